This design comes from an exercise in tuning for small area and a short achievable clock period on the open sky130 flow, not from production work. RTL that was checked went through simulation tests only; none was proved equivalent to the original. Runs are listed by start time; runs that overlapped did not see each other's results, and the first one shown may already differ from the original design. Some runs may be left out. An edit can pass the tests and still lose a function that they never use. The RTL of run 5 was laid out without a check of its function. Power is estimated from default activity; no workload was simulated.

--- flow/run.sh ---
#!/bin/bash
# synth_recipe.tcl (not shown) runs the flow's synth.tcl, then flattens the netlist and writes it again
# the make line also repeats each setting of config.mk as NAME=value (left out here)
make -C /OpenROAD-flow-scripts/flow DESIGN_CONFIG=/design/flow/config.mk WORK_HOME=/design/flow/orfs CLKGATE_MAP_FILE= SYNTH_SCRIPT=/design/flow/synth_recipe.tcl finish
--- flow/config.mk ---
export PLATFORM = sky130hd
export DESIGN_NAME = rv32i_cpu
export DESIGN_NICKNAME = rv32i_cpu
export VERILOG_FILES = /design/flow/design.v
export SDC_FILE = /design/flow/constraint.sdc
export NUM_CORES = 8
export LEC_CHECK = 0
export CAP_MARGIN = 20
export CORE_MARGIN = 2
export CORE_UTILIZATION = 40
export PLACE_DENSITY = 0.6
export SLEW_MARGIN = 20
--- flow/constraint.sdc ---
create_clock -name core_clock -period 19.5 [get_ports {clk}]
set_input_delay 3.9000 -clock core_clock [delete_from_list [all_inputs] [get_ports {clk}]]
set_output_delay 3.9000 -clock core_clock [all_outputs]
set_load 0.01 [all_outputs]
--- flow/design.v ---
module FullAdder (
    input a, 
    input b, 
    input cin,
    output sum, 
    output cout 
);
  assign sum = a ^ b ^ cin;
  assign cout = ((a ^ b) & cin) | (a & b);
endmodule
module RippleAdder (
    input[31:0] a, 
    input[31:0] b,
    input ci,
    output[31:0] s,
    output co,
    output last_ci
);
    wire [32:0] c;
    assign c[0] = ci;
    assign co = c[32];
    assign last_ci = c[31];
  FullAdder fa0(a[0], b[0], c[0], s[0], c[1]);
  FullAdder fa1(a[1], b[1], c[1], s[1], c[2]);
  FullAdder fa2(a[2], b[2], c[2], s[2], c[3]);
  FullAdder fa3(a[3], b[3], c[3], s[3], c[4]);
  FullAdder fa4(a[4], b[4], c[4], s[4], c[5]);
  FullAdder fa5(a[5], b[5], c[5], s[5], c[6]);
  FullAdder fa6(a[6], b[6], c[6], s[6], c[7]);
  FullAdder fa7(a[7], b[7], c[7], s[7], c[8]);
  FullAdder fa8(a[8], b[8], c[8], s[8], c[9]);
  FullAdder fa9(a[9], b[9], c[9], s[9], c[10]);
  FullAdder fa10(a[10], b[10], c[10], s[10], c[11]);
  FullAdder fa11(a[11], b[11], c[11], s[11], c[12]);
  FullAdder fa12(a[12], b[12], c[12], s[12], c[13]);
  FullAdder fa13(a[13], b[13], c[13], s[13], c[14]);
  FullAdder fa14(a[14], b[14], c[14], s[14], c[15]);
  FullAdder fa15(a[15], b[15], c[15], s[15], c[16]);
  FullAdder fa16(a[16], b[16], c[16], s[16], c[17]);
  FullAdder fa17(a[17], b[17], c[17], s[17], c[18]);
  FullAdder fa18(a[18], b[18], c[18], s[18], c[19]);
  FullAdder fa19(a[19], b[19], c[19], s[19], c[20]);
  FullAdder fa20(a[20], b[20], c[20], s[20], c[21]);
  FullAdder fa21(a[21], b[21], c[21], s[21], c[22]);
  FullAdder fa22(a[22], b[22], c[22], s[22], c[23]);
  FullAdder fa23(a[23], b[23], c[23], s[23], c[24]);
  FullAdder fa24(a[24], b[24], c[24], s[24], c[25]);
  FullAdder fa25(a[25], b[25], c[25], s[25], c[26]);
  FullAdder fa26(a[26], b[26], c[26], s[26], c[27]);
  FullAdder fa27(a[27], b[27], c[27], s[27], c[28]);
  FullAdder fa28(a[28], b[28], c[28], s[28], c[29]);
  FullAdder fa29(a[29], b[29], c[29], s[29], c[30]);
  FullAdder fa30(a[30], b[30], c[30], s[30], c[31]);
  FullAdder fa31(a[31], b[31], c[31], s[31], c[32]);
endmodule
module alu(
input [31:0] a, b,
input [4:0] control,
output reg [31:0] result,
output N,
output Z,
output C,
output V
);
    wire [31:0] sum, bxor;
    wire [32:0] c;
    wire sign;
    always @ (*) begin
        case (control)
            5'b0_0000: begin
                result = a + b; 
            end
            5'b1_0000: begin
                result = a - b;
            end
            5'b0_0010:  result = a | b;
            5'b0_0001: result = a & b;
            5'b0_0011: result = a ^ b;
            5'b0_0101: result = a >> b[4:0];
            5'b0_0110: result = $signed(a) >>> b[4:0];
            5'b0_0100: result = a << b[4:0];
            5'b1_0111: result = ($signed(a) < $signed(b)) ? 1 : 0;
            5'b1_1000: result = ( a < b ) ? 1 : 0;
            default: result = 0;
        endcase
    end
    assign sign = control[4];
    assign bxor = (sign)? ~b : b;
    RippleAdder rca (
        .a(a), 
        .b(bxor),
        .ci(sign),
        .s(sum),
        .co(c[32]),
        .last_ci(c[31])        
    );
    assign N = sum[31];
    assign Z = (sum == 32'b0);
    assign C = c[32];    
    assign V = c[31] ^ c[32];
endmodule
module regfile( 
  input		clk, 
  input		we, 
  input   	[4:0]    	rs1, rs2, rd, 
  input    	[31:0]   	rd_data, 
  output reg [31:0]  	rs1_data, rs2_data);
	reg [31:0] x1;
	reg [31:0] x2;
	reg [31:0] x3;
	reg [31:0] x4;
	reg [31:0] x5;
	reg [31:0] x6;
	reg [31:0] x7;
	reg [31:0] x8;
	reg [31:0] x9;
	reg [31:0] x10;
	reg [31:0] x11;
	reg [31:0] x12;
	reg [31:0] x13;
	reg [31:0] x14;
	reg [31:0] x15;
	reg [31:0] x16;
	reg [31:0] x17;
	reg [31:0] x18;
	reg [31:0] x19;
	reg [31:0] x20;
	reg [31:0] x21;
	reg [31:0] x22;
	reg [31:0] x23;
	reg [31:0] x24;
	reg [31:0] x25;
	reg [31:0] x26;
	reg [31:0] x27;
	reg [31:0] x28;
	reg [31:0] x29;
	reg [31:0] x30;
	reg [31:0] x31;
always @(*)	begin
           case (rs1[4:0])
	5'd0:   rs1_data = 32'b0;
	5'd1:   rs1_data = x1;
	5'd2:   rs1_data = x2;
	5'd3:   rs1_data = x3;
	5'd4:   rs1_data = x4;
	5'd5:   rs1_data = x5;
	5'd6:   rs1_data = x6;
	5'd7:   rs1_data = x7;
	5'd8:   rs1_data = x8;
	5'd9:   rs1_data = x9;
	5'd10:  rs1_data = x10;
	5'd11:  rs1_data = x11;
	5'd12:  rs1_data = x12;
	5'd13:  rs1_data = x13;
	5'd14:  rs1_data = x14;
	5'd15:  rs1_data = x15;
	5'd16:  rs1_data = x16;
	5'd17:  rs1_data = x17;
	5'd18:  rs1_data = x18;
	5'd19:  rs1_data = x19;
	5'd20:  rs1_data = x20;
	5'd21:  rs1_data = x21;
	5'd22:  rs1_data = x22;
	5'd23:  rs1_data = x23;
	5'd24:  rs1_data = x24;
	5'd25:  rs1_data = x25;
	5'd26:  rs1_data = x26;
	5'd27:  rs1_data = x27;
	5'd28:  rs1_data = x28;
	5'd29:  rs1_data = x29;
	5'd30:  rs1_data = x30;
	5'd31:  rs1_data = x31;
          endcase
end
always @(*) begin
         case (rs2[4:0])
	5'd0:   rs2_data = 32'b0;
	5'd1:   rs2_data = x1;
	5'd2:   rs2_data = x2;
	5'd3:   rs2_data = x3;
	5'd4:   rs2_data = x4;
	5'd5:   rs2_data = x5;
	5'd6:   rs2_data = x6;
	5'd7:   rs2_data = x7;
	5'd8:   rs2_data = x8;
	5'd9:   rs2_data = x9;
	5'd10:  rs2_data = x10;
	5'd11:  rs2_data = x11;
	5'd12:  rs2_data = x12;
	5'd13:  rs2_data = x13;
	5'd14:  rs2_data = x14;
	5'd15:  rs2_data = x15;
	5'd16:  rs2_data = x16;
	5'd17:  rs2_data = x17;
	5'd18:  rs2_data = x18;
	5'd19:  rs2_data = x19;
	5'd20:  rs2_data = x20;
	5'd21:  rs2_data = x21;
	5'd22:  rs2_data = x22;
	5'd23:  rs2_data = x23;
	5'd24:  rs2_data = x24;
	5'd25:  rs2_data = x25;
	5'd26:  rs2_data = x26;
	5'd27:  rs2_data = x27;
	5'd28:  rs2_data = x28;
	5'd29:  rs2_data = x29;
	5'd30:  rs2_data = x30;
	5'd31:  rs2_data = x31;
          endcase
end
always @(posedge clk) begin
    if (we) begin
        case (rd[4:0])
	5'd0:   ;
	5'd1:   x1  <= rd_data;
	5'd2:   x2  <= rd_data;
	5'd3:   x3  <= rd_data;
	5'd4:   x4  <= rd_data;
	5'd5:   x5  <= rd_data;
	5'd6:   x6  <= rd_data;
	5'd7:   x7  <= rd_data;
	5'd8:   x8  <= rd_data;
	5'd9:   x9  <= rd_data;
	5'd10:  x10 <= rd_data;
	5'd11:  x11 <= rd_data;
	5'd12:  x12 <= rd_data;
	5'd13:  x13 <= rd_data;
	5'd14:  x14 <= rd_data;
	5'd15:  x15 <= rd_data;
	5'd16:  x16 <= rd_data;
	5'd17:  x17 <= rd_data;
	5'd18:  x18 <= rd_data;
	5'd19:  x19 <= rd_data;
	5'd20:  x20 <= rd_data;
	5'd21:  x21 <= rd_data;
	5'd22:  x22 <= rd_data;
	5'd23:  x23 <= rd_data;
	5'd24:  x24 <= rd_data;
	5'd25:  x25 <= rd_data;
	5'd26:  x26 <= rd_data;
	5'd27:  x27 <= rd_data;
	5'd28:  x28 <= rd_data;
	5'd29:  x29 <= rd_data;
	5'd30:  x30 <= rd_data;
	5'd31:  x31 <= rd_data;
	endcase
        end
end
endmodule
module rv32i_cpu(
        input   clk, 
        input   rst,
        output reg [31:0]  pc,  
        input   [31:0]  inst,  
        output  MemWen, 	
        output  [31:0]  MemAddr, 
        output  [31:0]  MemWdata, 
        input   [31:0]  MemRdata 
    );
    wire [6:0] opcode; 
    wire [4:0] rs1, rs2, rd;
    wire [31:0] rs1_data, rs2_data; 
    reg [31:0] rd_data;
    wire [6:0] funct7; 
    wire [2:0] funct3;
    reg [31:0] alusrc1, alusrc2;    
    wire [31:0] aluout; 
    reg [4:0] alucontrol;   
    reg alusrc, regwrite, lui, auipc, memwrite, branch, jal, jalr, mem2reg;
    wire fjbeq, fjbne, fjblt, fjbge, fjbltu, fjbgeu;
    wire Nflag, Zflag, Cflag, Vflag;
    wire beq_true, bne_true, blt_true, bge_true, bltu_true, bgeu_true;
    wire branch_true;
assign fjbeq = {funct3 == 3'b000};
assign fjbne = {funct3 == 3'b001};
assign fjblt = {funct3 == 3'b100};
assign fjbge = {funct3 == 3'b101};
assign fjbltu = {funct3 == 3'b110};
assign fjbgeu = {funct3 == 3'b111};
assign beq_true = branch & fjbeq & Zflag;
assign bne_true = branch & fjbne & ~Zflag;
assign blt_true = branch & fjblt & (Nflag ^ Vflag);
assign bge_true = branch & fjbge & ~(Nflag ^ Vflag);
assign bltu_true = branch & fjbltu & ~Cflag;
assign bgeu_true = branch & fjbgeu & Cflag;
assign branch_true = beq_true | bne_true | blt_true | bge_true | bltu_true | bgeu_true;
    always @ (posedge clk, posedge rst)
    begin
        if (rst)
            pc <= 0;
        else if(jalr)
            pc <= {aluout[31:1], 1'b0};
        else if(jal)
            pc <= pc + {{11{inst[31]}}, {inst[31], inst[19:12], inst[20], inst[30:21], 1'b0} };
        else if(branch_true)
            pc <=pc + {{19{inst[31]}}, {inst[31], inst[7], inst[30:25], inst[11:8], 1'b0} };
        else
            pc <= pc+4; 
    end
    regfile regfile_inst( 
        .clk(clk), 
        .we(regwrite),
        .rs1(rs1),
        .rs2(rs2),
        .rd(rd),
        .rd_data(rd_data),
        .rs1_data(rs1_data),
        .rs2_data(rs2_data)
    );  
    assign rs1 = inst[19:15]; 
    assign rs2 = inst[24:20];
    assign rd = inst[11:7];
    assign opcode = inst[6:0];
    assign funct7 = inst[31:25];
    assign funct3 = inst[14:12];
    always @* begin 
        case (opcode)
            7'b0110011:  
                case ({funct7,funct3}) 
                    10'b0000000_000: alucontrol = 5'b0_0000;
                    10'b0100000_000: alucontrol = 5'b1_0000;
                    10'b0000000_001: alucontrol = 5'b0_0100;
                    10'b0000000_010: alucontrol = 5'b1_0111;
                    10'b0000000_011: alucontrol = 5'b1_1000;
                    10'b0000000_100: alucontrol = 5'b0_0011;
                    10'b0000000_101: alucontrol = 5'b0_0101;
                    10'b0100000_101: alucontrol = 5'b0_0110;
                    10'b0000000_110: alucontrol = 5'b0_0010;
                    10'b0000000_111: alucontrol = 5'b0_0001;
                    default: alucontrol = 5'b0_0000;
                endcase
            7'b0010011:  
                case (funct3)
                    3'b000 : alucontrol = 5'b0_0000;  
                    3'b001 : alucontrol = 5'b0_0100;  
                    3'b010 : alucontrol = 5'b1_0111;  
                    3'b011 : alucontrol = 5'b1_1000;  
                    3'b100 : alucontrol = 5'b0_0011;  
                    3'b101 : alucontrol = funct7[5] ? 5'b0_0110 : 5'b0_0101;  
                    3'b110 : alucontrol = 5'b0_0010;  
                    3'b111 : alucontrol = 5'b0_0001;  
                    default: alucontrol = 5'b0_0000; 
                endcase
            7'b0110111 : alucontrol = 5'b0_0000;
            7'b1101111 : alucontrol = 5'b0_0000;
            7'b1100111 : alucontrol = 5'b0_0000;
            7'b0000011 : alucontrol = 5'b0_0000;
            7'b0010111 : alucontrol = 5'b0_0000;
            7'b0100011: alucontrol = 5'b0_0000;
            7'b1100011: alucontrol = 5'b1_0000;
            default: 
                alucontrol = 5'b0;
        endcase
    end
    always @* begin
        alusrc = 1'b0; 
        regwrite = 1'b0;
        lui = 1'b0; 
        auipc = 1'b0;
        memwrite = 1'b0;
        jal = 1'b0;
        jalr = 1'b0;
        mem2reg = 1'b0;
        branch = 1'b0; 
        case (opcode)
            7'b0110011: begin  
                regwrite = 1'b1;
            end 
            7'b0010011: begin  
                alusrc = 1'b1; 
                regwrite = 1'b1;
            end
            7'b0110111: begin
                regwrite = 1'b1;
                lui = 1'b1; 
             end
            7'b0010111: begin
                regwrite = 1'b1;
                auipc = 1'b1; 
             end
             7'b0100011: begin
                 memwrite = 1'b1;
              end
              7'b1101111: begin
                regwrite = 1'b1;
                jal = 1'b1;
              end 
              7'b1100111: begin
                alusrc = 1'b1; 
                regwrite = 1'b1;
                jalr = 1'b1;
             end
             7'b1100011: begin
                branch = 1'b1;
             end
             7'b0000011: begin
                alusrc = 1'b1; 
                regwrite = 1'b1;
                mem2reg = 1'b1;
             end  
             default: begin
            end
         endcase
    end 
    always @* begin
        if (lui) alusrc1 = 0; 
        else if (jal | auipc) alusrc1 = pc;
        else alusrc1 = rs1_data; 
    end
    always @* begin
        if (alusrc) alusrc2 = {{20{inst[31]}}, inst[31:20]};
        else if (lui | auipc) alusrc2 = {inst[31:12], 12'b0};
        else if (memwrite) alusrc2 = {{20{inst[31]}}, inst[31:25], inst[11:7]};
        else if (jal) alusrc2 = 4;  
        else alusrc2 = rs2_data;
    end
    alu alu_inst(
          .a(alusrc1), 
          .b(alusrc2),
          .control(alucontrol),
          .result(aluout),
          .N(Nflag),
          .Z(Zflag),
          .C(Cflag),
          .V(Vflag)
    );   
    always@* begin
        if(mem2reg) rd_data = MemRdata;
        else if(jalr) rd_data = pc+4;
        else rd_data = aluout;
    end
    assign MemAddr = aluout;  
    assign MemWdata = rs2_data; 
    assign MemWen = memwrite; 
endmodule
==> impl_metrics.tcl, run 1 <==
set metrics [dict create \
    synth_area_leaders "edfxtp_1 (50%), a22oi_1 (8.5%), and3_1 (3.5%), ha_1 (3.0%), nand2_1 (2.4%)" \
    rsz0062_at_grt "no" \
    synth_edf_count 992 \
    cp_slowest_cell "or4_1" \
    syn_inst 5429 \
    leakage_nw 26.4 \
    sw_frac_of_total 0.378 \
    numCtsBuffers 107 \
    ys_seq_area_frac 0.512 \
    grt_max_degree 60 \
    fin_util 0.480 \
    io_buffers 161 \
    track_usage 0.442 \
    cts_hold_buf 0 \
    coreArea_um2 148000 \
    crit_path_start_kind "input pin" \
    h-tree-depth 3 \
    grtUsageMet1 0.546 \
    synth_ff_type "edfxtp_1" \
    slew_headroom 0.0752 \
    avgSynthCellArea_um2 11.0 \
    worst_hold_path.num_cells 3 \
    seq_power_share 0.368 \
    initial_core_util 0.403 \
    layout_common_cells "edfxtp_1 (992), a22oi_1 (673), buf_4 (517)" \
    final_layout_size_suffix_gt1_frac 0.175 \
    worst_ep_required_time_ps 20110 \
    grt_antenna_before_repair 43 \
    holdPathEnd "pc[23]$_DFF_PP0_" \
    area_growth_pct 19.1 \
    vias_per_cell 7.64 \
    crit_path_frequent_cell "fa_2" \
    nNetsFinal 6071 \
    power_density_nw_per_um2 112 \
    p_clk_frac 0.277 \
    min_period_over_period 0.977 \
    grt_pass1_vias 54600 \
    num_rows 141 \
    place_congestion 1.03 \
    grt-ovfl-total 0 \
    clkTransAtPathRegs_ps 60 \
    firstDrtPassIters 12 \
    die-area_um2 152000 \
    vias 60200 \
    grt_busiest_layer "met2" \
    pin_count 163 \
    period_minus_slack_ps 19050 \
    end_kind "flop" \
    fin_cells 7880 \
    min_from "pc[23]$_DFF_PP0_" \
    cts_buffer_depth 3 \
    synthDistinctLibCells 120 \
    placed_area_um2 67100 \
    finalSetupViolations 0 \
    wire_per_inst_um 44.5 \
    final_antenna_net_count 0 \
    die-width_um 390 \
    maxCapViolCount 0 \
    r2r_start "regfile_inst.x18[0]$_DFFE_PP_" \
    status "timing/DRC/antenna clean" \
    crit_path_max_incr_delay_ps 570 \
    hold_viol 0 \
    reg2reg_to "pc[23]$_DFF_PP0_" \
    layout_commonest_cell "edfxtp_1" \
    crit_fanout 15 \
    drt-initial-drc-count 14800 \
    placed_cells 7641 \
    max_freq_ghz 0.0525 \
    dp_hpwl_mm 229 \
    insertion_delay_ps 780 \
    skew_ps 69.1 \
    path_class "input pin to flop" \
    worst-slew-pin-transition_ps 1380 \
    routed_wirelength_mm 351 \
    drv_slew 0 \
    irDropWorstVdd_mv 0.0712 \
    synth_top_area_frac 0.499 \
    worst_hold_path_type "flop to flop" \
    ys_warn_count 3 \
    r2r_slack_ps 3680 \
    cts_tree "built" \
    async_flop_share 0.0303 \
    ctsRootBufferMaster "clkbuf_16" \
    final_area_um2 71100 \
    p_switching_mw 3.00 \
    worst-r2r-cell-count 55 \
    cp.arrival_ps 19660 \
    use_met2 0.611 \
    n_fill_cell 13400 \
    intPower_mw 4.94 \
    combinationalPowerShare 0.355 \
    clkSinkCount 1023 \
    synth_seq_cells 1023 \
    grt_pass1_wl_mm 464 \
    netlist_area_um2 59700 \
    fp.dieH_um 390 \
    yosysTopAreaCell "edfxtp_1" \
    drc 0 \
    gr-usage-met3 0.190 \
]
worst max-delay path: cells and delay by family:
| family | cells | cell delay (ps) |
|---|---|---|
| XOR/XNOR | 1 | 80 |
| AND/OR/NAND/NOR | 10 | 2660 |
| adder cells (fa/ha/maj) | 31 | 11040 |
| buffers and inverters | 6 | 680 |
| AO/OA/AOI/OAI | 7 | 1240 |
how the worst max path moves through the flow:
stage / end / startpoint / cells past startpoint
after floorplan: pc[10]$_DFF_PP0_ / inst[3] / 58
after global placement: pc[23]$_DFF_PP0_ / inst[21] / 58
after detailed placement: pc[23]$_DFF_PP0_ / inst[21] / 58
after CTS: pc[23]$_DFF_PP0_ / inst[21] / 58
after global routing: pc[23]$_DFF_PP0_ / inst[3] / 58
final: pc[23]$_DFF_PP0_ / inst[18] / 55
power by group through the flow:
stage,registers (mW),logic [mW],clock network (mW)
2_1_floorplan,2.92,1.42,0
3_3_place_gp,2.96,2.65,0
3_5_place_dp,2.96,2.66,0
4_1_cts,2.91,2.67,2.19
5_1_grt,2.92,2.89,2.27
6_report,2.92,2.82,2.20
synthesized netlist by cell type, types with 115 or more instances:
library cell  count
and3_1          333
nand4_1         115
a22oi_1         673
nand3_1         161
o21ai_0         119
edfxtp_1        992
nand2_1         379
mux2i_1         133
a21oi_1         173
ha_1            141
clkbuf_1        257
nor2_1          341
cells by family (layout without fill, tap and decap cells):
| family | Yosys count | in the layout | share of synthesized area |
|---|---|---|---|
| AOI/OAI and AO/OA | 1683 | 1683 | 0.209 |
| DFF | 1023 | 1023 | 0.512 |
| and+or+nand+nor | 1701 | 1701 | 0.149 |
| other | 1 | 32 | 0.0000628 |
| xor gates and xnor gates | 127 | 127 | 0.0186 |
| adders and majority gates | 177 | 177 | 0.0416 |
| buffers and inverters | 546 | 1036 | 0.0390 |
| muxes | 171 | 171 | 0.0300 |
layer usage:
layer  share of wire  wire length, µm  vias to the layer above
met3            0.17            59600                     1962
met2            0.39           137000                     6748
met1            0.34           119000                    29000
met4           0.097            34200                       50
met5          0.0016              563                        -
li1                -                -                    22500
layout make-up:
class	instances	area (µm²)	area share
diodes	31	77.6	0.00109
repair buffers	707	6000	0.0844
flip-flops and latches	1023	30600	0.430
well taps	1930	2410	0.0340
inverters	129	493	0.00693
multi-input cells	3860	27900	0.392
clock buffers	128	2760	0.0388
clock inverters	72	941	0.0132
stage by stage:
stage	hold WS (ps)	power, mW	setup TNS, ps	setup WS [ps]
after floorplan	771	4.33	0	22.1
after global placement	942	5.61	-17420	-689
after detailed placement	949	5.62	-21650	-850
after CTS	964	7.77	0	8.71
after global routing	1030	8.07	0	20.9
final	994	7.94	0	446
timing repair:
item	4_1_cts	5_1_grt
pin swaps	1	14
setup endpoints to repair	16	31
resized for setup	1	50
cloned	0	2
hold endpoints to repair	0	0
setup buffers	1	5
==> inputs of run 2 (changes only) <==
==> flow/design.v (replaced) <==
module add_bk #(parameter N = 32, parameter L = 5) (
  input  [N-1:0] a, b,
  input          cin,
  output [N-1:0] s,
  output         cout,
  output [N-1:0] p, g
);
  assign p = a ^ b;
  assign g = a & b;
  wire [N-1:0] G [0:2*L-1];
  wire [N-1:0] P [0:2*L-1];
  assign G[0] = {g[N-1:1], g[0] | (p[0] & cin)};
  assign P[0] = p;
  genvar st, i;
  generate
    for (st = 1; st < 2*L; st = st + 1) begin : g_st
      for (i = 0; i < N; i = i + 1) begin : g_i
        localparam integer l  = (st <= L) ? st - 1 : 2*L - 1 - st;
        localparam integer d  = 1 << l;
        localparam integer ok = (st <= L) ? (((i + 1) % (2*d)) == 0)
                                          : ((i >= 3*d - 1) && (((i + 1 - d) % (2*d)) == 0));
        if (ok && i - d >= 0) begin : g_c
          assign G[st][i] = G[st-1][i] | (P[st-1][i] & G[st-1][i-d]);
          assign P[st][i] = P[st-1][i] & P[st-1][i-d];
        end else begin : g_p
          assign G[st][i] = G[st-1][i];
          assign P[st][i] = P[st-1][i];
        end
      end
    end
  endgenerate
  assign s    = p ^ {G[2*L-1][N-2:0], cin};
  assign cout = G[2*L-1][N-1];
endmodule
module agu (
  input  [31:0] r,
  input  [11:0] m,
  output [31:0] y
);
  wire [11:0] lo;
  wire        c12;
  wire [11:0] pl, gl;
  add_bk #(12, 4) lo_add (.a(r[11:0]), .b(m), .cin(1'b0), .s(lo), .cout(c12), .p(pl), .g(gl));
  wire sg = m[11];
  genvar i;
  generate
    for (i = 12; i < 32; i = i + 1) begin : g_hi
      wire all1 = (i == 12) ? 1'b1 : &r[(i > 12 ? i - 1 : 12):12];
      wire all0 = (i == 12) ? 1'b1 : ~|r[(i > 12 ? i - 1 : 12):12];
      assign y[i] = r[i] ^ (c12 ? (~sg & all1) : (sg & all0));
    end
  endgenerate
  assign y[11:0] = lo;
endmodule
module mx2n (input a, input b, input s, input sn, output y);
  assign y = ~((a | s) & (b | sn));
endmodule
module shr32 (
  input  [31:0] a,
  input  [4:0]  sh,
  input         left,
  input         fill,
  output [31:0] y
);
  wire [31:0] x [0:5];
  wire [4:0] shn = ~sh;
  wire leftn = ~left;
  wire filln = ~fill;
  genvar i, k;
  generate
    for (i = 0; i < 32; i = i + 1) begin : g_rev
      mx2n m (.a(a[i]), .b(a[31-i]), .s(left), .sn(leftn), .y(x[0][i]));
    end
    for (k = 0; k < 5; k = k + 1) begin : g_st
      for (i = 0; i < 32; i = i + 1) begin : g_i
        if (i + (1 << k) < 32) begin : g_m
          mx2n m (.a(x[k][i]), .b(x[k][i + (1 << k)]), .s(sh[k]), .sn(shn[k]), .y(x[k+1][i]));
        end else begin : g_f
          mx2n m (.a(x[k][i]), .b((k % 2 == 0) ? filln : fill), .s(sh[k]), .sn(shn[k]), .y(x[k+1][i]));
        end
      end
    end
  endgenerate
  assign y = x[5];
endmodule
module rf_hold (input q, input d, input w, input wn, output y);
  assign y = (q & wn) | (d & w);
endmodule
module rf_aoi3 (input a, input sa, input b, input sb, input c, input sc, output y);
  assign y = ~((a & sa) | (b & sb) | (c & sc));
endmodule
module regfile (
  input             clk,
  input             we,
  input      [4:0]  rs1, rs2, rd,
  input      [31:0] rd_data,
  output     [31:0] rs1_data, rs2_data
);
  wire [31:0] q [0:31];
  wire [31:0] s1, s2;
  assign q[0] = 32'b0;
  genvar r, k, j;
  generate
    for (r = 0; r < 32; r = r + 1) begin : g_dec
      assign s1[r] = (rs1 == r);
      assign s2[r] = (rs2 == r);
    end
    for (r = 1; r < 32; r = r + 1) begin : g_r
      reg  [31:0] x;
      wire [31:0] d;
      wire        w  = we & (rd == r);
      wire        wn = ~w;
      for (k = 0; k < 32; k = k + 1) begin : g_b
        rf_hold h (.q(x[k]), .d(rd_data[k]), .w(w), .wn(wn), .y(d[k]));
      end
      always @(posedge clk) x <= d;
      assign q[r] = x;
    end
    for (k = 0; k < 32; k = k + 1) begin : g_col
      wire [10:0] a1, a2;
      for (j = 0; j < 10; j = j + 1) begin : g_t
        rf_aoi3 t1 (.a(q[3*j+1][k]), .sa(s1[3*j+1]), .b(q[3*j+2][k]), .sb(s1[3*j+2]),
                    .c(q[3*j+3][k]), .sc(s1[3*j+3]), .y(a1[j]));
        rf_aoi3 t2 (.a(q[3*j+1][k]), .sa(s2[3*j+1]), .b(q[3*j+2][k]), .sb(s2[3*j+2]),
                    .c(q[3*j+3][k]), .sc(s2[3*j+3]), .y(a2[j]));
      end
      assign a1[10] = ~(q[31][k] & s1[31]);
      assign a2[10] = ~(q[31][k] & s2[31]);
      assign rs1_data[k] = ~&a1;
      assign rs2_data[k] = ~&a2;
    end
  endgenerate
endmodule
module rv32i_cpu (
  input             clk,
  input             rst,
  output     [31:0] pc,
  input      [31:0] inst,
  output            MemWen,
  output     [31:0] MemAddr,
  output     [31:0] MemWdata,
  input      [31:0] MemRdata
);
  wire b6 = inst[6], b5 = inst[5], b4 = inst[4], b3 = inst[3], b2 = inst[2];
  wire [2:0] f3 = inst[14:12];
  wire is_store  = ~b6 &  b5 & ~b4;
  wire is_load   = ~b6 & ~b5 & ~b4;
  wire is_branch =  b6 & ~b2;
  wire is_jalr   =  b6 & ~b3 & b2;
  wire is_jal    =  b6 &  b3;
  wire is_lui    = ~b6 &  b5 & b4 &  b2;
  wire is_auipc  = ~b6 & ~b5 & b4 &  b2;
  wire is_alu    = ~b6 & b4 & ~b2;           
  wire regwrite  = ~(is_store | is_branch);
  wire [31:0] immI = {{20{inst[31]}}, inst[31:20]};
  wire [31:0] immB = {{20{inst[31]}}, inst[7], inst[30:25], inst[11:8], 1'b0};
  wire [31:0] immJ = {{12{inst[31]}}, inst[19:12], inst[20], inst[30:21], 1'b0};
  wire [31:0] immU = {inst[31:12], 12'b0};
  wire [31:0] rs1v, rs2v;
  reg  [31:0] rd_data;
  regfile rf (
    .clk(clk), .we(regwrite), .rs1(inst[19:15]), .rs2(inst[24:20]), .rd(inst[11:7]),
    .rd_data(rd_data), .rs1_data(rs1v), .rs2_data(rs2v)
  );
  wire [31:0] agu_y;
  agu agu_i (.r(rs1v), .m({inst[31:25], is_store ? inst[11:7] : inst[24:20]}), .y(agu_y));
  assign MemAddr  = agu_y;
  assign MemWdata = rs2v;
  assign MemWen   = is_store;
  wire [31:0] op2 = b5 ? rs2v : immI;
  wire sub = is_branch | (f3[2:1] == 2'b01) | (b5 & inst[30] & (f3 == 3'b000));
  wire [31:0] sum, p, g;
  wire cout;
  add_bk #(32, 5) alu_add (.a(rs1v), .b(op2 ^ {32{sub}}), .cin(sub), .s(sum), .cout(cout), .p(p), .g(g));
  wire ltu = ~cout;
  wire lt  = (rs1v[31] ^ op2[31]) ? rs1v[31] : ltu;
  wire eq  = &p;
  wire cond = f3[2] ? (f3[1] ? ltu : lt) : eq;
  wire taken = cond ^ f3[0];
  wire [31:0] shr;
  shr32 sh_i (.a(rs1v), .sh(op2[4:0]), .left(~f3[2]), .fill(inst[30] & rs1v[31]), .y(shr));
  wire [31:0] shl;
  genvar gi;
  generate for (gi = 0; gi < 32; gi = gi + 1) begin : g_shl
    assign shl[gi] = shr[31-gi];
  end endgenerate
  wire [31:0] logic_r = (p & {32{~(f3[1] & f3[0])}}) | (g & {32{f3[1]}});
  wire [31:0] tgt, tp, tg;
  wire tc;
  add_bk #(32, 5) pc_add (.a(pc), .b(b6 ? (b3 ? immJ : immB) : immU), .cin(1'b0), .s(tgt), .cout(tc), .p(tp), .g(tg));
  wire [31:0] pc4 = {pc[31:2] + 30'd1, pc[1:0]};
  wire s_sum   = is_alu & (f3 == 3'b000);
  wire s_sll   = is_alu & (f3 == 3'b001);
  wire s_slt   = is_alu & (f3 == 3'b010);
  wire s_sltu  = is_alu & (f3 == 3'b011);
  wire s_logic = is_alu & f3[2] & (f3[1] | ~f3[0]);
  wire s_shr   = is_alu & (f3 == 3'b101);
  always @* begin
    rd_data = ({32{s_sum}}    & sum)
            | ({32{s_sll}}    & shl)
            | ({32{s_slt}}    & {31'b0, lt})
            | ({32{s_sltu}}   & {31'b0, ltu})
            | ({32{s_logic}}  & logic_r)
            | ({32{s_shr}}    & shr)
            | ({32{is_load}}  & MemRdata)
            | ({32{b6}}       & pc4)
            | ({32{is_lui}}   & immU)
            | ({32{is_auipc}} & tgt);
  end
  reg [31:1] pcr;
  assign pc = {pcr, 1'b0};
  always @(posedge clk or posedge rst) begin
    if (rst)                               pcr <= 31'b0;
    else if (is_jalr)                      pcr <= agu_y[31:1];
    else if (is_jal | (is_branch & taken)) pcr <= tgt[31:1];
    else                                   pcr <= pc4[31:1];
  end
endmodule
--- a/flow/config.mk
+++ b/flow/config.mk
@@ -10,3 +10,4 @@
 export CORE_UTILIZATION = 40
 export PLACE_DENSITY = 0.6
 export SLEW_MARGIN = 20
+export SYNTH_HIERARCHICAL = 1
==> impl_metrics.tcl, run 2 <==
set metrics [dict create \
    status "timing/DRC/antenna clean" \
    crit_path_start_kind "input pin" \
    regMostFlops "rf.g_r.x" \
    n_fill_cell 10900 \
    dp_hpwl_mm 150 \
    ys_warn_count 11 \
    syn_inst 4428 \
    final_area_um2 56400 \
    irDropWorstVdd_mv 0.0880 \
    coreArea_um2 118000 \
    grt_pass1_vias 46300 \
    crit_fanout 32 \
    post_cts_buffers 0 \
    grt_antenna_before_repair 9 \
    routed_wirelength_mm 244 \
    grt_max_degree 47 \
    netlist_area_um2 47500 \
    placed_area_um2 52600 \
    largest_reg_flops 992 \
    min_period_over_period 0.797 \
    maxCapViolCount 0 \
    period_minus_slack_ps 15540 \
    numCtsBuffers 106 \
    final_layout_size_suffix_gt1_frac 0.108 \
    place_congestion 1.05 \
    power_density_nw_per_um2 153 \
    place_ws_ps 4240 \
    vias_per_cell 7.76 \
    drt-initial-drc-count 11500 \
    reg_top3 "rf.g_r.x: 992 flops, pcr: 31 flops" \
    cts_hold_buf 0 \
    h-tree-depth 3 \
    seqCellArea_um2 20600 \
    worst-slew-pin-transition_ps 1290 \
    drv_slew 0 \
    grt-ovfl-total 0 \
    max_freq_ghz 0.0643 \
    fp.dieH_um 349 \
    worst_hold_path_type "flop to flop" \
    ctsRootBufferMaster "clkbuf_16" \
    die-area_um2 122000 \
    num_rows 126 \
    layout_common_cells "a22o_1 (993), dfxtp_1 (992), a222oi_1 (677)" \
    vias 49700 \
    nNetsFinal 4960 \
    finalSetupViolations 0 \
    skew_ps 46.9 \
    io_buffers 159 \
    initial_core_util 0.403 \
    drc 0 \
    clkTransAtPathRegs_ps 60 \
    wire_per_inst_um 38.1 \
    die-width_um 349 \
    rsz0062_at_grt "no" \
    grt_pass1_wl_mm 339 \
    leakage_nw 21.4 \
    area_growth_pct 18.8 \
    multi_input_area_um2 26800 \
    fin_util 0.479 \
    clkSinkCount 1023 \
    layout_commonest_cell "a22o_1" \
    avgSynthCellArea_um2 10.7 \
    path_class "input pin to output port" \
    end_kind "output port" \
    track_usage 0.380 \
    pin_count 163 \
    firstDrtPassIters 13 \
    setup_slack_ps 3960 \
    fin_tns_setup_ps 0 \
    insertion_delay_ps 740 \
    cp.arrival_ps 11640 \
    slew_headroom 0.140 \
    cts_tree "built" \
    hold_viol 0 \
    worst_ep_required_time_ps 15600 \
    final_antenna_net_count 0 \
    cts_buffer_depth 3 \
    postCtsResizedCells 0 \
]
[run 2: critical path, cell delays in order]
cell             delay (ps)
clkdlybuf4s50_1         890
nand2b_1                790
nor2_4                   10
buf_4                   330
a222oi_1                450
nand4_1                 350
a2111o_1                670
inv_1                   160
fa_1                    180
inv_1                    50
fa_1                    410
a211oi_2                270
nor3_2                   90
o211ai_2                180
a311oi_2                240
or4b_1                  780
nor4_4                  580
a32oi_1                 240
xnor2_1                 380
clkdlybuf4s50_1         620
[run 2: final timing paths]
kind / from / end / slack [ps] / depth (start not counted)
setup / recovery: inst[16] / MemAddr[31] / 3960 / 20
hold / removal: rf.g_r[14].x[10]$_DFF_P_ / rf.g_r[14].x[10]$_DFF_P_ / 510 / 1
setup reg to reg: rf.g_r[1].x[0]$_DFF_P_ / pcr[20]$_DFF_PP0_ / 12860 / 22
hold reg to reg: rf.g_r[14].x[10]$_DFF_P_ / rf.g_r[14].x[10]$_DFF_P_ / 510 / 1
max in group asynchronous: rst / pcr[24]$_DFF_PP0_ / 15540 / 3
min in group asynchronous: rst / pcr[1]$_DFFE_PP0P_ / 3580 / 3
[run 2: per-stage QoR]
stage,hold WS (ps),instances,total power [mW]
4_1_cts,511,6405,8.45
2_1_floorplan,477,4431,5.09
6_report,513,6409,8.61
5_1_grt,523,6407,8.88
3_5_place_dp,492,6207,6.28
3_3_place_gp,487,6203,6.22
[run 2: power breakdown]
part	internal (mW)	leakage, nW	switching, mW	total, mW
sequential	2.83	8.58	0.628	3.45
combinational	1.25	11.0	1.70	2.96
clock	1.26	1.84	0.929	2.19
total	5.34	21.4	3.26	8.61
[run 2: layer usage]
metal / track usage / wire length [µm] / share of wire / vias up
li1: - / - / - / 20300
met1: 0.468 / 87700 / 0.36 / 24200
met2: 0.554 / 102000 / 0.42 / 4307
met3: 0.124 / 34600 / 0.14 / 914
met4: 0.276 / 20000 / 0.082 / 12
met5: 0 / 75 / 0.00031 / -
[run 2: area by class of cell]
cell class / count / share of cell area
multi-input combinational: 3229 / 0.475
sequential: 1023 / 0.366
clock buffer: 151 / 0.0559
timing repair buffer: 328 / 0.0526
tap: 1536 / 0.0341
clock inverter: 47 / 0.0109
inverter: 93 / 0.00619
antenna: 2 / 0.0000887
==> inputs of run 3 (changes only) <==
==> flow/flow/run.sh (new file) <==
#!/bin/bash
# Own layout flow: the standard flow (standard.sh), with
#  - the standard synthesis run on its own first, unchanged;
#  - port buffers of a normal buffer cell instead of the default delay cell;
#  - clock tree synthesis without dummy loads;
#  - a larger setup margin for the timing repair steps.
# Each step's full output goes to a log file in this folder; ORFS's own logs are under orfs/logs.
set -euo pipefail
cd "$(dirname "$0")/.."
bash standard.sh synth > flow_synth.log 2>&1
bash standard.sh \
  "BUFFER_PORTS_ARGS=-buffer_cell sky130_fd_sc_hd__buf_2" \
  "CTS_ARGS=-sink_clustering_enable -repair_clock_nets -dont_use_dummy_load" \
  finish > flow_finish.log 2>&1
==> flow/standard.sh (new file) <==
#!/bin/bash
# synth_recipe.tcl (not shown) runs the flow's synth.tcl, then flattens the netlist and writes it again
# the make line also repeats each setting of config.mk as NAME=value (left out here)
make -C /OpenROAD-flow-scripts/flow DESIGN_CONFIG=/design/flow/config.mk WORK_HOME=/design/flow/orfs CLKGATE_MAP_FILE= SYNTH_SCRIPT=/design/flow/synth_recipe.tcl "${@:-finish}"
removed: flow/run.sh
==> impl_metrics.tcl, run 3 <==
set metrics [dict create \
    netlist_area_um2 47500 \
    pin_count 163 \
    post_cts_buffers 0 \
    place_congestion 1.02 \
    path_class "input pin to output port" \
    worst-r2r-cell-count 22 \
    placed_cells 6204 \
    fin_tns_setup_ps 0 \
    reg_top3 "rf.g_r.x: 992 flops, pcr: 31 flops" \
    grt-ovfl-total 0 \
    fp.dieH_um 349 \
    drt-initial-drc-count 11500 \
    drv_slew 0 \
    worst-slew-pin-transition_ps 1250 \
    avgSynthCellArea_um2 10.7 \
    num_rows 126 \
    slew_headroom 0.162 \
    worst_hold_path.num_cells 1 \
    fin_cells 6313 \
    crit_path_start_kind "input pin" \
    worst_hold_path_type "flop to flop" \
    track_usage 0.381 \
    grt_antenna_before_repair 13 \
    clkSinkCount 1023 \
    coreArea_um2 118000 \
    max_freq_ghz 0.0689 \
    nNetsFinal 4956 \
    regMostFlops "rf.g_r.x" \
    initial_core_util 0.403 \
    fin_util 0.462 \
    irDropWorstVdd_mv 0.0886 \
    hold_viol 0 \
    postCtsResizedCells 0 \
    routed_wirelength_mm 243 \
    finalSetupViolations 0 \
    grt_pass1_vias 46200 \
    min_period_over_period 0.744 \
    worst_ep_required_time_ps 15600 \
    crit_fanout 32 \
    area_growth_pct 14.6 \
    power_density_nw_per_um2 149 \
    maxCapViolCount 0 \
    numCtsBuffers 106 \
    skew_ps 101 \
    cts_tree "built" \
    layout_commonest_cell "a22o_1" \
    die-area_um2 122000 \
    clkTransAtPathRegs_ps 60 \
    insertion_delay_ps 740 \
    ys_warn_count 11 \
    end_kind "output port" \
    ctsRootBufferMaster "clkbuf_16" \
    die-width_um 349 \
    largest_reg_flops 992 \
    dp_hpwl_mm 151 \
    final_layout_size_suffix_gt1_frac 0.125 \
    grt_pass1_wl_mm 340 \
    leakage_nw 20.9 \
    cts_buffer_depth 3 \
    syn_inst 4428 \
    cp.arrival_ps 10620 \
    grt_max_degree 43 \
    drc 0 \
    period_minus_slack_ps 14520 \
    io_buffers 159 \
    firstDrtPassIters 14 \
    status "timing/DRC/antenna clean" \
    vias_per_cell 7.82 \
    n_fill_cell 11100 \
    total_power_mw 8.10 \
    rsz0062_at_grt "no" \
    vias 49400 \
    h-tree-depth 3 \
    wire_per_inst_um 38.5 \
    layout_common_cells "a22o_1 (993), dfxtp_1 (992), a222oi_1 (677)" \
    final_antenna_net_count 0 \
    cts_hold_buf 0 \
]
==> run 3: cell types whose count changed in the layout (fill, tap and decap cells not counted), moves of 3 or more <==
cell and change:
bufinv_16 -10, nor2_2 -4, clkinv_4 -3, nor2_4 +4
clkbuf_8 -31, clkdlybuf4s50_1 -158, buf_2 +158, buf_16 -4
clkinv_2 -18, clkinvlp_4 -8, clkbuf_1 -13
==> run 3: final cells by class <==
cell class / instances / area, µm² / share of cell area
multi-input combinational: 3229 / 26800 / 0.492
sequential: 1023 / 20600 / 0.379
clock buffer: 106 / 2650 / 0.0487
timing repair buffer: 324 / 2090 / 0.0384
tap: 1536 / 1920 / 0.0353
inverter: 93 / 349 / 0.00641
antenna: 2 / 5.00 / 0.0000919
==> run 3: where the power goes <==
group,internal [mW],switching (mW),total [mW]
clock network,0.945,0.814,1.76
registers,2.83,0.630,3.46
logic,1.16,1.73,2.88
==> run 3: per-layer routing <==
metal	wire, µm	track usage	up-vias
li1	-	-	20200
met1	89900	0.477	24200
met2	100000	0.553	4125
met3	34900	0.134	791
met4	18300	0.249	18
met5	126	0	-
==> run 3: worst max-delay path: stages <==
cell	delay, ps
buf_2	300
nand2b_1	780
nor2_4	0
buf_4	320
a222oi_1	460
nand4_1	380
a2111o_1	660
inv_1	160
fa_1	180
inv_1	50
fa_1	420
a211oi_2	300
nor3_2	100
o211ai_2	180
a311oi_2	240
or4b_1	790
nor4_4	560
a32oi_1	160
xnor2_1	400
buf_2	220
==> run 3: path summary, 6_finish.rpt <==
check,from,to,slack (ps)
min,rf.g_r[2].x[21]$_DFF_P_,rf.g_r[2].x[21]$_DFF_P_,510
max reg2reg,rf.g_r[28].x[0]$_DFF_P_,pcr[20]$_DFF_PP0_,12600
max,inst[16],MemAddr[31],4980
min reg2reg,rf.g_r[2].x[21]$_DFF_P_,rf.g_r[2].x[21]$_DFF_P_,510
min in group asynchronous,rst,pcr[1]$_DFFE_PP0P_,3270
max in group asynchronous,rst,pcr[12]$_DFF_PP0_,15800
==> run 3: per-stage QoR <==
step,worst slack (ps),area (µm²),hold slack (ps)
4_1_cts,5220,54400,510
3_5_place_dp,5230,51800,493
5_1_grt,4950,54400,520
2_1_floorplan,7010,47500,477
3_3_place_gp,5210,51700,487
6_report,4980,54500,511
==> inputs of run 4 (changes only) <==
--- a/flow/design.v
+++ b/flow/design.v
@@ -1,3 +1,281 @@
+module c_inv   (input a, output y);                   assign y = ~a;                    endmodule
+module c_nand2 (input a, input b, output y);          assign y = ~(a & b);              endmodule
+module c_nand3 (input a, input b, input c, output y); assign y = ~(a & b & c);          endmodule
+module c_nand4 (input a, input b, input c, input d, output y); assign y = ~(a & b & c & d); endmodule
+module c_nor2  (input a, input b, output y);          assign y = ~(a | b);              endmodule
+module c_nor3  (input a, input b, input c, output y); assign y = ~(a | b | c);          endmodule
+module c_xor2  (input a, input b, output y);          assign y = a ^ b;                 endmodule
+module c_xnor2 (input a, input b, output y);          assign y = ~(a ^ b);              endmodule
+module c_a21oi (input a, input b, input c, output y); assign y = ~((a & b) | c);        endmodule
+module c_o21ai (input a, input b, input c, output y); assign y = ~((a | b) & c);        endmodule
+module c_mux2i (input a, input b, input s, output y); assign y = ~(s ? b : a);          endmodule
+module c_mxi   (input a, input b, input s, input sn, output y); assign y = ~((a | s) & (b | sn)); endmodule
+module agu (
+  input  [31:0] rn,
+  input  [11:0] m,
+  output [31:0] y
+);
+  wire a_n1, a_n2, a_n3, a_n4, a_n5, a_n6, a_n7, a_n8, a_n9, a_n10, a_n11, a_n12, a_n13, a_n14, a_n15, a_n16, a_n17, a_n18, a_n19, a_n20, a_n21, a_n22, a_n23, a_n24, a_n25, a_n26, a_n27, a_n28, a_n29, a_n30, a_n31, a_n32, a_n33, a_n34, a_n35, a_n36, a_n37, a_n38, a_n39, a_n40, a_n41, a_n42, a_n43, a_n44, a_n45, a_n46, a_n47, a_n48, a_n49, a_n50, a_n51, a_n52, a_n53, a_n54, a_n55, a_n56, a_n57, a_n58, a_n59, a_n60, a_n61, a_n62, a_n63, a_n64, a_n65, a_n66, a_n67, a_n68, a_n69, a_n70, a_n71, a_n72, a_n73, a_n74, a_n75, a_n76, a_n77, a_n78, a_n79, a_n80, a_n81, a_n82, a_n83, a_n84, a_n85, a_n86, a_n87, a_n88, a_n89, a_n90, a_n91, a_n92, a_n93, a_n94, a_n95, a_n96, a_n97, a_n98, a_n99, a_n100, a_n101, a_n102, a_n103, a_n104, a_n105, a_n106, a_n107, a_n108, a_n109, a_n110, a_n111, a_n112, a_n113, a_n114, a_n115, a_n116, a_n117, a_n118, a_n119, a_n120, a_n121, a_n122, a_n123, a_n124, a_n125, a_n126, a_n127, a_n128, a_n129, a_n130, a_n131, a_n132, a_n133, a_n134, a_n135, a_n136, a_n137, a_n138, a_n139, a_n140, a_n141, a_n142, a_n143, a_n144, a_n145, a_n146, a_n147, a_n148, a_n149, a_n150, a_n151, a_n152, a_n153, a_n154, a_n155, a_n156, a_n157, a_n158, a_n159, a_n160, a_n161, a_n162, a_n163, a_n164, a_n165, a_n166, a_n167, a_n168, a_n169, a_n170, a_n171, a_n172, a_n173, a_n174, a_n175, a_n176, a_n177, a_n178, a_n179, a_n180, a_n181, a_n182, a_n183, a_n184, a_n185, a_n186, a_n187, a_n188, a_n189, a_n190, a_n191, a_n192, a_n193, a_n194, a_n195, a_n196, a_n197, a_n198, a_n199, a_n200, a_n201, a_n202, a_n203, a_n204, a_n205, a_n206, a_n207, a_n208, a_n209, a_n210, a_n211, a_n212, a_n213, a_n214, a_n215, a_n216, a_n217, a_n218, a_n219, a_n220, a_n221, a_n222, a_n223, a_n224, a_n225, a_n226, a_n227;
+  c_inv u_a_n1 (m[0], a_n1);
+  c_inv u_a_n2 (m[1], a_n2);
+  c_inv u_a_n3 (m[2], a_n3);
+  c_inv u_a_n4 (m[3], a_n4);
+  c_inv u_a_n5 (m[4], a_n5);
+  c_inv u_a_n6 (m[5], a_n6);
+  c_inv u_a_n7 (m[6], a_n7);
+  c_inv u_a_n8 (m[7], a_n8);
+  c_inv u_a_n9 (m[8], a_n9);
+  c_inv u_a_n10 (m[9], a_n10);
+  c_inv u_a_n11 (m[10], a_n11);
+  c_inv u_a_n12 (m[11], a_n12);
+  c_nor2 u_a_n13 (rn[0], a_n1, a_n13);
+  c_nand2 u_a_n14 (rn[0], a_n1, a_n14);
+  c_nor2 u_a_n15 (rn[1], a_n2, a_n15);
+  c_nand2 u_a_n16 (rn[1], a_n2, a_n16);
+  c_nor2 u_a_n17 (rn[2], a_n3, a_n17);
+  c_nand2 u_a_n18 (rn[2], a_n3, a_n18);
+  c_nor2 u_a_n19 (rn[3], a_n4, a_n19);
+  c_nand2 u_a_n20 (rn[3], a_n4, a_n20);
+  c_nor2 u_a_n21 (rn[4], a_n5, a_n21);
+  c_nand2 u_a_n22 (rn[4], a_n5, a_n22);
+  c_nor2 u_a_n23 (rn[5], a_n6, a_n23);
+  c_nand2 u_a_n24 (rn[5], a_n6, a_n24);
+  c_nor2 u_a_n25 (rn[6], a_n7, a_n25);
+  c_nand2 u_a_n26 (rn[6], a_n7, a_n26);
+  c_nor2 u_a_n27 (rn[7], a_n8, a_n27);
+  c_nand2 u_a_n28 (rn[7], a_n8, a_n28);
+  c_nor2 u_a_n29 (rn[8], a_n9, a_n29);
+  c_nand2 u_a_n30 (rn[8], a_n9, a_n30);
+  c_nor2 u_a_n31 (rn[9], a_n10, a_n31);
+  c_nand2 u_a_n32 (rn[9], a_n10, a_n32);
+  c_nor2 u_a_n33 (rn[10], a_n11, a_n33);
+  c_nand2 u_a_n34 (rn[10], a_n11, a_n34);
+  c_nor2 u_a_n35 (rn[11], a_n12, a_n35);
+  c_nand2 u_a_n36 (rn[11], a_n12, a_n36);
+  c_a21oi u_a_n37 (a_n16, a_n13, a_n15, a_n37);
+  c_a21oi u_a_n38 (a_n20, a_n17, a_n19, a_n38);
+  c_nand2 u_a_n39 (a_n20, a_n18, a_n39);
+  c_a21oi u_a_n40 (a_n24, a_n21, a_n23, a_n40);
+  c_nand2 u_a_n41 (a_n24, a_n22, a_n41);
+  c_a21oi u_a_n42 (a_n28, a_n25, a_n27, a_n42);
+  c_nand2 u_a_n43 (a_n28, a_n26, a_n43);
+  c_a21oi u_a_n44 (a_n32, a_n29, a_n31, a_n44);
+  c_nand2 u_a_n45 (a_n32, a_n30, a_n45);
+  c_a21oi u_a_n46 (a_n36, a_n33, a_n35, a_n46);
+  c_nand2 u_a_n47 (a_n36, a_n34, a_n47);
+  c_inv u_a_n48 (a_n37, a_n48);
+  c_a21oi u_a_n49 (a_n18, a_n48, a_n17, a_n49);
+  c_o21ai u_a_n50 (a_n39, a_n37, a_n38, a_n50);
+  c_inv u_a_n51 (a_n40, a_n51);
+  c_a21oi u_a_n52 (a_n26, a_n51, a_n25, a_n52);
+  c_inv u_a_n53 (a_n41, a_n53);
+  c_nand2 u_a_n54 (a_n26, a_n53, a_n54);
+  c_o21ai u_a_n55 (a_n43, a_n40, a_n42, a_n55);
+  c_nor2 u_a_n56 (a_n43, a_n41, a_n56);
+  c_inv u_a_n57 (a_n44, a_n57);
+  c_a21oi u_a_n58 (a_n34, a_n57, a_n33, a_n58);
+  c_inv u_a_n59 (a_n45, a_n59);
+  c_nand2 u_a_n60 (a_n34, a_n59, a_n60);
+  c_o21ai u_a_n61 (a_n47, a_n44, a_n46, a_n61);
+  c_nor2 u_a_n62 (a_n47, a_n45, a_n62);
+  c_a21oi u_a_n63 (a_n22, a_n50, a_n21, a_n63);
+  c_inv u_a_n64 (a_n50, a_n64);
+  c_o21ai u_a_n65 (a_n41, a_n64, a_n40, a_n65);
+  c_o21ai u_a_n66 (a_n54, a_n64, a_n52, a_n66);
+  c_a21oi u_a_n67 (a_n56, a_n50, a_n55, a_n67);
+  c_inv u_a_n68 (a_n67, a_n68);
+  c_a21oi u_a_n69 (a_n30, a_n68, a_n29, a_n69);
+  c_o21ai u_a_n70 (a_n45, a_n67, a_n44, a_n70);
+  c_o21ai u_a_n71 (a_n60, a_n67, a_n58, a_n71);
+  c_a21oi u_a_n72 (a_n62, a_n68, a_n61, a_n72);
+  c_a21oi u_a_n73 (a_n62, a_n68, a_n61, a_n73);
+  c_a21oi u_a_n74 (a_n62, a_n68, a_n61, a_n74);
+  c_a21oi u_a_n75 (a_n62, a_n68, a_n61, a_n75);
+  c_xnor2 u_a_n76 (rn[0], m[0], a_n76);
+  c_xnor2 u_a_n77 (rn[1], m[1], a_n77);
+  c_xnor2 u_a_n78 (rn[2], m[2], a_n78);
+  c_xnor2 u_a_n79 (rn[3], m[3], a_n79);
+  c_xnor2 u_a_n80 (rn[4], m[4], a_n80);
+  c_xnor2 u_a_n81 (rn[5], m[5], a_n81);
+  c_xnor2 u_a_n82 (rn[6], m[6], a_n82);
+  c_xnor2 u_a_n83 (rn[7], m[7], a_n83);
+  c_xnor2 u_a_n84 (rn[8], m[8], a_n84);
+  c_xnor2 u_a_n85 (rn[9], m[9], a_n85);
+  c_xnor2 u_a_n86 (rn[10], m[10], a_n86);
+  c_xnor2 u_a_n87 (rn[11], m[11], a_n87);
+  c_xnor2 u_y_0 (rn[0], m[0], y[0]);
+  c_xor2 u_y_1 (a_n77, a_n13, y[1]);
+  c_xnor2 u_y_2 (a_n78, a_n37, y[2]);
+  c_xnor2 u_y_3 (a_n79, a_n49, y[3]);
+  c_xor2 u_y_4 (a_n80, a_n50, y[4]);
+  c_xnor2 u_y_5 (a_n81, a_n63, y[5]);
+  c_xor2 u_y_6 (a_n82, a_n65, y[6]);
+  c_xor2 u_y_7 (a_n83, a_n66, y[7]);
+  c_xnor2 u_y_8 (a_n84, a_n67, y[8]);
+  c_xnor2 u_y_9 (a_n85, a_n69, y[9]);
+  c_xor2 u_y_10 (a_n86, a_n70, y[10]);
+  c_xor2 u_y_11 (a_n87, a_n71, y[11]);
+  c_nor2 u_a_n88 (rn[12], m[11], a_n88);
+  c_nor2 u_a_n89 (rn[14], rn[13], a_n89);
+  c_nor2 u_a_n90 (rn[16], rn[15], a_n90);
+  c_nor2 u_a_n91 (rn[18], rn[17], a_n91);
+  c_nor2 u_a_n92 (rn[20], rn[19], a_n92);
+  c_nor2 u_a_n93 (rn[22], rn[21], a_n93);
+  c_nor2 u_a_n94 (rn[24], rn[23], a_n94);
+  c_nor2 u_a_n95 (rn[26], rn[25], a_n95);
+  c_nor2 u_a_n96 (rn[28], rn[27], a_n96);
+  c_nor2 u_a_n97 (rn[30], rn[29], a_n97);
+  c_inv u_a_n98 (rn[13], a_n98);
+  c_nand2 u_a_n99 (a_n98, a_n88, a_n99);
+  c_nand2 u_a_n100 (a_n89, a_n88, a_n100);
+  c_inv u_a_n101 (rn[17], a_n101);
+  c_nand2 u_a_n102 (a_n101, a_n90, a_n102);
+  c_nand2 u_a_n103 (a_n91, a_n90, a_n103);
+  c_inv u_a_n104 (rn[21], a_n104);
+  c_nand2 u_a_n105 (a_n104, a_n92, a_n105);
+  c_nand2 u_a_n106 (a_n93, a_n92, a_n106);
+  c_inv u_a_n107 (rn[25], a_n107);
+  c_nand2 u_a_n108 (a_n107, a_n94, a_n108);
+  c_nand2 u_a_n109 (a_n95, a_n94, a_n109);
+  c_inv u_a_n110 (rn[29], a_n110);
+  c_nand2 u_a_n111 (a_n110, a_n96, a_n111);
+  c_nand2 u_a_n112 (a_n97, a_n96, a_n112);
+  c_nor2 u_a_n113 (rn[15], a_n100, a_n113);
+  c_inv u_a_n114 (a_n100, a_n114);
+  c_nand2 u_a_n115 (a_n90, a_n114, a_n115);
+  c_nor2 u_a_n116 (a_n102, a_n100, a_n116);
+  c_nor2 u_a_n117 (a_n103, a_n100, a_n117);
+  c_nor2 u_a_n118 (rn[23], a_n106, a_n118);
+  c_inv u_a_n119 (a_n106, a_n119);
+  c_nand2 u_a_n120 (a_n94, a_n119, a_n120);
+  c_nor2 u_a_n121 (a_n108, a_n106, a_n121);
+  c_nor2 u_a_n122 (a_n109, a_n106, a_n122);
+  c_inv u_a_n123 (rn[19], a_n123);
+  c_nand2 u_a_n124 (a_n123, a_n117, a_n124);
+  c_nand2 u_a_n125 (a_n92, a_n117, a_n125);
+  c_inv u_a_n126 (a_n105, a_n126);
+  c_nand2 u_a_n127 (a_n126, a_n117, a_n127);
+  c_nand2 u_a_n128 (a_n119, a_n117, a_n128);
+  c_nand2 u_a_n129 (a_n118, a_n117, a_n129);
+  c_inv u_a_n130 (a_n120, a_n130);
+  c_nand2 u_a_n131 (a_n130, a_n117, a_n131);
+  c_nand2 u_a_n132 (a_n121, a_n117, a_n132);
+  c_nand2 u_a_n133 (a_n122, a_n117, a_n133);
+  c_nor2 u_a_n134 (rn[27], a_n133, a_n134);
+  c_inv u_a_n135 (a_n133, a_n135);
+  c_nand2 u_a_n136 (a_n96, a_n135, a_n136);
+  c_nor2 u_a_n137 (a_n111, a_n133, a_n137);
+  c_nor2 u_a_n138 (a_n112, a_n133, a_n138);
+  c_nand2 u_a_n139 (rn[12], m[11], a_n139);
+  c_nand2 u_a_n140 (rn[14], rn[13], a_n140);
+  c_nand2 u_a_n141 (rn[16], rn[15], a_n141);
+  c_nand2 u_a_n142 (rn[18], rn[17], a_n142);
+  c_nand2 u_a_n143 (rn[20], rn[19], a_n143);
+  c_nand2 u_a_n144 (rn[22], rn[21], a_n144);
+  c_nand2 u_a_n145 (rn[24], rn[23], a_n145);
+  c_nand2 u_a_n146 (rn[26], rn[25], a_n146);
+  c_nand2 u_a_n147 (rn[28], rn[27], a_n147);
+  c_nand2 u_a_n148 (rn[30], rn[29], a_n148);
+  c_inv u_a_n149 (a_n139, a_n149);
+  c_nand2 u_a_n150 (rn[13], a_n149, a_n150);
+  c_nor2 u_a_n151 (a_n140, a_n139, a_n151);
+  c_inv u_a_n152 (a_n141, a_n152);
+  c_nand2 u_a_n153 (rn[17], a_n152, a_n153);
+  c_nor2 u_a_n154 (a_n142, a_n141, a_n154);
+  c_inv u_a_n155 (a_n143, a_n155);
+  c_nand2 u_a_n156 (rn[21], a_n155, a_n156);
+  c_nor2 u_a_n157 (a_n144, a_n143, a_n157);
+  c_inv u_a_n158 (a_n145, a_n158);
+  c_nand2 u_a_n159 (rn[25], a_n158, a_n159);
+  c_nor2 u_a_n160 (a_n146, a_n145, a_n160);
+  c_inv u_a_n161 (a_n147, a_n161);
+  c_nand2 u_a_n162 (rn[29], a_n161, a_n162);
+  c_nor2 u_a_n163 (a_n148, a_n147, a_n163);
+  c_nand2 u_a_n164 (rn[15], a_n151, a_n164);
+  c_nand2 u_a_n165 (a_n152, a_n151, a_n165);
+  c_inv u_a_n166 (a_n153, a_n166);
+  c_nand2 u_a_n167 (a_n166, a_n151, a_n167);
+  c_nand2 u_a_n168 (a_n154, a_n151, a_n168);
+  c_nand2 u_a_n169 (rn[23], a_n157, a_n169);
+  c_nand2 u_a_n170 (a_n158, a_n157, a_n170);
+  c_inv u_a_n171 (a_n159, a_n171);
+  c_nand2 u_a_n172 (a_n171, a_n157, a_n172);
+  c_nand2 u_a_n173 (a_n160, a_n157, a_n173);
+  c_inv u_a_n174 (a_n168, a_n174);
+  c_nand2 u_a_n175 (rn[19], a_n174, a_n175);
+  c_nor2 u_a_n176 (a_n143, a_n168, a_n176);
+  c_nor2 u_a_n177 (a_n156, a_n168, a_n177);
+  c_nand2 u_a_n178 (a_n157, a_n174, a_n178);
+  c_nor2 u_a_n179 (a_n169, a_n168, a_n179);
+  c_nor2 u_a_n180 (a_n170, a_n168, a_n180);
+  c_nor2 u_a_n181 (a_n172, a_n168, a_n181);
+  c_nor2 u_a_n182 (a_n173, a_n168, a_n182);
+  c_nand2 u_a_n183 (rn[27], a_n182, a_n183);
+  c_nand2 u_a_n184 (a_n161, a_n182, a_n184);
+  c_inv u_a_n185 (a_n162, a_n185);
+  c_nand2 u_a_n186 (a_n185, a_n182, a_n186);
+  c_nand2 u_a_n187 (a_n163, a_n182, a_n187);
+  c_xnor2 u_a_n188 (rn[12], m[11], a_n188);
+  c_xor2 u_a_n189 (rn[12], m[11], a_n189);
+  c_mux2i u_y_12 (a_n188, a_n189, a_n72, y[12]);
+  c_xor2 u_a_n190 (rn[13], a_n88, a_n190);
+  c_xnor2 u_a_n191 (rn[13], a_n139, a_n191);
+  c_mux2i u_y_13 (a_n190, a_n191, a_n73, y[13]);
+  c_xnor2 u_a_n192 (rn[14], a_n99, a_n192);
+  c_xnor2 u_a_n193 (rn[14], a_n150, a_n193);
+  c_mux2i u_y_14 (a_n192, a_n193, a_n74, y[14]);
+  c_xnor2 u_a_n194 (rn[15], a_n100, a_n194);
+  c_xor2 u_a_n195 (rn[15], a_n151, a_n195);
+  c_mux2i u_y_15 (a_n194, a_n195, a_n75, y[15]);
+  c_xor2 u_a_n196 (rn[16], a_n113, a_n196);
+  c_xnor2 u_a_n197 (rn[16], a_n164, a_n197);
+  c_mux2i u_y_16 (a_n196, a_n197, a_n72, y[16]);
+  c_xnor2 u_a_n198 (rn[17], a_n115, a_n198);
+  c_xnor2 u_a_n199 (rn[17], a_n165, a_n199);
+  c_mux2i u_y_17 (a_n198, a_n199, a_n73, y[17]);
+  c_xor2 u_a_n200 (rn[18], a_n116, a_n200);
+  c_xnor2 u_a_n201 (rn[18], a_n167, a_n201);
+  c_mux2i u_y_18 (a_n200, a_n201, a_n74, y[18]);
+  c_xor2 u_a_n202 (rn[19], a_n117, a_n202);
+  c_xnor2 u_a_n203 (rn[19], a_n168, a_n203);
+  c_mux2i u_y_19 (a_n202, a_n203, a_n75, y[19]);
+  c_xnor2 u_a_n204 (rn[20], a_n124, a_n204);
+  c_xnor2 u_a_n205 (rn[20], a_n175, a_n205);
+  c_mux2i u_y_20 (a_n204, a_n205, a_n72, y[20]);
+  c_xnor2 u_a_n206 (rn[21], a_n125, a_n206);
+  c_xor2 u_a_n207 (rn[21], a_n176, a_n207);
+  c_mux2i u_y_21 (a_n206, a_n207, a_n73, y[21]);
+  c_xnor2 u_a_n208 (rn[22], a_n127, a_n208);
+  c_xor2 u_a_n209 (rn[22], a_n177, a_n209);
+  c_mux2i u_y_22 (a_n208, a_n209, a_n74, y[22]);
+  c_xnor2 u_a_n210 (rn[23], a_n128, a_n210);
+  c_xnor2 u_a_n211 (rn[23], a_n178, a_n211);
+  c_mux2i u_y_23 (a_n210, a_n211, a_n75, y[23]);
+  c_xnor2 u_a_n212 (rn[24], a_n129, a_n212);
+  c_xor2 u_a_n213 (rn[24], a_n179, a_n213);
+  c_mux2i u_y_24 (a_n212, a_n213, a_n72, y[24]);
+  c_xnor2 u_a_n214 (rn[25], a_n131, a_n214);
+  c_xor2 u_a_n215 (rn[25], a_n180, a_n215);
+  c_mux2i u_y_25 (a_n214, a_n215, a_n73, y[25]);
+  c_xnor2 u_a_n216 (rn[26], a_n132, a_n216);
+  c_xor2 u_a_n217 (rn[26], a_n181, a_n217);
+  c_mux2i u_y_26 (a_n216, a_n217, a_n74, y[26]);
+  c_xnor2 u_a_n218 (rn[27], a_n133, a_n218);
+  c_xor2 u_a_n219 (rn[27], a_n182, a_n219);
+  c_mux2i u_y_27 (a_n218, a_n219, a_n75, y[27]);
+  c_xor2 u_a_n220 (rn[28], a_n134, a_n220);
+  c_xnor2 u_a_n221 (rn[28], a_n183, a_n221);
+  c_mux2i u_y_28 (a_n220, a_n221, a_n72, y[28]);
+  c_xnor2 u_a_n222 (rn[29], a_n136, a_n222);
+  c_xnor2 u_a_n223 (rn[29], a_n184, a_n223);
+  c_mux2i u_y_29 (a_n222, a_n223, a_n73, y[29]);
+  c_xor2 u_a_n224 (rn[30], a_n137, a_n224);
+  c_xnor2 u_a_n225 (rn[30], a_n186, a_n225);
+  c_mux2i u_y_30 (a_n224, a_n225, a_n74, y[30]);
+  c_xor2 u_a_n226 (rn[31], a_n138, a_n226);
+  c_xnor2 u_a_n227 (rn[31], a_n187, a_n227);
+  c_mux2i u_y_31 (a_n226, a_n227, a_n75, y[31]);
+endmodule
 module add_bk #(parameter N = 32, parameter L = 5) (
   input  [N-1:0] a, b,
   input          cin,
@@ -32,29 +310,6 @@
   assign s    = p ^ {G[2*L-1][N-2:0], cin};
   assign cout = G[2*L-1][N-1];
 endmodule
-module agu (
-  input  [31:0] r,
-  input  [11:0] m,
-  output [31:0] y
-);
-  wire [11:0] lo;
-  wire        c12;
-  wire [11:0] pl, gl;
-  add_bk #(12, 4) lo_add (.a(r[11:0]), .b(m), .cin(1'b0), .s(lo), .cout(c12), .p(pl), .g(gl));
-  wire sg = m[11];
-  genvar i;
-  generate
-    for (i = 12; i < 32; i = i + 1) begin : g_hi
-      wire all1 = (i == 12) ? 1'b1 : &r[(i > 12 ? i - 1 : 12):12];
-      wire all0 = (i == 12) ? 1'b1 : ~|r[(i > 12 ? i - 1 : 12):12];
-      assign y[i] = r[i] ^ (c12 ? (~sg & all1) : (sg & all0));
-    end
-  endgenerate
-  assign y[11:0] = lo;
-endmodule
-module mx2n (input a, input b, input s, input sn, output y);
-  assign y = ~((a | s) & (b | sn));
-endmodule
 module shr32 (
   input  [31:0] a,
   input  [4:0]  sh,
@@ -62,26 +317,41 @@
   input         fill,
   output [31:0] y
 );
-  wire [31:0] x [0:5];
+  wire [31:0] x0, x1, x2, x3, x4;
   wire [4:0] shn = ~sh;
   wire leftn = ~left;
   wire filln = ~fill;
-  genvar i, k;
+  genvar i;
   generate
-    for (i = 0; i < 32; i = i + 1) begin : g_rev
-      mx2n m (.a(a[i]), .b(a[31-i]), .s(left), .sn(leftn), .y(x[0][i]));
-    end
-    for (k = 0; k < 5; k = k + 1) begin : g_st
-      for (i = 0; i < 32; i = i + 1) begin : g_i
-        if (i + (1 << k) < 32) begin : g_m
-          mx2n m (.a(x[k][i]), .b(x[k][i + (1 << k)]), .s(sh[k]), .sn(shn[k]), .y(x[k+1][i]));
-        end else begin : g_f
-          mx2n m (.a(x[k][i]), .b((k % 2 == 0) ? filln : fill), .s(sh[k]), .sn(shn[k]), .y(x[k+1][i]));
-        end
+    for (i = 0; i < 32; i = i + 1) begin : g_i
+      c_mxi m0 (.a(a[i]), .b(a[31-i]), .s(left), .sn(leftn), .y(x0[i]));
+      if (i + 1 < 32) begin : s0
+        c_mxi m (.a(x0[i]), .b(x0[i+1]), .s(sh[0]), .sn(shn[0]), .y(x1[i]));
+      end else begin : f0
+        c_mxi m (.a(x0[i]), .b(filln), .s(sh[0]), .sn(shn[0]), .y(x1[i]));
+      end
+      if (i + 2 < 32) begin : s1
+        c_mxi m (.a(x1[i]), .b(x1[i+2]), .s(sh[1]), .sn(shn[1]), .y(x2[i]));
+      end else begin : f1
+        c_mxi m (.a(x1[i]), .b(fill), .s(sh[1]), .sn(shn[1]), .y(x2[i]));
+      end
+      if (i + 4 < 32) begin : s2
+        c_mxi m (.a(x2[i]), .b(x2[i+4]), .s(sh[2]), .sn(shn[2]), .y(x3[i]));
+      end else begin : f2
+        c_mxi m (.a(x2[i]), .b(filln), .s(sh[2]), .sn(shn[2]), .y(x3[i]));
+      end
+      if (i + 8 < 32) begin : s3
+        c_mxi m (.a(x3[i]), .b(x3[i+8]), .s(sh[3]), .sn(shn[3]), .y(x4[i]));
+      end else begin : f3
+        c_mxi m (.a(x3[i]), .b(fill), .s(sh[3]), .sn(shn[3]), .y(x4[i]));
+      end
+      if (i + 16 < 32) begin : s4
+        c_mxi m (.a(x4[i]), .b(x4[i+16]), .s(sh[4]), .sn(shn[4]), .y(y[i]));
+      end else begin : f4
+        c_mxi m (.a(x4[i]), .b(filln), .s(sh[4]), .sn(shn[4]), .y(y[i]));
       end
     end
   endgenerate
-  assign y = x[5];
 endmodule
 module rf_hold (input q, input d, input w, input wn, output y);
   assign y = (q & wn) | (d & w);
@@ -94,7 +364,7 @@
   input             we,
   input      [4:0]  rs1, rs2, rd,
   input      [31:0] rd_data,
-  output     [31:0] rs1_data, rs2_data
+  output     [31:0] rs1n, rs1n_agu, rs2n
 );
   wire [31:0] q [0:31];
   wire [31:0] s1, s2;
@@ -118,16 +388,24 @@
     end
     for (k = 0; k < 32; k = k + 1) begin : g_col
       wire [10:0] a1, a2;
+      wire [2:0]  o1, o2;
       for (j = 0; j < 10; j = j + 1) begin : g_t
         rf_aoi3 t1 (.a(q[3*j+1][k]), .sa(s1[3*j+1]), .b(q[3*j+2][k]), .sb(s1[3*j+2]),
                     .c(q[3*j+3][k]), .sc(s1[3*j+3]), .y(a1[j]));
         rf_aoi3 t2 (.a(q[3*j+1][k]), .sa(s2[3*j+1]), .b(q[3*j+2][k]), .sb(s2[3*j+2]),
                     .c(q[3*j+3][k]), .sc(s2[3*j+3]), .y(a2[j]));
       end
-      assign a1[10] = ~(q[31][k] & s1[31]);
-      assign a2[10] = ~(q[31][k] & s2[31]);
-      assign rs1_data[k] = ~&a1;
-      assign rs2_data[k] = ~&a2;
+      c_nand2 n1 (.a(q[31][k]), .b(s1[31]), .y(a1[10]));
+      c_nand2 n2 (.a(q[31][k]), .b(s2[31]), .y(a2[10]));
+      c_nand4 p10 (.a(a1[0]), .b(a1[1]), .c(a1[2]), .d(a1[3]), .y(o1[0]));
+      c_nand4 p11 (.a(a1[4]), .b(a1[5]), .c(a1[6]), .d(a1[7]), .y(o1[1]));
+      c_nand3 p12 (.a(a1[8]), .b(a1[9]), .c(a1[10]), .y(o1[2]));
+      c_nand4 p20 (.a(a2[0]), .b(a2[1]), .c(a2[2]), .d(a2[3]), .y(o2[0]));
+      c_nand4 p21 (.a(a2[4]), .b(a2[5]), .c(a2[6]), .d(a2[7]), .y(o2[1]));
+      c_nand3 p22 (.a(a2[8]), .b(a2[9]), .c(a2[10]), .y(o2[2]));
+      c_nor3 f1a (.a(o1[0]), .b(o1[1]), .c(o1[2]), .y(rs1n_agu[k]));
+      c_nor3 f1b (.a(o1[0]), .b(o1[1]), .c(o1[2]), .y(rs1n[k]));
+      c_nor3 f2  (.a(o2[0]), .b(o2[1]), .c(o2[2]), .y(rs2n[k]));
     end
   endgenerate
 endmodule
@@ -156,14 +434,16 @@
   wire [31:0] immB = {{20{inst[31]}}, inst[7], inst[30:25], inst[11:8], 1'b0};
   wire [31:0] immJ = {{12{inst[31]}}, inst[19:12], inst[20], inst[30:21], 1'b0};
   wire [31:0] immU = {inst[31:12], 12'b0};
-  wire [31:0] rs1v, rs2v;
+  wire [31:0] rs1n, rs1n_agu, rs2n;
   reg  [31:0] rd_data;
   regfile rf (
     .clk(clk), .we(regwrite), .rs1(inst[19:15]), .rs2(inst[24:20]), .rd(inst[11:7]),
-    .rd_data(rd_data), .rs1_data(rs1v), .rs2_data(rs2v)
+    .rd_data(rd_data), .rs1n(rs1n), .rs1n_agu(rs1n_agu), .rs2n(rs2n)
   );
+  wire [31:0] rs1v = ~rs1n;
+  wire [31:0] rs2v = ~rs2n;
   wire [31:0] agu_y;
-  agu agu_i (.r(rs1v), .m({inst[31:25], is_store ? inst[11:7] : inst[24:20]}), .y(agu_y));
+  agu agu_i (.rn(rs1n_agu), .m({inst[31:25], is_store ? inst[11:7] : inst[24:20]}), .y(agu_y));
   assign MemAddr  = agu_y;
   assign MemWdata = rs2v;
   assign MemWen   = is_store;
==> flow/flow/run.sh (replaced) <==
#!/bin/bash
# Own layout flow: the standard flow (standard.sh) with these changes:
#  - the standard synthesis runs first, on its own and unchanged;
#  - ports are buffered with buf_2 instead of the default delay cell;
#  - clock tree synthesis uses clkbuf_4/clkbuf_8 and inserts no dummy loads;
#  - the timing repair steps aim for a setup slack margin, which sizes up the critical path.
# Each step's full output goes to its own log file in this folder; ORFS's logs are under orfs/logs.
set -euo pipefail
cd "$(dirname "$0")/.."
MARGIN=${MARGIN:-9}
bash standard.sh synth > flow_synth.log 2>&1
bash standard.sh \
  "BUFFER_PORTS_ARGS=-buffer_cell sky130_fd_sc_hd__buf_2" \
  "CTS_ARGS=-sink_clustering_enable -repair_clock_nets -dont_use_dummy_load -buf_list {sky130_fd_sc_hd__clkbuf_4 sky130_fd_sc_hd__clkbuf_8}" \
  "SETUP_SLACK_MARGIN=$MARGIN" \
  "TNS_END_PERCENT=5" \
  finish > flow_finish.log 2>&1
==> impl_metrics.tcl, run 4 <==
set metrics [dict create \
    seq_power_share 0.419 \
    sw_frac_of_total 0.399 \
    grt_max_degree 57 \
    placed_area_um2 53200 \
    worst-r2r-cell-count 22 \
    clkSinkCount 1023 \
    slew_headroom 0.141 \
    coreArea_um2 120000 \
    track_usage 0.388 \
    min_period_over_period 0.583 \
    holdPathEnd "rf.g_r[21].x[27]$_DFF_P_" \
    combinationalPowerShare 0.384 \
    maxCapViolCount 0 \
    min_from "rf.g_r[21].x[27]$_DFF_P_" \
    leakage_nw 22.8 \
    num_rows 127 \
    drc 0 \
    intPower_mw 4.91 \
    dp_hpwl_mm 152 \
    finalSetupViolations 0 \
    fp.dieH_um 352 \
    total_power_mw 8.18 \
    cts_hold_buf 0 \
    ctsRootBufferMaster "clkbuf_8" \
    rsz0062_at_grt "yes" \
    layout_common_cells "a22o_1 (994), dfxtp_1 (992), a222oi_1 (674)" \
    final_antenna_net_count 0 \
    insertion_delay_ps 940 \
    grt-ovfl-total 0 \
    skew_ps 145 \
    vias_per_cell 7.55 \
    ys_warn_count 9 \
    drv_slew 0 \
    n_fill_cell 11200 \
    status "timing/DRC/antenna clean" \
    worst_ep_required_time_ps 15600 \
    irDropWorstVdd_mv 0.0773 \
    final_area_um2 58600 \
    drt-initial-drc-count 12600 \
    largest_reg_flops 992 \
    regMostFlops "rf.g_r.x" \
    r2r_start "rf.g_r[16].x[0]$_DFF_P_" \
    setup_slack_ps 8120 \
    fin_cells 6885 \
    vias 52000 \
    reg_top3 "rf.g_r.x: 992 flops, pcr: 31 flops" \
    hold_viol 0 \
    period_minus_slack_ps 11380 \
    initial_core_util 0.404 \
    die-area_um2 124000 \
    cts_tree "built" \
    p_switching_mw 3.27 \
    die-width_um 352 \
    worst-slew-pin-transition_ps 1290 \
    worst_hold_path.num_cells 1 \
    p_clk_frac 0.197 \
    placed_cells 6517 \
    cts_buffer_depth 3 \
    max_freq_ghz 0.0879 \
    crit_path_frequent_cell "buf_2" \
    nNetsFinal 5431 \
    numCtsBuffers 172 \
    pin_count 163 \
    grt_antenna_before_repair 3 \
    area_growth_pct 20.7 \
    h-tree-depth 4 \
    syn_inst 4659 \
    final_layout_size_suffix_gt1_frac 0.189 \
    avgSynthCellArea_um2 10.4 \
    wire_per_inst_um 37.2 \
    end_kind "output port" \
    power_density_nw_per_um2 140 \
    fin_tns_setup_ps 0 \
    cp_slowest_cell "a222oi_1" \
    grt_pass1_vias 48200 \
    clkTransAtPathRegs_ps 50 \
    layout_commonest_cell "a22o_1" \
    cp.arrival_ps 7480 \
    r2r_slack_ps 13020 \
    io_buffers 159 \
    crit_path_max_incr_delay_ps 680 \
    place_ws_ps 6500 \
    crit_fanout 32 \
    place_congestion 1.03 \
    path_class "input pin to output port" \
    routed_wirelength_mm 256 \
    reg2reg_to "rf.g_r[21].x[31]$_DFF_P_" \
    worst_hold_path_type "flop to flop" \
    firstDrtPassIters 14 \
    grt_pass1_wl_mm 353 \
    crit_path_start_kind "input pin" \
    crit_chain "buf_2 -> nand2b_2 -> nor2_4 -> buf_4 -> a222oi_1 -> nand4_1 -> nor3_2 -> inv_1 -> buf_2" \
    netlist_area_um2 48600 \
]
[run 4: repair_timing]
action,in CTS,in global routing
cloned,11,4
hold endpoints to repair,0,0
buffers inserted,140,28
endpoints found under the setup margin,64,298
gates resized for setup,185,56
pin swaps,105,43
[run 4: worst max path at each step]
stage          startpoint      endpoint  slack (ps)
4_1_cts          inst[17]   MemAddr[17]        8340
5_1_grt          inst[17]   MemAddr[18]        8220
6_report         inst[24]  MemWdata[17]        8120
3_5_place_dp     inst[19]   MemAddr[28]        6500
3_3_place_gp     inst[19]   MemAddr[28]        6490
2_1_floorplan    inst[15]   MemAddr[29]        9010
[run 4: final cells by class]
type / instances / area, µm² / area share
multi-input combinational: 3385 / 28300 / 0.483
sequential: 1023 / 20600 / 0.352
clock buffer: 172 / 2370 / 0.0404
tap: 1612 / 2020 / 0.0344
antenna: 6 / 15.0 / 0.000256
timing repair buffer: 506 / 4550 / 0.0776
inverter: 181 / 687 / 0.0117
[run 4: power by group through the flow]
stage / sequential (mW) / clock, mW / combinational (mW)
after global routing: 3.50 / 1.70 / 3.27
final: 3.43 / 1.61 / 3.14
after global placement: 3.39 / 0 / 2.74
after CTS: 3.39 / 1.61 / 2.93
after detailed placement: 3.42 / 0 / 2.76
after floorplan: 3.29 / 0 / 1.81
[run 4: layer usage]
layer | global-route usage | wire length (µm)
met3 | 0.144 | 38000
met5 | 0.00923 | 167
met4 | 0.270 | 19800
met2 | 0.538 | 103000
met1 | 0.493 | 95000
[run 4: worst max-delay path, delay by kind of cell]
| kind | cells | cell delay, ps |
|---|---|---|
| and+or+nand+nor | 4 | 1900 |
| buffers and inverters | 4 | 960 |
| AOI/OAI and AO/OA | 1 | 680 |
[run 4: metrics by stage]
step                      utilization  hold WS [ps]
after floorplan                     -           477
after global placement          0.441           487
after detailed placement        0.443           494
after CTS                       0.481           509
after global routing            0.488           517
final                           0.488           510
==> inputs of run 5 (changes only) <==
--- a/flow/design.v
+++ b/flow/design.v
@@ -2,7 +2,9 @@
 module c_nand2 (input a, input b, output y);          assign y = ~(a & b);              endmodule
 module c_nand3 (input a, input b, input c, output y); assign y = ~(a & b & c);          endmodule
 module c_nand4 (input a, input b, input c, input d, output y); assign y = ~(a & b & c & d); endmodule
+module c_and2  (input a, input b, output y);          assign y = a & b;                 endmodule
 module c_nor2  (input a, input b, output y);          assign y = ~(a | b);              endmodule
+module c_or3   (input a, input b, input c, output y); assign y = a | b | c;            endmodule
 module c_nor3  (input a, input b, input c, output y); assign y = ~(a | b | c);          endmodule
 module c_xor2  (input a, input b, output y);          assign y = a ^ b;                 endmodule
 module c_xnor2 (input a, input b, output y);          assign y = ~(a ^ b);              endmodule
@@ -276,6 +278,133 @@
   c_xnor2 u_a_n227 (rn[31], a_n187, a_n227);
   c_mux2i u_y_31 (a_n226, a_n227, a_n75, y[31]);
 endmodule
+module pc_add (
+  input  [30:0] a, b,
+  output [30:0] s
+);
+  wire r_n1, r_n2, r_n3, r_n4, r_n5, r_n6, r_n7, r_n8, r_n9, r_n10, r_n11, r_n12, r_n13, r_n14, r_n15, r_n16, r_n17, r_n18, r_n19, r_n20, r_n21, r_n22, r_n23, r_n24, r_n25, r_n26, r_n27, r_n28, r_n29, r_n30, r_n31, r_n32, r_n33, r_n34, r_n35, r_n36, r_n37, r_n38, r_n39, r_n40, r_n41, r_n42, r_n43, r_n44, r_n45, r_n46, r_n47, r_n48, r_n49, r_n50, r_n51, r_n52, r_n53, r_n54, r_n55, r_n56, r_n57, r_n58, r_n59, r_n60, r_n61, r_n62, r_n63, r_n64, r_n65, r_n66, r_n67, r_n68, r_n69, r_n70, r_n71, r_n72, r_n73, r_n74, r_n75, r_n76, r_n77, r_n78, r_n79, r_n80, r_n81, r_n82, r_n83, r_n84, r_n85, r_n86, r_n87, r_n88, r_n89, r_n90;
+  c_xor2 u_s_0 (a[0], b[0], s[0]);
+  c_nand2 u_r_n1 (a[0], b[0], r_n1);
+  c_xnor2 u_r_n2 (a[1], b[1], r_n2);
+  c_nand2 u_r_n3 (a[1], b[1], r_n3);
+  c_xor2 u_s_1 (r_n2, r_n1, s[1]);
+  c_o21ai u_r_n4 (r_n2, r_n1, r_n3, r_n4);
+  c_xor2 u_r_n5 (a[2], b[2], r_n5);
+  c_and2 u_r_n6 (a[2], b[2], r_n6);
+  c_xor2 u_s_2 (r_n5, r_n4, s[2]);
+  c_a21oi u_r_n7 (r_n5, r_n4, r_n6, r_n7);
+  c_xnor2 u_r_n8 (a[3], b[3], r_n8);
+  c_nand2 u_r_n9 (a[3], b[3], r_n9);
+  c_xor2 u_s_3 (r_n8, r_n7, s[3]);
+  c_o21ai u_r_n10 (r_n8, r_n7, r_n9, r_n10);
+  c_xor2 u_r_n11 (a[4], b[4], r_n11);
+  c_and2 u_r_n12 (a[4], b[4], r_n12);
+  c_xor2 u_s_4 (r_n11, r_n10, s[4]);
+  c_a21oi u_r_n13 (r_n11, r_n10, r_n12, r_n13);
+  c_xnor2 u_r_n14 (a[5], b[5], r_n14);
+  c_nand2 u_r_n15 (a[5], b[5], r_n15);
+  c_xor2 u_s_5 (r_n14, r_n13, s[5]);
+  c_o21ai u_r_n16 (r_n14, r_n13, r_n15, r_n16);
+  c_xor2 u_r_n17 (a[6], b[6], r_n17);
+  c_and2 u_r_n18 (a[6], b[6], r_n18);
+  c_xor2 u_s_6 (r_n17, r_n16, s[6]);
+  c_a21oi u_r_n19 (r_n17, r_n16, r_n18, r_n19);
+  c_xnor2 u_r_n20 (a[7], b[7], r_n20);
+  c_nand2 u_r_n21 (a[7], b[7], r_n21);
+  c_xor2 u_s_7 (r_n20, r_n19, s[7]);
+  c_o21ai u_r_n22 (r_n20, r_n19, r_n21, r_n22);
+  c_xor2 u_r_n23 (a[8], b[8], r_n23);
+  c_and2 u_r_n24 (a[8], b[8], r_n24);
+  c_xor2 u_s_8 (r_n23, r_n22, s[8]);
+  c_a21oi u_r_n25 (r_n23, r_n22, r_n24, r_n25);
+  c_xnor2 u_r_n26 (a[9], b[9], r_n26);
+  c_nand2 u_r_n27 (a[9], b[9], r_n27);
+  c_xor2 u_s_9 (r_n26, r_n25, s[9]);
+  c_o21ai u_r_n28 (r_n26, r_n25, r_n27, r_n28);
+  c_xor2 u_r_n29 (a[10], b[10], r_n29);
+  c_and2 u_r_n30 (a[10], b[10], r_n30);
+  c_xor2 u_s_10 (r_n29, r_n28, s[10]);
+  c_a21oi u_r_n31 (r_n29, r_n28, r_n30, r_n31);
+  c_xnor2 u_r_n32 (a[11], b[11], r_n32);
+  c_nand2 u_r_n33 (a[11], b[11], r_n33);
+  c_xor2 u_s_11 (r_n32, r_n31, s[11]);
+  c_o21ai u_r_n34 (r_n32, r_n31, r_n33, r_n34);
+  c_xor2 u_r_n35 (a[12], b[12], r_n35);
+  c_and2 u_r_n36 (a[12], b[12], r_n36);
+  c_xor2 u_s_12 (r_n35, r_n34, s[12]);
+  c_a21oi u_r_n37 (r_n35, r_n34, r_n36, r_n37);
+  c_xnor2 u_r_n38 (a[13], b[13], r_n38);
+  c_nand2 u_r_n39 (a[13], b[13], r_n39);
+  c_xor2 u_s_13 (r_n38, r_n37, s[13]);
+  c_o21ai u_r_n40 (r_n38, r_n37, r_n39, r_n40);
+  c_xor2 u_r_n41 (a[14], b[14], r_n41);
+  c_and2 u_r_n42 (a[14], b[14], r_n42);
+  c_xor2 u_s_14 (r_n41, r_n40, s[14]);
+  c_a21oi u_r_n43 (r_n41, r_n40, r_n42, r_n43);
+  c_xnor2 u_r_n44 (a[15], b[15], r_n44);
+  c_nand2 u_r_n45 (a[15], b[15], r_n45);
+  c_xor2 u_s_15 (r_n44, r_n43, s[15]);
+  c_o21ai u_r_n46 (r_n44, r_n43, r_n45, r_n46);
+  c_xor2 u_r_n47 (a[16], b[16], r_n47);
+  c_and2 u_r_n48 (a[16], b[16], r_n48);
+  c_xor2 u_s_16 (r_n47, r_n46, s[16]);
+  c_a21oi u_r_n49 (r_n47, r_n46, r_n48, r_n49);
+  c_xnor2 u_r_n50 (a[17], b[17], r_n50);
+  c_nand2 u_r_n51 (a[17], b[17], r_n51);
+  c_xor2 u_s_17 (r_n50, r_n49, s[17]);
+  c_o21ai u_r_n52 (r_n50, r_n49, r_n51, r_n52);
+  c_xor2 u_r_n53 (a[18], b[18], r_n53);
+  c_and2 u_r_n54 (a[18], b[18], r_n54);
+  c_xor2 u_s_18 (r_n53, r_n52, s[18]);
+  c_a21oi u_r_n55 (r_n53, r_n52, r_n54, r_n55);
+  c_xnor2 u_r_n56 (a[19], b[19], r_n56);
+  c_nand2 u_r_n57 (a[19], b[19], r_n57);
+  c_xor2 u_s_19 (r_n56, r_n55, s[19]);
+  c_o21ai u_r_n58 (r_n56, r_n55, r_n57, r_n58);
+  c_xor2 u_r_n59 (a[20], b[20], r_n59);
+  c_and2 u_r_n60 (a[20], b[20], r_n60);
+  c_xor2 u_s_20 (r_n59, r_n58, s[20]);
+  c_a21oi u_r_n61 (r_n59, r_n58, r_n60, r_n61);
+  c_xnor2 u_r_n62 (a[21], b[21], r_n62);
+  c_nand2 u_r_n63 (a[21], b[21], r_n63);
+  c_xor2 u_s_21 (r_n62, r_n61, s[21]);
+  c_o21ai u_r_n64 (r_n62, r_n61, r_n63, r_n64);
+  c_xor2 u_r_n65 (a[22], b[22], r_n65);
+  c_and2 u_r_n66 (a[22], b[22], r_n66);
+  c_xor2 u_s_22 (r_n65, r_n64, s[22]);
+  c_a21oi u_r_n67 (r_n65, r_n64, r_n66, r_n67);
+  c_xnor2 u_r_n68 (a[23], b[23], r_n68);
+  c_nand2 u_r_n69 (a[23], b[23], r_n69);
+  c_xor2 u_s_23 (r_n68, r_n67, s[23]);
+  c_o21ai u_r_n70 (r_n68, r_n67, r_n69, r_n70);
+  c_xor2 u_r_n71 (a[24], b[24], r_n71);
+  c_and2 u_r_n72 (a[24], b[24], r_n72);
+  c_xor2 u_s_24 (r_n71, r_n70, s[24]);
+  c_a21oi u_r_n73 (r_n71, r_n70, r_n72, r_n73);
+  c_xnor2 u_r_n74 (a[25], b[25], r_n74);
+  c_nand2 u_r_n75 (a[25], b[25], r_n75);
+  c_xor2 u_s_25 (r_n74, r_n73, s[25]);
+  c_o21ai u_r_n76 (r_n74, r_n73, r_n75, r_n76);
+  c_xor2 u_r_n77 (a[26], b[26], r_n77);
+  c_and2 u_r_n78 (a[26], b[26], r_n78);
+  c_xor2 u_s_26 (r_n77, r_n76, s[26]);
+  c_a21oi u_r_n79 (r_n77, r_n76, r_n78, r_n79);
+  c_xnor2 u_r_n80 (a[27], b[27], r_n80);
+  c_nand2 u_r_n81 (a[27], b[27], r_n81);
+  c_xor2 u_s_27 (r_n80, r_n79, s[27]);
+  c_o21ai u_r_n82 (r_n80, r_n79, r_n81, r_n82);
+  c_xor2 u_r_n83 (a[28], b[28], r_n83);
+  c_and2 u_r_n84 (a[28], b[28], r_n84);
+  c_xor2 u_s_28 (r_n83, r_n82, s[28]);
+  c_a21oi u_r_n85 (r_n83, r_n82, r_n84, r_n85);
+  c_xnor2 u_r_n86 (a[29], b[29], r_n86);
+  c_nand2 u_r_n87 (a[29], b[29], r_n87);
+  c_xor2 u_s_29 (r_n86, r_n85, s[29]);
+  c_o21ai u_r_n88 (r_n86, r_n85, r_n87, r_n88);
+  c_xor2 u_r_n89 (a[30], b[30], r_n89);
+  c_and2 u_r_n90 (a[30], b[30], r_n90);
+  c_xor2 u_s_30 (r_n89, r_n88, s[30]);
+endmodule
 module add_bk #(parameter N = 32, parameter L = 5) (
   input  [N-1:0] a, b,
   input          cin,
@@ -364,7 +493,9 @@
   input             we,
   input      [4:0]  rs1, rs2, rd,
   input      [31:0] rd_data,
-  output     [31:0] rs1n, rs1n_agu, rs2n
+  input             use_imm,
+  input      [31:0] imm,
+  output     [31:0] rs1v, rs1n_agu, rs2v
 );
   wire [31:0] q [0:31];
   wire [31:0] s1, s2;
@@ -373,7 +504,7 @@
   generate
     for (r = 0; r < 32; r = r + 1) begin : g_dec
       assign s1[r] = (rs1 == r);
-      assign s2[r] = (rs2 == r);
+      assign s2[r] = (rs2 == r) & ~use_imm;
     end
     for (r = 1; r < 32; r = r + 1) begin : g_r
       reg  [31:0] x;
@@ -396,7 +527,7 @@
                     .c(q[3*j+3][k]), .sc(s2[3*j+3]), .y(a2[j]));
       end
       c_nand2 n1 (.a(q[31][k]), .b(s1[31]), .y(a1[10]));
-      c_nand2 n2 (.a(q[31][k]), .b(s2[31]), .y(a2[10]));
+      rf_aoi3 n2 (.a(q[31][k]), .sa(s2[31]), .b(imm[k]), .sb(use_imm), .c(1'b0), .sc(1'b0), .y(a2[10]));
       c_nand4 p10 (.a(a1[0]), .b(a1[1]), .c(a1[2]), .d(a1[3]), .y(o1[0]));
       c_nand4 p11 (.a(a1[4]), .b(a1[5]), .c(a1[6]), .d(a1[7]), .y(o1[1]));
       c_nand3 p12 (.a(a1[8]), .b(a1[9]), .c(a1[10]), .y(o1[2]));
@@ -404,8 +535,8 @@
       c_nand4 p21 (.a(a2[4]), .b(a2[5]), .c(a2[6]), .d(a2[7]), .y(o2[1]));
       c_nand3 p22 (.a(a2[8]), .b(a2[9]), .c(a2[10]), .y(o2[2]));
       c_nor3 f1a (.a(o1[0]), .b(o1[1]), .c(o1[2]), .y(rs1n_agu[k]));
-      c_nor3 f1b (.a(o1[0]), .b(o1[1]), .c(o1[2]), .y(rs1n[k]));
-      c_nor3 f2  (.a(o2[0]), .b(o2[1]), .c(o2[2]), .y(rs2n[k]));
+      c_or3  f1b (.a(o1[0]), .b(o1[1]), .c(o1[2]), .y(rs1v[k]));
+      c_or3  f2  (.a(o2[0]), .b(o2[1]), .c(o2[2]), .y(rs2v[k]));
     end
   endgenerate
 endmodule
@@ -434,20 +565,18 @@
   wire [31:0] immB = {{20{inst[31]}}, inst[7], inst[30:25], inst[11:8], 1'b0};
   wire [31:0] immJ = {{12{inst[31]}}, inst[19:12], inst[20], inst[30:21], 1'b0};
   wire [31:0] immU = {inst[31:12], 12'b0};
-  wire [31:0] rs1n, rs1n_agu, rs2n;
+  wire [31:0] rs1v, rs1n_agu, op2;
   reg  [31:0] rd_data;
   regfile rf (
     .clk(clk), .we(regwrite), .rs1(inst[19:15]), .rs2(inst[24:20]), .rd(inst[11:7]),
-    .rd_data(rd_data), .rs1n(rs1n), .rs1n_agu(rs1n_agu), .rs2n(rs2n)
+    .rd_data(rd_data), .use_imm(~b5), .imm(immI),
+    .rs1v(rs1v), .rs1n_agu(rs1n_agu), .rs2v(op2)
   );
-  wire [31:0] rs1v = ~rs1n;
-  wire [31:0] rs2v = ~rs2n;
   wire [31:0] agu_y;
   agu agu_i (.rn(rs1n_agu), .m({inst[31:25], is_store ? inst[11:7] : inst[24:20]}), .y(agu_y));
   assign MemAddr  = agu_y;
-  assign MemWdata = rs2v;
+  assign MemWdata = op2;       
   assign MemWen   = is_store;
-  wire [31:0] op2 = b5 ? rs2v : immI;
   wire sub = is_branch | (f3[2:1] == 2'b01) | (b5 & inst[30] & (f3 == 3'b000));
   wire [31:0] sum, p, g;
   wire cout;
@@ -465,10 +594,19 @@
     assign shl[gi] = shr[31-gi];
   end endgenerate
   wire [31:0] logic_r = (p & {32{~(f3[1] & f3[0])}}) | (g & {32{f3[1]}});
-  wire [31:0] tgt, tp, tg;
-  wire tc;
-  add_bk #(32, 5) pc_add (.a(pc), .b(b6 ? (b3 ? immJ : immB) : immU), .cin(1'b0), .s(tgt), .cout(tc), .p(tp), .g(tg));
-  wire [31:0] pc4 = {pc[31:2] + 30'd1, pc[1:0]};
+  wire [31:0] pimm = b6 ? (b3 ? immJ : immB) : immU;
+  wire [31:0] tgt;
+  pc_add pc_add_i (.a(pc[31:1]), .b(pimm[31:1]), .s(tgt[31:1]));
+  assign tgt[0] = 1'b0;
+  wire [31:0] pc4;
+  wire [30:0] ic;
+  assign ic[0] = 1'b1;
+  genvar ii;
+  generate for (ii = 2; ii < 32; ii = ii + 1) begin : g_inc
+    assign pc4[ii]  = pc[ii] ^ ic[ii-2];
+    assign ic[ii-1] = pc[ii] & ic[ii-2];
+  end endgenerate
+  assign pc4[1:0] = pc[1:0];
   wire s_sum   = is_alu & (f3 == 3'b000);
   wire s_sll   = is_alu & (f3 == 3'b001);
   wire s_slt   = is_alu & (f3 == 3'b010);
--- a/flow/flow/run.sh
+++ b/flow/flow/run.sh
@@ -7,7 +7,7 @@
 # Each step's full output goes to its own log file in this folder; ORFS's logs are under orfs/logs.
 set -euo pipefail
 cd "$(dirname "$0")/.."
-MARGIN=${MARGIN:-9}
+MARGIN=${MARGIN:-0}
 bash standard.sh synth > flow_synth.log 2>&1
 bash standard.sh \
   "BUFFER_PORTS_ARGS=-buffer_cell sky130_fd_sc_hd__buf_2" \
==> impl_metrics.tcl, run 5 <==
set metrics [dict create \
    grt-ovfl-total 0 \
    cp_slowest_cell "nand2b_1" \
    leakage_nw 20.9 \
    fin_tns_setup_ps 0 \
    ys_warn_count 9 \
    power_density_nw_per_um2 137 \
    firstDrtPassIters 13 \
    crit_chain "buf_2 -> nand2b_1 -> nor2_4 -> buf_4 -> a222oi_1 -> nand4_1 -> nor3_2 -> nor2_1 -> a21oi_2 -> o21ai_1 -> a21oi_2 -> inv_1 -> a21oi_2 -> mux2i_1 -> buf_2" \
    track_usage 0.383 \
    largest_reg_flops 992 \
    crit_buf_inv 4 \
    drv_slew 0 \
    yosysMostFrequentCell "a22o_1" \
    crit_fanout 32 \
    h-tree-depth 4 \
    insertion_delay_ps 950 \
    min_period_over_period 0.682 \
    end_kind "output port" \
    crit_path_max_incr_delay_ps 750 \
    clkTransAtPathRegs_ps 60 \
    die-area_um2 122000 \
    final_antenna_net_count 0 \
    cts_hold_buf 0 \
    clkSinkCount 1023 \
    numCtsBuffers 168 \
    cp.arrival_ps 9400 \
    synth_edf_count 0 \
    cts_buffer_depth 3 \
    total_power_mw 7.52 \
    grt_antenna_before_repair 18 \
    avgSynthCellArea_um2 10.6 \
    routed_wirelength_mm 247 \
    reg_top3 "rf.g_r.x: 992 flops, pcr: 31 flops" \
    seq_power_share 0.448 \
    post_cts_buffers 0 \
    irDropWorstVdd_mv 0.0733 \
    status "timing/DRC/antenna clean" \
    period_minus_slack_ps 13300 \
    io_buffers 159 \
    worst_ep_required_time_ps 15600 \
    grt_max_degree 65 \
    synth_top_area_frac 0.416 \
    async_flop_share 0.0303 \
    skew_ps 145 \
    layout_common_cells "a22o_1 (993), dfxtp_1 (992), a222oi_1 (703)" \
    crit_path_frequent_cell "a21oi_2" \
    vias 50700 \
    layout_commonest_cell "a22o_1" \
    die-width_um 350 \
    final_layout_size_suffix_gt1_frac 0.140 \
    cp_top_family "simple AND/OR/NAND/NOR gates" \
    crit_path_start_kind "input pin" \
    rsz0062_at_grt "no" \
    drc 0 \
    combinationalPowerShare 0.343 \
    cts_tree "built" \
    p_switching_mw 2.90 \
    r2r_slack_ps 11630 \
    drt-initial-drc-count 11800 \
    num_rows 126 \
    ys_seq_area_frac 0.432 \
    fp.dieH_um 350 \
    setup_slack_ps 6200 \
    ctsRootBufferMaster "clkbuf_8" \
    sw_frac_of_total 0.386 \
    initial_core_util 0.404 \
    postCtsResizedCells 0 \
    finalSetupViolations 0 \
    maxCapViolCount 0 \
    wire_per_inst_um 37.7 \
    area_growth_pct 15.2 \
    nNetsFinal 5149 \
    place_congestion 1.02 \
    slew_headroom 0.140 \
    vias_per_cell 7.74 \
    ys_top_cells_by_count "a22o_1 (993), dfxtp_1 (992), a222oi_1 (703)" \
    synth_seq_cells 1023 \
    path_class "input pin to output port" \
    grt_pass1_wl_mm 341 \
    pin_count 163 \
    place_ws_ps 6460 \
    p_clk_frac 0.209 \
    regMostFlops "rf.g_r.x" \
    dp_hpwl_mm 149 \
    grt_pass1_vias 46600 \
    worst-slew-pin-transition_ps 1290 \
    holdWs_ps 512 \
    synth_area_leaders "dfxtp_1 (42%), a22o_1 (18%), a222oi_1 (15%), o22ai_1 (2.5%), nand2_1 (2.1%)" \
    worst_hold_path_type "flop to flop" \
    fin_util 0.465 \
    syn_inst 4515 \
    intPower_mw 4.62 \
    max_freq_ghz 0.0752 \
    synth_ff_type "dfxtp_1" \
    coreArea_um2 118000 \
    netlist_area_um2 47800 \
    synthDistinctLibCells 83 \
    hold_viol 0 \
    yosysTopAreaCell "dfxtp_1" \
]
[run 5: path summary, 6_finish.rpt]
kind	startpoint	to	depth (start not counted)
worst max-delay path	inst[19]	MemAddr[29]	15
worst min-delay path	rf.g_r[7].x[31]$_DFF_P_	rf.g_r[7].x[31]$_DFF_P_	1
worst max register to register	pcr[2]$_DFF_PP0_	rf.g_r[18].x[31]$_DFF_P_	33
worst min register to register	rf.g_r[7].x[31]$_DFF_P_	rf.g_r[7].x[31]$_DFF_P_	1
max in group asynchronous	rst	pcr[14]$_DFF_PP0_	3
min in group asynchronous	rst	pcr[1]$_DFFE_PP0P_	3
[run 5: cells by family (layout without fill, tap and decap cells)]
group	after synthesis	count (layout)	share of synthesized area
AOI/OAI and AO/OA	2204	2204	0.401
xor gates and xnor gates	172	172	0.0315
DFF	1023	1023	0.432
muxes	25	25	0.00524
other	2	75	0.000157
adders and majority gates	77	77	0.0228
and+or+nand+nor	843	843	0.0927
buffers and inverters	169	595	0.0140
[run 5: area by class of cell]
type                       instances  area [µm²]
timing repair buffer             339        2380
inverter                          88         330
multi-input combinational       3386       27400
sequential                      1023       20600
clock buffer                     168        2310
antenna                           10        25.0
tap                             1536        1920
fill                           11000       63200
[run 5: routing by layer]
layer	global-route usage	up-vias	wire length (µm)
met5	0.0102	-	160
met3	0.155	874	37300
li1	-	20700	-
met2	0.535	4395	99200
met4	0.265	10	18600
met1	0.479	24700	91600
[run 5: Yosys stat by module, one instance, submodules excluded, a selection]
| module | cells | cell area [µm²] | flip-flops and latches |
|---|---|---|---|
| c_a21oi | 1 | 8.76 | 0 |
| c_inv | 1 | 3.75 | 0 |
| c_mxi | 1 | 6.26 | 0 |
| c_nand2 | 1 | 3.75 | 0 |
| c_nand3 | 1 | 5.00 | 0 |
| c_nor3 | 1 | 10.0 | 0 |
| c_o21ai | 1 | 5.00 | 0 |
| c_xnor2 | 1 | 8.76 | 0 |
| c_xor2 | 1 | 8.76 | 0 |
| regfile | 1181 | 20800 | 992 |
| rf_aoi3 | 1 | 10.0 | 0 |
| rv32i_cpu | 608 | 4500 | 31 |
[run 5: through the flow]
stage | instance area [µm²] | cells
4_1_cts | 54800 | 6529
5_1_grt | 55000 | 6547
3_3_place_gp | 52300 | 6357
6_report | 55000 | 6550
2_1_floorplan | 48000 | 4578
3_5_place_dp | 52500 | 6361
[run 5: power groups by stage]
stage / logic, mW / registers [mW] / clock network [mW]
after CTS: 2.47 / 3.33 / 1.58
after global routing: 2.69 / 3.44 / 1.66
after global placement: 2.44 / 3.34 / 0
after detailed placement: 2.46 / 3.37 / 0
after floorplan: 1.65 / 3.25 / 0
final: 2.58 / 3.37 / 1.57
==> inputs of run 6 (changes only) <==
--- a/flow/design.v
+++ b/flow/design.v
@@ -495,7 +495,7 @@
   input      [31:0] rd_data,
   input             use_imm,
   input      [31:0] imm,
-  output     [31:0] rs1v, rs1n_agu, rs2v
+  output     [31:0] rs1v, rs1n_agu, rs2v, rs2v_mem
 );
   wire [31:0] q [0:31];
   wire [31:0] s1, s2;
@@ -536,7 +536,8 @@
       c_nand3 p22 (.a(a2[8]), .b(a2[9]), .c(a2[10]), .y(o2[2]));
       c_nor3 f1a (.a(o1[0]), .b(o1[1]), .c(o1[2]), .y(rs1n_agu[k]));
       c_or3  f1b (.a(o1[0]), .b(o1[1]), .c(o1[2]), .y(rs1v[k]));
-      c_or3  f2  (.a(o2[0]), .b(o2[1]), .c(o2[2]), .y(rs2v[k]));
+      c_or3  f2a (.a(o2[0]), .b(o2[1]), .c(o2[2]), .y(rs2v[k]));
+      c_or3  f2b (.a(o2[0]), .b(o2[1]), .c(o2[2]), .y(rs2v_mem[k]));
     end
   endgenerate
 endmodule
@@ -565,17 +566,17 @@
   wire [31:0] immB = {{20{inst[31]}}, inst[7], inst[30:25], inst[11:8], 1'b0};
   wire [31:0] immJ = {{12{inst[31]}}, inst[19:12], inst[20], inst[30:21], 1'b0};
   wire [31:0] immU = {inst[31:12], 12'b0};
-  wire [31:0] rs1v, rs1n_agu, op2;
+  wire [31:0] rs1v, rs1n_agu, op2, rs2_mem;
   reg  [31:0] rd_data;
   regfile rf (
     .clk(clk), .we(regwrite), .rs1(inst[19:15]), .rs2(inst[24:20]), .rd(inst[11:7]),
     .rd_data(rd_data), .use_imm(~b5), .imm(immI),
-    .rs1v(rs1v), .rs1n_agu(rs1n_agu), .rs2v(op2)
+    .rs1v(rs1v), .rs1n_agu(rs1n_agu), .rs2v(op2), .rs2v_mem(rs2_mem)
   );
   wire [31:0] agu_y;
   agu agu_i (.rn(rs1n_agu), .m({inst[31:25], is_store ? inst[11:7] : inst[24:20]}), .y(agu_y));
   assign MemAddr  = agu_y;
-  assign MemWdata = op2;       
+  assign MemWdata = rs2_mem;   
   assign MemWen   = is_store;
   wire sub = is_branch | (f3[2:1] == 2'b01) | (b5 & inst[30] & (f3 == 3'b000));
   wire [31:0] sum, p, g;
==> flow/flow/run.sh (replaced) <==
#!/bin/bash
# Own layout flow: the standard flow (standard.sh) with these changes:
#  - the standard synthesis runs first, on its own and unchanged;
#  - ports are buffered with buf_2 instead of the default delay cell;
#  - clock tree synthesis uses clusters of up to 14 sinks and 60 um, clkbuf_4/8, no dummy loads;
#  - the timing repair steps aim for a setup slack margin, which sizes up the critical path.
# Each step's full output goes to its own log file in this folder; ORFS's logs are under orfs/logs.
set -euo pipefail
cd "$(dirname "$0")/.."
MARGIN=${MARGIN:-9}
bash standard.sh synth > flow_synth.log 2>&1
bash standard.sh \
  "BUFFER_PORTS_ARGS=-buffer_cell sky130_fd_sc_hd__buf_2" \
  "CTS_ARGS=-sink_clustering_enable -repair_clock_nets -dont_use_dummy_load -sink_clustering_size 14 -sink_clustering_max_diameter 60 -buf_list {sky130_fd_sc_hd__clkbuf_4 sky130_fd_sc_hd__clkbuf_8}" \
  "SETUP_SLACK_MARGIN=$MARGIN" \
  "TNS_END_PERCENT=5" \
  finish > flow_finish.log 2>&1
==> impl_metrics.tcl, run 6 <==
set metrics [dict create \
    synth_top_area_frac 0.414 \
    regMostFlops "rf.g_r.x" \
    synth_area_leaders "dfxtp_1 (41%), a22o_1 (18%), a222oi_1 (15%), o22ai_1 (2.5%), nand2_1 (2.1%)" \
    numCtsBuffers 93 \
    netlist_area_um2 48000 \
    cts_buffer_depth 3 \
    grt_max_degree 65 \
    coreArea_um2 119000 \
    ys_warn_count 9 \
    end_kind "output port" \
    num_rows 127 \
    final_area_um2 56400 \
    period_minus_slack_ps 11430 \
    layout_commonest_cell "a22o_1" \
    cts_tree "built" \
    hold_viol 0 \
    power_density_nw_per_um2 130 \
    startpoint "inst[17]" \
    grt_pass1_vias 46800 \
    pin_count 163 \
    async_flop_share 0.0303 \
    grt_busiest_layer "met2" \
    clkTransAtPathRegs_ps 40 \
    min_from "rf.g_r[28].x[18]$_DFF_P_" \
    vias_per_cell 7.68 \
    yosysMostFrequentCell "a22o_1" \
    clkSinkCount 1023 \
    largest_reg_flops 992 \
    synth_compound_area_frac 0.400 \
    grt-ovfl-total 0 \
    ctsRootBufferMaster "clkbuf_8" \
    drc 0 \
    layout_common_cells "a22o_1 (993), dfxtp_1 (992), a222oi_1 (703)" \
    gr-usage-met3 0.149 \
    leakage_nw 21.4 \
    muxShareOfSynthArea 0.00522 \
    fin_tns_setup_ps 0 \
    ys_top_cells_by_count "a22o_1 (993), dfxtp_1 (992), a222oi_1 (703)" \
    drv_slew 0 \
    placed_area_um2 52800 \
    setup_slack_ps 8070 \
    yosysTopAreaCell "dfxtp_1" \
    use_met2 0.546 \
    fin_cells 6697 \
    crit_fanout 8 \
    reg_top3 "rf.g_r.x: 992 flops, pcr: 31 flops" \
    firstDrtPassIters 15 \
    status "timing/DRC/antenna clean" \
    worst_hold_path_type "flop to flop" \
    die-width_um 350 \
    nNetsFinal 5217 \
    synth_top_family_by_area "compound AO/OA/AOI/OAI gates" \
    placed_cells 6465 \
    synth_ff_type "dfxtp_1" \
    ys_seq_area_frac 0.430 \
    vias 51400 \
    fp.dieH_um 350 \
    skew_ps 122 \
    maxCapViolCount 0 \
    final_layout_size_suffix_gt1_frac 0.156 \
    insertion_delay_ps 860 \
    rsz0062_at_grt "yes" \
    avgSynthCellArea_um2 10.5 \
    path_class "input pin to output port" \
    finalSetupViolations 0 \
    place_congestion 1.04 \
    syn_inst 4547 \
    r2r_start "pcr[2]$_DFF_PP0_" \
    h-tree-depth 3 \
    synth_seq_cells 1023 \
    routed_wirelength_mm 252 \
    place_ws_ps 6330 \
    synthXorXnorAreaFrac 0.0314 \
    io_buffers 159 \
    grtUsageMet1 0.478 \
    irDropWorstVdd_mv 0.0604 \
    initial_core_util 0.401 \
    crit_path_start_kind "input pin" \
    worst_ep_required_time_ps 15600 \
    synthDistinctLibCells 83 \
    drt-initial-drc-count 12900 \
    final_antenna_net_count 0 \
    grt_antenna_before_repair 18 \
    cp.arrival_ps 7530 \
    synth_edf_count 0 \
    max_freq_ghz 0.0875 \
    total_power_mw 7.32 \
    min_period_over_period 0.586 \
    dp_hpwl_mm 149 \
    worst-slew-pin-transition_ps 1290 \
    synthAdderAreaFrac 0.0227 \
    wire_per_inst_um 37.7 \
    grt_pass1_wl_mm 344 \
    area_growth_pct 17.6 \
    synthSimpleGateAreaFrac 0.0965 \
    die-area_um2 123000 \
    slew_headroom 0.135 \
    track_usage 0.386 \
]
[run 6: cell count changes after synthesis]
cell / previous run / this run
or3_1: 68 / 100
[run 6: final timing paths]
| path | depth (start not counted) | slack (ps) | end |
|---|---|---|---|
| worst max-delay path | 16 | 8070 | MemAddr[21] |
| worst min-delay path | 1 | 510 | rf.g_r[28].x[18]$_DFF_P_ |
| worst max register to register | 33 | 11790 | rf.g_r[6].x[30]$_DFF_P_ |
| worst min register to register | 1 | 510 | rf.g_r[28].x[18]$_DFF_P_ |
| max in group asynchronous | 3 | 15910 | pcr[9]$_DFF_PP0_ |
| min in group asynchronous | 3 | 3170 | pcr[25]$_DFF_PP0_ |
[run 6: per-layer routing]
layer	vias up	share of wire
met2	4436	0.40
met3	952	0.15
met5	-	0.00040
met4	16	0.080
met1	25100	0.36
li1	21000	-
[run 6: kinds of logic after synthesis]
group                      count (synthesis)
AOI/OAI and AO/OA                       2204
other                                      2
adders and majority gates                 77
xor gates and xnor gates                 172
buffers and inverters                    169
DFF                                     1023
muxes                                     25
and+or+nand+nor                          875
[run 6: per-module statistics from Yosys (local to each module, per instance), a selection]
module	cell area, µm²	flip-flops and latches	cells	times used
rf_aoi3	10.0	0	1	672
c_nor2	3.75	0	1	44
c_o21ai	5.00	0	1	22
regfile	20800	992	1181	1
c_nand2	3.75	0	1	116
c_nand3	5.00	0	1	64
shr32	26.3	0	7	1
[run 6: critical path, cell delays in order]
cell      delay (ps)
buf_16           130
or3b_4           270
buf_12           110
nor2_4            60
buf_12           170
buf_8            160
a222oi_1         420
nand4_1          490
nor3_2           400
nand2_1          130
a21oi_2          220
o21ai_2          180
a21oi_4          180
buf_12           160
mux2i_4          330
buf_2            190
[run 6: timing repair]
item | 4_1_cts | 5_1_grt
setup endpoints to repair | 291 | 419
hold buffers | 0 | 0
gates cloned | 3 | 3
resized for setup | 165 | 48
pin swaps | 89 | 35
setup buffers | 100 | 8
[run 6: power breakdown]
part | internal (mW) | switching (mW) | total, mW
clock network | 0.423 | 0.735 | 1.16
registers | 2.79 | 0.576 | 3.37
logic | 1.19 | 1.61 | 2.80
total | 4.40 | 2.92 | 7.32
[run 6: metrics by stage]
stage           util  hold WS (ps)
2_1_floorplan      -           477
3_3_place_gp   0.441           487
3_5_place_dp   0.442           493
4_1_cts        0.467           511
5_1_grt        0.472           528
6_report       0.472           511
[run 6: layout make-up]
type,count,area [µm²]
fill,11200,63100
clock buffer,93,1280
multi-input combinational,3420,28300
inverter,88,335
antenna,13,32.5
tap,1612,2020
timing repair buffer,448,3840
sequential,1023,20600
==> inputs of run 7 (changes only) <==
--- a/flow/design.v
+++ b/flow/design.v
@@ -502,9 +502,28 @@
   assign q[0] = 32'b0;
   genvar r, k, j;
   generate
-    for (r = 0; r < 32; r = r + 1) begin : g_dec
-      assign s1[r] = (rs1 == r);
-      assign s2[r] = (rs2 == r) & ~use_imm;
+    wire [4:0] rs1n, rs2n;
+    wire [3:0] lo1n, lo2n;
+    wire [7:0] hi1n, hi2n;
+    wire       use_imm_n;
+    c_inv ui (.a(use_imm), .y(use_imm_n));
+    for (j = 0; j < 5; j = j + 1) begin : g_inv
+      c_inv i1 (.a(rs1[j]), .y(rs1n[j]));
+      c_inv i2 (.a(rs2[j]), .y(rs2n[j]));
+    end
+    for (j = 0; j < 4; j = j + 1) begin : g_lo
+      c_nand2 l1 (.a(j[0] ? rs1[0] : rs1n[0]), .b(j[1] ? rs1[1] : rs1n[1]), .y(lo1n[j]));
+      c_nand3 l2 (.a(j[0] ? rs2[0] : rs2n[0]), .b(j[1] ? rs2[1] : rs2n[1]), .c(use_imm_n), .y(lo2n[j]));
+    end
+    for (j = 0; j < 8; j = j + 1) begin : g_hi
+      c_nand3 h1 (.a(j[0] ? rs1[2] : rs1n[2]), .b(j[1] ? rs1[3] : rs1n[3]), .c(j[2] ? rs1[4] : rs1n[4]), .y(hi1n[j]));
+      c_nand3 h2 (.a(j[0] ? rs2[2] : rs2n[2]), .b(j[1] ? rs2[3] : rs2n[3]), .c(j[2] ? rs2[4] : rs2n[4]), .y(hi2n[j]));
+    end
+    assign s1[0] = 1'b0;
+    assign s2[0] = 1'b0;
+    for (r = 1; r < 32; r = r + 1) begin : g_dec
+      c_nor2 d1 (.a(hi1n[r/4]), .b(lo1n[r%4]), .y(s1[r]));
+      c_nor2 d2 (.a(hi2n[r/4]), .b(lo2n[r%4]), .y(s2[r]));
     end
     for (r = 1; r < 32; r = r + 1) begin : g_r
       reg  [31:0] x;
@@ -520,6 +539,7 @@
     for (k = 0; k < 32; k = k + 1) begin : g_col
       wire [10:0] a1, a2;
       wire [2:0]  o1, o2;
+      wire        a2i;
       for (j = 0; j < 10; j = j + 1) begin : g_t
         rf_aoi3 t1 (.a(q[3*j+1][k]), .sa(s1[3*j+1]), .b(q[3*j+2][k]), .sb(s1[3*j+2]),
                     .c(q[3*j+3][k]), .sc(s1[3*j+3]), .y(a1[j]));
@@ -527,13 +547,14 @@
                     .c(q[3*j+3][k]), .sc(s2[3*j+3]), .y(a2[j]));
       end
       c_nand2 n1 (.a(q[31][k]), .b(s1[31]), .y(a1[10]));
-      rf_aoi3 n2 (.a(q[31][k]), .sa(s2[31]), .b(imm[k]), .sb(use_imm), .c(1'b0), .sc(1'b0), .y(a2[10]));
+      c_nand2 n2 (.a(q[31][k]), .b(s2[31]), .y(a2[10]));
+      c_nand2 n3 (.a(imm[k]), .b(use_imm), .y(a2i));
       c_nand4 p10 (.a(a1[0]), .b(a1[1]), .c(a1[2]), .d(a1[3]), .y(o1[0]));
       c_nand4 p11 (.a(a1[4]), .b(a1[5]), .c(a1[6]), .d(a1[7]), .y(o1[1]));
       c_nand3 p12 (.a(a1[8]), .b(a1[9]), .c(a1[10]), .y(o1[2]));
       c_nand4 p20 (.a(a2[0]), .b(a2[1]), .c(a2[2]), .d(a2[3]), .y(o2[0]));
       c_nand4 p21 (.a(a2[4]), .b(a2[5]), .c(a2[6]), .d(a2[7]), .y(o2[1]));
-      c_nand3 p22 (.a(a2[8]), .b(a2[9]), .c(a2[10]), .y(o2[2]));
+      c_nand4 p22 (.a(a2[8]), .b(a2[9]), .c(a2[10]), .d(a2i), .y(o2[2]));
       c_nor3 f1a (.a(o1[0]), .b(o1[1]), .c(o1[2]), .y(rs1n_agu[k]));
       c_or3  f1b (.a(o1[0]), .b(o1[1]), .c(o1[2]), .y(rs1v[k]));
       c_or3  f2a (.a(o2[0]), .b(o2[1]), .c(o2[2]), .y(rs2v[k]));
--- a/flow/config.mk
+++ b/flow/config.mk
@@ -7,7 +7,7 @@
 export LEC_CHECK = 0
 export CAP_MARGIN = 20
 export CORE_MARGIN = 2
-export CORE_UTILIZATION = 40
-export PLACE_DENSITY = 0.6
+export CORE_UTILIZATION = 50
+export PLACE_DENSITY = 0.65
 export SLEW_MARGIN = 20
 export SYNTH_HIERARCHICAL = 1
==> impl_metrics.tcl, run 7 <==
set metrics [dict create \
    crit_path_frequent_cell "nand2_1" \
    grt_max_degree 65 \
    clkSinkCount 1023 \
    synth_area_leaders "dfxtp_1 (41%), a22o_1 (18%), a222oi_1 (14%), o22ai_1 (2.5%), nand2_1 (2.5%)" \
    cts_buffer_depth 3 \
    wire_per_inst_um 39.4 \
    placed_cells 6096 \
    fin_tns_setup_ps 0 \
    skew_ps 97.7 \
    holdWs_ps 513 \
    yosysMostFrequentCell "a22o_1" \
    drt-initial-drc-count 13900 \
    combinationalPowerShare 0.389 \
    die-area_um2 98300 \
    sw_frac_of_total 0.403 \
    insertion_delay_ps 820 \
    critPathCapture "MemAddr[31]" \
    grt_pass1_wl_mm 342 \
    grt_busiest_layer "met2" \
    reg_top3 "rf.g_r.x: 992 flops, pcr: 31 flops" \
    status "timing/DRC/antenna clean" \
    nNetsFinal 5235 \
    maxCapViolCount 0 \
    finalSetupViolations 0 \
    seq_power_share 0.454 \
    cp_top_family "simple AND/OR/NAND/NOR gates" \
    crit_chain "buf_12 -> clkinvlp_4 -> buf_6 -> nand3_4 -> nor2_4 -> buf_4 -> bufbuf_16 -> a222oi_1 -> nand4_1 -> nor3_4 -> nand2_1 -> nor2_1 -> nand2_1 -> xnor2_1 -> mux2i_2 -> buf_2" \
    dp_hpwl_mm 148 \
    cp.arrival_ps 7750 \
    io_buffers 159 \
    reg2reg_to "rf.g_r[4].x[30]$_DFF_P_" \
    leakage_nw 21.5 \
    vias_per_cell 8.12 \
    crit_path_start_kind "input pin" \
    final_layout_size_suffix_gt1_frac 0.167 \
    worst_ep_required_time_ps 15600 \
    r2r_start "pcr[2]$_DFF_PP0_" \
    worst_hold_path_type "flop to flop" \
    async_flop_share 0.0303 \
    synth_edf_count 0 \
    ctsRootBufferMaster "clkbuf_8" \
    critical_path_cell_count 16 \
    p_clk_frac 0.157 \
    fp.dieH_um 314 \
    largest_reg_flops 992 \
    drv_slew 0 \
    power_density_nw_per_um2 132 \
    synth_top_area_frac 0.415 \
    layout_commonest_cell "a22o_1" \
    place_congestion 1.04 \
    die-width_um 314 \
    vias 51800 \
    layout_common_cells "a22o_1 (993), dfxtp_1 (992), a222oi_1 (671)" \
    h-tree-depth 3 \
    irDropWorstVdd_mv 0.0590 \
    max_freq_ghz 0.0859 \
    worst-slew-pin-transition_ps 1340 \
    startpoint "inst[19]" \
    cts_tree "built" \
    yosysTopAreaCell "dfxtp_1" \
    worst-r2r-cell-count 33 \
    grt_pass1_vias 46200 \
    pin_count 163 \
    min_period_over_period 0.597 \
    crit_buf_inv 6 \
    avgSynthCellArea_um2 10.4 \
    period_minus_slack_ps 11650 \
    num_rows 113 \
    crit_fanout 16 \
    initial_core_util 0.504 \
    coreArea_um2 95000 \
    grt_antenna_before_repair 15 \
    use_met2 0.664 \
    syn_inst 4587 \
    numCtsBuffers 92 \
    ys_seq_area_frac 0.431 \
    intPower_mw 4.42 \
    final_antenna_net_count 0 \
    grt-ovfl-total 0 \
    p_switching_mw 2.98 \
    drc 0 \
    gr-usage-met3 0.215 \
    cp_slowest_cell "nand4_1" \
    ys_top_cells_by_count "a22o_1 (993), dfxtp_1 (992), a222oi_1 (671)" \
    ys_warn_count 9 \
    hold_viol 0 \
    crit_path_max_incr_delay_ps 800 \
    worst_hold_path.num_cells 1 \
    synth_ff_type "dfxtp_1" \
    clkTransAtPathRegs_ps 60 \
    path_class "input pin to output port" \
    firstDrtPassIters 14 \
    track_usage 0.477 \
    area_growth_pct 17.1 \
    slew_headroom 0.103 \
    fin_cells 6370 \
    end_kind "output port" \
    cts_hold_buf 0 \
    synthDistinctLibCells 78 \
    routed_wirelength_mm 251 \
    rsz0062_at_grt "yes" \
    grtUsageMet1 0.583 \
    regMostFlops "rf.g_r.x" \
    synth_seq_cells 1023 \
    r2r_slack_ps 12130 \
    netlist_area_um2 47900 \
]
==> run 7: routing by layer <==
layer  vias to the layer above  part of all wire
met1                     25000              0.35
met4                        10             0.090
met2                      4676              0.39
li1                      21000                 -
met3                       996              0.17
met5                         -           0.00095
==> run 7: cell families (layout without fill, tap and decap cells) <==
logic type	after synthesis	after routing	synth area share
xor+xnor	172	172	0.0314
other cells	1	16	0.0000783
buf+inv	174	673	0.0144
simple gates	943	947	0.102
flops	1023	1023	0.431
mux	25	25	0.00522
fa+ha+maj	77	77	0.0228
compound gates	2172	2172	0.394
==> run 7: modules after synthesis, one instance, submodules excluded, excerpt <==
module	times used	flops+latches
regfile	1	992
rv32i_cpu	1	31
rf_aoi3	640	0
c_xnor2	57	0
c_a21oi	30	0
c_nand4	160	0
c_nand3	52	0
c_o21ai	22	0
c_inv	50	0
==> run 7: power groups by stage <==
stage	registers [mW]	logic, mW	clock network (mW)
floorplan	3.25	1.68	0
global placement	3.33	2.50	0
detailed placement	3.36	2.53	0
CTS	3.32	2.67	1.14
global route	3.43	2.98	1.22
finish	3.36	2.88	1.16
==> run 7: repair_timing <==
action / in CTS / in global routing
gates resized for setup: 175 / 90
endpoints found under the setup margin: 313 / 711
gates cloned: 7 / 5
buffers inserted: 92 / 57
pin swaps: 99 / 74
==> run 7: how the worst min path moves through the flow <==
stage                                    end                startpoint
finish              rf.g_r[31].x[15]$_DFF_P_  rf.g_r[31].x[15]$_DFF_P_
global route        rf.g_r[14].x[25]$_DFF_P_  rf.g_r[14].x[25]$_DFF_P_
CTS                 rf.g_r[31].x[14]$_DFF_P_  rf.g_r[31].x[14]$_DFF_P_
detailed placement   rf.g_r[22].x[4]$_DFF_P_   rf.g_r[22].x[4]$_DFF_P_
global placement      rf.g_r[7].x[7]$_DFF_P_    rf.g_r[7].x[7]$_DFF_P_
floorplan            rf.g_r[10].x[0]$_DFF_P_   rf.g_r[10].x[0]$_DFF_P_
==> run 7: final cells by class <==
cell class | instances | area [µm²]
Sequential cell | 1023 | 20600
Timing Repair Buffer | 482 | 4130
Antenna cell | 15 | 37.5
Clock buffer | 92 | 1270
Multi-Input combinational cell | 3394 | 28100
Inverter | 99 | 394
Tap cell | 1265 | 1580
Fill cell | 8092 | 38900
==> run 7: stage by stage <==
step | total power [mW] | cell area, µm² | setup slack (ps) | utilization
2_1_floorplan | 4.93 | 47900 | 8590 | -
4_1_cts | 7.13 | 55000 | 8050 | 0.579
3_5_place_dp | 5.90 | 51900 | 6610 | 0.546
3_3_place_gp | 5.84 | 51800 | 6620 | 0.546
6_report | 7.40 | 56100 | 7850 | 0.590
5_1_grt | 7.63 | 56100 | 7860 | 0.590
==> run 7: worst register-to-register path, delay by kind of cell, from the launching register on <==
kind / cells / cell delay [ps]
adder cells (fa/ha/maj): 28 / 5440
flip-flops: 1 / 480
buffers and inverters: 1 / 280
AO/OA/AOI/OAI: 4 / 1090
==> inputs of run 8 (changes only) <==
--- a/flow/design.v
+++ b/flow/design.v
@@ -3,11 +3,17 @@
 module c_nand3 (input a, input b, input c, output y); assign y = ~(a & b & c);          endmodule
 module c_nand4 (input a, input b, input c, input d, output y); assign y = ~(a & b & c & d); endmodule
 module c_and2  (input a, input b, output y);          assign y = a & b;                 endmodule
+module c_and3  (input a, input b, input c, output y); assign y = a & b & c;            endmodule
+module c_and4  (input a, input b, input c, input d, output y); assign y = a & b & c & d;  endmodule
+module c_or2   (input a, input b, output y);          assign y = a | b;                 endmodule
+module c_or4   (input a, input b, input c, input d, output y); assign y = a | b | c | d;  endmodule
 module c_nor2  (input a, input b, output y);          assign y = ~(a | b);              endmodule
 module c_or3   (input a, input b, input c, output y); assign y = a | b | c;            endmodule
 module c_nor3  (input a, input b, input c, output y); assign y = ~(a | b | c);          endmodule
 module c_xor2  (input a, input b, output y);          assign y = a ^ b;                 endmodule
 module c_xnor2 (input a, input b, output y);          assign y = ~(a ^ b);              endmodule
+module c_nor4  (input a, input b, input c, input d, output y); assign y = ~(a | b | c | d); endmodule
+module c_a221oi (input a1, input a2, input b1, input b2, input c, output y); assign y = ~((a1 & a2) | (b1 & b2) | c); endmodule
 module c_a21oi (input a, input b, input c, output y); assign y = ~((a & b) | c);        endmodule
 module c_o21ai (input a, input b, input c, output y); assign y = ~((a | b) & c);        endmodule
 module c_mux2i (input a, input b, input s, output y); assign y = ~(s ? b : a);          endmodule
@@ -17,7 +23,7 @@
   input  [11:0] m,
   output [31:0] y
 );
-  wire a_n1, a_n2, a_n3, a_n4, a_n5, a_n6, a_n7, a_n8, a_n9, a_n10, a_n11, a_n12, a_n13, a_n14, a_n15, a_n16, a_n17, a_n18, a_n19, a_n20, a_n21, a_n22, a_n23, a_n24, a_n25, a_n26, a_n27, a_n28, a_n29, a_n30, a_n31, a_n32, a_n33, a_n34, a_n35, a_n36, a_n37, a_n38, a_n39, a_n40, a_n41, a_n42, a_n43, a_n44, a_n45, a_n46, a_n47, a_n48, a_n49, a_n50, a_n51, a_n52, a_n53, a_n54, a_n55, a_n56, a_n57, a_n58, a_n59, a_n60, a_n61, a_n62, a_n63, a_n64, a_n65, a_n66, a_n67, a_n68, a_n69, a_n70, a_n71, a_n72, a_n73, a_n74, a_n75, a_n76, a_n77, a_n78, a_n79, a_n80, a_n81, a_n82, a_n83, a_n84, a_n85, a_n86, a_n87, a_n88, a_n89, a_n90, a_n91, a_n92, a_n93, a_n94, a_n95, a_n96, a_n97, a_n98, a_n99, a_n100, a_n101, a_n102, a_n103, a_n104, a_n105, a_n106, a_n107, a_n108, a_n109, a_n110, a_n111, a_n112, a_n113, a_n114, a_n115, a_n116, a_n117, a_n118, a_n119, a_n120, a_n121, a_n122, a_n123, a_n124, a_n125, a_n126, a_n127, a_n128, a_n129, a_n130, a_n131, a_n132, a_n133, a_n134, a_n135, a_n136, a_n137, a_n138, a_n139, a_n140, a_n141, a_n142, a_n143, a_n144, a_n145, a_n146, a_n147, a_n148, a_n149, a_n150, a_n151, a_n152, a_n153, a_n154, a_n155, a_n156, a_n157, a_n158, a_n159, a_n160, a_n161, a_n162, a_n163, a_n164, a_n165, a_n166, a_n167, a_n168, a_n169, a_n170, a_n171, a_n172, a_n173, a_n174, a_n175, a_n176, a_n177, a_n178, a_n179, a_n180, a_n181, a_n182, a_n183, a_n184, a_n185, a_n186, a_n187, a_n188, a_n189, a_n190, a_n191, a_n192, a_n193, a_n194, a_n195, a_n196, a_n197, a_n198, a_n199, a_n200, a_n201, a_n202, a_n203, a_n204, a_n205, a_n206, a_n207, a_n208, a_n209, a_n210, a_n211, a_n212, a_n213, a_n214, a_n215, a_n216, a_n217, a_n218, a_n219, a_n220, a_n221, a_n222, a_n223, a_n224, a_n225, a_n226, a_n227;
+  wire a_n1, a_n2, a_n3, a_n4, a_n5, a_n6, a_n7, a_n8, a_n9, a_n10, a_n11, a_n12, a_n13, a_n14, a_n15, a_n16, a_n17, a_n18, a_n19, a_n20, a_n21, a_n22, a_n23, a_n24, a_n25, a_n26, a_n27, a_n28, a_n29, a_n30, a_n31, a_n32, a_n33, a_n34, a_n35, a_n36, a_n37, a_n38, a_n39, a_n40, a_n41, a_n42, a_n43, a_n44, a_n45, a_n46, a_n47, a_n48, a_n49, a_n50, a_n51, a_n52, a_n53, a_n54, a_n55, a_n56, a_n57, a_n58, a_n59, a_n60, a_n61, a_n62, a_n63, a_n64, a_n65, a_n66, a_n67, a_n68, a_n69, a_n70, a_n71, a_n72, a_n73, a_n74, a_n75, a_n76, a_n77, a_n78, a_n79, a_n80, a_n81, a_n82, a_n83, a_n84, a_n85, a_n86, a_n87, a_n88, a_n89, a_n90, a_n91, a_n92, a_n93, a_n94, a_n95, a_n96, a_n97, a_n98, a_n99, a_n100, a_n101, a_n102, a_n103, a_n104, a_n105, a_n106, a_n107, a_n108, a_n109, a_n110, a_n111, a_n112, a_n113, a_n114, a_n115, a_n116, a_n117, a_n118, a_n119, a_n120, a_n121, a_n122, a_n123, a_n124, a_n125, a_n126, a_n127, a_n128, a_n129, a_n130, a_n131, a_n132, a_n133, a_n134, a_n135, a_n136, a_n137, a_n138, a_n139, a_n140, a_n141, a_n142, a_n143, a_n144, a_n145, a_n146, a_n147, a_n148, a_n149, a_n150, a_n151, a_n152, a_n153, a_n154, a_n155, a_n156, a_n157, a_n158, a_n159, a_n160, a_n161, a_n162, a_n163, a_n164, a_n165, a_n166, a_n167, a_n168, a_n169, a_n170, a_n171, a_n172, a_n173, a_n174, a_n175, a_n176, a_n177, a_n178, a_n179, a_n180, a_n181, a_n182, a_n183, a_n184, a_n185, a_n186, a_n187, a_n188, a_n189, a_n190, a_n191, a_n192, a_n193, a_n194, a_n195, a_n196, a_n197, a_n198, a_n199, a_n200, a_n201, a_n202, a_n203, a_n204, a_n205, a_n206, a_n207, a_n208, a_n209, a_n210, a_n211, a_n212, a_n213, a_n214, a_n215, a_n216, a_n217, a_n218, a_n219, a_n220, a_n221, a_n222;
   c_inv u_a_n1 (m[0], a_n1);
   c_inv u_a_n2 (m[1], a_n2);
   c_inv u_a_n3 (m[2], a_n3);
@@ -31,252 +37,247 @@
   c_inv u_a_n11 (m[10], a_n11);
   c_inv u_a_n12 (m[11], a_n12);
   c_nor2 u_a_n13 (rn[0], a_n1, a_n13);
-  c_nand2 u_a_n14 (rn[0], a_n1, a_n14);
-  c_nor2 u_a_n15 (rn[1], a_n2, a_n15);
-  c_nand2 u_a_n16 (rn[1], a_n2, a_n16);
-  c_nor2 u_a_n17 (rn[2], a_n3, a_n17);
-  c_nand2 u_a_n18 (rn[2], a_n3, a_n18);
-  c_nor2 u_a_n19 (rn[3], a_n4, a_n19);
-  c_nand2 u_a_n20 (rn[3], a_n4, a_n20);
-  c_nor2 u_a_n21 (rn[4], a_n5, a_n21);
-  c_nand2 u_a_n22 (rn[4], a_n5, a_n22);
-  c_nor2 u_a_n23 (rn[5], a_n6, a_n23);
-  c_nand2 u_a_n24 (rn[5], a_n6, a_n24);
-  c_nor2 u_a_n25 (rn[6], a_n7, a_n25);
-  c_nand2 u_a_n26 (rn[6], a_n7, a_n26);
-  c_nor2 u_a_n27 (rn[7], a_n8, a_n27);
-  c_nand2 u_a_n28 (rn[7], a_n8, a_n28);
-  c_nor2 u_a_n29 (rn[8], a_n9, a_n29);
-  c_nand2 u_a_n30 (rn[8], a_n9, a_n30);
-  c_nor2 u_a_n31 (rn[9], a_n10, a_n31);
-  c_nand2 u_a_n32 (rn[9], a_n10, a_n32);
-  c_nor2 u_a_n33 (rn[10], a_n11, a_n33);
-  c_nand2 u_a_n34 (rn[10], a_n11, a_n34);
-  c_nor2 u_a_n35 (rn[11], a_n12, a_n35);
+  c_nor2 u_a_n14 (rn[1], a_n2, a_n14);
+  c_nor2 u_a_n15 (rn[2], a_n3, a_n15);
+  c_nor2 u_a_n16 (rn[3], a_n4, a_n16);
+  c_nor2 u_a_n17 (rn[4], a_n5, a_n17);
+  c_nor2 u_a_n18 (rn[5], a_n6, a_n18);
+  c_nor2 u_a_n19 (rn[6], a_n7, a_n19);
+  c_nor2 u_a_n20 (rn[7], a_n8, a_n20);
+  c_nor2 u_a_n21 (rn[8], a_n9, a_n21);
+  c_nor2 u_a_n22 (rn[9], a_n10, a_n22);
+  c_nor2 u_a_n23 (rn[10], a_n11, a_n23);
+  c_nor2 u_a_n24 (rn[11], a_n12, a_n24);
+  c_nand2 u_a_n25 (rn[0], a_n1, a_n25);
+  c_nand2 u_a_n26 (rn[1], a_n2, a_n26);
+  c_nand2 u_a_n27 (rn[2], a_n3, a_n27);
+  c_nand2 u_a_n28 (rn[3], a_n4, a_n28);
+  c_nand2 u_a_n29 (rn[4], a_n5, a_n29);
+  c_nand2 u_a_n30 (rn[5], a_n6, a_n30);
+  c_nand2 u_a_n31 (rn[6], a_n7, a_n31);
+  c_nand2 u_a_n32 (rn[7], a_n8, a_n32);
+  c_nand2 u_a_n33 (rn[8], a_n9, a_n33);
+  c_nand2 u_a_n34 (rn[9], a_n10, a_n34);
+  c_nand2 u_a_n35 (rn[10], a_n11, a_n35);
   c_nand2 u_a_n36 (rn[11], a_n12, a_n36);
-  c_a21oi u_a_n37 (a_n16, a_n13, a_n15, a_n37);
-  c_a21oi u_a_n38 (a_n20, a_n17, a_n19, a_n38);
-  c_nand2 u_a_n39 (a_n20, a_n18, a_n39);
-  c_a21oi u_a_n40 (a_n24, a_n21, a_n23, a_n40);
-  c_nand2 u_a_n41 (a_n24, a_n22, a_n41);
-  c_a21oi u_a_n42 (a_n28, a_n25, a_n27, a_n42);
-  c_nand2 u_a_n43 (a_n28, a_n26, a_n43);
-  c_a21oi u_a_n44 (a_n32, a_n29, a_n31, a_n44);
-  c_nand2 u_a_n45 (a_n32, a_n30, a_n45);
-  c_a21oi u_a_n46 (a_n36, a_n33, a_n35, a_n46);
-  c_nand2 u_a_n47 (a_n36, a_n34, a_n47);
-  c_inv u_a_n48 (a_n37, a_n48);
-  c_a21oi u_a_n49 (a_n18, a_n48, a_n17, a_n49);
-  c_o21ai u_a_n50 (a_n39, a_n37, a_n38, a_n50);
-  c_inv u_a_n51 (a_n40, a_n51);
-  c_a21oi u_a_n52 (a_n26, a_n51, a_n25, a_n52);
-  c_inv u_a_n53 (a_n41, a_n53);
-  c_nand2 u_a_n54 (a_n26, a_n53, a_n54);
-  c_o21ai u_a_n55 (a_n43, a_n40, a_n42, a_n55);
-  c_nor2 u_a_n56 (a_n43, a_n41, a_n56);
-  c_inv u_a_n57 (a_n44, a_n57);
-  c_a21oi u_a_n58 (a_n34, a_n57, a_n33, a_n58);
-  c_inv u_a_n59 (a_n45, a_n59);
-  c_nand2 u_a_n60 (a_n34, a_n59, a_n60);
-  c_o21ai u_a_n61 (a_n47, a_n44, a_n46, a_n61);
-  c_nor2 u_a_n62 (a_n47, a_n45, a_n62);
-  c_a21oi u_a_n63 (a_n22, a_n50, a_n21, a_n63);
-  c_inv u_a_n64 (a_n50, a_n64);
-  c_o21ai u_a_n65 (a_n41, a_n64, a_n40, a_n65);
-  c_o21ai u_a_n66 (a_n54, a_n64, a_n52, a_n66);
-  c_a21oi u_a_n67 (a_n56, a_n50, a_n55, a_n67);
-  c_inv u_a_n68 (a_n67, a_n68);
-  c_a21oi u_a_n69 (a_n30, a_n68, a_n29, a_n69);
-  c_o21ai u_a_n70 (a_n45, a_n67, a_n44, a_n70);
-  c_o21ai u_a_n71 (a_n60, a_n67, a_n58, a_n71);
-  c_a21oi u_a_n72 (a_n62, a_n68, a_n61, a_n72);
-  c_a21oi u_a_n73 (a_n62, a_n68, a_n61, a_n73);
-  c_a21oi u_a_n74 (a_n62, a_n68, a_n61, a_n74);
-  c_a21oi u_a_n75 (a_n62, a_n68, a_n61, a_n75);
-  c_xnor2 u_a_n76 (rn[0], m[0], a_n76);
-  c_xnor2 u_a_n77 (rn[1], m[1], a_n77);
-  c_xnor2 u_a_n78 (rn[2], m[2], a_n78);
-  c_xnor2 u_a_n79 (rn[3], m[3], a_n79);
-  c_xnor2 u_a_n80 (rn[4], m[4], a_n80);
-  c_xnor2 u_a_n81 (rn[5], m[5], a_n81);
-  c_xnor2 u_a_n82 (rn[6], m[6], a_n82);
-  c_xnor2 u_a_n83 (rn[7], m[7], a_n83);
-  c_xnor2 u_a_n84 (rn[8], m[8], a_n84);
-  c_xnor2 u_a_n85 (rn[9], m[9], a_n85);
-  c_xnor2 u_a_n86 (rn[10], m[10], a_n86);
-  c_xnor2 u_a_n87 (rn[11], m[11], a_n87);
+  c_a21oi u_a_n37 (a_n26, a_n13, a_n14, a_n37);
+  c_nand2 u_a_n38 (a_n26, a_n25, a_n38);
+  c_a21oi u_a_n39 (a_n28, a_n15, a_n16, a_n39);
+  c_nand2 u_a_n40 (a_n28, a_n27, a_n40);
+  c_a21oi u_a_n41 (a_n30, a_n17, a_n18, a_n41);
+  c_nand2 u_a_n42 (a_n30, a_n29, a_n42);
+  c_a21oi u_a_n43 (a_n32, a_n19, a_n20, a_n43);
+  c_nand2 u_a_n44 (a_n32, a_n31, a_n44);
+  c_a21oi u_a_n45 (a_n34, a_n21, a_n22, a_n45);
+  c_nand2 u_a_n46 (a_n34, a_n33, a_n46);
+  c_a21oi u_a_n47 (a_n36, a_n23, a_n24, a_n47);
+  c_nand2 u_a_n48 (a_n36, a_n35, a_n48);
+  c_o21ai u_a_n49 (a_n40, a_n37, a_n39, a_n49);
+  c_nor2 u_a_n50 (a_n40, a_n38, a_n50);
+  c_o21ai u_a_n51 (a_n44, a_n41, a_n43, a_n51);
+  c_nor2 u_a_n52 (a_n44, a_n42, a_n52);
+  c_o21ai u_a_n53 (a_n48, a_n45, a_n47, a_n53);
+  c_nor2 u_a_n54 (a_n48, a_n46, a_n54);
+  c_nor4 u_a_n55 (a_n48, a_n46, a_n44, a_n42, a_n55);
+  c_a221oi u_a_n56 (a_n54, a_n51, a_n55, a_n49, a_n53, a_n56);
+  c_a221oi u_a_n57 (a_n54, a_n51, a_n55, a_n49, a_n53, a_n57);
+  c_a221oi u_a_n58 (a_n54, a_n51, a_n55, a_n49, a_n53, a_n58);
+  c_a221oi u_a_n59 (a_n54, a_n51, a_n55, a_n49, a_n53, a_n59);
+  c_inv u_a_n60 (a_n37, a_n60);
+  c_a21oi u_a_n61 (a_n27, a_n60, a_n15, a_n61);
+  c_a21oi u_a_n62 (a_n29, a_n49, a_n17, a_n62);
+  c_inv u_a_n63 (a_n49, a_n63);
+  c_o21ai u_a_n64 (a_n42, a_n63, a_n41, a_n64);
+  c_a21oi u_a_n65 (a_n31, a_n64, a_n19, a_n65);
+  c_a21oi u_a_n66 (a_n52, a_n49, a_n51, a_n66);
+  c_inv u_a_n67 (a_n66, a_n67);
+  c_a21oi u_a_n68 (a_n33, a_n67, a_n21, a_n68);
+  c_o21ai u_a_n69 (a_n46, a_n66, a_n45, a_n69);
+  c_a21oi u_a_n70 (a_n35, a_n69, a_n23, a_n70);
+  c_xnor2 u_a_n71 (rn[0], m[0], a_n71);
+  c_xnor2 u_a_n72 (rn[1], m[1], a_n72);
+  c_xnor2 u_a_n73 (rn[2], m[2], a_n73);
+  c_xnor2 u_a_n74 (rn[3], m[3], a_n74);
+  c_xnor2 u_a_n75 (rn[4], m[4], a_n75);
+  c_xnor2 u_a_n76 (rn[5], m[5], a_n76);
+  c_xnor2 u_a_n77 (rn[6], m[6], a_n77);
+  c_xnor2 u_a_n78 (rn[7], m[7], a_n78);
+  c_xnor2 u_a_n79 (rn[8], m[8], a_n79);
+  c_xnor2 u_a_n80 (rn[9], m[9], a_n80);
+  c_xnor2 u_a_n81 (rn[10], m[10], a_n81);
+  c_xnor2 u_a_n82 (rn[11], m[11], a_n82);
   c_xnor2 u_y_0 (rn[0], m[0], y[0]);
-  c_xor2 u_y_1 (a_n77, a_n13, y[1]);
-  c_xnor2 u_y_2 (a_n78, a_n37, y[2]);
-  c_xnor2 u_y_3 (a_n79, a_n49, y[3]);
-  c_xor2 u_y_4 (a_n80, a_n50, y[4]);
-  c_xnor2 u_y_5 (a_n81, a_n63, y[5]);
-  c_xor2 u_y_6 (a_n82, a_n65, y[6]);
-  c_xor2 u_y_7 (a_n83, a_n66, y[7]);
-  c_xnor2 u_y_8 (a_n84, a_n67, y[8]);
-  c_xnor2 u_y_9 (a_n85, a_n69, y[9]);
-  c_xor2 u_y_10 (a_n86, a_n70, y[10]);
-  c_xor2 u_y_11 (a_n87, a_n71, y[11]);
-  c_nor2 u_a_n88 (rn[12], m[11], a_n88);
-  c_nor2 u_a_n89 (rn[14], rn[13], a_n89);
-  c_nor2 u_a_n90 (rn[16], rn[15], a_n90);
-  c_nor2 u_a_n91 (rn[18], rn[17], a_n91);
-  c_nor2 u_a_n92 (rn[20], rn[19], a_n92);
-  c_nor2 u_a_n93 (rn[22], rn[21], a_n93);
-  c_nor2 u_a_n94 (rn[24], rn[23], a_n94);
-  c_nor2 u_a_n95 (rn[26], rn[25], a_n95);
-  c_nor2 u_a_n96 (rn[28], rn[27], a_n96);
-  c_nor2 u_a_n97 (rn[30], rn[29], a_n97);
-  c_inv u_a_n98 (rn[13], a_n98);
-  c_nand2 u_a_n99 (a_n98, a_n88, a_n99);
-  c_nand2 u_a_n100 (a_n89, a_n88, a_n100);
-  c_inv u_a_n101 (rn[17], a_n101);
-  c_nand2 u_a_n102 (a_n101, a_n90, a_n102);
-  c_nand2 u_a_n103 (a_n91, a_n90, a_n103);
-  c_inv u_a_n104 (rn[21], a_n104);
-  c_nand2 u_a_n105 (a_n104, a_n92, a_n105);
-  c_nand2 u_a_n106 (a_n93, a_n92, a_n106);
-  c_inv u_a_n107 (rn[25], a_n107);
-  c_nand2 u_a_n108 (a_n107, a_n94, a_n108);
-  c_nand2 u_a_n109 (a_n95, a_n94, a_n109);
-  c_inv u_a_n110 (rn[29], a_n110);
-  c_nand2 u_a_n111 (a_n110, a_n96, a_n111);
-  c_nand2 u_a_n112 (a_n97, a_n96, a_n112);
-  c_nor2 u_a_n113 (rn[15], a_n100, a_n113);
-  c_inv u_a_n114 (a_n100, a_n114);
-  c_nand2 u_a_n115 (a_n90, a_n114, a_n115);
-  c_nor2 u_a_n116 (a_n102, a_n100, a_n116);
-  c_nor2 u_a_n117 (a_n103, a_n100, a_n117);
-  c_nor2 u_a_n118 (rn[23], a_n106, a_n118);
-  c_inv u_a_n119 (a_n106, a_n119);
-  c_nand2 u_a_n120 (a_n94, a_n119, a_n120);
-  c_nor2 u_a_n121 (a_n108, a_n106, a_n121);
-  c_nor2 u_a_n122 (a_n109, a_n106, a_n122);
-  c_inv u_a_n123 (rn[19], a_n123);
-  c_nand2 u_a_n124 (a_n123, a_n117, a_n124);
-  c_nand2 u_a_n125 (a_n92, a_n117, a_n125);
-  c_inv u_a_n126 (a_n105, a_n126);
-  c_nand2 u_a_n127 (a_n126, a_n117, a_n127);
-  c_nand2 u_a_n128 (a_n119, a_n117, a_n128);
-  c_nand2 u_a_n129 (a_n118, a_n117, a_n129);
-  c_inv u_a_n130 (a_n120, a_n130);
-  c_nand2 u_a_n131 (a_n130, a_n117, a_n131);
-  c_nand2 u_a_n132 (a_n121, a_n117, a_n132);
-  c_nand2 u_a_n133 (a_n122, a_n117, a_n133);
-  c_nor2 u_a_n134 (rn[27], a_n133, a_n134);
-  c_inv u_a_n135 (a_n133, a_n135);
-  c_nand2 u_a_n136 (a_n96, a_n135, a_n136);
-  c_nor2 u_a_n137 (a_n111, a_n133, a_n137);
-  c_nor2 u_a_n138 (a_n112, a_n133, a_n138);
-  c_nand2 u_a_n139 (rn[12], m[11], a_n139);
-  c_nand2 u_a_n140 (rn[14], rn[13], a_n140);
-  c_nand2 u_a_n141 (rn[16], rn[15], a_n141);
-  c_nand2 u_a_n142 (rn[18], rn[17], a_n142);
-  c_nand2 u_a_n143 (rn[20], rn[19], a_n143);
-  c_nand2 u_a_n144 (rn[22], rn[21], a_n144);
-  c_nand2 u_a_n145 (rn[24], rn[23], a_n145);
-  c_nand2 u_a_n146 (rn[26], rn[25], a_n146);
-  c_nand2 u_a_n147 (rn[28], rn[27], a_n147);
-  c_nand2 u_a_n148 (rn[30], rn[29], a_n148);
-  c_inv u_a_n149 (a_n139, a_n149);
-  c_nand2 u_a_n150 (rn[13], a_n149, a_n150);
-  c_nor2 u_a_n151 (a_n140, a_n139, a_n151);
-  c_inv u_a_n152 (a_n141, a_n152);
-  c_nand2 u_a_n153 (rn[17], a_n152, a_n153);
-  c_nor2 u_a_n154 (a_n142, a_n141, a_n154);
-  c_inv u_a_n155 (a_n143, a_n155);
-  c_nand2 u_a_n156 (rn[21], a_n155, a_n156);
-  c_nor2 u_a_n157 (a_n144, a_n143, a_n157);
-  c_inv u_a_n158 (a_n145, a_n158);
-  c_nand2 u_a_n159 (rn[25], a_n158, a_n159);
-  c_nor2 u_a_n160 (a_n146, a_n145, a_n160);
-  c_inv u_a_n161 (a_n147, a_n161);
-  c_nand2 u_a_n162 (rn[29], a_n161, a_n162);
-  c_nor2 u_a_n163 (a_n148, a_n147, a_n163);
-  c_nand2 u_a_n164 (rn[15], a_n151, a_n164);
-  c_nand2 u_a_n165 (a_n152, a_n151, a_n165);
-  c_inv u_a_n166 (a_n153, a_n166);
-  c_nand2 u_a_n167 (a_n166, a_n151, a_n167);
-  c_nand2 u_a_n168 (a_n154, a_n151, a_n168);
-  c_nand2 u_a_n169 (rn[23], a_n157, a_n169);
-  c_nand2 u_a_n170 (a_n158, a_n157, a_n170);
-  c_inv u_a_n171 (a_n159, a_n171);
-  c_nand2 u_a_n172 (a_n171, a_n157, a_n172);
-  c_nand2 u_a_n173 (a_n160, a_n157, a_n173);
-  c_inv u_a_n174 (a_n168, a_n174);
-  c_nand2 u_a_n175 (rn[19], a_n174, a_n175);
-  c_nor2 u_a_n176 (a_n143, a_n168, a_n176);
-  c_nor2 u_a_n177 (a_n156, a_n168, a_n177);
-  c_nand2 u_a_n178 (a_n157, a_n174, a_n178);
-  c_nor2 u_a_n179 (a_n169, a_n168, a_n179);
-  c_nor2 u_a_n180 (a_n170, a_n168, a_n180);
-  c_nor2 u_a_n181 (a_n172, a_n168, a_n181);
-  c_nor2 u_a_n182 (a_n173, a_n168, a_n182);
-  c_nand2 u_a_n183 (rn[27], a_n182, a_n183);
-  c_nand2 u_a_n184 (a_n161, a_n182, a_n184);
-  c_inv u_a_n185 (a_n162, a_n185);
-  c_nand2 u_a_n186 (a_n185, a_n182, a_n186);
-  c_nand2 u_a_n187 (a_n163, a_n182, a_n187);
-  c_xnor2 u_a_n188 (rn[12], m[11], a_n188);
-  c_xor2 u_a_n189 (rn[12], m[11], a_n189);
-  c_mux2i u_y_12 (a_n188, a_n189, a_n72, y[12]);
-  c_xor2 u_a_n190 (rn[13], a_n88, a_n190);
-  c_xnor2 u_a_n191 (rn[13], a_n139, a_n191);
-  c_mux2i u_y_13 (a_n190, a_n191, a_n73, y[13]);
-  c_xnor2 u_a_n192 (rn[14], a_n99, a_n192);
-  c_xnor2 u_a_n193 (rn[14], a_n150, a_n193);
-  c_mux2i u_y_14 (a_n192, a_n193, a_n74, y[14]);
-  c_xnor2 u_a_n194 (rn[15], a_n100, a_n194);
-  c_xor2 u_a_n195 (rn[15], a_n151, a_n195);
-  c_mux2i u_y_15 (a_n194, a_n195, a_n75, y[15]);
-  c_xor2 u_a_n196 (rn[16], a_n113, a_n196);
-  c_xnor2 u_a_n197 (rn[16], a_n164, a_n197);
-  c_mux2i u_y_16 (a_n196, a_n197, a_n72, y[16]);
-  c_xnor2 u_a_n198 (rn[17], a_n115, a_n198);
-  c_xnor2 u_a_n199 (rn[17], a_n165, a_n199);
-  c_mux2i u_y_17 (a_n198, a_n199, a_n73, y[17]);
-  c_xor2 u_a_n200 (rn[18], a_n116, a_n200);
-  c_xnor2 u_a_n201 (rn[18], a_n167, a_n201);
-  c_mux2i u_y_18 (a_n200, a_n201, a_n74, y[18]);
-  c_xor2 u_a_n202 (rn[19], a_n117, a_n202);
-  c_xnor2 u_a_n203 (rn[19], a_n168, a_n203);
-  c_mux2i u_y_19 (a_n202, a_n203, a_n75, y[19]);
-  c_xnor2 u_a_n204 (rn[20], a_n124, a_n204);
-  c_xnor2 u_a_n205 (rn[20], a_n175, a_n205);
-  c_mux2i u_y_20 (a_n204, a_n205, a_n72, y[20]);
-  c_xnor2 u_a_n206 (rn[21], a_n125, a_n206);
-  c_xor2 u_a_n207 (rn[21], a_n176, a_n207);
-  c_mux2i u_y_21 (a_n206, a_n207, a_n73, y[21]);
-  c_xnor2 u_a_n208 (rn[22], a_n127, a_n208);
-  c_xor2 u_a_n209 (rn[22], a_n177, a_n209);
-  c_mux2i u_y_22 (a_n208, a_n209, a_n74, y[22]);
-  c_xnor2 u_a_n210 (rn[23], a_n128, a_n210);
-  c_xnor2 u_a_n211 (rn[23], a_n178, a_n211);
-  c_mux2i u_y_23 (a_n210, a_n211, a_n75, y[23]);
-  c_xnor2 u_a_n212 (rn[24], a_n129, a_n212);
-  c_xor2 u_a_n213 (rn[24], a_n179, a_n213);
-  c_mux2i u_y_24 (a_n212, a_n213, a_n72, y[24]);
-  c_xnor2 u_a_n214 (rn[25], a_n131, a_n214);
-  c_xor2 u_a_n215 (rn[25], a_n180, a_n215);
-  c_mux2i u_y_25 (a_n214, a_n215, a_n73, y[25]);
-  c_xnor2 u_a_n216 (rn[26], a_n132, a_n216);
-  c_xor2 u_a_n217 (rn[26], a_n181, a_n217);
-  c_mux2i u_y_26 (a_n216, a_n217, a_n74, y[26]);
-  c_xnor2 u_a_n218 (rn[27], a_n133, a_n218);
-  c_xor2 u_a_n219 (rn[27], a_n182, a_n219);
-  c_mux2i u_y_27 (a_n218, a_n219, a_n75, y[27]);
-  c_xor2 u_a_n220 (rn[28], a_n134, a_n220);
-  c_xnor2 u_a_n221 (rn[28], a_n183, a_n221);
-  c_mux2i u_y_28 (a_n220, a_n221, a_n72, y[28]);
-  c_xnor2 u_a_n222 (rn[29], a_n136, a_n222);
-  c_xnor2 u_a_n223 (rn[29], a_n184, a_n223);
-  c_mux2i u_y_29 (a_n222, a_n223, a_n73, y[29]);
-  c_xor2 u_a_n224 (rn[30], a_n137, a_n224);
-  c_xnor2 u_a_n225 (rn[30], a_n186, a_n225);
-  c_mux2i u_y_30 (a_n224, a_n225, a_n74, y[30]);
-  c_xor2 u_a_n226 (rn[31], a_n138, a_n226);
-  c_xnor2 u_a_n227 (rn[31], a_n187, a_n227);
-  c_mux2i u_y_31 (a_n226, a_n227, a_n75, y[31]);
+  c_xor2 u_y_1 (a_n72, a_n13, y[1]);
+  c_xnor2 u_y_2 (a_n73, a_n37, y[2]);
+  c_xnor2 u_y_3 (a_n74, a_n61, y[3]);
+  c_xor2 u_y_4 (a_n75, a_n49, y[4]);
+  c_xnor2 u_y_5 (a_n76, a_n62, y[5]);
+  c_xor2 u_y_6 (a_n77, a_n64, y[6]);
+  c_xnor2 u_y_7 (a_n78, a_n65, y[7]);
+  c_xnor2 u_y_8 (a_n79, a_n66, y[8]);
+  c_xnor2 u_y_9 (a_n80, a_n68, y[9]);
+  c_xor2 u_y_10 (a_n81, a_n69, y[10]);
+  c_xnor2 u_y_11 (a_n82, a_n70, y[11]);
+  c_nor2 u_a_n83 (rn[12], m[11], a_n83);
+  c_nor2 u_a_n84 (rn[14], rn[13], a_n84);
+  c_nor2 u_a_n85 (rn[16], rn[15], a_n85);
+  c_nor2 u_a_n86 (rn[18], rn[17], a_n86);
+  c_nor2 u_a_n87 (rn[20], rn[19], a_n87);
+  c_nor2 u_a_n88 (rn[22], rn[21], a_n88);
+  c_nor2 u_a_n89 (rn[24], rn[23], a_n89);
+  c_nor2 u_a_n90 (rn[26], rn[25], a_n90);
+  c_nor2 u_a_n91 (rn[28], rn[27], a_n91);
+  c_nor2 u_a_n92 (rn[30], rn[29], a_n92);
+  c_inv u_a_n93 (rn[13], a_n93);
+  c_nand2 u_a_n94 (a_n93, a_n83, a_n94);
+  c_nand2 u_a_n95 (a_n84, a_n83, a_n95);
+  c_inv u_a_n96 (rn[17], a_n96);
+  c_nand2 u_a_n97 (a_n96, a_n85, a_n97);
+  c_nand2 u_a_n98 (a_n86, a_n85, a_n98);
+  c_inv u_a_n99 (rn[21], a_n99);
+  c_nand2 u_a_n100 (a_n99, a_n87, a_n100);
+  c_nand2 u_a_n101 (a_n88, a_n87, a_n101);
+  c_inv u_a_n102 (rn[25], a_n102);
+  c_nand2 u_a_n103 (a_n102, a_n89, a_n103);
+  c_nand2 u_a_n104 (a_n90, a_n89, a_n104);
+  c_inv u_a_n105 (rn[29], a_n105);
+  c_nand2 u_a_n106 (a_n105, a_n91, a_n106);
+  c_nand2 u_a_n107 (a_n92, a_n91, a_n107);
+  c_nor2 u_a_n108 (rn[15], a_n95, a_n108);
+  c_inv u_a_n109 (a_n95, a_n109);
+  c_nand2 u_a_n110 (a_n85, a_n109, a_n110);
+  c_nor2 u_a_n111 (a_n97, a_n95, a_n111);
+  c_nor2 u_a_n112 (a_n98, a_n95, a_n112);
+  c_nor2 u_a_n113 (rn[23], a_n101, a_n113);
+  c_inv u_a_n114 (a_n101, a_n114);
+  c_nand2 u_a_n115 (a_n89, a_n114, a_n115);
+  c_nor2 u_a_n116 (a_n103, a_n101, a_n116);
+  c_nor2 u_a_n117 (a_n104, a_n101, a_n117);
+  c_inv u_a_n118 (rn[19], a_n118);
+  c_nand2 u_a_n119 (a_n118, a_n112, a_n119);
+  c_nand2 u_a_n120 (a_n87, a_n112, a_n120);
+  c_inv u_a_n121 (a_n100, a_n121);
+  c_nand2 u_a_n122 (a_n121, a_n112, a_n122);
+  c_nand2 u_a_n123 (a_n114, a_n112, a_n123);
+  c_nand2 u_a_n124 (a_n113, a_n112, a_n124);
+  c_inv u_a_n125 (a_n115, a_n125);
+  c_nand2 u_a_n126 (a_n125, a_n112, a_n126);
+  c_nand2 u_a_n127 (a_n116, a_n112, a_n127);
+  c_nand2 u_a_n128 (a_n117, a_n112, a_n128);
+  c_nor2 u_a_n129 (rn[27], a_n128, a_n129);
+  c_inv u_a_n130 (a_n128, a_n130);
+  c_nand2 u_a_n131 (a_n91, a_n130, a_n131);
+  c_nor2 u_a_n132 (a_n106, a_n128, a_n132);
+  c_nor2 u_a_n133 (a_n107, a_n128, a_n133);
+  c_nand2 u_a_n134 (rn[12], m[11], a_n134);
+  c_nand2 u_a_n135 (rn[14], rn[13], a_n135);
+  c_nand2 u_a_n136 (rn[16], rn[15], a_n136);
+  c_nand2 u_a_n137 (rn[18], rn[17], a_n137);
+  c_nand2 u_a_n138 (rn[20], rn[19], a_n138);
+  c_nand2 u_a_n139 (rn[22], rn[21], a_n139);
+  c_nand2 u_a_n140 (rn[24], rn[23], a_n140);
+  c_nand2 u_a_n141 (rn[26], rn[25], a_n141);
+  c_nand2 u_a_n142 (rn[28], rn[27], a_n142);
+  c_nand2 u_a_n143 (rn[30], rn[29], a_n143);
+  c_inv u_a_n144 (a_n134, a_n144);
+  c_nand2 u_a_n145 (rn[13], a_n144, a_n145);
+  c_nor2 u_a_n146 (a_n135, a_n134, a_n146);
+  c_inv u_a_n147 (a_n136, a_n147);
+  c_nand2 u_a_n148 (rn[17], a_n147, a_n148);
+  c_nor2 u_a_n149 (a_n137, a_n136, a_n149);
+  c_inv u_a_n150 (a_n138, a_n150);
+  c_nand2 u_a_n151 (rn[21], a_n150, a_n151);
+  c_nor2 u_a_n152 (a_n139, a_n138, a_n152);
+  c_inv u_a_n153 (a_n140, a_n153);
+  c_nand2 u_a_n154 (rn[25], a_n153, a_n154);
+  c_nor2 u_a_n155 (a_n141, a_n140, a_n155);
+  c_inv u_a_n156 (a_n142, a_n156);
+  c_nand2 u_a_n157 (rn[29], a_n156, a_n157);
+  c_nor2 u_a_n158 (a_n143, a_n142, a_n158);
+  c_nand2 u_a_n159 (rn[15], a_n146, a_n159);
+  c_nand2 u_a_n160 (a_n147, a_n146, a_n160);
+  c_inv u_a_n161 (a_n148, a_n161);
+  c_nand2 u_a_n162 (a_n161, a_n146, a_n162);
+  c_nand2 u_a_n163 (a_n149, a_n146, a_n163);
+  c_nand2 u_a_n164 (rn[23], a_n152, a_n164);
+  c_nand2 u_a_n165 (a_n153, a_n152, a_n165);
+  c_inv u_a_n166 (a_n154, a_n166);
+  c_nand2 u_a_n167 (a_n166, a_n152, a_n167);
+  c_nand2 u_a_n168 (a_n155, a_n152, a_n168);
+  c_inv u_a_n169 (a_n163, a_n169);
+  c_nand2 u_a_n170 (rn[19], a_n169, a_n170);
+  c_nor2 u_a_n171 (a_n138, a_n163, a_n171);
+  c_nor2 u_a_n172 (a_n151, a_n163, a_n172);
+  c_nand2 u_a_n173 (a_n152, a_n169, a_n173);
+  c_nor2 u_a_n174 (a_n164, a_n163, a_n174);
+  c_nor2 u_a_n175 (a_n165, a_n163, a_n175);
+  c_nor2 u_a_n176 (a_n167, a_n163, a_n176);
+  c_nor2 u_a_n177 (a_n168, a_n163, a_n177);
+  c_nand2 u_a_n178 (rn[27], a_n177, a_n178);
+  c_nand2 u_a_n179 (a_n156, a_n177, a_n179);
+  c_inv u_a_n180 (a_n157, a_n180);
+  c_nand2 u_a_n181 (a_n180, a_n177, a_n181);
+  c_nand2 u_a_n182 (a_n158, a_n177, a_n182);
+  c_xnor2 u_a_n183 (rn[12], m[11], a_n183);
+  c_xor2 u_a_n184 (rn[12], m[11], a_n184);
+  c_mux2i u_y_12 (a_n183, a_n184, a_n56, y[12]);
+  c_xor2 u_a_n185 (rn[13], a_n83, a_n185);
+  c_xnor2 u_a_n186 (rn[13], a_n134, a_n186);
+  c_mux2i u_y_13 (a_n185, a_n186, a_n57, y[13]);
+  c_xnor2 u_a_n187 (rn[14], a_n94, a_n187);
+  c_xnor2 u_a_n188 (rn[14], a_n145, a_n188);
+  c_mux2i u_y_14 (a_n187, a_n188, a_n58, y[14]);
+  c_xnor2 u_a_n189 (rn[15], a_n95, a_n189);
+  c_xor2 u_a_n190 (rn[15], a_n146, a_n190);
+  c_mux2i u_y_15 (a_n189, a_n190, a_n59, y[15]);
+  c_xor2 u_a_n191 (rn[16], a_n108, a_n191);
+  c_xnor2 u_a_n192 (rn[16], a_n159, a_n192);
+  c_mux2i u_y_16 (a_n191, a_n192, a_n56, y[16]);
+  c_xnor2 u_a_n193 (rn[17], a_n110, a_n193);
+  c_xnor2 u_a_n194 (rn[17], a_n160, a_n194);
+  c_mux2i u_y_17 (a_n193, a_n194, a_n57, y[17]);
+  c_xor2 u_a_n195 (rn[18], a_n111, a_n195);
+  c_xnor2 u_a_n196 (rn[18], a_n162, a_n196);
+  c_mux2i u_y_18 (a_n195, a_n196, a_n58, y[18]);
+  c_xor2 u_a_n197 (rn[19], a_n112, a_n197);
+  c_xnor2 u_a_n198 (rn[19], a_n163, a_n198);
+  c_mux2i u_y_19 (a_n197, a_n198, a_n59, y[19]);
+  c_xnor2 u_a_n199 (rn[20], a_n119, a_n199);
+  c_xnor2 u_a_n200 (rn[20], a_n170, a_n200);
+  c_mux2i u_y_20 (a_n199, a_n200, a_n56, y[20]);
+  c_xnor2 u_a_n201 (rn[21], a_n120, a_n201);
+  c_xor2 u_a_n202 (rn[21], a_n171, a_n202);
+  c_mux2i u_y_21 (a_n201, a_n202, a_n57, y[21]);
+  c_xnor2 u_a_n203 (rn[22], a_n122, a_n203);
+  c_xor2 u_a_n204 (rn[22], a_n172, a_n204);
+  c_mux2i u_y_22 (a_n203, a_n204, a_n58, y[22]);
+  c_xnor2 u_a_n205 (rn[23], a_n123, a_n205);
+  c_xnor2 u_a_n206 (rn[23], a_n173, a_n206);
+  c_mux2i u_y_23 (a_n205, a_n206, a_n59, y[23]);
+  c_xnor2 u_a_n207 (rn[24], a_n124, a_n207);
+  c_xor2 u_a_n208 (rn[24], a_n174, a_n208);
+  c_mux2i u_y_24 (a_n207, a_n208, a_n56, y[24]);
+  c_xnor2 u_a_n209 (rn[25], a_n126, a_n209);
+  c_xor2 u_a_n210 (rn[25], a_n175, a_n210);
+  c_mux2i u_y_25 (a_n209, a_n210, a_n57, y[25]);
+  c_xnor2 u_a_n211 (rn[26], a_n127, a_n211);
+  c_xor2 u_a_n212 (rn[26], a_n176, a_n212);
+  c_mux2i u_y_26 (a_n211, a_n212, a_n58, y[26]);
+  c_xnor2 u_a_n213 (rn[27], a_n128, a_n213);
+  c_xor2 u_a_n214 (rn[27], a_n177, a_n214);
+  c_mux2i u_y_27 (a_n213, a_n214, a_n59, y[27]);
+  c_xor2 u_a_n215 (rn[28], a_n129, a_n215);
+  c_xnor2 u_a_n216 (rn[28], a_n178, a_n216);
+  c_mux2i u_y_28 (a_n215, a_n216, a_n56, y[28]);
+  c_xnor2 u_a_n217 (rn[29], a_n131, a_n217);
+  c_xnor2 u_a_n218 (rn[29], a_n179, a_n218);
+  c_mux2i u_y_29 (a_n217, a_n218, a_n57, y[29]);
+  c_xor2 u_a_n219 (rn[30], a_n132, a_n219);
+  c_xnor2 u_a_n220 (rn[30], a_n181, a_n220);
+  c_mux2i u_y_30 (a_n219, a_n220, a_n58, y[30]);
+  c_xor2 u_a_n221 (rn[31], a_n133, a_n221);
+  c_xnor2 u_a_n222 (rn[31], a_n182, a_n222);
+  c_mux2i u_y_31 (a_n221, a_n222, a_n59, y[31]);
 endmodule
 module pc_add (
   input  [30:0] a, b,
==> impl_metrics.tcl, run 8 <==
set metrics [dict create \
    hold_viol 0 \
    fin_tns_setup_ps 0 \
    firstDrtPassIters 15 \
    place_congestion 1.02 \
    path_class "input pin to output port" \
    track_usage 0.486 \
    min_period_over_period 0.588 \
    crit_chain "buf_2 -> inv_1 -> buf_4 -> inv_1 -> nand3_2 -> nor2_4 -> buf_4 -> a222oi_1 -> nand4_1 -> or3_1 -> buf_2" \
    synth_top_area_frac 0.414 \
    final_antenna_net_count 0 \
    grt-ovfl-total 0 \
    h-tree-depth 3 \
    period_minus_slack_ps 11470 \
    netlist_area_um2 47900 \
    irDropWorstVdd_mv 0.0674 \
    grt_max_degree 65 \
    num_rows 113 \
    coreArea_um2 95000 \
    largest_reg_flops 992 \
    n_fill_cell 8202 \
    initial_core_util 0.504 \
    synth_area_leaders "dfxtp_1 (41%), a22o_1 (18%), a222oi_1 (14%), o22ai_1 (2.5%), nand2_1 (2.5%)" \
    regMostFlops "rf.g_r.x" \
    insertion_delay_ps 850 \
    placed_cells 6086 \
    nNetsFinal 5255 \
    end_kind "output port" \
    leakage_nw 21.7 \
    wire_per_inst_um 40.0 \
    area_growth_pct 17.7 \
    worst-slew-pin-transition_ps 1320 \
    crit_path_start_kind "input pin" \
    ctsRootBufferMaster "clkbuf_8" \
    crit_fanout 34 \
    ys_top_cells_by_count "a22o_1 (993), dfxtp_1 (992), a222oi_1 (671)" \
    grt_pass1_vias 47300 \
    clkSinkCount 1023 \
    maxCapViolCount 0 \
    clkTransAtPathRegs_ps 70 \
    slew_headroom 0.115 \
    seqCellArea_um2 20600 \
    drv_slew 0 \
    syn_inst 4580 \
    cts_hold_buf 0 \
    fin_cells 6382 \
    power_density_nw_per_um2 133 \
    cp.arrival_ps 7570 \
    dp_hpwl_mm 150 \
    skew_ps 154 \
    drc 0 \
    numCtsBuffers 97 \
    ys_seq_area_frac 0.431 \
    vias 52300 \
    multi_input_area_um2 28100 \
    fin_util 0.594 \
    ys_warn_count 9 \
    avgSynthCellArea_um2 10.5 \
    cp_slowest_cell "or3_1" \
    grt_pass1_wl_mm 348 \
    final_layout_size_suffix_gt1_frac 0.175 \
    die-width_um 314 \
    yosysTopAreaCell "dfxtp_1" \
    io_buffers 159 \
    grt_antenna_before_repair 15 \
    vias_per_cell 8.20 \
    reg_top3 "rf.g_r.x: 992 flops, pcr: 31 flops" \
    finalSetupViolations 0 \
    layout_common_cells "a22o_1 (993), dfxtp_1 (992), a222oi_1 (671)" \
    drt-initial-drc-count 13700 \
    crit_path_max_incr_delay_ps 610 \
    yosysMostFrequentCell "a22o_1" \
    synth_seq_cells 1023 \
    die-area_um2 98300 \
    rsz0062_at_grt "yes" \
    pin_count 163 \
    routed_wirelength_mm 256 \
    async_flop_share 0.0303 \
    fp.dieH_um 314 \
    synthDistinctLibCells 79 \
    worst_ep_required_time_ps 15600 \
    cts_buffer_depth 3 \
    layout_commonest_cell "a22o_1" \
    synth_edf_count 0 \
    max_freq_ghz 0.0872 \
    r2r_slack_ps 11910 \
    worst_hold_path_type "flop to flop" \
    holdWs_ps 513 \
    cts_tree "built" \
    synth_ff_type "dfxtp_1" \
    status "timing/DRC/antenna clean" \
]
run 8: cell types whose count changed after synthesis, sizes merged:
cell | before | now
nor4 | 6 | 7
inv | 99 | 95
xor2 | 78 | 76
o21ai | 80 | 78
a221oi | 21 | 25
a21oi | 73 | 69
nand2 | 323 | 321
xnor2 | 94 | 96
run 8: metrics by stage:
step                      worst slack (ps)  instance area, µm²  power (mW)
final                                 8030               56400        7.51
after global routing                  7960               56400        7.73
after CTS                             8290               55700        7.24
after detailed placement              6580               51900        5.91
after global placement                6590               51800        5.86
after floorplan                       8460               47900        4.94
run 8: timing repair:
action | 4_1_cts | 5_1_grt
pin swaps | 124 | 66
buffers inserted | 140 | 38
setup endpoints to repair | 479 | 710
gates resized for setup | 221 | 69
cloned | 8 | 4
run 8: logic make-up after synthesis:
logic type	synth area share
adder cells (fa/ha/maj)	0.0228
XOR/XNOR	0.0314
AO/OA/AOI/OAI	0.394
multiplexers	0.00522
flip-flops	0.431
other	0.0000783
buffers and inverters	0.0141
AND/OR/NAND/NOR	0.102
run 8: routing by layer:
layer | share of wire | vias up | global-route usage
li1 | - | 21100 | -
met1 | 0.34 | 25200 | 0.587
met2 | 0.40 | 4970 | 0.687
met3 | 0.16 | 1056 | 0.200
met4 | 0.096 | 6 | 0.366
met5 | 0.00015 | - | 0
run 8: per-module statistics from Yosys, one instance, submodules excluded, excerpt:
module   cell area [µm²]  flip-flops and latches  cells
c_nand2             3.75                       0      1
c_mxi               6.26                       0      1
c_xor2              8.76                       0      1
c_nand4             6.26                       0      1
c_xnor2             8.76                       0      1
c_mux2i             10.0                       0      1
rf_hold             8.76                       0      1
c_nor2              3.75                       0      1
run 8: final timing paths:
kind,depth (start not counted),from,endpoint
max,11,inst[5],MemWdata[4]
max in group asynchronous,3,rst,pcr[4]$_DFF_PP0_
max reg2reg,33,pcr[2]$_DFF_PP0_,rf.g_r[15].x[30]$_DFF_P_
min in group asynchronous,3,rst,pcr[24]$_DFF_PP0_
min,1,rf.g_r[31].x[4]$_DFF_P_,rf.g_r[31].x[4]$_DFF_P_
min reg2reg,1,rf.g_r[31].x[4]$_DFF_P_,rf.g_r[31].x[4]$_DFF_P_
run 8: worst max-delay path: cells and delay by family:
kind / cells / cell delay, ps
compound gates: 1 / 590
buf+inv: 6 / 1460
simple gates: 4 / 1550
run 8: power breakdown:
group	total (mW)	internal [mW]	leakage (nW)	switching (mW)
combinational	2.97	1.24	12.4	1.73
clock	1.18	0.440	0.697	0.739
sequential	3.36	2.79	8.58	0.571
total	7.51	4.47	21.7	3.03
run 8: cell type report:
type                    instances  share of cell area
multi-input cells            3387               0.499
flip-flops and latches       1023               0.366
well taps                    1265              0.0281
diodes                          7            0.000311
inverters                      95             0.00652
repair buffers                508              0.0767
clock buffers                  97              0.0237
==> inputs of run 9 (changes only) <==
==> flow/design.v: back to that of run 6 <==
--- a/flow/flow/run.sh
+++ b/flow/flow/run.sh
@@ -13,5 +13,5 @@
   "BUFFER_PORTS_ARGS=-buffer_cell sky130_fd_sc_hd__buf_2" \
   "CTS_ARGS=-sink_clustering_enable -repair_clock_nets -dont_use_dummy_load -sink_clustering_size 14 -sink_clustering_max_diameter 60 -buf_list {sky130_fd_sc_hd__clkbuf_4 sky130_fd_sc_hd__clkbuf_8}" \
   "SETUP_SLACK_MARGIN=$MARGIN" \
-  "TNS_END_PERCENT=5" \
+  "TNS_END_PERCENT=25" \
   finish > flow_finish.log 2>&1
--- a/flow/config.mk
+++ b/flow/config.mk
@@ -7,7 +7,7 @@
 export LEC_CHECK = 0
 export CAP_MARGIN = 20
 export CORE_MARGIN = 2
-export CORE_UTILIZATION = 50
-export PLACE_DENSITY = 0.65
+export CORE_UTILIZATION = 40
+export PLACE_DENSITY = 0.6
 export SLEW_MARGIN = 20
 export SYNTH_HIERARCHICAL = 1
==> impl_metrics.tcl, run 9 <==
set metrics [dict create \
    fin_tns_setup_ps 0 \
    cp.arrival_ps 7460 \
    area_growth_pct 19.9 \
    layout_commonest_cell "a22o_1" \
    final_layout_size_suffix_gt1_frac 0.172 \
    grt_pass1_wl_mm 346 \
    placed_area_um2 52800 \
    firstDrtPassIters 13 \
    synth_top_family_by_area "compound AO/OA/AOI/OAI gates" \
    synthAdderAreaFrac 0.0227 \
    vias_per_cell 7.63 \
    layout_common_cells "a22o_1 (993), dfxtp_1 (992), a222oi_1 (703)" \
    ys_seq_area_frac 0.430 \
    clkTransAtPathRegs_ps 40 \
    end_kind "output port" \
    reg_top3 "rf.g_r.x: 992 flops, pcr: 31 flops" \
    insertion_delay_ps 840 \
    fp.dieH_um 350 \
    grt_max_degree 65 \
    maxCapViolCount 0 \
    avgSynthCellArea_um2 10.5 \
    yosysMostFrequentCell "a22o_1" \
    holdWs_ps 512 \
    grt_antenna_before_repair 14 \
    min_period_over_period 0.583 \
    max_freq_ghz 0.0880 \
    die-area_um2 123000 \
    finalSetupViolations 0 \
    yosysTopAreaCell "dfxtp_1" \
    h-tree-depth 3 \
    syn_inst 4547 \
    grt_pass1_vias 47100 \
    synth_seq_cells 1023 \
    placed_cells 6460 \
    synth_compound_area_frac 0.400 \
    place_ws_ps 6290 \
    synth_top_area_frac 0.414 \
    hold_viol 0 \
    final_antenna_net_count 0 \
    nNetsFinal 5289 \
    routed_wirelength_mm 253 \
    numCtsBuffers 94 \
    io_buffers 159 \
    power_density_nw_per_um2 129 \
    track_usage 0.386 \
    vias 51600 \
    cts_buffer_depth 3 \
    synthXorXnorAreaFrac 0.0314 \
    ys_warn_count 9 \
    dp_hpwl_mm 150 \
    path_class "input pin to output port" \
    final_area_um2 57500 \
    crit_fanout 32 \
    fin_util 0.481 \
    synth_edf_count 0 \
    slew_headroom 0.127 \
    netlist_area_um2 48000 \
    n_fill_cell 11100 \
    wire_per_inst_um 37.4 \
    num_rows 127 \
    muxShareOfSynthArea 0.00522 \
    synth_area_leaders "dfxtp_1 (41%), a22o_1 (18%), a222oi_1 (15%), o22ai_1 (2.5%), nand2_1 (2.1%)" \
    skew_ps 126 \
    coreArea_um2 119000 \
    grt-ovfl-total 0 \
    rsz0062_at_grt "yes" \
    drt-initial-drc-count 12800 \
    regMostFlops "rf.g_r.x" \
    synth_ff_type "dfxtp_1" \
    clkSinkCount 1023 \
    period_minus_slack_ps 11360 \
    worst-slew-pin-transition_ps 1310 \
    total_power_mw 7.43 \
    setup_slack_ps 8140 \
    fin_cells 6764 \
    pin_count 163 \
    ctsRootBufferMaster "clkbuf_8" \
    worst_ep_required_time_ps 15600 \
    worst_hold_path_type "flop to flop" \
    crit_path_start_kind "input pin" \
    drc 0 \
    synthSimpleGateAreaFrac 0.0965 \
    irDropWorstVdd_mv 0.0640 \
    largest_reg_flops 992 \
    status "timing/DRC/antenna clean" \
    synthDistinctLibCells 83 \
    cts_tree "built" \
    initial_core_util 0.401 \
    place_congestion 1.06 \
    die-width_um 350 \
    ys_top_cells_by_count "a22o_1 (993), dfxtp_1 (992), a222oi_1 (703)" \
    leakage_nw 21.9 \
    drv_slew 0 \
    async_flop_share 0.0303 \
]
[run 9: cell types whose count changed after synthesis, sizes merged, moves of 4 or more]
cell,change
nand3,+5
nor2,+6
clkbuf,+7
a221oi,-4
a21oi,+4
inv,-7
nand2,-57
nand4,-32
nor3,-7
a222oi,+32
[run 9: worst max-delay path, stage by stage]
cell and delay [ps]:
buf_16 150, nand2b_4 210, buf_12 130, buf_12 100
nor2_4 30, buf_6 220, a222oi_1 290, nand4_1 650
nor3_4 710, nand2_1 140, inv_1 100, nand2_1 50
inv_1 70, nand2_1 80, xnor2_2 160, mux2i_4 230
buf_2 180
[run 9: report_power, final]
group	total (mW)	internal (mW)	switching [mW]	leakage, nW
Combinational	2.89	1.25	1.64	12.6
Sequential	3.37	2.79	0.577	8.58
Clock	1.17	0.428	0.745	0.676
Total	7.43	4.47	2.96	21.9
[run 9: layer usage]
metal,up-vias,wire [µm],global-route usage
li1,21100,-,-
met1,25200,93000,0.491
met2,4458,102000,0.537
met3,821,38900,0.137
met4,6,19800,0.274
met5,-,39,0.00314
[run 9: layout make-up]
class | instances | area, µm² | area share
tap | 1612 | 2020 | 0.0351
antenna | 8 | 20.0 | 0.000348
multi-input combinational | 3420 | 28500 | 0.495
clock buffer | 94 | 1290 | 0.0225
inverter | 88 | 335 | 0.00583
sequential | 1023 | 20600 | 0.359
timing repair buffer | 519 | 4730 | 0.0823
[run 9: kinds of logic (layout without fill, tap and decap cells)]
group,count (synthesis),after routing
buffers and inverters,169,701
XOR/XNOR,172,172
AO/OA/AOI/OAI,2204,2206
AND/OR/NAND/NOR,875,875
other,2,73
adder cells (fa/ha/maj),77,77
flip-flops,1023,1023
multiplexers,25,25
[run 9: timing repair]
item / in CTS / in global routing
cloned: 8 / 10
pin swaps: 99 / 62
resized for setup: 194 / 79
setup buffers: 132 / 43
endpoints found under the setup margin: 161 / 338
endpoints found under the hold margin: 0 / 0
hold buffers: 0 / 0
[run 9: worst paths after layout]
kind                                           from                       end  slack, ps  depth (start not counted)
min in group asynchronous                       rst         pcr[24]$_DFF_PP0_       3200                          3
min                        rf.g_r[31].x[18]$_DFF_P_  rf.g_r[31].x[18]$_DFF_P_        510                          1
min reg2reg                rf.g_r[31].x[18]$_DFF_P_  rf.g_r[31].x[18]$_DFF_P_        510                          1
max                                        inst[19]               MemAddr[30]       8140                         17
max reg2reg                        pcr[2]$_DFF_PP0_  rf.g_r[22].x[30]$_DFF_P_      11650                         33
max in group asynchronous                       rst         pcr[25]$_DFF_PP0_      15910                          3
[run 9: modules after synthesis, one instance, submodules excluded, a selection]
module | cell area [µm²] | copies in the design
c_and2 | 6.26 | 14
c_inv | 3.75 | 39
c_mux2i | 10.0 | 20
c_mxi | 6.26 | 192
c_nand4 | 6.26 | 128
c_nor3 | 10.0 | 32
c_o21ai | 5.00 | 22
c_or3 | 6.26 | 96
c_xor2 | 8.76 | 67
regfile | 20800 | 1
rf_aoi3 | 10.0 | 672
rf_hold | 8.76 | 992
rv32i_cpu | 4500 | 1
shr32 | 26.3 | 1
==> inputs of run 10 (changes only) <==
==> flow/design.v (replaced) <==
module c_inv   (input a, output y);                   assign y = ~a;                    endmodule
module c_nand2 (input a, input b, output y);          assign y = ~(a & b);              endmodule
module c_nand3 (input a, input b, input c, output y); assign y = ~(a & b & c);          endmodule
module c_nand4 (input a, input b, input c, input d, output y); assign y = ~(a & b & c & d); endmodule
module c_and2  (input a, input b, output y);          assign y = a & b;                 endmodule
module c_and3  (input a, input b, input c, output y); assign y = a & b & c;            endmodule
module c_and4  (input a, input b, input c, input d, output y); assign y = a & b & c & d;  endmodule
module c_or2   (input a, input b, output y);          assign y = a | b;                 endmodule
module c_or4   (input a, input b, input c, input d, output y); assign y = a | b | c | d;  endmodule
module c_nor2  (input a, input b, output y);          assign y = ~(a | b);              endmodule
module c_or3   (input a, input b, input c, output y); assign y = a | b | c;            endmodule
module c_nor3  (input a, input b, input c, output y); assign y = ~(a | b | c);          endmodule
module c_xor2  (input a, input b, output y);          assign y = a ^ b;                 endmodule
module c_xnor2 (input a, input b, output y);          assign y = ~(a ^ b);              endmodule
module c_nor4  (input a, input b, input c, input d, output y); assign y = ~(a | b | c | d); endmodule
module c_a221oi (input a1, input a2, input b1, input b2, input c, output y); assign y = ~((a1 & a2) | (b1 & b2) | c); endmodule
module c_a21oi (input a, input b, input c, output y); assign y = ~((a & b) | c);        endmodule
module c_o21ai (input a, input b, input c, output y); assign y = ~((a | b) & c);        endmodule
module c_mux2i (input a, input b, input s, output y); assign y = ~(s ? b : a);          endmodule
module c_mxi   (input a, input b, input s, input sn, output y); assign y = ~((a | s) & (b | sn)); endmodule
module agu (
  input  [31:0] rn,
  input  [11:0] m,
  output [31:0] y
);
  wire a_n1, a_n2, a_n3, a_n4, a_n5, a_n6, a_n7, a_n8, a_n9, a_n10, a_n11, a_n12, a_n13, a_n14, a_n15, a_n16, a_n17, a_n18, a_n19, a_n20, a_n21, a_n22, a_n23, a_n24, a_n25, a_n26, a_n27, a_n28, a_n29, a_n30, a_n31, a_n32, a_n33, a_n34, a_n35, a_n36, a_n37, a_n38, a_n39, a_n40, a_n41, a_n42, a_n43, a_n44, a_n45, a_n46, a_n47, a_n48, a_n49, a_n50, a_n51, a_n52, a_n53, a_n54, a_n55, a_n56, a_n57, a_n58, a_n59, a_n60, a_n61, a_n62, a_n63, a_n64, a_n65, a_n66, a_n67, a_n68, a_n69, a_n70, a_n71, a_n72, a_n73, a_n74, a_n75, a_n76, a_n77, a_n78, a_n79, a_n80, a_n81, a_n82, a_n83, a_n84, a_n85, a_n86, a_n87, a_n88, a_n89, a_n90, a_n91, a_n92, a_n93, a_n94, a_n95, a_n96, a_n97, a_n98, a_n99, a_n100, a_n101, a_n102, a_n103, a_n104, a_n105, a_n106, a_n107, a_n108, a_n109, a_n110, a_n111, a_n112, a_n113, a_n114, a_n115, a_n116, a_n117, a_n118, a_n119, a_n120, a_n121, a_n122, a_n123, a_n124, a_n125, a_n126, a_n127, a_n128, a_n129, a_n130, a_n131, a_n132, a_n133, a_n134, a_n135, a_n136, a_n137, a_n138, a_n139, a_n140, a_n141, a_n142, a_n143, a_n144, a_n145, a_n146, a_n147, a_n148, a_n149, a_n150, a_n151, a_n152, a_n153, a_n154, a_n155, a_n156, a_n157, a_n158, a_n159, a_n160, a_n161, a_n162, a_n163, a_n164, a_n165, a_n166, a_n167, a_n168, a_n169, a_n170, a_n171, a_n172, a_n173, a_n174, a_n175, a_n176, a_n177, a_n178, a_n179, a_n180, a_n181, a_n182, a_n183, a_n184, a_n185, a_n186, a_n187, a_n188, a_n189, a_n190, a_n191, a_n192, a_n193, a_n194, a_n195, a_n196, a_n197, a_n198, a_n199, a_n200, a_n201, a_n202, a_n203, a_n204, a_n205, a_n206, a_n207, a_n208, a_n209, a_n210, a_n211, a_n212, a_n213, a_n214, a_n215, a_n216, a_n217, a_n218, a_n219, a_n220, a_n221, a_n222;
  c_inv u_a_n1 (m[0], a_n1);
  c_inv u_a_n2 (m[1], a_n2);
  c_inv u_a_n3 (m[2], a_n3);
  c_inv u_a_n4 (m[3], a_n4);
  c_inv u_a_n5 (m[4], a_n5);
  c_inv u_a_n6 (m[5], a_n6);
  c_inv u_a_n7 (m[6], a_n7);
  c_inv u_a_n8 (m[7], a_n8);
  c_inv u_a_n9 (m[8], a_n9);
  c_inv u_a_n10 (m[9], a_n10);
  c_inv u_a_n11 (m[10], a_n11);
  c_inv u_a_n12 (m[11], a_n12);
  c_nor2 u_a_n13 (rn[0], a_n1, a_n13);
  c_nor2 u_a_n14 (rn[1], a_n2, a_n14);
  c_nor2 u_a_n15 (rn[2], a_n3, a_n15);
  c_nor2 u_a_n16 (rn[3], a_n4, a_n16);
  c_nor2 u_a_n17 (rn[4], a_n5, a_n17);
  c_nor2 u_a_n18 (rn[5], a_n6, a_n18);
  c_nor2 u_a_n19 (rn[6], a_n7, a_n19);
  c_nor2 u_a_n20 (rn[7], a_n8, a_n20);
  c_nor2 u_a_n21 (rn[8], a_n9, a_n21);
  c_nor2 u_a_n22 (rn[9], a_n10, a_n22);
  c_nor2 u_a_n23 (rn[10], a_n11, a_n23);
  c_nor2 u_a_n24 (rn[11], a_n12, a_n24);
  c_nand2 u_a_n25 (rn[0], a_n1, a_n25);
  c_nand2 u_a_n26 (rn[1], a_n2, a_n26);
  c_nand2 u_a_n27 (rn[2], a_n3, a_n27);
  c_nand2 u_a_n28 (rn[3], a_n4, a_n28);
  c_nand2 u_a_n29 (rn[4], a_n5, a_n29);
  c_nand2 u_a_n30 (rn[5], a_n6, a_n30);
  c_nand2 u_a_n31 (rn[6], a_n7, a_n31);
  c_nand2 u_a_n32 (rn[7], a_n8, a_n32);
  c_nand2 u_a_n33 (rn[8], a_n9, a_n33);
  c_nand2 u_a_n34 (rn[9], a_n10, a_n34);
  c_nand2 u_a_n35 (rn[10], a_n11, a_n35);
  c_nand2 u_a_n36 (rn[11], a_n12, a_n36);
  c_a21oi u_a_n37 (a_n26, a_n13, a_n14, a_n37);
  c_nand2 u_a_n38 (a_n26, a_n25, a_n38);
  c_a21oi u_a_n39 (a_n28, a_n15, a_n16, a_n39);
  c_nand2 u_a_n40 (a_n28, a_n27, a_n40);
  c_a21oi u_a_n41 (a_n30, a_n17, a_n18, a_n41);
  c_nand2 u_a_n42 (a_n30, a_n29, a_n42);
  c_a21oi u_a_n43 (a_n32, a_n19, a_n20, a_n43);
  c_nand2 u_a_n44 (a_n32, a_n31, a_n44);
  c_a21oi u_a_n45 (a_n34, a_n21, a_n22, a_n45);
  c_nand2 u_a_n46 (a_n34, a_n33, a_n46);
  c_a21oi u_a_n47 (a_n36, a_n23, a_n24, a_n47);
  c_nand2 u_a_n48 (a_n36, a_n35, a_n48);
  c_o21ai u_a_n49 (a_n40, a_n37, a_n39, a_n49);
  c_nor2 u_a_n50 (a_n40, a_n38, a_n50);
  c_o21ai u_a_n51 (a_n44, a_n41, a_n43, a_n51);
  c_nor2 u_a_n52 (a_n44, a_n42, a_n52);
  c_o21ai u_a_n53 (a_n48, a_n45, a_n47, a_n53);
  c_nor2 u_a_n54 (a_n48, a_n46, a_n54);
  c_nor4 u_a_n55 (a_n48, a_n46, a_n44, a_n42, a_n55);
  c_a221oi u_a_n56 (a_n54, a_n51, a_n55, a_n49, a_n53, a_n56);
  c_a221oi u_a_n57 (a_n54, a_n51, a_n55, a_n49, a_n53, a_n57);
  c_a221oi u_a_n58 (a_n54, a_n51, a_n55, a_n49, a_n53, a_n58);
  c_a221oi u_a_n59 (a_n54, a_n51, a_n55, a_n49, a_n53, a_n59);
  c_inv u_a_n60 (a_n37, a_n60);
  c_a21oi u_a_n61 (a_n27, a_n60, a_n15, a_n61);
  c_a21oi u_a_n62 (a_n29, a_n49, a_n17, a_n62);
  c_inv u_a_n63 (a_n49, a_n63);
  c_o21ai u_a_n64 (a_n42, a_n63, a_n41, a_n64);
  c_a21oi u_a_n65 (a_n31, a_n64, a_n19, a_n65);
  c_a21oi u_a_n66 (a_n52, a_n49, a_n51, a_n66);
  c_inv u_a_n67 (a_n66, a_n67);
  c_a21oi u_a_n68 (a_n33, a_n67, a_n21, a_n68);
  c_o21ai u_a_n69 (a_n46, a_n66, a_n45, a_n69);
  c_a21oi u_a_n70 (a_n35, a_n69, a_n23, a_n70);
  c_xnor2 u_a_n71 (rn[0], m[0], a_n71);
  c_xnor2 u_a_n72 (rn[1], m[1], a_n72);
  c_xnor2 u_a_n73 (rn[2], m[2], a_n73);
  c_xnor2 u_a_n74 (rn[3], m[3], a_n74);
  c_xnor2 u_a_n75 (rn[4], m[4], a_n75);
  c_xnor2 u_a_n76 (rn[5], m[5], a_n76);
  c_xnor2 u_a_n77 (rn[6], m[6], a_n77);
  c_xnor2 u_a_n78 (rn[7], m[7], a_n78);
  c_xnor2 u_a_n79 (rn[8], m[8], a_n79);
  c_xnor2 u_a_n80 (rn[9], m[9], a_n80);
  c_xnor2 u_a_n81 (rn[10], m[10], a_n81);
  c_xnor2 u_a_n82 (rn[11], m[11], a_n82);
  c_xnor2 u_y_0 (rn[0], m[0], y[0]);
  c_xor2 u_y_1 (a_n72, a_n13, y[1]);
  c_xnor2 u_y_2 (a_n73, a_n37, y[2]);
  c_xnor2 u_y_3 (a_n74, a_n61, y[3]);
  c_xor2 u_y_4 (a_n75, a_n49, y[4]);
  c_xnor2 u_y_5 (a_n76, a_n62, y[5]);
  c_xor2 u_y_6 (a_n77, a_n64, y[6]);
  c_xnor2 u_y_7 (a_n78, a_n65, y[7]);
  c_xnor2 u_y_8 (a_n79, a_n66, y[8]);
  c_xnor2 u_y_9 (a_n80, a_n68, y[9]);
  c_xor2 u_y_10 (a_n81, a_n69, y[10]);
  c_xnor2 u_y_11 (a_n82, a_n70, y[11]);
  c_nor2 u_a_n83 (rn[12], m[11], a_n83);
  c_nor2 u_a_n84 (rn[14], rn[13], a_n84);
  c_nor2 u_a_n85 (rn[16], rn[15], a_n85);
  c_nor2 u_a_n86 (rn[18], rn[17], a_n86);
  c_nor2 u_a_n87 (rn[20], rn[19], a_n87);
  c_nor2 u_a_n88 (rn[22], rn[21], a_n88);
  c_nor2 u_a_n89 (rn[24], rn[23], a_n89);
  c_nor2 u_a_n90 (rn[26], rn[25], a_n90);
  c_nor2 u_a_n91 (rn[28], rn[27], a_n91);
  c_nor2 u_a_n92 (rn[30], rn[29], a_n92);
  c_inv u_a_n93 (rn[13], a_n93);
  c_nand2 u_a_n94 (a_n93, a_n83, a_n94);
  c_nand2 u_a_n95 (a_n84, a_n83, a_n95);
  c_inv u_a_n96 (rn[17], a_n96);
  c_nand2 u_a_n97 (a_n96, a_n85, a_n97);
  c_nand2 u_a_n98 (a_n86, a_n85, a_n98);
  c_inv u_a_n99 (rn[21], a_n99);
  c_nand2 u_a_n100 (a_n99, a_n87, a_n100);
  c_nand2 u_a_n101 (a_n88, a_n87, a_n101);
  c_inv u_a_n102 (rn[25], a_n102);
  c_nand2 u_a_n103 (a_n102, a_n89, a_n103);
  c_nand2 u_a_n104 (a_n90, a_n89, a_n104);
  c_inv u_a_n105 (rn[29], a_n105);
  c_nand2 u_a_n106 (a_n105, a_n91, a_n106);
  c_nand2 u_a_n107 (a_n92, a_n91, a_n107);
  c_nor2 u_a_n108 (rn[15], a_n95, a_n108);
  c_inv u_a_n109 (a_n95, a_n109);
  c_nand2 u_a_n110 (a_n85, a_n109, a_n110);
  c_nor2 u_a_n111 (a_n97, a_n95, a_n111);
  c_nor2 u_a_n112 (a_n98, a_n95, a_n112);
  c_nor2 u_a_n113 (rn[23], a_n101, a_n113);
  c_inv u_a_n114 (a_n101, a_n114);
  c_nand2 u_a_n115 (a_n89, a_n114, a_n115);
  c_nor2 u_a_n116 (a_n103, a_n101, a_n116);
  c_nor2 u_a_n117 (a_n104, a_n101, a_n117);
  c_inv u_a_n118 (rn[19], a_n118);
  c_nand2 u_a_n119 (a_n118, a_n112, a_n119);
  c_nand2 u_a_n120 (a_n87, a_n112, a_n120);
  c_inv u_a_n121 (a_n100, a_n121);
  c_nand2 u_a_n122 (a_n121, a_n112, a_n122);
  c_nand2 u_a_n123 (a_n114, a_n112, a_n123);
  c_nand2 u_a_n124 (a_n113, a_n112, a_n124);
  c_inv u_a_n125 (a_n115, a_n125);
  c_nand2 u_a_n126 (a_n125, a_n112, a_n126);
  c_nand2 u_a_n127 (a_n116, a_n112, a_n127);
  c_nand2 u_a_n128 (a_n117, a_n112, a_n128);
  c_nor2 u_a_n129 (rn[27], a_n128, a_n129);
  c_inv u_a_n130 (a_n128, a_n130);
  c_nand2 u_a_n131 (a_n91, a_n130, a_n131);
  c_nor2 u_a_n132 (a_n106, a_n128, a_n132);
  c_nor2 u_a_n133 (a_n107, a_n128, a_n133);
  c_nand2 u_a_n134 (rn[12], m[11], a_n134);
  c_nand2 u_a_n135 (rn[14], rn[13], a_n135);
  c_nand2 u_a_n136 (rn[16], rn[15], a_n136);
  c_nand2 u_a_n137 (rn[18], rn[17], a_n137);
  c_nand2 u_a_n138 (rn[20], rn[19], a_n138);
  c_nand2 u_a_n139 (rn[22], rn[21], a_n139);
  c_nand2 u_a_n140 (rn[24], rn[23], a_n140);
  c_nand2 u_a_n141 (rn[26], rn[25], a_n141);
  c_nand2 u_a_n142 (rn[28], rn[27], a_n142);
  c_nand2 u_a_n143 (rn[30], rn[29], a_n143);
  c_inv u_a_n144 (a_n134, a_n144);
  c_nand2 u_a_n145 (rn[13], a_n144, a_n145);
  c_nor2 u_a_n146 (a_n135, a_n134, a_n146);
  c_inv u_a_n147 (a_n136, a_n147);
  c_nand2 u_a_n148 (rn[17], a_n147, a_n148);
  c_nor2 u_a_n149 (a_n137, a_n136, a_n149);
  c_inv u_a_n150 (a_n138, a_n150);
  c_nand2 u_a_n151 (rn[21], a_n150, a_n151);
  c_nor2 u_a_n152 (a_n139, a_n138, a_n152);
  c_inv u_a_n153 (a_n140, a_n153);
  c_nand2 u_a_n154 (rn[25], a_n153, a_n154);
  c_nor2 u_a_n155 (a_n141, a_n140, a_n155);
  c_inv u_a_n156 (a_n142, a_n156);
  c_nand2 u_a_n157 (rn[29], a_n156, a_n157);
  c_nor2 u_a_n158 (a_n143, a_n142, a_n158);
  c_nand2 u_a_n159 (rn[15], a_n146, a_n159);
  c_nand2 u_a_n160 (a_n147, a_n146, a_n160);
  c_inv u_a_n161 (a_n148, a_n161);
  c_nand2 u_a_n162 (a_n161, a_n146, a_n162);
  c_nand2 u_a_n163 (a_n149, a_n146, a_n163);
  c_nand2 u_a_n164 (rn[23], a_n152, a_n164);
  c_nand2 u_a_n165 (a_n153, a_n152, a_n165);
  c_inv u_a_n166 (a_n154, a_n166);
  c_nand2 u_a_n167 (a_n166, a_n152, a_n167);
  c_nand2 u_a_n168 (a_n155, a_n152, a_n168);
  c_inv u_a_n169 (a_n163, a_n169);
  c_nand2 u_a_n170 (rn[19], a_n169, a_n170);
  c_nor2 u_a_n171 (a_n138, a_n163, a_n171);
  c_nor2 u_a_n172 (a_n151, a_n163, a_n172);
  c_nand2 u_a_n173 (a_n152, a_n169, a_n173);
  c_nor2 u_a_n174 (a_n164, a_n163, a_n174);
  c_nor2 u_a_n175 (a_n165, a_n163, a_n175);
  c_nor2 u_a_n176 (a_n167, a_n163, a_n176);
  c_nor2 u_a_n177 (a_n168, a_n163, a_n177);
  c_nand2 u_a_n178 (rn[27], a_n177, a_n178);
  c_nand2 u_a_n179 (a_n156, a_n177, a_n179);
  c_inv u_a_n180 (a_n157, a_n180);
  c_nand2 u_a_n181 (a_n180, a_n177, a_n181);
  c_nand2 u_a_n182 (a_n158, a_n177, a_n182);
  c_xnor2 u_a_n183 (rn[12], m[11], a_n183);
  c_xor2 u_a_n184 (rn[12], m[11], a_n184);
  c_mux2i u_y_12 (a_n183, a_n184, a_n56, y[12]);
  c_xor2 u_a_n185 (rn[13], a_n83, a_n185);
  c_xnor2 u_a_n186 (rn[13], a_n134, a_n186);
  c_mux2i u_y_13 (a_n185, a_n186, a_n57, y[13]);
  c_xnor2 u_a_n187 (rn[14], a_n94, a_n187);
  c_xnor2 u_a_n188 (rn[14], a_n145, a_n188);
  c_mux2i u_y_14 (a_n187, a_n188, a_n58, y[14]);
  c_xnor2 u_a_n189 (rn[15], a_n95, a_n189);
  c_xor2 u_a_n190 (rn[15], a_n146, a_n190);
  c_mux2i u_y_15 (a_n189, a_n190, a_n59, y[15]);
  c_xor2 u_a_n191 (rn[16], a_n108, a_n191);
  c_xnor2 u_a_n192 (rn[16], a_n159, a_n192);
  c_mux2i u_y_16 (a_n191, a_n192, a_n56, y[16]);
  c_xnor2 u_a_n193 (rn[17], a_n110, a_n193);
  c_xnor2 u_a_n194 (rn[17], a_n160, a_n194);
  c_mux2i u_y_17 (a_n193, a_n194, a_n57, y[17]);
  c_xor2 u_a_n195 (rn[18], a_n111, a_n195);
  c_xnor2 u_a_n196 (rn[18], a_n162, a_n196);
  c_mux2i u_y_18 (a_n195, a_n196, a_n58, y[18]);
  c_xor2 u_a_n197 (rn[19], a_n112, a_n197);
  c_xnor2 u_a_n198 (rn[19], a_n163, a_n198);
  c_mux2i u_y_19 (a_n197, a_n198, a_n59, y[19]);
  c_xnor2 u_a_n199 (rn[20], a_n119, a_n199);
  c_xnor2 u_a_n200 (rn[20], a_n170, a_n200);
  c_mux2i u_y_20 (a_n199, a_n200, a_n56, y[20]);
  c_xnor2 u_a_n201 (rn[21], a_n120, a_n201);
  c_xor2 u_a_n202 (rn[21], a_n171, a_n202);
  c_mux2i u_y_21 (a_n201, a_n202, a_n57, y[21]);
  c_xnor2 u_a_n203 (rn[22], a_n122, a_n203);
  c_xor2 u_a_n204 (rn[22], a_n172, a_n204);
  c_mux2i u_y_22 (a_n203, a_n204, a_n58, y[22]);
  c_xnor2 u_a_n205 (rn[23], a_n123, a_n205);
  c_xnor2 u_a_n206 (rn[23], a_n173, a_n206);
  c_mux2i u_y_23 (a_n205, a_n206, a_n59, y[23]);
  c_xnor2 u_a_n207 (rn[24], a_n124, a_n207);
  c_xor2 u_a_n208 (rn[24], a_n174, a_n208);
  c_mux2i u_y_24 (a_n207, a_n208, a_n56, y[24]);
  c_xnor2 u_a_n209 (rn[25], a_n126, a_n209);
  c_xor2 u_a_n210 (rn[25], a_n175, a_n210);
  c_mux2i u_y_25 (a_n209, a_n210, a_n57, y[25]);
  c_xnor2 u_a_n211 (rn[26], a_n127, a_n211);
  c_xor2 u_a_n212 (rn[26], a_n176, a_n212);
  c_mux2i u_y_26 (a_n211, a_n212, a_n58, y[26]);
  c_xnor2 u_a_n213 (rn[27], a_n128, a_n213);
  c_xor2 u_a_n214 (rn[27], a_n177, a_n214);
  c_mux2i u_y_27 (a_n213, a_n214, a_n59, y[27]);
  c_xor2 u_a_n215 (rn[28], a_n129, a_n215);
  c_xnor2 u_a_n216 (rn[28], a_n178, a_n216);
  c_mux2i u_y_28 (a_n215, a_n216, a_n56, y[28]);
  c_xnor2 u_a_n217 (rn[29], a_n131, a_n217);
  c_xnor2 u_a_n218 (rn[29], a_n179, a_n218);
  c_mux2i u_y_29 (a_n217, a_n218, a_n57, y[29]);
  c_xor2 u_a_n219 (rn[30], a_n132, a_n219);
  c_xnor2 u_a_n220 (rn[30], a_n181, a_n220);
  c_mux2i u_y_30 (a_n219, a_n220, a_n58, y[30]);
  c_xor2 u_a_n221 (rn[31], a_n133, a_n221);
  c_xnor2 u_a_n222 (rn[31], a_n182, a_n222);
  c_mux2i u_y_31 (a_n221, a_n222, a_n59, y[31]);
endmodule
module pc_add (
  input  [30:0] a, b,
  output [30:0] s
);
  wire r_n1, r_n2, r_n3, r_n4, r_n5, r_n6, r_n7, r_n8, r_n9, r_n10, r_n11, r_n12, r_n13, r_n14, r_n15, r_n16, r_n17, r_n18, r_n19, r_n20, r_n21, r_n22, r_n23, r_n24, r_n25, r_n26, r_n27, r_n28, r_n29, r_n30, r_n31, r_n32, r_n33, r_n34, r_n35, r_n36, r_n37, r_n38, r_n39, r_n40, r_n41, r_n42, r_n43, r_n44, r_n45, r_n46, r_n47, r_n48, r_n49, r_n50, r_n51, r_n52, r_n53, r_n54, r_n55, r_n56, r_n57, r_n58, r_n59, r_n60, r_n61, r_n62, r_n63, r_n64, r_n65, r_n66, r_n67, r_n68, r_n69, r_n70, r_n71, r_n72, r_n73, r_n74, r_n75, r_n76, r_n77, r_n78, r_n79, r_n80, r_n81, r_n82, r_n83, r_n84, r_n85, r_n86, r_n87, r_n88, r_n89, r_n90;
  c_xor2 u_s_0 (a[0], b[0], s[0]);
  c_nand2 u_r_n1 (a[0], b[0], r_n1);
  c_xnor2 u_r_n2 (a[1], b[1], r_n2);
  c_nand2 u_r_n3 (a[1], b[1], r_n3);
  c_xor2 u_s_1 (r_n2, r_n1, s[1]);
  c_o21ai u_r_n4 (r_n2, r_n1, r_n3, r_n4);
  c_xor2 u_r_n5 (a[2], b[2], r_n5);
  c_and2 u_r_n6 (a[2], b[2], r_n6);
  c_xor2 u_s_2 (r_n5, r_n4, s[2]);
  c_a21oi u_r_n7 (r_n5, r_n4, r_n6, r_n7);
  c_xnor2 u_r_n8 (a[3], b[3], r_n8);
  c_nand2 u_r_n9 (a[3], b[3], r_n9);
  c_xor2 u_s_3 (r_n8, r_n7, s[3]);
  c_o21ai u_r_n10 (r_n8, r_n7, r_n9, r_n10);
  c_xor2 u_r_n11 (a[4], b[4], r_n11);
  c_and2 u_r_n12 (a[4], b[4], r_n12);
  c_xor2 u_s_4 (r_n11, r_n10, s[4]);
  c_a21oi u_r_n13 (r_n11, r_n10, r_n12, r_n13);
  c_xnor2 u_r_n14 (a[5], b[5], r_n14);
  c_nand2 u_r_n15 (a[5], b[5], r_n15);
  c_xor2 u_s_5 (r_n14, r_n13, s[5]);
  c_o21ai u_r_n16 (r_n14, r_n13, r_n15, r_n16);
  c_xor2 u_r_n17 (a[6], b[6], r_n17);
  c_and2 u_r_n18 (a[6], b[6], r_n18);
  c_xor2 u_s_6 (r_n17, r_n16, s[6]);
  c_a21oi u_r_n19 (r_n17, r_n16, r_n18, r_n19);
  c_xnor2 u_r_n20 (a[7], b[7], r_n20);
  c_nand2 u_r_n21 (a[7], b[7], r_n21);
  c_xor2 u_s_7 (r_n20, r_n19, s[7]);
  c_o21ai u_r_n22 (r_n20, r_n19, r_n21, r_n22);
  c_xor2 u_r_n23 (a[8], b[8], r_n23);
  c_and2 u_r_n24 (a[8], b[8], r_n24);
  c_xor2 u_s_8 (r_n23, r_n22, s[8]);
  c_a21oi u_r_n25 (r_n23, r_n22, r_n24, r_n25);
  c_xnor2 u_r_n26 (a[9], b[9], r_n26);
  c_nand2 u_r_n27 (a[9], b[9], r_n27);
  c_xor2 u_s_9 (r_n26, r_n25, s[9]);
  c_o21ai u_r_n28 (r_n26, r_n25, r_n27, r_n28);
  c_xor2 u_r_n29 (a[10], b[10], r_n29);
  c_and2 u_r_n30 (a[10], b[10], r_n30);
  c_xor2 u_s_10 (r_n29, r_n28, s[10]);
  c_a21oi u_r_n31 (r_n29, r_n28, r_n30, r_n31);
  c_xnor2 u_r_n32 (a[11], b[11], r_n32);
  c_nand2 u_r_n33 (a[11], b[11], r_n33);
  c_xor2 u_s_11 (r_n32, r_n31, s[11]);
  c_o21ai u_r_n34 (r_n32, r_n31, r_n33, r_n34);
  c_xor2 u_r_n35 (a[12], b[12], r_n35);
  c_and2 u_r_n36 (a[12], b[12], r_n36);
  c_xor2 u_s_12 (r_n35, r_n34, s[12]);
  c_a21oi u_r_n37 (r_n35, r_n34, r_n36, r_n37);
  c_xnor2 u_r_n38 (a[13], b[13], r_n38);
  c_nand2 u_r_n39 (a[13], b[13], r_n39);
  c_xor2 u_s_13 (r_n38, r_n37, s[13]);
  c_o21ai u_r_n40 (r_n38, r_n37, r_n39, r_n40);
  c_xor2 u_r_n41 (a[14], b[14], r_n41);
  c_and2 u_r_n42 (a[14], b[14], r_n42);
  c_xor2 u_s_14 (r_n41, r_n40, s[14]);
  c_a21oi u_r_n43 (r_n41, r_n40, r_n42, r_n43);
  c_xnor2 u_r_n44 (a[15], b[15], r_n44);
  c_nand2 u_r_n45 (a[15], b[15], r_n45);
  c_xor2 u_s_15 (r_n44, r_n43, s[15]);
  c_o21ai u_r_n46 (r_n44, r_n43, r_n45, r_n46);
  c_xor2 u_r_n47 (a[16], b[16], r_n47);
  c_and2 u_r_n48 (a[16], b[16], r_n48);
  c_xor2 u_s_16 (r_n47, r_n46, s[16]);
  c_a21oi u_r_n49 (r_n47, r_n46, r_n48, r_n49);
  c_xnor2 u_r_n50 (a[17], b[17], r_n50);
  c_nand2 u_r_n51 (a[17], b[17], r_n51);
  c_xor2 u_s_17 (r_n50, r_n49, s[17]);
  c_o21ai u_r_n52 (r_n50, r_n49, r_n51, r_n52);
  c_xor2 u_r_n53 (a[18], b[18], r_n53);
  c_and2 u_r_n54 (a[18], b[18], r_n54);
  c_xor2 u_s_18 (r_n53, r_n52, s[18]);
  c_a21oi u_r_n55 (r_n53, r_n52, r_n54, r_n55);
  c_xnor2 u_r_n56 (a[19], b[19], r_n56);
  c_nand2 u_r_n57 (a[19], b[19], r_n57);
  c_xor2 u_s_19 (r_n56, r_n55, s[19]);
  c_o21ai u_r_n58 (r_n56, r_n55, r_n57, r_n58);
  c_xor2 u_r_n59 (a[20], b[20], r_n59);
  c_and2 u_r_n60 (a[20], b[20], r_n60);
  c_xor2 u_s_20 (r_n59, r_n58, s[20]);
  c_a21oi u_r_n61 (r_n59, r_n58, r_n60, r_n61);
  c_xnor2 u_r_n62 (a[21], b[21], r_n62);
  c_nand2 u_r_n63 (a[21], b[21], r_n63);
  c_xor2 u_s_21 (r_n62, r_n61, s[21]);
  c_o21ai u_r_n64 (r_n62, r_n61, r_n63, r_n64);
  c_xor2 u_r_n65 (a[22], b[22], r_n65);
  c_and2 u_r_n66 (a[22], b[22], r_n66);
  c_xor2 u_s_22 (r_n65, r_n64, s[22]);
  c_a21oi u_r_n67 (r_n65, r_n64, r_n66, r_n67);
  c_xnor2 u_r_n68 (a[23], b[23], r_n68);
  c_nand2 u_r_n69 (a[23], b[23], r_n69);
  c_xor2 u_s_23 (r_n68, r_n67, s[23]);
  c_o21ai u_r_n70 (r_n68, r_n67, r_n69, r_n70);
  c_xor2 u_r_n71 (a[24], b[24], r_n71);
  c_and2 u_r_n72 (a[24], b[24], r_n72);
  c_xor2 u_s_24 (r_n71, r_n70, s[24]);
  c_a21oi u_r_n73 (r_n71, r_n70, r_n72, r_n73);
  c_xnor2 u_r_n74 (a[25], b[25], r_n74);
  c_nand2 u_r_n75 (a[25], b[25], r_n75);
  c_xor2 u_s_25 (r_n74, r_n73, s[25]);
  c_o21ai u_r_n76 (r_n74, r_n73, r_n75, r_n76);
  c_xor2 u_r_n77 (a[26], b[26], r_n77);
  c_and2 u_r_n78 (a[26], b[26], r_n78);
  c_xor2 u_s_26 (r_n77, r_n76, s[26]);
  c_a21oi u_r_n79 (r_n77, r_n76, r_n78, r_n79);
  c_xnor2 u_r_n80 (a[27], b[27], r_n80);
  c_nand2 u_r_n81 (a[27], b[27], r_n81);
  c_xor2 u_s_27 (r_n80, r_n79, s[27]);
  c_o21ai u_r_n82 (r_n80, r_n79, r_n81, r_n82);
  c_xor2 u_r_n83 (a[28], b[28], r_n83);
  c_and2 u_r_n84 (a[28], b[28], r_n84);
  c_xor2 u_s_28 (r_n83, r_n82, s[28]);
  c_a21oi u_r_n85 (r_n83, r_n82, r_n84, r_n85);
  c_xnor2 u_r_n86 (a[29], b[29], r_n86);
  c_nand2 u_r_n87 (a[29], b[29], r_n87);
  c_xor2 u_s_29 (r_n86, r_n85, s[29]);
  c_o21ai u_r_n88 (r_n86, r_n85, r_n87, r_n88);
  c_xor2 u_r_n89 (a[30], b[30], r_n89);
  c_and2 u_r_n90 (a[30], b[30], r_n90);
  c_xor2 u_s_30 (r_n89, r_n88, s[30]);
endmodule
module add_bk #(parameter N = 32, parameter L = 5) (
  input  [N-1:0] a, b,
  input          cin,
  output [N-1:0] s,
  output         cout,
  output [N-1:0] p, g
);
  assign p = a ^ b;
  assign g = a & b;
  wire [N-1:0] G [0:2*L-1];
  wire [N-1:0] P [0:2*L-1];
  assign G[0] = {g[N-1:1], g[0] | (p[0] & cin)};
  assign P[0] = p;
  genvar st, i;
  generate
    for (st = 1; st < 2*L; st = st + 1) begin : g_st
      for (i = 0; i < N; i = i + 1) begin : g_i
        localparam integer l  = (st <= L) ? st - 1 : 2*L - 1 - st;
        localparam integer d  = 1 << l;
        localparam integer ok = (st <= L) ? (((i + 1) % (2*d)) == 0)
                                          : ((i >= 3*d - 1) && (((i + 1 - d) % (2*d)) == 0));
        if (ok && i - d >= 0) begin : g_c
          assign G[st][i] = G[st-1][i] | (P[st-1][i] & G[st-1][i-d]);
          assign P[st][i] = P[st-1][i] & P[st-1][i-d];
        end else begin : g_p
          assign G[st][i] = G[st-1][i];
          assign P[st][i] = P[st-1][i];
        end
      end
    end
  endgenerate
  assign s    = p ^ {G[2*L-1][N-2:0], cin};
  assign cout = G[2*L-1][N-1];
endmodule
module shr32 (
  input  [31:0] a,
  input  [4:0]  sh,
  input         left,
  input         fill,
  output [31:0] y
);
  wire [31:0] x0, x1, x2, x3, x4;
  wire [4:0] shn = ~sh;
  wire leftn = ~left;
  wire filln = ~fill;
  genvar i;
  generate
    for (i = 0; i < 32; i = i + 1) begin : g_i
      c_mxi m0 (.a(a[i]), .b(a[31-i]), .s(left), .sn(leftn), .y(x0[i]));
      if (i + 1 < 32) begin : s0
        c_mxi m (.a(x0[i]), .b(x0[i+1]), .s(sh[0]), .sn(shn[0]), .y(x1[i]));
      end else begin : f0
        c_mxi m (.a(x0[i]), .b(filln), .s(sh[0]), .sn(shn[0]), .y(x1[i]));
      end
      if (i + 2 < 32) begin : s1
        c_mxi m (.a(x1[i]), .b(x1[i+2]), .s(sh[1]), .sn(shn[1]), .y(x2[i]));
      end else begin : f1
        c_mxi m (.a(x1[i]), .b(fill), .s(sh[1]), .sn(shn[1]), .y(x2[i]));
      end
      if (i + 4 < 32) begin : s2
        c_mxi m (.a(x2[i]), .b(x2[i+4]), .s(sh[2]), .sn(shn[2]), .y(x3[i]));
      end else begin : f2
        c_mxi m (.a(x2[i]), .b(filln), .s(sh[2]), .sn(shn[2]), .y(x3[i]));
      end
      if (i + 8 < 32) begin : s3
        c_mxi m (.a(x3[i]), .b(x3[i+8]), .s(sh[3]), .sn(shn[3]), .y(x4[i]));
      end else begin : f3
        c_mxi m (.a(x3[i]), .b(fill), .s(sh[3]), .sn(shn[3]), .y(x4[i]));
      end
      if (i + 16 < 32) begin : s4
        c_mxi m (.a(x4[i]), .b(x4[i+16]), .s(sh[4]), .sn(shn[4]), .y(y[i]));
      end else begin : f4
        c_mxi m (.a(x4[i]), .b(filln), .s(sh[4]), .sn(shn[4]), .y(y[i]));
      end
    end
  endgenerate
endmodule
module rf_hold (input q, input d, input w, input wn, output y);
  assign y = (q & wn) | (d & w);
endmodule
module rf_aoi3 (input a, input sa, input b, input sb, input c, input sc, output y);
  assign y = ~((a & sa) | (b & sb) | (c & sc));
endmodule
module regfile (
  input             clk,
  input             we,
  input      [4:0]  rs1, rs2, rd,
  input      [31:0] rd_data,
  input             use_imm,
  input      [31:0] imm,
  output     [31:0] rs1v, rs1n_agu, rs2v, rs2v_mem
);
  wire [31:0] q [0:31];
  wire [127:0] s1f, s2f, wf, wnf;
  assign q[0] = 32'b0;
  genvar r, k, j;
  generate
    wire [4:0] rs1n, rs2n;
    wire [3:0] lo1n, lo2n;
    wire [7:0] hi1n, hi2n;
    wire       use_imm_n;
    c_inv ui (.a(use_imm), .y(use_imm_n));
    for (j = 0; j < 5; j = j + 1) begin : g_inv
      c_inv i1 (.a(rs1[j]), .y(rs1n[j]));
      c_inv i2 (.a(rs2[j]), .y(rs2n[j]));
    end
    for (j = 0; j < 4; j = j + 1) begin : g_lo
      c_nand2 l1 (.a(j[0] ? rs1[0] : rs1n[0]), .b(j[1] ? rs1[1] : rs1n[1]), .y(lo1n[j]));
      c_nand3 l2 (.a(j[0] ? rs2[0] : rs2n[0]), .b(j[1] ? rs2[1] : rs2n[1]), .c(use_imm_n), .y(lo2n[j]));
    end
    for (j = 0; j < 8; j = j + 1) begin : g_hi
      c_nand3 h1 (.a(j[0] ? rs1[2] : rs1n[2]), .b(j[1] ? rs1[3] : rs1n[3]), .c(j[2] ? rs1[4] : rs1n[4]), .y(hi1n[j]));
      c_nand3 h2 (.a(j[0] ? rs2[2] : rs2n[2]), .b(j[1] ? rs2[3] : rs2n[3]), .c(j[2] ? rs2[4] : rs2n[4]), .y(hi2n[j]));
    end
    wire [4:0] rdn;
    wire [3:0] low_n;
    wire [7:0] hiw_n;
    for (j = 0; j < 5; j = j + 1) begin : g_invw
      c_inv iw (.a(rd[j]), .y(rdn[j]));
    end
    for (j = 0; j < 4; j = j + 1) begin : g_low
      c_nand3 lw (.a(j[0] ? rd[0] : rdn[0]), .b(j[1] ? rd[1] : rdn[1]), .c(we), .y(low_n[j]));
    end
    for (j = 0; j < 8; j = j + 1) begin : g_hiw
      c_nand3 hw (.a(j[0] ? rd[2] : rdn[2]), .b(j[1] ? rd[3] : rdn[3]), .c(j[2] ? rd[4] : rdn[4]), .y(hiw_n[j]));
    end
    for (r = 1; r < 32; r = r + 1) begin : g_dec
      for (j = 0; j < 4; j = j + 1) begin : g_grp
        c_nor2 d1 (.a(hi1n[r/4]), .b(lo1n[r%4]), .y(s1f[32*j+r]));
        c_nor2 d2 (.a(hi2n[r/4]), .b(lo2n[r%4]), .y(s2f[32*j+r]));
        c_nor2 dw (.a(hiw_n[r/4]), .b(low_n[r%4]), .y(wf[32*j+r]));
        c_inv  dn (.a(wf[32*j+r]), .y(wnf[32*j+r]));
      end
    end
    for (r = 1; r < 32; r = r + 1) begin : g_r
      reg  [31:0] x;
      wire [31:0] d;
      for (k = 0; k < 32; k = k + 1) begin : g_b
        rf_hold h (.q(x[k]), .d(rd_data[k]), .w(wf[32*(k/8)+r]), .wn(wnf[32*(k/8)+r]), .y(d[k]));
      end
      always @(posedge clk) x <= d;
      assign q[r] = x;
    end
    for (k = 0; k < 32; k = k + 1) begin : g_col
      wire [10:0] a1, a2;
      wire [2:0]  o1, o2;
      wire        a2i;
      for (j = 0; j < 10; j = j + 1) begin : g_t
        rf_aoi3 t1 (.a(q[3*j+1][k]), .sa(s1f[32*(k/8)+3*j+1]), .b(q[3*j+2][k]), .sb(s1f[32*(k/8)+3*j+2]),
                    .c(q[3*j+3][k]), .sc(s1f[32*(k/8)+3*j+3]), .y(a1[j]));
        rf_aoi3 t2 (.a(q[3*j+1][k]), .sa(s2f[32*(k/8)+3*j+1]), .b(q[3*j+2][k]), .sb(s2f[32*(k/8)+3*j+2]),
                    .c(q[3*j+3][k]), .sc(s2f[32*(k/8)+3*j+3]), .y(a2[j]));
      end
      c_nand2 n1 (.a(q[31][k]), .b(s1f[32*(k/8)+31]), .y(a1[10]));
      c_nand2 n2 (.a(q[31][k]), .b(s2f[32*(k/8)+31]), .y(a2[10]));
      c_nand2 n3 (.a(imm[k]), .b(use_imm), .y(a2i));
      c_nand4 p10 (.a(a1[0]), .b(a1[1]), .c(a1[2]), .d(a1[3]), .y(o1[0]));
      c_nand4 p11 (.a(a1[4]), .b(a1[5]), .c(a1[6]), .d(a1[7]), .y(o1[1]));
      c_nand3 p12 (.a(a1[8]), .b(a1[9]), .c(a1[10]), .y(o1[2]));
      c_nand4 p20 (.a(a2[0]), .b(a2[1]), .c(a2[2]), .d(a2[3]), .y(o2[0]));
      c_nand4 p21 (.a(a2[4]), .b(a2[5]), .c(a2[6]), .d(a2[7]), .y(o2[1]));
      c_nand4 p22 (.a(a2[8]), .b(a2[9]), .c(a2[10]), .d(a2i), .y(o2[2]));
      c_nor3 f1a (.a(o1[0]), .b(o1[1]), .c(o1[2]), .y(rs1n_agu[k]));
      c_or3  f1b (.a(o1[0]), .b(o1[1]), .c(o1[2]), .y(rs1v[k]));
      c_or3  f2a (.a(o2[0]), .b(o2[1]), .c(o2[2]), .y(rs2v[k]));
      c_or3  f2b (.a(o2[0]), .b(o2[1]), .c(o2[2]), .y(rs2v_mem[k]));
    end
  endgenerate
endmodule
module rv32i_cpu (
  input             clk,
  input             rst,
  output     [31:0] pc,
  input      [31:0] inst,
  output            MemWen,
  output     [31:0] MemAddr,
  output     [31:0] MemWdata,
  input      [31:0] MemRdata
);
  wire b6 = inst[6], b5 = inst[5], b4 = inst[4], b3 = inst[3], b2 = inst[2];
  wire [2:0] f3 = inst[14:12];
  wire is_store  = ~b6 &  b5 & ~b4;
  wire is_load   = ~b6 & ~b5 & ~b4;
  wire is_branch =  b6 & ~b2;
  wire is_jalr   =  b6 & ~b3 & b2;
  wire is_jal    =  b6 &  b3;
  wire is_lui    = ~b6 &  b5 & b4 &  b2;
  wire is_auipc  = ~b6 & ~b5 & b4 &  b2;
  wire is_alu    = ~b6 & b4 & ~b2;           
  wire regwrite  = ~(is_store | is_branch);
  wire [31:0] immI = {{20{inst[31]}}, inst[31:20]};
  wire [31:0] immB = {{20{inst[31]}}, inst[7], inst[30:25], inst[11:8], 1'b0};
  wire [31:0] immJ = {{12{inst[31]}}, inst[19:12], inst[20], inst[30:21], 1'b0};
  wire [31:0] immU = {inst[31:12], 12'b0};
  wire [31:0] rs1v, rs1n_agu, op2, rs2_mem;
  reg  [31:0] rd_data;
  regfile rf (
    .clk(clk), .we(regwrite), .rs1(inst[19:15]), .rs2(inst[24:20]), .rd(inst[11:7]),
    .rd_data(rd_data), .use_imm(~b5), .imm(immI),
    .rs1v(rs1v), .rs1n_agu(rs1n_agu), .rs2v(op2), .rs2v_mem(rs2_mem)
  );
  wire [31:0] agu_y;
  agu agu_i (.rn(rs1n_agu), .m({inst[31:25], is_store ? inst[11:7] : inst[24:20]}), .y(agu_y));
  assign MemAddr  = agu_y;
  assign MemWdata = rs2_mem;   
  assign MemWen   = is_store;
  wire sub = is_branch | (f3[2:1] == 2'b01) | (b5 & inst[30] & (f3 == 3'b000));
  wire [31:0] sum, p, g;
  wire cout;
  add_bk #(32, 5) alu_add (.a(rs1v), .b(op2 ^ {32{sub}}), .cin(sub), .s(sum), .cout(cout), .p(p), .g(g));
  wire ltu = ~cout;
  wire lt  = (rs1v[31] ^ op2[31]) ? rs1v[31] : ltu;
  wire eq  = &p;
  wire cond = f3[2] ? (f3[1] ? ltu : lt) : eq;
  wire taken = cond ^ f3[0];
  wire [31:0] shr;
  shr32 sh_i (.a(rs1v), .sh(op2[4:0]), .left(~f3[2]), .fill(inst[30] & rs1v[31]), .y(shr));
  wire [31:0] shl;
  genvar gi;
  generate for (gi = 0; gi < 32; gi = gi + 1) begin : g_shl
    assign shl[gi] = shr[31-gi];
  end endgenerate
  wire [31:0] logic_r = (p & {32{~(f3[1] & f3[0])}}) | (g & {32{f3[1]}});
  wire [31:0] pimm = b6 ? (b3 ? immJ : immB) : immU;
  wire [31:0] tgt;
  pc_add pc_add_i (.a(pc[31:1]), .b(pimm[31:1]), .s(tgt[31:1]));
  assign tgt[0] = 1'b0;
  wire [31:0] pc4;
  wire [30:0] ic;
  assign ic[0] = 1'b1;
  genvar ii;
  generate for (ii = 2; ii < 32; ii = ii + 1) begin : g_inc
    assign pc4[ii]  = pc[ii] ^ ic[ii-2];
    assign ic[ii-1] = pc[ii] & ic[ii-2];
  end endgenerate
  assign pc4[1:0] = pc[1:0];
  wire s_sum   = is_alu & (f3 == 3'b000);
  wire s_sll   = is_alu & (f3 == 3'b001);
  wire s_slt   = is_alu & (f3 == 3'b010);
  wire s_sltu  = is_alu & (f3 == 3'b011);
  wire s_logic = is_alu & f3[2] & (f3[1] | ~f3[0]);
  wire s_shr   = is_alu & (f3 == 3'b101);
  always @* begin
    rd_data = ({32{s_sum}}    & sum)
            | ({32{s_sll}}    & shl)
            | ({32{s_slt}}    & {31'b0, lt})
            | ({32{s_sltu}}   & {31'b0, ltu})
            | ({32{s_logic}}  & logic_r)
            | ({32{s_shr}}    & shr)
            | ({32{is_load}}  & MemRdata)
            | ({32{b6}}       & pc4)
            | ({32{is_lui}}   & immU)
            | ({32{is_auipc}} & tgt);
  end
  reg [31:1] pcr;
  assign pc = {pcr, 1'b0};
  always @(posedge clk or posedge rst) begin
    if (rst)                               pcr <= 31'b0;
    else if (is_jalr)                      pcr <= agu_y[31:1];
    else if (is_jal | (is_branch & taken)) pcr <= tgt[31:1];
    else                                   pcr <= pc4[31:1];
  end
endmodule
--- a/flow/flow/run.sh
+++ b/flow/flow/run.sh
@@ -13,5 +13,5 @@
   "BUFFER_PORTS_ARGS=-buffer_cell sky130_fd_sc_hd__buf_2" \
   "CTS_ARGS=-sink_clustering_enable -repair_clock_nets -dont_use_dummy_load -sink_clustering_size 14 -sink_clustering_max_diameter 60 -buf_list {sky130_fd_sc_hd__clkbuf_4 sky130_fd_sc_hd__clkbuf_8}" \
   "SETUP_SLACK_MARGIN=$MARGIN" \
-  "TNS_END_PERCENT=25" \
+  "TNS_END_PERCENT=5" \
   finish > flow_finish.log 2>&1
==> impl_metrics.tcl, run 10 <==
set metrics [dict create \
    rsz0062_at_grt "yes" \
    status "timing/DRC/antenna clean" \
    crit_chain "buf_2 -> inv_1 -> nand3_1 -> buf_4 -> nor2_1 -> a222oi_1 -> nand4_1 -> or3_1 -> buf_2" \
    final_layout_size_suffix_gt1_frac 0.143 \
    firstDrtPassIters 17 \
    hold_viol 0 \
    end_kind "output port" \
    drc 0 \
    coreArea_um2 122000 \
    async_flop_share 0.0303 \
    vias_per_cell 7.40 \
    fin_tns_setup_ps 0 \
    syn_inst 4922 \
    wire_per_inst_um 32.9 \
    routed_wirelength_mm 230 \
    grt_max_degree 63 \
    synth_area_leaders "dfxtp_1 (41%), a22o_1 (18%), a222oi_1 (14%), nor2_1 (3.3%), o22ai_1 (2.5%)" \
    path_class "input pin to output port" \
    drt-initial-drc-count 12700 \
    drv_slew 0 \
    crit_buf_inv 4 \
    ctsRootBufferMaster "clkbuf_8" \
    multi_input_area_um2 28500 \
    cp_slowest_cell "nand3_1" \
    synth_edf_count 0 \
    clkTransAtPathRegs_ps 80 \
    layout_commonest_cell "a22o_1" \
    reg_top3 "rf.g_r.x: 992 flops, pcr: 31 flops" \
    grt_antenna_before_repair 9 \
    crit_path_start_kind "input pin" \
    layout_common_cells "a22o_1 (993), dfxtp_1 (992), a222oi_1 (671)" \
    place_ws_ps 6170 \
    place_congestion 1.07 \
    cts_tree "built" \
    placed_cells 6732 \
    grt-ovfl-total 0 \
    fin_cells 7015 \
    worst-slew-pin-transition_ps 1210 \
    seqCellArea_um2 20600 \
    grt_pass1_wl_mm 324 \
    nNetsFinal 5533 \
    crit_path_frequent_cell "buf_2" \
    ys_seq_area_frac 0.421 \
    max_freq_ghz 0.0884 \
    setup_slack_ps 8190 \
    regMostFlops "rf.g_r.x" \
    worst_hold_path_type "flop to flop" \
    synth_top_area_frac 0.405 \
    slew_headroom 0.193 \
    yosysTopAreaCell "dfxtp_1" \
    yosysMostFrequentCell "a22o_1" \
    finalSetupViolations 0 \
    netlist_area_um2 49000 \
    synth_seq_cells 1023 \
    insertion_delay_ps 810 \
    synthDistinctLibCells 69 \
    die-area_um2 125000 \
    fp.dieH_um 354 \
    numCtsBuffers 97 \
    period_minus_slack_ps 11310 \
    cts_buffer_depth 3 \
    min_period_over_period 0.580 \
    worst_ep_required_time_ps 15600 \
    track_usage 0.345 \
    irDropWorstVdd_mv 0.0548 \
    dp_hpwl_mm 155 \
    final_antenna_net_count 0 \
    area_growth_pct 16.1 \
    cp_top_family "simple AND/OR/NAND/NOR gates" \
    cp.arrival_ps 7410 \
    h-tree-depth 3 \
    total_power_mw 7.55 \
    ys_top_cells_by_count "a22o_1 (993), dfxtp_1 (992), a222oi_1 (671)" \
    ys_warn_count 9 \
    crit_fanout 9 \
    pin_count 163 \
    crit_path_max_incr_delay_ps 680 \
    io_buffers 159 \
    avgSynthCellArea_um2 9.96 \
    die-width_um 354 \
    num_rows 128 \
    initial_core_util 0.403 \
    clkSinkCount 1023 \
    synth_ff_type "dfxtp_1" \
    maxCapViolCount 0 \
    n_fill_cell 11500 \
    power_density_nw_per_um2 133 \
    leakage_nw 21.5 \
    vias 51900 \
    grt_pass1_vias 46100 \
    skew_ps 112 \
    largest_reg_flops 992 \
    cts_hold_buf 0 \
]
[run 10: cell count changes in the layout (fill, tap and decap cells not counted), sizes merged, moves of 5 or more]
| cell | change |
|---|---|
| buf | -77 |
| diode | -6 |
| conb | -64 |
| nand4 | +29 |
| a222oi | -32 |
| clkinvlp | +5 |
| nand2 | +34 |
| nand2b | -6 |
| clkbuf | -5 |
| nand4bb | -6 |
| nor2 | +273 |
| a221oi | +5 |
| inv | +137 |
[run 10: worst reg2reg max path: cells and delay by family (launching register included)]
| kind | cells | cell delay [ps] |
|---|---|---|
| adder cells (fa/ha/maj) | 28 | 5800 |
| buffers and inverters | 1 | 290 |
| flip-flops | 1 | 460 |
| AO/OA/AOI/OAI | 4 | 1200 |
[run 10: final timing paths]
path                                                from                  endpoint  slack (ps)  cells after the start
max in group asynchronous                            rst         pcr[22]$_DFF_PP0_       15480                      2
worst min-delay path            rf.g_r[17].x[20]$_DFF_P_  rf.g_r[17].x[20]$_DFF_P_         520                      1
worst min register to register  rf.g_r[17].x[20]$_DFF_P_  rf.g_r[17].x[20]$_DFF_P_         520                      1
min in group asynchronous                            rst          pcr[6]$_DFF_PP0_        3350                      2
worst max-delay path                            inst[24]              MemWdata[31]        8190                      9
worst max register to register          pcr[2]$_DFF_PP0_  rf.g_r[21].x[30]$_DFF_P_       11560                     33
[run 10: report_power, final]
part	switching [mW]	internal, mW	total, mW
Sequential	0.684	2.79	3.47
Clock	0.713	0.441	1.15
Combinational	1.67	1.25	2.92
Total	3.07	4.48	7.55
[run 10: what timing repair did]
action / in CTS / in global routing
gates resized for setup: 256 / 74
endpoints found under the setup margin: 359 / 501
buffers inserted: 140 / 36
gates cloned: 4 / 2
pin swaps: 134 / 74
[run 10: per-stage QoR]
stage,util,cell area [µm²],hold WS (ps)
6_report,0.468,56900,518
5_1_grt,0.468,56900,528
4_1_cts,0.462,56300,512
3_5_place_dp,0.431,52400,496
3_3_place_gp,0.431,52400,488
2_1_floorplan,-,49000,477
[run 10: layer usage]
layer | routed length [µm] | global-route usage
met1 | 89000 | 0.465
met2 | 91500 | 0.481
met3 | 33300 | 0.105
met4 | 16600 | 0.204
met5 | 47 | 0
[run 10: logic make-up (layout without fill, tap and decap cells)]
family | after synthesis | after routing | synth area share
AOI/OAI and AO/OA | 2168 | 2168 | 0.385
and+or+nand+nor | 1162 | 1164 | 0.112
DFF | 1023 | 1023 | 0.421
buffers and inverters | 294 | 758 | 0.0232
xor gates and xnor gates | 172 | 172 | 0.0307
adders and majority gates | 77 | 77 | 0.0223
muxes | 25 | 25 | 0.00511
other | 1 | 3 | 0.0000765
[run 10: area by class of cell]
cell class,instances,area share
inverters,229,0.0154
well taps,1625,0.0357
clock buffers,97,0.0235
diodes,2,0.0000879
flip-flops and latches,1023,0.363
repair buffers,432,0.0626
multi-input cells,3607,0.500
[run 10: modules after synthesis (local to each module, per instance), a selection]
module	copies in the design	area, µm²	flip-flops and latches	cells
c_or3	96	6.26	0	1
regfile	1	19900	992	992
c_and2	14	6.26	0	1
c_mxi	192	6.26	0	1
c_nor2	416	3.75	0	1
rf_hold	992	8.76	0	1
c_inv	175	3.75	0	1
c_mux2i	20	10.0	0	1
c_xor2	65	8.76	0	1
c_a21oi	26	8.76	0	1
==> inputs of run 11 (changes only) <==
==> flow/design.v: back to that of run 8 <==
==> impl_metrics.tcl, run 11 <==
set metrics [dict create \
    die-area_um2 123000 \
    numCtsBuffers 95 \
    crit_chain "buf_16 -> clkinvlp_4 -> nand2_8 -> buf_12 -> nor2_4 -> buf_12 -> a222oi_1 -> nand4_1 -> buf_6 -> nor3_4 -> nand2_2 -> a21oi_4 -> o21ai_4 -> a221oi_4 -> buf_12 -> buf_8 -> mux2i_4 -> buf_2" \
    vias_per_cell 7.64 \
    dp_hpwl_mm 151 \
    crit_path_max_incr_delay_ps 430 \
    firstDrtPassIters 16 \
    period_minus_slack_ps 11390 \
    grt_pass1_wl_mm 346 \
    drt-initial-drc-count 12200 \
    layout_common_cells "a22o_1 (993), dfxtp_1 (992), a222oi_1 (671)" \
    worst_hold_path_type "flop to flop" \
    drv_slew 0 \
    grt_antenna_before_repair 13 \
    ys_top_cells_by_count "a22o_1 (993), dfxtp_1 (992), a222oi_1 (671)" \
    max_freq_ghz 0.0878 \
    die-width_um 350 \
    h-tree-depth 3 \
    grt-ovfl-total 0 \
    synthDistinctLibCells 79 \
    status "timing/DRC/antenna clean" \
    finalSetupViolations 0 \
    final_layout_size_suffix_gt1_frac 0.167 \
    hold_viol 0 \
    syn_inst 4580 \
    skew_ps 116 \
    worst-slew-pin-transition_ps 1300 \
    slew_headroom 0.130 \
    io_buffers 159 \
    fin_tns_setup_ps 0 \
    crit_path_frequent_cell "buf_12" \
    end_kind "output port" \
    area_growth_pct 18.0 \
    total_power_mw 7.39 \
    initial_core_util 0.405 \
    fp.dieH_um 350 \
    layout_commonest_cell "a22o_1" \
    grt_pass1_vias 46900 \
    coreArea_um2 118000 \
    ctsRootBufferMaster "clkbuf_8" \
    cts_buffer_depth 3 \
    synth_ff_type "dfxtp_1" \
    synth_area_leaders "dfxtp_1 (41%), a22o_1 (18%), a222oi_1 (14%), o22ai_1 (2.5%), nand2_1 (2.5%)" \
    wire_per_inst_um 37.7 \
    clkSinkCount 1023 \
    synth_seq_cells 1023 \
    nNetsFinal 5222 \
    placed_area_um2 52500 \
    crit_fanout 8 \
    cp.arrival_ps 7490 \
    path_class "input pin to output port" \
    largest_reg_flops 992 \
    regMostFlops "rf.g_r.x" \
    routed_wirelength_mm 252 \
    synth_edf_count 0 \
    clkTransAtPathRegs_ps 50 \
    irDropWorstVdd_mv 0.0605 \
    vias 51100 \
    cts_tree "built" \
    rsz0062_at_grt "yes" \
    netlist_area_um2 47900 \
    insertion_delay_ps 830 \
    place_congestion 1.06 \
    drc 0 \
    async_flop_share 0.0303 \
    maxCapViolCount 0 \
    final_area_um2 56500 \
    yosysTopAreaCell "dfxtp_1" \
    placed_cells 6430 \
    num_rows 126 \
    crit_path_start_kind "input pin" \
    final_antenna_net_count 0 \
    power_density_nw_per_um2 131 \
    avgSynthCellArea_um2 10.5 \
    yosysMostFrequentCell "a22o_1" \
    ys_warn_count 9 \
    worst_ep_required_time_ps 15600 \
    fin_util 0.477 \
    cts_hold_buf 0 \
    leakage_nw 21.5 \
    synth_top_area_frac 0.414 \
    fin_cells 6688 \
    min_period_over_period 0.584 \
    cp_slowest_cell "a222oi_1" \
    track_usage 0.387 \
    grt_max_degree 65 \
    ys_seq_area_frac 0.431 \
    reg_top3 "rf.g_r.x: 992 flops, pcr: 31 flops" \
    pin_count 163 \
]
==> run 11: changes by cell type in the layout (fill, tap and decap cells not counted), moves of 22 or more <==
cell | previous run | this run
nor2_1 | 359 | 48
inv_1 | 221 | 87
nor2_4 | 22 | 81
buf_4 | 215 | 247
nor2_2 | 47 | 20
nand2_1 | 279 | 301
==> run 11: where the power goes <==
| group | internal, mW | total, mW | switching, mW |
|---|---|---|---|
| Sequential | 2.79 | 3.37 | 0.576 |
| Combinational | 1.21 | 2.85 | 1.64 |
| Clock | 0.432 | 1.18 | 0.743 |
==> run 11: Yosys stat by module (local to each module, per instance), excerpt <==
module | area, µm² | cells inside | flip-flops and latches
c_o21ai | 5.00 | 1 | 0
c_a21oi | 8.76 | 1 | 0
c_xnor2 | 8.76 | 1 | 0
c_nand3 | 5.00 | 1 | 0
c_nor2 | 3.75 | 1 | 0
c_mux2i | 10.0 | 1 | 0
c_or3 | 6.26 | 1 | 0
==> run 11: layout make-up <==
class | count | area, µm²
clock buffer | 95 | 1310
inverter | 95 | 379
timing repair buffer | 477 | 4120
fill | 11000 | 61900
sequential | 1023 | 20600
multi-input combinational | 3387 | 28100
tap | 1600 | 2000
antenna | 11 | 27.5
==> run 11: logic make-up (layout without fill, tap and decap cells) <==
family / count (synthesis) / in the layout / share of synthesized area
XOR/XNOR: 172 / 172 / 0.0314
AO/OA/AOI/OAI: 2170 / 2170 / 0.394
other: 1 / 12 / 0.0000783
AND/OR/NAND/NOR: 942 / 942 / 0.102
flip-flops: 1023 / 1023 / 0.431
adder cells (fa/ha/maj): 77 / 77 / 0.0228
multiplexers: 25 / 25 / 0.00522
buffers and inverters: 170 / 667 / 0.0141
==> run 11: per-layer routing <==
layer,track usage,vias to the layer above,share of wire,routed length (µm)
met5,0,-,0.000028,7
met3,0.152,822,0.15,37900
met1,0.479,25000,0.37,92200
met4,0.268,2,0.078,19600
li1,-,21000,-,-
met2,0.549,4344,0.41,103000
==> run 11: what timing repair did <==
action                                  4_1_cts  5_1_grt
resized for setup                           183       63
cloned                                        3        4
setup buffers                               113       26
pin swaps                                    99       63
endpoints found under the setup margin      357      494
==> run 11: critical path, delay by kind of cell <==
kind	cells	cell delay (ps)
AO/OA/AOI/OAI	4	1120
buffers and inverters	8	1300
multiplexers	1	280
AND/OR/NAND/NOR	5	870
==> run 11: final timing paths <==
check	start	endpoint	slack (ps)	depth (start not counted)
min in group asynchronous	rst	pcr[29]$_DFF_PP0_	3210	3
max in group asynchronous	rst	pcr[21]$_DFF_PP0_	15860	3
worst min-delay path	rf.g_r[2].x[23]$_DFF_P_	rf.g_r[2].x[23]$_DFF_P_	510	1
worst min register to register	rf.g_r[2].x[23]$_DFF_P_	rf.g_r[2].x[23]$_DFF_P_	510	1
worst max register to register	pcr[2]$_DFF_PP0_	rf.g_r[23].x[30]$_DFF_P_	11700	33
worst max-delay path	inst[15]	MemAddr[21]	8110	18
==> run 11: stage by stage <==
step	setup WS, ps	hold slack (ps)
2_1_floorplan	8460	477
3_3_place_gp	6260	487
3_5_place_dp	6200	492
4_1_cts	8350	510
5_1_grt	8120	528
6_report	8110	515
==> inputs of run 12 (changes only) <==
==> flow/design.v: back to that of run 10 <==
--- a/flow/config.mk
+++ b/flow/config.mk
@@ -7,7 +7,7 @@
 export LEC_CHECK = 0
 export CAP_MARGIN = 20
 export CORE_MARGIN = 2
-export CORE_UTILIZATION = 40
-export PLACE_DENSITY = 0.6
+export CORE_UTILIZATION = 55
+export PLACE_DENSITY = 0.68
 export SLEW_MARGIN = 20
 export SYNTH_HIERARCHICAL = 1
==> impl_metrics.tcl, run 12 <==
set metrics [dict create \
    final_antenna_net_count 0 \
    grt_pass1_wl_mm 312 \
    r2r_slack_ps 11780 \
    cp.arrival_ps 7540 \
    finalSetupViolations 0 \
    dp_hpwl_mm 149 \
    clkSinkCount 1023 \
    clkTransAtPathRegs_ps 60 \
    final_layout_size_suffix_gt1_frac 0.131 \
    netlist_area_um2 49000 \
    synth_edf_count 0 \
    drt-initial-drc-count 13500 \
    regMostFlops "rf.g_r.x" \
    yosysTopAreaCell "dfxtp_1" \
    holdPathEnd "rf.g_r[31].x[0]$_DFF_P_" \
    crit_path_start_kind "input pin" \
    drc 0 \
    fin_util 0.628 \
    coreArea_um2 88400 \
    n_fill_cell 7635 \
    die-width_um 303 \
    end_kind "output port" \
    skew_ps 85.0 \
    crit_fanout 19 \
    fin_tns_setup_ps 0 \
    largest_reg_flops 992 \
    io_buffers 159 \
    pin_count 163 \
    insertion_delay_ps 830 \
    rsz0062_at_grt "yes" \
    synth_ff_type "dfxtp_1" \
    track_usage 0.457 \
    fp.dieH_um 303 \
    hold_viol 0 \
    synthDistinctLibCells 69 \
    worst-r2r-cell-count 33 \
    area_growth_pct 13.1 \
    h-tree-depth 3 \
    die-area_um2 91500 \
    fin_cells 6499 \
    grt_pass1_vias 45700 \
    synth_seq_cells 1023 \
    cp_slowest_cell "a222oi_1" \
    crit_chain "buf_2 -> inv_1 -> nand3_2 -> buf_4 -> nor2_1 -> a222oi_1 -> nand4_1 -> or3_1 -> buf_2" \
    min_from "rf.g_r[31].x[0]$_DFF_P_" \
    routed_wirelength_mm 221 \
    placed_area_um2 51800 \
    period_minus_slack_ps 11440 \
    worst_ep_required_time_ps 15600 \
    synth_top_area_frac 0.405 \
    maxCapViolCount 0 \
    worst_hold_path.num_cells 1 \
    status "timing/DRC/antenna clean" \
    layout_commonest_cell "a22o_1" \
    placed_cells 6270 \
    ctsRootBufferMaster "clkbuf_8" \
    grt_max_degree 64 \
    syn_inst 4922 \
    numCtsBuffers 91 \
    layout_common_cells "a22o_1 (993), dfxtp_1 (992), a222oi_1 (671)" \
    cts_hold_buf 0 \
    ys_top_cells_by_count "a22o_1 (993), dfxtp_1 (992), a222oi_1 (671)" \
    slew_headroom 0.140 \
    min_period_over_period 0.587 \
    nNetsFinal 5471 \
    synth_area_leaders "dfxtp_1 (41%), a22o_1 (18%), a222oi_1 (14%), nor2_1 (3.3%), o22ai_1 (2.5%)" \
    reg2reg_to "rf.g_r[24].x[30]$_DFF_P_" \
    wire_per_inst_um 34.1 \
    final_area_um2 55500 \
    irDropWorstVdd_mv 0.103 \
    path_class "input pin to output port" \
    avgSynthCellArea_um2 9.96 \
    grt_antenna_before_repair 11 \
    yosysMostFrequentCell "a22o_1" \
    reg_top3 "rf.g_r.x: 992 flops, pcr: 31 flops" \
    drv_slew 0 \
    max_freq_ghz 0.0874 \
    crit_path_frequent_cell "buf_2" \
    worst_hold_path_type "flop to flop" \
    firstDrtPassIters 22 \
    initial_core_util 0.555 \
    crit_path_max_incr_delay_ps 750 \
    async_flop_share 0.0303 \
    worst-slew-pin-transition_ps 1290 \
    cts_tree "built" \
    grt-ovfl-total 0 \
    place_congestion 1.06 \
    vias 52100 \
    leakage_nw 21.1 \
    cts_buffer_depth 3 \
    ys_warn_count 9 \
    vias_per_cell 8.01 \
    r2r_start "pcr[2]$_DFF_PP0_" \
    num_rows 109 \
    power_density_nw_per_um2 134 \
    ys_seq_area_frac 0.421 \
]
## run 12: cell types whose count changed after synthesis, moves of 5 or more
cell      before  now
nand2_1      319  296
nor2_1       147  428
nor3_1        10    3
nand2b_1       8    3
buf_2         12    7
inv_1         93  227
## run 12: per-stage QoR
stage	hold slack, ps	setup WS (ps)	power (mW)
floorplan	477	8600	4.93
global placement	488	6780	5.89
detailed placement	492	6730	5.95
CTS	510	8350	7.20
global route	529	8100	7.64
finish	518	8060	7.41
## run 12: worst max-delay path by stage
| stage | slack, ps | cells after the start | end | from |
|---|---|---|---|---|
| 6_report | 8060 | 9 | MemWdata[25] | inst[20] |
| 2_1_floorplan | 8600 | 39 | rf.g_r[10].x[31]$_DFF_P_ | inst[6] |
| 5_1_grt | 8100 | 16 | MemAddr[26] | inst[19] |
| 4_1_cts | 8350 | 16 | MemAddr[23] | inst[15] |
| 3_5_place_dp | 6730 | 15 | MemAddr[28] | inst[16] |
| 3_3_place_gp | 6780 | 15 | MemAddr[31] | inst[15] |
## run 12: cell families (layout without fill, tap and decap cells)
kind of cell / Yosys count / in the layout / synth area share
AO/OA/AOI/OAI: 2168 / 2168 / 0.385
AND/OR/NAND/NOR: 1162 / 1162 / 0.112
flip-flops: 1023 / 1023 / 0.421
buffers and inverters: 294 / 698 / 0.0232
XOR/XNOR: 172 / 172 / 0.0307
adder cells (fa/ha/maj): 77 / 77 / 0.0223
multiplexers: 25 / 25 / 0.00511
other: 1 / 9 / 0.0000765
## run 12: layout make-up
class	count	area, µm²	area share
multi-input combinational	3605	28300	0.510
inverter	229	878	0.0158
clock buffer	91	1250	0.0226
sequential	1023	20600	0.372
antenna	8	20.0	0.000361
tap	1165	1460	0.0263
timing repair buffer	378	2920	0.0526
## run 12: report_power, final
part           switching (mW)  internal [mW]  leakage, nW  total [mW]
registers               0.689           2.79         8.58        3.48
logic                    1.61           1.20         11.9        2.81
clock network           0.705          0.415        0.654        1.12
## run 12: timing repair
action	CTS	global route
resized for setup	214	53
pin swaps	103	49
buffers inserted	99	28
gates cloned	2	1
setup endpoints to repair	346	499
## run 12: per-layer routing
| layer | share of wire | vias up | global-route usage |
|---|---|---|---|
| li1 | - | 21700 | - |
| met1 | 0.38 | 24900 | 0.626 |
| met2 | 0.39 | 4463 | 0.634 |
| met3 | 0.15 | 951 | 0.140 |
| met4 | 0.074 | 16 | 0.257 |
| met5 | 0.00083 | - | 0.00828 |
## run 12: Yosys stat by module, one instance, submodules excluded, excerpt
module | flip-flops and latches | area, µm² | times used
c_nor4 | 0 | 12.5 | 1
rf_aoi3 | 0 | 10.0 | 640
rf_hold | 0 | 8.76 | 992
c_and2 | 0 | 6.26 | 14
c_xnor2 | 0 | 8.76 | 59
c_nand2 | 0 | 3.75 | 182
c_or3 | 0 | 6.26 | 96
c_xor2 | 0 | 8.76 | 65
c_mux2i | 0 | 10.0 | 20
c_a21oi | 0 | 8.76 | 26
## run 12: worst max-delay path: cells and delay by family
kind,cells,cell delay (ps)
simple gates,4,1690
buf+inv,4,1170
compound gates,1,750
==> inputs of run 13 (changes only) <==
--- a/flow/flow/run.sh
+++ b/flow/flow/run.sh
@@ -7,7 +7,7 @@
 # Each step's full output goes to its own log file in this folder; ORFS's logs are under orfs/logs.
 set -euo pipefail
 cd "$(dirname "$0")/.."
-MARGIN=${MARGIN:-9}
+MARGIN=${MARGIN:-10}
 bash standard.sh synth > flow_synth.log 2>&1
 bash standard.sh \
   "BUFFER_PORTS_ARGS=-buffer_cell sky130_fd_sc_hd__buf_2" \
--- a/flow/config.mk
+++ b/flow/config.mk
@@ -7,7 +7,7 @@
 export LEC_CHECK = 0
 export CAP_MARGIN = 20
 export CORE_MARGIN = 2
-export CORE_UTILIZATION = 55
-export PLACE_DENSITY = 0.68
+export CORE_UTILIZATION = 40
+export PLACE_DENSITY = 0.6
 export SLEW_MARGIN = 20
 export SYNTH_HIERARCHICAL = 1
==> impl_metrics.tcl, run 13 <==
set metrics [dict create \
    io_buffers 159 \
    synthDistinctLibCells 69 \
    worst_hold_path.num_cells 1 \
    crit_path_frequent_cell "buf_12" \
    ys_warn_count 9 \
    cts_buffer_depth 3 \
    fp.dieH_um 354 \
    crit_chain "buf_16 -> nand2_8 -> buf_12 -> nor2_2 -> a222oi_1 -> nand4_1 -> nor3_2 -> nand2_1 -> a21oi_2 -> o21ai_4 -> a221oi_4 -> buf_12 -> mux2i_2 -> buf_2" \
    power_density_nw_per_um2 130 \
    avgSynthCellArea_um2 9.96 \
    cts_hold_buf 0 \
    min_period_over_period 0.588 \
    routed_wirelength_mm 244 \
    maxCapViolCount 0 \
    final_layout_size_suffix_gt1_frac 0.187 \
    coreArea_um2 122000 \
    firstDrtPassIters 14 \
    nNetsFinal 5652 \
    drc 0 \
    yosysMostFrequentCell "a22o_1" \
    reg2reg_to "rf.g_r[14].x[29]$_DFF_P_" \
    period_minus_slack_ps 11460 \
    area_growth_pct 21.6 \
    vias_per_cell 7.42 \
    min_from "rf.g_r[16].x[3]$_DFF_P_" \
    rsz0062_at_grt "yes" \
    layout_common_cells "a22o_1 (993), dfxtp_1 (992), a222oi_1 (671)" \
    die-area_um2 125000 \
    worst-r2r-cell-count 31 \
    hold_viol 0 \
    die-width_um 354 \
    worst_ep_required_time_ps 15600 \
    yosysTopAreaCell "dfxtp_1" \
    slew_headroom 0.180 \
    max_freq_ghz 0.0872 \
    pin_count 163 \
    crit_path_start_kind "input pin" \
    ys_seq_area_frac 0.421 \
    syn_inst 4922 \
    synth_edf_count 0 \
    clkTransAtPathRegs_ps 60 \
    holdWs_ps 516 \
    synth_area_leaders "dfxtp_1 (41%), a22o_1 (18%), a222oi_1 (14%), nor2_1 (3.3%), o22ai_1 (2.5%)" \
    synth_seq_cells 1023 \
    fin_tns_setup_ps 0 \
    dp_hpwl_mm 155 \
    grt_pass1_vias 47300 \
    end_kind "output port" \
    fin_cells 7141 \
    final_antenna_net_count 0 \
    reg_top3 "rf.g_r.x: 992 flops, pcr: 31 flops" \
    finalSetupViolations 0 \
    initial_core_util 0.403 \
    synth_ff_type "dfxtp_1" \
    drt-initial-drc-count 12800 \
    regMostFlops "rf.g_r.x" \
    track_usage 0.363 \
    grt-ovfl-total 0 \
    netlist_area_um2 49000 \
    cts_tree "built" \
    num_rows 128 \
    ctsRootBufferMaster "clkbuf_8" \
    ys_top_cells_by_count "a22o_1 (993), dfxtp_1 (992), a222oi_1 (671)" \
    vias 53000 \
    largest_reg_flops 992 \
    skew_ps 88.5 \
    numCtsBuffers 99 \
    cp_top_family "compound AO/OA/AOI/OAI gates" \
    grt_max_degree 54 \
    holdPathEnd "rf.g_r[16].x[3]$_DFF_P_" \
    leakage_nw 22.4 \
    clkSinkCount 1023 \
    grt_antenna_before_repair 15 \
    worst-slew-pin-transition_ps 1230 \
    cp_slowest_cell "a222oi_1" \
    irDropWorstVdd_mv 0.0814 \
    r2r_start "pcr[2]$_DFF_PP0_" \
    cp.arrival_ps 7560 \
    r2r_slack_ps 11720 \
    synth_top_area_frac 0.405 \
    worst_hold_path_type "flop to flop" \
    h-tree-depth 3 \
    crit_fanout 17 \
    path_class "input pin to output port" \
    wire_per_inst_um 34.2 \
    grt_pass1_wl_mm 338 \
    drv_slew 0 \
    insertion_delay_ps 830 \
    status "timing/DRC/antenna clean" \
    async_flop_share 0.0303 \
    placed_cells 6716 \
    crit_path_max_incr_delay_ps 550 \
    layout_commonest_cell "a22o_1" \
    crit_buf_inv 4 \
    place_congestion 1.03 \
]
## run 13: report_power, final
part	switching [mW]	total, mW	internal, mW
combinational	1.75	3.08	1.33
sequential	0.669	3.46	2.79
clock	0.733	1.18	0.450
## run 13: cell type report
| type | instances | area, µm² |
|---|---|---|
| fillers | 11300 | 62100 |
| multi-input cells | 3620 | 29500 |
| flip-flops and latches | 1023 | 20600 |
| repair buffers | 535 | 5110 |
| well taps | 1625 | 2030 |
| clock buffers | 99 | 1360 |
| inverters | 229 | 893 |
| diodes | 9 | 22.5 |
| repair inverters | 1 | 7.51 |
## run 13: per-stage QoR
| stage | total power [mW] | utilization | worst slack, ps | area [µm²] |
|---|---|---|---|---|
| floorplan | 4.97 | - | 9280 | 49500 |
| global placement | 5.98 | 0.433 | 6950 | 52700 |
| detailed placement | 6.03 | 0.433 | 6930 | 52700 |
| CTS | 7.46 | 0.481 | 8290 | 58500 |
| global route | 7.98 | 0.490 | 8080 | 59600 |
| finish | 7.72 | 0.490 | 8040 | 59600 |
## run 13: routing by layer
layer,share of wire,up-vias,wire [µm],track usage
met2,0.38,4407,94000,0.489
met5,0.00065,-,159,0
met3,0.15,1031,36900,0.140
met1,0.38,25400,93000,0.475
met4,0.083,14,20300,0.241
li1,-,22100,-,-
## run 13: cell families (layout without fill, tap and decap cells)
kind of cell	after synthesis	count (layout)	share of synthesized area
AOI/OAI and AO/OA	2168	2168	0.385
xor gates and xnor gates	172	172	0.0307
adders and majority gates	77	77	0.0223
buffers and inverters	294	864	0.0232
DFF	1023	1023	0.421
muxes	25	25	0.00511
other	1	10	0.0000765
and+or+nand+nor	1162	1177	0.112
## run 13: repair_timing
item / CTS / global route
endpoints found under the setup margin: 1088 / 1065
resized for setup: 403 / 96
setup buffers: 225 / 71
gates cloned: 14 / 7
pin swaps: 267 / 127
## run 13: worst max path at each step
stage               startpoint     endpoint  slack, ps  cells after the start
floorplan             inst[19]  MemAddr[11]       9280                     13
global route          inst[15]  MemAddr[29]       8080                     18
detailed placement    inst[18]  MemAddr[22]       6930                     13
CTS                   inst[15]  MemAddr[29]       8290                     18
global placement      inst[18]  MemAddr[22]       6950                     13
finish                inst[16]  MemAddr[13]       8040                     14
## run 13: per-module statistics from Yosys, one instance, submodules excluded, a selection
module	copies in the design	flops+latches	area [µm²]
c_a221oi	4	0	15.0
c_and2	14	0	6.26
c_mux2i	20	0	10.0
c_nand2	182	0	3.75
c_nand3	64	0	5.00
c_nand4	160	0	6.26
c_nor2	416	0	3.75
c_o21ai	20	0	5.00
c_or3	96	0	6.26
c_xor2	65	0	8.76
regfile	1	992	19900
rf_aoi3	640	0	10.0
rv32i_cpu	1	31	4500
shr32	1	0	26.3
==> inputs of run 14 (changes only) <==
--- a/flow/flow/run.sh
+++ b/flow/flow/run.sh
@@ -7,7 +7,7 @@
 # Each step's full output goes to its own log file in this folder; ORFS's logs are under orfs/logs.
 set -euo pipefail
 cd "$(dirname "$0")/.."
-MARGIN=${MARGIN:-10}
+MARGIN=${MARGIN:-8.5}
 bash standard.sh synth > flow_synth.log 2>&1
 bash standard.sh \
   "BUFFER_PORTS_ARGS=-buffer_cell sky130_fd_sc_hd__buf_2" \
==> impl_metrics.tcl, run 14 <==
set metrics [dict create \
    status "timing/DRC/antenna clean" \
    final_area_um2 56200 \
    p_clk_frac 0.155 \
    drv_slew 0 \
    intPower_mw 4.43 \
    crit_fanout 8 \
    rsz0062_at_grt "yes" \
    wl_met3_mm 32.6 \
    synth_seq_cells 1023 \
    hold_viol 0 \
    largest_reg_flops 992 \
    layout_common_cells "a22o_1 (993), dfxtp_1 (992), a222oi_1 (671)" \
    slew_headroom 0.189 \
    h-tree-depth 3 \
    irDropWorstVdd_mv 0.0544 \
    grt_antenna_before_repair 12 \
    fin_util 0.462 \
    dp_hpwl_mm 155 \
    area_growth_pct 14.7 \
    skew_ps 109 \
    min_period_over_period 0.584 \
    ys_seq_area_frac 0.421 \
    drt-initial-drc-count 12400 \
    async_flop_share 0.0303 \
    vias_per_cell 7.42 \
    path_class "input pin to output port" \
    cts_tree "built" \
    p_switching_mw 3.04 \
    fp.dieH_um 354 \
    wl_met1_mm 89.5 \
    total_power_mw 7.47 \
    final_layout_size_suffix_gt1_frac 0.128 \
    place_ws_ps 6170 \
    holdWs_ps 517 \
    clkSinkCount 1023 \
    place_congestion 1.07 \
    clkTransAtPathRegs_ps 80 \
    routed_wirelength_mm 230 \
    vias 51700 \
    placed_cells 6732 \
    ctsRootBufferMaster "clkbuf_8" \
    seq_power_share 0.465 \
    maxCapViolCount 0 \
    yosysTopAreaCell "dfxtp_1" \
    io_buffers 159 \
    wl_met2_mm 91.1 \
    crit_path_start_kind "input pin" \
    synthDistinctLibCells 69 \
    placed_area_um2 52400 \
    cp.arrival_ps 7480 \
    syn_inst 4922 \
    grt-ovfl-total 0 \
    grt_pass1_wl_mm 324 \
    synth_edf_count 0 \
    n_fill_cell 11600 \
    final_antenna_net_count 0 \
    grt_max_degree 63 \
    period_minus_slack_ps 11380 \
    finalSetupViolations 0 \
    max_freq_ghz 0.0879 \
    ys_warn_count 9 \
    power_density_nw_per_um2 133 \
    wire_per_inst_um 32.9 \
    worst_hold_path_type "flop to flop" \
    leakage_nw 21.2 \
    reg_top3 "rf.g_r.x: 992 flops, pcr: 31 flops" \
    sw_frac_of_total 0.407 \
    worst-slew-pin-transition_ps 1220 \
    die-area_um2 125000 \
    ys_top_cells_by_count "a22o_1 (993), dfxtp_1 (992), a222oi_1 (671)" \
    setup_slack_ps 8120 \
    highest_layer "met5" \
    grt_pass1_vias 46100 \
    nNetsFinal 5490 \
    drc 0 \
    synth_area_leaders "dfxtp_1 (41%), a22o_1 (18%), a222oi_1 (14%), nor2_1 (3.3%), o22ai_1 (2.5%)" \
    num_rows 128 \
    pin_count 163 \
    synth_top_area_frac 0.405 \
    worst_ep_required_time_ps 15600 \
    coreArea_um2 122000 \
    firstDrtPassIters 22 \
    fin_tns_setup_ps 0 \
    combinationalPowerShare 0.380 \
    yosysMostFrequentCell "a22o_1" \
    fin_cells 6975 \
    initial_core_util 0.403 \
    end_kind "output port" \
    layout_commonest_cell "a22o_1" \
    insertion_delay_ps 810 \
    netlist_area_um2 49000 \
    cts_buffer_depth 3 \
    die-width_um 354 \
    numCtsBuffers 97 \
    avgSynthCellArea_um2 9.96 \
    synth_ff_type "dfxtp_1" \
    regMostFlops "rf.g_r.x" \
    track_usage 0.344 \
]
[run 14: cell counts after synthesis]
Identical to the previous run, type by type.
[run 14: worst max-delay path, stage by stage]
cell,delay (ps)
buf_12,90
clkinvlp_4,110
buf_6,150
nand3_4,90
buf_12,170
nor2_4,80
a222oi_1,610
nand4_1,200
buf_6,190
nor3_4,250
nor2_2,90
a21oi_2,160
o21ai_1,90
buf_6,160
a221oi_4,260
buf_6,240
mux2i_4,380
buf_2,200
[run 14: timing repair]
| item | 4_1_cts | 5_1_grt |
|---|---|---|
| hold buffers | 0 | 0 |
| cloned | 4 | 1 |
| buffers inserted | 132 | 3 |
| endpoints found under the hold margin | 0 | 0 |
| pin swaps | 133 | 6 |
| gates resized for setup | 231 | 17 |
| endpoints found under the setup margin | 89 | 324 |
[run 14: final cells by class]
cell class	instances	area [µm²]	share of cell area
tap	1625	2030	0.0362
timing repair buffer	389	3090	0.0549
inverter	229	878	0.0156
clock buffer	97	1340	0.0237
antenna	5	12.5	0.000223
multi-input combinational	3607	28200	0.502
sequential	1023	20600	0.367
[run 14: worst paths after layout]
check / to / slack [ps] / cells past startpoint / start
max in group asynchronous: pcr[22]$_DFF_PP0_ / 15490 / 2 / rst
min in group asynchronous: pcr[10]$_DFF_PP0_ / 3350 / 2 / rst
min reg2reg: rf.g_r[17].x[20]$_DFF_P_ / 520 / 1 / rf.g_r[17].x[20]$_DFF_P_
max reg2reg: rf.g_r[19].x[29]$_DFF_P_ / 11620 / 32 / pcr[2]$_DFF_PP0_
max: MemAddr[30] / 8120 / 18 / inst[18]
min: rf.g_r[17].x[20]$_DFF_P_ / 520 / 1 / rf.g_r[17].x[20]$_DFF_P_
[run 14: cells by family after synthesis]
kind of cell,count (synthesis),synth area share
XOR/XNOR,172,0.0307
other,1,0.0000765
AO/OA/AOI/OAI,2168,0.385
buffers and inverters,294,0.0232
AND/OR/NAND/NOR,1162,0.112
flip-flops,1023,0.421
adder cells (fa/ha/maj),77,0.0223
multiplexers,25,0.00511
[run 14: routing by layer]
metal / up-vias / track usage
li1: 21800 / -
met1: 25000 / 0.465
met5: - / 0
met3: 838 / 0.104
met4: 10 / 0.208
met2: 4165 / 0.479
[run 14: power by group through the flow]
stage          logic (mW)  registers (mW)  clock network, mW
6_report             2.84            3.48               1.16
5_1_grt              2.97            3.53               1.24
2_1_floorplan        1.68            3.25                  0
4_1_cts              2.72            3.43               1.16
3_3_place_gp         2.51            3.45                  0
3_5_place_dp         2.54            3.46                  0
[run 14: Yosys stat by module (local to each module, per instance), a selection]
module | flops+latches | copies in the design | cells
regfile | 992 | 1 | 992
rv32i_cpu | 31 | 1 | 608
rf_aoi3 | 0 | 640 | 1
c_mux2i | 0 | 20 | 1
c_nor3 | 0 | 32 | 1
c_a21oi | 0 | 26 | 1
rf_hold | 0 | 992 | 1
c_mxi | 0 | 192 | 1
c_or3 | 0 | 96 | 1
c_nand4 | 0 | 160 | 1
c_nand3 | 0 | 64 | 1
c_o21ai | 0 | 20 | 1
c_nand2 | 0 | 182 | 1
c_inv | 0 | 175 | 1
==> inputs of run 15 (changes only) <==
--- a/flow/flow/run.sh
+++ b/flow/flow/run.sh
@@ -7,7 +7,7 @@
 # Each step's full output goes to its own log file in this folder; ORFS's logs are under orfs/logs.
 set -euo pipefail
 cd "$(dirname "$0")/.."
-MARGIN=${MARGIN:-8.5}
+MARGIN=${MARGIN:-9}
 bash standard.sh synth > flow_synth.log 2>&1
 bash standard.sh \
   "BUFFER_PORTS_ARGS=-buffer_cell sky130_fd_sc_hd__buf_2" \
--- a/flow/config.mk
+++ b/flow/config.mk
@@ -7,7 +7,7 @@
 export LEC_CHECK = 0
 export CAP_MARGIN = 20
 export CORE_MARGIN = 2
-export CORE_UTILIZATION = 40
-export PLACE_DENSITY = 0.6
+export CORE_UTILIZATION = 62
+export PLACE_DENSITY = 0.72
 export SLEW_MARGIN = 20
 export SYNTH_HIERARCHICAL = 1
==> impl_metrics.tcl, run 15 <==
set metrics [dict create \
    grt_pass1_wl_mm 308 \
    avgSynthCellArea_um2 9.96 \
    rsz0062_at_grt "yes" \
    cp_slowest_cell "buf_4" \
    total_power_mw 7.39 \
    die-width_um 285 \
    synthAdderAreaFrac 0.0223 \
    synth_edf_count 0 \
    pin_count 163 \
    synth_ff_type "dfxtp_1" \
    synthSimpleGateAreaFrac 0.112 \
    max_freq_ghz 0.0875 \
    num_rows 103 \
    layout_common_cells "a22o_1 (993), dfxtp_1 (992), a222oi_1 (671)" \
    grt_antenna_before_repair 6 \
    yosysTopAreaCell "dfxtp_1" \
    wire_per_inst_um 33.9 \
    irDropWorstVdd_mv 0.0985 \
    coreArea_um2 78600 \
    vias 53200 \
    final_antenna_net_count 0 \
    die-area_um2 81300 \
    reg2reg_to "rf.g_r[22].x[30]$_DFF_P_" \
    grt_max_degree 64 \
    final_layout_size_suffix_gt1_frac 0.127 \
    cts_tree "built" \
    leakage_nw 21.0 \
    nNetsFinal 5455 \
    insertion_delay_ps 790 \
    synthDistinctLibCells 69 \
    numCtsBuffers 89 \
    synth_top_area_frac 0.405 \
    crit_fanout 19 \
    fin_tns_setup_ps 0 \
    ys_warn_count 9 \
    r2r_start "pcr[2]$_DFF_PP0_" \
    clkSinkCount 1023 \
    r2r_slack_ps 11850 \
    track_usage 0.498 \
    ys_seq_area_frac 0.421 \
    syn_inst 4922 \
    ctsRootBufferMaster "clkbuf_8" \
    place_congestion 1.04 \
    crit_path_start_kind "input pin" \
    vias_per_cell 8.35 \
    skew_ps 129 \
    regMostFlops "rf.g_r.x" \
    worst-r2r-cell-count 33 \
    end_kind "output port" \
    synthXorXnorAreaFrac 0.0307 \
    h-tree-depth 3 \
    firstDrtPassIters 23 \
    drv_slew 0 \
    worst_hold_path.num_cells 1 \
    synth_area_leaders "dfxtp_1 (41%), a22o_1 (18%), a222oi_1 (14%), nor2_1 (3.3%), o22ai_1 (2.5%)" \
    synth_top_family_by_area "compound AO/OA/AOI/OAI gates" \
    fp.dieH_um 285 \
    seqCellArea_um2 20600 \
    path_class "input pin to output port" \
    hold_viol 0 \
    n_fill_cell 6112 \
    reg_top3 "rf.g_r.x: 992 flops, pcr: 31 flops" \
    drc 0 \
    grt-ovfl-total 0 \
    min_period_over_period 0.586 \
    multi_input_area_um2 28300 \
    period_minus_slack_ps 11420 \
    dp_hpwl_mm 143 \
    finalSetupViolations 0 \
    routed_wirelength_mm 216 \
    worst_ep_required_time_ps 15600 \
    ys_top_cells_by_count "a22o_1 (993), dfxtp_1 (992), a222oi_1 (671)" \
    muxShareOfSynthArea 0.00511 \
    cts_hold_buf 0 \
    critical_path_cell_count 9 \
    async_flop_share 0.0303 \
    crit_path_frequent_cell "buf_2" \
    io_buffers 159 \
    crit_buf_inv 4 \
    synth_compound_area_frac 0.385 \
    worst-slew-pin-transition_ps 1180 \
    yosysMostFrequentCell "a22o_1" \
    holdPathEnd "rf.g_r[31].x[1]$_DFF_P_" \
    status "timing/DRC/antenna clean" \
    largest_reg_flops 992 \
    power_density_nw_per_um2 134 \
    startpoint "inst[20]" \
    netlist_area_um2 49000 \
    min_from "rf.g_r[31].x[1]$_DFF_P_" \
    area_growth_pct 12.5 \
    cp_top_family "simple AND/OR/NAND/NOR gates" \
    maxCapViolCount 0 \
    initial_core_util 0.623 \
    drt-initial-drc-count 14700 \
    layout_commonest_cell "a22o_1" \
    slew_headroom 0.214 \
    clkTransAtPathRegs_ps 60 \
    cp.arrival_ps 7520 \
    crit_path_max_incr_delay_ps 620 \
    worst_hold_path_type "flop to flop" \
    cts_buffer_depth 3 \
    synth_seq_cells 1023 \
    crit_chain "buf_2 -> inv_1 -> nand3_2 -> buf_4 -> nor2_1 -> a222oi_1 -> nand4_1 -> or3_1 -> buf_2" \
    grt_pass1_vias 47200 \
]
run 15: cell types whose count changed in the layout (fill, tap and decap cells not counted), sizes merged, moves of 2 or more:
cell	change
clkbuf	-7
nand2	-2
bufbuf	+2
diode	+3
inv	+2
clkinvlp	-3
buf	-29
run 15: report_power, final:
group,switching (mW),total (mW),leakage [nW],internal (mW)
Combinational,1.63,2.83,11.8,1.19
Sequential,0.674,3.46,8.58,2.79
Clock,0.694,1.10,0.640,0.407
run 15: repair_timing:
| item | CTS | global route |
|---|---|---|
| resized for setup | 229 | 31 |
| endpoints found under the setup margin | 315 | 476 |
| cloned | 6 | 1 |
| pin swaps | 104 | 13 |
| setup buffers | 97 | 7 |
run 15: cell type report:
class	count	area share
Antenna cell	8	0.000363
Clock buffer	89	0.0222
Inverter	229	0.0157
Multi-Input combinational cell	3606	0.513
Sequential cell	1023	0.374
Tap cell	1050	0.0238
Timing Repair Buffer	363	0.0501
run 15: worst max path at each step:
stage | to | slack [ps]
final | MemWdata[31] | 8080
after global routing | MemAddr[19] | 8080
after CTS | MemAddr[23] | 8420
after detailed placement | MemAddr[29] | 6920
after global placement | MemAddr[15] | 6670
after floorplan | rf.g_r[10].x[31]$_DFF_P_ | 8600
run 15: kinds of logic after synthesis:
| group | count (synthesis) |
|---|---|
| XOR/XNOR | 172 |
| AO/OA/AOI/OAI | 2168 |
| adder cells (fa/ha/maj) | 77 |
| AND/OR/NAND/NOR | 1162 |
| flip-flops | 1023 |
| other | 1 |
| buffers and inverters | 294 |
| multiplexers | 25 |
run 15: per-stage QoR:
stage               std cells   util  hold slack (ps)  instance area [µm²]  setup slack (ps)
finish                   6368  0.701              516                55100              8080
global route             6363  0.701              529                55100              8080
CTS                      6351  0.698              510                54900              8420
detailed placement       6159  0.657              493                51700              6920
global placement         6158  0.657              488                51700              6670
floorplan                4922      -              477                49000              8600
run 15: per-layer routing:
layer / global-route usage / wire length (µm) / up-vias
li1: - / - / 21700
met1: 0.662 / 77700 / 25200
met2: 0.669 / 83400 / 5107
met3: 0.203 / 38300 / 1186
met4: 0.300 / 16500 / 2
met5: 0 / 15 / -
run 15: per-module statistics from Yosys (local to each module, per instance), a selection:
| module | times used | area (µm²) | flops+latches | cells |
|---|---|---|---|---|
| c_nor4 | 1 | 12.5 | 0 | 1 |
| c_mxi | 192 | 6.26 | 0 | 1 |
| c_o21ai | 20 | 5.00 | 0 | 1 |
| c_xor2 | 65 | 8.76 | 0 | 1 |
| rf_hold | 992 | 8.76 | 0 | 1 |
| shr32 | 1 | 26.3 | 0 | 7 |
| c_or3 | 96 | 6.26 | 0 | 1 |
| c_and2 | 14 | 6.26 | 0 | 1 |
| c_a221oi | 4 | 15.0 | 0 | 1 |
| c_nor2 | 416 | 3.75 | 0 | 1 |
| c_nand3 | 64 | 5.00 | 0 | 1 |
==> inputs of run 16 (changes only) <==
--- a/flow/flow/run.sh
+++ b/flow/flow/run.sh
@@ -7,7 +7,7 @@
 # Each step's full output goes to its own log file in this folder; ORFS's logs are under orfs/logs.
 set -euo pipefail
 cd "$(dirname "$0")/.."
-MARGIN=${MARGIN:-9}
+MARGIN=${MARGIN:-8}
 bash standard.sh synth > flow_synth.log 2>&1
 bash standard.sh \
   "BUFFER_PORTS_ARGS=-buffer_cell sky130_fd_sc_hd__buf_2" \
--- a/flow/config.mk
+++ b/flow/config.mk
@@ -7,7 +7,7 @@
 export LEC_CHECK = 0
 export CAP_MARGIN = 20
 export CORE_MARGIN = 2
-export CORE_UTILIZATION = 62
-export PLACE_DENSITY = 0.72
+export CORE_UTILIZATION = 55
+export PLACE_DENSITY = 0.68
 export SLEW_MARGIN = 20
 export SYNTH_HIERARCHICAL = 1
==> impl_metrics.tcl, run 16 <==
set metrics [dict create \
    status "timing/DRC/antenna clean" \
    track_usage 0.440 \
    synth_top_area_frac 0.405 \
    netlist_area_um2 49000 \
    synth_seq_cells 1023 \
    cts_hold_buf 0 \
    drv_slew 0 \
    synth_top_family_by_area "compound AO/OA/AOI/OAI gates" \
    initial_core_util 0.555 \
    numCtsBuffers 94 \
    area_growth_pct 11.4 \
    grt_pass1_vias 44800 \
    grt-ovfl-total 0 \
    crit_fanout 16 \
    drt-initial-drc-count 12600 \
    worst_ep_required_time_ps 15600 \
    fp.dieH_um 303 \
    async_flop_share 0.0303 \
    wire_per_inst_um 33.1 \
    min_period_over_period 0.592 \
    intPower_mw 4.36 \
    cp.arrival_ps 7650 \
    vias 51100 \
    synth_compound_area_frac 0.385 \
    synth_ff_type "dfxtp_1" \
    sw_frac_of_total 0.400 \
    n_fill_cell 7675 \
    final_antenna_net_count 0 \
    grt_max_degree 65 \
    crit_path_start_kind "input pin" \
    fin_util 0.618 \
    clkTransAtPathRegs_ps 60 \
    place_congestion 1.05 \
    largest_reg_flops 992 \
    p_clk_frac 0.156 \
    final_layout_size_suffix_gt1_frac 0.112 \
    cts_buffer_depth 3 \
    clkSinkCount 1023 \
    coreArea_um2 88400 \
    leakage_nw 20.8 \
    fin_tns_setup_ps 0 \
    ys_warn_count 9 \
    num_rows 109 \
    synthXorXnorAreaFrac 0.0307 \
    ys_seq_area_frac 0.421 \
    synthSimpleGateAreaFrac 0.112 \
    synthDistinctLibCells 69 \
    cts_tree "built" \
    h-tree-depth 3 \
    yosysMostFrequentCell "a22o_1" \
    ys_top_cells_by_count "a22o_1 (993), dfxtp_1 (992), a222oi_1 (671)" \
    slew_headroom 0.244 \
    grt_antenna_before_repair 8 \
    muxShareOfSynthArea 0.00511 \
    reg_top3 "rf.g_r.x: 992 flops, pcr: 31 flops" \
    holdWs_ps 518 \
    path_class "input pin to output port" \
    skew_ps 89.0 \
    end_kind "output port" \
    synthAdderAreaFrac 0.0223 \
    rsz0062_at_grt "yes" \
    irDropWorstVdd_mv 0.0824 \
    dp_hpwl_mm 147 \
    finalSetupViolations 0 \
    syn_inst 4922 \
    insertion_delay_ps 810 \
    synth_area_leaders "dfxtp_1 (41%), a22o_1 (18%), a222oi_1 (14%), nor2_1 (3.3%), o22ai_1 (2.5%)" \
    seq_power_share 0.473 \
    layout_common_cells "a22o_1 (993), dfxtp_1 (992), a222oi_1 (671)" \
    regMostFlops "rf.g_r.x" \
    worst-slew-pin-transition_ps 1120 \
    firstDrtPassIters 20 \
    drc 0 \
    power_density_nw_per_um2 133 \
    io_buffers 159 \
    synth_edf_count 0 \
    layout_commonest_cell "a22o_1" \
    avgSynthCellArea_um2 9.96 \
    r2r_slack_ps 11770 \
    combinationalPowerShare 0.371 \
    pin_count 163 \
    vias_per_cell 7.92 \
    ctsRootBufferMaster "clkbuf_8" \
    max_freq_ghz 0.0866 \
    routed_wirelength_mm 214 \
    hold_viol 0 \
    total_power_mw 7.28 \
    p_switching_mw 2.91 \
    maxCapViolCount 0 \
    nNetsFinal 5427 \
    worst_hold_path_type "flop to flop" \
    period_minus_slack_ps 11550 \
    die-width_um 303 \
    die-area_um2 91500 \
    yosysTopAreaCell "dfxtp_1" \
    grt_pass1_wl_mm 302 \
]
-- run 16: cell count changes in the layout (fill, tap and decap cells not counted), sizes merged, moves of 2 or more --
cell | previous run | this run
inv | 226 | 224
buf | 358 | 329
bufbuf | 3 | 0
clkbuf | 91 | 96
clkinvlp | 2 | 4
-- run 16: worst paths after layout --
kind | endpoint | startpoint | cells past startpoint
max | MemAddr[19] | inst[15] | 15
min | rf.g_r[2].x[6]$_DFF_P_ | rf.g_r[2].x[6]$_DFF_P_ | 1
max reg2reg | rf.g_r[19].x[29]$_DFF_P_ | pcr[1]$_DFFE_PP0P_ | 34
min reg2reg | rf.g_r[2].x[6]$_DFF_P_ | rf.g_r[2].x[6]$_DFF_P_ | 1
max in group asynchronous | pcr[3]$_DFF_PP0_ | rst | 3
min in group asynchronous | pcr[27]$_DFF_PP0_ | rst | 3
-- run 16: timing repair --
item	in CTS	in global routing
resized for setup	97	63
setup buffers	42	36
endpoints found under the setup margin	29	203
pin swaps	51	54
cloned	0	2
-- run 16: worst max-delay path, stage by stage --
cell and delay [ps]:
buf_8 130, clkinvlp_4 200, nand2_8 110, buf_12 200
nor2_2 120, a222oi_1 680, nand4_1 340, nor3_4 320
nand2_1 120, a21oi_2 200, o21ai_4 120, a221oi_2 290
buf_6 260, mux2i_4 400, buf_2 200
-- run 16: metrics by stage --
step | cell area (µm²) | instances | setup slack (ps)
after floorplan | 49000 | 4922 | 8330
after global placement | 51800 | 6273 | 6690
after detailed placement | 51800 | 6273 | 6650
after CTS | 54000 | 6409 | 7990
after global routing | 54600 | 6452 | 7990
final | 54600 | 6454 | 7950
-- run 16: cell families after synthesis --
logic type / Yosys count
AO/OA/AOI/OAI: 2168
XOR/XNOR: 172
adder cells (fa/ha/maj): 77
buffers and inverters: 294
flip-flops: 1023
multiplexers: 25
other: 1
AND/OR/NAND/NOR: 1162
-- run 16: layer usage --
| metal | routed length [µm] | track usage | vias up |
|---|---|---|---|
| met4 | 14300 | 0.240 | 0 |
| met3 | 35100 | 0.161 | 735 |
| li1 | - | - | 21600 |
| met2 | 80300 | 0.573 | 4317 |
| met5 | 0 | 0 | - |
| met1 | 83800 | 0.621 | 24400 |
-- run 16: power groups by stage --
stage	Combinational (mW)	Sequential, mW	Clock (mW)
floorplan	1.68	3.25	0
global placement	2.44	3.42	0
detailed placement	2.48	3.43	0
CTS	2.56	3.40	1.13
global route	2.83	3.51	1.20
finish	2.70	3.44	1.13
-- run 16: cell type report --
class                   count  area [µm²]  area share
inverters                 229         875      0.0160
flip-flops and latches   1023       20600       0.378
clock buffers              94        1290      0.0237
multi-input cells        3605       28000       0.512
repair buffers            331        2390      0.0437
well taps                1165        1460      0.0267
diodes                      7        17.5    0.000321
-- run 16: modules after synthesis, one instance, submodules excluded, excerpt --
module	copies in the design	cells inside	area [µm²]
c_xor2	65	1	8.76
c_a21oi	26	1	8.76
c_nor2	416	1	3.75
c_o21ai	20	1	5.00
c_nand3	64	1	5.00
c_nor4	1	1	12.5
rf_aoi3	640	1	10.0
c_nand2	182	1	3.75
c_xnor2	59	1	8.76
==> inputs of run 17 (changes only) <==
--- a/flow/flow/run.sh
+++ b/flow/flow/run.sh
@@ -7,7 +7,7 @@
 # Each step's full output goes to its own log file in this folder; ORFS's logs are under orfs/logs.
 set -euo pipefail
 cd "$(dirname "$0")/.."
-MARGIN=${MARGIN:-8}
+MARGIN=${MARGIN:-8.5}
 bash standard.sh synth > flow_synth.log 2>&1
 bash standard.sh \
   "BUFFER_PORTS_ARGS=-buffer_cell sky130_fd_sc_hd__buf_2" \
--- a/flow/config.mk
+++ b/flow/config.mk
@@ -7,7 +7,7 @@
 export LEC_CHECK = 0
 export CAP_MARGIN = 20
 export CORE_MARGIN = 2
-export CORE_UTILIZATION = 55
-export PLACE_DENSITY = 0.68
+export CORE_UTILIZATION = 62
+export PLACE_DENSITY = 0.72
 export SLEW_MARGIN = 20
 export SYNTH_HIERARCHICAL = 1
==> impl_metrics.tcl, run 17 <==
set metrics [dict create \
    grt_busiest_layer "met2" \
    vias 53400 \
    drv_slew 0 \
    irDropWorstVdd_mv 0.0984 \
    fin_cells 6392 \
    final_antenna_net_count 0 \
    multi_input_area_um2 28400 \
    skew_ps 125 \
    max_freq_ghz 0.0869 \
    hold_viol 0 \
    firstDrtPassIters 23 \
    fin_tns_setup_ps 0 \
    seqCellArea_um2 20600 \
    ctsRootBufferMaster "clkbuf_8" \
    leakage_nw 21.1 \
    drt-initial-drc-count 14600 \
    grt_antenna_before_repair 10 \
    place_congestion 1.04 \
    grt_max_degree 64 \
    io_buffers 159 \
    clkTransAtPathRegs_ps 60 \
    total_power_mw 7.41 \
    ys_top_cells_by_count "a22o_1 (993), dfxtp_1 (992), a222oi_1 (671)" \
    synthDistinctLibCells 69 \
    r2r_start "pcr[2]$_DFF_PP0_" \
    maxCapViolCount 0 \
    initial_core_util 0.623 \
    slew_headroom 0.128 \
    worst_hold_path_type "flop to flop" \
    clkSinkCount 1023 \
    cp.arrival_ps 7600 \
    synth_seq_cells 1023 \
    netlist_area_um2 49000 \
    syn_inst 4922 \
    cts_tree "built" \
    h-tree-depth 3 \
    use_met2 0.667 \
    reg_top3 "rf.g_r.x: 992 flops, pcr: 31 flops" \
    grt_pass1_vias 47200 \
    rsz0062_at_grt "yes" \
    layout_common_cells "a22o_1 (993), dfxtp_1 (992), a222oi_1 (671)" \
    nNetsFinal 5478 \
    power_density_nw_per_um2 134 \
    critPathCapture "MemWdata[29]" \
    synth_area_leaders "dfxtp_1 (41%), a22o_1 (18%), a222oi_1 (14%), nor2_1 (3.3%), o22ai_1 (2.5%)" \
    regMostFlops "rf.g_r.x" \
    startpoint "inst[24]" \
    area_growth_pct 13.2 \
    die-area_um2 81300 \
    dp_hpwl_mm 143 \
    path_class "input pin to output port" \
    final_layout_size_suffix_gt1_frac 0.134 \
    ys_warn_count 9 \
    pin_count 163 \
    routed_wirelength_mm 217 \
    fin_util 0.706 \
    largest_reg_flops 992 \
    grt-ovfl-total 0 \
    layout_commonest_cell "a22o_1" \
    crit_fanout 9 \
    end_kind "output port" \
    synth_ff_type "dfxtp_1" \
    async_flop_share 0.0303 \
    yosysTopAreaCell "dfxtp_1" \
    yosysMostFrequentCell "a22o_1" \
    reg2reg_to "rf.g_r[22].x[30]$_DFF_P_" \
    worst-r2r-cell-count 33 \
    min_period_over_period 0.590 \
    worst_ep_required_time_ps 15600 \
    worst-slew-pin-transition_ps 1300 \
    insertion_delay_ps 800 \
    status "timing/DRC/antenna clean" \
    track_usage 0.499 \
    placed_cells 6159 \
    coreArea_um2 78600 \
    gr-usage-met3 0.215 \
    period_minus_slack_ps 11500 \
    fp.dieH_um 285 \
    cts_hold_buf 0 \
    synth_top_area_frac 0.405 \
    numCtsBuffers 89 \
    drc 0 \
    vias_per_cell 8.35 \
    grt_pass1_wl_mm 309 \
    holdWs_ps 514 \
    n_fill_cell 6052 \
    grtUsageMet1 0.662 \
    crit_path_start_kind "input pin" \
    cts_buffer_depth 3 \
    avgSynthCellArea_um2 9.96 \
    die-width_um 285 \
    ys_seq_area_frac 0.421 \
    r2r_slack_ps 11840 \
    finalSetupViolations 0 \
    wire_per_inst_um 33.9 \
    num_rows 103 \
    synth_edf_count 0 \
]
[run 17: layout make-up]
type | instances | share of cell area
tap | 1050 | 0.0237
timing repair buffer | 386 | 0.0540
inverter | 229 | 0.0157
multi-input combinational | 3606 | 0.512
sequential | 1023 | 0.372
antenna | 9 | 0.000406
clock buffer | 89 | 0.0221
[run 17: through the flow]
stage	instance area (µm²)	setup WS, ps
after global routing	55500	8170
final	55500	8000
after global placement	51700	6670
after floorplan	49000	8600
after CTS	55100	8400
after detailed placement	51700	6920
[run 17: worst min path at each step]
stage | startpoint | end | slack, ps | depth (start not counted)
after global routing | rf.g_r[26].x[3]$_DFF_P_ | rf.g_r[26].x[3]$_DFF_P_ | 530 | 1
after detailed placement | rf.g_r[1].x[15]$_DFF_P_ | rf.g_r[1].x[15]$_DFF_P_ | 490 | 1
after global placement | rf.g_r[22].x[23]$_DFF_P_ | rf.g_r[22].x[23]$_DFF_P_ | 490 | 1
after CTS | rf.g_r[31].x[1]$_DFF_P_ | rf.g_r[31].x[1]$_DFF_P_ | 510 | 1
final | rf.g_r[31].x[1]$_DFF_P_ | rf.g_r[31].x[1]$_DFF_P_ | 510 | 1
after floorplan | rf.g_r[10].x[0]$_DFF_P_ | rf.g_r[10].x[0]$_DFF_P_ | 480 | 1
[run 17: cell families (layout without fill, tap and decap cells)]
| group | Yosys count | count (layout) | synth area share |
|---|---|---|---|
| other | 1 | 10 | 0.0000765 |
| AND/OR/NAND/NOR | 1162 | 1163 | 0.112 |
| AO/OA/AOI/OAI | 2168 | 2168 | 0.385 |
| multiplexers | 25 | 25 | 0.00511 |
| flip-flops | 1023 | 1023 | 0.421 |
| XOR/XNOR | 172 | 172 | 0.0307 |
| buffers and inverters | 294 | 704 | 0.0232 |
| adder cells (fa/ha/maj) | 77 | 77 | 0.0223 |
[run 17: Yosys stat by module (local to each module, per instance), a selection]
module | cells | copies in the design
c_nand3 | 1 | 64
rf_aoi3 | 1 | 640
regfile | 992 | 1
c_nand4 | 1 | 160
c_and2 | 1 | 14
c_mux2i | 1 | 20
shr32 | 7 | 1
c_mxi | 1 | 192
[run 17: repair_timing]
action,in CTS,in global routing
gates cloned,7,0
pin swaps,112,42
setup buffers,105,23
endpoints found under the setup margin,111,305
resized for setup,243,65
[run 17: worst max-delay path: stages]
cell,delay [ps]
buf_2,330
inv_1,160
nand3_1,890
buf_4,420
nor2_1,190
a222oi_1,640
nand4_1,360
or3_1,520
buf_2,180
[run 17: power by group]
part | internal (mW) | total (mW) | switching, mW
logic | 1.21 | 2.85 | 1.64
clock network | 0.407 | 1.10 | 0.693
registers | 2.79 | 3.46 | 0.675
total | 4.40 | 7.41 | 3.01
[run 17: metal layers]
metal  vias up  share of wire
li1      21700              -
met1     25200           0.36
met2      5207           0.38
met3      1240           0.18
met4        10          0.079
met5         -        0.00052
==> inputs of run 18 (changes only) <==
--- a/flow/design.v
+++ b/flow/design.v
@@ -503,22 +503,24 @@
   assign q[0] = 32'b0;
   genvar r, k, j;
   generate
-    wire [4:0] rs1n, rs2n;
-    wire [3:0] lo1n, lo2n;
-    wire [7:0] hi1n, hi2n;
-    wire       use_imm_n;
-    c_inv ui (.a(use_imm), .y(use_imm_n));
-    for (j = 0; j < 5; j = j + 1) begin : g_inv
-      c_inv i1 (.a(rs1[j]), .y(rs1n[j]));
-      c_inv i2 (.a(rs2[j]), .y(rs2n[j]));
-    end
-    for (j = 0; j < 4; j = j + 1) begin : g_lo
-      c_nand2 l1 (.a(j[0] ? rs1[0] : rs1n[0]), .b(j[1] ? rs1[1] : rs1n[1]), .y(lo1n[j]));
-      c_nand3 l2 (.a(j[0] ? rs2[0] : rs2n[0]), .b(j[1] ? rs2[1] : rs2n[1]), .c(use_imm_n), .y(lo2n[j]));
-    end
-    for (j = 0; j < 8; j = j + 1) begin : g_hi
-      c_nand3 h1 (.a(j[0] ? rs1[2] : rs1n[2]), .b(j[1] ? rs1[3] : rs1n[3]), .c(j[2] ? rs1[4] : rs1n[4]), .y(hi1n[j]));
-      c_nand3 h2 (.a(j[0] ? rs2[2] : rs2n[2]), .b(j[1] ? rs2[3] : rs2n[3]), .c(j[2] ? rs2[4] : rs2n[4]), .y(hi2n[j]));
+    wire [31:0] hi1n, hi2n;
+    wire [15:0] lo1n, lo2n;
+    for (k = 0; k < 4; k = k + 1) begin : g_pd
+      wire [4:0] rs1n, rs2n;
+      wire       use_imm_n;
+      c_inv ui (.a(use_imm), .y(use_imm_n));
+      for (j = 0; j < 5; j = j + 1) begin : g_inv
+        c_inv i1 (.a(rs1[j]), .y(rs1n[j]));
+        c_inv i2 (.a(rs2[j]), .y(rs2n[j]));
+      end
+      for (j = 0; j < 4; j = j + 1) begin : g_lo
+        c_nand2 l1 (.a(j[0] ? rs1[0] : rs1n[0]), .b(j[1] ? rs1[1] : rs1n[1]), .y(lo1n[4*k+j]));
+        c_nand3 l2 (.a(j[0] ? rs2[0] : rs2n[0]), .b(j[1] ? rs2[1] : rs2n[1]), .c(use_imm_n), .y(lo2n[4*k+j]));
+      end
+      for (j = 0; j < 8; j = j + 1) begin : g_hi
+        c_nand3 h1 (.a(j[0] ? rs1[2] : rs1n[2]), .b(j[1] ? rs1[3] : rs1n[3]), .c(j[2] ? rs1[4] : rs1n[4]), .y(hi1n[8*k+j]));
+        c_nand3 h2 (.a(j[0] ? rs2[2] : rs2n[2]), .b(j[1] ? rs2[3] : rs2n[3]), .c(j[2] ? rs2[4] : rs2n[4]), .y(hi2n[8*k+j]));
+      end
     end
     wire [4:0] rdn;
     wire [3:0] low_n;
@@ -534,8 +536,8 @@
     end
     for (r = 1; r < 32; r = r + 1) begin : g_dec
       for (j = 0; j < 4; j = j + 1) begin : g_grp
-        c_nor2 d1 (.a(hi1n[r/4]), .b(lo1n[r%4]), .y(s1f[32*j+r]));
-        c_nor2 d2 (.a(hi2n[r/4]), .b(lo2n[r%4]), .y(s2f[32*j+r]));
+        c_nor2 d1 (.a(hi1n[8*j+r/4]), .b(lo1n[4*j+r%4]), .y(s1f[32*j+r]));
+        c_nor2 d2 (.a(hi2n[8*j+r/4]), .b(lo2n[4*j+r%4]), .y(s2f[32*j+r]));
         c_nor2 dw (.a(hiw_n[r/4]), .b(low_n[r%4]), .y(wf[32*j+r]));
         c_inv  dn (.a(wf[32*j+r]), .y(wnf[32*j+r]));
       end
--- a/flow/flow/run.sh
+++ b/flow/flow/run.sh
@@ -7,7 +7,7 @@
 # Each step's full output goes to its own log file in this folder; ORFS's logs are under orfs/logs.
 set -euo pipefail
 cd "$(dirname "$0")/.."
-MARGIN=${MARGIN:-8.5}
+MARGIN=${MARGIN:-9}
 bash standard.sh synth > flow_synth.log 2>&1
 bash standard.sh \
   "BUFFER_PORTS_ARGS=-buffer_cell sky130_fd_sc_hd__buf_2" \
==> impl_metrics.tcl, run 18 <==
set metrics [dict create \
    status "timing/DRC/antenna clean" \
    synthDistinctLibCells 69 \
    hold_viol 0 \
    synth_seq_cells 1023 \
    n_fill_cell 6087 \
    leakage_nw 21.3 \
    place_congestion 1.04 \
    final_layout_size_suffix_gt1_frac 0.128 \
    vias 53300 \
    setup_slack_ps 8050 \
    cts_buffer_depth 3 \
    period_minus_slack_ps 11450 \
    ys_warn_count 9 \
    skew_ps 125 \
    slew_headroom 0.241 \
    use_met2 0.684 \
    avgSynthCellArea_um2 9.84 \
    insertion_delay_ps 780 \
    irDropWorstVdd_mv 0.0951 \
    fin_cells 6465 \
    crit_fanout 35 \
    track_usage 0.488 \
    ys_top_cells_by_count "a22o_1 (993), dfxtp_1 (992), a222oi_1 (671)" \
    placed_cells 6244 \
    rsz0062_at_grt "yes" \
    cts_tree "built" \
    vias_per_cell 8.24 \
    drc 0 \
    synth_area_leaders "dfxtp_1 (40%), a22o_1 (18%), a222oi_1 (14%), nor2_1 (3.2%), o22ai_1 (2.4%)" \
    crit_buf_inv 5 \
    drv_slew 0 \
    crit_path_start_kind "input pin" \
    finalSetupViolations 0 \
    maxCapViolCount 0 \
    die-width_um 287 \
    fin_tns_setup_ps 0 \
    fp.dieH_um 287 \
    yosysMostFrequentCell "a22o_1" \
    io_buffers 159 \
    yosysTopAreaCell "dfxtp_1" \
    area_growth_pct 13.0 \
    syn_inst 5027 \
    drt-initial-drc-count 13900 \
    async_flop_share 0.0303 \
    numCtsBuffers 89 \
    worst_hold_path_type "flop to flop" \
    cp_slowest_cell "nand3_1" \
    grt_antenna_before_repair 13 \
    final_area_um2 55900 \
    largest_reg_flops 992 \
    firstDrtPassIters 28 \
    synth_ff_type "dfxtp_1" \
    synth_edf_count 0 \
    routed_wirelength_mm 215 \
    grt-ovfl-total 0 \
    final_antenna_net_count 0 \
    fin_util 0.708 \
    h-tree-depth 3 \
    ys_seq_area_frac 0.417 \
    cts_hold_buf 0 \
    synth_top_area_frac 0.401 \
    ctsRootBufferMaster "clkbuf_8" \
    clkSinkCount 1023 \
    reg_top3 "rf.g_r.x: 992 flops, pcr: 31 flops" \
    die-area_um2 82100 \
    clkTransAtPathRegs_ps 60 \
    grt_pass1_wl_mm 306 \
    worst-slew-pin-transition_ps 1140 \
    grtUsageMet1 0.639 \
    layout_common_cells "a22o_1 (993), dfxtp_1 (992), a222oi_1 (671)" \
    cp_top_family "simple AND/OR/NAND/NOR gates" \
    crit_path_max_incr_delay_ps 590 \
    grt_busiest_layer "met2" \
    power_density_nw_per_um2 133 \
    wire_per_inst_um 33.2 \
    holdWs_ps 517 \
    layout_commonest_cell "a22o_1" \
    worst_ep_required_time_ps 15600 \
    path_class "input pin to output port" \
    total_power_mw 7.45 \
    cp.arrival_ps 7550 \
    max_freq_ghz 0.0874 \
    dp_hpwl_mm 143 \
    grt_max_degree 65 \
    end_kind "output port" \
    nNetsFinal 5556 \
    initial_core_util 0.626 \
    crit_chain "buf_2 -> inv_1 -> buf_4 -> inv_1 -> nand3_1 -> nor2_1 -> a222oi_1 -> nand4_1 -> or3_1 -> buf_2" \
    netlist_area_um2 49500 \
    min_period_over_period 0.587 \
    coreArea_um2 79000 \
    gr-usage-met3 0.174 \
    place_ws_ps 6880 \
    regMostFlops "rf.g_r.x" \
    pin_count 163 \
    placed_area_um2 52000 \
    num_rows 103 \
    grt_pass1_vias 46900 \
]
## run 18: worst register-to-register path: cells and delay by family (launching register included)
| kind | cells | cell delay [ps] |
|---|---|---|
| adder cells (fa/ha/maj) | 27 | 5490 |
| flip-flops | 1 | 520 |
| AO/OA/AOI/OAI | 4 | 1730 |
## run 18: kinds of logic after synthesis
group | Yosys count | synth area share
xor+xnor | 172 | 0.0304
compound gates | 2168 | 0.382
simple gates | 1234 | 0.118
fa+ha+maj | 77 | 0.0220
other cells | 1 | 0.0000758
mux | 25 | 0.00506
buf+inv | 327 | 0.0254
flops | 1023 | 0.417
## run 18: final cells by class
cell class | count | area [µm²] | share of cell area
antenna | 4 | 10.0 | 0.000179
clock buffer | 89 | 1220 | 0.0219
inverter | 262 | 1000 | 0.0179
multi-input combinational | 3681 | 29000 | 0.518
sequential | 1023 | 20600 | 0.369
tap | 1050 | 1310 | 0.0235
timing repair buffer | 356 | 2750 | 0.0491
## run 18: path summary, 6_finish.rpt
| path | start | end | slack, ps | cells past startpoint |
|---|---|---|---|---|
| min in group asynchronous | rst | pcr[26]$_DFF_PP0_ | 3270 | 3 |
| setup / recovery | inst[5] | MemWdata[29] | 8050 | 10 |
| max in group asynchronous | rst | pcr[3]$_DFF_PP0_ | 15760 | 3 |
| setup reg to reg | pcr[2]$_DFF_PP0_ | rf.g_r[21].x[29]$_DFF_P_ | 11620 | 31 |
| hold reg to reg | rf.g_r[11].x[25]$_DFF_P_ | rf.g_r[11].x[25]$_DFF_P_ | 520 | 1 |
| hold / removal | rf.g_r[11].x[25]$_DFF_P_ | rf.g_r[11].x[25]$_DFF_P_ | 520 | 1 |
## run 18: per-module statistics from Yosys (local to each module, per instance), a selection
module     times used  cell area (µm²)  flip-flops and latches  cells
c_mxi             192             6.26                       0      1
c_nor3             32             10.0                       0      1
c_nor4              1             12.5                       0      1
shr32               1             26.3                       0      7
c_nand3           124             5.00                       0      1
c_nand2           194             3.75                       0      1
rv32i_cpu           1             4500                      31    608
regfile             1            19900                     992    992
c_nand4           160             6.26                       0      1
c_or3              96             6.26                       0      1
c_xor2             65             8.76                       0      1
c_o21ai            20             5.00                       0      1
c_xnor2            59             8.76                       0      1
c_nor2            416             3.75                       0      1
## run 18: routing by layer
layer  vias up  share of wire
met5         -        0.00032
met4        10          0.085
met3      1127           0.17
met2      5089           0.39
met1     25000           0.35
li1      22000              -
## run 18: what timing repair did
item	CTS	global route
buffers inserted	77	41
endpoints found under the setup margin	307	406
resized for setup	212	114
gates cloned	4	5
pin swaps	87	79
## run 18: where the power goes
part | internal [mW] | switching, mW | leakage (nW) | total, mW
registers | 2.79 | 0.692 | 8.58 | 3.48
clock network | 0.407 | 0.693 | 0.640 | 1.10
logic | 1.22 | 1.65 | 12.1 | 2.86
==> inputs of run 19 (changes only) <==
==> flow/design.v: back to that of run 10 <==
==> flow/flow/run.sh (replaced) <==
#!/bin/bash
# Own layout flow: the standard flow (standard.sh) with these changes:
#  - the standard synthesis runs first, on its own and unchanged;
#  - ports are buffered with buf_1 instead of the default delay cell;
#  - clock tree synthesis uses clusters of up to 16 sinks and 70 um, clkbuf_4/8, no dummy loads;
#  - the timing repair steps aim for a setup slack margin, which sizes up the critical path.
# Each step's full output goes to its own log file in this folder; ORFS's logs are under orfs/logs.
set -euo pipefail
cd "$(dirname "$0")/.."
MARGIN=${MARGIN:-9}
bash standard.sh synth > flow_synth.log 2>&1
bash standard.sh \
  "BUFFER_PORTS_ARGS=-buffer_cell sky130_fd_sc_hd__buf_1" \
  "CTS_ARGS=-sink_clustering_enable -repair_clock_nets -dont_use_dummy_load -sink_clustering_size 16 -sink_clustering_max_diameter 70 -buf_list {sky130_fd_sc_hd__clkbuf_4 sky130_fd_sc_hd__clkbuf_8}" \
  "SETUP_SLACK_MARGIN=$MARGIN" \
  "TNS_END_PERCENT=5" \
  finish > flow_finish.log 2>&1
==> impl_metrics.tcl, run 19 <==
set metrics [dict create \
    max_freq_ghz 0.0870 \
    crit_path_start_kind "input pin" \
    firstDrtPassIters 22 \
    intPower_mw 4.33 \
    drt-initial-drc-count 15500 \
    layout_commonest_cell "a22o_1" \
    fin_cells 6378 \
    slew_headroom 0.159 \
    h-tree-depth 3 \
    fp.dieH_um 285 \
    synth_compound_area_frac 0.385 \
    path_class "input pin to output port" \
    ys_warn_count 9 \
    vias_per_cell 8.29 \
    largest_reg_flops 992 \
    drc 0 \
    r2r_start "pcr[2]$_DFF_PP0_" \
    routed_wirelength_mm 215 \
    cp_slowest_cell "a222oi_1" \
    vias 52900 \
    grt_antenna_before_repair 5 \
    crit_path_max_incr_delay_ps 910 \
    synth_ff_type "dfxtp_1" \
    ctsRootBufferMaster "clkbuf_8" \
    fin_tns_setup_ps 0 \
    synth_seq_cells 1023 \
    irDropWorstVdd_mv 0.0902 \
    syn_inst 4922 \
    synth_edf_count 0 \
    synthSimpleGateAreaFrac 0.112 \
    numCtsBuffers 77 \
    worst_hold_path_type "flop to flop" \
    area_growth_pct 12.3 \
    p_switching_mw 3.01 \
    wl_met1_mm 77.5 \
    hold_viol 0 \
    reg_top3 "rf.g_r.x: 992 flops, pcr: 31 flops" \
    async_flop_share 0.0303 \
    die-width_um 285 \
    ys_top_cells_by_count "a22o_1 (993), dfxtp_1 (992), a222oi_1 (671)" \
    period_minus_slack_ps 11500 \
    final_antenna_net_count 0 \
    startpoint "inst[5]" \
    maxCapViolCount 0 \
    coreArea_um2 78600 \
    layout_common_cells "a22o_1 (993), dfxtp_1 (992), a222oi_1 (671)" \
    setup_slack_ps 8000 \
    ys_seq_area_frac 0.421 \
    skew_ps 136 \
    sw_frac_of_total 0.410 \
    grt_max_degree 64 \
    place_congestion 1.09 \
    p_clk_frac 0.141 \
    regMostFlops "rf.g_r.x" \
    seq_power_share 0.472 \
    avgSynthCellArea_um2 9.96 \
    n_fill_cell 6196 \
    insertion_delay_ps 790 \
    worst_ep_required_time_ps 15600 \
    placed_cells 6164 \
    die-area_um2 81300 \
    min_period_over_period 0.590 \
    grt_pass1_vias 47000 \
    rsz0062_at_grt "yes" \
    dp_hpwl_mm 141 \
    worst-r2r-cell-count 33 \
    num_rows 103 \
    synth_top_family_by_area "compound AO/OA/AOI/OAI gates" \
    worst-slew-pin-transition_ps 1260 \
    crit_fanout 34 \
    clkSinkCount 1023 \
    holdWs_ps 518 \
    yosysMostFrequentCell "a22o_1" \
    wl_met2_mm 81.3 \
    wl_met3_mm 39.5 \
    yosysTopAreaCell "dfxtp_1" \
    synthXorXnorAreaFrac 0.0307 \
    nNetsFinal 5470 \
    cp.arrival_ps 7600 \
    synth_top_area_frac 0.405 \
    critPathCapture "MemWdata[7]" \
    finalSetupViolations 0 \
    clkTransAtPathRegs_ps 60 \
    cts_buffer_depth 3 \
    grt_pass1_wl_mm 307 \
    synthDistinctLibCells 69 \
    track_usage 0.496 \
    synth_area_leaders "dfxtp_1 (41%), a22o_1 (18%), a222oi_1 (14%), nor2_1 (3.3%), o22ai_1 (2.5%)" \
    cts_tree "built" \
    netlist_area_um2 49000 \
    reg2reg_to "rf.g_r[3].x[30]$_DFF_P_" \
    leakage_nw 20.6 \
    power_density_nw_per_um2 133 \
    place_ws_ps 6580 \
    initial_core_util 0.623 \
    io_buffers 159 \
    r2r_slack_ps 11790 \
    highest_layer "met5" \
    synthAdderAreaFrac 0.0223 \
    multi_input_area_um2 28300 \
    crit_chain "buf_1 -> inv_1 -> buf_6 -> inv_1 -> nand3_2 -> buf_6 -> nor2_1 -> a222oi_1 -> nand4_1 -> or3_1 -> buf_1" \
    seqCellArea_um2 20600 \
    pin_count 163 \
    wire_per_inst_um 33.7 \
    combinationalPowerShare 0.387 \
    final_layout_size_suffix_gt1_frac 0.106 \
    end_kind "output port" \
    grt-ovfl-total 0 \
    drv_slew 0 \
    status "timing/DRC/antenna clean" \
    muxShareOfSynthArea 0.00511 \
]
[run 19: cell types whose count changed after synthesis, sizes merged]
cell	change
inv	-33
nand2	-12
nand3	-60
[run 19: through the flow]
step	power, mW	utilization	instance area (µm²)
4_1_cts	7.09	0.697	54800
3_5_place_dp	5.91	0.655	51500
2_1_floorplan	4.93	-	49000
6_report	7.35	0.700	55100
5_1_grt	7.55	0.700	55100
3_3_place_gp	5.82	0.655	51500
[run 19: repair_timing]
item | CTS | global route
setup endpoints to repair | 343 | 448
pin swaps | 130 | 33
cloned | 2 | 1
hold buffers | 0 | 0
buffers inserted | 123 | 8
gates resized for setup | 266 | 40
[run 19: modules after synthesis (local to each module, per instance), excerpt]
| module | cell area (µm²) | cells inside | times used |
|---|---|---|---|
| c_inv | 3.75 | 1 | 175 |
| c_nand2 | 3.75 | 1 | 182 |
| c_nand3 | 5.00 | 1 | 64 |
| c_o21ai | 5.00 | 1 | 20 |
| c_or3 | 6.26 | 1 | 96 |
| c_xnor2 | 8.76 | 1 | 59 |
| regfile | 19900 | 992 | 1 |
| rv32i_cpu | 4500 | 608 | 1 |
[run 19: cell families after synthesis]
| group | count (synthesis) |
|---|---|
| other cells | 1 |
| simple gates | 1162 |
| buf+inv | 294 |
| compound gates | 2168 |
| flops | 1023 |
| xor+xnor | 172 |
| mux | 25 |
| fa+ha+maj | 77 |
[run 19: metal layers]
layer  vias up  global-route usage
li1      21700                   -
met1     24800               0.669
met2      5286               0.657
met3      1088               0.208
met4         6               0.290
met5         -             0.00465
[run 19: how the worst min path moves through the flow]
stage                             start                       end  cells past startpoint
3_3_place_gp   rf.g_r[22].x[18]$_DFF_P_  rf.g_r[22].x[18]$_DFF_P_                      1
4_1_cts        rf.g_r[31].x[31]$_DFF_P_  rf.g_r[31].x[31]$_DFF_P_                      1
3_5_place_dp   rf.g_r[31].x[18]$_DFF_P_  rf.g_r[31].x[18]$_DFF_P_                      1
5_1_grt        rf.g_r[31].x[23]$_DFF_P_  rf.g_r[31].x[23]$_DFF_P_                      1
2_1_floorplan   rf.g_r[10].x[0]$_DFF_P_   rf.g_r[10].x[0]$_DFF_P_                      1
6_report       rf.g_r[31].x[31]$_DFF_P_  rf.g_r[31].x[31]$_DFF_P_                      1
[run 19: power groups by stage]
stage / logic (mW) / clock network [mW] / registers (mW)
6_report: 2.84 / 1.04 / 3.47
5_1_grt: 2.93 / 1.10 / 3.52
4_1_cts: 2.66 / 1.03 / 3.41
3_5_place_dp: 2.46 / 0 / 3.45
3_3_place_gp: 2.40 / 0 / 3.43
2_1_floorplan: 1.68 / 0 / 3.25
[run 19: area by class of cell]
| type | instances | share of cell area |
|---|---|---|
| Timing Repair Buffer | 391 | 0.0514 |
| Tap cell | 1050 | 0.0239 |
| Inverter | 229 | 0.0160 |
| Multi-Input combinational cell | 3605 | 0.515 |
| Clock buffer | 77 | 0.0192 |
| Antenna cell | 3 | 0.000136 |
| Sequential cell | 1023 | 0.375 |
[run 19: critical path, delay by kind of cell]
family                 cells  cell delay (ps)
buffers and inverters      6             1530
AOI/OAI and AO/OA          1              910
and+or+nand+nor            4             1220
==> inputs of run 20 (changes only) <==
==> flow/flow/run.sh (replaced) <==
#!/bin/bash
# Own layout flow: the standard flow (standard.sh) with these changes:
#  - the standard synthesis runs first, on its own and unchanged;
#  - ports are buffered with buf_2 instead of the default delay cell;
#  - clock tree synthesis uses clusters of up to 14 sinks and 60 um, clkbuf_4/8, no dummy loads;
#  - the timing repair steps aim for a setup slack margin, which sizes up the critical path.
# Each step's full output goes to its own log file in this folder; ORFS's logs are under orfs/logs.
set -euo pipefail
cd "$(dirname "$0")/.."
MARGIN=${MARGIN:-9}
bash standard.sh synth > flow_synth.log 2>&1
bash standard.sh \
  "BUFFER_PORTS_ARGS=-buffer_cell sky130_fd_sc_hd__buf_2" \
  "CTS_ARGS=-sink_clustering_enable -repair_clock_nets -dont_use_dummy_load -sink_clustering_size 14 -sink_clustering_max_diameter 60 -buf_list {sky130_fd_sc_hd__clkbuf_4 sky130_fd_sc_hd__clkbuf_8}" \
  "SETUP_SLACK_MARGIN=$MARGIN" \
  "TNS_END_PERCENT=2" \
  finish > flow_finish.log 2>&1
--- a/flow/config.mk
+++ b/flow/config.mk
@@ -7,7 +7,7 @@
 export LEC_CHECK = 0
 export CAP_MARGIN = 20
 export CORE_MARGIN = 2
-export CORE_UTILIZATION = 62
-export PLACE_DENSITY = 0.72
+export CORE_UTILIZATION = 55
+export PLACE_DENSITY = 0.68
 export SLEW_MARGIN = 20
 export SYNTH_HIERARCHICAL = 1
==> impl_metrics.tcl, run 20 <==
set metrics [dict create \
    grt_antenna_before_repair 11 \
    p_clk_frac 0.152 \
    initial_core_util 0.555 \
    num_rows 109 \
    ctsRootBufferMaster "clkbuf_8" \
    crit_path_start_kind "input pin" \
    synth_compound_area_frac 0.385 \
    status "timing/DRC/antenna clean" \
    coreArea_um2 88400 \
    wire_per_inst_um 34.1 \
    insertion_delay_ps 820 \
    crit_chain "buf_12 -> clkinvlp_4 -> buf_12 -> nand3_4 -> buf_12 -> nor2_4 -> a222oi_1 -> nand4_1 -> nor3_4 -> nand2_2 -> a21oi_4 -> o21ai_4 -> a221oi_2 -> buf_6 -> mux2i_4 -> buf_2" \
    place_congestion 1.06 \
    h-tree-depth 3 \
    drc 0 \
    synthAdderAreaFrac 0.0223 \
    worst_hold_path_type "flop to flop" \
    syn_inst 4922 \
    die-area_um2 91500 \
    r2r_slack_ps 11770 \
    vias 52000 \
    synth_area_leaders "dfxtp_1 (41%), a22o_1 (18%), a222oi_1 (14%), nor2_1 (3.3%), o22ai_1 (2.5%)" \
    yosysMostFrequentCell "a22o_1" \
    seq_power_share 0.470 \
    area_growth_pct 13.1 \
    synth_ff_type "dfxtp_1" \
    layout_commonest_cell "a22o_1" \
    end_kind "output port" \
    die-width_um 303 \
    grt_pass1_vias 45700 \
    leakage_nw 21.1 \
    track_usage 0.457 \
    maxCapViolCount 0 \
    worst_hold_path.num_cells 1 \
    worst-slew-pin-transition_ps 1310 \
    grt_max_degree 64 \
    ys_warn_count 9 \
    firstDrtPassIters 17 \
    rsz0062_at_grt "yes" \
    final_layout_size_suffix_gt1_frac 0.130 \
    layout_common_cells "a22o_1 (993), dfxtp_1 (992), a222oi_1 (671)" \
    synth_top_family_by_area "compound AO/OA/AOI/OAI gates" \
    worst_ep_required_time_ps 15600 \
    slew_headroom 0.125 \
    drv_slew 0 \
    avgSynthCellArea_um2 9.96 \
    synth_edf_count 0 \
    p_switching_mw 3.01 \
    crit_path_max_incr_delay_ps 460 \
    nNetsFinal 5467 \
    ys_top_cells_by_count "a22o_1 (993), dfxtp_1 (992), a222oi_1 (671)" \
    async_flop_share 0.0303 \
    fin_tns_setup_ps 0 \
    power_density_nw_per_um2 134 \
    finalSetupViolations 0 \
    sw_frac_of_total 0.406 \
    irDropWorstVdd_mv 0.104 \
    synth_seq_cells 1023 \
    grt-ovfl-total 0 \
    muxShareOfSynthArea 0.00511 \
    routed_wirelength_mm 221 \
    combinationalPowerShare 0.378 \
    cts_hold_buf 0 \
    dp_hpwl_mm 149 \
    synthDistinctLibCells 69 \
    min_from "rf.g_r[31].x[0]$_DFF_P_" \
    regMostFlops "rf.g_r.x" \
    yosysTopAreaCell "dfxtp_1" \
    crit_path_frequent_cell "buf_12" \
    synthSimpleGateAreaFrac 0.112 \
    clkSinkCount 1023 \
    holdPathEnd "rf.g_r[31].x[0]$_DFF_P_" \
    vias_per_cell 8.01 \
    cts_buffer_depth 3 \
    worst-r2r-cell-count 33 \
    netlist_area_um2 49000 \
    fp.dieH_um 303 \
    cts_tree "built" \
    io_buffers 159 \
    setup_slack_ps 8110 \
    cp.arrival_ps 7490 \
    largest_reg_flops 992 \
    pin_count 163 \
    cp_slowest_cell "a222oi_1" \
    clkTransAtPathRegs_ps 60 \
    numCtsBuffers 91 \
    r2r_start "pcr[2]$_DFF_PP0_" \
    final_antenna_net_count 0 \
    reg2reg_to "rf.g_r[24].x[30]$_DFF_P_" \
    intPower_mw 4.39 \
    crit_fanout 8 \
    min_period_over_period 0.584 \
    path_class "input pin to output port" \
    drt-initial-drc-count 13600 \
    grt_pass1_wl_mm 312 \
    place_ws_ps 6730 \
    hold_viol 0 \
    synthXorXnorAreaFrac 0.0307 \
    ys_seq_area_frac 0.421 \
    period_minus_slack_ps 11390 \
    synth_top_area_frac 0.405 \
    max_freq_ghz 0.0878 \
    skew_ps 86.5 \
    reg_top3 "rf.g_r.x: 992 flops, pcr: 31 flops" \
]
==> run 20: cell counts after synthesis <==
Identical to the previous run, type by type.
==> run 20: layout make-up <==
cell class	count	area, µm²
diodes	8	20.0
clock buffers	91	1250
fillers	7638	33000
inverters	229	878
multi-input cells	3605	28300
flip-flops and latches	1023	20600
well taps	1165	1460
repair buffers	374	2880
==> run 20: stage by stage <==
stage	utilization	area, µm²	hold WS [ps]	total power, mW	std cells
6_report	0.627	55400	511	7.40	6495
5_1_grt	0.627	55400	529	7.64	6491
4_1_cts	0.622	55000	510	7.19	6459
3_5_place_dp	0.586	51800	492	5.95	6270
3_3_place_gp	0.586	51800	488	5.89	6270
2_1_floorplan	-	49000	477	4.93	4922
==> run 20: kinds of logic (layout without fill, tap and decap cells) <==
logic type / count (synthesis) / in the layout
fa+ha+maj: 77 / 77
simple gates: 1162 / 1162
xor+xnor: 172 / 172
mux: 25 / 25
flops: 1023 / 1023
buf+inv: 294 / 694
compound gates: 2168 / 2168
other cells: 1 / 9
==> run 20: what timing repair did <==
item / CTS / global route
setup endpoints to repair: 346 / 499
setup buffers: 96 / 27
resized for setup: 213 / 53
pin swaps: 103 / 48
gates cloned: 2 / 1
==> run 20: per-layer routing <==
layer | global-route usage | vias to the layer above | part of all wire
li1 | - | 21700 | -
met1 | 0.625 | 24900 | 0.37
met2 | 0.634 | 4557 | 0.39
met3 | 0.141 | 909 | 0.16
met4 | 0.257 | 14 | 0.073
met5 | 0.00828 | - | 0.00086
==> run 20: how the worst max path moves through the flow <==
stage,slack (ps),cells after the start,start,end
after floorplan,8600,39,inst[6],rf.g_r[10].x[31]$_DFF_P_
after global placement,6780,15,inst[15],MemAddr[31]
after detailed placement,6730,15,inst[16],MemAddr[28]
after CTS,8350,16,inst[15],MemAddr[23]
after global routing,8100,16,inst[19],MemAddr[26]
final,8110,16,inst[17],MemAddr[23]
==> run 20: Yosys stat by module (local to each module, per instance), excerpt <==
module    flops+latches  area, µm²  copies in the design  cells inside
c_or3                 0       6.26                    96             1
c_o21ai               0       5.00                    20             1
c_nor3                0       10.0                    32             1
rf_hold               0       8.76                   992             1
c_xor2                0       8.76                    65             1
c_xnor2               0       8.76                    59             1
c_mux2i               0       10.0                    20             1
c_and2                0       6.26                    14             1
c_nor4                0       12.5                     1             1
regfile             992      19900                     1           992
c_a221oi              0       15.0                     4             1
c_inv                 0       3.75                   175             1
shr32                 0       26.3                     1             7
c_nand2               0       3.75                   182             1
c_a21oi               0       8.76                    26             1
c_nor2                0       3.75                   416             1
==> run 20: power groups by stage <==
stage	logic [mW]	registers (mW)	clock network [mW]
after floorplan	1.68	3.25	0
after global placement	2.45	3.45	0
after detailed placement	2.49	3.46	0
after CTS	2.64	3.43	1.12
after global routing	2.91	3.53	1.19
final	2.80	3.48	1.12
==> run 20: critical path: cells and delay by family <==
family          cells  cell delay, ps
compound gates      4            1140
buf+inv             6            1060
mux                 1             360
simple gates        5             990
==> inputs of run 21 (changes only) <==
--- a/flow/flow/run.sh
+++ b/flow/flow/run.sh
@@ -13,5 +13,5 @@
   "BUFFER_PORTS_ARGS=-buffer_cell sky130_fd_sc_hd__buf_2" \
   "CTS_ARGS=-sink_clustering_enable -repair_clock_nets -dont_use_dummy_load -sink_clustering_size 14 -sink_clustering_max_diameter 60 -buf_list {sky130_fd_sc_hd__clkbuf_4 sky130_fd_sc_hd__clkbuf_8}" \
   "SETUP_SLACK_MARGIN=$MARGIN" \
-  "TNS_END_PERCENT=2" \
+  "TNS_END_PERCENT=1" \
   finish > flow_finish.log 2>&1
==> impl_metrics.tcl, run 21 <==
set metrics [dict create \
    ys_top_cells_by_count "a22o_1 (993), dfxtp_1 (992), a222oi_1 (671)" \
    maxCapViolCount 0 \
    min_period_over_period 0.588 \
    sw_frac_of_total 0.407 \
    layout_common_cells "a22o_1 (993), dfxtp_1 (992), a222oi_1 (671)" \
    initial_core_util 0.555 \
    dp_hpwl_mm 149 \
    worst-r2r-cell-count 33 \
    final_antenna_net_count 0 \
    skew_ps 91.9 \
    numCtsBuffers 91 \
    clkTransAtPathRegs_ps 60 \
    reg_top3 "rf.g_r.x: 992 flops, pcr: 31 flops" \
    netlist_area_um2 49000 \
    fp.dieH_um 303 \
    synth_ff_type "dfxtp_1" \
    grt_pass1_wl_mm 312 \
    use_met2 0.630 \
    max_freq_ghz 0.0872 \
    regMostFlops "rf.g_r.x" \
    io_buffers 159 \
    grt-ovfl-total 0 \
    fin_tns_setup_ps 0 \
    drc 0 \
    drt-initial-drc-count 13500 \
    cts_buffer_depth 3 \
    rsz0062_at_grt "yes" \
    largest_reg_flops 992 \
    ys_seq_area_frac 0.421 \
    drv_slew 0 \
    crit_path_start_kind "input pin" \
    combinationalPowerShare 0.378 \
    insertion_delay_ps 830 \
    final_layout_size_suffix_gt1_frac 0.131 \
    area_growth_pct 13.1 \
    routed_wirelength_mm 222 \
    period_minus_slack_ps 11460 \
    grt_busiest_layer "met2" \
    seq_power_share 0.470 \
    total_power_mw 7.40 \
    intPower_mw 4.39 \
    grtUsageMet1 0.624 \
    finalSetupViolations 0 \
    ys_warn_count 9 \
    holdPathEnd "rf.g_r[1].x[12]$_DFF_P_" \
    cts_hold_buf 0 \
    yosysTopAreaCell "dfxtp_1" \
    crit_fanout 8 \
    die-width_um 303 \
    worst_hold_path_type "flop to flop" \
    grt_max_degree 64 \
    worst-slew-pin-transition_ps 1330 \
    async_flop_share 0.0303 \
    cts_tree "built" \
    end_kind "output port" \
    coreArea_um2 88400 \
    p_switching_mw 3.01 \
    synthDistinctLibCells 69 \
    setup_slack_ps 8040 \
    p_clk_frac 0.152 \
    reg2reg_to "rf.g_r[24].x[30]$_DFF_P_" \
    avgSynthCellArea_um2 9.96 \
    track_usage 0.456 \
    clkSinkCount 1023 \
    power_density_nw_per_um2 134 \
    h-tree-depth 3 \
    gr-usage-met3 0.145 \
    worst_hold_path.num_cells 1 \
    fin_util 0.627 \
    synth_edf_count 0 \
    synth_area_leaders "dfxtp_1 (41%), a22o_1 (18%), a222oi_1 (14%), nor2_1 (3.3%), o22ai_1 (2.5%)" \
    synth_top_area_frac 0.405 \
    r2r_slack_ps 11740 \
    worst_ep_required_time_ps 15600 \
    grt_pass1_vias 45700 \
    place_ws_ps 6730 \
    min_from "rf.g_r[1].x[12]$_DFF_P_" \
    grt_antenna_before_repair 9 \
    vias_per_cell 8.03 \
    r2r_start "pcr[2]$_DFF_PP0_" \
    syn_inst 4922 \
    layout_commonest_cell "a22o_1" \
    nNetsFinal 5465 \
    cp.arrival_ps 7560 \
    ctsRootBufferMaster "clkbuf_8" \
    num_rows 109 \
    leakage_nw 21.1 \
    path_class "input pin to output port" \
    pin_count 163 \
    synth_seq_cells 1023 \
    slew_headroom 0.109 \
    firstDrtPassIters 22 \
    vias 52100 \
    wire_per_inst_um 34.1 \
    die-area_um2 91500 \
    hold_viol 0 \
    status "timing/DRC/antenna clean" \
    yosysMostFrequentCell "a22o_1" \
    place_congestion 1.06 \
    irDropWorstVdd_mv 0.102 \
]
-- run 21: cell counts after synthesis --
Identical to the previous run, type by type.
-- run 21: how the worst max path moves through the flow --
stage	start	end	slack (ps)	cells past startpoint
CTS	inst[15]	MemAddr[23]	8350	16
global placement	inst[15]	MemAddr[31]	6780	15
finish	inst[19]	MemAddr[19]	8040	17
floorplan	inst[6]	rf.g_r[10].x[31]$_DFF_P_	8600	39
global route	inst[19]	MemAddr[26]	8130	17
detailed placement	inst[16]	MemAddr[28]	6730	15
-- run 21: power by group through the flow --
stage / logic [mW] / registers (mW) / clock network (mW)
finish: 2.80 / 3.48 / 1.12
global route: 2.91 / 3.53 / 1.19
CTS: 2.64 / 3.43 / 1.12
detailed placement: 2.49 / 3.46 / 0
global placement: 2.45 / 3.45 / 0
floorplan: 1.68 / 3.25 / 0
-- run 21: cells by family (layout without fill, tap and decap cells) --
family          count (synthesis)  after routing  share of synthesized area
fa+ha+maj                      77             77                     0.0223
other cells                     1              7                  0.0000765
mux                            25             25                    0.00511
simple gates                 1162           1162                      0.112
buf+inv                       294            692                     0.0232
compound gates               2168           2168                      0.385
xor+xnor                      172            172                     0.0307
flops                        1023           1023                      0.421
-- run 21: Yosys stat by module, one instance, submodules excluded, a selection --
module	times used	flip-flops and latches
rv32i_cpu	1	31
c_inv	175	0
c_or3	96	0
shr32	1	0
c_nor4	1	0
c_nand3	64	0
c_xnor2	59	0
c_mxi	192	0
rf_aoi3	640	0
c_mux2i	20	0
c_nor3	32	0
-- run 21: repair_timing --
| action | 4_1_cts | 5_1_grt |
|---|---|---|
| cloned | 2 | 1 |
| setup buffers | 95 | 26 |
| resized for setup | 205 | 69 |
| setup endpoints to repair | 346 | 496 |
| pin swaps | 100 | 61 |
-- run 21: metrics by stage --
| step | instance area, µm² | hold WS (ps) | instances |
|---|---|---|---|
| floorplan | 49000 | 477 | 4922 |
| global placement | 51800 | 488 | 6270 |
| detailed placement | 51800 | 492 | 6270 |
| CTS | 54900 | 510 | 6458 |
| global route | 55400 | 529 | 6489 |
| finish | 55400 | 518 | 6491 |
-- run 21: area by class of cell --
| class | instances | area, µm² |
|---|---|---|
| antenna | 6 | 15.0 |
| fill | 7642 | 33000 |
| clock buffer | 91 | 1250 |
| inverter | 229 | 878 |
| sequential | 1023 | 20600 |
| multi-input combinational | 3605 | 28300 |
| timing repair buffer | 372 | 2870 |
| tap | 1165 | 1460 |
-- run 21: critical path, cell delays in order --
cell,delay (ps)
buf_8,120
clkinvlp_4,140
buf_4,170
nand3_4,110
buf_12,140
nor2_2,80
a222oi_1,670
nand4_1,350
nor3_2,280
buf_4,170
nand2_2,70
nand2_2,140
nor4_4,80
a221oi_2,300
buf_6,270
mux2i_4,360
buf_2,190
-- run 21: routing by layer --
layer | vias up | part of all wire
met4 | 8 | 0.071
met1 | 24900 | 0.38
met2 | 4583 | 0.39
li1 | 21700 | -
met3 | 919 | 0.16
met5 | - | 0.00022
==> inputs of run 22 (changes only) <==
--- a/flow/flow/run.sh
+++ b/flow/flow/run.sh
@@ -7,11 +7,11 @@
 # Each step's full output goes to its own log file in this folder; ORFS's logs are under orfs/logs.
 set -euo pipefail
 cd "$(dirname "$0")/.."
-MARGIN=${MARGIN:-9}
+MARGIN=${MARGIN:-8.5}
 bash standard.sh synth > flow_synth.log 2>&1
 bash standard.sh \
   "BUFFER_PORTS_ARGS=-buffer_cell sky130_fd_sc_hd__buf_2" \
   "CTS_ARGS=-sink_clustering_enable -repair_clock_nets -dont_use_dummy_load -sink_clustering_size 14 -sink_clustering_max_diameter 60 -buf_list {sky130_fd_sc_hd__clkbuf_4 sky130_fd_sc_hd__clkbuf_8}" \
   "SETUP_SLACK_MARGIN=$MARGIN" \
-  "TNS_END_PERCENT=1" \
+  "TNS_END_PERCENT=2" \
   finish > flow_finish.log 2>&1
==> impl_metrics.tcl, run 22 <==
set metrics [dict create \
    place_congestion 1.06 \
    grt-ovfl-total 0 \
    reg_top3 "rf.g_r.x: 992 flops, pcr: 31 flops" \
    num_rows 109 \
    crit_path_max_incr_delay_ps 710 \
    firstDrtPassIters 22 \
    ys_seq_area_frac 0.421 \
    power_density_nw_per_um2 133 \
    holdWs_ps 519 \
    crit_path_frequent_cell "buf_2" \
    routed_wirelength_mm 221 \
    fp.dieH_um 303 \
    die-width_um 303 \
    ys_top_cells_by_count "a22o_1 (993), dfxtp_1 (992), a222oi_1 (671)" \
    multi_input_area_um2 28300 \
    min_period_over_period 0.585 \
    final_layout_size_suffix_gt1_frac 0.130 \
    end_kind "output port" \
    period_minus_slack_ps 11410 \
    n_fill_cell 7649 \
    crit_chain "buf_2 -> inv_1 -> nand3_2 -> buf_4 -> nor2_1 -> a222oi_1 -> nand4_1 -> or3_1 -> buf_2" \
    area_growth_pct 13.0 \
    maxCapViolCount 0 \
    crit_fanout 19 \
    grt_antenna_before_repair 8 \
    cp_slowest_cell "a222oi_1" \
    p_clk_frac 0.152 \
    slew_headroom 0.108 \
    finalSetupViolations 0 \
    final_area_um2 55400 \
    fin_tns_setup_ps 0 \
    synthDistinctLibCells 69 \
    vias 52000 \
    drc 0 \
    ys_warn_count 9 \
    io_buffers 159 \
    layout_common_cells "a22o_1 (993), dfxtp_1 (992), a222oi_1 (671)" \
    layout_commonest_cell "a22o_1" \
    ctsRootBufferMaster "clkbuf_8" \
    track_usage 0.457 \
    largest_reg_flops 992 \
    insertion_delay_ps 830 \
    cts_buffer_depth 3 \
    avgSynthCellArea_um2 9.96 \
    cts_hold_buf 0 \
    async_flop_share 0.0303 \
    max_freq_ghz 0.0876 \
    pin_count 163 \
    sw_frac_of_total 0.406 \
    combinationalPowerShare 0.378 \
    drv_slew 0 \
    placed_area_um2 51800 \
    h-tree-depth 3 \
    status "timing/DRC/antenna clean" \
    crit_path_start_kind "input pin" \
    synth_ff_type "dfxtp_1" \
    final_antenna_net_count 0 \
    grt_pass1_vias 45700 \
    clkSinkCount 1023 \
    seqCellArea_um2 20600 \
    dp_hpwl_mm 149 \
    grt_max_degree 64 \
    skew_ps 88.7 \
    worst_ep_required_time_ps 15600 \
    synth_seq_cells 1023 \
    rsz0062_at_grt "yes" \
    synth_edf_count 0 \
    synth_area_leaders "dfxtp_1 (41%), a22o_1 (18%), a222oi_1 (14%), nor2_1 (3.3%), o22ai_1 (2.5%)" \
    path_class "input pin to output port" \
    regMostFlops "rf.g_r.x" \
    coreArea_um2 88400 \
    syn_inst 4922 \
    p_switching_mw 3.00 \
    initial_core_util 0.555 \
    cp.arrival_ps 7510 \
    cts_tree "built" \
    wire_per_inst_um 34.0 \
    yosysTopAreaCell "dfxtp_1" \
    leakage_nw 21.0 \
    worst_hold_path_type "flop to flop" \
    vias_per_cell 8.01 \
    netlist_area_um2 49000 \
    nNetsFinal 5464 \
    worst-slew-pin-transition_ps 1330 \
    die-area_um2 91500 \
    grt_pass1_wl_mm 312 \
    yosysMostFrequentCell "a22o_1" \
    numCtsBuffers 91 \
    irDropWorstVdd_mv 0.103 \
    synth_top_area_frac 0.405 \
    drt-initial-drc-count 13600 \
    clkTransAtPathRegs_ps 60 \
    seq_power_share 0.471 \
    hold_viol 0 \
    intPower_mw 4.39 \
]
## run 22: stage by stage
step           worst slack [ps]   util  cells  total power, mW
2_1_floorplan              8600      -   4922             4.93
3_5_place_dp               6730  0.586   6270             5.95
3_3_place_gp               6780  0.586   6270             5.89
4_1_cts                    8350  0.621   6455             7.18
5_1_grt                    8130  0.626   6488             7.63
6_report                   8090  0.626   6491             7.39
## run 22: timing repair
action                                  4_1_cts  5_1_grt
setup buffers                                92       29
endpoints found under the setup margin       77      397
cloned                                        2        0
pin swaps                                    96       68
gates resized for setup                     201       64
## run 22: worst paths after layout
check	startpoint	cells after the start	endpoint	slack, ps
hold reg to reg	rf.g_r[26].x[0]$_DFF_P_	1	rf.g_r[26].x[0]$_DFF_P_	520
min in group asynchronous	rst	2	pcr[12]$_DFF_PP0_	3320
setup / recovery	inst[20]	9	MemWdata[25]	8090
hold / removal	rf.g_r[26].x[0]$_DFF_P_	1	rf.g_r[26].x[0]$_DFF_P_	520
max in group asynchronous	rst	2	pcr[26]$_DFF_PP0_	15610
setup reg to reg	pcr[2]$_DFF_PP0_	32	rf.g_r[17].x[29]$_DFF_P_	11720
## run 22: Yosys stat by module, one instance, submodules excluded, excerpt
module,flops+latches,area [µm²],cells inside
regfile,992,19900,992
shr32,0,26.3,7
c_a221oi,0,15.0,1
c_nor3,0,10.0,1
c_xor2,0,8.76,1
c_nor2,0,3.75,1
## run 22: area by class of cell
cell class / instances / area share
Antenna cell: 7 / 0.000316
Clock buffer: 91 / 0.0226
Inverter: 229 / 0.0159
Multi-Input combinational cell: 3605 / 0.511
Sequential cell: 1023 / 0.373
Tap cell: 1165 / 0.0263
Timing Repair Buffer: 371 / 0.0512
## run 22: power groups by stage
stage	clock network, mW	registers [mW]	logic, mW
after floorplan	0	3.25	1.68
after global placement	0	3.45	2.45
after detailed placement	0	3.46	2.49
after CTS	1.12	3.43	2.64
after global routing	1.19	3.53	2.90
final	1.12	3.48	2.79
## run 22: cell families after synthesis
logic type      synth area share
xor+xnor                  0.0307
fa+ha+maj                 0.0223
flops                      0.421
mux                      0.00511
compound gates             0.385
simple gates               0.112
other cells            0.0000765
buf+inv                   0.0232
## run 22: metal layers
layer,global-route usage,up-vias,share of wire
met1,0.623,24900,0.38
met4,0.257,8,0.071
met2,0.632,4518,0.39
met3,0.147,895,0.15
met5,0,-,0.00023
li1,-,21700,-
## run 22: critical path, delay by kind of cell
family | cells | cell delay (ps)
buf+inv | 4 | 1170
simple gates | 4 | 1690
compound gates | 1 | 710
==> inputs of run 23 (changes only) <==
--- a/flow/design.v
+++ b/flow/design.v
@@ -571,7 +571,9 @@
       c_nor3 f1a (.a(o1[0]), .b(o1[1]), .c(o1[2]), .y(rs1n_agu[k]));
       c_or3  f1b (.a(o1[0]), .b(o1[1]), .c(o1[2]), .y(rs1v[k]));
       c_or3  f2a (.a(o2[0]), .b(o2[1]), .c(o2[2]), .y(rs2v[k]));
-      c_or3  f2b (.a(o2[0]), .b(o2[1]), .c(o2[2]), .y(rs2v_mem[k]));
+      wire   m2n;
+      c_nor3 f2b (.a(o2[0]), .b(o2[1]), .c(o2[2]), .y(m2n));
+      c_inv  f2c (.a(m2n), .y(rs2v_mem[k]));
     end
   endgenerate
 endmodule
--- a/flow/flow/run.sh
+++ b/flow/flow/run.sh
@@ -7,7 +7,7 @@
 # Each step's full output goes to its own log file in this folder; ORFS's logs are under orfs/logs.
 set -euo pipefail
 cd "$(dirname "$0")/.."
-MARGIN=${MARGIN:-8.5}
+MARGIN=${MARGIN:-9}
 bash standard.sh synth > flow_synth.log 2>&1
 bash standard.sh \
   "BUFFER_PORTS_ARGS=-buffer_cell sky130_fd_sc_hd__buf_2" \
==> impl_metrics.tcl, run 23 <==
set metrics [dict create \
    status "timing/DRC/antenna clean" \
    clkTransAtPathRegs_ps 50 \
    grt-ovfl-total 0 \
    netlist_area_um2 49300 \
    synthDistinctLibCells 69 \
    yosysMostFrequentCell "a22o_1" \
    synth_area_leaders "dfxtp_1 (40%), a22o_1 (18%), a222oi_1 (14%), nor2_1 (3.3%), o22ai_1 (2.5%)" \
    ctsRootBufferMaster "clkbuf_8" \
    drc 0 \
    h-tree-depth 3 \
    numCtsBuffers 94 \
    initial_core_util 0.556 \
    vias_per_cell 8.03 \
    end_kind "output port" \
    power_density_nw_per_um2 133 \
    skew_ps 120 \
    rsz0062_at_grt "yes" \
    crit_fanout 8 \
    io_buffers 159 \
    layout_common_cells "a22o_1 (993), dfxtp_1 (992), a222oi_1 (671)" \
    num_rows 109 \
    pin_count 163 \
    grt_pass1_wl_mm 313 \
    ys_warn_count 9 \
    wire_per_inst_um 34.3 \
    placed_area_um2 52100 \
    coreArea_um2 88500 \
    cp.arrival_ps 7450 \
    drv_slew 0 \
    crit_path_start_kind "input pin" \
    reg_top3 "rf.g_r.x: 992 flops, pcr: 31 flops" \
    max_freq_ghz 0.0881 \
    routed_wirelength_mm 225 \
    grt_max_degree 65 \
    place_congestion 1.04 \
    largest_reg_flops 992 \
    final_antenna_net_count 0 \
    syn_inst 4954 \
    synth_seq_cells 1023 \
    cts_buffer_depth 3 \
    min_period_over_period 0.582 \
    synth_top_area_frac 0.403 \
    hold_viol 0 \
    period_minus_slack_ps 11350 \
    synth_edf_count 0 \
    die-area_um2 92000 \
    async_flop_share 0.0303 \
    leakage_nw 21.4 \
    vias 52600 \
    ys_seq_area_frac 0.419 \
    grt_pass1_vias 46100 \
    path_class "input pin to output port" \
    track_usage 0.457 \
    final_layout_size_suffix_gt1_frac 0.139 \
    finalSetupViolations 0 \
    fp.dieH_um 303 \
    die-width_um 303 \
    regMostFlops "rf.g_r.x" \
    avgSynthCellArea_um2 9.94 \
    nNetsFinal 5520 \
    drt-initial-drc-count 14500 \
    cts_hold_buf 0 \
    cts_tree "built" \
    final_area_um2 56100 \
    ys_top_cells_by_count "a22o_1 (993), dfxtp_1 (992), a222oi_1 (671)" \
    synth_ff_type "dfxtp_1" \
    slew_headroom 0.206 \
    dp_hpwl_mm 149 \
    firstDrtPassIters 17 \
    worst_hold_path_type "flop to flop" \
    insertion_delay_ps 820 \
    grt_antenna_before_repair 13 \
    yosysTopAreaCell "dfxtp_1" \
    irDropWorstVdd_mv 0.0876 \
    worst-slew-pin-transition_ps 1190 \
    layout_commonest_cell "a22o_1" \
    worst_ep_required_time_ps 15600 \
    clkSinkCount 1023 \
    maxCapViolCount 0 \
    area_growth_pct 13.8 \
    fin_tns_setup_ps 0 \
]
## run 23: cell count changes in the layout (fill, tap and decap cells not counted), moves of 7 or more
cell,delta
nor3_2,+34
inv_1,+32
or3_1,-32
nor2_2,-18
nor2_1,+15
buf_6,+10
o21ai_2,+9
buf_4,+7
nand3_2,-7
## run 23: what timing repair did
item / in CTS / in global routing
pin swaps: 134 / 36
gates cloned: 3 / 6
endpoints found under the setup margin: 260 / 605
gates resized for setup: 234 / 74
setup buffers: 116 / 12
## run 23: metrics by stage
step / std cells / power (mW) / hold WS, ps / setup WS (ps) / util
floorplan: 4954 / 4.94 / 477 / 8930 / -
global placement: 6308 / 5.91 / 489 / 6750 / 0.589
detailed placement: 6308 / 5.97 / 493 / 6720 / 0.589
CTS: 6521 / 7.25 / 507 / 8400 / 0.627
global route: 6546 / 7.72 / 525 / 8170 / 0.633
finish: 6547 / 7.48 / 516 / 8150 / 0.633
## run 23: final timing paths
check / cells past startpoint / endpoint / from / slack (ps)
worst max-delay path: 17 / MemAddr[23] / inst[18] / 8150
worst min-delay path: 1 / rf.g_r[14].x[7]$_DFF_P_ / rf.g_r[14].x[7]$_DFF_P_ / 520
worst max register to register: 32 / rf.g_r[7].x[31]$_DFF_P_ / pcr[2]$_DFF_PP0_ / 10800
worst min register to register: 1 / rf.g_r[14].x[7]$_DFF_P_ / rf.g_r[14].x[7]$_DFF_P_ / 520
max in group asynchronous: 3 / pcr[7]$_DFF_PP0_ / rst / 15800
min in group asynchronous: 3 / pcr[12]$_DFF_PP0_ / rst / 3240
## run 23: layout make-up
type	instances	area, µm²
fill	7513	32400
multi-input combinational	3610	28600
sequential	1023	20600
timing repair buffer	387	3040
tap	1165	1460
clock buffer	94	1290
inverter	261	998
antenna	7	17.5
## run 23: modules after synthesis, one instance, submodules excluded, a selection
module / flip-flops and latches / cells inside
c_mux2i: 0 / 1
c_or3: 0 / 1
c_nor4: 0 / 1
c_nand2: 0 / 1
shr32: 0 / 7
c_nor3: 0 / 1
c_inv: 0 / 1
rv32i_cpu: 31 / 608
rf_aoi3: 0 / 1
## run 23: where the power goes
part | leakage [nW] | switching [mW] | internal (mW)
clock | 0.676 | 0.706 | 0.428
combinational | 12.1 | 1.66 | 1.22
sequential | 8.58 | 0.678 | 2.79
total | 21.4 | 3.05 | 4.44
## run 23: cell families after synthesis
group                    after synthesis  synth area share
flip-flops                          1023             0.419
multiplexers                          25           0.00508
buffers and inverters                326            0.0255
other                                  1         0.0000761
adder cells (fa/ha/maj)               77            0.0222
AO/OA/AOI/OAI                       2168             0.383
AND/OR/NAND/NOR                     1162             0.114
XOR/XNOR                             172            0.0306
## run 23: worst max-delay path, stage by stage
cell	delay (ps)
buf_12	100
clkinvlp_4	180
buf_6	180
nand3_4	80
buf_12	150
nor2_4	70
a222oi_1	600
nand4_1	330
nor3_2	270
buf_4	170
nand2_2	70
nand2_2	140
nor4_4	100
a221oi_4	280
buf_8	250
mux2i_4	350
buf_2	190
## run 23: per-layer routing
layer	track usage	wire (µm)
met1	0.631	84700
met2	0.625	87600
met3	0.149	36200
met4	0.255	16100
met5	0	69
==> inputs of run 24 (changes only) <==
--- a/flow/design.v
+++ b/flow/design.v
@@ -571,9 +571,7 @@
       c_nor3 f1a (.a(o1[0]), .b(o1[1]), .c(o1[2]), .y(rs1n_agu[k]));
       c_or3  f1b (.a(o1[0]), .b(o1[1]), .c(o1[2]), .y(rs1v[k]));
       c_or3  f2a (.a(o2[0]), .b(o2[1]), .c(o2[2]), .y(rs2v[k]));
-      wire   m2n;
-      c_nor3 f2b (.a(o2[0]), .b(o2[1]), .c(o2[2]), .y(m2n));
-      c_inv  f2c (.a(m2n), .y(rs2v_mem[k]));
+      c_or3  f2b (.a(o2[0]), .b(o2[1]), .c(o2[2]), .y(rs2v_mem[k]));
     end
   endgenerate
 endmodule
--- a/flow/config.mk
+++ b/flow/config.mk
@@ -7,7 +7,7 @@
 export LEC_CHECK = 0
 export CAP_MARGIN = 20
 export CORE_MARGIN = 2
-export CORE_UTILIZATION = 55
-export PLACE_DENSITY = 0.68
+export CORE_UTILIZATION = 58
+export PLACE_DENSITY = 0.7
 export SLEW_MARGIN = 20
 export SYNTH_HIERARCHICAL = 1
==> impl_metrics.tcl, run 24 <==
set metrics [dict create \
    min_period_over_period 0.582 \
    routed_wirelength_mm 220 \
    final_antenna_net_count 0 \
    slew_headroom 0.125 \
    irDropWorstVdd_mv 0.0952 \
    fp.dieH_um 295 \
    status "timing/DRC/antenna clean" \
    path_class "input pin to output port" \
    crit_fanout 8 \
    avgSynthCellArea_um2 9.96 \
    setup_slack_ps 8140 \
    synth_ff_type "dfxtp_1" \
    combinationalPowerShare 0.382 \
    leakage_nw 21.2 \
    coreArea_um2 83700 \
    grt-ovfl-total 0 \
    clkTransAtPathRegs_ps 70 \
    place_ws_ps 6640 \
    crit_path_start_kind "input pin" \
    cp.arrival_ps 7460 \
    ys_top_cells_by_count "a22o_1 (993), dfxtp_1 (992), a222oi_1 (671)" \
    h-tree-depth 3 \
    ctsRootBufferMaster "clkbuf_8" \
    layout_commonest_cell "a22o_1" \
    die-width_um 295 \
    hold_viol 0 \
    drv_slew 0 \
    fin_tns_setup_ps 0 \
    grt_pass1_wl_mm 312 \
    reg_top3 "rf.g_r.x: 992 flops, pcr: 31 flops" \
    firstDrtPassIters 19 \
    yosysTopAreaCell "dfxtp_1" \
    async_flop_share 0.0303 \
    syn_inst 4922 \
    drc 0 \
    finalSetupViolations 0 \
    ys_seq_area_frac 0.421 \
    grt_antenna_before_repair 8 \
    grt_max_degree 65 \
    power_density_nw_per_um2 133 \
    worst_hold_path_type "flop to flop" \
    synth_edf_count 0 \
    skew_ps 81.6 \
    rsz0062_at_grt "yes" \
    vias 52700 \
    cts_buffer_depth 3 \
    cts_hold_buf 0 \
    synthDistinctLibCells 69 \
    synth_top_area_frac 0.405 \
    maxCapViolCount 0 \
    end_kind "output port" \
    intPower_mw 4.42 \
    place_congestion 1.08 \
    seq_power_share 0.469 \
    wire_per_inst_um 33.9 \
    initial_core_util 0.586 \
    period_minus_slack_ps 11360 \
    netlist_area_um2 49000 \
    p_switching_mw 3.00 \
    synth_seq_cells 1023 \
    clkSinkCount 1023 \
    drt-initial-drc-count 14100 \
    num_rows 106 \
    pin_count 163 \
    synth_area_leaders "dfxtp_1 (41%), a22o_1 (18%), a222oi_1 (14%), nor2_1 (3.3%), o22ai_1 (2.5%)" \
    cts_tree "built" \
    layout_common_cells "a22o_1 (993), dfxtp_1 (992), a222oi_1 (671)" \
    grt_pass1_vias 46200 \
    die-area_um2 86800 \
    nNetsFinal 5496 \
    final_layout_size_suffix_gt1_frac 0.137 \
    insertion_delay_ps 780 \
    ys_warn_count 9 \
    io_buffers 159 \
    dp_hpwl_mm 146 \
    numCtsBuffers 92 \
    worst_ep_required_time_ps 15600 \
    yosysMostFrequentCell "a22o_1" \
    max_freq_ghz 0.0880 \
    p_clk_frac 0.149 \
    track_usage 0.481 \
    vias_per_cell 8.12 \
    largest_reg_flops 992 \
    regMostFlops "rf.g_r.x" \
    area_growth_pct 13.7 \
    worst-slew-pin-transition_ps 1310 \
    sw_frac_of_total 0.405 \
]
==> run 24: cell count changes after synthesis <==
| cell | change |
|---|---|
| or3_1 | +32 |
| inv_1 | -32 |
| nor3_2 | -32 |
==> run 24: worst max-delay path, cell delays in order <==
cell,delay (ps)
buf_12,120
clkinvlp_4,160
buf_4,180
nand3_4,100
buf_6,190
nor2_1,150
a222oi_1,460
nand4_1,370
nor3_4,390
nand2_1,120
nor2_1,150
nand2_2,170
nor2_4,200
nand2_1,80
xnor2_1,140
mux2i_2,330
buf_2,210
==> run 24: logic make-up after synthesis <==
group,after synthesis,synth area share
compound gates,2168,0.385
simple gates,1162,0.112
flops,1023,0.421
buf+inv,294,0.0232
xor+xnor,172,0.0307
fa+ha+maj,77,0.0223
mux,25,0.00511
other cells,1,0.0000765
==> run 24: final cells by class <==
cell class / instances / area (µm²)
Antenna cell: 6 / 15.0
Clock buffer: 92 / 1270
Fill cell: 6965 / 27900
Inverter: 229 / 878
Multi-Input combinational cell: 3607 / 28400
Sequential cell: 1023 / 20600
Tap cell: 1134 / 1420
Timing Repair Buffer: 400 / 3140
==> run 24: path summary, 6_finish.rpt <==
path	from	end	slack (ps)	cells past startpoint
setup / recovery	inst[19]	MemAddr[31]	8140	17
hold / removal	rf.g_r[11].x[4]$_DFF_P_	rf.g_r[11].x[4]$_DFF_P_	520	1
setup reg to reg	pcr[2]$_DFF_PP0_	rf.g_r[15].x[29]$_DFF_P_	11620	32
hold reg to reg	rf.g_r[11].x[4]$_DFF_P_	rf.g_r[11].x[4]$_DFF_P_	520	1
max in group asynchronous	rst	pcr[1]$_DFFE_PP0P_	15770	3
min in group asynchronous	rst	pcr[14]$_DFF_PP0_	3300	3
==> run 24: through the flow <==
step,power [mW],cell area (µm²),util,instances,hold WS (ps)
6_report,7.43,55700,0.666,6491,516
5_1_grt,7.65,55700,0.666,6487,529
4_1_cts,7.20,55300,0.660,6456,511
3_5_place_dp,5.94,51800,0.619,6243,494
3_3_place_gp,5.88,51800,0.619,6242,487
2_1_floorplan,4.93,49000,-,4922,477
==> run 24: layer usage <==
metal	routed length, µm	GRT usage	up-vias
li1	-	-	21800
met1	80900	0.646	25000
met2	84500	0.646	4890
met3	37600	0.179	1053
met4	17000	0.295	10
met5	106	0	-
==> run 24: what timing repair did <==
item                                    in CTS  in global routing
endpoints found under the setup margin     374                605
buffers inserted                           116                 28
gates cloned                                 5                  1
pin swaps                                  121                 50
resized for setup                          223                 65
==> run 24: Yosys stat by module, one instance, submodules excluded, excerpt <==
module / cells inside / area [µm²] / copies in the design
c_a221oi: 1 / 15.0 / 4
c_mux2i: 1 / 10.0 / 20
c_xnor2: 1 / 8.76 / 59
c_and2: 1 / 6.26 / 14
c_or3: 1 / 6.26 / 96
c_o21ai: 1 / 5.00 / 20
c_nand3: 1 / 5.00 / 64
c_inv: 1 / 3.75 / 175
==> run 24: power groups by stage <==
stage	Clock [mW]	Sequential, mW	Combinational, mW
CTS	1.11	3.43	2.66
global placement	0	3.45	2.43
floorplan	0	3.25	1.68
global route	1.18	3.53	2.94
finish	1.11	3.48	2.84
detailed placement	0	3.46	2.48

## separate check: timing with driven ports
No port has a modelled driver above. Below, the same layouts with a new extraction and two added sets of constraints. Step 1, drivers: a clkbuf_16 drives clk and a buf_2 each remaining input, both assumed. Step 2 moves the port delays by t, midway between the first and last clock arrival at a register: inputs arrive t later, outputs are due t later. That takes back most of the time a late clock gives input paths. Slacks: ideal ports / drivers / drivers and shift; pairs: ideal ports / drivers.
run	t (ns)	slack for setup (ns)	hold slack, ns	worst data-port slew with drivers (ns)
run 1	0.825	0.446 / 0.481 / -0.344	0.994 / 0.994 / 0.994	0.08
run 2	0.790	3.959 / 3.933 / 3.933	0.513 / 0.513 / 0.513	0.05
run 3	0.770	4.985 / 4.964 / 4.964	0.511 / 0.511 / 0.511	0.05
run 4	0.944	8.124 / 8.039 / 7.952	0.510 / 0.510 / 0.510	0.23
run 5	0.946	6.200 / 6.172 / 6.172	0.512 / 0.512 / 0.512	0.15
run 6	0.885	8.067 / 7.986 / 7.822	0.511 / 0.511 / 0.511	0.14
run 7	0.842	7.854 / 7.786 / 7.786	0.513 / 0.513 / 0.513	0.21
run 8	0.844	8.028 / 7.957 / 7.463	0.513 / 0.513 / 0.513	0.09
run 9	0.850	8.139 / 7.996 / 7.996	0.512 / 0.512 / 0.512	0.27
run 10	0.829	8.186 / 8.021 / 7.711	0.518 / 0.518 / 0.518	0.19
run 11	0.852	8.111 / 8.018 / 7.736	0.515 / 0.515 / 0.515	0.11
run 12	0.850	8.058 / 7.942 / 7.618	0.518 / 0.518 / 0.518	0.22
run 13	0.865	8.036 / 7.866 / 7.866	0.516 / 0.516 / 0.516	0.23
run 14	0.829	8.121 / 7.956 / 7.655	0.517 / 0.517 / 0.517	0.18
run 15	0.790	8.075 / 7.960 / 7.671	0.516 / 0.516 / 0.516	0.11
run 16	0.841	7.952 / 7.887 / 7.282	0.518 / 0.518 / 0.518	0.12
run 17	0.804	7.996 / 7.968 / 7.437	0.514 / 0.514 / 0.514	0.14
run 18	0.783	8.053 / 8.029 / 7.724	0.517 / 0.517 / 0.517	0.14
run 19	0.794	8.000 / 7.977 / 7.595	0.518 / 0.518 / 0.518	0.13
run 20	0.849	8.107 / 7.962 / 7.564	0.511 / 0.511 / 0.511	0.22
run 21	0.850	8.038 / 7.915 / 7.543	0.518 / 0.518 / 0.518	0.23
run 22	0.848	8.086 / 7.991 / 7.493	0.519 / 0.519 / 0.519	0.22
run 23	0.838	8.152 / 8.075 / 7.695	0.516 / 0.516 / 0.516	0.19
run 24	0.812	8.141 / 8.073 / 7.534	0.516 / 0.516 / 0.516	0.06
Met with ideal ports but missed after step 2: setup timing in run 1. The setup slack of run 1, which loses most, moves by +0.035 ns with the drivers and by -0.790 ns with both steps.
